This design comes from an exercise in tuning for small area and a short achievable clock period on the open sky130 flow, not from production work. Where RTL was checked, it was by simulation tests only, not by an equivalence proof against the original. Runs are listed by start time; runs that overlapped did not see each other's results, and the first one shown may already differ from the original design. The series may have gaps, and a smaller design here may also do less where the tests do not look. For runs 4 to 15, 18, 27, 32, 34, 37, 38 and 41 to 44, only the layout was checked, not whether the RTL still works. Power and IR drop assume default switching activity.

--- run.sh ---
#!/bin/bash
# synth_recipe.tcl (not shown) runs the flow's synth.tcl, then flattens the netlist and writes it again
# the make line also repeats each setting of config.mk as NAME=value (left out here)
make -C /OpenROAD-flow-scripts/flow DESIGN_CONFIG=/design/flow/config.mk WORK_HOME=/design/flow/orfs CLKGATE_MAP_FILE= SYNTH_SCRIPT=/design/flow/synth_recipe.tcl finish
--- config.mk ---
export PLATFORM = sky130hd
export DESIGN_NAME = CPU
export DESIGN_NICKNAME = CPU
export VERILOG_FILES = /design/flow/design.v
export SDC_FILE = /design/flow/constraint.sdc
export NUM_CORES = 4
export LEC_CHECK = 0
export CAP_MARGIN = 20
export CORE_MARGIN = 2
export CORE_UTILIZATION = 40
export SLEW_MARGIN = 20
--- design.v ---
`timescale 1ns / 1ps
module CPU(
input [15:0]i_datain,
input [15:0]d_datain,
input clock,
input reset,
input enable,
input start,
output [7:0]i_addr,
output [7:0]d_addr,
output [15:0]d_dataout,
output d_we
);
reg [15:0]gr[7:0];
reg state;
reg next_state;
reg [7:0]pc;
reg [15:0]id_ir;
reg [15:0]ex_ir;
reg [15:0]mem_ir;
reg [15:0]wb_ir;
reg [15:0]reg_A;
reg [15:0]reg_B;
reg [15:0]reg_C;
reg [15:0]reg_C1;
reg [15:0]smdr;
reg [15:0]smdr1;
wire [15:0]ALUo;
reg nf,zf,dw;
reg cf;
wire alu_cf;    
assign i_addr = pc;
assign d_addr = reg_C[7:0];
assign d_we = dw;
assign d_dataout = smdr1;
always @(posedge clock or negedge reset)
    begin
        if (!reset)
            state <= 1'b0;
        else
            state <= next_state;
    end
always @(*)
    begin
        case (state)
            1'b0 : 
                if ((enable == 1'b1) 
                && (start == 1'b1))
                    next_state <= 1'b1;
                else    
                    next_state <= 1'b0;
            1'b1 :
                if ((enable == 1'b0) 
                || (wb_ir[15:11] == 5'b00001))
                    next_state <= 1'b0;
                else
                    next_state <= 1'b1;
        endcase
    end
always @(posedge clock or negedge reset)
    begin
        if (!reset)
            begin
                id_ir <= 0;
                pc <= 0;
            end
        else if (state ==1'b1)
            begin
                id_ir <= i_datain;
                if((mem_ir[15:11] == 5'b11000)
                || (mem_ir[15:11] == 5'b11001)
                ||  ((mem_ir[15:11] == 5'b11010)
                    && (zf == 1'b1)) 
                || ((mem_ir[15:11] == 5'b11011)
                    && (zf == 1'b0)) 
                || ((mem_ir[15:11] == 5'b11100)
                    && (nf == 1'b1))
                || ((mem_ir[15:11] == 5'b11101)
                    && (nf == 1'b0))
                || ((mem_ir[15:11] == 5'b11110)
                    && (cf == 1'b1))
                || ((mem_ir[15:11] == 5'b11111)
                    && (cf == 1'b0)))
                    pc <= reg_C[7:0]; 
                else
                    pc <= pc + 1; 
            end
    end
always @(posedge clock or negedge reset)
    begin
        if (!reset)
            begin
                ex_ir<=0;
                reg_A<=0;
                reg_B<=0;
                smdr<=0;
            end
        else if (state == 1'b1)
            begin
                ex_ir <= id_ir;
                if ((id_ir[15:11] == 5'b10000)
                || (id_ir[15:11] == 5'b01001) || (id_ir[15:11] == 5'b01011)
                || (id_ir[15:11] == 5'b11001)
                || (id_ir[15:11] == 5'b11010) || (id_ir[15:11] == 5'b11011)
                || (id_ir[15:11] == 5'b11100) || (id_ir[15:11] == 5'b11101)
                || (id_ir[15:11] == 5'b11110) || (id_ir[15:11] == 5'b11111))
                    reg_A <= gr[(id_ir[10:8])]; 
                else if(id_ir[15:11] == 5'b11000)
                    reg_A <= {8'b0000_0000, id_ir[7:0]}; 
                else
                    reg_A <= gr[id_ir[6:4]]; 
                if ((id_ir[15:11] == 5'b00010)
                || (id_ir[15:11] == 5'b00100) || (id_ir[15:11] == 5'b00110) 
                || (id_ir[15:11] == 5'b00101) || (id_ir[15:11] == 5'b00111))
                    reg_B <= {12'b0000_0000_0000, id_ir[3:0]}; 
                else if (id_ir[15:11] == 5'b00011)
                    begin
                        reg_B <= {12'b0000_0000_0000, id_ir[3:0]}; 
                        smdr <= gr[id_ir[10:8]];
                    end
                else if ((id_ir[15:11] == 5'b01001) || (id_ir[15:11] == 5'b01011) 
                || (id_ir[15:11] == 5'b11010) || (id_ir[15:11] == 5'b11011) 
                || (id_ir[15:11] == 5'b11100) || (id_ir[15:11] == 5'b11101) 
                || (id_ir[15:11] == 5'b11110) || (id_ir[15:11] == 5'b11111) 
                || (id_ir[15:11] == 5'b11001))
                    reg_B <= {8'b0000_0000,id_ir[7:0]}; 
                else if (id_ir[15:11] == 5'b11000) 
                    reg_B <= 0; 
                else if ((id_ir[15:11] == 5'b10001) || (id_ir[15:11] == 5'b10010))
                    reg_B <= gr[id_ir[2:0]]+cf; 
                else if (id_ir[15:11] == 5'b10000)
                   reg_B <= {id_ir[7:0],8'b0000_0000}; 
                else
                   reg_B <= gr[id_ir[2:0]];
            end
    end
ALU alu(
    .a(reg_A),
    .b(reg_B),
    .ir(ex_ir[15:11]),
    .ALUo(ALUo),
    .cf(alu_cf)
);
always @(posedge clock or negedge reset)
    begin
        if (!reset)
            begin
                reg_C<=0;
                mem_ir<=0;
                zf<=0;
                nf<=0;
                cf<=0;
                dw<=0;
                smdr1<=0;
            end
        else if (state == 1'b1)
            begin
                mem_ir <= ex_ir;
                reg_C <= ALUo;
                if ((ex_ir[15:11] == 5'b01000) || (ex_ir[15:11] == 5'b01001) || (ex_ir[15:11] == 5'b10001)
                || (ex_ir[15:11] == 5'b01010) || (ex_ir[15:11] == 5'b01011) || (ex_ir[15:11] == 5'b10010)
                || (ex_ir[15:11] == 5'b01100))
                    begin
                        if (ALUo == 16'b0000_0000_0000_0000)
                            zf <= 1'b1;
                        else
                            zf <= 1'b0;
                        begin
                        if (ALUo[15] == 1'b1)
                            nf <= 1'b1;
                        else
                            nf <= 1'b0;
                        end
                    end
                if ((ex_ir[15:11] == 5'b01000) || (ex_ir[15:11] == 5'b01001) || (ex_ir[15:11] == 5'b10001))
                    cf <= alu_cf;
                if (ex_ir[15:11] == 5'b00011)
                    begin
                        dw <= 1'b1;
                        smdr1 <= smdr;
                    end
                else
                    dw <= 1'b0;
            end
    end
always @(posedge clock or negedge reset)
    begin
        if (!reset)
            begin
                reg_C1<=0;
                wb_ir<=0;
            end
        else if (state == 1'b1)
            begin
                wb_ir <= mem_ir;
                if (mem_ir[15:11] == 5'b00010)
                    reg_C1 <= d_datain;
                else
                    reg_C1 <= reg_C;
            end
    end     
always @(posedge clock or negedge reset)
    begin
        if (!reset)
            begin
                gr[0] <= 16'b0000_0000_0000_0000;
                gr[1] <= 16'b0000_0000_0000_0000;
                gr[2] <= 16'b0000_0000_0000_0000;
                gr[3] <= 16'b0000_0000_0000_0000;
                gr[4] <= 16'b0000_0000_0000_0000;
                gr[5] <= 16'b0000_0000_0000_0000;
                gr[6] <= 16'b0000_0000_0000_0000;
                gr[7] <= 16'b0000_0000_0000_0000;
            end
        else if (state == 1'b1)
            begin
                if ((wb_ir[15:11] == 5'b00010) || (wb_ir[15:11] == 5'b10000)
                || (wb_ir[15:11] == 5'b01000)|| (wb_ir[15:11] == 5'b01001) || (wb_ir[15:11] == 5'b10001)
                || (wb_ir[15:11] == 5'b01010)|| (wb_ir[15:11] == 5'b01011) || (wb_ir[15:11] == 5'b10010)
                || (wb_ir[15:11] == 5'b01101)|| (wb_ir[15:11] == 5'b01110) || (wb_ir[15:11] == 5'b01111)
                || (wb_ir[15:11] == 5'b00100)|| (wb_ir[15:11] == 5'b00110) 
                || (wb_ir[15:11] == 5'b00101)|| (wb_ir[15:11] == 5'b00111))
                    gr[wb_ir[10:8]] <= reg_C1;
            end
    end
endmodule
module ALU(
input [15:0]a,
input [15:0]b,
input [4:0]ir,
output reg [15:0]ALUo,
output reg cf
);
always@(a or b or ir)begin
    cf <= 1'b0;
    if(ir==5'b00010 || ir==5'b00011 || ir==5'b10000
    || ir==5'b01000 || ir==5'b01001 || ir==5'b10001
    || ir==5'b11000 || ir==5'b11001 
    || ir==5'b11010 || ir==5'b11011 || ir==5'b11100 || ir==5'b11101 || ir==5'b11110 || ir==5'b11111)
        {cf,ALUo} <= a+b;
    else if(ir==5'b01010 || ir==5'b01011 || ir==5'b10010
    || ir==5'b01100)
        ALUo <= $signed(a)-b;
    else if(ir==5'b01101)
        ALUo <= a&b;
    else if(ir==5'b01110)
        ALUo <= a|b;
    else if(ir==5'b01111)
        ALUo <= a^b;
    else if(ir==5'b00100)
        ALUo <= a<<b;
    else if(ir==5'b00110)
        ALUo <= a>>b;
    else if(ir==5'b00101)
        ALUo <= $signed(a)<<<b;
    else if(ir==5'b00111)
        ALUo <= $signed(a)>>>b;
    else
        ALUo <= 16'b0000_0000_0000_0000;
end
endmodule
--- constraint.sdc ---
create_clock -name core_clock -period 3.8 [get_ports {clock}]
set_input_delay 0.7600 -clock core_clock [delete_from_list [all_inputs] [get_ports {clock}]]
set_output_delay 0.7600 -clock core_clock [all_outputs]
set_load 0.01 [all_outputs]
==> summary.txt, run 1 <==
Pwr
  – Static Leak: 9.64 nW
  – IR Drop Worst-Case VDD: 0.499 mV
  – PwrDens: 949 nW/µm²

Synthesis
  – Area leader, netlist: dfrtp_1
  – Largest cells by area after synthesis: dfrtp_1, mux2_2, mux4_2, mux2i_1, a21oi_1
  – Synthesis-stage register bit count: 277
  – Share of Yosys cell area claimed by the top area cell type: 0.348
  – Summed instance area of the synthesized netlist: 19900 µm²
  – Post-synth cell types: 93
  – Most common flop cell mapped by yosys: dfrtp_1
  – Most frequent cells after synthesis: dfrtp_1, mux2_2, nor2_1
  – Post-synth EDFFs: 0
  – Count of warnings emitted by yosys: 3
  – Post-synthesis async set-or-reset flop share: 1.00
  – Post-synthesis sequential area ratio: 0.348
  – Most numerous cell in the Yosys netlist: dfrtp_1
  – Cell count after synthesis: 2126
  – Synth Area per Inst: 9.37 µm²
  – Post-synthesis net count: 2214

Setup path
  – Critical Path Start: reg_A[0]
  – CP max stage delay: 0.48 ns
  – Kind of start point of the critical path: flop
  – Setup Crit Path Kind: flop to flop
  – Reg-to-reg setup timing slack: 0.28 ns
  – Data required time of the critical path: 4.33 ns
  – Termination of the worst setup path: zf
  – Worst Path Max Fanout: 7
  – Sequence of cells on the critical path: buf_4 -> inv_1 -> ha_1 -> fa_1 -> o21ba_2 -> or4_1 -> a21o_1 -> nand3_1 -> and4_1 -> a2111oi_0 -> buf_4 -> nor4_1 -> nand4_1 -> o21ai_1
  – Slowest stage cell, crit path: or4_1
  – Reg2reg end: zf
  – Worst flop-to-flop path startpoint: reg_A[0]
  – Most frequent cell on the critical path: buf_4
  – Crit path DAT: 4.05 ns
  – Critical path endpoint category: flop
  – Path depth of the worst reg2reg path: 14

Place
  – Total instance count after detailed placement: 2854
  – Routability-driven placement congestion ratio: 0.984
  – Buffers on Ports: 68
  – Cell Area, Placed: 22100 µm²
  – HPWL after DPL: 60300 µm

Floorplanning
  – Placeable core area: 49100 µm²
  – IO Count: 69
  – Die area: 51600 µm²
  – Die span in y: 227 µm
  – Starting density of the core: 0.406
  – Die width: 227 µm
  – Total number of placement rows: 81

Final layout
  – Non-Filler Cell Area, Final: 23200 µm²
  – Proportion of layout cells with a drive suffix above 1: 0.233
  – Signed area change from the synthesized netlist to the final layout: 16.4%
  – Total number of nets in the final design: 2312
  – Final non-filler cell total: 2914

Timing
  – Ratio of final minimum period to clock period: 0.927
  – Endpoints failing hold: 0
  – Unrepaired setup endpoints after global routing: false
  – F_max: 284 MHz
  – Slew at the pin closest to its max-slew limit: 0.955 ns
  – Setup violation total in the final timing report: 0
  – Number of max-slew violations in the final report: 0
  – Post-route clock skew: 0.0345 ns
  – Hold slack: 0.204 ns
  – Clock period minus final worst setup slack: 3.52 ns
  – Final setup TNS: 0 ns
  – Worst max-slew margin expressed relative to the limit: 0.362

Clock network
  – Register clock-pin slew on the reported worst setup and hold paths: 0.07 ns
  – Total of hold buffers inserted after clock tree synthesis: 0
  – Clk latency of the worst-skew pair: 0.60 ns
  – Clock tree root buffer cell: clkbuf_16
  – Post-CTS Repair Setup Buffers: 0
  – TritonCTS buffer count: 31
  – Clock tree sinks: 277
  – Number of levels the H-tree was split into: 1
  – Clock Path Buffers: 3
  – Number of gates resized after CTS: 0
  – CTS tree: yes

Detailed routing
  – Number of vias in the routed layout: 18771
  – Number of vias per cell: 6.44
  – Drt pass-1 iters: 6
  – Antenna Nets Post-Route: 0
  – Final routed wirelength across all metal layers: 81200 µm
  – Violation count after the first detailed-routing iteration: 2462
  – Residual DRC: 0
  – Wire per inst: 27.9 µm

Run status
  – Outcome: no timing/DRC/antenna violations

Flow run
  – Count of maximum capacitance violations: 0

Global routing
  – Wire length of the first global-routing pass: 121000 µm
  – Largest net degree at the start of global routing: 90
  – Grt ovf: 0
  – Via count of the first global-routing pass: 18278
  – Initial antenna violation count: 3
  – Global routing usage summed across all routing layers: 0.314

Min path
  – Tightest Hold Check Type: input port to asynchronous set/reset pin
[layer usage]
metal / up-vias / track usage / part of all wire
met4: 0 / 0.156 / 0.059
met3: 251 / 0.0350 / 0.073
met5: - / 0 / 0
met2: 1067 / 0.515 / 0.46
met1: 9283 / 0.411 / 0.40
li1: 8170 / - / -
[power by group]
| part | total [mW] | internal (mW) | switching (mW) | leakage, nW |
|---|---|---|---|---|
| Combinational | 12.7 | 5.40 | 7.30 | 5.68 |
| Sequential | 6.03 | 4.22 | 1.81 | 3.41 |
| Clock | 3.29 | 1.97 | 1.32 | 0.542 |
| Total | 22.0 | 11.6 | 10.4 | 9.64 |
[sequential cells by signal, summed over array words and instances, names as in the netlist]
name    flops
reg_C1     16
dw          1
reg_C      16
cf          1
gr        128
nf          1
reg_B      16
smdr       16
smdr1      16
ex_ir       8
reg_A      16
mem_ir      8
zf          1
state       1
id_ir      16
wb_ir       8
pc          8
[cell families after synthesis]
group	share of synthesized area
multiplexers	0.211
XOR/XNOR	0.00439
flip-flops	0.348
AO/OA/AOI/OAI	0.209
AND/OR/NAND/NOR	0.140
adder cells (fa/ha/maj)	0.0334
buffers and inverters	0.0537
[stage by stage]
stage                     total power, mW   util  setup WS, ns
final                                22.0  0.473         0.276
after floorplan                      13.3      -         0.106
after detailed placement             18.4  0.450         0.366
after global placement               18.4  0.450         0.375
after global routing                 23.2  0.473         0.107
after CTS                            21.8  0.473         0.348
[worst min path at each step]
| stage | to | cells after the start | slack, ns | start |
|---|---|---|---|---|
| floorplan | smdr[11] | 2 | 0.44 | smdr[11] |
| global placement | smdr[12] | 2 | 0.47 | smdr[12] |
| detailed placement | smdr[12] | 2 | 0.48 | smdr[12] |
| CTS | id_ir[1] | 1 | 0.21 | reset |
| global route | id_ir[2] | 1 | 0.26 | reset |
| finish | gr[7][9] | 1 | 0.20 | reset |
[final cells by class]
| type | instances | area (µm²) |
|---|---|---|
| diodes | 1 | 2.50 |
| clock buffers | 38 | 832 |
| clock inverters | 20 | 270 |
| fillers | 4742 | 25900 |
| inverters | 84 | 315 |
| multi-input cells | 1595 | 12000 |
| flip-flops and latches | 277 | 6940 |
| well taps | 664 | 831 |
| repair buffers | 235 | 2060 |
[worst max-delay path, delay by kind of cell (launching register included)]
family	cells	cell delay (ns)
flip-flops	1	0.36
adder cells (fa/ha/maj)	2	0.67
AO/OA/AOI/OAI	4	0.68
buffers and inverters	3	0.41
AND/OR/NAND/NOR	5	1.33
[layout by cell type, fill, tap and decap left out, types with 9 or more instances in the layout]
cell type        instances
dfrtp_1                272
mux2_2                 210
nor2_1                 185
buf_4                  157
a21oi_1                152
nand2_1                134
o21ai_0                121
mux2i_1                 85
inv_1                   79
clkdlybuf4s50_1         67
nor3_1                  52
ha_1                    50
o22ai_1                 49
mux4_2                  43
a221oi_1                38
nand3_1                 37
clkbuf_16               31
a211oi_1                28
nand2b_1                27
a31oi_1                 22
o211ai_1                20
nor2b_1                 18
o31ai_1                 18
and3_1                  17
o221ai_1                16
or3_1                   13
nor4_1                  13
a21o_1                  13
a22oi_1                 13
a22o_1                  10
or2_2                   10
o2bb2ai_1                9
nor3b_1                  9
nand3b_1                 9
and2_1                   9
a211o_1                  9
buf_12                   9
==> inputs of run 2 (changes only) <==
==> design.v (replaced) <==
`timescale 1ns / 1ps
module CPU(
input [15:0]i_datain,
input [15:0]d_datain,
input clock,
input reset,
input enable,
input start,
output [7:0]i_addr,
output [7:0]d_addr,
output [15:0]d_dataout,
output d_we
);
reg        state;           
wire       run = state;
reg  [7:0] pc;
reg  [4:0] id_op;           
reg  [10:0] id_f;           
reg  [2:0] id_ixl, id_ixh, id_iy;    
reg  [4:0] ex_op;           
reg  [2:0] ex_rd;
reg  [15:0] ex_a, ex_b;
reg        ex_cin;
reg  [7:0] ex_sd;           
reg  [15:0] m_c;
reg  [7:0] m_sd;
reg        m_we, m_take, m_wen, m_halt;    
reg        m_load;
reg  [2:0] m_rd;
reg  [15:0] w_c;
reg        w_wen, w_halt;                  
reg  [2:0] w_rd;
reg        zf, nf, cf;
reg  [15:0] gr [7:0];
assign i_addr    = pc;
assign d_addr    = m_c[7:0];
assign d_we      = m_we;
assign d_dataout = {m_c[15:8], m_sd};
always @(posedge clock or negedge reset)
    if (!reset)
        state <= 1'b0;
    else if (state)
        state <= enable & ~w_halt;
    else
        state <= enable & start;
wire [4:0] f_op = i_datain[15:11];
wire f_user1 = (f_op == 5'b10000) || (f_op == 5'b01001) || (f_op == 5'b01011)
             || (f_op[4:3] == 2'b11);
wire f_store = (f_op == 5'b00011);
always @(posedge clock or negedge reset)
    if (!reset) begin
        pc <= 8'd0;
        id_op <= 5'd0;
    end else if (run) begin
        pc <= m_take ? m_c[7:0] : pc + 8'd1;
        id_op <= f_op;
    end
always @(posedge clock)
    if (run) begin
        id_f <= i_datain[10:0];
        id_ixl <= f_user1 ? i_datain[10:8] : i_datain[6:4];
        id_ixh <= f_user1 ? i_datain[10:8] : i_datain[6:4];
        id_iy  <= f_store ? i_datain[10:8] : i_datain[2:0];
    end
wire [15:0] rx = {gr[id_ixh][15:8], gr[id_ixl][7:0]};
wire [15:0] ry = gr[id_iy];
wire [7:0]  imm8 = id_f[7:0];
wire d_jump  = (id_op == 5'b11000);
wire d_store = (id_op == 5'b00011);
wire d_shl   = (id_op[4:1] == 4'b0010);
wire d_val3  = (id_op[4:2] == 3'b001) || (id_op[4:1] == 4'b0001);   
wire d_imm   = (id_op == 5'b01001) || (id_op == 5'b01011) || (id_op[4:3] == 2'b11);
wire d_ldih  = (id_op == 5'b10000);
wire d_sub   = (id_op == 5'b01010) || (id_op == 5'b01011) || (id_op == 5'b10010)
             || (id_op == 5'b01100);
wire d_addc  = (id_op == 5'b10001);
wire d_subc  = (id_op == 5'b10010);
integer k;
reg [15:0] d_a, d_b;
always @(*) begin
    for (k = 0; k < 16; k = k + 1)
        d_a[k] = d_shl ? rx[15-k] : rx[k];
    if (d_store) d_a[15:8] = 8'd0;
    if (d_val3)
        d_b = {(d_store ? ry[15:8] : 8'd0), 4'd0, id_f[3:0]};
    else if (d_imm)
        d_b = {8'd0, imm8};
    else if (d_ldih)
        d_b = {imm8, 8'd0};
    else
        d_b = ry;
    if (d_sub) d_b = ~d_b;
end
always @(posedge clock or negedge reset)
    if (!reset)
        ex_op <= 5'd0;
    else if (run)
        ex_op <= id_op;
always @(posedge clock)
    if (run) begin
        ex_rd <= id_f[10:8];
        ex_a <= d_a;
        ex_b <= d_b;
        ex_cin <= d_addc ? cf : d_subc ? ~cf : d_sub;
        ex_sd <= ry[7:0];
    end
wire [15:0] a = ex_a;
wire [15:0] b = ex_b;
wire [16:0] s = {1'b0, a} + {1'b0, b} + {16'd0, ex_cin};
wire [15:0] sum = s[15:0];
wire        cout = s[16];
wire [15:0] p = a ^ b;
wire [15:0] o = a | b;
wire        z = &(~(p ^ {o[14:0], ex_cin}));
reg t3, t2, t1;
always @(*) begin
    case (ex_op)
        5'b01101: {t3, t2, t1} = 3'b100;    
        5'b01110: {t3, t2, t1} = 3'b111;    
        5'b01111: {t3, t2, t1} = 3'b011;    
        default:  {t3, t2, t1} = 3'b101;    
    endcase
end
wire [15:0] lg = (a & b & {16{t3}}) | (a & ~b & {16{t2}}) | (~a & b & {16{t1}});
wire        e_shl = (ex_op[4:1] == 4'b0010);
wire        fill = (ex_op == 5'b00111) & a[15];
wire [31:0] sh0 = {{16{fill}}, a};
wire [31:0] sh1 = b[0] ? {1'b0, sh0[31:1]} : sh0;
wire [31:0] sh2 = b[1] ? {2'b0, sh1[31:2]} : sh1;
wire [31:0] sh3 = b[2] ? {4'b0, sh2[31:4]} : sh2;
wire [15:0] y   = b[3] ? sh3[23:8] : sh3[15:0];
reg  [15:0] yr;
always @(*)
    for (k = 0; k < 16; k = k + 1)
        yr[k] = y[15-k];
wire e_logic = (ex_op[4:2] == 3'b011);
wire e_shift = (ex_op[4:2] == 3'b001);
wire e_jump  = (ex_op == 5'b11000);
wire e_store = (ex_op == 5'b00011);
wire [15:0] sh = e_shl ? yr : y;
wire [7:0] res_lo = (e_logic | e_jump) ? lg[7:0] : e_shift ? sh[7:0] : sum[7:0];
wire [7:0] res_hi = (e_logic | e_store) ? lg[15:8] : e_shift ? sh[15:8] : sum[15:8];
wire e_zn = (ex_op == 5'b01000) || (ex_op == 5'b01001) || (ex_op == 5'b10001)
          || (ex_op == 5'b01010) || (ex_op == 5'b01011) || (ex_op == 5'b10010)
          || (ex_op == 5'b01100);
wire e_c  = (ex_op == 5'b01000) || (ex_op == 5'b01001) || (ex_op == 5'b10001);
wire kill = (ex_op == 5'b10001) & ex_cin & (&b);
reg cond;
always @(*)
    case (ex_op[2:1])
        2'b00: cond = 1'b1;
        2'b01: cond = zf;
        2'b10: cond = nf;
        2'b11: cond = cf;
    endcase
wire e_take = (ex_op[4:3] == 2'b11) && ((ex_op[2:1] == 2'b00) || (cond ^ ex_op[0]));
wire e_wen = (ex_op == 5'b00010) || (ex_op == 5'b10000) || (ex_op == 5'b01000)
          || (ex_op == 5'b01001) || (ex_op == 5'b10001) || (ex_op == 5'b01010)
          || (ex_op == 5'b01011) || (ex_op == 5'b10010) || (ex_op == 5'b01101)
          || (ex_op == 5'b01110) || (ex_op == 5'b01111) || (ex_op[4:2] == 3'b001);
always @(posedge clock or negedge reset)
    if (!reset) begin
        zf <= 1'b0; nf <= 1'b0; cf <= 1'b0;
        m_we <= 1'b0; m_take <= 1'b0; m_wen <= 1'b0; m_halt <= 1'b0;
    end else if (run) begin
        if (e_zn) begin
            zf <= z;
            nf <= sum[15];
        end
        if (e_c)
            cf <= cout & ~kill;
        m_we <= e_store;
        m_take <= e_take;
        m_wen <= e_wen;
        m_halt <= (ex_op == 5'b00001);
    end
always @(posedge clock)
    if (run) begin
        m_c <= {res_hi, res_lo};
        m_sd <= ex_sd;
        m_load <= (ex_op == 5'b00010);
        m_rd <= ex_rd;
    end
always @(posedge clock or negedge reset)
    if (!reset) begin
        w_wen <= 1'b0; w_halt <= 1'b0;
    end else if (run) begin
        w_wen <= m_wen;
        w_halt <= m_halt;
    end
always @(posedge clock)
    if (run) begin
        w_c <= m_load ? d_datain : m_c;
        w_rd <= m_rd;
    end
always @(posedge clock or negedge reset)
    if (!reset) begin
        for (k = 0; k < 8; k = k + 1)
            gr[k] <= 16'd0;
    end else if (run & w_wen)
        gr[w_rd] <= w_c;
endmodule
==> summary.txt, run 2 <==
Run status
  – Outcome: no timing/DRC/antenna violations

Clock network
  – Total of hold buffers inserted after clock tree synthesis: 0 (unchanged)
  – Clock tree root buffer cell: clkbuf_16
  – Clk latency of the worst-skew pair: 0.57 ns (-0.03 ns)
  – Register clock-pin slew on the reported worst setup and hold paths: 0.06 ns (about the same)
  – Number of gates resized after CTS: 0 (unchanged)
  – Clock Path Buffers: 3 (unchanged)
  – Post-CTS Repair Setup Buffers: 0 (unchanged)
  – CTS tree: yes
  – TritonCTS buffer count: 30 (-3.2%)
  – Number of levels the H-tree was split into: 1 (unchanged)
  – Clock tree sinks: 264 (-4.7%)

Synthesis
  – Synth Area per Inst: 11.2 µm² (+20%)
  – Area leader, netlist: dfrtp_1
  – Share of Yosys cell area claimed by the top area cell type: 0.248 (-0.100)
  – Most numerous cell in the Yosys netlist: mux2_2
  – Post-synthesis async set-or-reset flop share: 0.591 (-0.409)
  – Post-synth EDFFs: 108 (+108)
  – Most frequent cells after synthesis: mux2_2, dfrtp_1, edfxtp_1
  – Post-synthesis sequential area ratio: 0.454 (+0.106)
  – Summed instance area of the synthesized netlist: 15800 µm² (-21%)
  – Synthesis-stage register bit count: 264 (-4.7%)
  – Largest cells by area after synthesis: dfrtp_1, edfxtp_1, mux2_2, ha_1, mux4_2
  – Most common flop cell mapped by yosys: dfrtp_1
  – Count of warnings emitted by yosys: 2 (-1)
  – Post-synthesis net count: 1505 (-32%)
  – Post-synth cell types: 82 (-12%)
  – Cell count after synthesis: 1403 (-34%)

Setup path
  – Critical Path Start: ex_a[0]
  – Critical path endpoint category: flop
  – Worst flop-to-flop path startpoint: ex_a[0]
  – Worst Path Max Fanout: 4 (-3)
  – Crit path DAT: 3.42 ns (-0.63 ns)
  – Kind of start point of the critical path: flop
  – Sequence of cells on the critical path: inv_1 -> fa_1 -> fa_1 -> nor2b_1 -> o31ai_1 -> a211o_1 -> a31o_1 -> or3_1 -> a32oi_1
  – Most frequent cell on the critical path: fa_1
  – Slowest stage cell, crit path: fa_1
  – Data required time of the critical path: 4.19 ns (-0.14 ns)
  – CP max stage delay: 0.46 ns (-0.02 ns)
  – Setup Crit Path Kind: flop to flop

Final layout
  – Final non-filler cell total: 1994 (-32%)
  – Biggest register: gr
  – Max reg flops: 128 (unchanged)
  – Antenna cell count: 0 (-1)
  – Proportion of layout cells with a drive suffix above 1: 0.210 (-0.0230)
  – Number of fill cells: 3583 (-24%)
  – Highest-count cells in the layout ignoring fill and taps: mux2_2, dfrtp_1, edfxtp_1
  – Signed area change from the synthesized netlist to the final layout: 14.6%
  – Total number of nets in the final design: 1554 (-33%)
  – Post-layout utilization of the core: 0.466 (-0.00690)
  – Most common cell after layout, fill and taps aside: mux2_2

Timing
  – Number of max-slew violations in the final report: 0 (unchanged)
  – Final setup TNS: 0 ns (unchanged)
  – Unrepaired setup endpoints after global routing: false
  – Ratio of final minimum period to clock period: 0.795 (-0.132)
  – Setup violation total in the final timing report: 0 (unchanged)
  – Endpoints failing hold: 0 (unchanged)
  – Worst max-slew margin expressed relative to the limit: 0.319 (-0.0428)
  – Clock period minus final worst setup slack: 3.02 ns (-0.503 ns)
  – Slew at the pin closest to its max-slew limit: 1.02 ns (+0.0665 ns)
  – Post-route clock skew: 0.0126 ns (-0.0218 ns)
  – F_max: 331 MHz (+17%)

Place
  – HPWL after DPL: 35500 µm (-41%)
  – Routability-driven placement congestion ratio: 0.966 (-1.8%)
  – Buffers on Ports: 68 (unchanged)
  – Total instance count after detailed placement: 1938 (-32%)

Detailed routing
  – Number of vias in the routed layout: 11895 (-37%)
  – Final routed wirelength across all metal layers: 48600 µm (-40%)
  – Antenna Nets Post-Route: 0 (unchanged)
  – Drt pass-1 iters: 6 (unchanged)
  – Number of vias per cell: 5.97 (-7.4%)
  – Violation count after the first detailed-routing iteration: 1040 (-58%)
  – Residual DRC: 0 (unchanged)
  – Wire per inst: 24.4 µm (-13%)

Pwr
  – Power dissipated by switching net loads: 4.44 mW (-57%)
  – Power share of the combinational group: 0.352 (-0.225)
  – Switching share of power: 0.358 (-0.116)
  – IR Drop Worst-Case VDD: 0.442 mV (-11%)
  – Static Leak: 7.32 nW (-24%)
  – P_int: 7.96 mW (-31%)
  – Clock Power Share: 0.246 (+0.097)
  – PwrDens: 687 nW/µm² (-28%)
  – Proportion of power drawn by flip-flops and latches: 0.401 (+0.127)

Global routing
  – Wire length of the first global-routing pass: 74000 µm (-39%)
  – Via count of the first global-routing pass: 11779 (-36%)
  – Global routing usage summed across all routing layers: 0.236 (-0.0773)
  – Largest net degree at the start of global routing: 80 (-11%)
  – Initial antenna violation count: 0 (-3)
  – Grt ovf: 0 (unchanged)

Flow run
  – Count of maximum capacitance violations: 0 (unchanged)

Floorplanning
  – Die width: 202 µm (-11%)
  – Die span in y: 202 µm (-11%)
  – Total number of placement rows: 72 (-11%)
  – Starting density of the core: 0.407 (about the same)
  – IO Count: 69 (unchanged)
  – Die area: 41000 µm² (-21%)
  – Placeable core area: 38700 µm² (-21%)

Min path
  – Tightest Hold Check Type: input port to asynchronous set/reset pin
## run 2: changes by cell type after synthesis, moves of 36 or more
| cell | change |
|---|---|
| dfrtp_1 | -121 |
| edfxtp_1 | +108 |
| nor2_1 | -95 |
| a21oi_1 | -94 |
| clkbuf_1 | -67 |
| o21ai_0 | -64 |
| nand2_1 | -48 |
| nor3_1 | -40 |
| mux2i_1 | -38 |
| mux2_2 | -36 |
## run 2: kinds of logic (layout without fill, tap and decap cells)
| family | after synthesis | count (layout) | share of synthesized area |
|---|---|---|---|
| simple gates | 328 | 328 | 0.104 |
| compound gates | 318 | 318 | 0.141 |
| flops | 264 | 264 | 0.454 |
| mux | 245 | 245 | 0.189 |
| buf+inv | 146 | 219 | 0.0400 |
| fa+ha+maj | 66 | 66 | 0.0534 |
| xor+xnor | 36 | 36 | 0.0200 |
## run 2: per-layer routing
metal,global-route usage,share of wire,up-vias
met4,0.0633,0.028,0
met5,0,0,-
met3,0.0282,0.051,84
met1,0.324,0.44,6062
met2,0.396,0.48,398
li1,-,-,5351
## run 2: cell type report
cell class              count  area (µm²)  area share
clock buffers              41         863      0.0478
clock inverters            15         189      0.0105
inverters                  54         203      0.0112
multi-input cells         993        7990       0.442
flip-flops and latches    264        7150       0.396
well taps                 518         648      0.0359
repair buffers            109        1010      0.0562
## run 2: critical path: cells and delay by family (launching register included)
| kind | cells | cell delay (ns) |
|---|---|---|
| AND/OR/NAND/NOR | 2 | 0.55 |
| AO/OA/AOI/OAI | 4 | 0.93 |
| adder cells (fa/ha/maj) | 2 | 0.87 |
| flip-flops | 1 | 0.39 |
| buffers and inverters | 1 | 0.11 |
## run 2: through the flow
step | worst slack (ns) | total power, mW | instance area [µm²] | hold WS, ns
floorplan | 0.648 | 7.71 | 15800 | 0.400
global route | 0.609 | 13.1 | 18100 | 0.180
finish | 0.779 | 12.4 | 18100 | 0.154
detailed placement | 0.858 | 9.32 | 17000 | 0.405
CTS | 0.819 | 12.4 | 18100 | 0.159
global placement | 0.830 | 9.27 | 17000 | 0.403
## run 2: worst paths after layout
check | endpoint | depth (start not counted) | slack, ns
max | m_c[14] | 9 | 0.78
min | gr[3][7] | 1 | 0.15
max reg2reg | m_c[14] | 9 | 0.78
min reg2reg | m_rd[0] | 0 | 0.42
max in group asynchronous | state | 2 | 2.75
min in group core_clock | m_rd[0] | 0 | 0.42
## run 2: power by group through the flow
stage / combinational [mW] / sequential (mW) / clock (mW)
after floorplan: 3.06 / 4.65 / 0
final: 4.37 / 4.97 / 3.06
after CTS: 4.34 / 4.96 / 3.11
after detailed placement: 4.32 / 5.01 / 0
after global routing: 4.74 / 5.10 / 3.22
after global placement: 4.29 / 4.98 / 0
==> inputs of run 3 (changes only) <==
--- a/design.v
+++ b/design.v
@@ -64,4 +64,5 @@
     end
-wire [15:0] rx = {gr[id_ixh][15:8], gr[id_ixl][7:0]};
-wire [15:0] ry = gr[id_iy];
+reg  [7:0] gv;
+wire [15:0] rx = {gr[id_ixh][15:8] & {8{gv[id_ixh]}}, gr[id_ixl][7:0] & {8{gv[id_ixl]}}};
+wire [15:0] ry = gr[id_iy] & {16{gv[id_iy]}};
 wire [7:0]  imm8 = id_f[7:0];
@@ -108,5 +109,18 @@
 wire [15:0] b = ex_b;
-wire [16:0] s = {1'b0, a} + {1'b0, b} + {16'd0, ex_cin};
-wire [15:0] sum = s[15:0];
-wire        cout = s[16];
+reg  [16:0] pg, pp;
+reg  [16:0] c;
+integer lv, j;
+always @(*) begin
+    pg = {a & b, ex_cin};
+    pp = {a ^ b, 1'b0};
+    for (lv = 0; lv < 5; lv = lv + 1)
+        for (j = 16; j >= 0; j = j - 1)
+            if (j[lv]) begin
+                pg[j] = pg[j] | (pp[j] & pg[((j >> lv) << lv) - 1]);
+                pp[j] = pp[j] & pp[((j >> lv) << lv) - 1];
+            end
+    c = pg;
+end
+wire [15:0] sum = (a ^ b) ^ c[15:0];
+wire        cout = c[16];
 wire [15:0] p = a ^ b;
@@ -196,6 +210,8 @@
 always @(posedge clock or negedge reset)
-    if (!reset) begin
-        for (k = 0; k < 8; k = k + 1)
-            gr[k] <= 16'd0;
-    end else if (run & w_wen)
+    if (!reset)
+        gv <= 8'd0;
+    else if (run & w_wen)
+        gv[w_rd] <= 1'b1;
+always @(posedge clock)
+    if (run & w_wen)
         gr[w_rd] <= w_c;
==> summary.txt, run 3 <==
Min path
  – Tightest Hold Check Type: input port to asynchronous set/reset pin

Timing
  – Post-route clock skew: 0.0394 ns (+0.0268 ns)
  – Setup violation total in the final timing report: 0 (unchanged)
  – Hold slack: 0.303 ns (+0.149 ns)
  – Final setup TNS: 0 ns (unchanged)
  – Clock period minus final worst setup slack: 3.20 ns (+0.175 ns)
  – Slew at the pin closest to its max-slew limit: 1.13 ns (+0.113 ns)
  – Endpoints failing hold: 0 (unchanged)
  – Number of max-slew violations in the final report: 0 (unchanged)
  – Ratio of final minimum period to clock period: 0.841 (+0.0459)
  – F_max: 313 MHz (-5.5%)
  – Unrepaired setup endpoints after global routing: false
  – Worst max-slew margin expressed relative to the limit: 0.244 (-0.0753)

Clock network
  – Register clock-pin slew on the reported worst setup and hold paths: 0.06 ns (about the same)
  – Clock tree sinks: 278 (+5.3%)
  – Clock Path Buffers: 3 (unchanged)
  – Clock tree root buffer cell: clkbuf_16
  – Number of levels the H-tree was split into: 1 (unchanged)
  – TritonCTS buffer count: 30 (unchanged)
  – CTS tree: yes
  – Total of hold buffers inserted after clock tree synthesis: 0 (unchanged)
  – Number of gates resized after CTS: 0 (unchanged)
  – Clk latency of the worst-skew pair: 0.58 ns (about the same)
  – Post-CTS Repair Setup Buffers: 0 (unchanged)

Synthesis
  – Dominant combinational cell family by area after synthesis: multiplexers
  – Post-synthesis async set-or-reset flop share: 0.129 (-0.461)
  – Most common flop cell mapped by yosys: edfxtp_1
  – Synth Area per Inst: 13.3 µm² (+19%)
  – Xor-xnor portion of the synthesized cell area: 0.0212 (+0.00120)
  – Largest cells by area after synthesis: edfxtp_1, mux4_2, dfrtp_1, ha_1, mux2i_1
  – Count of warnings emitted by yosys: 1 (-1)
  – Synthesized-area fraction occupied by adder cells: 0.0623 (+0.00888)
  – Cell count after synthesis: 1147 (-18%)
  – Synthesis-stage register bit count: 278 (+5.3%)
  – Post-synth EDFFs: 236 (+120%)
  – Most frequent cells after synthesis: edfxtp_1, mux4_2, nor2_1
  – Post-synthesis sequential area ratio: 0.531 (+0.0771)
  – Post-synthesis net count: 1256 (-17%)
  – Area fraction in compound gates after synthesis: 0.0911 (-0.0494)
  – Share of Yosys cell area claimed by the top area cell type: 0.464 (+0.216)
  – Summed instance area of the synthesized netlist: 15300 µm² (-3.0%)
  – Post-synth cell types: 67 (-18%)
  – Most numerous cell in the Yosys netlist: edfxtp_1
  – Mux contribution to synthesized area: 0.184 (-0.00491)
  – Area leader, netlist: edfxtp_1
  – Fraction of the mapped netlist area in simple logic gates: 0.0797 (-0.0241)

Floorplanning
  – Starting density of the core: 0.405 (-0.00113)
  – Placeable core area: 37700 µm² (-2.8%)
  – IO Count: 69 (unchanged)
  – Die area: 39800 µm² (-3.0%)
  – Die span in y: 199 µm (-1.5%)
  – Die width: 199 µm (-1.5%)
  – Total number of placement rows: 71 (-1.4%)

Detailed routing
  – Final routed wirelength across all metal layers: 42200 µm (-13%)
  – Violation count after the first detailed-routing iteration: 915 (-12%)
  – Residual DRC: 0 (unchanged)
  – Antenna Nets Post-Route: 0 (unchanged)
  – Number of vias in the routed layout: 10086 (-15%)
  – Wire per inst: 24.2 µm (-0.78%)
  – Drt pass-1 iters: 8 (+2)
  – Number of vias per cell: 5.77 (-3.2%)

Final layout
  – Highest-count cells in the layout ignoring fill and taps: edfxtp_1, mux4_2, nor2_1
  – Biggest register: gr
  – Post-layout utilization of the core: 0.465 (-0.000632)
  – Final non-filler cell total: 1747 (-12%)
  – Most common cell after layout, fill and taps aside: edfxtp_1
  – Signed area change from the synthesized netlist to the final layout: 14.8%
  – Antenna cell count: 0 (unchanged)
  – Proportion of layout cells with a drive suffix above 1: 0.182 (-0.0280)
  – Max reg flops: 128 (unchanged)
  – Number of fill cells: 3371 (-5.9%)
  – Total number of nets in the final design: 1321 (-15%)

Setup path
  – Worst Path Max Fanout: 4 (unchanged)
  – Kind of start point of the critical path: flop
  – Data required time of the critical path: 4.08 ns (-0.11 ns)
  – Setup Crit Path Kind: flop to flop
  – Path depth of the worst reg2reg path: 11 (+2)
  – Critical path endpoint category: flop
  – Crit path DAT: 3.48 ns (+0.06 ns)

Global routing
  – Largest net degree at the start of global routing: 71 (-11%)
  – Wire length of the first global-routing pass: 63900 µm (-14%)
  – Initial antenna violation count: 1 (+1)
  – Grt ovf: 0 (unchanged)
  – Via count of the first global-routing pass: 10168 (-14%)
  – Global routing usage summed across all routing layers: 0.217 (-0.0191)

Pwr
  – PwrDens: 592 nW/µm² (-14%)
  – Static Leak: 6.43 nW (-12%)
  – IR Drop Worst-Case VDD: 0.379 mV (-14%)

Place
  – Total instance count after detailed placement: 1691 (-13%)
  – HPWL after DPL: 30000 µm (-15%)
  – Buffers on Ports: 68 (unchanged)
  – Routability-driven placement congestion ratio: 0.959 (-0.67%)

Flow run
  – Count of maximum capacitance violations: 0 (unchanged)

Run status
  – Outcome: no timing/DRC/antenna violations
-- run 3: cell count changes after synthesis, moves of 18 or more --
cell,before,now
buf_2,27,9
edfxtp_1,108,236
a221oi_1,33,7
nor2b_1,22,4
nand2_1,86,68
mux2_2,174,34
dfrtp_1,156,36
mux4_2,24,78
o21ai_0,57,33
-- run 3: logic make-up (layout without fill, tap and decap cells) --
group / count (synthesis) / in the layout
simple gates: 252 / 252
compound gates: 210 / 210
mux: 176 / 176
fa+ha+maj: 73 / 73
buf+inv: 121 / 210
xor+xnor: 37 / 37
flops: 278 / 278
-- run 3: area by class of cell --
class / instances / area [µm²] / share of cell area
inverter: 47 / 176 / 0.0101
clock inverter: 13 / 91.3 / 0.00521
sequential: 278 / 8110 / 0.463
tap: 511 / 639 / 0.0365
clock buffer: 43 / 830 / 0.0473
multi-input combinational: 748 / 6710 / 0.383
timing repair buffer: 107 / 968 / 0.0552
-- run 3: worst paths after layout --
path                         start  endpoint  slack, ns
min reg2reg                m_rd[2]   w_rd[2]       0.42
max reg2reg                ex_a[0]    m_c[8]       0.60
max                        ex_a[0]    m_c[8]       0.60
min in group core_clock    m_rd[2]   w_rd[2]       0.42
max in group asynchronous    reset     state       2.79
min                          reset     gv[3]       0.30
-- run 3: metal layers --
layer  vias up  part of all wire  global-route usage
met5         -                 0                   0
met4         0             0.032              0.0702
met3        74             0.052              0.0209
met2       344              0.48               0.364
met1      5133              0.44               0.299
li1       4535                 -                   -
-- run 3: worst max-delay path, stage by stage, from the launching register on --
cell,delay (ns)
edfxtp_1,0.48
fa_1,0.53
a211oi_1,0.35
o21ai_0,0.22
a21o_1,0.24
nand2_1,0.07
nand2_1,0.06
fa_1,0.38
xnor2_1,0.18
nor3_1,0.06
a221oi_1,0.25
o21ai_1,0.11
-- run 3: through the flow --
stage          power, mW  cell area [µm²]  setup slack [ns]
6_report            10.4            17500             0.604
4_1_cts             10.4            17500             0.630
3_5_place_dp        7.70            16600             0.676
5_1_grt             10.9            17500             0.388
3_3_place_gp        7.70            16600             0.737
2_1_floorplan       6.38            15300             0.177
-- run 3: power breakdown --
group / switching, mW / internal, mW
Clock: 1.19 / 1.52
Sequential: 0.495 / 3.84
Combinational: 1.87 / 1.46
==> inputs of run 4 (changes only) <==
--- a/design.v
+++ b/design.v
@@ -18,3 +18,3 @@
 reg  [10:0] id_f;           
-reg  [2:0] id_ixl, id_ixh, id_iy;    
+reg  [2:0] id_ixl, id_iy;    
 reg  [4:0] ex_op;           
@@ -34,2 +34,3 @@
 reg  [15:0] gr [7:0];
+integer k;
 assign i_addr    = pc;
@@ -61,3 +62,2 @@
         id_ixl <= f_user1 ? i_datain[10:8] : i_datain[6:4];
-        id_ixh <= f_user1 ? i_datain[10:8] : i_datain[6:4];
         id_iy  <= f_store ? i_datain[10:8] : i_datain[2:0];
@@ -65,4 +65,13 @@
 reg  [7:0] gv;
-wire [15:0] rx = {gr[id_ixh][15:8] & {8{gv[id_ixh]}}, gr[id_ixl][7:0] & {8{gv[id_ixl]}}};
-wire [15:0] ry = gr[id_iy] & {16{gv[id_iy]}};
+wire [7:0] selx = (8'd1 << id_ixl) & gv;
+wire [7:0] sely = (8'd1 << id_iy) & gv;
+reg  [15:0] rx, ry;
+always @(*) begin
+    rx = 16'd0;
+    ry = 16'd0;
+    for (k = 0; k < 8; k = k + 1) begin
+        rx = rx | (gr[k] & {16{selx[k]}});
+        ry = ry | (gr[k] & {16{sely[k]}});
+    end
+end
 wire [7:0]  imm8 = id_f[7:0];
@@ -78,3 +87,2 @@
 wire d_subc  = (id_op == 5'b10010);
-integer k;
 reg [15:0] d_a, d_b;
@@ -109,18 +117,20 @@
 wire [15:0] b = ex_b;
-reg  [16:0] pg, pp;
-reg  [16:0] c;
+reg  [15:0] gg, gp, tg, tp;
 integer lv, j;
 always @(*) begin
-    pg = {a & b, ex_cin};
-    pp = {a ^ b, 1'b0};
-    for (lv = 0; lv < 5; lv = lv + 1)
-        for (j = 16; j >= 0; j = j - 1)
-            if (j[lv]) begin
-                pg[j] = pg[j] | (pp[j] & pg[((j >> lv) << lv) - 1]);
-                pp[j] = pp[j] & pp[((j >> lv) << lv) - 1];
+    gg = a & b;
+    gp = a ^ b;
+    for (lv = 0; lv < 4; lv = lv + 1) begin
+        tg = gg;
+        tp = gp;
+        for (j = 0; j < 16; j = j + 1)
+            if (j >= (1 << lv)) begin
+                gg[j] = tg[j] | (tp[j] & tg[j - (1 << lv)]);
+                gp[j] = tp[j] & tp[j - (1 << lv)];
             end
-    c = pg;
-end
-wire [15:0] sum = (a ^ b) ^ c[15:0];
-wire        cout = c[16];
+    end
+end
+wire [15:0] p0 = a ^ b;
+wire [15:0] sum = (p0 ^ {gg[14:0], 1'b0}) ^ ({gp[14:0], 1'b1} & {16{ex_cin}});
+wire        cout = gg[15] | (gp[15] & ex_cin);
 wire [15:0] p = a ^ b;
==> summary.txt, run 4 <==
Run status
  – Outcome: no timing/DRC/antenna violations

Setup path
  – Setup Crit Path Kind: flop to flop
  – Slowest stage cell, crit path: a2111oi_0
  – Worst Path Max Fanout: 14 (+10)
  – Critical path endpoint category: flop
  – Sequence of cells on the critical path: buf_4 -> nand4bb_1 -> nor2_1 -> o211ai_1 -> o21ai_0 -> a2111oi_0 -> mux2i_1
  – WP buf/inv: 1 (+1)
  – Crit path DAT: 3.57 ns (+0.09 ns)
  – Data required time of the critical path: 4.03 ns (-0.05 ns)
  – CP max stage delay: 0.63 ns (+0.10 ns)
  – Family with the most delay on the worst path: compound AO/OA/AOI/OAI gates
  – Kind of start point of the critical path: flop

Final layout
  – Signed area change from the synthesized netlist to the final layout: 14.9% (about the same)
  – Max reg flops: 128 (unchanged)
  – Highest-count cells in the layout ignoring fill and taps: edfxtp_1, nand2_1, ha_1
  – Non-Filler Cell Area, Final: 17500 µm² (-0.22%)
  – Biggest register: gr
  – Most common cell after layout, fill and taps aside: edfxtp_1
  – Multi-input logic area: 6700 µm² (-0.26%)
  – Proportion of layout cells with a drive suffix above 1: 0.140 (-0.0423)
  – Area of all sequential standard cells: 7990 µm² (-1.5%)
  – Final non-filler cell total: 1864 (+6.7%)
  – Number of fill cells: 3331 (-1.2%)
  – Antenna cell count: 0 (unchanged)
  – Total number of nets in the final design: 1434 (+8.6%)

Floorplanning
  – Total number of placement rows: 71 (unchanged)
  – Die span in y: 199 µm (-0.14%)
  – Die width: 199 µm (-0.14%)
  – Starting density of the core: 0.405 (about the same)
  – IO Count: 69 (unchanged)
  – Placeable core area: 37600 µm² (-0.24%)
  – Die area: 39700 µm² (-0.27%)

Synthesis
  – Synthesis-stage register bit count: 272 (-2.2%)
  – Post-synth EDFFs: 236 (unchanged)
  – Cell count after synthesis: 1271 (+11%)
  – Most numerous cell in the Yosys netlist: edfxtp_1
  – Most common flop cell mapped by yosys: edfxtp_1
  – Count of warnings emitted by yosys: 1 (unchanged)
  – Most frequent cells after synthesis: edfxtp_1, nand2_1, ha_1
  – Post-synthesis net count: 1376 (+9.6%)
  – Largest cells by area after synthesis: edfxtp_1, dfrtp_1, ha_1, a22oi_1, mux2_2
  – Share of Yosys cell area claimed by the top area cell type: 0.465 (+0.00130)
  – Post-synthesis async set-or-reset flop share: 0.132 (+0.00286)
  – Post-synth cell types: 98 (+46%)
  – Area leader, netlist: edfxtp_1
  – Summed instance area of the synthesized netlist: 15200 µm² (-0.28%)
  – Synth Area per Inst: 12.0 µm² (-10%)
  – Post-synthesis sequential area ratio: 0.524 (-0.00640)

Detailed routing
  – Final routed wirelength across all metal layers: 49000 µm (+16%)
  – Number of vias per cell: 6.17 (+6.8%)
  – Residual DRC: 0 (unchanged)
  – Violation count after the first detailed-routing iteration: 1294 (+41%)
  – Antenna Nets Post-Route: 0 (unchanged)
  – Drt pass-1 iters: 9 (+1)
  – Wire per inst: 26.3 µm (+8.7%)
  – Number of vias in the routed layout: 11492 (+14%)

Timing
  – Clock period minus final worst setup slack: 3.34 ns (+0.147 ns)
  – Hold slack: 0.261 ns (-0.0411 ns)
  – F_max: 299 MHz (-4.4%)
  – Unrepaired setup endpoints after global routing: false
  – Worst max-slew margin expressed relative to the limit: 0.325 (+0.0816)
  – Final setup TNS: 0 ns (unchanged)
  – Setup violation total in the final timing report: 0 (unchanged)
  – Number of max-slew violations in the final report: 0 (unchanged)
  – Endpoints failing hold: 0 (unchanged)
  – Slew at the pin closest to its max-slew limit: 1.01 ns (-0.123 ns)
  – Ratio of final minimum period to clock period: 0.880 (+0.0386)
  – Post-route clock skew: 0.0390 ns (-0.000384 ns)

Place
  – HPWL after DPL: 34500 µm (+15%)
  – Buffers on Ports: 68 (unchanged)
  – Cell Area, Placed: 16500 µm² (-0.71%)
  – Total instance count after detailed placement: 1808 (+6.9%)
  – Routability-driven placement congestion ratio: 0.980 (+2.2%)

Pwr
  – Clock Power Share: 0.270 (+0.009)
  – Proportion of power drawn by flip-flops and latches: 0.404 (-0.014)
  – Switching share of power: 0.356 (+0.0131)
  – Static Leak: 6.23 nW (-3.1%)
  – Power share of the combinational group: 0.326 (+0.005)
  – P_int: 6.96 mW (+2.0%)
  – Power dissipated by switching net loads: 3.85 mW (+8.1%)
  – PwrDens: 618 nW/µm² (+4.3%)
  – IR Drop Worst-Case VDD: 0.407 mV (+7.3%)

Clock network
  – TritonCTS buffer count: 30 (unchanged)
  – Post-CTS Repair Setup Buffers: 0 (unchanged)
  – Clock tree root buffer cell: clkbuf_16
  – CTS tree: yes
  – Register clock-pin slew on the reported worst setup and hold paths: 0.06 ns (about the same)
  – Number of gates resized after CTS: 0 (unchanged)
  – Number of levels the H-tree was split into: 1 (unchanged)
  – Clock Path Buffers: 3 (unchanged)
  – Total of hold buffers inserted after clock tree synthesis: 0 (unchanged)
  – Clk latency of the worst-skew pair: 0.59 ns (about the same)
  – Clock tree sinks: 272 (-2.2%)

Global routing
  – Initial antenna violation count: 1 (unchanged)
  – Wire length of the first global-routing pass: 72500 µm (+13%)
  – Via count of the first global-routing pass: 11261 (+11%)
  – Largest net degree at the start of global routing: 58 (-18%)
  – Global routing usage summed across all routing layers: 0.248 (+0.0308)
  – Grt ovf: 0 (unchanged)

Min path
  – Tightest Hold Check Type: input port to asynchronous set/reset pin

Flow run
  – Count of maximum capacitance violations: 0 (unchanged)
[run 4: cell count changes after synthesis, moves of 20 or more]
| cell | delta |
|---|---|
| mux4_2 | -62 |
| a22oi_1 | +41 |
| mux2i_1 | -40 |
| a222oi_1 | +29 |
| nand3_1 | +23 |
| o21ai_0 | +20 |
[run 4: cell type report]
type                            instances  share of cell area
Clock inverter                         20              0.0129
Tap cell                              511              0.0365
Clock buffer                           36              0.0442
Sequential cell                       272               0.457
Timing Repair Buffer                  110              0.0566
Multi-Input combinational cell        868               0.383
Inverter                               47              0.0101
[run 4: final timing paths]
kind,from,endpoint,slack [ns],cells past startpoint
hold / removal,reset,gv[7],0.26,1
setup reg to reg,ex_op[3],m_c[6],0.46,7
hold reg to reg,ex_sd[2],m_sd[2],0.42,0
setup / recovery,ex_op[3],m_c[6],0.46,7
min in group core_clock,ex_sd[2],m_sd[2],0.42,0
max in group asynchronous,reset,state,2.89,1
[run 4: kinds of logic (layout without fill, tap and decap cells)]
kind of cell / Yosys count / after routing / synth area share
adders and majority gates: 69 / 69 / 0.0572
buffers and inverters: 131 / 213 / 0.0398
and+or+nand+nor: 308 / 308 / 0.109
xor gates and xnor gates: 48 / 48 / 0.0276
DFF: 272 / 272 / 0.524
muxes: 71 / 71 / 0.0628
AOI/OAI and AO/OA: 372 / 372 / 0.179
[run 4: power groups by stage]
| stage | combinational [mW] | sequential (mW) | clock (mW) |
|---|---|---|---|
| floorplan | 2.35 | 4.15 | 0 |
| global placement | 3.46 | 4.40 | 0 |
| detailed placement | 3.45 | 4.41 | 0 |
| CTS | 3.48 | 4.36 | 2.97 |
| global route | 3.79 | 4.42 | 3.09 |
| finish | 3.53 | 4.37 | 2.92 |
[run 4: routing by layer]
metal / vias up / wire [µm] / track usage
li1: 5141 / - / -
met1: 5691 / 20300 / 0.327
met2: 534 / 22700 / 0.402
met3: 126 / 3280 / 0.0343
met4: 0 / 2710 / 0.124
met5: - / 0 / 0
[run 4: through the flow]
stage          power (mW)   util  setup WS [ns]
3_3_place_gp         7.87  0.439          0.506
2_1_floorplan        6.50      -          0.335
3_5_place_dp         7.86  0.439          0.560
6_report             10.8  0.466          0.457
4_1_cts              10.8  0.466          0.520
5_1_grt              11.3  0.466          0.325
==> inputs of run 5 (changes only) <==
--- a/design.v
+++ b/design.v
@@ -117,20 +117,18 @@
 wire [15:0] b = ex_b;
-reg  [15:0] gg, gp, tg, tp;
+reg  [16:0] pg, pp;
+reg  [16:0] c;
 integer lv, j;
 always @(*) begin
-    gg = a & b;
-    gp = a ^ b;
-    for (lv = 0; lv < 4; lv = lv + 1) begin
-        tg = gg;
-        tp = gp;
-        for (j = 0; j < 16; j = j + 1)
-            if (j >= (1 << lv)) begin
-                gg[j] = tg[j] | (tp[j] & tg[j - (1 << lv)]);
-                gp[j] = tp[j] & tp[j - (1 << lv)];
+    pg = {a & b, ex_cin};
+    pp = {a ^ b, 1'b0};
+    for (lv = 0; lv < 5; lv = lv + 1)
+        for (j = 16; j >= 0; j = j - 1)
+            if (j[lv]) begin
+                pg[j] = pg[j] | (pp[j] & pg[((j >> lv) << lv) - 1]);
+                pp[j] = pp[j] & pp[((j >> lv) << lv) - 1];
             end
-    end
-end
-wire [15:0] p0 = a ^ b;
-wire [15:0] sum = (p0 ^ {gg[14:0], 1'b0}) ^ ({gp[14:0], 1'b1} & {16{ex_cin}});
-wire        cout = gg[15] | (gp[15] & ex_cin);
+    c = pg;
+end
+wire [15:0] sum = (a ^ b) ^ c[15:0];
+wire        cout = c[16];
 wire [15:0] p = a ^ b;
==> summary.txt, run 5 <==
Run status
  – Outcome: no timing/DRC/antenna violations

Floorplanning
  – Die width: 194 µm (-2.8%)
  – IO Count: 69 (unchanged)
  – Die span in y: 194 µm (-2.8%)
  – Total number of placement rows: 69 (-2.8%)
  – Starting density of the core: 0.405 (about the same)
  – Die area: 37500 µm² (-5.5%)
  – Placeable core area: 35500 µm² (-5.6%)

Detailed routing
  – Antenna Nets Post-Route: 0 (unchanged)
  – Residual DRC: 0 (unchanged)
  – Number of vias in the routed layout: 10626 (-7.5%)
  – Drt pass-1 iters: 8 (-1)
  – Final routed wirelength across all metal layers: 45100 µm (-7.9%)
  – Number of vias per cell: 6.14 (-0.49%)
  – Wire per inst: 26.1 µm (-0.84%)
  – Violation count after the first detailed-routing iteration: 1031 (-20%)

Setup path
  – Worst flop-to-flop path startpoint: ex_b[2]
  – Worst Path Max Fanout: 9 (-5)
  – Reg2reg end: m_c[8]
  – Family with the most delay on the worst path: compound AO/OA/AOI/OAI gates
  – WP buf/inv: 2 (+1)
  – Critical path endpoint category: flop
  – Slowest stage cell, crit path: ha_1
  – CP max stage delay: 0.38 ns (-0.25 ns)
  – Crit path DAT: 3.45 ns (-0.12 ns)
  – Reg-to-reg setup timing slack: 0.65 ns (+0.19 ns)
  – Data required time of the critical path: 4.10 ns (+0.07 ns)
  – Sequence of cells on the critical path: buf_4 -> clkinv_1 -> ha_1 -> o211ai_1 -> o21ai_0 -> a21oi_1 -> nor2b_1 -> nor2_1 -> fa_1 -> xor2_1 -> o21ai_0 -> a221oi_1 -> a21oi_1
  – Setup Crit Path Kind: flop to flop
  – Path depth of the worst reg2reg path: 13 (+6)
  – Kind of start point of the critical path: flop

Final layout
  – Highest-count cells in the layout ignoring fill and taps: edfxtp_1, a22oi_1, nand2_1
  – Proportion of layout cells with a drive suffix above 1: 0.138 (-0.00200)
  – Signed area change from the synthesized netlist to the final layout: 17.2%
  – Final non-filler cell total: 1732 (-7.1%)
  – Antenna cell count: 0 (unchanged)
  – Non-Filler Cell Area, Final: 16800 µm² (-3.7%)
  – Max reg flops: 128 (unchanged)
  – Post-layout utilization of the core: 0.475 (+0.00936)
  – Most common cell after layout, fill and taps aside: edfxtp_1
  – Number of fill cells: 3156 (-5.3%)
  – Total number of nets in the final design: 1355 (-5.5%)
  – Biggest register: gr
  – Area of all sequential standard cells: 7990 µm² (unchanged)
  – Multi-input logic area: 6000 µm² (-10%)

Timing
  – Setup violation total in the final timing report: 0 (unchanged)
  – Number of max-slew violations in the final report: 0 (unchanged)
  – Endpoints failing hold: 0 (unchanged)
  – Unrepaired setup endpoints after global routing: false
  – PnR worst setup slack: 0.648 ns (+0.191 ns)
  – Ratio of final minimum period to clock period: 0.829 (-0.0502)
  – Final setup TNS: 0 ns (unchanged)
  – Post-route clock skew: 0.0379 ns (-0.00108 ns)
  – Hold slack: 0.273 ns (+0.0117 ns)
  – Worst max-slew margin expressed relative to the limit: 0.300 (-0.0254)
  – Clock period minus final worst setup slack: 3.15 ns (-0.191 ns)
  – Slew at the pin closest to its max-slew limit: 1.05 ns (+0.0355 ns)
  – F_max: 317 MHz (+6.1%)

Synthesis
  – Most common flop cell mapped by yosys: edfxtp_1
  – Most numerous cell in the Yosys netlist: edfxtp_1
  – Largest cells by area after synthesis: edfxtp_1, dfrtp_1, ha_1, a22oi_1, mux2_2
  – Post-synthesis net count: 1284 (-6.7%)
  – Post-synthesis async set-or-reset flop share: 0.132 (unchanged)
  – Post-synth EDFFs: 236 (unchanged)
  – Count of warnings emitted by yosys: 1 (unchanged)
  – Summed instance area of the synthesized netlist: 14400 µm² (-5.6%)
  – Post-synthesis sequential area ratio: 0.556 (+0.0312)
  – Most frequent cells after synthesis: edfxtp_1, a22oi_1, nand2_1
  – Cell count after synthesis: 1176 (-7.5%)
  – Synthesis-stage register bit count: 272 (unchanged)
  – Synth Area per Inst: 12.2 µm² (+2.0%)
  – Share of Yosys cell area claimed by the top area cell type: 0.493 (+0.0277)
  – Post-synth cell types: 67 (-32%)
  – Area leader, netlist: edfxtp_1

Clock network
  – Total of hold buffers inserted after clock tree synthesis: 0 (unchanged)
  – Clock tree sinks: 272 (unchanged)
  – Clock tree root buffer cell: clkbuf_16
  – Clock Path Buffers: 3 (unchanged)
  – Clk latency of the worst-skew pair: 0.59 ns (about the same)
  – Number of levels the H-tree was split into: 1 (unchanged)
  – TritonCTS buffer count: 30 (unchanged)
  – Number of gates resized after CTS: 0 (unchanged)
  – CTS tree: yes
  – Post-CTS Repair Setup Buffers: 0 (unchanged)
  – Register clock-pin slew on the reported worst setup and hold paths: 0.06 ns (about the same)

Pwr
  – PwrDens: 623 nW/µm² (+0.76%)
  – Static Leak: 6.15 nW (-1.4%)
  – Total power consumption of the routed design: 10.5 mW (-2.9%)
  – IR Drop Worst-Case VDD: 0.482 mV (+18%)

Place
  – Total instance count after detailed placement: 1675 (-7.4%)
  – Minimum setup slack after placement: 0.657 ns (+0.0970 ns)
  – Cell Area, Placed: 15800 µm² (-4.5%)
  – Buffers on Ports: 68 (unchanged)
  – HPWL after DPL: 31400 µm (-9.0%)
  – Routability-driven placement congestion ratio: 0.903 (-7.9%)

Min path
  – Tightest Hold Check Type: input port to asynchronous set/reset pin

Global routing
  – Global routing usage summed across all routing layers: 0.235 (-0.0133)
  – Grt ovf: 0 (unchanged)
  – Initial antenna violation count: 1 (unchanged)
  – Via count of the first global-routing pass: 10353 (-8.1%)
  – Largest net degree at the start of global routing: 71 (+22%)
  – Wire length of the first global-routing pass: 66700 µm (-8.0%)

Flow run
  – Count of maximum capacitance violations: 0 (unchanged)
==> run 5: changes by cell type after synthesis, sizes merged, moves of 14 or more <==
cell,delta
nand2,-14
a22oi,+30
xor2,+17
a222oi,-18
xnor2,-22
==> run 5: power breakdown <==
group	total [mW]	switching [mW]	leakage [nW]	internal [mW]
Sequential	4.25	0.480	2.63	3.77
Combinational	3.14	1.84	2.99	1.30
Clock	3.10	1.26	0.525	1.84
Total	10.5	3.58	6.15	6.92
==> run 5: metal layers <==
layer  GRT usage  share of wire  vias to the layer above  wire length (µm)
met5           0        0.00035                        -                16
met4      0.0950          0.040                        2              1790
met3      0.0309          0.066                      116              3000
met2       0.381           0.47                      476             21400
met1       0.319           0.42                     5307             18900
li1            -              -                     4725                 -
==> run 5: cell type report <==
type	count	share of cell area
flip-flops and latches	272	0.474
clock buffers	37	0.0492
clock inverters	19	0.0148
well taps	461	0.0342
multi-input cells	785	0.356
repair buffers	114	0.0618
inverters	44	0.00980
==> run 5: worst max path at each step <==
| stage | start | endpoint | slack (ns) | cells past startpoint |
|---|---|---|---|---|
| global placement | ex_op[3] | m_c[10] | 0.73 | 8 |
| CTS | ex_b[2] | m_c[8] | 0.64 | 13 |
| global route | ex_b[2] | m_c[8] | 0.41 | 13 |
| floorplan | state | gr[4][0] | 0.40 | 4 |
| finish | ex_b[2] | m_c[8] | 0.65 | 13 |
| detailed placement | ex_b[2] | m_c[8] | 0.66 | 13 |
==> run 5: kinds of logic after synthesis <==
kind of cell    Yosys count  share of synthesized area
simple gates            255                     0.0914
flops                   272                      0.556
buf+inv                 119                     0.0323
mux                      73                     0.0618
xor+xnor                 43                     0.0262
compound gates          342                      0.167
fa+ha+maj                72                     0.0653
==> inputs of run 6 (changes only) <==
--- a/config.mk
+++ b/config.mk
@@ -10,2 +10,3 @@
 export CORE_UTILIZATION = 40
+export SETUP_SLACK_MARGIN = 1.0
 export SLEW_MARGIN = 20
==> summary.txt, run 6 <==
Run status
  – Outcome: no timing/DRC/antenna violations

Timing
  – Number of max-slew violations in the final report: 0 (unchanged)
  – Clock period minus final worst setup slack: 2.79 ns (-0.362 ns)
  – Ratio of final minimum period to clock period: 0.734 (-0.0952)
  – Final setup TNS: 0 ns (unchanged)
  – Endpoints failing hold: 0 (unchanged)
  – Worst max-slew margin expressed relative to the limit: 0.266 (-0.0338)
  – Slew at the pin closest to its max-slew limit: 1.10 ns (+0.0505 ns)
  – PnR worst setup slack: 1.01 ns (+0.362 ns)
  – Post-route clock skew: 0.0314 ns (-0.00655 ns)
  – F_max: 358 MHz (+13%)
  – Setup violation total in the final timing report: 0 (unchanged)
  – Unrepaired setup endpoints after global routing: true

Clock network
  – CTS tree: yes
  – TritonCTS buffer count: 30 (unchanged)
  – Clk latency of the worst-skew pair: 0.58 ns (about the same)
  – Register clock-pin slew on the reported worst setup and hold paths: 0.07 ns (about the same)
  – Number of levels the H-tree was split into: 1 (unchanged)
  – Clock Path Buffers: 3 (unchanged)
  – Clock tree root buffer cell: clkbuf_16
  – Clock tree sinks: 272 (unchanged)

Floorplanning
  – Starting density of the core: 0.405 (unchanged)
  – Placeable core area: 35500 µm² (unchanged)
  – Total number of placement rows: 69 (unchanged)
  – Die width: 194 µm (unchanged)
  – IO Count: 69 (unchanged)
  – Die span in y: 194 µm (unchanged)
  – Die area: 37500 µm² (unchanged)

Synthesis
  – Post-synthesis sequential area ratio: 0.556 (unchanged)
  – Synthesis-stage register bit count: 272 (unchanged)
  – Post-synth EDFFs: 236 (unchanged)
  – Post-synthesis net count: 1284 (unchanged)
  – Synth Area per Inst: 12.2 µm² (unchanged)
  – Post-synthesis async set-or-reset flop share: 0.132 (unchanged)
  – Cell count after synthesis: 1176 (unchanged)
  – Most frequent cells after synthesis: edfxtp_1, a22oi_1, nand2_1
  – Most numerous cell in the Yosys netlist: edfxtp_1
  – Summed instance area of the synthesized netlist: 14400 µm² (unchanged)
  – Post-synth cell types: 67 (unchanged)
  – Count of warnings emitted by yosys: 1 (unchanged)
  – Largest cells by area after synthesis: edfxtp_1, dfrtp_1, ha_1, a22oi_1, mux2_2
  – Share of Yosys cell area claimed by the top area cell type: 0.493 (unchanged)
  – Most common flop cell mapped by yosys: edfxtp_1
  – Area leader, netlist: edfxtp_1

Pwr
  – IR Drop Worst-Case VDD: 0.439 mV (-8.8%)
  – Proportion of power drawn by flip-flops and latches: 0.407 (+0.002)
  – Power share of the combinational group: 0.316 (+0.016)
  – Switching share of power: 0.343 (+0.00267)
  – Static Leak: 6.23 nW (+1.3%)
  – Clock Power Share: 0.277 (-0.018)
  – P_int: 6.89 mW (-0.35%)
  – PwrDens: 613 nW/µm² (-1.5%)
  – Power dissipated by switching net loads: 3.61 mW (+0.84%)

Setup path
  – Worst Path Max Fanout: 3 (-6)
  – Reg2reg end: m_c[15]
  – Crit path DAT: 3.23 ns (-0.22 ns)
  – Kind of start point of the critical path: flop
  – Path depth of the worst reg2reg path: 9 (-4)
  – Worst flop-to-flop path startpoint: ex_a[0]
  – Data required time of the critical path: 4.24 ns (+0.14 ns)
  – Setup Crit Path Kind: flop to flop
  – Critical Path Start: ex_a[0]
  – Critical path endpoint category: flop
  – Reg-to-reg setup timing slack: 1.01 ns (+0.36 ns)

Final layout
  – Max reg flops: 128 (unchanged)
  – Antenna cell count: 0 (unchanged)
  – Proportion of layout cells with a drive suffix above 1: 0.170 (+0.0318)
  – Biggest register: gr
  – Signed area change from the synthesized netlist to the final layout: 19.1%
  – Highest-count cells in the layout ignoring fill and taps: edfxtp_1, a22oi_1, nand2_1
  – Total number of nets in the final design: 1376 (+1.5%)
  – Most common cell after layout, fill and taps aside: edfxtp_1

Global routing
  – Wire length of the first global-routing pass: 67400 µm (+1.1%)
  – Grt ovf: 0 (unchanged)
  – Initial antenna violation count: 1 (unchanged)
  – Largest net degree at the start of global routing: 66 (-7.0%)
  – Via count of the first global-routing pass: 10359 (+0.058%)
  – Global routing usage summed across all routing layers: 0.239 (+0.00408)

Detailed routing
  – Residual DRC: 0 (unchanged)
  – Number of vias per cell: 6.16 (+0.33%)
  – Final routed wirelength across all metal layers: 45700 µm (+1.2%)
  – Drt pass-1 iters: 8 (unchanged)
  – Antenna Nets Post-Route: 0 (unchanged)
  – Violation count after the first detailed-routing iteration: 1212 (+18%)
  – Wire per inst: 26.0 µm (about the same)
  – Number of vias in the routed layout: 10790 (+1.5%)

Flow run
  – Count of maximum capacitance violations: 0 (unchanged)

Place
  – Minimum setup slack after placement: 0.637 ns (-0.0199 ns)
  – Buffers on Ports: 68 (unchanged)
  – HPWL after DPL: 31300 µm (-0.21%)
  – Routability-driven placement congestion ratio: 0.977 (+8.3%)

Min path
  – Tightest Hold Check Type: input port to asynchronous set/reset pin
## run 6: cell counts after synthesis
No cell type changed its count.
## run 6: worst max path at each step
stage | endpoint | slack (ns) | cells after the start
global placement | m_c[15] | 0.67 | 9
CTS | m_c[8] | 0.97 | 12
detailed placement | m_c[8] | 0.64 | 11
finish | m_c[15] | 1.01 | 9
floorplan | gr[5][0] | 0.82 | 4
global route | m_c[8] | 0.93 | 11
## run 6: cell type report
type | count | area, µm²
Timing Repair Buffer | 135 | 1230
Multi-Input combinational cell | 785 | 6140
Sequential cell | 272 | 8000
Tap cell | 461 | 577
Clock buffer | 35 | 779
Clock inverter | 21 | 226
Fill cell | 3126 | 18400
Inverter | 44 | 173
## run 6: metal layers
layer  vias up  global-route usage  part of all wire
li1       4775                   -                 -
met1      5390               0.322              0.41
met2       513               0.396              0.48
met3       112              0.0258             0.070
met4         0              0.0947             0.040
met5         -                   0                 0
## run 6: through the flow
| stage | total power [mW] | instances | utilization | hold slack, ns | area [µm²] |
|---|---|---|---|---|---|
| CTS | 10.4 | 1743 | 0.478 | 0.320 | 17000 |
| global route | 11.0 | 1753 | 0.482 | 0.360 | 17100 |
| floorplan | 6.08 | 1176 | - | 0.400 | 14400 |
| finish | 10.5 | 1753 | 0.482 | 0.305 | 17100 |
| detailed placement | 7.38 | 1671 | 0.444 | 0.406 | 15800 |
| global placement | 7.37 | 1671 | 0.444 | 0.402 | 15800 |
## run 6: timing repair
item | CTS | global route
hold buffers | 0 | 0
pin swaps | 5 | 5
buffers inserted | 15 | 10
endpoints found under the setup margin | 8 | 14
resized for setup | 15 | 19
cloned | 1 | 0
## run 6: cell families (layout without fill, tap and decap cells)
logic type / Yosys count / count (layout) / synth area share
AO/OA/AOI/OAI: 342 / 342 / 0.167
XOR/XNOR: 43 / 43 / 0.0262
adder cells (fa/ha/maj): 72 / 72 / 0.0653
buffers and inverters: 119 / 235 / 0.0323
flip-flops: 272 / 272 / 0.556
multiplexers: 73 / 73 / 0.0618
AND/OR/NAND/NOR: 255 / 255 / 0.0914
## run 6: power by group through the flow
stage	Clock (mW)	Combinational (mW)	Sequential, mW
global route	3.10	3.57	4.32
detailed placement	0	3.04	4.34
global placement	0	3.04	4.33
CTS	2.97	3.19	4.27
finish	2.91	3.32	4.27
floorplan	0	1.94	4.15
## run 6: critical path, stage by stage (launching register included)
cell,delay (ns)
edfxtp_1,0.43
fa_2,0.45
a211oi_4,0.27
o211a_1,0.27
o211ai_1,0.13
a21o_1,0.22
a21oi_4,0.18
fa_1,0.45
nand3_1,0.08
and3_1,0.17
==> inputs of run 7 (changes only) <==
--- a/config.mk
+++ b/config.mk
@@ -10,3 +10,3 @@
 export CORE_UTILIZATION = 40
-export SETUP_SLACK_MARGIN = 1.0
+export SETUP_SLACK_MARGIN = 1.5
 export SLEW_MARGIN = 20
==> summary.txt, run 7 <==
Run status
  – Outcome: no timing/DRC/antenna violations

Detailed routing
  – Antenna Nets Post-Route: 0 (unchanged)
  – Number of vias in the routed layout: 11035 (+2.3%)
  – Residual DRC: 0 (unchanged)
  – Violation count after the first detailed-routing iteration: 1261 (+4.0%)
  – Number of vias per cell: 6.07 (-1.4%)
  – Wire per inst: 25.8 µm (-1.1%)
  – Drt pass-1 iters: 6 (-2)
  – Final routed wirelength across all metal layers: 46800 µm (+2.6%)

Synthesis
  – Mux contribution to synthesized area: 0.0618 (unchanged)
  – Synthesized-area fraction occupied by adder cells: 0.0653 (unchanged)
  – Synthesis-stage register bit count: 272 (unchanged)
  – Fraction of the mapped netlist area in simple logic gates: 0.0914 (unchanged)
  – Xor-xnor portion of the synthesized cell area: 0.0262 (unchanged)
  – Share of Yosys cell area claimed by the top area cell type: 0.493 (unchanged)
  – Area leader, netlist: edfxtp_1
  – Post-synthesis net count: 1284 (unchanged)
  – Most numerous cell in the Yosys netlist: edfxtp_1
  – Synth Area per Inst: 12.2 µm² (unchanged)
  – Post-synth EDFFs: 236 (unchanged)
  – Post-synthesis async set-or-reset flop share: 0.132 (unchanged)
  – Most common flop cell mapped by yosys: edfxtp_1
  – Post-synth cell types: 67 (unchanged)
  – Cell count after synthesis: 1176 (unchanged)
  – Dominant combinational cell family by area after synthesis: compound AO/OA/AOI/OAI gates
  – Summed instance area of the synthesized netlist: 14400 µm² (unchanged)
  – Post-synthesis sequential area ratio: 0.556 (unchanged)
  – Area fraction in compound gates after synthesis: 0.167 (unchanged)
  – Most frequent cells after synthesis: edfxtp_1, a22oi_1, nand2_1
  – Count of warnings emitted by yosys: 1 (unchanged)
  – Largest cells by area after synthesis: edfxtp_1, dfrtp_1, ha_1, a22oi_1, mux2_2

Clock network
  – Register clock-pin slew on the reported worst setup and hold paths: 0.07 ns (about the same)
  – Clock tree root buffer cell: clkbuf_16
  – CTS tree: yes
  – Clk latency of the worst-skew pair: 0.56 ns (-0.02 ns)
  – Clock tree sinks: 272 (unchanged)
  – TritonCTS buffer count: 30 (unchanged)
  – Number of levels the H-tree was split into: 1 (unchanged)
  – Clock Path Buffers: 3 (unchanged)

Pwr
  – Proportion of power drawn by flip-flops and latches: 0.379 (-0.028)
  – PwrDens: 612 nW/µm² (-0.26%)
  – Power dissipated by switching net loads: 3.76 mW (+4.3%)
  – Power share of the combinational group: 0.346 (+0.030)
  – Switching share of power: 0.338 (-0.00500)
  – Static Leak: 6.76 nW (+8.5%)
  – P_int: 7.35 mW (+6.7%)
  – IR Drop Worst-Case VDD: 0.393 mV (-11%)
  – Clock Power Share: 0.276 (about the same)

Final layout
  – Multi-input logic area: 6560 µm² (+6.8%)
  – Highest-count cells in the layout ignoring fill and taps: edfxtp_1, buf_4, a22oi_1
  – Antenna cell count: 0 (unchanged)
  – Biggest register: gr
  – Number of fill cells: 3051 (-2.4%)
  – Max reg flops: 128 (unchanged)
  – Proportion of layout cells with a drive suffix above 1: 0.258 (+0.0890)
  – Final non-filler cell total: 1819 (+3.8%)
  – Most common cell after layout, fill and taps aside: edfxtp_1
  – Signed area change from the synthesized netlist to the final layout: 26.4%
  – Total number of nets in the final design: 1442 (+4.8%)
  – Area of all sequential standard cells: 8000 µm² (about the same)

Setup path
  – Critical Path Start: ex_b[1]
  – Sequence of cells on the critical path: clkinvlp_4 -> ha_4 -> a211oi_4 -> o211a_1 -> o211ai_1 -> a21o_1 -> a21oi_2 -> fa_1 -> nand3_1 -> and3_1
  – Crit path DAT: 3.01 ns (-0.22 ns)
  – Critical path endpoint category: flop
  – Setup Crit Path Kind: flop to flop
  – CP max stage delay: 0.50 ns (+0.05 ns)
  – Worst flop-to-flop path startpoint: ex_b[1]
  – Family with the most delay on the worst path: compound AO/OA/AOI/OAI gates
  – Worst Path Max Fanout: 3 (unchanged)
  – Reg2reg end: m_c[15]
  – Data required time of the critical path: 4.12 ns (-0.12 ns)
  – Path depth of the worst reg2reg path: 10 (+1)
  – WP buf/inv: 1 (+1)
  – Slowest stage cell, crit path: fa_1
  – Kind of start point of the critical path: flop
  – Reg-to-reg setup timing slack: 1.11 ns (+0.10 ns)

Global routing
  – Via count of the first global-routing pass: 10940 (+5.6%)
  – Largest net degree at the start of global routing: 150 (+130%)
  – Grt ovf: 0 (unchanged)
  – Wire length of the first global-routing pass: 68900 µm (+2.2%)
  – Global routing usage summed across all routing layers: 0.241 (+0.00186)
  – Initial antenna violation count: 2 (+1)

Timing
  – Unrepaired setup endpoints after global routing: true
  – Slew at the pin closest to its max-slew limit: 0.961 ns (-0.136 ns)
  – Clock period minus final worst setup slack: 2.69 ns (-0.0969 ns)
  – F_max: 371 MHz (+3.6%)
  – Endpoints failing hold: 0 (unchanged)
  – Number of max-slew violations in the final report: 0 (unchanged)
  – Setup violation total in the final timing report: 0 (unchanged)
  – Final setup TNS: 0 ns (unchanged)
  – Worst max-slew margin expressed relative to the limit: 0.357 (+0.0912)
  – Post-route clock skew: 0.0158 ns (-0.0156 ns)
  – Ratio of final minimum period to clock period: 0.709 (-0.0255)

Min path
  – Tightest Hold Check Type: input port to asynchronous set/reset pin

Floorplanning
  – Total number of placement rows: 69 (unchanged)
  – Die area: 37500 µm² (unchanged)
  – Die span in y: 194 µm (unchanged)
  – Die width: 194 µm (unchanged)
  – IO Count: 69 (unchanged)
  – Starting density of the core: 0.405 (unchanged)
  – Placeable core area: 35500 µm² (unchanged)

Place
  – Buffers on Ports: 68 (unchanged)
  – Routability-driven placement congestion ratio: 0.972 (-0.52%)
  – HPWL after DPL: 31100 µm (-0.66%)
  – Total instance count after detailed placement: 1661 (-0.60%)

Flow run
  – Count of maximum capacitance violations: 0 (unchanged)
## run 7: final cells by class
class | count | area share
timing repair buffer | 200 | 0.100
multi-input combinational | 786 | 0.361
clock buffer | 37 | 0.0450
sequential | 272 | 0.440
tap | 461 | 0.0317
clock inverter | 19 | 0.0125
inverter | 44 | 0.00978
## run 7: per-stage QoR
stage          setup slack (ns)  cell area [µm²]  utilization  hold slack [ns]  power [mW]
2_1_floorplan             0.953            14600            -            0.400        6.12
3_3_place_gp              0.788            15800        0.445            0.404        7.37
3_5_place_dp              0.708            15800        0.445            0.406        7.37
4_1_cts                    1.13            17700        0.498            0.350        10.9
5_1_grt                   0.992            18200        0.512            0.387        11.6
6_report                   1.11            18200        0.512            0.325        11.1
## run 7: cell families after synthesis
kind of cell	count (synthesis)
AOI/OAI and AO/OA	342
DFF	272
and+or+nand+nor	255
buffers and inverters	119
muxes	73
adders and majority gates	72
xor gates and xnor gates	43
## run 7: worst max-delay path by stage
stage                         end  slack (ns)  cells after the start
after global placement    m_c[15]        0.79                      9
after detailed placement   m_c[8]        0.71                     12
after global routing      m_c[15]        0.99                     10
after CTS                 m_c[15]        1.13                     10
after floorplan           m_c[15]        0.95                     12
final                     m_c[15]        1.11                     10
## run 7: power groups by stage
stage | Clock, mW | Sequential (mW) | Combinational [mW]
2_1_floorplan | 0 | 4.16 | 1.96
3_3_place_gp | 0 | 4.34 | 3.03
3_5_place_dp | 0 | 4.34 | 3.02
4_1_cts | 3.11 | 4.21 | 3.54
5_1_grt | 3.24 | 4.25 | 4.11
6_report | 3.06 | 4.21 | 3.84
## run 7: timing repair
item / 4_1_cts / 5_1_grt
resized for setup: 91 / 55
hold buffers: 0 / 0
setup buffers: 63 / 36
pin swaps: 22 / 32
endpoints found under the setup margin: 63 / 55
gates cloned: 1 / 2
## run 7: metal layers
layer  track usage  wire length (µm)  up-vias
li1              -                 -     4904
met1         0.313             18900     5506
met2         0.400             22600      509
met3        0.0387              3270      116
met4         0.101              1990        0
met5             0                 0        -
==> inputs of run 8 (changes only) <==
--- a/design.v
+++ b/design.v
@@ -117,18 +117,20 @@
 wire [15:0] b = ex_b;
-reg  [16:0] pg, pp;
-reg  [16:0] c;
+reg  [15:0] gg, gp, tg, tp;
 integer lv, j;
 always @(*) begin
-    pg = {a & b, ex_cin};
-    pp = {a ^ b, 1'b0};
-    for (lv = 0; lv < 5; lv = lv + 1)
-        for (j = 16; j >= 0; j = j - 1)
-            if (j[lv]) begin
-                pg[j] = pg[j] | (pp[j] & pg[((j >> lv) << lv) - 1]);
-                pp[j] = pp[j] & pp[((j >> lv) << lv) - 1];
+    gg = a & b;
+    gp = a ^ b;
+    for (lv = 0; lv < 4; lv = lv + 1) begin
+        tg = gg;
+        tp = gp;
+        for (j = 0; j < 16; j = j + 1)
+            if (j & (1 << lv)) begin
+                gg[j] = tg[j] | (tp[j] & tg[((j >> lv) << lv) - 1]);
+                gp[j] = tp[j] & tp[((j >> lv) << lv) - 1];
             end
-    c = pg;
-end
-wire [15:0] sum = (a ^ b) ^ c[15:0];
-wire        cout = c[16];
+    end
+end
+wire [15:0] p0 = a ^ b;
+wire [15:0] sum = p0 ^ ({gg[14:0], 1'b0} ^ ({gp[14:0], 1'b1} & {16{ex_cin}}));
+wire        cout = gg[15] | (gp[15] & ex_cin);
 wire [15:0] p = a ^ b;
--- a/config.mk
+++ b/config.mk
@@ -10,3 +10,3 @@
 export CORE_UTILIZATION = 40
-export SETUP_SLACK_MARGIN = 1.5
+export SETUP_SLACK_MARGIN = 1.0
 export SLEW_MARGIN = 20
==> summary.txt, run 8 <==
Setup path
  – CP max stage delay: 0.41 ns (-0.09 ns)
  – Worst Path Max Fanout: 6 (+3)
  – Sequence of cells on the critical path: buf_4 -> ha_1 -> a21o_4 -> a211oi_4 -> nand3_4 -> and2_4 -> or3_1 -> a32o_1 -> a41o_1
  – Critical path endpoint category: flop
  – WP buf/inv: 1 (unchanged)
  – Worst flop-to-flop path startpoint: ex_a[4]
  – Reg2reg end: m_c[14]
  – Slowest stage cell, crit path: edfxtp_1
  – Crit path DAT: 3.05 ns (+0.04 ns)
  – Path depth of the worst reg2reg path: 9 (-1)
  – Data required time of the critical path: 4.10 ns (-0.02 ns)
  – Reg-to-reg setup timing slack: 1.05 ns (-0.06 ns)
  – Setup Crit Path Kind: flop to flop
  – Family with the most delay on the worst path: compound AO/OA/AOI/OAI gates
  – Kind of start point of the critical path: flop

Final layout
  – Multi-input logic area: 6560 µm² (about the same)
  – Antenna cell count: 0 (unchanged)
  – Signed area change from the synthesized netlist to the final layout: 18.7%
  – Max reg flops: 128 (unchanged)
  – Most common cell after layout, fill and taps aside: edfxtp_1
  – Total number of nets in the final design: 1433 (-0.62%)
  – Area of all sequential standard cells: 7990 µm² (about the same)
  – Highest-count cells in the layout ignoring fill and taps: edfxtp_1, nand2_1, a22oi_1
  – Number of fill cells: 3280 (+7.5%)
  – Biggest register: gr
  – Proportion of layout cells with a drive suffix above 1: 0.175 (-0.0835)

Timing
  – Unrepaired setup endpoints after global routing: true
  – Final setup TNS: 0 ns (unchanged)
  – Post-route clock skew: 0.0147 ns (-0.00107 ns)
  – Ratio of final minimum period to clock period: 0.725 (+0.0162)
  – Hold slack: 0.329 ns (+0.00353 ns)
  – F_max: 363 MHz (-2.2%)
  – Clock period minus final worst setup slack: 2.75 ns (+0.0617 ns)
  – Worst max-slew margin expressed relative to the limit: 0.257 (-0.101)
  – Setup violation total in the final timing report: 0 (unchanged)
  – Endpoints failing hold: 0 (unchanged)
  – Number of max-slew violations in the final report: 0 (unchanged)
  – Slew at the pin closest to its max-slew limit: 1.11 ns (+0.154 ns)
  – PnR worst setup slack: 1.05 ns (-0.0617 ns)

Synthesis
  – Post-synth EDFFs: 236 (unchanged)
  – Most numerous cell in the Yosys netlist: edfxtp_1
  – Xor-xnor portion of the synthesized cell area: 0.0303 (+0.00411)
  – Synthesized-area fraction occupied by adder cells: 0.0582 (-0.00704)
  – Post-synthesis async set-or-reset flop share: 0.132 (unchanged)
  – Summed instance area of the synthesized netlist: 14700 µm² (+2.5%)
  – Post-synthesis sequential area ratio: 0.542 (-0.0137)
  – Largest cells by area after synthesis: edfxtp_1, dfrtp_1, ha_1, a22oi_1, mux2_2
  – Mux contribution to synthesized area: 0.0632 (+0.00144)
  – Count of warnings emitted by yosys: 1 (unchanged)
  – Post-synthesis net count: 1340 (+4.4%)
  – Cell count after synthesis: 1236 (+5.1%)
  – Area leader, netlist: edfxtp_1
  – Share of Yosys cell area claimed by the top area cell type: 0.481 (-0.0122)
  – Dominant combinational cell family by area after synthesis: compound AO/OA/AOI/OAI gates
  – Area fraction in compound gates after synthesis: 0.163 (-0.00448)
  – Most common flop cell mapped by yosys: edfxtp_1
  – Post-synth cell types: 83 (+24%)
  – Synth Area per Inst: 11.9 µm² (-2.4%)
  – Synthesis-stage register bit count: 272 (unchanged)
  – Most frequent cells after synthesis: edfxtp_1, nand2_1, a22oi_1
  – Fraction of the mapped netlist area in simple logic gates: 0.110 (+0.0185)

Run status
  – Outcome: no timing/DRC/antenna violations

Min path
  – Tightest Hold Check Type: input port to asynchronous set/reset pin

Global routing
  – Grt ovf: 0 (unchanged)
  – Initial antenna violation count: 0 (-2)
  – Via count of the first global-routing pass: 10768 (-1.6%)
  – Largest net degree at the start of global routing: 63 (-58%)
  – Wire length of the first global-routing pass: 69400 µm (+0.70%)
  – Global routing usage summed across all routing layers: 0.243 (+0.00219)

Clock network
  – Total of hold buffers inserted after clock tree synthesis: 0 (unchanged)
  – Clock Path Buffers: 3 (unchanged)
  – Clock tree sinks: 272 (unchanged)
  – Register clock-pin slew on the reported worst setup and hold paths: 0.06 ns (about the same)
  – TritonCTS buffer count: 28 (-6.7%)
  – Number of levels the H-tree was split into: 1 (unchanged)
  – Clock tree root buffer cell: clkbuf_16
  – CTS tree: yes
  – Clk latency of the worst-skew pair: 0.55 ns (about the same)

Detailed routing
  – Number of vias per cell: 6.20 (+2.2%)
  – Violation count after the first detailed-routing iteration: 1410 (+12%)
  – Wire per inst: 26.4 µm (+2.4%)
  – Final routed wirelength across all metal layers: 47900 µm (+2.3%)
  – Number of vias in the routed layout: 11261 (+2.0%)
  – Residual DRC: 0 (unchanged)
  – Drt pass-1 iters: 6 (unchanged)
  – Antenna Nets Post-Route: 0 (unchanged)

Flow run
  – Count of maximum capacitance violations: 0 (unchanged)

Place
  – Buffers on Ports: 68 (unchanged)
  – Routability-driven placement congestion ratio: 0.963 (-0.93%)
  – Minimum setup slack after placement: 0.777 ns (+0.0684 ns)
  – HPWL after DPL: 33300 µm (+7.0%)

Floorplanning
  – Die area: 38400 µm² (+2.5%)
  – Die span in y: 196 µm (+1.2%)
  – Die width: 196 µm (+1.2%)
  – Starting density of the core: 0.405 (-0.000595)
  – IO Count: 69 (unchanged)
  – Placeable core area: 36400 µm² (+2.7%)
  – Total number of placement rows: 70 (+1.4%)

Pwr
  – IR Drop Worst-Case VDD: 0.318 mV (-19%)
  – PwrDens: 612 nW/µm² (about the same)
  – Static Leak: 6.28 nW (-7.1%)
-- run 8: cell count changes after synthesis, moves of 6 or more --
| cell | delta |
|---|---|
| nand2_1 | +21 |
| o21ai_1 | +6 |
| a22oi_1 | -17 |
| xor2_1 | -15 |
| xnor2_1 | +23 |
| a221oi_1 | +16 |
| a211oi_1 | -7 |
| o21ai_0 | -7 |
| o22ai_1 | +6 |
| nor4_1 | +6 |
| or2_2 | -7 |
| nand3_1 | +15 |
-- run 8: worst max path at each step --
stage / from / end / slack, ns / depth (start not counted)
after floorplan: state / gr[5][0] / 0.82 / 4
after global placement: ex_a[9] / m_c[14] / 0.85 / 9
after detailed placement: ex_a[9] / m_c[14] / 0.78 / 9
after CTS: ex_b[3] / m_c[14] / 1.00 / 10
after global routing: ex_a[15] / m_c[13] / 0.92 / 7
final: ex_a[4] / m_c[14] / 1.05 / 9
-- run 8: cell families after synthesis --
logic type / Yosys count
compound gates: 337
xor+xnor: 51
fa+ha+maj: 68
buf+inv: 124
flops: 272
mux: 72
simple gates: 312
-- run 8: layout make-up --
cell class,instances,area share
multi-input cells,840,0.375
clock buffers,33,0.0423
repair buffers,145,0.0742
well taps,468,0.0335
inverters,42,0.00915
flip-flops and latches,272,0.457
clock inverters,17,0.00901
-- run 8: per-stage QoR --
step                utilization  area [µm²]  cells  total power [mW]
floorplan                     -       14800   1236              6.35
global placement          0.441       16100   1734              7.74
detailed placement        0.441       16100   1734              7.74
CTS                       0.470       17100   1791              10.5
global route              0.480       17500   1817              11.2
finish                    0.480       17500   1817              10.7
-- run 8: layer usage --
| layer | vias to the layer above | routed length (µm) | track usage |
|---|---|---|---|
| li1 | 5002 | - | - |
| met4 | 0 | 2350 | 0.114 |
| met1 | 5566 | 19600 | 0.322 |
| met5 | - | 0 | 0 |
| met3 | 134 | 3430 | 0.0325 |
| met2 | 559 | 22600 | 0.398 |
-- run 8: repair_timing --
action                     CTS  global route
setup endpoints to repair    8            19
gates resized for setup     17            37
setup buffers                7            25
cloned                       0             1
pin swaps                    2             7
-- run 8: where the power goes --
| part | internal, mW | switching (mW) |
|---|---|---|
| Combinational | 1.58 | 2.20 |
| Clock | 1.54 | 1.15 |
| Sequential | 3.78 | 0.461 |
==> inputs of run 9 (changes only) <==
--- a/design.v
+++ b/design.v
@@ -126,5 +126,5 @@
         for (j = 0; j < 16; j = j + 1)
-            if (j & (1 << lv)) begin
-                gg[j] = tg[j] | (tp[j] & tg[((j >> lv) << lv) - 1]);
-                gp[j] = tp[j] & tp[((j >> lv) << lv) - 1];
+            if (j >= (1 << lv)) begin
+                gg[j] = tg[j] | (tp[j] & tg[j - (1 << lv)]);
+                gp[j] = tp[j] & tp[j - (1 << lv)];
             end
==> summary.txt, run 9 <==
Run status
  – Outcome: no timing/DRC/antenna violations

Timing
  – Clock period minus final worst setup slack: 2.75 ns (-0.00127 ns)
  – Worst max-slew margin expressed relative to the limit: 0.355 (+0.0988)
  – Endpoints failing hold: 0 (unchanged)
  – PnR worst setup slack: 1.05 ns (+0.00127 ns)
  – Setup violation total in the final timing report: 0 (unchanged)
  – Hold slack: 0.305 ns (-0.0239 ns)
  – Ratio of final minimum period to clock period: 0.725 (about the same)
  – Slew at the pin closest to its max-slew limit: 0.966 ns (-0.149 ns)
  – Post-route clock skew: 0.0238 ns (+0.00912 ns)
  – F_max: 363 MHz (about the same)
  – Number of max-slew violations in the final report: 0 (unchanged)
  – Unrepaired setup endpoints after global routing: true
  – Final setup TNS: 0 ns (unchanged)

Final layout
  – Proportion of layout cells with a drive suffix above 1: 0.163 (-0.0124)
  – Most common cell after layout, fill and taps aside: edfxtp_1
  – Highest-count cells in the layout ignoring fill and taps: edfxtp_1, a22oi_1, nand2_1
  – Post-layout utilization of the core: 0.472 (-0.00862)
  – Final non-filler cell total: 1791 (-1.4%)
  – Max reg flops: 128 (unchanged)
  – Non-Filler Cell Area, Final: 17300 µm² (-0.85%)
  – Signed area change from the synthesized netlist to the final layout: 15.7%
  – Biggest register: gr
  – Total number of nets in the final design: 1403 (-2.1%)
  – Antenna cell count: 0 (unchanged)

Setup path
  – Setup Crit Path Kind: flop to flop
  – CP max stage delay: 0.45 ns (+0.04 ns)
  – Data required time of the critical path: 4.09 ns (about the same)
  – Sequence of cells on the critical path: clkinv_2 -> ha_4 -> nand4_4 -> or3_4 -> a21oi_1 -> xnor2_1 -> a221oi_2 -> a21oi_1
  – Worst Path Max Fanout: 9 (+3)
  – Worst flop-to-flop path startpoint: ex_b[3]
  – Crit path DAT: 3.04 ns (about the same)
  – Kind of start point of the critical path: flop
  – Slowest stage cell, crit path: or3_4
  – Critical Path Start: ex_b[3]
  – Most frequent cell on the critical path: a21oi_1
  – Critical path endpoint category: flop

Floorplanning
  – IO Count: 69 (unchanged)
  – Placeable core area: 36800 µm² (+0.96%)
  – Starting density of the core: 0.408 (+0.00319)
  – Die span in y: 198 µm (+0.86%)
  – Die width: 198 µm (+0.86%)
  – Total number of placement rows: 70 (unchanged)
  – Die area: 39100 µm² (+1.7%)

Detailed routing
  – Violation count after the first detailed-routing iteration: 1417 (+0.50%)
  – Residual DRC: 0 (unchanged)
  – Wire per inst: 26.8 µm (+1.7%)
  – Drt pass-1 iters: 6 (unchanged)
  – Final routed wirelength across all metal layers: 48000 µm (+0.25%)
  – Number of vias per cell: 6.32 (+2.0%)
  – Number of vias in the routed layout: 11317 (+0.50%)
  – Antenna Nets Post-Route: 0 (unchanged)

Synthesis
  – Cell count after synthesis: 1235 (-0.081%)
  – Post-synthesis sequential area ratio: 0.533 (-0.00936)
  – Synth Area per Inst: 12.1 µm² (+1.8%)
  – Post-synthesis async set-or-reset flop share: 0.132 (unchanged)
  – Most numerous cell in the Yosys netlist: edfxtp_1
  – Area leader, netlist: edfxtp_1
  – Most frequent cells after synthesis: edfxtp_1, a22oi_1, nand2_1
  – Post-synth cell types: 87 (+4.8%)
  – Summed instance area of the synthesized netlist: 15000 µm² (+1.8%)
  – Post-synthesis net count: 1339 (-0.075%)
  – Synthesis-stage register bit count: 272 (unchanged)
  – Largest cells by area after synthesis: edfxtp_1, dfrtp_1, ha_1, a22oi_1, mux2_2
  – Post-synth EDFFs: 236 (unchanged)
  – Share of Yosys cell area claimed by the top area cell type: 0.472 (-0.00830)
  – Count of warnings emitted by yosys: 1 (unchanged)
  – Most common flop cell mapped by yosys: edfxtp_1

Pwr
  – Static Leak: 6.12 nW (-2.5%)
  – Total power consumption of the routed design: 10.6 mW (-1.5%)
  – IR Drop Worst-Case VDD: 0.378 mV (+19%)
  – PwrDens: 608 nW/µm² (-0.61%)

Place
  – Minimum setup slack after placement: 0.658 ns (-0.118 ns)
  – Cell Area, Placed: 16200 µm² (+0.63%)
  – HPWL after DPL: 33100 µm (-0.42%)
  – Buffers on Ports: 68 (unchanged)
  – Total instance count after detailed placement: 1723 (-0.63%)
  – Routability-driven placement congestion ratio: 0.958 (-0.53%)

Global routing
  – Grt ovf: 0 (unchanged)
  – Initial antenna violation count: 2 (+2)
  – Global routing usage summed across all routing layers: 0.244 (+0.00151)
  – Wire length of the first global-routing pass: 70900 µm (+2.2%)
  – Largest net degree at the start of global routing: 129 (+100%)
  – Via count of the first global-routing pass: 11125 (+3.3%)

Flow run
  – Count of maximum capacitance violations: 0 (unchanged)

Clock network
  – Clock tree root buffer cell: clkbuf_16
  – Clk latency of the worst-skew pair: 0.58 ns (+0.03 ns)
  – Number of levels the H-tree was split into: 1 (unchanged)
  – Clock tree sinks: 272 (unchanged)
  – CTS tree: yes
  – Register clock-pin slew on the reported worst setup and hold paths: 0.07 ns (about the same)
  – Clock Path Buffers: 3 (unchanged)
  – TritonCTS buffer count: 30 (+7.1%)

Min path
  – Tightest Hold Check Type: input port to asynchronous set/reset pin
run 9: cell types whose count changed in the layout (fill, tap and decap cells not counted), sizes merged, moves of 6 or more:
| cell | previous run | this run |
|---|---|---|
| a221oi | 36 | 24 |
| nand2 | 92 | 70 |
| xnor2 | 35 | 28 |
| a222oi | 18 | 37 |
| mux2i | 23 | 17 |
| nor2 | 62 | 68 |
| clkinv | 11 | 20 |
| a22o | 16 | 23 |
| a41oi | 0 | 8 |
| buf | 77 | 51 |
run 9: kinds of logic (layout without fill, tap and decap cells):
family          count (synthesis)  in the layout  synth area share
fa+ha+maj                      68             68            0.0572
mux                            70             70            0.0616
simple gates                  280            280            0.0994
compound gates                364            364             0.178
xor+xnor                       49             49            0.0286
buf+inv                       132            220            0.0423
flops                         272            272             0.533
run 9: final cells by class:
| cell class | count | area [µm²] |
|---|---|---|
| repair buffers | 118 | 1070 |
| fillers | 3263 | 19400 |
| clock inverters | 23 | 139 |
| inverters | 46 | 175 |
| flip-flops and latches | 272 | 7990 |
| multi-input cells | 831 | 6630 |
| well taps | 468 | 586 |
| clock buffers | 33 | 762 |
run 9: per-layer routing:
layer / part of all wire / GRT usage / wire length (µm) / vias up
met5: 0.00044 / 0 / 21 / -
met4: 0.039 / 0.0936 / 1870 / 4
met3: 0.075 / 0.0422 / 3580 / 121
met2: 0.47 / 0.406 / 22600 / 522
met1: 0.41 / 0.320 / 19900 / 5675
li1: - / - / - / 4995
run 9: worst max-delay path: cells and delay by family, from the launching register on:
| family | cells | cell delay (ns) |
|---|---|---|
| AO/OA/AOI/OAI | 3 | 0.73 |
| XOR/XNOR | 1 | 0.12 |
| adder cells (fa/ha/maj) | 1 | 0.40 |
| buffers and inverters | 1 | 0.18 |
| flip-flops | 1 | 0.39 |
| AND/OR/NAND/NOR | 2 | 0.62 |
run 9: timing repair:
| action | CTS | global route |
|---|---|---|
| setup buffers | 8 | 4 |
| pin swaps | 3 | 5 |
| hold buffers | 0 | 0 |
| setup endpoints to repair | 10 | 15 |
| gates resized for setup | 11 | 27 |
run 9: report_power, final:
| part | internal, mW | switching [mW] | total (mW) |
|---|---|---|---|
| clock | 1.45 | 1.21 | 2.66 |
| sequential | 3.77 | 0.531 | 4.31 |
| combinational | 1.52 | 2.07 | 3.58 |
run 9: final timing paths:
path                           end  slack, ns  depth (start not counted)
setup reg to reg           m_c[10]       1.05                          8
max in group asynchronous    state       2.81                          1
setup / recovery           m_c[10]       1.05                          8
hold reg to reg            w_rd[2]       0.42                          0
min in group core_clock    w_rd[2]       0.42                          0
hold / removal               gv[7]       0.30                          1
==> inputs of run 10 (changes only) <==
==> design.v (replaced) <==
`timescale 1ns / 1ps
module CPU(
input [15:0]i_datain,
input [15:0]d_datain,
input clock,
input reset,
input enable,
input start,
output [7:0]i_addr,
output [7:0]d_addr,
output [15:0]d_dataout,
output d_we
);
reg        state;           
wire       run = state;
reg  [7:0] pc;
reg  [15:0] gr [7:0];
reg  [7:0] gv;              
reg        zf, nf, cf;
reg  [4:0] d_op;            
reg  [2:0] d_rd;
reg  [15:0] d_a, d_b;
reg  [4:0] e_op;            
reg  [2:0] e_rd;
reg  [15:0] e_r;            
reg  [7:0] e_sd;            
reg        e_cf;            
reg  [15:0] m_c;
reg  [7:0] m_sd;
reg        m_we, m_take, m_wen, m_halt;    
reg        m_load;
reg  [2:0] m_rd;
reg        w_halt;          
integer k;
assign i_addr    = pc;
assign d_addr    = m_c[7:0];
assign d_we      = m_we;
assign d_dataout = {m_c[15:8], m_sd};
always @(posedge clock or negedge reset)
    if (!reset)
        state <= 1'b0;
    else if (state)
        state <= enable & ~w_halt;
    else
        state <= enable & start;
wire [4:0] f_op  = i_datain[15:11];
wire [2:0] f_r1  = i_datain[10:8];
wire [7:0] f_imm = i_datain[7:0];
wire f_user1 = (f_op == 5'b10000) || (f_op == 5'b01001) || (f_op == 5'b01011)
             || (f_op[4:3] == 2'b11);
wire f_store = (f_op == 5'b00011);
wire f_shl   = (f_op[4:1] == 4'b0010);
wire f_val3  = (f_op[4:2] == 3'b001) || (f_op[4:1] == 4'b0001);   
wire f_imm8  = (f_op == 5'b01001) || (f_op == 5'b01011) || (f_op[4:3] == 2'b11);
wire f_ldih  = (f_op == 5'b10000);
wire f_sub   = (f_op == 5'b01010) || (f_op == 5'b01011) || (f_op == 5'b10010)
             || (f_op == 5'b01100);
wire [2:0] f_ia = f_user1 ? f_r1 : i_datain[6:4];
wire [2:0] f_ib = f_store ? f_r1 : i_datain[2:0];
wire [7:0] sela = (8'd1 << f_ia) & gv;
wire [7:0] selb = (8'd1 << f_ib) & gv;
reg  [15:0] rx, ry;
always @(*) begin
    rx = 16'd0;
    ry = 16'd0;
    for (k = 0; k < 8; k = k + 1) begin
        rx = rx | (gr[k] & {16{sela[k]}});
        ry = ry | (gr[k] & {16{selb[k]}});
    end
end
reg [15:0] f_a, f_b;
always @(*) begin
    for (k = 0; k < 16; k = k + 1)
        f_a[k] = f_shl ? rx[15-k] : rx[k];
    if (f_store) f_a[15:8] = ry[7:0];         
    if (f_val3)
        f_b = {(f_store ? ry[15:8] : 8'd0), 4'd0, i_datain[3:0]};
    else if (f_imm8)
        f_b = {8'd0, f_imm};
    else if (f_ldih)
        f_b = {f_imm, 8'd0};
    else
        f_b = ry;
    if (f_sub) f_b = ~f_b;
end
always @(posedge clock or negedge reset)
    if (!reset) begin
        pc <= 8'd0;
        d_op <= 5'd0;
    end else if (run) begin
        pc <= m_take ? m_c[7:0] : pc + 8'd1;
        d_op <= f_op;
    end
always @(posedge clock)
    if (run) begin
        d_rd <= f_r1;
        d_a <= f_a;
        d_b <= f_b;
    end
wire [15:0] a = d_a;
wire [15:0] b = d_b;
wire d_addc = (d_op == 5'b10001);
wire d_subc = (d_op == 5'b10010);
wire d_sub  = (d_op == 5'b01010) || (d_op == 5'b01011) || (d_op == 5'b01100);
wire cin = d_addc ? cf : d_subc ? ~cf : d_sub;
reg  [15:0] gg, gp, tg, tp;
integer lv, j;
always @(*) begin
    gg = a & b;
    gp = a ^ b;
    for (lv = 0; lv < 4; lv = lv + 1) begin
        tg = gg;
        tp = gp;
        for (j = 0; j < 16; j = j + 1)
            if (j >= (1 << lv)) begin
                gg[j] = tg[j] | (tp[j] & tg[j - (1 << lv)]);
                gp[j] = tp[j] & tp[j - (1 << lv)];
            end
    end
end
wire [15:0] p0   = a ^ b;
wire [15:0] sum  = p0 ^ ({gg[14:0], 1'b0} ^ ({gp[14:0], 1'b1} & {16{cin}}));
wire        cout = gg[15] | (gp[15] & cin);
wire        kill = d_addc & cf & (&b);
reg t3, t2, t1;
always @(*) begin
    case (d_op)
        5'b01101: {t3, t2, t1} = 3'b100;    
        5'b01110: {t3, t2, t1} = 3'b111;    
        5'b01111: {t3, t2, t1} = 3'b011;    
        default:  {t3, t2, t1} = 3'b101;    
    endcase
end
wire [15:0] lg = (a & b & {16{t3}}) | (a & ~b & {16{t2}}) | (~a & b & {16{t1}});
wire        d_shl = (d_op[4:1] == 4'b0010);
wire        fill = (d_op == 5'b00111) & a[15];
wire [31:0] sh0 = {{16{fill}}, a};
wire [31:0] sh1 = b[0] ? {1'b0, sh0[31:1]} : sh0;
wire [31:0] sh2 = b[1] ? {2'b0, sh1[31:2]} : sh1;
wire [31:0] sh3 = b[2] ? {4'b0, sh2[31:4]} : sh2;
wire [15:0] y   = b[3] ? sh3[23:8] : sh3[15:0];
reg  [15:0] yr;
always @(*)
    for (k = 0; k < 16; k = k + 1)
        yr[k] = y[15-k];
wire d_logic = (d_op[4:2] == 3'b011) && (d_op[1:0] != 2'b00);    
wire d_shift = (d_op[4:2] == 3'b001);
wire d_jump  = (d_op == 5'b11000);
wire d_store = (d_op == 5'b00011);
wire [15:0] sh = d_shl ? yr : y;
wire [7:0] res_lo = (d_logic | d_jump) ? lg[7:0] : d_shift ? sh[7:0] : sum[7:0];
wire [7:0] res_hi = (d_logic | d_store) ? lg[15:8] : d_shift ? sh[15:8] : sum[15:8];
always @(posedge clock or negedge reset)
    if (!reset)
        e_op <= 5'd0;
    else if (run)
        e_op <= d_op;
always @(posedge clock)
    if (run) begin
        e_rd <= d_rd;
        e_r  <= {res_hi, res_lo};
        e_sd <= a[15:8];
        e_cf <= cout & ~kill;
    end
wire e_zn = (e_op == 5'b01000) || (e_op == 5'b01001) || (e_op == 5'b10001)
          || (e_op == 5'b01010) || (e_op == 5'b01011) || (e_op == 5'b10010)
          || (e_op == 5'b01100);
wire e_c  = (e_op == 5'b01000) || (e_op == 5'b01001) || (e_op == 5'b10001);
reg cond;
always @(*)
    case (e_op[2:1])
        2'b00: cond = 1'b1;
        2'b01: cond = zf;
        2'b10: cond = nf;
        2'b11: cond = cf;
    endcase
wire e_take = (e_op[4:3] == 2'b11) && ((e_op[2:1] == 2'b00) || (cond ^ e_op[0]));
wire e_wen = (e_op == 5'b00010) || (e_op == 5'b10000) || (e_op == 5'b01000)
          || (e_op == 5'b01001) || (e_op == 5'b10001) || (e_op == 5'b01010)
          || (e_op == 5'b01011) || (e_op == 5'b10010) || (e_op == 5'b01101)
          || (e_op == 5'b01110) || (e_op == 5'b01111) || (e_op[4:2] == 3'b001);
always @(posedge clock or negedge reset)
    if (!reset) begin
        zf <= 1'b0; nf <= 1'b0; cf <= 1'b0;
        m_we <= 1'b0; m_take <= 1'b0; m_wen <= 1'b0; m_halt <= 1'b0;
    end else if (run) begin
        if (e_zn) begin
            zf <= (e_r == 16'd0);
            nf <= e_r[15];
        end
        if (e_c)
            cf <= e_cf;
        m_we <= (e_op == 5'b00011);
        m_take <= e_take;
        m_wen <= e_wen;
        m_halt <= (e_op == 5'b00001);
    end
always @(posedge clock)
    if (run) begin
        m_c <= e_r;
        m_sd <= e_sd;
        m_load <= (e_op == 5'b00010);
        m_rd <= e_rd;
    end
always @(posedge clock or negedge reset)
    if (!reset) begin
        w_halt <= 1'b0;
        gv <= 8'd0;
    end else if (run) begin
        w_halt <= m_halt;
        if (m_wen)
            gv[m_rd] <= 1'b1;
    end
always @(posedge clock)
    if (run & m_wen)
        gr[m_rd] <= m_load ? d_datain : m_c;
endmodule
==> summary.txt, run 10 <==
Run status
  – Outcome: no timing/DRC/antenna violations

Detailed routing
  – Number of vias per cell: 6.27 (-0.79%)
  – Violation count after the first detailed-routing iteration: 1265 (-11%)
  – Residual DRC: 0 (unchanged)
  – Final routed wirelength across all metal layers: 49600 µm (+3.4%)
  – Number of vias in the routed layout: 12136 (+7.2%)
  – Wire per inst: 25.6 µm (-4.4%)
  – Drt pass-1 iters: 9 (+3)
  – Antenna Nets Post-Route: 0 (unchanged)

Floorplanning
  – Die span in y: 195 µm (-1.5%)
  – Starting density of the core: 0.408 (about the same)
  – IO Count: 69 (unchanged)
  – Die width: 195 µm (-1.5%)
  – Placeable core area: 35700 µm² (-3.1%)
  – Total number of placement rows: 69 (-1.4%)
  – Die area: 37900 µm² (-2.9%)

Clock network
  – Clock tree sinks: 254 (-6.6%)
  – Total of hold buffers inserted after clock tree synthesis: 0 (unchanged)
  – Number of levels the H-tree was split into: 1 (unchanged)
  – CTS tree: yes
  – Register clock-pin slew on the reported worst setup and hold paths: 0.06 ns (about the same)
  – Clock tree root buffer cell: clkbuf_16
  – Clk latency of the worst-skew pair: 0.56 ns (-0.02 ns)
  – Clock Path Buffers: 3 (unchanged)
  – TritonCTS buffer count: 28 (-6.7%)

Setup path
  – Crit path DAT: 3.21 ns (+0.17 ns)
  – Kind of start point of the critical path: flop
  – Critical path endpoint category: flop
  – Sequence of cells on the critical path: buf_6 -> ha_4 -> or4_4 -> o22ai_4 -> o221a_4 -> mux2i_1 -> o21ai_1 -> xnor2_1 -> o311a_1
  – Worst Path Max Fanout: 4 (-5)
  – Slowest stage cell, crit path: edfxtp_1
  – CP max stage delay: 0.54 ns (+0.09 ns)
  – Setup Crit Path Kind: flop to flop
  – Data required time of the critical path: 4.09 ns (about the same)

Timing
  – F_max: 342 MHz (-5.9%)
  – Post-route clock skew: 0.0129 ns (-0.0109 ns)
  – Slew at the pin closest to its max-slew limit: 1.14 ns (+0.176 ns)
  – Number of max-slew violations in the final report: 0 (unchanged)
  – Unrepaired setup endpoints after global routing: true
  – Hold slack: 0.318 ns (+0.0130 ns)
  – Endpoints failing hold: 0 (unchanged)
  – Clock period minus final worst setup slack: 2.93 ns (+0.172 ns)
  – Ratio of final minimum period to clock period: 0.770 (+0.0452)
  – Setup violation total in the final timing report: 0 (unchanged)
  – Worst max-slew margin expressed relative to the limit: 0.232 (-0.124)

Synthesis
  – Post-synthesis sequential area ratio: 0.512 (-0.0204)
  – Most numerous cell in the Yosys netlist: edfxtp_1
  – Post-synthesis net count: 1373 (+2.5%)
  – Area leader, netlist: edfxtp_1
  – Cell count after synthesis: 1284 (+4.0%)
  – Post-synth EDFFs: 219 (-7.2%)
  – Most common flop cell mapped by yosys: edfxtp_1
  – Count of warnings emitted by yosys: 1 (unchanged)
  – Share of Yosys cell area claimed by the top area cell type: 0.452 (-0.0205)
  – Most frequent cells after synthesis: edfxtp_1, nand2_1, a22oi_1
  – Synth Area per Inst: 11.3 µm² (-6.7%)
  – Largest cells by area after synthesis: edfxtp_1, dfrtp_1, ha_1, mux2i_1, a22oi_1
  – Summed instance area of the synthesized netlist: 14600 µm² (-3.0%)
  – Post-synthesis async set-or-reset flop share: 0.138 (+0.00544)
  – Post-synth cell types: 86 (-1.1%)
  – Synthesis-stage register bit count: 254 (-6.6%)

Pwr
  – Static Leak: 6.89 nW (+13%)
  – PwrDens: 514 nW/µm² (-16%)
  – Total power consumption of the routed design: 9.60 mW (-9.0%)
  – IR Drop Worst-Case VDD: 0.288 mV (-24%)

Global routing
  – Wire length of the first global-routing pass: 73300 µm (+3.3%)
  – Largest net degree at the start of global routing: 58 (-55%)
  – Via count of the first global-routing pass: 11784 (+5.9%)
  – Initial antenna violation count: 0 (-2)
  – Global routing usage summed across all routing layers: 0.253 (+0.00916)
  – Grt ovf: 0 (unchanged)

Final layout
  – Biggest register: gr
  – Signed area change from the synthesized netlist to the final layout: 28.4%
  – Number of fill cells: 3059 (-6.3%)
  – Multi-input logic area: 7450 µm² (+13%)
  – Area of all sequential standard cells: 7460 µm² (-6.7%)
  – Proportion of layout cells with a drive suffix above 1: 0.277 (+0.114)
  – Most common cell after layout, fill and taps aside: edfxtp_1
  – Max reg flops: 128 (unchanged)
  – Antenna cell count: 0 (unchanged)
  – Total number of nets in the final design: 1542 (+9.9%)
  – Highest-count cells in the layout ignoring fill and taps: edfxtp_1, buf_4, nand2_1

Flow run
  – Count of maximum capacitance violations: 0 (unchanged)

Place
  – HPWL after DPL: 34200 µm (+3.3%)
  – Routability-driven placement congestion ratio: 0.936 (-2.3%)
  – Buffers on Ports: 68 (unchanged)

Min path
  – Tightest Hold Check Type: input port to asynchronous set/reset pin
run 10: cell count changes in the layout (fill, tap and decap cells not counted), moves of 10 or more:
cell / previous run / this run
mux2i_1: 16 / 43
edfxtp_1: 236 / 219
a22oi_1: 78 / 49
buf_6: 1 / 14
buf_4: 48 / 136
a221oi_2: 2 / 15
xnor2_1: 28 / 12
clkdlybuf4s50_1: 67 / 56
a22oi_2: 0 / 10
nand2_1: 70 / 105
nor2_1: 67 / 51
ha_1: 56 / 40
a221oi_1: 22 / 12
run 10: path summary, 6_finish.rpt:
kind | startpoint | endpoint | slack, ns | cells after the start
min in group core_clock | e_rd[0] | m_rd[0] | 0.42 | 0
min reg2reg | e_rd[0] | m_rd[0] | 0.42 | 0
max reg2reg | d_a[6] | e_r[11] | 0.87 | 9
max | d_a[6] | e_r[11] | 0.87 | 9
min | reset | gv[0] | 0.32 | 1
max in group asynchronous | reset | state | 2.83 | 1
run 10: kinds of logic (layout without fill, tap and decap cells):
family / Yosys count / in the layout / share of synthesized area
AND/OR/NAND/NOR: 345 / 345 / 0.119
XOR/XNOR: 34 / 34 / 0.0205
multiplexers: 94 / 94 / 0.0772
adder cells (fa/ha/maj): 53 / 53 / 0.0461
buffers and inverters: 147 / 337 / 0.0414
flip-flops: 254 / 254 / 0.512
AO/OA/AOI/OAI: 357 / 358 / 0.183
run 10: cell type report:
type	count	share of cell area
Multi-Input combinational cell	884	0.399
Clock inverter	21	0.0119
Clock buffer	31	0.0381
Sequential cell	254	0.399
Inverter	58	0.0122
Tap cell	461	0.0309
Timing Repair Buffer	227	0.109
run 10: report_power, final:
group          switching, mW  internal (mW)  total [mW]
clock network           1.17           1.58        2.74
logic                   1.68           1.34        3.02
registers              0.379           3.46        3.83
run 10: layer usage:
layer	global-route usage	up-vias	wire length (µm)
met1	0.331	5981	20200
li1	-	5378	-
met4	0.117	0	2370
met3	0.0314	149	3450
met2	0.423	628	23600
met5	0	-	0
run 10: timing repair:
item	in CTS	in global routing
gates resized for setup	93	83
setup buffers	41	29
pin swaps	36	36
gates cloned	0	1
endpoints found under the setup margin	42	42
run 10: critical path, delay by kind of cell (launching register included):
family | cells | cell delay [ns]
AOI/OAI and AO/OA | 4 | 0.91
and+or+nand+nor | 1 | 0.52
DFF | 1 | 0.54
muxes | 1 | 0.19
adders and majority gates | 1 | 0.14
xor gates and xnor gates | 1 | 0.14
buffers and inverters | 1 | 0.19
run 10: stage by stage:
step	instances	utilization	area, µm²	setup TNS, ns	setup slack (ns)
after floorplan	1284	-	15000	0	0.894
after global placement	1813	0.461	16400	-0.162	-0.162
after detailed placement	1813	0.461	16400	-0.181	-0.144
after CTS	1906	0.506	18100	0	0.966
after global routing	1936	0.524	18700	0	0.852
final	1936	0.524	18700	0	0.875
==> inputs of run 11 (changes only) <==
--- a/config.mk
+++ b/config.mk
@@ -10,3 +10,3 @@
 export CORE_UTILIZATION = 40
-export SETUP_SLACK_MARGIN = 1.0
+export SETUP_SLACK_MARGIN = 1.5
 export SLEW_MARGIN = 20
==> summary.txt, run 11 <==
Run status
  – Outcome: no timing/DRC/antenna violations

Synthesis
  – Summed instance area of the synthesized netlist: 14600 µm² (unchanged)
  – Most numerous cell in the Yosys netlist: edfxtp_1
  – Cell count after synthesis: 1284 (unchanged)
  – Count of warnings emitted by yosys: 1 (unchanged)
  – Most common flop cell mapped by yosys: edfxtp_1
  – Post-synth EDFFs: 219 (unchanged)
  – Post-synthesis net count: 1373 (unchanged)
  – Area leader, netlist: edfxtp_1
  – Post-synth cell types: 86 (unchanged)
  – Post-synthesis sequential area ratio: 0.512 (unchanged)
  – Synthesis-stage register bit count: 254 (unchanged)
  – Post-synthesis async set-or-reset flop share: 0.138 (unchanged)
  – Largest cells by area after synthesis: edfxtp_1, dfrtp_1, ha_1, mux2i_1, a22oi_1
  – Synth Area per Inst: 11.3 µm² (unchanged)
  – Share of Yosys cell area claimed by the top area cell type: 0.452 (unchanged)
  – Most frequent cells after synthesis: edfxtp_1, nand2_1, a22oi_1

Timing
  – Worst max-slew margin expressed relative to the limit: 0.201 (-0.0308)
  – Setup violation total in the final timing report: 0 (unchanged)
  – Post-route clock skew: 0.0247 ns (+0.0118 ns)
  – Number of max-slew violations in the final report: 0 (unchanged)
  – Final setup TNS: 0 ns (unchanged)
  – Clock period minus final worst setup slack: 2.84 ns (-0.0814 ns)
  – Unrepaired setup endpoints after global routing: true
  – Slew at the pin closest to its max-slew limit: 1.19 ns (+0.0457 ns)
  – Ratio of final minimum period to clock period: 0.748 (-0.0214)
  – Hold slack: 0.291 ns (-0.0264 ns)
  – Endpoints failing hold: 0 (unchanged)
  – F_max: 352 MHz (+2.9%)

Detailed routing
  – Antenna Nets Post-Route: 0 (unchanged)
  – Violation count after the first detailed-routing iteration: 1821 (+44%)
  – Residual DRC: 0 (unchanged)
  – Final routed wirelength across all metal layers: 53500 µm (+7.8%)
  – Wire per inst: 26.5 µm (+3.5%)
  – Number of vias per cell: 6.37 (+1.7%)
  – Drt pass-1 iters: 9 (unchanged)
  – Number of vias in the routed layout: 12857 (+5.9%)

Final layout
  – Proportion of layout cells with a drive suffix above 1: 0.389 (+0.113)
  – Post-layout utilization of the core: 0.573 (+0.0491)
  – Final non-filler cell total: 2017 (+4.2%)
  – Most common cell after layout, fill and taps aside: edfxtp_1
  – Signed area change from the synthesized netlist to the final layout: 40.4%
  – Antenna cell count: 0 (unchanged)
  – Total number of nets in the final design: 1625 (+5.4%)
  – Biggest register: gr
  – Highest-count cells in the layout ignoring fill and taps: edfxtp_1, buf_4, nand2_1
  – Max reg flops: 128 (unchanged)

Floorplanning
  – IO Count: 69 (unchanged)
  – Starting density of the core: 0.408 (unchanged)
  – Die width: 195 µm (unchanged)
  – Die area: 37900 µm² (unchanged)
  – Placeable core area: 35700 µm² (unchanged)
  – Die span in y: 195 µm (unchanged)
  – Total number of placement rows: 69 (unchanged)

Place
  – Buffers on Ports: 68 (unchanged)
  – HPWL after DPL: 34300 µm (+0.27%)
  – Routability-driven placement congestion ratio: 0.980 (+4.6%)
  – Total instance count after detailed placement: 1792 (-1.2%)

Clock network
  – Clock Path Buffers: 3 (unchanged)
  – Register clock-pin slew on the reported worst setup and hold paths: 0.07 ns (about the same)
  – Clock tree root buffer cell: clkbuf_16
  – Clk latency of the worst-skew pair: 0.56 ns (about the same)
  – TritonCTS buffer count: 26 (-7.1%)
  – CTS tree: yes
  – Clock tree sinks: 254 (unchanged)
  – Number of levels the H-tree was split into: 1 (unchanged)
  – Total of hold buffers inserted after clock tree synthesis: 0 (unchanged)

Setup path
  – Family with the most delay on the worst path: compound AO/OA/AOI/OAI gates
  – Sequence of cells on the critical path: buf_6 -> ha_4 -> or4_4 -> o22ai_4 -> o221a_4 -> mux2i_1 -> o21ai_1 -> xnor2_1 -> o311a_1
  – CP max stage delay: 0.50 ns (-0.04 ns)
  – Crit path DAT: 3.13 ns (-0.08 ns)
  – Reg-to-reg setup timing slack: 0.96 ns (+0.08 ns)
  – WP buf/inv: 1 (unchanged)
  – Slowest stage cell, crit path: edfxtp_1
  – Data required time of the critical path: 4.09 ns (about the same)
  – Kind of start point of the critical path: flop
  – Worst flop-to-flop path startpoint: d_b[4]
  – Critical Path Start: d_b[4]
  – Worst Path Max Fanout: 5 (+1)
  – Setup Crit Path Kind: flop to flop
  – Critical path endpoint category: flop

Global routing
  – Initial antenna violation count: 0 (unchanged)
  – Wire length of the first global-routing pass: 78300 µm (+6.9%)
  – Via count of the first global-routing pass: 12235 (+3.8%)
  – Grt ovf: 0 (unchanged)
  – Global routing usage summed across all routing layers: 0.271 (+0.0175)
  – Largest net degree at the start of global routing: 68 (+17%)

Pwr
  – Static Leak: 7.72 nW (+12%)
  – Power dissipated by switching net loads: 3.47 mW (+7.5%)
  – Switching share of power: 0.341 (+0.00446)
  – Proportion of power drawn by flip-flops and latches: 0.377 (-0.022)
  – Power share of the combinational group: 0.351 (+0.036)
  – Clock Power Share: 0.273 (-0.013)
  – IR Drop Worst-Case VDD: 0.326 mV (+13%)
  – P_int: 6.71 mW (+5.3%)
  – Total power consumption of the routed design: 10.2 mW (+6.1%)
  – PwrDens: 498 nW/µm² (-3.0%)

Min path
  – Tightest Hold Check Type: input port to asynchronous set/reset pin

Flow run
  – Count of maximum capacitance violations: 0 (unchanged)
[run 11: layout make-up]
type | count | area [µm²]
Inverter | 58 | 220
Clock inverter | 21 | 268
Fill cell | 2854 | 15200
Clock buffer | 27 | 676
Multi-Input combinational cell | 889 | 8240
Timing Repair Buffer | 307 | 3000
Sequential cell | 254 | 7460
Tap cell | 461 | 577
[run 11: kinds of logic after synthesis]
logic type,synth area share
xor+xnor,0.0205
simple gates,0.119
flops,0.512
mux,0.0772
compound gates,0.183
fa+ha+maj,0.0461
buf+inv,0.0414
[run 11: what timing repair did]
action | 4_1_cts | 5_1_grt
pin swaps | 99 | 84
setup buffers | 116 | 50
endpoints found under the setup margin | 66 | 63
gates resized for setup | 260 | 117
cloned | 9 | 2
[run 11: power by group through the flow]
| stage | registers [mW] | clock network (mW) | logic, mW |
|---|---|---|---|
| after floorplan | 3.76 | 0 | 1.84 |
| after global placement | 3.89 | 0 | 2.62 |
| after detailed placement | 3.88 | 0 | 2.64 |
| after CTS | 3.83 | 2.82 | 3.19 |
| after global routing | 3.87 | 2.93 | 3.77 |
| final | 3.84 | 2.78 | 3.57 |
[run 11: metal layers]
layer | vias up | GRT usage | part of all wire | wire, µm
met5 | - | 0 | 0 | 0
met4 | 0 | 0.125 | 0.059 | 3180
met3 | 191 | 0.0338 | 0.085 | 4560
met2 | 771 | 0.441 | 0.46 | 24700
met1 | 6334 | 0.362 | 0.39 | 21000
li1 | 5561 | - | - | -
[run 11: worst reg2reg max path, cell delays in order (launching register included)]
cell      delay, ns
edfxtp_1       0.50
buf_6          0.17
ha_4           0.17
or4_4          0.50
o22ai_4        0.21
o221a_4        0.27
mux2i_1        0.20
o21ai_1        0.10
xnor2_1        0.14
o311a_1        0.33
[run 11: path summary, 6_finish.rpt]
path,to,cells past startpoint
setup / recovery,e_r[11],9
setup reg to reg,e_r[11],9
hold / removal,gv[6],1
max in group asynchronous,state,1
hold reg to reg,m_rd[2],0
min in group core_clock,m_rd[2],0
[run 11: per-stage QoR]
stage                     worst slack, ns  cell area (µm²)
final                               0.956            20400
after global routing                0.866            20400
after CTS                            1.01            19500
after detailed placement          -0.0950            16500
after global placement            -0.0790            16500
after floorplan                     0.904            15300
==> inputs of run 12 (changes only) <==
==> design.v (replaced) <==
`timescale 1ns / 1ps
module CPU(
input [15:0]i_datain,
input [15:0]d_datain,
input clock,
input reset,
input enable,
input start,
output [7:0]i_addr,
output [7:0]d_addr,
output [15:0]d_dataout,
output d_we
);
reg        state;           
wire       run = state;
reg  [7:0] pc;
reg  [4:0] id_op;           
reg  [10:0] id_f;           
reg  [2:0] id_ixl, id_iy;    
reg  [4:0] ex_op;           
reg  [2:0] ex_rd;
reg  [15:0] ex_a, ex_b;
reg        ex_cin;
reg  [7:0] ex_sd;           
reg  [15:0] m_c;
reg  [7:0] m_sd;
reg        m_we, m_take, m_wen, m_halt;    
reg        m_load;
reg  [2:0] m_rd;
reg  [15:0] w_c;
reg        w_wen, w_halt;                  
reg  [2:0] w_rd;
reg        zf, nf, cf;
reg  [15:0] gr [7:0];
integer k;
assign i_addr    = pc;
assign d_addr    = m_c[7:0];
assign d_we      = m_we;
assign d_dataout = {m_c[15:8], m_sd};
always @(posedge clock or negedge reset)
    if (!reset)
        state <= 1'b0;
    else if (state)
        state <= enable & ~w_halt;
    else
        state <= enable & start;
wire [4:0] f_op = i_datain[15:11];
wire f_user1 = (f_op == 5'b10000) || (f_op == 5'b01001) || (f_op == 5'b01011)
             || (f_op[4:3] == 2'b11);
wire f_store = (f_op == 5'b00011);
always @(posedge clock or negedge reset)
    if (!reset) begin
        pc <= 8'd0;
        id_op <= 5'd0;
    end else if (run) begin
        pc <= m_take ? m_c[7:0] : pc + 8'd1;
        id_op <= f_op;
    end
always @(posedge clock)
    if (run) begin
        id_f <= i_datain[10:0];
        id_ixl <= f_user1 ? i_datain[10:8] : i_datain[6:4];
        id_iy  <= f_store ? i_datain[10:8] : i_datain[2:0];
    end
reg  [7:0] gv;
wire [7:0] selx = (8'd1 << id_ixl) & gv;
wire [7:0] sely = (8'd1 << id_iy) & gv;
reg  [15:0] rx, ry;
always @(*) begin
    rx = 16'd0;
    ry = 16'd0;
    for (k = 0; k < 8; k = k + 1) begin
        rx = rx | (gr[k] & {16{selx[k]}});
        ry = ry | (gr[k] & {16{sely[k]}});
    end
end
wire [7:0]  imm8 = id_f[7:0];
wire d_jump  = (id_op == 5'b11000);
wire d_store = (id_op == 5'b00011);
wire d_shl   = (id_op[4:1] == 4'b0010);
wire d_val3  = (id_op[4:2] == 3'b001) || (id_op[4:1] == 4'b0001);   
wire d_imm   = (id_op == 5'b01001) || (id_op == 5'b01011) || (id_op[4:3] == 2'b11);
wire d_ldih  = (id_op == 5'b10000);
wire d_sub   = (id_op == 5'b01010) || (id_op == 5'b01011) || (id_op == 5'b10010)
             || (id_op == 5'b01100);
wire d_addc  = (id_op == 5'b10001);
wire d_subc  = (id_op == 5'b10010);
reg [15:0] d_a, d_b;
always @(*) begin
    for (k = 0; k < 16; k = k + 1)
        d_a[k] = d_shl ? rx[15-k] : rx[k];
    if (d_store) d_a[15:8] = 8'd0;
    if (d_val3)
        d_b = {(d_store ? ry[15:8] : 8'd0), 4'd0, id_f[3:0]};
    else if (d_imm)
        d_b = {8'd0, imm8};
    else if (d_ldih)
        d_b = {imm8, 8'd0};
    else
        d_b = ry;
    if (d_sub) d_b = ~d_b;
end
always @(posedge clock or negedge reset)
    if (!reset)
        ex_op <= 5'd0;
    else if (run)
        ex_op <= id_op;
always @(posedge clock)
    if (run) begin
        ex_rd <= id_f[10:8];
        ex_a <= d_a;
        ex_b <= d_b;
        ex_cin <= d_addc ? cf : d_subc ? ~cf : d_sub;
        ex_sd <= ry[7:0];
    end
wire [15:0] a = ex_a;
wire [15:0] b = ex_b;
wire [15:0] g = a & b;
wire [15:0] t = a | b;
reg  [15:0] gg, gt, tg, tt;
integer lv, j;
always @(*) begin
    gg = g;
    gt = t;
    for (lv = 0; lv < 4; lv = lv + 1) begin
        tg = gg;
        tt = gt;
        for (j = 0; j < 16; j = j + 1)
            if (j >= (1 << lv)) begin
                gg[j] = tg[j] | (tt[j] & tg[j - (1 << lv)]);
                gt[j] = tt[j] & tt[j - (1 << lv)];
            end
    end
end
wire [15:0] c    = {gg[14:0], 1'b0} | ({gt[14:0], 1'b1} & {16{ex_cin}});
wire [15:0] sum  = (t ^ c) ^ g;
wire        cout = gg[15] | (gt[15] & ex_cin);
wire        z = &(~((t ^ {t[14:0], ex_cin}) ^ g));
reg t3, t2, t1;
always @(*) begin
    case (ex_op)
        5'b01101: {t3, t2, t1} = 3'b100;    
        5'b01110: {t3, t2, t1} = 3'b111;    
        5'b01111: {t3, t2, t1} = 3'b011;    
        default:  {t3, t2, t1} = 3'b101;    
    endcase
end
wire [15:0] lg = (a & b & {16{t3}}) | (a & ~b & {16{t2}}) | (~a & b & {16{t1}});
wire        e_shl = (ex_op[4:1] == 4'b0010);
wire        fill = (ex_op == 5'b00111) & a[15];
wire [31:0] sh0 = {{16{fill}}, a};
wire [31:0] sh1 = b[0] ? {1'b0, sh0[31:1]} : sh0;
wire [31:0] sh2 = b[1] ? {2'b0, sh1[31:2]} : sh1;
wire [31:0] sh3 = b[2] ? {4'b0, sh2[31:4]} : sh2;
wire [15:0] y   = b[3] ? sh3[23:8] : sh3[15:0];
reg  [15:0] yr;
always @(*)
    for (k = 0; k < 16; k = k + 1)
        yr[k] = y[15-k];
wire e_logic = (ex_op[4:2] == 3'b011);
wire e_shift = (ex_op[4:2] == 3'b001);
wire e_jump  = (ex_op == 5'b11000);
wire e_store = (ex_op == 5'b00011);
wire [15:0] sh = e_shl ? yr : y;
wire [7:0] res_lo = (e_logic | e_jump) ? lg[7:0] : e_shift ? sh[7:0] : sum[7:0];
wire [7:0] res_hi = (e_logic | e_store) ? lg[15:8] : e_shift ? sh[15:8] : sum[15:8];
wire e_zn = (ex_op == 5'b01000) || (ex_op == 5'b01001) || (ex_op == 5'b10001)
          || (ex_op == 5'b01010) || (ex_op == 5'b01011) || (ex_op == 5'b10010)
          || (ex_op == 5'b01100);
wire e_c  = (ex_op == 5'b01000) || (ex_op == 5'b01001) || (ex_op == 5'b10001);
wire kill = (ex_op == 5'b10001) & ex_cin & (&b);
reg cond;
always @(*)
    case (ex_op[2:1])
        2'b00: cond = 1'b1;
        2'b01: cond = zf;
        2'b10: cond = nf;
        2'b11: cond = cf;
    endcase
wire e_take = (ex_op[4:3] == 2'b11) && ((ex_op[2:1] == 2'b00) || (cond ^ ex_op[0]));
wire e_wen = (ex_op == 5'b00010) || (ex_op == 5'b10000) || (ex_op == 5'b01000)
          || (ex_op == 5'b01001) || (ex_op == 5'b10001) || (ex_op == 5'b01010)
          || (ex_op == 5'b01011) || (ex_op == 5'b10010) || (ex_op == 5'b01101)
          || (ex_op == 5'b01110) || (ex_op == 5'b01111) || (ex_op[4:2] == 3'b001);
always @(posedge clock or negedge reset)
    if (!reset) begin
        zf <= 1'b0; nf <= 1'b0; cf <= 1'b0;
        m_we <= 1'b0; m_take <= 1'b0; m_wen <= 1'b0; m_halt <= 1'b0;
    end else if (run) begin
        if (e_zn) begin
            zf <= z;
            nf <= sum[15];
        end
        if (e_c)
            cf <= cout & ~kill;
        m_we <= e_store;
        m_take <= e_take;
        m_wen <= e_wen;
        m_halt <= (ex_op == 5'b00001);
    end
always @(posedge clock)
    if (run) begin
        m_c <= {res_hi, res_lo};
        m_sd <= ex_sd;
        m_load <= (ex_op == 5'b00010);
        m_rd <= ex_rd;
    end
always @(posedge clock or negedge reset)
    if (!reset) begin
        w_wen <= 1'b0; w_halt <= 1'b0;
    end else if (run) begin
        w_wen <= m_wen;
        w_halt <= m_halt;
    end
always @(posedge clock)
    if (run) begin
        w_c <= m_load ? d_datain : m_c;
        w_rd <= m_rd;
    end
always @(posedge clock or negedge reset)
    if (!reset)
        gv <= 8'd0;
    else if (run & w_wen)
        gv[w_rd] <= 1'b1;
always @(posedge clock)
    if (run & w_wen)
        gr[w_rd] <= w_c;
endmodule
--- a/config.mk
+++ b/config.mk
@@ -10,3 +10,3 @@
 export CORE_UTILIZATION = 40
-export SETUP_SLACK_MARGIN = 1.5
+export SETUP_SLACK_MARGIN = 1.0
 export SLEW_MARGIN = 20
==> summary.txt, run 12 <==
Run status
  – Outcome: no timing/DRC/antenna violations

Timing
  – Number of max-slew violations in the final report: 0 (unchanged)
  – Final setup TNS: 0 ns (unchanged)
  – Ratio of final minimum period to clock period: 0.747 (-0.00187)
  – F_max: 353 MHz (+0.25%)
  – Worst max-slew margin expressed relative to the limit: 0.270 (+0.0694)
  – Slew at the pin closest to its max-slew limit: 1.09 ns (-0.0931 ns)
  – Setup violation total in the final timing report: 0 (unchanged)
  – Clock period minus final worst setup slack: 2.84 ns (-0.00709 ns)
  – Unrepaired setup endpoints after global routing: true
  – PnR worst setup slack: 0.963 ns (+0.00709 ns)
  – Post-route clock skew: 0.0156 ns (-0.00906 ns)
  – Endpoints failing hold: 0 (unchanged)

Synthesis
  – Post-synth cell types: 89 (+3.5%)
  – Mux contribution to synthesized area: 0.0734 (-0.00384)
  – Post-synth EDFFs: 236 (+7.8%)
  – Count of warnings emitted by yosys: 1 (unchanged)
  – Fraction of the mapped netlist area in simple logic gates: 0.113 (-0.00592)
  – Largest cells by area after synthesis: edfxtp_1, dfrtp_1, mux2_2, a22oi_1, nand2_1
  – Most frequent cells after synthesis: edfxtp_1, nand2_1, a21oi_1
  – Synth Area per Inst: 11.8 µm² (+4.1%)
  – Synthesized-area fraction occupied by adder cells: 0.0192 (-0.0269)
  – Synthesis-stage register bit count: 272 (+7.1%)
  – Summed instance area of the synthesized netlist: 14500 µm² (-0.16%)
  – Area fraction in compound gates after synthesis: 0.178 (-0.00530)
  – Cell count after synthesis: 1232 (-4.0%)
  – Post-synthesis sequential area ratio: 0.550 (+0.0377)
  – Most common flop cell mapped by yosys: edfxtp_1
  – Share of Yosys cell area claimed by the top area cell type: 0.488 (+0.0359)
  – Post-synthesis net count: 1288 (-6.2%)
  – Xor-xnor portion of the synthesized cell area: 0.0289 (+0.00847)
  – Dominant combinational cell family by area after synthesis: compound AO/OA/AOI/OAI gates
  – Post-synthesis async set-or-reset flop share: 0.132 (-0.00544)
  – Most numerous cell in the Yosys netlist: edfxtp_1
  – Area leader, netlist: edfxtp_1

Floorplanning
  – IO Count: 69 (unchanged)
  – Die area: 37900 µm² (-0.16%)
  – Total number of placement rows: 69 (unchanged)
  – Die span in y: 195 µm (about the same)
  – Placeable core area: 35700 µm² (unchanged)
  – Starting density of the core: 0.407 (-0.000667)
  – Die width: 195 µm (about the same)

Final layout
  – Highest-count cells in the layout ignoring fill and taps: edfxtp_1, nand2_1, a21oi_1
  – Signed area change from the synthesized netlist to the final layout: 16.7%
  – Total number of nets in the final design: 1343 (-17%)
  – Proportion of layout cells with a drive suffix above 1: 0.164 (-0.225)
  – Antenna cell count: 0 (unchanged)
  – Max reg flops: 128 (unchanged)
  – Most common cell after layout, fill and taps aside: edfxtp_1
  – Number of fill cells: 3202 (+12%)
  – Biggest register: gr
  – Final non-filler cell total: 1772 (-12%)

Place
  – Total instance count after detailed placement: 1701 (-5.1%)
  – HPWL after DPL: 32700 µm (-4.9%)
  – Minimum setup slack after placement: 0.697 ns (+0.792 ns)
  – Buffers on Ports: 68 (unchanged)
  – Routability-driven placement congestion ratio: 0.975 (-0.50%)

Clock network
  – Number of levels the H-tree was split into: 1 (unchanged)
  – Clock tree root buffer cell: clkbuf_16
  – Total of hold buffers inserted after clock tree synthesis: 0 (unchanged)
  – Clk latency of the worst-skew pair: 0.59 ns (+0.03 ns)
  – TritonCTS buffer count: 31 (+19%)
  – CTS tree: yes
  – Register clock-pin slew on the reported worst setup and hold paths: 0.06 ns (about the same)
  – Clock tree sinks: 272 (+7.1%)
  – Clock Path Buffers: 3 (unchanged)

Setup path
  – Setup Crit Path Kind: flop to flop
  – Most frequent cell on the critical path: a21oi_1
  – Worst Path Max Fanout: 15 (+10)
  – Family with the most delay on the worst path: simple AND/OR/NAND/NOR gates
  – Reg-to-reg setup timing slack: 0.96 ns (about the same)
  – Critical path endpoint category: flop
  – Slowest stage cell, crit path: or3b_1
  – WP buf/inv: 0 (-1)
  – Sequence of cells on the critical path: or3b_1 -> or2_2 -> a21oi_1 -> o21a_1 -> a21oi_1 -> a31oi_1
  – Kind of start point of the critical path: flop
  – Crit path DAT: 3.14 ns (about the same)
  – CP max stage delay: 0.62 ns (+0.12 ns)
  – Data required time of the critical path: 4.11 ns (+0.02 ns)

Pwr
  – Static Leak: 5.93 nW (-23%)
  – IR Drop Worst-Case VDD: 0.462 mV (+42%)
  – Total power consumption of the routed design: 10.7 mW (+5.4%)
  – PwrDens: 633 nW/µm² (+27%)

Global routing
  – Largest net degree at the start of global routing: 71 (+4.4%)
  – Via count of the first global-routing pass: 10454 (-15%)
  – Global routing usage summed across all routing layers: 0.245 (-0.0257)
  – Initial antenna violation count: 1 (+1)
  – Grt ovf: 0 (unchanged)
  – Wire length of the first global-routing pass: 69700 µm (-11%)

Detailed routing
  – Number of vias per cell: 6.31 (-0.96%)
  – Wire per inst: 26.7 µm (+0.61%)
  – Drt pass-1 iters: 9 (unchanged)
  – Violation count after the first detailed-routing iteration: 1445 (-21%)
  – Number of vias in the routed layout: 11187 (-13%)
  – Residual DRC: 0 (unchanged)
  – Antenna Nets Post-Route: 0 (unchanged)
  – Final routed wirelength across all metal layers: 47300 µm (-12%)

Min path
  – Tightest Hold Check Type: input port to asynchronous set/reset pin

Flow run
  – Count of maximum capacitance violations: 0 (unchanged)
[run 12: cell count changes in the layout (fill, tap and decap cells not counted), moves of 26 or more]
cell / before / now
a21oi_1: 44 / 72
buf_4: 158 / 47
a22oi_1: 35 / 65
buf_6: 58 / 0
o21ai_0: 30 / 56
clkdlybuf4s50_1: 35 / 67
[run 12: through the flow]
stage | hold slack [ns] | util | instance area [µm²]
final | 0.0822 | 0.475 | 17000
after global routing | 0.0698 | 0.475 | 17000
after CTS | 0.358 | 0.470 | 16800
after detailed placement | 0.405 | 0.440 | 15700
after global placement | 0.400 | 0.440 | 15700
after floorplan | 0.400 | - | 14600
[run 12: metal layers]
metal  up-vias  track usage  wire [µm]
met1      5514        0.349      20600
met3        87       0.0446       4210
li1       4959            -          -
met4         0       0.0695       1360
met2       627        0.385      21200
met5         -            0          0
[run 12: repair_timing]
| action | CTS | global route |
|---|---|---|
| buffers inserted | 1 | 12 |
| gates resized for setup | 4 | 9 |
| hold endpoints to repair | 0 | 0 |
| endpoints found under the setup margin | 4 | 23 |
| cloned | 0 | 0 |
[run 12: worst paths after layout]
check,start,endpoint,cells after the start
worst max-delay path,ex_op[3],m_c[8],6
worst min-delay path,reset,gv[0],1
worst max register to register,ex_op[3],m_c[8],6
worst min register to register,ex_sd[5],m_sd[5],0
max in group asynchronous,reset,state,2
min in group core_clock,ex_sd[5],m_sd[5],0
[run 12: final cells by class]
type	count	area, µm²	area share
multi-input cells	837	6150	0.363
inverters	27	101	0.00598
repair buffers	118	1080	0.0639
well taps	461	577	0.0340
clock inverters	22	253	0.0149
flip-flops and latches	272	7990	0.472
clock buffers	35	791	0.0467
[run 12: kinds of logic (layout without fill, tap and decap cells)]
kind of cell	count (synthesis)	in the layout
compound gates	366	366
simple gates	318	318
flops	272	272
buf+inv	123	202
mux	83	83
xor+xnor	48	48
fa+ha+maj	22	22
[run 12: worst reg2reg max path, cell delays in order (launching register included)]
cell     delay (ns)
dfrtp_1        0.54
or3b_1         0.62
or2_2          0.40
a21oi_1        0.32
o21a_1         0.18
a21oi_1        0.04
a31oi_1        0.46
[run 12: where the power goes]
group          leakage, nW  switching (mW)  internal [mW]
sequential            2.63           0.607           3.77
clock                0.510            1.26           1.78
combinational         2.79            1.90           1.41
total                 5.93            3.77           6.97
==> inputs of run 13 (changes only) <==
--- a/config.mk
+++ b/config.mk
@@ -10,3 +10,3 @@
 export CORE_UTILIZATION = 40
-export SETUP_SLACK_MARGIN = 1.0
+export SETUP_SLACK_MARGIN = 0.7
 export SLEW_MARGIN = 20
==> summary.txt, run 13 <==
Setup path
  – Setup Crit Path Kind: flop to flop
  – Most frequent cell on the critical path: a21oi_1
  – CP max stage delay: 0.81 ns (+0.19 ns)
  – Termination of the worst setup path: m_c[5]
  – Sequence of cells on the critical path: buf_4 -> mux2_2 -> mux4_2 -> nor2_1 -> a21oi_1 -> a221oi_1 -> a21oi_1
  – Reg2reg end: m_c[5]
  – Reg-to-reg setup timing slack: 0.85 ns (-0.12 ns)
  – Critical Path Start: ex_b[1]
  – Worst flop-to-flop path startpoint: ex_b[1]
  – Worst Path Max Fanout: 19 (+4)
  – Slowest stage cell, crit path: edfxtp_1
  – Path depth of the worst reg2reg path: 7 (+1)
  – Data required time of the critical path: 4.08 ns (-0.03 ns)
  – Crit path DAT: 3.24 ns (+0.10 ns)
  – Kind of start point of the critical path: flop
  – Critical path endpoint category: flop

Floorplanning
  – Total number of placement rows: 69 (unchanged)
  – Die span in y: 195 µm (unchanged)
  – Placeable core area: 35700 µm² (unchanged)
  – IO Count: 69 (unchanged)
  – Die area: 37900 µm² (unchanged)
  – Die width: 195 µm (unchanged)
  – Starting density of the core: 0.407 (unchanged)

Min path
  – Tightest Hold Check Type: input port to asynchronous set/reset pin

Clock network
  – TritonCTS buffer count: 29 (-6.5%)
  – CTS tree: yes
  – Post-CTS Repair Setup Buffers: 0 (-1)
  – Clk latency of the worst-skew pair: 0.59 ns (about the same)
  – Clock tree sinks: 272 (unchanged)
  – Number of levels the H-tree was split into: 1 (unchanged)
  – Register clock-pin slew on the reported worst setup and hold paths: 0.07 ns (about the same)
  – Clock Path Buffers: 3 (unchanged)
  – Clock tree root buffer cell: clkbuf_16

Synthesis
  – Count of warnings emitted by yosys: 1 (unchanged)
  – Synthesis-stage register bit count: 272 (unchanged)
  – Post-synth EDFFs: 236 (unchanged)
  – Summed instance area of the synthesized netlist: 14500 µm² (unchanged)
  – Largest cells by area after synthesis: edfxtp_1, dfrtp_1, mux2_2, a22oi_1, nand2_1
  – Share of Yosys cell area claimed by the top area cell type: 0.488 (unchanged)
  – Post-synthesis sequential area ratio: 0.550 (unchanged)
  – Most numerous cell in the Yosys netlist: edfxtp_1
  – Cell count after synthesis: 1232 (unchanged)
  – Most frequent cells after synthesis: edfxtp_1, nand2_1, a21oi_1
  – Synth Area per Inst: 11.8 µm² (unchanged)
  – Area leader, netlist: edfxtp_1
  – Post-synthesis async set-or-reset flop share: 0.132 (unchanged)
  – Most common flop cell mapped by yosys: edfxtp_1
  – Post-synth cell types: 89 (unchanged)
  – Post-synthesis net count: 1288 (unchanged)

Pwr
  – Static Leak: 5.81 nW (-2.0%)
  – PwrDens: 630 nW/µm² (-0.49%)
  – IR Drop Worst-Case VDD: 0.373 mV (-19%)

Final layout
  – Max reg flops: 128 (unchanged)
  – Antenna cell count: 0 (unchanged)
  – Total number of nets in the final design: 1326 (-1.3%)
  – Signed area change from the synthesized netlist to the final layout: 15.1%
  – Highest-count cells in the layout ignoring fill and taps: edfxtp_1, nand2_1, a21oi_1
  – Proportion of layout cells with a drive suffix above 1: 0.147 (-0.0171)
  – Most common cell after layout, fill and taps aside: edfxtp_1
  – Final non-filler cell total: 1754 (-1.0%)
  – Number of fill cells: 3160 (-1.3%)
  – Biggest register: gr

Global routing
  – Met1 Usage GRT: 0.365 (+0.0156)
  – Met2 Use GR: 0.384 (-0.000796)
  – Via count of the first global-routing pass: 10517 (+0.60%)
  – Global routing usage summed across all routing layers: 0.249 (+0.00379)
  – Grt ovf: 0 (unchanged)
  – Largest net degree at the start of global routing: 122 (+72%)
  – Most heavily used metal layer in global routing: met2
  – Wire length of the first global-routing pass: 70500 µm (+1.2%)
  – Met3 track utilization from global routing: 0.0338 (-0.0108)
  – Initial antenna violation count: 2 (+1)

Timing
  – Setup violation total in the final timing report: 0 (unchanged)
  – Slew at the pin closest to its max-slew limit: 1.13 ns (+0.0310 ns)
  – Clock period minus final worst setup slack: 2.95 ns (+0.116 ns)
  – F_max: 339 MHz (-3.9%)
  – Ratio of final minimum period to clock period: 0.777 (+0.0305)
  – Worst max-slew margin expressed relative to the limit: 0.249 (-0.0207)
  – Unrepaired setup endpoints after global routing: false
  – Final setup TNS: 0 ns (unchanged)
  – Number of max-slew violations in the final report: 0 (unchanged)
  – Endpoints failing hold: 0 (unchanged)
  – Post-route clock skew: 0.0357 ns (+0.0201 ns)
  – Hold slack: 0.170 ns (+0.0875 ns)

Run status
  – Outcome: no timing/DRC/antenna violations

Place
  – Routability-driven placement congestion ratio: 0.988 (+1.4%)
  – HPWL after DPL: 33300 µm (+2.1%)
  – Total instance count after detailed placement: 1699 (-0.12%)
  – Buffers on Ports: 68 (unchanged)

Detailed routing
  – Antenna Nets Post-Route: 0 (unchanged)
  – Drt pass-1 iters: 9 (unchanged)
  – Number of vias in the routed layout: 11121 (-0.59%)
  – Violation count after the first detailed-routing iteration: 1695 (+17%)
  – Number of vias per cell: 6.34 (+0.43%)
  – Final routed wirelength across all metal layers: 47800 µm (+1.0%)
  – Wire per inst: 27.2 µm (+2.0%)
  – Residual DRC: 0 (unchanged)

Flow run
  – Count of maximum capacitance violations: 0 (unchanged)
## run 13: changes by cell type in the layout (fill, tap and decap cells not counted), sizes merged
cell	before	now
clkinv	14	10
clkinvlp	2	5
buf	51	36
bufinv	4	3
clkbuf	35	34
## run 13: final cells by class
type	count	area [µm²]	share of cell area
tap	461	577	0.0345
multi-input combinational	837	6090	0.364
clock buffer	34	774	0.0463
sequential	272	7990	0.478
clock inverter	20	223	0.0133
timing repair buffer	103	973	0.0582
inverter	27	101	0.00606
## run 13: how the worst min path moves through the flow
stage | slack (ns) | to | from
final | 0.17 | gv[0] | reset
after global routing | 0.19 | gv[0] | reset
after CTS | 0.36 | gv[0] | reset
after detailed placement | 0.41 | ex_rd[2] | id_f[10]
after global placement | 0.40 | ex_rd[0] | id_f[8]
after floorplan | 0.40 | ex_rd[0] | id_f[8]
## run 13: where the power goes
part | total [mW] | switching [mW] | internal (mW)
Sequential | 4.41 | 0.643 | 3.77
Clock | 2.94 | 1.26 | 1.69
Combinational | 3.19 | 1.82 | 1.36
## run 13: stage by stage
stage / total power, mW / worst slack, ns / area [µm²] / utilization
final: 10.5 / 0.847 / 16700 / 0.469
after global routing: 11.0 / 0.719 / 16700 / 0.469
after CTS: 10.5 / 0.725 / 16700 / 0.468
after detailed placement: 7.56 / 0.764 / 15700 / 0.440
after global placement: 7.56 / 0.766 / 15700 / 0.440
after floorplan: 6.28 / 0.425 / 14500 / -
## run 13: layer usage
layer / share of wire / wire length [µm] / vias up
met5: 0 / 0 / -
met4: 0.033 / 1550 / 0
met3: 0.090 / 4300 / 89
met2: 0.44 / 21200 / 666
met1: 0.43 / 20800 / 5450
li1: - / - / 4916
## run 13: cells by family after synthesis
| logic type | synth area share |
|---|---|
| AO/OA/AOI/OAI | 0.178 |
| adder cells (fa/ha/maj) | 0.0192 |
| XOR/XNOR | 0.0289 |
| AND/OR/NAND/NOR | 0.113 |
| buffers and inverters | 0.0371 |
| multiplexers | 0.0734 |
| flip-flops | 0.550 |
## run 13: worst max-delay path: cells and delay by family, from the launching register on
family	cells	cell delay (ns)
DFF	1	0.81
buffers and inverters	1	0.36
AOI/OAI and AO/OA	3	0.52
muxes	2	0.85
and+or+nand+nor	1	0.10
## run 13: timing repair
| item | 4_1_cts | 5_1_grt |
|---|---|---|
| hold buffers | 0 | 0 |
| setup endpoints to repair | 0 | 3 |
| resized for setup | 0 | 2 |
==> inputs of run 14 (changes only) <==
--- a/config.mk
+++ b/config.mk
@@ -10,3 +10,4 @@
 export CORE_UTILIZATION = 40
-export SETUP_SLACK_MARGIN = 0.7
+export CTS_BUF_LIST = sky130_fd_sc_hd__clkbuf_8
+export SETUP_SLACK_MARGIN = 1.0
 export SLEW_MARGIN = 20
==> summary.txt, run 14 <==
Run status
  – Outcome: no timing/DRC/antenna violations

Setup path
  – Data required time of the critical path: 4.13 ns (+0.05 ns)
  – Worst flop-to-flop path startpoint: ex_op[4]
  – Worst Path Max Fanout: 17 (-2)
  – Critical path endpoint category: flop
  – Setup Crit Path Kind: flop to flop
  – Crit path DAT: 3.10 ns (-0.14 ns)
  – Kind of start point of the critical path: flop
  – Reg2reg end: m_c[4]
  – Reg-to-reg setup timing slack: 1.03 ns (+0.18 ns)
  – Path depth of the worst reg2reg path: 6 (-1)

Synthesis
  – Post-synthesis net count: 1288 (unchanged)
  – Synth Area per Inst: 11.8 µm² (unchanged)
  – Post-synth cell types: 89 (unchanged)
  – Post-synth EDFFs: 236 (unchanged)
  – Post-synthesis sequential area ratio: 0.550 (unchanged)
  – Largest cells by area after synthesis: edfxtp_1, dfrtp_1, mux2_2, a22oi_1, nand2_1
  – Count of warnings emitted by yosys: 1 (unchanged)
  – Summed instance area of the synthesized netlist: 14500 µm² (unchanged)
  – Cell count after synthesis: 1232 (unchanged)
  – Synthesis-stage register bit count: 272 (unchanged)
  – Most common flop cell mapped by yosys: edfxtp_1
  – Most numerous cell in the Yosys netlist: edfxtp_1
  – Area leader, netlist: edfxtp_1
  – Share of Yosys cell area claimed by the top area cell type: 0.488 (unchanged)
  – Most frequent cells after synthesis: edfxtp_1, nand2_1, a21oi_1
  – Post-synthesis async set-or-reset flop share: 0.132 (unchanged)

Clock network
  – Number of levels the H-tree was split into: 2 (+1)
  – TritonCTS buffer count: 48 (+66%)
  – Clock Path Buffers: 3 (unchanged)
  – Clock tree root buffer cell: clkbuf_8
  – Clk latency of the worst-skew pair: 0.63 ns (+0.04 ns)
  – Register clock-pin slew on the reported worst setup and hold paths: 0.07 ns (about the same)
  – CTS tree: yes
  – Clock tree sinks: 272 (unchanged)
  – Total of hold buffers inserted after clock tree synthesis: 0 (unchanged)

Global routing
  – Met1 Usage GRT: 0.345 (-0.0200)
  – Met3 track utilization from global routing: 0.0557 (+0.0219)
  – Initial antenna violation count: 4 (+2)
  – Largest net degree at the start of global routing: 71 (-42%)
  – Most heavily used metal layer in global routing: met2
  – Met2 Use GR: 0.379 (-0.00518)
  – Grt ovf: 0 (unchanged)
  – Via count of the first global-routing pass: 10699 (+1.7%)
  – Global routing usage summed across all routing layers: 0.248 (-0.000785)
  – Wire length of the first global-routing pass: 69900 µm (-0.87%)

Place
  – HPWL after DPL: 32700 µm (-2.0%)
  – Minimum setup slack after placement: 0.697 ns (-0.0677 ns)
  – Buffers on Ports: 68 (unchanged)
  – Routability-driven placement congestion ratio: 0.975 (-1.4%)

Min path
  – Tightest Hold Check Type: input port to asynchronous set/reset pin

Final layout
  – Max reg flops: 128 (unchanged)
  – Biggest register: gr
  – Antenna cell count: 0 (unchanged)
  – Signed area change from the synthesized netlist to the final layout: 17.3%
  – Total number of nets in the final design: 1364 (+2.9%)
  – Most common cell after layout, fill and taps aside: edfxtp_1
  – Proportion of layout cells with a drive suffix above 1: 0.176 (+0.0291)
  – Highest-count cells in the layout ignoring fill and taps: edfxtp_1, nand2_1, a21oi_1

Detailed routing
  – Wire per inst: 26.3 µm (-3.3%)
  – Drt pass-1 iters: 8 (-1)
  – Residual DRC: 0 (unchanged)
  – Violation count after the first detailed-routing iteration: 1323 (-22%)
  – Final routed wirelength across all metal layers: 47600 µm (-0.41%)
  – Number of vias in the routed layout: 11428 (+2.8%)
  – Antenna Nets Post-Route: 0 (unchanged)
  – Number of vias per cell: 6.32 (-0.25%)

Floorplanning
  – Die width: 195 µm (unchanged)
  – IO Count: 69 (unchanged)
  – Placeable core area: 35700 µm² (unchanged)
  – Die area: 37900 µm² (unchanged)
  – Total number of placement rows: 69 (unchanged)
  – Starting density of the core: 0.407 (unchanged)
  – Die span in y: 195 µm (unchanged)

Timing
  – Post-route clock skew: 0.0380 ns (+0.00232 ns)
  – Final setup TNS: 0 ns (unchanged)
  – F_max: 361 MHz (+6.6%)
  – Worst max-slew margin expressed relative to the limit: 0.307 (+0.0574)
  – Slew at the pin closest to its max-slew limit: 1.04 ns (-0.0860 ns)
  – Clock period minus final worst setup slack: 2.77 ns (-0.182 ns)
  – Unrepaired setup endpoints after global routing: true
  – Endpoints failing hold: 0 (unchanged)
  – Number of max-slew violations in the final report: 0 (unchanged)
  – PnR worst setup slack: 1.03 ns (+0.182 ns)
  – Ratio of final minimum period to clock period: 0.729 (-0.0479)
  – Setup violation total in the final timing report: 0 (unchanged)
  – Hold slack: 0.0281 ns (-0.142 ns)

Pwr
  – IR Drop Worst-Case VDD: 0.269 mV (-28%)
  – PwrDens: 635 nW/µm² (+0.82%)
  – Static Leak: 6.03 nW (+3.9%)

Flow run
  – Count of maximum capacitance violations: 0 (unchanged)
-- run 14: cell counts after synthesis --
Identical to the previous run, type by type.
-- run 14: where the power goes --
part	internal (mW)	switching (mW)	leakage [nW]
Clock	1.84	1.28	0.588
Sequential	3.77	0.609	2.63
Combinational	1.42	1.89	2.81
-- run 14: timing repair --
| item | CTS | global route |
|---|---|---|
| setup buffers | 0 | 16 |
| setup endpoints to repair | 4 | 19 |
| cloned | 0 | 0 |
| resized for setup | 5 | 12 |
-- run 14: how the worst max path moves through the flow --
stage	startpoint	end	slack, ns	cells past startpoint
6_report	ex_op[4]	m_c[4]	1.03	6
2_1_floorplan	state	gr[5][0]	0.83	5
5_1_grt	ex_op[4]	m_c[2]	1.0	6
3_3_place_gp	ex_a[6]	m_c[15]	0.74	8
3_5_place_dp	ex_a[6]	m_c[15]	0.70	8
4_1_cts	ex_b[2]	m_c[15]	0.98	7
-- run 14: area by class of cell --
class / instances / area, µm²
repair buffers: 122 / 1100
fillers: 3229 / 18600
multi-input cells: 837 / 6170
flip-flops and latches: 272 / 7990
inverters: 27 / 101
clock buffers: 50 / 688
clock inverters: 38 / 405
well taps: 461 / 577
-- run 14: routing by layer --
| layer | vias up | share of wire |
|---|---|---|
| met1 | 5670 | 0.42 |
| met2 | 630 | 0.45 |
| li1 | 5014 | - |
| met5 | - | 0.00063 |
| met3 | 110 | 0.090 |
| met4 | 4 | 0.036 |
-- run 14: worst max-delay path, stage by stage, from the launching register on --
cell	delay (ns)
dfrtp_1	0.55
or3b_1	0.61
nor2_4	0.33
o22ai_1	0.21
o21ai_0	0.20
a21oi_1	0.06
a311oi_1	0.53
-- run 14: kinds of logic (layout without fill, tap and decap cells) --
kind of cell | Yosys count | after routing | share of synthesized area
xor+xnor | 48 | 48 | 0.0289
mux | 83 | 83 | 0.0734
simple gates | 318 | 318 | 0.113
buf+inv | 123 | 237 | 0.0371
flops | 272 | 272 | 0.550
compound gates | 366 | 366 | 0.178
fa+ha+maj | 22 | 22 | 0.0192
-- run 14: through the flow --
step                       util  total power [mW]  area (µm²)  std cells
after global routing      0.478              11.3       17000       1807
after floorplan               -              6.28       14600       1232
final                     0.478              10.8       17000       1807
after detailed placement  0.440              7.56       15700       1701
after global placement    0.440              7.55       15700       1700
after CTS                 0.472              10.7       16800       1789
==> inputs of run 15 (changes only) <==
--- a/config.mk
+++ b/config.mk
@@ -10,3 +10,3 @@
 export CORE_UTILIZATION = 40
-export CTS_BUF_LIST = sky130_fd_sc_hd__clkbuf_8
+export CTS_BUF_LIST = sky130_fd_sc_hd__clkbuf_4 sky130_fd_sc_hd__clkbuf_8
 export SETUP_SLACK_MARGIN = 1.0
==> summary.txt, run 15 <==
Setup path
  – Worst flop-to-flop path startpoint: ex_op[4]
  – Critical Path Start: ex_op[4]
  – Worst Path Max Fanout: 17 (unchanged)
  – Reg-to-reg setup timing slack: 1.06 ns (+0.03 ns)
  – Data required time of the critical path: 4.13 ns (about the same)
  – Reg2reg end: m_c[4]
  – Setup Crit Path Kind: flop to flop
  – Critical path endpoint category: flop
  – Termination of the worst setup path: m_c[4]
  – Crit path DAT: 3.07 ns (-0.03 ns)
  – Kind of start point of the critical path: flop
  – Path depth of the worst reg2reg path: 6 (unchanged)

Synthesis
  – Post-synthesis net count: 1288 (unchanged)
  – Post-synthesis sequential area ratio: 0.550 (unchanged)
  – Synth Area per Inst: 11.8 µm² (unchanged)
  – Synthesis-stage register bit count: 272 (unchanged)
  – Area leader, netlist: edfxtp_1
  – Share of Yosys cell area claimed by the top area cell type: 0.488 (unchanged)
  – Post-synthesis async set-or-reset flop share: 0.132 (unchanged)
  – Most frequent cells after synthesis: edfxtp_1, nand2_1, a21oi_1
  – Cell count after synthesis: 1232 (unchanged)
  – Count of warnings emitted by yosys: 1 (unchanged)
  – Synthesized-area fraction occupied by adder cells: 0.0192 (unchanged)
  – Largest cells by area after synthesis: edfxtp_1, dfrtp_1, mux2_2, a22oi_1, nand2_1
  – Xor-xnor portion of the synthesized cell area: 0.0289 (unchanged)
  – Dominant combinational cell family by area after synthesis: compound AO/OA/AOI/OAI gates
  – Post-synth EDFFs: 236 (unchanged)
  – Fraction of the mapped netlist area in simple logic gates: 0.113 (unchanged)
  – Most numerous cell in the Yosys netlist: edfxtp_1
  – Most common flop cell mapped by yosys: edfxtp_1
  – Area fraction in compound gates after synthesis: 0.178 (unchanged)
  – Summed instance area of the synthesized netlist: 14500 µm² (unchanged)
  – Post-synth cell types: 89 (unchanged)
  – Mux contribution to synthesized area: 0.0734 (unchanged)

Pwr
  – Clock Power Share: 0.296 (+0.007)
  – PwrDens: 641 nW/µm² (+0.87%)
  – P_int: 7.15 mW (+1.5%)
  – Switching share of power: 0.347 (-0.00261)
  – Static Leak: 6.01 nW (-0.29%)
  – Proportion of power drawn by flip-flops and latches: 0.401 (-0.004)
  – IR Drop Worst-Case VDD: 0.286 mV (+6.2%)
  – Power dissipated by switching net loads: 3.79 mW (+0.31%)
  – Power share of the combinational group: 0.303 (-0.003)

Clock network
  – Clock Path Buffers: 3 (unchanged)
  – Clock tree sinks: 272 (unchanged)
  – Clk latency of the worst-skew pair: 0.63 ns (about the same)
  – TritonCTS buffer count: 48 (unchanged)
  – Number of levels the H-tree was split into: 2 (unchanged)
  – Total of hold buffers inserted after clock tree synthesis: 0 (unchanged)
  – Register clock-pin slew on the reported worst setup and hold paths: 0.07 ns (about the same)
  – CTS tree: yes
  – Clock tree root buffer cell: clkbuf_8

Final layout
  – Post-layout utilization of the core: 0.479 (+0.000947)
  – Highest-count cells in the layout ignoring fill and taps: edfxtp_1, nand2_1, a21oi_1
  – Proportion of layout cells with a drive suffix above 1: 0.185 (+0.00845)
  – Total number of nets in the final design: 1362 (-0.15%)
  – Number of fill cells: 3221 (-0.25%)
  – Signed area change from the synthesized netlist to the final layout: 17.5%
  – Most common cell after layout, fill and taps aside: edfxtp_1
  – Non-Filler Cell Area, Final: 17100 µm² (+0.20%)
  – Biggest register: gr
  – Max reg flops: 128 (unchanged)
  – Antenna cell count: 0 (unchanged)

Detailed routing
  – Antenna Nets Post-Route: 0 (unchanged)
  – Drt pass-1 iters: 6 (-2)
  – Final routed wirelength across all metal layers: 47800 µm (+0.45%)
  – Residual DRC: 0 (unchanged)
  – Violation count after the first detailed-routing iteration: 1384 (+4.6%)
  – Number of vias in the routed layout: 11439 (+0.096%)
  – Number of vias per cell: 6.34 (+0.21%)
  – Wire per inst: 26.5 µm (+0.56%)

Floorplanning
  – Die area: 37900 µm² (unchanged)
  – Die span in y: 195 µm (unchanged)
  – Placeable core area: 35700 µm² (unchanged)
  – IO Count: 69 (unchanged)
  – Die width: 195 µm (unchanged)
  – Total number of placement rows: 69 (unchanged)
  – Starting density of the core: 0.407 (unchanged)

Place
  – Routability-driven placement congestion ratio: 0.975 (unchanged)
  – Cell Area, Placed: 15700 µm² (unchanged)
  – Buffers on Ports: 68 (unchanged)
  – HPWL after DPL: 32700 µm (unchanged)

Timing
  – Clock period minus final worst setup slack: 2.74 ns (-0.0287 ns)
  – Worst max-slew margin expressed relative to the limit: 0.291 (-0.0157)
  – Setup violation total in the final timing report: 0 (unchanged)
  – Endpoints failing hold: 0 (unchanged)
  – Post-route clock skew: 0.0383 ns (+0.000291 ns)
  – F_max: 365 MHz (+1.0%)
  – Ratio of final minimum period to clock period: 0.722 (-0.00756)
  – Number of max-slew violations in the final report: 0 (unchanged)
  – Slew at the pin closest to its max-slew limit: 1.06 ns (+0.0235 ns)
  – Final setup TNS: 0 ns (unchanged)
  – Unrepaired setup endpoints after global routing: true

Min path
  – Tightest Hold Check Type: input port to asynchronous set/reset pin

Global routing
  – Via count of the first global-routing pass: 10726 (+0.25%)
  – Grt ovf: 0 (unchanged)
  – Global routing usage summed across all routing layers: 0.249 (+0.000379)
  – Initial antenna violation count: 4 (unchanged)
  – Largest net degree at the start of global routing: 71 (unchanged)
  – Wire length of the first global-routing pass: 70100 µm (+0.23%)

Run status
  – Outcome: no timing/DRC/antenna violations

Flow run
  – Count of maximum capacitance violations: 0 (unchanged)
run 15: cell counts after synthesis:
No cell type changed its count.
run 15: metal layers:
layer	GRT usage	vias to the layer above	routed length, µm
met5	0	-	44
met4	0.0991	6	1750
met3	0.0569	105	4330
met2	0.379	629	21300
met1	0.344	5693	20300
li1	-	5006	-
run 15: worst min path at each step:
stage              from  slack (ns)        to  depth (start not counted)
6_report          reset        0.03     gv[0]                          1
5_1_grt           reset        0.02     gv[2]                          1
4_1_cts           reset        0.31     gv[0]                          1
3_5_place_dp   ex_sd[5]        0.40   m_sd[5]                          0
3_3_place_gp    id_f[9]        0.40  ex_rd[1]                          0
2_1_floorplan   id_f[8]        0.40  ex_rd[0]                          0
run 15: final cells by class:
type                            instances  area (µm²)  share of cell area
Inverter                               27         101             0.00594
Sequential cell                       272        7990               0.468
Timing Repair Buffer                  120        1090              0.0638
Clock buffer                           61         771              0.0452
Tap cell                              461         577              0.0338
Multi-Input combinational cell        837        6170               0.362
Clock inverter                         27         364              0.0213
run 15: what timing repair did:
action / 4_1_cts / 5_1_grt
buffers inserted: 0 / 15
resized for setup: 5 / 14
setup endpoints to repair: 4 / 25
endpoints found under the hold margin: 0 / 0
cloned: 0 / 0
run 15: power by group through the flow:
| stage | registers [mW] | clock network (mW) | logic [mW] |
|---|---|---|---|
| after floorplan | 4.11 | 0 | 2.17 |
| after global placement | 4.45 | 0 | 3.10 |
| after detailed placement | 4.45 | 0 | 3.11 |
| after CTS | 4.40 | 3.30 | 3.15 |
| after global routing | 4.44 | 3.42 | 3.57 |
| final | 4.38 | 3.24 | 3.32 |
run 15: worst max-delay path, stage by stage (launching register included):
cell and delay (ns):
dfrtp_1 0.55, or3b_1 0.61, nor2_4 0.32, o22ai_1 0.22
o21ai_0 0.20, a21oi_1 0.06, a311oi_1 0.50
run 15: kinds of logic after synthesis:
group                      after synthesis
AOI/OAI and AO/OA                      366
and+or+nand+nor                        318
DFF                                    272
buffers and inverters                  123
muxes                                   83
xor gates and xnor gates                48
adders and majority gates               22
run 15: through the flow:
| stage | cells | setup WS (ns) | power (mW) | hold slack, ns |
|---|---|---|---|---|
| floorplan | 1232 | 0.827 | 6.28 | 0.400 |
| global placement | 1700 | 0.744 | 7.55 | 0.400 |
| detailed placement | 1701 | 0.697 | 7.56 | 0.405 |
| CTS | 1789 | 0.978 | 10.9 | 0.306 |
| global route | 1805 | 0.998 | 11.4 | 0.0194 |
| finish | 1805 | 1.06 | 10.9 | 0.0286 |
==> inputs of run 16 (changes only) <==
--- a/design.v
+++ b/design.v
@@ -23,2 +23,4 @@
 reg        ex_cin;
+reg        ex_sra;
+reg        ex_lo_lg, ex_hi_lg, ex_lo_sum, ex_hi_sum, ex_shl, ex_shr;    
 reg  [7:0] ex_sd;           
@@ -86,2 +88,4 @@
 wire d_addc  = (id_op == 5'b10001);
+wire d_logic = (id_op[4:2] == 3'b011);
+wire d_shift = (id_op[4:2] == 3'b001);
 wire d_subc  = (id_op == 5'b10010);
@@ -113,2 +117,9 @@
         ex_cin <= d_addc ? cf : d_subc ? ~cf : d_sub;
+        ex_lo_lg  <= d_logic | d_jump;
+        ex_hi_lg  <= d_logic | d_store;
+        ex_lo_sum <= ~(d_logic | d_jump | d_shift);
+        ex_hi_sum <= ~(d_logic | d_store | d_shift);
+        ex_shl <= d_shl;
+        ex_sra <= (id_op == 5'b00111);
+        ex_shr <= d_shift & ~d_shl;
         ex_sd <= ry[7:0];
@@ -148,4 +159,3 @@
 wire [15:0] lg = (a & b & {16{t3}}) | (a & ~b & {16{t2}}) | (~a & b & {16{t1}});
-wire        e_shl = (ex_op[4:1] == 4'b0010);
-wire        fill = (ex_op == 5'b00111) & a[15];
+wire        fill = ex_sra & a[15];
 wire [31:0] sh0 = {{16{fill}}, a};
@@ -159,9 +169,7 @@
         yr[k] = y[15-k];
-wire e_logic = (ex_op[4:2] == 3'b011);
-wire e_shift = (ex_op[4:2] == 3'b001);
-wire e_jump  = (ex_op == 5'b11000);
 wire e_store = (ex_op == 5'b00011);
-wire [15:0] sh = e_shl ? yr : y;
-wire [7:0] res_lo = (e_logic | e_jump) ? lg[7:0] : e_shift ? sh[7:0] : sum[7:0];
-wire [7:0] res_hi = (e_logic | e_store) ? lg[15:8] : e_shift ? sh[15:8] : sum[15:8];
+wire [7:0] res_lo = (lg[7:0] & {8{ex_lo_lg}}) | (yr[7:0] & {8{ex_shl}})
+                  | (y[7:0] & {8{ex_shr}}) | (sum[7:0] & {8{ex_lo_sum}});
+wire [7:0] res_hi = (lg[15:8] & {8{ex_hi_lg}}) | (yr[15:8] & {8{ex_shl}})
+                  | (y[15:8] & {8{ex_shr}}) | (sum[15:8] & {8{ex_hi_sum}});
 wire e_zn = (ex_op == 5'b01000) || (ex_op == 5'b01001) || (ex_op == 5'b10001)
--- a/config.mk
+++ b/config.mk
@@ -10,3 +10,4 @@
 export CORE_UTILIZATION = 40
-export CTS_BUF_LIST = sky130_fd_sc_hd__clkbuf_4 sky130_fd_sc_hd__clkbuf_8
+export CTS_CLUSTER_DIAMETER = 100
+export CTS_CLUSTER_SIZE = 30
 export SETUP_SLACK_MARGIN = 1.0
==> summary.txt, run 16 <==
Synthesis
  – Count of warnings emitted by yosys: 1 (unchanged)
  – Cell count after synthesis: 1169 (-5.1%)
  – Post-synthesis async set-or-reset flop share: 0.129 (-0.00332)
  – Post-synth cell types: 69 (-22%)
  – Post-synthesis sequential area ratio: 0.569 (+0.0190)
  – Most frequent cells after synthesis: edfxtp_1, a22oi_1, nand2_1
  – Share of Yosys cell area claimed by the top area cell type: 0.506 (+0.0185)
  – Synthesis-stage register bit count: 279 (+2.6%)
  – Post-synthesis net count: 1225 (-4.9%)
  – Synth Area per Inst: 12.3 µm² (+4.6%)
  – Largest cells by area after synthesis: edfxtp_1, dfrtp_1, a22oi_1, mux2_2, mux2i_1
  – Summed instance area of the synthesized netlist: 14400 µm² (-0.79%)
  – Area leader, netlist: edfxtp_1
  – Most common flop cell mapped by yosys: edfxtp_1
  – Most numerous cell in the Yosys netlist: edfxtp_1
  – Post-synth EDFFs: 243 (+3.0%)

Setup path
  – Reg2reg end: m_c[15]
  – Kind of start point of the critical path: flop
  – Number of cells on the critical path: 7 (+1)
  – Critical path endpoint category: flop
  – Path depth of the worst reg2reg path: 7 (+1)
  – Crit path DAT: 2.96 ns (-0.11 ns)
  – Data required time of the critical path: 4.05 ns (-0.08 ns)
  – Reg-to-reg setup timing slack: 1.09 ns (+0.03 ns)
  – WP buf/inv: 0 (unchanged)
  – Family with the most delay on the worst path: compound AO/OA/AOI/OAI gates
  – Worst Path Max Fanout: 8 (-9)
  – Worst flop-to-flop path startpoint: ex_a[2]
  – Setup Crit Path Kind: flop to flop
  – CP max stage delay: 0.59 ns (-0.02 ns)
  – Sequence of cells on the critical path: or2_2 -> ha_1 -> a2bb2oi_2 -> o31ai_2 -> a31oi_2 -> mux2i_1 -> a211o_1
  – Slowest stage cell, crit path: edfxtp_1

Final layout
  – Proportion of layout cells with a drive suffix above 1: 0.131 (-0.0531)
  – Antenna cell count: 0 (unchanged)
  – Most common cell after layout, fill and taps aside: edfxtp_1
  – Biggest register: gr
  – Signed area change from the synthesized netlist to the final layout: 12.0%
  – Final non-filler cell total: 1678 (-7.0%)
  – Highest-count cells in the layout ignoring fill and taps: edfxtp_1, a22oi_1, nand2_1
  – Total number of nets in the final design: 1265 (-7.1%)
  – Non-Filler Cell Area, Final: 16100 µm² (-5.4%)
  – Max reg flops: 128 (unchanged)

Floorplanning
  – Starting density of the core: 0.405 (-0.00225)
  – Die width: 194 µm (-0.39%)
  – Die span in y: 194 µm (-0.39%)
  – Placeable core area: 35600 µm² (-0.24%)
  – Die area: 37600 µm² (-0.77%)
  – IO Count: 69 (unchanged)
  – Total number of placement rows: 69 (unchanged)

Clock network
  – Clock Path Buffers: 3 (unchanged)
  – Clock tree sinks: 279 (+2.6%)
  – TritonCTS buffer count: 14 (-71%)
  – Clk latency of the worst-skew pair: 0.54 ns (-0.09 ns)
  – Clock tree root buffer cell: clkbuf_16
  – CTS tree: yes
  – Number of levels the H-tree was split into: 1 (-1)
  – Total of hold buffers inserted after clock tree synthesis: 0 (unchanged)
  – Register clock-pin slew on the reported worst setup and hold paths: 0.11 ns (+0.04 ns)

Timing
  – Worst max-slew margin expressed relative to the limit: 0.254 (-0.0376)
  – Number of max-slew violations in the final report: 0 (unchanged)
  – F_max: 369 MHz (+1.1%)
  – Endpoints failing hold: 0 (unchanged)
  – Clock period minus final worst setup slack: 2.71 ns (-0.0296 ns)
  – Unrepaired setup endpoints after global routing: true
  – Post-route clock skew: 0.0583 ns (+0.0200 ns)
  – PnR worst setup slack: 1.09 ns (+0.0296 ns)
  – Ratio of final minimum period to clock period: 0.714 (-0.00778)
  – Slew at the pin closest to its max-slew limit: 1.12 ns (+0.0564 ns)
  – Setup violation total in the final timing report: 0 (unchanged)
  – Final setup TNS: 0 ns (unchanged)

Global routing
  – Grt ovf: 0 (unchanged)
  – Initial antenna violation count: 3 (-1)
  – Global routing usage summed across all routing layers: 0.236 (-0.0123)
  – Largest net degree at the start of global routing: 66 (-7.0%)
  – Via count of the first global-routing pass: 10064 (-6.2%)
  – Wire length of the first global-routing pass: 66700 µm (-4.9%)

Pwr
  – PwrDens: 559 nW/µm² (-13%)
  – Static Leak: 5.44 nW (-9.5%)
  – Total power consumption of the routed design: 9.03 mW (-17%)
  – IR Drop Worst-Case VDD: 0.350 mV (+22%)

Detailed routing
  – Residual DRC: 0 (unchanged)
  – Drt pass-1 iters: 9 (+3)
  – Final routed wirelength across all metal layers: 45500 µm (-4.9%)
  – Antenna Nets Post-Route: 0 (unchanged)
  – Wire per inst: 27.1 µm (+2.3%)
  – Violation count after the first detailed-routing iteration: 1338 (-3.3%)
  – Number of vias per cell: 6.32 (-0.23%)
  – Number of vias in the routed layout: 10610 (-7.2%)

Place
  – Routability-driven placement congestion ratio: 0.962 (-1.3%)
  – Minimum setup slack after placement: 0.880 ns (+0.184 ns)
  – HPWL after DPL: 31400 µm (-3.7%)
  – Cell Area, Placed: 15600 µm² (-0.55%)
  – Total instance count after detailed placement: 1643 (-3.4%)
  – Buffers on Ports: 68 (unchanged)

Min path
  – Tightest Hold Check Type: input port to asynchronous set/reset pin

Flow run
  – Count of maximum capacitance violations: 0 (unchanged)

Run status
  – Outcome: no timing/DRC/antenna violations
run 16: cell types whose count changed after synthesis, moves of 12 or more:
cell and change:
a222oi_1 -20, a22o_1 +16, nor2_1 -17, buf_2 -13, nand2_1 -22, a21oi_1 -21
and3_1 +12, a22oi_1 +23
run 16: where the power goes:
part           switching, mW  internal, mW
clock                  0.981         0.731
sequential             0.567          3.82
combinational           1.62          1.31
run 16: how the worst max path moves through the flow:
stage | from | end | slack (ns)
CTS | ex_b[0] | m_c[8] | 1.04
global placement | ex_b[1] | m_c[12] | 0.90
global route | ex_op[0] | m_c[9] | 0.98
detailed placement | ex_b[1] | m_c[12] | 0.88
finish | ex_a[2] | m_c[15] | 1.09
floorplan | state | gr[1][0] | 0.54
run 16: per-layer routing:
metal	track usage	vias to the layer above	routed length, µm
li1	-	4659	-
met1	0.352	5308	19700
met2	0.360	572	20400
met3	0.0275	69	4010
met4	0.0786	2	1410
met5	0	-	13
run 16: cells by family after synthesis:
group | count (synthesis) | synth area share
DFF | 279 | 0.569
muxes | 90 | 0.0793
and+or+nand+nor | 279 | 0.102
xor gates and xnor gates | 52 | 0.0316
buffers and inverters | 109 | 0.0311
AOI/OAI and AO/OA | 338 | 0.168
adders and majority gates | 22 | 0.0193
run 16: what timing repair did:
action | 4_1_cts | 5_1_grt
gates resized for setup | 0 | 5
endpoints found under the hold margin | 0 | 0
setup endpoints to repair | 7 | 8
cloned | 0 | 0
buffers inserted | 5 | 6
run 16: per-stage QoR:
stage / util / hold slack, ns
after detailed placement: 0.439 / 0.405
final: 0.454 / 0.223
after floorplan: - / 0.400
after global placement: 0.439 / 0.401
after global routing: 0.454 / 0.249
after CTS: 0.452 / 0.231
run 16: layout make-up:
cell class,count,area [µm²]
fillers,3217,19400
flip-flops and latches,279,8200
multi-input cells,781,5860
repair buffers,107,993
well taps,461,577
clock buffers,21,387
inverters,26,97.6
clock inverters,3,32.5
run 16: worst register-to-register path, stage by stage, from the launching register on:
cell,delay [ns]
edfxtp_1,0.59
or2_2,0.42
ha_1,0.21
a2bb2oi_2,0.22
o31ai_2,0.13
a31oi_2,0.41
mux2i_1,0.15
a211o_1,0.30
==> inputs of run 17 (changes only) <==
--- a/config.mk
+++ b/config.mk
@@ -10,4 +10,2 @@
 export CORE_UTILIZATION = 40
-export CTS_CLUSTER_DIAMETER = 100
-export CTS_CLUSTER_SIZE = 30
 export SETUP_SLACK_MARGIN = 1.0
==> summary.txt, run 17 <==
Place
  – Minimum setup slack after placement: 0.880 ns (unchanged)
  – Routability-driven placement congestion ratio: 0.962 (unchanged)
  – Buffers on Ports: 68 (unchanged)
  – HPWL after DPL: 31400 µm (unchanged)
  – Total instance count after detailed placement: 1643 (unchanged)

Timing
  – Final setup TNS: 0 ns (unchanged)
  – Unrepaired setup endpoints after global routing: true
  – F_max: 369 MHz (+0.20%)
  – Number of max-slew violations in the final report: 0 (unchanged)
  – Post-route clock skew: 0.0259 ns (-0.0324 ns)
  – Slew at the pin closest to its max-slew limit: 1.11 ns (-0.00774 ns)
  – Clock period minus final worst setup slack: 2.71 ns (-0.00537 ns)
  – Endpoints failing hold: 0 (unchanged)
  – Setup violation total in the final timing report: 0 (unchanged)
  – Ratio of final minimum period to clock period: 0.712 (-0.00141)
  – PnR worst setup slack: 1.09 ns (+0.00537 ns)
  – Worst max-slew margin expressed relative to the limit: 0.259 (+0.00516)

Run status
  – Outcome: no timing/DRC/antenna violations

Global routing
  – Grt ovf: 0 (unchanged)
  – Wire length of the first global-routing pass: 67500 µm (+1.2%)
  – Via count of the first global-routing pass: 10307 (+2.4%)
  – Global routing usage summed across all routing layers: 0.238 (+0.00200)
  – Largest net degree at the start of global routing: 66 (unchanged)
  – Initial antenna violation count: 2 (-1)

Detailed routing
  – Antenna Nets Post-Route: 0 (unchanged)
  – Number of vias in the routed layout: 10732 (+1.1%)
  – Violation count after the first detailed-routing iteration: 1357 (+1.4%)
  – Residual DRC: 0 (unchanged)
  – Wire per inst: 26.8 µm (-0.96%)
  – Drt pass-1 iters: 7 (-2)
  – Final routed wirelength across all metal layers: 45800 µm (+0.81%)
  – Number of vias per cell: 6.28 (-0.63%)

Clock network
  – CTS tree: yes
  – TritonCTS buffer count: 30 (+16)
  – Register clock-pin slew on the reported worst setup and hold paths: 0.06 ns (-0.05 ns)
  – Clock Path Buffers: 3 (unchanged)
  – Clock tree sinks: 279 (unchanged)
  – Number of levels the H-tree was split into: 1 (unchanged)
  – Clk latency of the worst-skew pair: 0.60 ns (+0.06 ns)
  – Clock tree root buffer cell: clkbuf_16
  – Total of hold buffers inserted after clock tree synthesis: 0 (unchanged)

Synthesis
  – Summed instance area of the synthesized netlist: 14400 µm² (unchanged)
  – Post-synthesis net count: 1225 (unchanged)
  – Post-synthesis async set-or-reset flop share: 0.129 (unchanged)
  – Area leader, netlist: edfxtp_1
  – Largest cells by area after synthesis: edfxtp_1, dfrtp_1, a22oi_1, mux2_2, mux2i_1
  – Most frequent cells after synthesis: edfxtp_1, a22oi_1, nand2_1
  – Post-synth cell types: 69 (unchanged)
  – Cell count after synthesis: 1169 (unchanged)
  – Count of warnings emitted by yosys: 1 (unchanged)
  – Synthesis-stage register bit count: 279 (unchanged)
  – Share of Yosys cell area claimed by the top area cell type: 0.506 (unchanged)
  – Post-synth EDFFs: 243 (unchanged)
  – Most numerous cell in the Yosys netlist: edfxtp_1
  – Post-synthesis sequential area ratio: 0.569 (unchanged)
  – Synth Area per Inst: 12.3 µm² (unchanged)
  – Most common flop cell mapped by yosys: edfxtp_1

Pwr
  – Switching share of power: 0.339 (-0.0123)
  – P_int: 6.72 mW (+15%)
  – IR Drop Worst-Case VDD: 0.459 mV (+31%)
  – PwrDens: 610 nW/µm² (+9.0%)
  – Clock Power Share: 0.280 (+0.090)
  – Proportion of power drawn by flip-flops and latches: 0.433 (-0.053)
  – Power dissipated by switching net loads: 3.44 mW (+8.6%)
  – Power share of the combinational group: 0.287 (-0.038)
  – Static Leak: 5.70 nW (+4.7%)

Floorplanning
  – Die span in y: 194 µm (unchanged)
  – Placeable core area: 35600 µm² (unchanged)
  – Total number of placement rows: 69 (unchanged)
  – Starting density of the core: 0.405 (unchanged)
  – IO Count: 69 (unchanged)
  – Die width: 194 µm (unchanged)
  – Die area: 37600 µm² (unchanged)

Final layout
  – Multi-input logic area: 5860 µm² (about the same)
  – Signed area change from the synthesized netlist to the final layout: 15.7%
  – Area of all sequential standard cells: 8200 µm² (unchanged)
  – Number of fill cells: 3181 (-1.1%)
  – Proportion of layout cells with a drive suffix above 1: 0.150 (+0.0186)
  – Total number of nets in the final design: 1278 (+1.0%)
  – Most common cell after layout, fill and taps aside: edfxtp_1
  – Biggest register: gr
  – Final non-filler cell total: 1708 (+1.8%)
  – Max reg flops: 128 (unchanged)
  – Highest-count cells in the layout ignoring fill and taps: edfxtp_1, a22oi_1, nand2_1

Setup path
  – CP max stage delay: 0.94 ns (+0.35 ns)
  – Worst Path Max Fanout: 16 (+8)
  – Most frequent cell on the critical path: a22oi_1
  – Slowest stage cell, crit path: and4b_1
  – Worst flop-to-flop path startpoint: id_iy[2]
  – Critical path endpoint category: flop
  – Reg2reg end: ex_b[0]
  – Sequence of cells on the critical path: and4b_1 -> a22oi_1 -> nand3_1 -> a22oi_1 -> xor2_1
  – Setup Crit Path Kind: flop to flop
  – Kind of start point of the critical path: flop
  – Crit path DAT: 2.99 ns (+0.03 ns)
  – Reg-to-reg setup timing slack: 1.09 ns (about the same)
  – Data required time of the critical path: 4.09 ns (+0.04 ns)
  – Path depth of the worst reg2reg path: 5 (-2)

Min path
  – Tightest Hold Check Type: input port to asynchronous set/reset pin

Flow run
  – Count of maximum capacitance violations: 0 (unchanged)
[run 17: cell families after synthesis]
logic type	Yosys count	synth area share
adder cells (fa/ha/maj)	22	0.0193
AO/OA/AOI/OAI	338	0.168
XOR/XNOR	52	0.0316
multiplexers	90	0.0793
flip-flops	279	0.569
buffers and inverters	109	0.0311
AND/OR/NAND/NOR	279	0.102
[run 17: worst max-delay path by stage]
stage | start | to | cells after the start
floorplan | state | gr[1][0] | 4
global placement | ex_b[1] | m_c[12] | 5
detailed placement | ex_b[1] | m_c[12] | 5
CTS | ex_b[0] | m_c[8] | 7
global route | ex_op[0] | m_c[9] | 6
finish | id_iy[2] | ex_b[0] | 5
[run 17: final cells by class]
class / instances / share of cell area
clock buffers: 33 / 0.0457
diodes: 1 / 0.000150
clock inverters: 23 / 0.0120
well taps: 461 / 0.0346
inverters: 26 / 0.00585
multi-input cells: 781 / 0.351
flip-flops and latches: 279 / 0.492
repair buffers: 104 / 0.0582
[run 17: power groups by stage]
| stage | combinational (mW) | clock (mW) | sequential [mW] |
|---|---|---|---|
| final | 2.92 | 2.84 | 4.40 |
| after global routing | 3.14 | 3.01 | 4.44 |
| after CTS | 2.84 | 2.89 | 4.40 |
| after detailed placement | 2.79 | 0 | 4.47 |
| after global placement | 2.77 | 0 | 4.47 |
| after floorplan | 1.98 | 0 | 4.16 |
[run 17: critical path: cells and delay by family (launching register included)]
kind,cells,cell delay (ns)
xor+xnor,1,0.18
compound gates,2,0.38
flops,1,0.51
simple gates,2,1.30
[run 17: metrics by stage]
step / area [µm²] / hold WS [ns] / utilization / power, mW
finish: 16700 / 0.179 / 0.469 / 10.2
global route: 16700 / 0.196 / 0.469 / 10.6
CTS: 16600 / 0.179 / 0.467 / 10.1
detailed placement: 15600 / 0.405 / 0.439 / 7.26
global placement: 15600 / 0.401 / 0.439 / 7.24
floorplan: 14400 / 0.400 / - / 6.14
[run 17: routing by layer]
layer	up-vias	part of all wire	GRT usage
li1	4717	-	-
met2	568	0.44	0.359
met4	0	0.039	0.0932
met3	94	0.091	0.0329
met1	5353	0.43	0.349
met5	-	0	0
[run 17: timing repair]
action	4_1_cts	5_1_grt
setup endpoints to repair	6	6
resized for setup	0	4
gates cloned	0	0
setup buffers	4	4
pin swaps	0	0
==> inputs of run 18 (changes only) <==
--- a/design.v
+++ b/design.v
@@ -25,3 +25,2 @@
 reg        ex_lo_lg, ex_hi_lg, ex_lo_sum, ex_hi_sum, ex_shl, ex_shr;    
-reg  [7:0] ex_sd;           
 reg  [15:0] m_c;
@@ -95,3 +94,3 @@
         d_a[k] = d_shl ? rx[15-k] : rx[k];
-    if (d_store) d_a[15:8] = 8'd0;
+    if (d_store) d_a[15:8] = ry[7:0];    
     if (d_val3)
@@ -124,3 +123,2 @@
         ex_shr <= d_shift & ~d_shl;
-        ex_sd <= ry[7:0];
     end
@@ -211,3 +209,3 @@
         m_c <= {res_hi, res_lo};
-        m_sd <= ex_sd;
+        m_sd <= a[15:8];
         m_load <= (ex_op == 5'b00010);
--- a/config.mk
+++ b/config.mk
@@ -10,2 +10,4 @@
 export CORE_UTILIZATION = 40
+export CTS_CLUSTER_DIAMETER = 80
+export CTS_CLUSTER_SIZE = 20
 export SETUP_SLACK_MARGIN = 1.0
==> summary.txt, run 18 <==
Final layout
  – Most common cell after layout, fill and taps aside: edfxtp_1
  – Proportion of layout cells with a drive suffix above 1: 0.132 (-0.0184)
  – Signed area change from the synthesized netlist to the final layout: 13.6%
  – Total number of nets in the final design: 1279 (+0.078%)
  – Highest-count cells in the layout ignoring fill and taps: edfxtp_1, nand2_1, a22oi_1
  – Biggest register: gr
  – Max reg flops: 128 (unchanged)
  – Antenna cell count: 0 (-1)
  – Number of fill cells: 3208 (+0.85%)

Place
  – Buffers on Ports: 68 (unchanged)
  – Routability-driven placement congestion ratio: 0.922 (-4.2%)
  – HPWL after DPL: 30400 µm (-3.5%)

Setup path
  – Data required time of the critical path: 4.05 ns (-0.04 ns)
  – Reg-to-reg setup timing slack: 1.06 ns (-0.04 ns)
  – Reg2reg end: m_c[11]
  – Worst flop-to-flop path startpoint: ex_a[1]
  – CP max stage delay: 0.57 ns (-0.37 ns)
  – Path depth of the worst reg2reg path: 8 (+3)
  – Crit path DAT: 3.00 ns (about the same)
  – Critical path endpoint category: flop
  – Worst Path Max Fanout: 10 (-6)
  – Kind of start point of the critical path: flop
  – Slowest stage cell, crit path: edfxtp_1
  – Sequence of cells on the critical path: or2_2 -> ha_1 -> o2bb2ai_1 -> a221oi_2 -> buf_4 -> and2_1 -> o22ai_1 -> a221o_1
  – Setup Crit Path Kind: flop to flop

Timing
  – F_max: 364 MHz (-1.4%)
  – Setup violation total in the final timing report: 0 (unchanged)
  – Hold slack: 0.333 ns (+0.154 ns)
  – Number of max-slew violations in the final report: 0 (unchanged)
  – Post-route clock skew: 0.0211 ns (-0.00486 ns)
  – Slew at the pin closest to its max-slew limit: 1.01 ns (-0.0974 ns)
  – Endpoints failing hold: 0 (unchanged)
  – Unrepaired setup endpoints after global routing: true
  – Final setup TNS: 0 ns (unchanged)
  – Clock period minus final worst setup slack: 2.74 ns (+0.0380 ns)
  – Ratio of final minimum period to clock period: 0.722 (+0.00999)
  – Worst max-slew margin expressed relative to the limit: 0.323 (+0.0644)

Pwr
  – Static Leak: 5.49 nW (-3.6%)
  – PwrDens: 556 nW/µm² (-8.8%)
  – IR Drop Worst-Case VDD: 0.298 mV (-35%)

Clock network
  – Register clock-pin slew on the reported worst setup and hold paths: 0.09 ns (+0.03 ns)
  – Clock Path Buffers: 3 (unchanged)
  – Clk latency of the worst-skew pair: 0.52 ns (-0.08 ns)
  – Number of levels the H-tree was split into: 1 (unchanged)
  – Clock tree root buffer cell: clkbuf_16
  – TritonCTS buffer count: 19 (-37%)
  – CTS tree: yes
  – Total of hold buffers inserted after clock tree synthesis: 0 (unchanged)
  – Clock tree sinks: 271 (-2.9%)

Global routing
  – Wire length of the first global-routing pass: 65000 µm (-3.6%)
  – Via count of the first global-routing pass: 10295 (-0.12%)
  – Grt ovf: 0 (unchanged)
  – Global routing usage summed across all routing layers: 0.238 (-0.000778)
  – Largest net degree at the start of global routing: 85 (+29%)
  – Initial antenna violation count: 0 (-2)

Synthesis
  – Most numerous cell in the Yosys netlist: edfxtp_1
  – Post-synth cell types: 69 (unchanged)
  – Summed instance area of the synthesized netlist: 14200 µm² (-1.2%)
  – Share of Yosys cell area claimed by the top area cell type: 0.496 (-0.0107)
  – Post-synthesis sequential area ratio: 0.559 (-0.00997)
  – Post-synthesis net count: 1226 (+0.082%)
  – Synthesis-stage register bit count: 271 (-2.9%)
  – Most frequent cells after synthesis: edfxtp_1, nand2_1, a22oi_1
  – Synth Area per Inst: 12.2 µm² (-1.3%)
  – Post-synthesis async set-or-reset flop share: 0.133 (+0.00381)
  – Largest cells by area after synthesis: edfxtp_1, dfrtp_1, a22oi_1, mux2_2, o21ai_0
  – Area leader, netlist: edfxtp_1
  – Most common flop cell mapped by yosys: edfxtp_1
  – Count of warnings emitted by yosys: 1 (unchanged)
  – Cell count after synthesis: 1170 (+0.086%)
  – Post-synth EDFFs: 235 (-3.3%)

Detailed routing
  – Drt pass-1 iters: 5 (-2)
  – Final routed wirelength across all metal layers: 44400 µm (-3.1%)
  – Antenna Nets Post-Route: 0 (unchanged)
  – Violation count after the first detailed-routing iteration: 1050 (-23%)
  – Wire per inst: 26.3 µm (-2.2%)
  – Number of vias per cell: 6.30 (+0.25%)
  – Residual DRC: 0 (unchanged)
  – Number of vias in the routed layout: 10652 (-0.75%)

Floorplanning
  – Die span in y: 193 µm (-0.59%)
  – Die width: 193 µm (-0.59%)
  – Die area: 37100 µm² (-1.2%)
  – IO Count: 69 (unchanged)
  – Starting density of the core: 0.403 (-0.00192)
  – Placeable core area: 35300 µm² (-0.73%)
  – Total number of placement rows: 69 (unchanged)

Run status
  – Outcome: no timing/DRC/antenna violations

Min path
  – Tightest Hold Check Type: input port to asynchronous set/reset pin

Flow run
  – Count of maximum capacitance violations: 0 (unchanged)
[run 18: cell count changes in the layout (fill, tap and decap cells not counted), sizes merged, moves of 7 or more]
cell and delta:
nor3b +9, a22oi -7, o21ai +31, clkinv -17
a21oi -9, a21o +9, a211oi -10, mux2i -8
nand2b +7, buf +12, nor2b -15, clkbuf -9
edfxtp -8
[run 18: worst max-delay path: cells and delay by family (launching register included)]
kind                       cells  cell delay (ns)
adders and majority gates      1             0.21
DFF                            1             0.57
and+or+nand+nor                2             0.60
buffers and inverters          1             0.17
AOI/OAI and AO/OA              4             0.92
[run 18: how the worst max path moves through the flow]
stage	start	endpoint	depth (start not counted)
floorplan	state	gr[1][0]	5
global placement	ex_b[1]	m_c[12]	5
detailed placement	ex_b[1]	m_c[11]	8
CTS	ex_b[0]	m_c[11]	5
global route	ex_a[5]	m_c[11]	9
finish	ex_a[1]	m_c[11]	8
[run 18: cell type report]
cell class | count | area (µm²) | area share
clock buffers | 24 | 494 | 0.0306
flip-flops and latches | 271 | 7960 | 0.492
clock inverters | 4 | 60.1 | 0.00371
inverters | 29 | 109 | 0.00673
well taps | 461 | 577 | 0.0357
multi-input cells | 786 | 5910 | 0.365
repair buffers | 116 | 1060 | 0.0656
[run 18: kinds of logic (layout without fill, tap and decap cells)]
group,count (synthesis),count (layout),synth area share
xor+xnor,52,52,0.0320
compound gates,356,356,0.175
simple gates,268,268,0.101
flops,271,271,0.559
mux,86,86,0.0799
fa+ha+maj,24,24,0.0210
buf+inv,113,173,0.0319
[run 18: power by group]
part           total, mW  internal, mW  leakage, nW  switching, mW
logic               2.75          1.27         2.61           1.48
clock network       2.01         0.952        0.268           1.05
registers           4.23          3.68         2.61          0.546
total               8.99          5.91         5.49           3.08
[run 18: repair_timing]
action | CTS | global route
buffers inserted | 4 | 7
gates cloned | 0 | 0
endpoints found under the setup margin | 10 | 7
gates resized for setup | 0 | 1
[run 18: through the flow]
| stage | utilization | total power, mW | area, µm² | worst slack [ns] | std cells |
|---|---|---|---|---|---|
| global route | 0.458 | 9.39 | 16200 | 0.931 | 1691 |
| global placement | 0.440 | 6.92 | 15500 | 0.835 | 1652 |
| detailed placement | 0.440 | 6.95 | 15500 | 0.795 | 1652 |
| finish | 0.458 | 8.99 | 16200 | 1.06 | 1691 |
| floorplan | - | 5.90 | 14300 | 0.430 | 1170 |
| CTS | 0.456 | 8.96 | 16100 | 1.01 | 1684 |
[run 18: layer usage]
layer,wire length (µm),vias to the layer above,GRT usage
met3,3340,140,0.0307
met4,2150,0,0.117
li1,-,4702,-
met5,0,-,0
met1,18200,5298,0.315
met2,20700,512,0.384
==> inputs of run 19 (changes only) <==
--- a/design.v
+++ b/design.v
@@ -25,2 +25,3 @@
 reg        ex_lo_lg, ex_hi_lg, ex_lo_sum, ex_hi_sum, ex_shl, ex_shr;    
+reg  [7:0] ex_sd;           
 reg  [15:0] m_c;
@@ -94,3 +95,3 @@
         d_a[k] = d_shl ? rx[15-k] : rx[k];
-    if (d_store) d_a[15:8] = ry[7:0];    
+    if (d_store) d_a[15:8] = 8'd0;
     if (d_val3)
@@ -123,2 +124,3 @@
         ex_shr <= d_shift & ~d_shl;
+        ex_sd <= ry[7:0];
     end
@@ -209,3 +211,3 @@
         m_c <= {res_hi, res_lo};
-        m_sd <= a[15:8];
+        m_sd <= ex_sd;
         m_load <= (ex_op == 5'b00010);
--- a/config.mk
+++ b/config.mk
@@ -12,3 +12,3 @@
 export CTS_CLUSTER_SIZE = 20
-export SETUP_SLACK_MARGIN = 1.0
+export SETUP_SLACK_MARGIN = 1.3
 export SLEW_MARGIN = 20
==> summary.txt, run 19 <==
Run status
  – Outcome: no timing/DRC/antenna violations

Clock network
  – CTS tree: yes
  – Clk latency of the worst-skew pair: 0.53 ns (about the same)
  – Total of hold buffers inserted after clock tree synthesis: 0 (unchanged)
  – Clock tree root buffer cell: clkbuf_16
  – Number of levels the H-tree was split into: 1 (unchanged)
  – Clock tree sinks: 279 (+3.0%)
  – Clock Path Buffers: 3 (unchanged)
  – TritonCTS buffer count: 19 (unchanged)
  – Register clock-pin slew on the reported worst setup and hold paths: 0.09 ns (about the same)

Timing
  – Slew at the pin closest to its max-slew limit: 0.865 ns (-0.150 ns)
  – Worst max-slew margin expressed relative to the limit: 0.423 (+0.100)
  – Clock period minus final worst setup slack: 2.57 ns (-0.175 ns)
  – Number of max-slew violations in the final report: 0 (unchanged)
  – Unrepaired setup endpoints after global routing: true
  – Final setup TNS: 0 ns (unchanged)
  – F_max: 389 MHz (+6.8%)
  – Setup violation total in the final timing report: 0 (unchanged)
  – Post-route clock skew: 0.0181 ns (-0.00298 ns)
  – Ratio of final minimum period to clock period: 0.676 (-0.0461)
  – PnR worst setup slack: 1.23 ns (+0.175 ns)
  – Endpoints failing hold: 0 (unchanged)
  – Hold slack: 0.279 ns (-0.0533 ns)

Setup path
  – Critical path endpoint category: flop
  – Sequence of cells on the critical path: buf_6 -> mux4_1 -> mux4_2 -> a221oi_1 -> o21ai_1
  – Crit path DAT: 2.81 ns (-0.19 ns)
  – Setup Crit Path Kind: flop to flop
  – Worst Path Max Fanout: 8 (-2)
  – Reg-to-reg setup timing slack: 1.23 ns (+0.17 ns)
  – Data required time of the critical path: 4.04 ns (about the same)
  – Kind of start point of the critical path: flop
  – Slowest stage cell, crit path: mux4_1
  – CP max stage delay: 0.60 ns (+0.03 ns)

Global routing
  – Global routing usage summed across all routing layers: 0.240 (+0.00218)
  – Via count of the first global-routing pass: 10004 (-2.8%)
  – Largest net degree at the start of global routing: 112 (+32%)
  – Wire length of the first global-routing pass: 67700 µm (+4.1%)
  – Initial antenna violation count: 0 (unchanged)
  – Grt ovf: 0 (unchanged)

Synthesis
  – Post-synth EDFFs: 243 (+3.4%)
  – Most frequent cells after synthesis: edfxtp_1, a22oi_1, nand2_1
  – Largest cells by area after synthesis: edfxtp_1, dfrtp_1, a22oi_1, mux2_2, mux2i_1
  – Share of Yosys cell area claimed by the top area cell type: 0.506 (+0.0107)
  – Synthesis-stage register bit count: 279 (+3.0%)
  – Summed instance area of the synthesized netlist: 14400 µm² (+1.2%)
  – Post-synthesis async set-or-reset flop share: 0.129 (-0.00381)
  – Post-synthesis net count: 1225 (-0.082%)
  – Count of warnings emitted by yosys: 1 (unchanged)
  – Post-synthesis sequential area ratio: 0.569 (+0.00997)
  – Post-synth cell types: 69 (unchanged)
  – Most common flop cell mapped by yosys: edfxtp_1
  – Synth Area per Inst: 12.3 µm² (+1.3%)
  – Cell count after synthesis: 1169 (-0.085%)
  – Most numerous cell in the Yosys netlist: edfxtp_1
  – Area leader, netlist: edfxtp_1

Pwr
  – IR Drop Worst-Case VDD: 0.323 mV (+8.7%)
  – PwrDens: 572 nW/µm² (+3.0%)
  – Static Leak: 5.82 nW (+6.0%)
  – Total power consumption of the routed design: 9.67 mW (+7.5%)

Floorplanning
  – Starting density of the core: 0.405 (+0.00192)
  – Die width: 194 µm (+0.59%)
  – Total number of placement rows: 69 (unchanged)
  – Die span in y: 194 µm (+0.59%)
  – Die area: 37600 µm² (+1.2%)
  – IO Count: 69 (unchanged)
  – Placeable core area: 35600 µm² (+0.73%)

Detailed routing
  – Residual DRC: 0 (unchanged)
  – Number of vias in the routed layout: 10938 (+2.7%)
  – Violation count after the first detailed-routing iteration: 1494 (+42%)
  – Number of vias per cell: 6.29 (about the same)
  – Drt pass-1 iters: 6 (+1)
  – Final routed wirelength across all metal layers: 46500 µm (+4.8%)
  – Antenna Nets Post-Route: 0 (unchanged)
  – Wire per inst: 26.8 µm (+2.0%)

Place
  – Routability-driven placement congestion ratio: 0.952 (+3.3%)
  – Buffers on Ports: 68 (unchanged)
  – Minimum setup slack after placement: 0.997 ns (+0.202 ns)
  – HPWL after DPL: 31400 µm (+3.5%)

Final layout
  – Signed area change from the synthesized netlist to the final layout: 17.2%
  – Biggest register: gr
  – Max reg flops: 128 (unchanged)
  – Proportion of layout cells with a drive suffix above 1: 0.189 (+0.0572)
  – Highest-count cells in the layout ignoring fill and taps: edfxtp_1, a22oi_1, buf_4
  – Most common cell after layout, fill and taps aside: edfxtp_1
  – Total number of nets in the final design: 1320 (+3.2%)

Flow run
  – Count of maximum capacitance violations: 0 (unchanged)

Min path
  – Tightest Hold Check Type: input port to asynchronous set/reset pin
==> run 19: changes by cell type after synthesis, sizes merged, moves of 7 or more <==
cell / previous run / this run
o21ai: 79 / 48
nor2b: 4 / 19
a211oi: 0 / 10
a21o: 14 / 5
a21oi: 44 / 53
nor3b: 15 / 6
edfxtp: 235 / 243
mux2i: 24 / 32
a22oi: 81 / 88
nand2b: 10 / 3
==> run 19: per-layer routing <==
metal  share of wire  global-route usage  vias to the layer above  wire [µm]
li1                -                   -                     4783          -
met1            0.44               0.363                     5455      20300
met2            0.44               0.353                      596      20400
met3           0.088              0.0287                      104       4100
met4           0.039              0.0909                        0       1800
met5               0                   0                        -          0
==> run 19: metrics by stage <==
stage	instance area [µm²]	util	cells
4_1_cts	16500	0.463	1697
6_report	16900	0.475	1738
2_1_floorplan	14500	-	1169
3_3_place_gp	15700	0.441	1646
5_1_grt	16900	0.475	1737
3_5_place_dp	15700	0.441	1646
==> run 19: power breakdown <==
| group | total, mW | internal, mW | switching (mW) |
|---|---|---|---|
| registers | 4.35 | 3.82 | 0.527 |
| logic | 3.24 | 1.47 | 1.77 |
| clock network | 2.08 | 0.964 | 1.11 |
| total | 9.67 | 6.25 | 3.42 |
==> run 19: layout make-up <==
| class | instances | area, µm² |
|---|---|---|
| fillers | 3222 | 18700 |
| well taps | 461 | 577 |
| multi-input cells | 781 | 6070 |
| diodes | 1 | 2.50 |
| clock buffers | 28 | 509 |
| repair buffers | 157 | 1380 |
| inverters | 26 | 97.6 |
| flip-flops and latches | 279 | 8200 |
| clock inverters | 5 | 53.8 |
==> run 19: repair_timing <==
action	CTS	global route
setup buffers	18	40
endpoints found under the setup margin	27	28
resized for setup	19	28
endpoints found under the hold margin	0	0
gates cloned	0	0
pin swaps	6	11
==> run 19: logic make-up after synthesis <==
family / Yosys count / synth area share
XOR/XNOR: 52 / 0.0316
adder cells (fa/ha/maj): 22 / 0.0193
AO/OA/AOI/OAI: 338 / 0.168
buffers and inverters: 109 / 0.0311
flip-flops: 279 / 0.569
multiplexers: 90 / 0.0793
AND/OR/NAND/NOR: 279 / 0.102
==> run 19: worst max-delay path: cells and delay by family, from the launching register on <==
| family | cells | cell delay [ns] |
|---|---|---|
| buffers and inverters | 1 | 0.18 |
| DFF | 1 | 0.45 |
| muxes | 2 | 1.13 |
| AOI/OAI and AO/OA | 2 | 0.53 |
==> run 19: worst paths after layout <==
check                      startpoint       to  cells past startpoint
setup / recovery              ex_b[1]  m_c[13]                      5
hold / removal                  reset    gv[5]                      1
setup reg to reg              ex_b[1]  m_c[13]                      5
hold reg to reg               m_rd[0]  w_rd[0]                      0
max in group asynchronous       reset    pc[7]                      2
min in group core_clock       m_rd[0]  w_rd[0]                      0
==> inputs of run 20 (changes only) <==
==> flow/run.sh (new file) <==
#!/bin/bash
# The standard flow (standard.sh), with one change: the buffers that the
# placement step puts on every input and output port are buf_2 cells
# instead of the cell buffer_ports picks by default.
set -euo pipefail
bash standard.sh synth > synth.log 2>&1
bash standard.sh "BUFFER_PORTS_ARGS=-buffer_cell sky130_fd_sc_hd__buf_2" finish > layout.log 2>&1
==> standard.sh (new file) <==
#!/bin/bash
# synth_recipe.tcl (not shown) runs the flow's synth.tcl, then flattens the netlist and writes it again
# the make line also repeats each setting of config.mk as NAME=value (left out here)
make -C /OpenROAD-flow-scripts/flow DESIGN_CONFIG=/design/flow/config.mk WORK_HOME=/design/flow/orfs CLKGATE_MAP_FILE= SYNTH_SCRIPT=/design/flow/synth_recipe.tcl "${@:-finish}"
removed: run.sh
==> summary.txt, run 20 <==
Run status
  – Outcome: no timing/DRC/antenna violations

Synthesis
  – Synthesis-stage register bit count: 279 (unchanged)
  – Post-synth EDFFs: 243 (unchanged)
  – Xor-xnor portion of the synthesized cell area: 0.0316 (unchanged)
  – Share of Yosys cell area claimed by the top area cell type: 0.506 (unchanged)
  – Dominant combinational cell family by area after synthesis: compound AO/OA/AOI/OAI gates
  – Most numerous cell in the Yosys netlist: edfxtp_1
  – Largest cells by area after synthesis: edfxtp_1, dfrtp_1, a22oi_1, mux2_2, mux2i_1
  – Post-synthesis async set-or-reset flop share: 0.129 (unchanged)
  – Synth Area per Inst: 12.3 µm² (unchanged)
  – Count of warnings emitted by yosys: 1 (unchanged)
  – Cell count after synthesis: 1169 (unchanged)
  – Most frequent cells after synthesis: edfxtp_1, a22oi_1, nand2_1
  – Most common flop cell mapped by yosys: edfxtp_1
  – Mux contribution to synthesized area: 0.0793 (unchanged)
  – Summed instance area of the synthesized netlist: 14400 µm² (unchanged)
  – Post-synth cell types: 69 (unchanged)
  – Post-synthesis net count: 1225 (unchanged)
  – Fraction of the mapped netlist area in simple logic gates: 0.102 (unchanged)
  – Synthesized-area fraction occupied by adder cells: 0.0193 (unchanged)
  – Area fraction in compound gates after synthesis: 0.168 (unchanged)
  – Area leader, netlist: edfxtp_1
  – Post-synthesis sequential area ratio: 0.569 (unchanged)

Floorplanning
  – Die area: 37600 µm² (unchanged)
  – Die width: 194 µm (unchanged)
  – Placeable core area: 35600 µm² (unchanged)
  – Starting density of the core: 0.405 (unchanged)
  – Die span in y: 194 µm (unchanged)
  – Total number of placement rows: 69 (unchanged)
  – IO Count: 69 (unchanged)

Global routing
  – Via count of the first global-routing pass: 10299 (+2.9%)
  – Largest net degree at the start of global routing: 84 (-25%)
  – Wire length of the first global-routing pass: 67700 µm (about the same)
  – Global routing usage summed across all routing layers: 0.241 (+0.00141)
  – Grt ovf: 0 (unchanged)
  – Initial antenna violation count: 0 (unchanged)

Clock network
  – Clock tree sinks: 279 (unchanged)
  – Register clock-pin slew on the reported worst setup and hold paths: 0.09 ns (about the same)
  – Total of hold buffers inserted after clock tree synthesis: 0 (unchanged)
  – CTS tree: yes
  – Number of levels the H-tree was split into: 1 (unchanged)
  – Clk latency of the worst-skew pair: 0.53 ns (about the same)
  – TritonCTS buffer count: 19 (unchanged)
  – Clock Path Buffers: 3 (unchanged)
  – Clock tree root buffer cell: clkbuf_16

Detailed routing
  – Residual DRC: 0 (unchanged)
  – Number of vias per cell: 6.30 (about the same)
  – Final routed wirelength across all metal layers: 46600 µm (+0.12%)
  – Wire per inst: 26.9 µm (+0.64%)
  – Number of vias in the routed layout: 10892 (-0.42%)
  – Drt pass-1 iters: 8 (+2)
  – Antenna Nets Post-Route: 0 (unchanged)
  – Violation count after the first detailed-routing iteration: 1416 (-5.2%)

Setup path
  – Setup Crit Path Kind: flop to flop
  – Family with the most delay on the worst path: multiplexers
  – Reg-to-reg setup timing slack: 1.24 ns (about the same)
  – Path depth of the worst reg2reg path: 5 (unchanged)
  – Data required time of the critical path: 4.08 ns (+0.04 ns)
  – Critical path endpoint category: flop
  – Sequence of cells on the critical path: mux4_1 -> mux4_2 -> nand2_1 -> o211ai_1 -> or3_1
  – Worst flop-to-flop path startpoint: ex_a[12]
  – Slowest stage cell, crit path: edfxtp_1
  – CP max stage delay: 0.62 ns (+0.02 ns)
  – Crit path DAT: 2.84 ns (+0.03 ns)
  – Kind of start point of the critical path: flop
  – Worst Path Max Fanout: 10 (+2)
  – WP buf/inv: 0 (-1)
  – Reg2reg end: m_c[12]

Final layout
  – Most common cell after layout, fill and taps aside: edfxtp_1
  – Max reg flops: 128 (unchanged)
  – Number of fill cells: 3230 (+0.25%)
  – Biggest register: gr
  – Highest-count cells in the layout ignoring fill and taps: edfxtp_1, a22oi_1, nand2_1
  – Signed area change from the synthesized netlist to the final layout: 14.5%
  – Proportion of layout cells with a drive suffix above 1: 0.232 (+0.0430)
  – Total number of nets in the final design: 1311 (-0.68%)
  – Post-layout utilization of the core: 0.464 (-0.0108)
  – Antenna cell count: 0 (-1)
  – Final non-filler cell total: 1729 (-0.52%)

Timing
  – Number of max-slew violations in the final report: 0 (unchanged)
  – Clock period minus final worst setup slack: 2.56 ns (-0.00562 ns)
  – Final setup TNS: 0 ns (unchanged)
  – Setup violation total in the final timing report: 0 (unchanged)
  – Ratio of final minimum period to clock period: 0.675 (-0.00148)
  – Endpoints failing hold: 0 (unchanged)
  – Post-route clock skew: 0.0170 ns (-0.00107 ns)
  – Unrepaired setup endpoints after global routing: true
  – F_max: 390 MHz (+0.22%)
  – Slew at the pin closest to its max-slew limit: 1.09 ns (+0.228 ns)
  – Worst max-slew margin expressed relative to the limit: 0.272 (-0.152)

Place
  – Routability-driven placement congestion ratio: 0.937 (-1.6%)
  – Buffers on Ports: 68 (unchanged)
  – HPWL after DPL: 31800 µm (+1.3%)
  – Total instance count after detailed placement: 1648 (+0.12%)

Pwr
  – Switching share of power: 0.354 (+0.000514)
  – Power dissipated by switching net loads: 3.36 mW (-1.7%)
  – IR Drop Worst-Case VDD: 0.277 mV (-14%)
  – P_int: 6.14 mW (-1.9%)
  – PwrDens: 575 nW/µm² (+0.49%)
  – Proportion of power drawn by flip-flops and latches: 0.460 (+0.010)
  – Static Leak: 5.81 nW (about the same)
  – Total power consumption of the routed design: 9.49 mW (-1.8%)
  – Power share of the combinational group: 0.324 (-0.011)
  – Clock Power Share: 0.216 (about the same)

Min path
  – Tightest Hold Check Type: input port to asynchronous set/reset pin

Flow run
  – Count of maximum capacitance violations: 0 (unchanged)
==> run 20: cell count changes in the layout (fill, tap and decap cells not counted), moves of 3 or more <==
cell,before,now
buf_2,1,68
clkdlybuf4s50_1,67,0
buf_4,82,71
buf_12,1,5
o21ai_0,45,42
==> run 20: how the worst max path moves through the flow <==
stage,cells after the start,from,end,slack [ns]
final,5,ex_a[12],m_c[12],1.24
after global placement,7,ex_b[1],m_c[14],0.87
after global routing,5,ex_a[12],m_c[12],1.21
after floorplan,3,state,gr[2][0],1.14
after CTS,5,ex_a[13],m_c[12],1.23
after detailed placement,7,ex_b[1],m_c[14],0.84
==> run 20: power by group through the flow <==
| stage | registers [mW] | clock network, mW | logic [mW] |
|---|---|---|---|
| after floorplan | 4.17 | 0 | 2.01 |
| after global placement | 4.49 | 0 | 2.67 |
| after detailed placement | 4.48 | 0 | 2.69 |
| after CTS | 4.38 | 2.09 | 2.84 |
| after global routing | 4.41 | 2.19 | 3.31 |
| final | 4.36 | 2.05 | 3.08 |
==> run 20: worst register-to-register path, cell delays in order (launching register included) <==
cell      delay, ns
edfxtp_1       0.62
mux4_1         0.63
mux4_2         0.51
nand2_1        0.09
o211ai_1       0.09
or3_1          0.37
==> run 20: repair_timing <==
| action | 4_1_cts | 5_1_grt |
|---|---|---|
| setup endpoints to repair | 36 | 32 |
| setup buffers | 18 | 29 |
| resized for setup | 17 | 31 |
| pin swaps | 3 | 17 |
==> run 20: metrics by stage <==
stage	worst slack (ns)	cell area, µm²	hold WS, ns
6_report	1.24	16500	0.301
5_1_grt	1.21	16500	0.330
4_1_cts	1.23	16200	0.312
3_5_place_dp	0.844	15400	0.405
3_3_place_gp	0.866	15400	0.401
2_1_floorplan	1.14	14500	0.400
==> run 20: cell type report <==
cell class,instances,area [µm²],area share
Inverter,26,97.6,0.00591
Multi-Input combinational cell,781,6050,0.366
Clock inverter,6,57.6,0.00349
Clock buffer,28,509,0.0308
Sequential cell,279,8200,0.497
Tap cell,461,577,0.0349
Timing Repair Buffer,148,1020,0.0617
==> run 20: cells by family (layout without fill, tap and decap cells) <==
kind of cell | after synthesis | count (layout)
xor+xnor | 52 | 52
fa+ha+maj | 22 | 22
compound gates | 338 | 338
buf+inv | 109 | 208
flops | 279 | 279
simple gates | 279 | 279
mux | 90 | 90
==> run 20: metal layers <==
layer / part of all wire / vias to the layer above / GRT usage
met2: 0.44 / 599 / 0.364
met3: 0.10 / 95 / 0.0405
met4: 0.039 / 0 / 0.0898
met5: 0 / - / 0
met1: 0.42 / 5442 / 0.350
li1: - / 4756 / -
==> inputs of run 21 (changes only) <==
==> run.sh (new file) <==
#!/bin/bash
# synth_recipe.tcl (not shown) runs the flow's synth.tcl, then flattens the netlist and writes it again
# the make line also repeats each setting of config.mk as NAME=value (left out here)
make -C /OpenROAD-flow-scripts/flow DESIGN_CONFIG=/design/flow/config.mk WORK_HOME=/design/flow/orfs CLKGATE_MAP_FILE= SYNTH_SCRIPT=/design/flow/synth_recipe.tcl finish
--- a/config.mk
+++ b/config.mk
@@ -12,3 +12,3 @@
 export CTS_CLUSTER_SIZE = 20
-export SETUP_SLACK_MARGIN = 1.3
+export SETUP_SLACK_MARGIN = 1.6
 export SLEW_MARGIN = 20
removed: flow/run.sh
removed: standard.sh
==> summary.txt, run 21 <==
Final layout
  – Highest-count cells in the layout ignoring fill and taps: edfxtp_1, buf_4, nand2_1
  – Multi-input logic area: 6680 µm² (+11%)
  – Total number of nets in the final design: 1418 (+8.2%)
  – Proportion of layout cells with a drive suffix above 1: 0.322 (+0.0906)
  – Max reg flops: 128 (unchanged)
  – Signed area change from the synthesized netlist to the final layout: 27.5%
  – Antenna cell count: 0 (unchanged)
  – Biggest register: gr
  – Area of all sequential standard cells: 8210 µm² (+0.12%)
  – Post-layout utilization of the core: 0.516 (+0.0524)
  – Number of fill cells: 3115 (-3.6%)
  – Most common cell after layout, fill and taps aside: edfxtp_1

Synthesis
  – Cell count after synthesis: 1169 (unchanged)
  – Post-synthesis net count: 1225 (unchanged)
  – Share of Yosys cell area claimed by the top area cell type: 0.506 (unchanged)
  – Post-synthesis sequential area ratio: 0.569 (unchanged)
  – Most numerous cell in the Yosys netlist: edfxtp_1
  – Largest cells by area after synthesis: edfxtp_1, dfrtp_1, a22oi_1, mux2_2, mux2i_1
  – Synth Area per Inst: 12.3 µm² (unchanged)
  – Most frequent cells after synthesis: edfxtp_1, a22oi_1, nand2_1
  – Post-synthesis async set-or-reset flop share: 0.129 (unchanged)
  – Count of warnings emitted by yosys: 1 (unchanged)
  – Synthesis-stage register bit count: 279 (unchanged)
  – Post-synth EDFFs: 243 (unchanged)
  – Most common flop cell mapped by yosys: edfxtp_1
  – Summed instance area of the synthesized netlist: 14400 µm² (unchanged)
  – Post-synth cell types: 69 (unchanged)
  – Area leader, netlist: edfxtp_1

Clock network
  – Clock tree sinks: 279 (unchanged)
  – Register clock-pin slew on the reported worst setup and hold paths: 0.09 ns (about the same)
  – Clk latency of the worst-skew pair: 0.54 ns (about the same)
  – Clock tree root buffer cell: clkbuf_16
  – Total of hold buffers inserted after clock tree synthesis: 0 (unchanged)
  – TritonCTS buffer count: 19 (unchanged)
  – CTS tree: yes
  – Number of levels the H-tree was split into: 1 (unchanged)
  – Clock Path Buffers: 3 (unchanged)

Timing
  – PnR worst setup slack: 1.36 ns (+0.121 ns)
  – Post-route clock skew: 0.0171 ns (+0.0000923 ns)
  – Endpoints failing hold: 0 (unchanged)
  – Worst max-slew margin expressed relative to the limit: 0.352 (+0.0806)
  – Final setup TNS: 0 ns (unchanged)
  – Clock period minus final worst setup slack: 2.44 ns (-0.121 ns)
  – Unrepaired setup endpoints after global routing: true
  – Ratio of final minimum period to clock period: 0.643 (-0.0317)
  – Slew at the pin closest to its max-slew limit: 0.972 ns (-0.121 ns)
  – Setup violation total in the final timing report: 0 (unchanged)
  – F_max: 409 MHz (+4.9%)
  – Number of max-slew violations in the final report: 0 (unchanged)

Setup path
  – Critical path endpoint category: flop
  – Setup Crit Path Kind: flop to flop
  – Worst flop-to-flop path startpoint: ex_b[8]
  – Sequence of cells on the critical path: or2_4 -> ha_4 -> and3_4 -> a32oi_4 -> nand3_4 -> and4_1 -> or3_1
  – Reg-to-reg setup timing slack: 1.36 ns (+0.12 ns)
  – Reg2reg end: m_c[12]
  – Slowest stage cell, crit path: edfxtp_1
  – CP max stage delay: 0.55 ns (-0.07 ns)
  – Worst Path Max Fanout: 3 (-7)
  – Data required time of the critical path: 4.08 ns (about the same)
  – Kind of start point of the critical path: flop
  – Crit path DAT: 2.72 ns (-0.12 ns)
  – Path depth of the worst reg2reg path: 7 (+2)

Global routing
  – Initial antenna violation count: 2 (+2)
  – Grt ovf: 0 (unchanged)
  – Wire length of the first global-routing pass: 69600 µm (+2.8%)
  – Largest net degree at the start of global routing: 71 (-15%)
  – Via count of the first global-routing pass: 10453 (+1.5%)
  – Global routing usage summed across all routing layers: 0.248 (+0.00648)

Floorplanning
  – Starting density of the core: 0.405 (unchanged)
  – IO Count: 69 (unchanged)
  – Placeable core area: 35600 µm² (unchanged)
  – Die area: 37600 µm² (unchanged)
  – Die width: 194 µm (unchanged)
  – Die span in y: 194 µm (unchanged)
  – Total number of placement rows: 69 (unchanged)

Detailed routing
  – Number of vias in the routed layout: 11698 (+7.4%)
  – Violation count after the first detailed-routing iteration: 1506 (+6.4%)
  – Number of vias per cell: 6.37 (+1.2%)
  – Final routed wirelength across all metal layers: 50800 µm (+9.0%)
  – Antenna Nets Post-Route: 0 (unchanged)
  – Wire per inst: 27.7 µm (+2.7%)
  – Drt pass-1 iters: 8 (unchanged)
  – Residual DRC: 0 (unchanged)

Min path
  – Tightest Hold Check Type: input port to asynchronous set/reset pin

Pwr
  – PwrDens: 558 nW/µm² (-2.9%)
  – Total power consumption of the routed design: 10.3 mW (+8.1%)
  – Power dissipated by switching net loads: 3.71 mW (+10%)
  – Static Leak: 6.56 nW (+13%)
  – IR Drop Worst-Case VDD: 0.349 mV (+26%)
  – Power share of the combinational group: 0.374 (+0.050)
  – Proportion of power drawn by flip-flops and latches: 0.425 (-0.035)
  – Switching share of power: 0.362 (+0.00784)
  – Clock Power Share: 0.201 (-0.015)
  – P_int: 6.55 mW (+6.7%)

Place
  – Minimum setup slack after placement: 0.951 ns (+0.107 ns)
  – HPWL after DPL: 31800 µm (-0.21%)
  – Routability-driven placement congestion ratio: 0.952 (+1.6%)
  – Buffers on Ports: 68 (unchanged)

Flow run
  – Count of maximum capacitance violations: 0 (unchanged)

Run status
  – Outcome: no timing/DRC/antenna violations
run 21: worst max-delay path, delay by kind of cell (launching register included):
kind	cells	cell delay, ns
and+or+nand+nor	5	1.20
DFF	1	0.55
AOI/OAI and AO/OA	1	0.25
adders and majority gates	1	0.19
run 21: worst max-delay path by stage:
stage                     startpoint  slack (ns)  endpoint
after global routing         ex_a[9]        1.31   m_c[12]
final                        ex_b[8]        1.36   m_c[12]
after detailed placement     ex_b[1]        0.95   m_c[10]
after floorplan                state        1.14  gr[2][0]
after CTS                    ex_b[1]        1.37   m_c[12]
after global placement       ex_b[1]        0.98   m_c[10]
run 21: power by group through the flow:
stage	clock (mW)	sequential (mW)	combinational, mW
floorplan	0	4.17	2.07
global placement	0	4.50	2.82
detailed placement	0	4.49	2.85
CTS	2.08	4.32	3.29
global route	2.18	4.39	4.05
finish	2.06	4.36	3.84
run 21: layer usage:
metal  global-route usage  share of wire
met1                0.362           0.42
met2                0.373           0.43
met3               0.0456           0.11
met4               0.0811          0.038
met5                    0        0.00039
run 21: kinds of logic (layout without fill, tap and decap cells):
kind of cell | after synthesis | in the layout | share of synthesized area
multiplexers | 90 | 90 | 0.0793
AO/OA/AOI/OAI | 338 | 338 | 0.168
AND/OR/NAND/NOR | 279 | 284 | 0.102
buffers and inverters | 109 | 309 | 0.0311
flip-flops | 279 | 279 | 0.569
XOR/XNOR | 52 | 52 | 0.0316
adder cells (fa/ha/maj) | 22 | 22 | 0.0193
run 21: what timing repair did:
action	CTS	global route
endpoints found under the setup margin	77	51
buffers inserted	72	81
cloned	0	9
pin swaps	15	63
gates resized for setup	101	138
run 21: area by class of cell:
class                   count  share of cell area
flip-flops and latches    279               0.447
multi-input cells         786               0.364
repair buffers            250               0.122
well taps                 461              0.0314
clock buffers              27              0.0275
inverters                  26             0.00531
clock inverters             6             0.00286
run 21: stage by stage:
stage | cell area, µm² | hold WS, ns | cells
after floorplan | 14600 | 0.400 | 1169
after global placement | 15700 | 0.401 | 1640
after detailed placement | 15700 | 0.405 | 1640
after CTS | 17100 | 0.300 | 1745
after global routing | 18400 | 0.335 | 1835
final | 18400 | 0.281 | 1835
==> inputs of run 22 (changes only) <==
==> flow/run.sh (new file) <==
#!/bin/bash
# The standard flow (standard.sh), with one change: the buffers that the
# placement step puts on every input and output port are buf_1 cells
# instead of the cell buffer_ports picks by default.
set -euo pipefail
bash standard.sh synth > synth.log 2>&1
bash standard.sh "BUFFER_PORTS_ARGS=-buffer_cell sky130_fd_sc_hd__buf_1" finish > layout.log 2>&1
==> standard.sh (new file) <==
#!/bin/bash
# synth_recipe.tcl (not shown) runs the flow's synth.tcl, then flattens the netlist and writes it again
# the make line also repeats each setting of config.mk as NAME=value (left out here)
make -C /OpenROAD-flow-scripts/flow DESIGN_CONFIG=/design/flow/config.mk WORK_HOME=/design/flow/orfs CLKGATE_MAP_FILE= SYNTH_SCRIPT=/design/flow/synth_recipe.tcl "${@:-finish}"
--- a/config.mk
+++ b/config.mk
@@ -12,3 +12,3 @@
 export CTS_CLUSTER_SIZE = 20
-export SETUP_SLACK_MARGIN = 1.6
+export SETUP_SLACK_MARGIN = 1.3
 export SLEW_MARGIN = 20
removed: run.sh
==> summary.txt, run 22 <==
Synthesis
  – Count of warnings emitted by yosys: 1 (unchanged)
  – Post-synth EDFFs: 243 (unchanged)
  – Cell count after synthesis: 1169 (unchanged)
  – Synthesis-stage register bit count: 279 (unchanged)
  – Synth Area per Inst: 12.3 µm² (unchanged)
  – Most frequent cells after synthesis: edfxtp_1, a22oi_1, nand2_1
  – Summed instance area of the synthesized netlist: 14400 µm² (unchanged)
  – Post-synthesis net count: 1225 (unchanged)
  – Post-synthesis async set-or-reset flop share: 0.129 (unchanged)
  – Share of Yosys cell area claimed by the top area cell type: 0.506 (unchanged)
  – Area leader, netlist: edfxtp_1
  – Most common flop cell mapped by yosys: edfxtp_1
  – Post-synth cell types: 69 (unchanged)
  – Largest cells by area after synthesis: edfxtp_1, dfrtp_1, a22oi_1, mux2_2, mux2i_1
  – Post-synthesis sequential area ratio: 0.569 (unchanged)
  – Most numerous cell in the Yosys netlist: edfxtp_1

Floorplanning
  – IO Count: 69 (unchanged)
  – Die span in y: 194 µm (unchanged)
  – Starting density of the core: 0.405 (unchanged)
  – Die width: 194 µm (unchanged)
  – Total number of placement rows: 69 (unchanged)
  – Die area: 37600 µm² (unchanged)
  – Placeable core area: 35600 µm² (unchanged)

Timing
  – F_max: 403 MHz (-1.6%)
  – Final setup TNS: 0 ns (unchanged)
  – Slew at the pin closest to its max-slew limit: 1.07 ns (+0.0977 ns)
  – Number of max-slew violations in the final report: 0 (unchanged)
  – Setup violation total in the final timing report: 0 (unchanged)
  – Clock period minus final worst setup slack: 2.48 ns (+0.0389 ns)
  – Worst max-slew margin expressed relative to the limit: 0.287 (-0.0651)
  – Post-route clock skew: 0.0161 ns (-0.000965 ns)
  – Unrepaired setup endpoints after global routing: true
  – Endpoints failing hold: 0 (unchanged)
  – PnR worst setup slack: 1.32 ns (-0.0389 ns)
  – Ratio of final minimum period to clock period: 0.653 (+0.0102)

Clock network
  – Register clock-pin slew on the reported worst setup and hold paths: 0.08 ns (about the same)
  – CTS tree: yes
  – TritonCTS buffer count: 19 (unchanged)
  – Number of levels the H-tree was split into: 1 (unchanged)
  – Clock Path Buffers: 3 (unchanged)
  – Clock tree sinks: 279 (unchanged)
  – Clock tree root buffer cell: clkbuf_16
  – Clk latency of the worst-skew pair: 0.52 ns (-0.02 ns)

Final layout
  – Multi-input logic area: 6040 µm² (-9.6%)
  – Number of fill cells: 3242 (+4.1%)
  – Most common cell after layout, fill and taps aside: edfxtp_1
  – Max reg flops: 128 (unchanged)
  – Proportion of layout cells with a drive suffix above 1: 0.184 (-0.138)
  – Area of all sequential standard cells: 8200 µm² (-0.11%)
  – Highest-count cells in the layout ignoring fill and taps: edfxtp_1, a22oi_1, buf_4
  – Antenna cell count: 0 (unchanged)
  – Biggest register: gr
  – Total number of nets in the final design: 1319 (-7.0%)
  – Signed area change from the synthesized netlist to the final layout: 14.2%

Detailed routing
  – Final routed wirelength across all metal layers: 46600 µm (-8.3%)
  – Number of vias in the routed layout: 10852 (-7.2%)
  – Wire per inst: 26.9 µm (-2.9%)
  – Residual DRC: 0 (unchanged)
  – Drt pass-1 iters: 6 (-2)
  – Number of vias per cell: 6.27 (-1.7%)
  – Violation count after the first detailed-routing iteration: 1494 (-0.80%)
  – Antenna Nets Post-Route: 0 (unchanged)

Pwr
  – P_int: 6.17 mW (-5.8%)
  – Power share of the combinational group: 0.323 (-0.051)
  – Static Leak: 5.66 nW (-14%)
  – Proportion of power drawn by flip-flops and latches: 0.459 (+0.034)
  – Clock Power Share: 0.218 (+0.017)
  – Switching share of power: 0.349 (-0.0124)
  – IR Drop Worst-Case VDD: 0.454 mV (+30%)
  – PwrDens: 576 nW/µm² (+3.1%)
  – Power dissipated by switching net loads: 3.31 mW (-11%)

Flow run
  – Count of maximum capacitance violations: 0 (unchanged)

Setup path
  – Critical path endpoint category: flop
  – Crit path DAT: 2.75 ns (+0.03 ns)
  – Setup Crit Path Kind: flop to flop
  – Data required time of the critical path: 4.06 ns (-0.02 ns)
  – Worst Path Max Fanout: 8 (+5)
  – Kind of start point of the critical path: flop

Global routing
  – Largest net degree at the start of global routing: 61 (-14%)
  – Grt ovf: 0 (unchanged)
  – Initial antenna violation count: 0 (-2)
  – Via count of the first global-routing pass: 10185 (-2.6%)
  – Global routing usage summed across all routing layers: 0.242 (-0.00567)
  – Wire length of the first global-routing pass: 68100 µm (-2.2%)

Place
  – Routability-driven placement congestion ratio: 0.938 (-1.5%)
  – Buffers on Ports: 68 (unchanged)
  – Minimum setup slack after placement: 0.753 ns (-0.198 ns)
  – HPWL after DPL: 32100 µm (+1.0%)

Min path
  – Tightest Hold Check Type: input port to asynchronous set/reset pin

Run status
  – Outcome: no timing/DRC/antenna violations
==> run 22: critical path: stages, from the launching register on <==
cell,delay (ns)
edfxtp_1,0.56
buf_4,0.21
mux4_2,0.43
mux4_2,0.48
nand2_1,0.09
o211ai_1,0.10
or3_1,0.38
==> run 22: power groups by stage <==
| stage | clock (mW) | combinational (mW) | sequential [mW] |
|---|---|---|---|
| floorplan | 0 | 2.01 | 4.17 |
| global placement | 0 | 2.67 | 4.48 |
| detailed placement | 0 | 2.68 | 4.48 |
| CTS | 2.12 | 2.88 | 4.35 |
| global route | 2.22 | 3.30 | 4.40 |
| finish | 2.06 | 3.06 | 4.35 |
==> run 22: final timing paths <==
kind,slack [ns],startpoint,cells after the start,endpoint
min in group core_clock,0.42,i_datain[7],1,id_f[7]
max in group asynchronous,2.75,reset,2,pc[6]
setup / recovery,1.32,ex_a[5],6,m_c[12]
hold / removal,0.36,reset,1,gv[2]
hold reg to reg,0.42,ex_sd[5],0,m_sd[5]
setup reg to reg,1.32,ex_a[5],6,m_c[12]
==> run 22: what timing repair did <==
| item | 4_1_cts | 5_1_grt |
|---|---|---|
| setup endpoints to repair | 34 | 30 |
| hold buffers | 0 | 0 |
| resized for setup | 15 | 27 |
| pin swaps | 4 | 9 |
| buffers inserted | 29 | 23 |
==> run 22: layer usage <==
layer	global-route usage	share of wire
met5	0	0
met4	0.0553	0.028
met3	0.0287	0.092
met2	0.374	0.45
met1	0.366	0.43
==> run 22: cell families (layout without fill, tap and decap cells) <==
group,count (synthesis),in the layout,synth area share
flops,279,279,0.569
xor+xnor,52,52,0.0316
buf+inv,109,211,0.0311
fa+ha+maj,22,22,0.0193
compound gates,338,338,0.168
simple gates,279,279,0.102
mux,90,90,0.0793
==> run 22: final cells by class <==
type | count | area share
Sequential cell | 279 | 0.499
Timing Repair Buffer | 156 | 0.0584
Clock buffer | 24 | 0.0306
Multi-Input combinational cell | 781 | 0.367
Clock inverter | 5 | 0.00426
Tap cell | 461 | 0.0351
Inverter | 26 | 0.00593
==> run 22: metrics by stage <==
| step | power (mW) | std cells | hold slack, ns | utilization | instance area (µm²) |
|---|---|---|---|---|---|
| 5_1_grt | 9.91 | 1732 | 0.396 | 0.463 | 16500 |
| 3_5_place_dp | 7.16 | 1651 | 0.405 | 0.430 | 15300 |
| 6_report | 9.47 | 1732 | 0.357 | 0.463 | 16500 |
| 3_3_place_gp | 7.15 | 1651 | 0.401 | 0.430 | 15300 |
| 2_1_floorplan | 6.17 | 1169 | 0.400 | - | 14500 |
| 4_1_cts | 9.35 | 1709 | 0.361 | 0.455 | 16200 |
==> inputs of run 23 (changes only) <==
--- a/design.v
+++ b/design.v
@@ -18,6 +18,6 @@
 reg  [10:0] id_f;           
-reg  [2:0] id_ixl, id_iy;    
+reg  [7:0] id_sa, id_sb;    
 reg  [4:0] ex_op;           
 reg  [2:0] ex_rd;
-reg  [15:0] ex_a, ex_b;
+reg  [15:0] ex_g, ex_t;    
 reg        ex_cin;
@@ -52,2 +52,7 @@
 wire f_store = (f_op == 5'b00011);
+wire f_jump  = (f_op == 5'b11000);
+reg  [7:0] gv;
+wire [7:0] gvn = gv | ({8{w_wen}} & (8'd1 << w_rd));
+wire [2:0] f_ia = f_user1 ? i_datain[10:8] : i_datain[6:4];
+wire [2:0] f_ib = f_store ? i_datain[10:8] : i_datain[2:0];
 always @(posedge clock or negedge reset)
@@ -63,8 +68,7 @@
         id_f <= i_datain[10:0];
-        id_ixl <= f_user1 ? i_datain[10:8] : i_datain[6:4];
-        id_iy  <= f_store ? i_datain[10:8] : i_datain[2:0];
-    end
-reg  [7:0] gv;
-wire [7:0] selx = (8'd1 << id_ixl) & gv;
-wire [7:0] sely = (8'd1 << id_iy) & gv;
+        id_sa <= f_jump ? 8'd0 : (8'd1 << f_ia) & gvn;    
+        id_sb <= (8'd1 << f_ib) & gvn;
+    end
+wire [7:0] selx = id_sa;
+wire [7:0] sely = id_sb;
 reg  [15:0] rx, ry;
@@ -96,3 +100,5 @@
     if (d_store) d_a[15:8] = 8'd0;
-    if (d_val3)
+    if (d_shift)
+        d_b = 16'd0;                         
+    else if (d_val3)
         d_b = {(d_store ? ry[15:8] : 8'd0), 4'd0, id_f[3:0]};
@@ -114,4 +120,4 @@
         ex_rd <= id_f[10:8];
-        ex_a <= d_a;
-        ex_b <= d_b;
+        ex_g <= d_a & d_b;
+        ex_t <= d_a | d_b;
         ex_cin <= d_addc ? cf : d_subc ? ~cf : d_sub;
@@ -124,8 +130,6 @@
         ex_shr <= d_shift & ~d_shl;
-        ex_sd <= ry[7:0];
-    end
-wire [15:0] a = ex_a;
-wire [15:0] b = ex_b;
-wire [15:0] g = a & b;
-wire [15:0] t = a | b;
+        ex_sd <= d_store ? ry[7:0] : d_shift ? {4'd0, id_f[3:0]} : {7'd0, d_addc & cf & (&ry)};
+    end
+wire [15:0] g = ex_g;
+wire [15:0] t = ex_t;
 reg  [15:0] gg, gt, tg, tt;
@@ -149,18 +153,12 @@
 wire        z = &(~((t ^ {t[14:0], ex_cin}) ^ g));
-reg t3, t2, t1;
-always @(*) begin
-    case (ex_op)
-        5'b01101: {t3, t2, t1} = 3'b100;    
-        5'b01110: {t3, t2, t1} = 3'b111;    
-        5'b01111: {t3, t2, t1} = 3'b011;    
-        default:  {t3, t2, t1} = 3'b101;    
-    endcase
-end
-wire [15:0] lg = (a & b & {16{t3}}) | (a & ~b & {16{t2}}) | (~a & b & {16{t1}});
-wire        fill = ex_sra & a[15];
-wire [31:0] sh0 = {{16{fill}}, a};
-wire [31:0] sh1 = b[0] ? {1'b0, sh0[31:1]} : sh0;
-wire [31:0] sh2 = b[1] ? {2'b0, sh1[31:2]} : sh1;
-wire [31:0] sh3 = b[2] ? {4'b0, sh2[31:4]} : sh2;
-wire [15:0] y   = b[3] ? sh3[23:8] : sh3[15:0];
+wire l_and = (ex_op[1:0] != 2'b11);        
+wire l_xor = (ex_op[1:0] != 2'b01);        
+wire [15:0] lg = (g & {16{l_and}}) | (t & ~g & {16{l_xor}});
+wire [3:0]  amt = ex_sd[3:0];
+wire        fill = ex_sra & t[15];
+wire [31:0] sh0 = {{16{fill}}, t};
+wire [31:0] sh1 = amt[0] ? {1'b0, sh0[31:1]} : sh0;
+wire [31:0] sh2 = amt[1] ? {2'b0, sh1[31:2]} : sh1;
+wire [31:0] sh3 = amt[2] ? {4'b0, sh2[31:4]} : sh2;
+wire [15:0] y   = amt[3] ? sh3[23:8] : sh3[15:0];
 reg  [15:0] yr;
@@ -178,3 +176,3 @@
 wire e_c  = (ex_op == 5'b01000) || (ex_op == 5'b01001) || (ex_op == 5'b10001);
-wire kill = (ex_op == 5'b10001) & ex_cin & (&b);
+wire kill = ex_sd[0];    
 reg cond;
--- a/config.mk
+++ b/config.mk
@@ -12,3 +12,3 @@
 export CTS_CLUSTER_SIZE = 20
-export SETUP_SLACK_MARGIN = 1.3
+export SETUP_SLACK_MARGIN = 1.7
 export SLEW_MARGIN = 20
==> summary.txt, run 23 <==
Run status
  – Outcome: no timing/DRC/antenna violations

Setup path
  – Data required time of the critical path: 4.06 ns (about the same)
  – Slowest stage cell, crit path: edfxtp_1
  – Kind of start point of the critical path: flop
  – Sequence of cells on the critical path: buf_6 -> mux4_2 -> nand2_1 -> o21ai_1 -> mux2_4 -> a221oi_2 -> o21ai_1
  – Setup Crit Path Kind: flop to flop
  – Family with the most delay on the worst path: multiplexers
  – Worst Path Max Fanout: 6 (-2)
  – CP max stage delay: 0.52 ns (-0.04 ns)
  – Crit path DAT: 2.54 ns (-0.21 ns)
  – Most frequent cell on the critical path: o21ai_1
  – WP buf/inv: 1 (unchanged)
  – Critical path endpoint category: flop

Final layout
  – Max reg flops: 128 (unchanged)
  – Total number of nets in the final design: 1441 (+9.2%)
  – Highest-count cells in the layout ignoring fill and taps: edfxtp_1, buf_4, a22oi_1
  – Signed area change from the synthesized netlist to the final layout: 20.9%
  – Antenna cell count: 0 (unchanged)
  – Biggest register: gr
  – Final non-filler cell total: 1862 (+7.5%)
  – Proportion of layout cells with a drive suffix above 1: 0.242 (+0.0584)
  – Most common cell after layout, fill and taps aside: edfxtp_1

Clock network
  – Clk latency of the worst-skew pair: 0.55 ns (+0.03 ns)
  – CTS tree: yes
  – Clock tree sinks: 289 (+3.6%)
  – TritonCTS buffer count: 20 (+1)
  – Clock Path Buffers: 3 (unchanged)
  – Register clock-pin slew on the reported worst setup and hold paths: 0.08 ns (about the same)
  – Total of hold buffers inserted after clock tree synthesis: 0 (unchanged)
  – Number of levels the H-tree was split into: 1 (unchanged)
  – Clock tree root buffer cell: clkbuf_16

Synthesis
  – Post-synthesis net count: 1286 (+5.0%)
  – Post-synthesis sequential area ratio: 0.579 (+0.00998)
  – Post-synthesis async set-or-reset flop share: 0.125 (-0.00446)
  – Most frequent cells after synthesis: edfxtp_1, a22oi_1, nand2_1
  – Most common flop cell mapped by yosys: edfxtp_1
  – Count of warnings emitted by yosys: 1 (unchanged)
  – Synth Area per Inst: 12.0 µm² (-2.9%)
  – Summed instance area of the synthesized netlist: 14700 µm² (+1.9%)
  – Largest cells by area after synthesis: edfxtp_1, a22oi_1, dfrtp_1, xnor2_1, nand2_1
  – Most numerous cell in the Yosys netlist: edfxtp_1
  – Cell count after synthesis: 1226 (+4.9%)
  – Area leader, netlist: edfxtp_1
  – Share of Yosys cell area claimed by the top area cell type: 0.517 (+0.0111)
  – Post-synth EDFFs: 253 (+4.1%)
  – Post-synth cell types: 78 (+13%)
  – Synthesis-stage register bit count: 289 (+3.6%)

Place
  – HPWL after DPL: 30200 µm (-5.9%)
  – Buffers on Ports: 68 (unchanged)
  – Routability-driven placement congestion ratio: 0.913 (-2.6%)
  – Total instance count after detailed placement: 1684 (+2.0%)

Floorplanning
  – Starting density of the core: 0.404 (-0.00124)
  – Die span in y: 196 µm (+0.91%)
  – Die width: 196 µm (+0.91%)
  – IO Count: 69 (unchanged)
  – Die area: 38300 µm² (+1.8%)
  – Total number of placement rows: 70 (+1.4%)
  – Placeable core area: 36300 µm² (+2.2%)

Detailed routing
  – Violation count after the first detailed-routing iteration: 1353 (-9.4%)
  – Number of vias in the routed layout: 11343 (+4.5%)
  – Number of vias per cell: 6.09 (-2.8%)
  – Wire per inst: 25.1 µm (-6.8%)
  – Drt pass-1 iters: 6 (unchanged)
  – Residual DRC: 0 (unchanged)
  – Antenna Nets Post-Route: 0 (unchanged)
  – Final routed wirelength across all metal layers: 46700 µm (+0.23%)

Timing
  – Setup violation total in the final timing report: 0 (unchanged)
  – Clock period minus final worst setup slack: 2.28 ns (-0.205 ns)
  – Endpoints failing hold: 0 (unchanged)
  – Number of max-slew violations in the final report: 0 (unchanged)
  – Post-route clock skew: 0.0332 ns (+0.0170 ns)
  – Worst max-slew margin expressed relative to the limit: 0.325 (+0.0378)
  – Final setup TNS: 0 ns (unchanged)
  – Ratio of final minimum period to clock period: 0.599 (-0.0540)
  – F_max: 439 MHz (+9.0%)
  – Slew at the pin closest to its max-slew limit: 1.01 ns (-0.0568 ns)
  – Unrepaired setup endpoints after global routing: true

Global routing
  – Wire length of the first global-routing pass: 69400 µm (+2.0%)
  – Grt ovf: 0 (unchanged)
  – Largest net degree at the start of global routing: 50 (-18%)
  – Initial antenna violation count: 0 (unchanged)
  – Global routing usage summed across all routing layers: 0.241 (-0.000845)
  – Via count of the first global-routing pass: 11058 (+8.6%)

Pwr
  – IR Drop Worst-Case VDD: 0.322 mV (-29%)
  – Static Leak: 6.16 nW (+8.7%)
  – PwrDens: 515 nW/µm² (-11%)

Flow run
  – Count of maximum capacitance violations: 0 (unchanged)

Min path
  – Tightest Hold Check Type: input port to asynchronous set/reset pin
[run 23: changes by cell type after synthesis, moves of 15 or more]
cell,delta
a22o_1,-27
a22oi_1,+54
and3_1,-16
xnor2_1,+33
or2_2,-15
mux2i_1,-17
nand2_1,+27
a221oi_1,-27
nand4_1,+18
[run 23: through the flow]
step                utilization  hold slack, ns  total power [mW]  setup WS [ns]  instance area, µm²
finish                    0.488           0.337              9.14           1.52               17700
CTS                       0.469           0.367              8.88           1.52               17100
detailed placement        0.422           0.405              6.44           1.06               15300
floorplan                     -           0.400              5.77           1.05               14800
global route              0.488           0.413              9.54           1.49               17700
global placement          0.422           0.402              6.41           1.01               15300
[run 23: routing by layer]
layer | up-vias | global-route usage | wire length, µm
met3 | 106 | 0.0636 | 4790
met5 | - | 0 | 0
li1 | 5053 | - | -
met2 | 642 | 0.383 | 21100
met1 | 5542 | 0.330 | 19400
met4 | 0 | 0.0597 | 1370
[run 23: cell type report]
type	count	area (µm²)
Timing Repair Buffer	222	1600
Fill cell	3176	18600
Multi-Input combinational cell	822	6310
Clock inverter	7	100
Inverter	26	104
Sequential cell	289	8510
Clock buffer	28	531
Tap cell	468	586
[run 23: logic make-up (layout without fill, tap and decap cells)]
logic type      count (synthesis)  in the layout  share of synthesized area
compound gates                363            363                      0.170
simple gates                  299            299                     0.0997
xor+xnor                       74             74                     0.0441
fa+ha+maj                      24             24                     0.0205
buf+inv                       115            283                     0.0326
mux                            62             62                     0.0539
flops                         289            289                      0.579
[run 23: where the power goes]
group	internal [mW]	switching, mW	total (mW)
Sequential	3.88	0.460	4.34
Combinational	1.13	1.44	2.57
Clock	1.08	1.16	2.24
[run 23: final timing paths]
path                         start        to  slack, ns  cells past startpoint
setup / recovery           ex_t[6]   m_c[12]       1.52                      7
hold / removal               reset     pc[7]       0.34                      1
setup reg to reg           ex_t[6]   m_c[12]       1.52                      7
hold reg to reg            m_rd[0]   w_rd[0]       0.41                      0
max in group asynchronous    reset  ex_op[1]       2.77                      1
min in group core_clock    m_rd[0]   w_rd[0]       0.41                      0
[run 23: timing repair]
action | in CTS | in global routing
endpoints found under the hold margin | 0 | 0
buffers inserted | 103 | 38
pin swaps | 28 | 54
gates cloned | 1 | 1
endpoints found under the setup margin | 139 | 114
resized for setup | 56 | 94
==> inputs of run 24 (changes only) <==
--- a/config.mk
+++ b/config.mk
@@ -12,3 +12,3 @@
 export CTS_CLUSTER_SIZE = 20
-export SETUP_SLACK_MARGIN = 1.7
+export SETUP_SLACK_MARGIN = 1.5
 export SLEW_MARGIN = 20
==> summary.txt, run 24 <==
Setup path
  – Slowest stage cell, crit path: edfxtp_1
  – Number of cells on the critical path: 8 (+1)
  – Crit path DAT: 2.56 ns (+0.02 ns)
  – Path depth of the worst reg2reg path: 8 (+1)
  – Family with the most delay on the worst path: multiplexers
  – Reg2reg end: m_c[12]
  – Most frequent cell on the critical path: buf_4
  – Sequence of cells on the critical path: buf_4 -> buf_4 -> mux2_4 -> a22oi_1 -> nand2_1 -> mux2_2 -> a221oi_4 -> o21ai_2
  – Critical path endpoint category: flop
  – Data required time of the critical path: 4.06 ns (about the same)
  – WP buf/inv: 2 (+1)
  – Reg-to-reg setup timing slack: 1.49 ns (-0.03 ns)
  – Setup Crit Path Kind: flop to flop
  – CP max stage delay: 0.42 ns (-0.10 ns)
  – Worst flop-to-flop path startpoint: ex_sd[1]
  – Kind of start point of the critical path: flop
  – Worst Path Max Fanout: 6 (unchanged)

Synthesis
  – Area leader, netlist: edfxtp_1
  – Synthesis-stage register bit count: 289 (unchanged)
  – Post-synth EDFFs: 253 (unchanged)
  – Most numerous cell in the Yosys netlist: edfxtp_1
  – Most common flop cell mapped by yosys: edfxtp_1
  – Post-synth cell types: 78 (unchanged)
  – Count of warnings emitted by yosys: 1 (unchanged)
  – Post-synthesis sequential area ratio: 0.579 (unchanged)
  – Post-synthesis async set-or-reset flop share: 0.125 (unchanged)
  – Summed instance area of the synthesized netlist: 14700 µm² (unchanged)
  – Cell count after synthesis: 1226 (unchanged)
  – Share of Yosys cell area claimed by the top area cell type: 0.517 (unchanged)
  – Most frequent cells after synthesis: edfxtp_1, a22oi_1, nand2_1
  – Largest cells by area after synthesis: edfxtp_1, a22oi_1, dfrtp_1, xnor2_1, nand2_1
  – Post-synthesis net count: 1286 (unchanged)
  – Synth Area per Inst: 12.0 µm² (unchanged)

Timing
  – Worst max-slew margin expressed relative to the limit: 0.312 (-0.0130)
  – Endpoints failing hold: 0 (unchanged)
  – Clock period minus final worst setup slack: 2.31 ns (+0.0313 ns)
  – Slew at the pin closest to its max-slew limit: 1.03 ns (+0.0195 ns)
  – F_max: 433 MHz (-1.4%)
  – Ratio of final minimum period to clock period: 0.607 (+0.00824)
  – Setup violation total in the final timing report: 0 (unchanged)
  – Unrepaired setup endpoints after global routing: true
  – Final setup TNS: 0 ns (unchanged)
  – Number of max-slew violations in the final report: 0 (unchanged)
  – Post-route clock skew: 0.0294 ns (-0.00374 ns)

Global routing
  – Global routing usage summed across all routing layers: 0.233 (-0.00763)
  – Via count of the first global-routing pass: 10522 (-4.8%)
  – Grt ovf: 0 (unchanged)
  – Wire length of the first global-routing pass: 66700 µm (-3.9%)
  – Largest net degree at the start of global routing: 123 (+150%)
  – Initial antenna violation count: 0 (unchanged)

Detailed routing
  – Number of vias in the routed layout: 11056 (-2.5%)
  – Wire per inst: 25.1 µm (+0.16%)
  – Number of vias per cell: 6.16 (+1.2%)
  – Violation count after the first detailed-routing iteration: 1303 (-3.7%)
  – Final routed wirelength across all metal layers: 45000 µm (-3.5%)
  – Drt pass-1 iters: 7 (+1)
  – Antenna Nets Post-Route: 0 (unchanged)
  – Residual DRC: 0 (unchanged)

Final layout
  – Biggest register: gr
  – Max reg flops: 128 (unchanged)
  – Highest-count cells in the layout ignoring fill and taps: edfxtp_1, a22oi_1, nand2_1
  – Number of fill cells: 3215 (+1.2%)
  – Non-Filler Cell Area, Final: 16900 µm² (-5.0%)
  – Most common cell after layout, fill and taps aside: edfxtp_1
  – Total number of nets in the final design: 1374 (-4.6%)
  – Signed area change from the synthesized netlist to the final layout: 14.8%
  – Antenna cell count: 0 (unchanged)
  – Final non-filler cell total: 1794 (-3.7%)
  – Proportion of layout cells with a drive suffix above 1: 0.163 (-0.0796)

Clock network
  – CTS tree: yes
  – Clock tree root buffer cell: clkbuf_16
  – Clock tree sinks: 289 (unchanged)
  – TritonCTS buffer count: 19 (-5.0%)
  – Register clock-pin slew on the reported worst setup and hold paths: 0.08 ns (about the same)
  – Clk latency of the worst-skew pair: 0.53 ns (-0.02 ns)
  – Clock Path Buffers: 3 (unchanged)
  – Number of levels the H-tree was split into: 1 (unchanged)
  – Total of hold buffers inserted after clock tree synthesis: 0 (unchanged)

Floorplanning
  – Die area: 38300 µm² (unchanged)
  – Starting density of the core: 0.404 (unchanged)
  – Die width: 196 µm (unchanged)
  – IO Count: 69 (unchanged)
  – Total number of placement rows: 70 (unchanged)
  – Placeable core area: 36300 µm² (unchanged)
  – Die span in y: 196 µm (unchanged)

Pwr
  – Static Leak: 5.70 nW (-7.5%)
  – IR Drop Worst-Case VDD: 0.331 mV (+3.0%)
  – PwrDens: 515 nW/µm² (about the same)

Min path
  – Tightest Hold Check Type: input port to asynchronous set/reset pin

Place
  – Routability-driven placement congestion ratio: 0.921 (+0.89%)
  – Buffers on Ports: 68 (unchanged)
  – Total instance count after detailed placement: 1687 (+0.18%)
  – HPWL after DPL: 30300 µm (+0.40%)
  – Cell Area, Placed: 15400 µm² (+0.16%)

Flow run
  – Count of maximum capacitance violations: 0 (unchanged)

Run status
  – Outcome: no timing/DRC/antenna violations
[run 24: cell types whose count changed in the layout (fill, tap and decap cells not counted), moves of 5 or more]
cell	delta
buf_4	-55
a22oi_1	+13
a22oi_2	-13
o21ai_0	+12
buf_6	-10
xnor2_1	+9
xnor2_2	-9
o21ai_1	-8
and4_1	+5
and4_4	-5
[run 24: what timing repair did]
item | in CTS | in global routing
pin swaps | 5 | 22
buffers inserted | 46 | 28
gates resized for setup | 17 | 39
setup endpoints to repair | 108 | 98
hold endpoints to repair | 0 | 0
gates cloned | 0 | 0
[run 24: per-stage QoR]
step	hold WS, ns	utilization	setup WS, ns	total power, mW
after global routing	0.394	0.464	1.44	9.09
after CTS	0.378	0.452	1.49	8.60
final	0.329	0.464	1.49	8.69
after detailed placement	0.407	0.423	1.05	6.45
after floorplan	0.400	-	1.04	5.76
after global placement	0.406	0.423	1.10	6.42
[run 24: final cells by class]
type / instances / area [µm²] / area share
Clock buffer: 29 / 523 / 0.0310
Clock inverter: 4 / 43.8 / 0.00260
Inverter: 26 / 98.8 / 0.00586
Multi-Input combinational cell: 822 / 6050 / 0.359
Timing Repair Buffer: 156 / 1050 / 0.0624
Tap cell: 468 / 586 / 0.0347
Sequential cell: 289 / 8510 / 0.504
[run 24: kinds of logic after synthesis]
kind of cell | share of synthesized area
xor+xnor | 0.0441
flops | 0.579
compound gates | 0.170
mux | 0.0539
simple gates | 0.0997
buf+inv | 0.0326
fa+ha+maj | 0.0205
[run 24: worst reg2reg max path: cells and delay by family (launching register included)]
| family | cells | cell delay [ns] |
|---|---|---|
| mux | 2 | 0.62 |
| buf+inv | 2 | 0.33 |
| flops | 1 | 0.42 |
| compound gates | 3 | 0.59 |
| simple gates | 1 | 0.10 |
[run 24: worst max path at each step]
stage          startpoint       end  slack, ns
2_1_floorplan       state  gr[2][0]       1.04
3_3_place_gp     ex_sd[1]   m_c[14]       1.10
3_5_place_dp     id_op[2]  ex_g[15]       1.05
4_1_cts           ex_t[4]   m_c[15]       1.49
5_1_grt          ex_sd[1]   m_c[12]       1.44
6_report         ex_sd[1]   m_c[12]       1.49
[run 24: report_power, final]
group / switching (mW) / internal (mW) / leakage [nW]
clock: 1.07 / 0.974 / 0.270
sequential: 0.548 / 3.87 / 2.74
combinational: 1.26 / 0.967 / 2.69
[run 24: per-layer routing]
metal,global-route usage,vias up,share of wire
li1,-,4903,-
met1,0.338,5439,0.43
met2,0.355,593,0.44
met3,0.0411,121,0.090
met4,0.0780,0,0.039
met5,0,-,0
==> inputs of run 25 (changes only) <==
==> flow/run.sh (replaced) <==
#!/bin/bash
# The standard flow (standard.sh), with one change: the buffers that the
# placement step puts on every input and output port are buf_2 cells
# instead of the cell buffer_ports picks by default.
set -euo pipefail
bash standard.sh synth > synth.log 2>&1
bash standard.sh "BUFFER_PORTS_ARGS=-buffer_cell sky130_fd_sc_hd__buf_2" finish > layout.log 2>&1
--- a/config.mk
+++ b/config.mk
@@ -12,3 +12,3 @@
 export CTS_CLUSTER_SIZE = 20
-export SETUP_SLACK_MARGIN = 1.5
+export SETUP_SLACK_MARGIN = 1.3
 export SLEW_MARGIN = 20
==> summary.txt, run 25 <==
Final layout
  – Highest-count cells in the layout ignoring fill and taps: edfxtp_1, a22oi_1, nand2_1
  – Number of fill cells: 3245 (+0.93%)
  – Biggest register: gr
  – Signed area change from the synthesized netlist to the final layout: 11.9%
  – Most common cell after layout, fill and taps aside: edfxtp_1
  – Antenna cell count: 0 (unchanged)
  – Proportion of layout cells with a drive suffix above 1: 0.164 (+0.00104)
  – Total number of nets in the final design: 1329 (-3.3%)
  – Non-Filler Cell Area, Final: 16400 µm² (-2.6%)
  – Max reg flops: 128 (unchanged)

Synthesis
  – Synthesis-stage register bit count: 289 (unchanged)
  – Post-synth cell types: 78 (unchanged)
  – Most numerous cell in the Yosys netlist: edfxtp_1
  – Post-synthesis net count: 1286 (unchanged)
  – Post-synthesis async set-or-reset flop share: 0.125 (unchanged)
  – Share of Yosys cell area claimed by the top area cell type: 0.517 (unchanged)
  – Largest cells by area after synthesis: edfxtp_1, a22oi_1, dfrtp_1, xnor2_1, nand2_1
  – Most common flop cell mapped by yosys: edfxtp_1
  – Summed instance area of the synthesized netlist: 14700 µm² (unchanged)
  – Cell count after synthesis: 1226 (unchanged)
  – Count of warnings emitted by yosys: 1 (unchanged)
  – Post-synth EDFFs: 253 (unchanged)
  – Area leader, netlist: edfxtp_1
  – Synth Area per Inst: 12.0 µm² (unchanged)
  – Post-synthesis sequential area ratio: 0.579 (unchanged)
  – Most frequent cells after synthesis: edfxtp_1, a22oi_1, nand2_1

Clock network
  – Clk latency of the worst-skew pair: 0.53 ns (about the same)
  – TritonCTS buffer count: 19 (unchanged)
  – Total of hold buffers inserted after clock tree synthesis: 0 (unchanged)
  – Clock tree root buffer cell: clkbuf_16
  – Clock Path Buffers: 3 (unchanged)
  – Clock tree sinks: 289 (unchanged)
  – Number of levels the H-tree was split into: 1 (unchanged)
  – CTS tree: yes
  – Register clock-pin slew on the reported worst setup and hold paths: 0.08 ns (about the same)

Place
  – HPWL after DPL: 30300 µm (-0.22%)
  – Cell Area, Placed: 15400 µm² (+0.42%)
  – Buffers on Ports: 68 (unchanged)
  – Routability-driven placement congestion ratio: 0.975 (+5.8%)

Timing
  – Final setup TNS: 0 ns (unchanged)
  – Ratio of final minimum period to clock period: 0.636 (+0.0286)
  – Unrepaired setup endpoints after global routing: false
  – Hold slack: 0.322 ns (-0.00696 ns)
  – Endpoints failing hold: 0 (unchanged)
  – Number of max-slew violations in the final report: 0 (unchanged)
  – Clock period minus final worst setup slack: 2.42 ns (+0.109 ns)
  – Worst max-slew margin expressed relative to the limit: 0.263 (-0.0489)
  – Post-route clock skew: 0.0235 ns (-0.00593 ns)
  – Slew at the pin closest to its max-slew limit: 1.10 ns (+0.0698 ns)
  – F_max: 414 MHz (-4.5%)
  – Setup violation total in the final timing report: 0 (unchanged)

Floorplanning
  – Die area: 38300 µm² (unchanged)
  – Total number of placement rows: 70 (unchanged)
  – Placeable core area: 36300 µm² (unchanged)
  – Die width: 196 µm (unchanged)
  – Die span in y: 196 µm (unchanged)
  – IO Count: 69 (unchanged)
  – Starting density of the core: 0.404 (unchanged)

Setup path
  – Worst flop-to-flop path startpoint: ex_t[3]
  – Worst Path Max Fanout: 10 (+4)
  – Critical path endpoint category: flop
  – Crit path DAT: 2.69 ns (+0.13 ns)
  – Critical Path Start: ex_t[3]
  – Kind of start point of the critical path: flop
  – Setup Crit Path Kind: flop to flop
  – Data required time of the critical path: 4.07 ns (about the same)

Global routing
  – Wire length of the first global-routing pass: 65700 µm (-1.5%)
  – Met3 track utilization from global routing: 0.0375 (-0.00363)
  – Most heavily used metal layer in global routing: met2
  – Met1 Usage GRT: 0.331 (-0.00744)
  – Grt ovf: 0 (unchanged)
  – Via count of the first global-routing pass: 10308 (-2.0%)
  – Met2 Use GR: 0.356 (+0.000794)
  – Global routing usage summed across all routing layers: 0.230 (-0.00386)
  – Initial antenna violation count: 1 (+1)
  – Largest net degree at the start of global routing: 86 (-30%)

Pwr
  – IR Drop Worst-Case VDD: 0.275 mV (-17%)
  – Total power consumption of the routed design: 8.60 mW (-1.0%)
  – Static Leak: 5.65 nW (-0.83%)
  – PwrDens: 524 nW/µm² (+1.6%)

Detailed routing
  – Wire per inst: 25.3 µm (+0.89%)
  – Antenna Nets Post-Route: 0 (unchanged)
  – Final routed wirelength across all metal layers: 44300 µm (-1.6%)
  – Drt pass-1 iters: 5 (-2)
  – Violation count after the first detailed-routing iteration: 1297 (-0.46%)
  – Number of vias in the routed layout: 10736 (-2.9%)
  – Residual DRC: 0 (unchanged)
  – Number of vias per cell: 6.14 (-0.40%)

Run status
  – Outcome: no timing/DRC/antenna violations

Min path
  – Tightest Hold Check Type: input port to asynchronous set/reset pin

Flow run
  – Count of maximum capacitance violations: 0 (unchanged)
## run 25: what timing repair did
action | in CTS | in global routing
buffers inserted | 6 | 23
hold endpoints to repair | 0 | 0
gates resized for setup | 3 | 6
setup endpoints to repair | 44 | 35
## run 25: area by class of cell
class                   count  area, µm²  share of cell area
well taps                 468        586              0.0356
flip-flops and latches    289       8500               0.518
inverters                  26       98.8             0.00602
clock buffers              27        515              0.0314
multi-input cells         822       5840               0.355
clock inverters             6       75.1             0.00457
repair buffers            111        812              0.0494
## run 25: worst paths after layout
path                            to  depth (start not counted)  slack (ns)
hold / removal               pc[5]                          1        0.32
hold reg to reg            m_rd[1]                          0        0.43
max in group asynchronous    state                          1        2.85
setup / recovery           m_c[15]                          7        1.38
min in group core_clock    id_f[7]                          1        0.40
setup reg to reg           m_c[15]                          7        1.38
## run 25: per-layer routing
metal | vias to the layer above | wire length (µm)
met5 | - | 0
met4 | 0 | 1440
met3 | 95 | 4180
met2 | 545 | 19800
met1 | 5280 | 18900
li1 | 4816 | -
## run 25: through the flow
stage | util | setup WS, ns | cells
finish | 0.452 | 1.38 | 1749
floorplan | - | 1.04 | 1226
detailed placement | 0.425 | 0.931 | 1686
global route | 0.452 | 1.30 | 1749
global placement | 0.425 | 0.965 | 1686
CTS | 0.443 | 1.31 | 1725
## run 25: worst max-delay path: stages (launching register included)
cell,delay (ns)
edfxtp_1,0.60
ha_1,0.31
nand2_1,0.08
o221ai_2,0.16
a311oi_2,0.40
nor2_1,0.14
mux2i_1,0.16
a221o_1,0.31
## run 25: kinds of logic (layout without fill, tap and decap cells)
group | after synthesis | in the layout | share of synthesized area
xor+xnor | 74 | 74 | 0.0441
simple gates | 299 | 299 | 0.0997
buf+inv | 115 | 170 | 0.0326
mux | 62 | 62 | 0.0539
fa+ha+maj | 24 | 24 | 0.0205
compound gates | 363 | 363 | 0.170
flops | 289 | 289 | 0.579
## run 25: power breakdown
part           internal [mW]  switching, mW
clock                   1.04           1.07
combinational          0.896           1.16
sequential              3.87          0.562
total                   5.81           2.80
==> inputs of run 26 (changes only) <==
==> flow/run.sh (replaced) <==
#!/bin/bash
# The standard flow (standard.sh), with one change: the buffers that the
# placement step puts on every input and output port are buf_1 cells
# instead of the cell buffer_ports picks by default.
set -euo pipefail
bash standard.sh synth > synth.log 2>&1
bash standard.sh "BUFFER_PORTS_ARGS=-buffer_cell sky130_fd_sc_hd__buf_1" finish > layout.log 2>&1
--- a/config.mk
+++ b/config.mk
@@ -10,5 +10,5 @@
 export CORE_UTILIZATION = 40
-export CTS_CLUSTER_DIAMETER = 80
-export CTS_CLUSTER_SIZE = 20
-export SETUP_SLACK_MARGIN = 1.3
+export CTS_CLUSTER_DIAMETER = 90
+export CTS_CLUSTER_SIZE = 25
+export SETUP_SLACK_MARGIN = 1.5
 export SLEW_MARGIN = 20
==> summary.txt, run 26 <==
Global routing
  – Via count of the first global-routing pass: 10381 (+0.71%)
  – Global routing usage summed across all routing layers: 0.232 (+0.00198)
  – Grt ovf: 0 (unchanged)
  – Largest net degree at the start of global routing: 123 (+43%)
  – Initial antenna violation count: 0 (-1)
  – Wire length of the first global-routing pass: 66200 µm (+0.87%)

Place
  – Buffers on Ports: 68 (unchanged)
  – Minimum setup slack after placement: 1.05 ns (+0.115 ns)
  – HPWL after DPL: 30300 µm (+0.22%)
  – Routability-driven placement congestion ratio: 0.921 (-5.5%)

Detailed routing
  – Number of vias per cell: 6.15 (+0.21%)
  – Violation count after the first detailed-routing iteration: 1262 (-2.7%)
  – Drt pass-1 iters: 6 (+1)
  – Antenna Nets Post-Route: 0 (unchanged)
  – Wire per inst: 25.2 µm (-0.44%)
  – Final routed wirelength across all metal layers: 44700 µm (+0.98%)
  – Number of vias in the routed layout: 10912 (+1.6%)
  – Residual DRC: 0 (unchanged)

Final layout
  – Signed area change from the synthesized netlist to the final layout: 13.4%
  – Most common cell after layout, fill and taps aside: edfxtp_1
  – Proportion of layout cells with a drive suffix above 1: 0.145 (-0.0185)
  – Antenna cell count: 0 (unchanged)
  – Area of all sequential standard cells: 8510 µm² (about the same)
  – Max reg flops: 128 (unchanged)
  – Total number of nets in the final design: 1356 (+2.0%)
  – Multi-input logic area: 6000 µm² (+2.9%)
  – Highest-count cells in the layout ignoring fill and taps: edfxtp_1, a22oi_1, nand2_1
  – Biggest register: gr
  – Number of fill cells: 3257 (+0.37%)

Timing
  – Final setup TNS: 0 ns (unchanged)
  – F_max: 433 MHz (+4.6%)
  – PnR worst setup slack: 1.49 ns (+0.106 ns)
  – Clock period minus final worst setup slack: 2.31 ns (-0.106 ns)
  – Number of max-slew violations in the final report: 0 (unchanged)
  – Setup violation total in the final timing report: 0 (unchanged)
  – Ratio of final minimum period to clock period: 0.608 (-0.0278)
  – Slew at the pin closest to its max-slew limit: 1.07 ns (-0.0354 ns)
  – Unrepaired setup endpoints after global routing: true
  – Post-route clock skew: 0.0399 ns (+0.0164 ns)
  – Endpoints failing hold: 0 (unchanged)
  – Worst max-slew margin expressed relative to the limit: 0.289 (+0.0260)

Synthesis
  – Post-synthesis sequential area ratio: 0.579 (unchanged)
  – Summed instance area of the synthesized netlist: 14700 µm² (unchanged)
  – Share of Yosys cell area claimed by the top area cell type: 0.517 (unchanged)
  – Cell count after synthesis: 1226 (unchanged)
  – Post-synth EDFFs: 253 (unchanged)
  – Most numerous cell in the Yosys netlist: edfxtp_1
  – Largest cells by area after synthesis: edfxtp_1, a22oi_1, dfrtp_1, xnor2_1, nand2_1
  – Area leader, netlist: edfxtp_1
  – Synth Area per Inst: 12.0 µm² (unchanged)
  – Post-synthesis async set-or-reset flop share: 0.125 (unchanged)
  – Count of warnings emitted by yosys: 1 (unchanged)
  – Post-synthesis net count: 1286 (unchanged)
  – Synthesis-stage register bit count: 289 (unchanged)
  – Most common flop cell mapped by yosys: edfxtp_1
  – Most frequent cells after synthesis: edfxtp_1, a22oi_1, nand2_1
  – Post-synth cell types: 78 (unchanged)

Clock network
  – Total of hold buffers inserted after clock tree synthesis: 0 (unchanged)
  – Clk latency of the worst-skew pair: 0.53 ns (about the same)
  – Clock tree sinks: 289 (unchanged)
  – Clock Path Buffers: 3 (unchanged)
  – Clock tree root buffer cell: clkbuf_16
  – TritonCTS buffer count: 16 (-3)
  – CTS tree: yes
  – Register clock-pin slew on the reported worst setup and hold paths: 0.11 ns (+0.03 ns)
  – Number of levels the H-tree was split into: 1 (unchanged)

Pwr
  – IR Drop Worst-Case VDD: 0.318 mV (+15%)
  – PwrDens: 514 nW/µm² (-1.8%)
  – Static Leak: 5.61 nW (-0.78%)
  – Total power consumption of the routed design: 8.56 mW (-0.47%)

Setup path
  – Critical Path Start: ex_sd[1]
  – Reg-to-reg setup timing slack: 1.49 ns (+0.11 ns)
  – Family with the most delay on the worst path: compound AO/OA/AOI/OAI gates
  – Number of cells on the critical path: 7 (unchanged)
  – Worst Path Max Fanout: 6 (-4)
  – Slowest stage cell, crit path: edfxtp_1
  – Path depth of the worst reg2reg path: 7 (unchanged)
  – Sequence of cells on the critical path: buf_4 -> mux2_1 -> a22oi_1 -> o21ai_1 -> a21o_1 -> a221oi_1 -> o21ai_1
  – Critical path endpoint category: flop
  – Reg2reg end: m_c[13]
  – Worst flop-to-flop path startpoint: ex_sd[1]
  – Data required time of the critical path: 4.03 ns (-0.04 ns)
  – Most frequent cell on the critical path: o21ai_1
  – Kind of start point of the critical path: flop
  – Setup Crit Path Kind: flop to flop
  – Crit path DAT: 2.54 ns (-0.15 ns)
  – Termination of the worst setup path: m_c[13]
  – CP max stage delay: 0.50 ns (-0.10 ns)
  – WP buf/inv: 1 (+1)

Floorplanning
  – Die width: 196 µm (unchanged)
  – Starting density of the core: 0.404 (unchanged)
  – IO Count: 69 (unchanged)
  – Die span in y: 196 µm (unchanged)
  – Die area: 38300 µm² (unchanged)
  – Placeable core area: 36300 µm² (unchanged)
  – Total number of placement rows: 70 (unchanged)

Min path
  – Tightest Hold Check Type: input port to asynchronous set/reset pin

Flow run
  – Count of maximum capacitance violations: 0 (unchanged)

Run status
  – Outcome: no timing/DRC/antenna violations
-- run 26: cell counts after synthesis --
Identical to the previous run, type by type.
-- run 26: what timing repair did --
action,in CTS,in global routing
endpoints found under the setup margin,108,87
pin swaps,4,13
buffers inserted,36,23
gates resized for setup,16,26
cloned,0,0
-- run 26: area by class of cell --
| class | instances | area share |
|---|---|---|
| Multi-Input combinational cell | 822 | 0.360 |
| Timing Repair Buffer | 141 | 0.0565 |
| Tap cell | 468 | 0.0352 |
| Clock buffer | 25 | 0.0279 |
| Inverter | 26 | 0.00593 |
| Clock inverter | 3 | 0.00346 |
| Sequential cell | 289 | 0.511 |
-- run 26: cell families after synthesis --
| family | synth area share |
|---|---|
| AO/OA/AOI/OAI | 0.170 |
| XOR/XNOR | 0.0441 |
| adder cells (fa/ha/maj) | 0.0205 |
| buffers and inverters | 0.0326 |
| flip-flops | 0.579 |
| multiplexers | 0.0539 |
| AND/OR/NAND/NOR | 0.0997 |
-- run 26: how the worst min path moves through the flow --
| stage | from | to | slack, ns | cells past startpoint |
|---|---|---|---|---|
| global placement | m_rd[0] | w_rd[0] | 0.41 | 0 |
| global route | i_datain[7] | id_f[7] | 0.40 | 1 |
| floorplan | id_f[8] | ex_rd[0] | 0.40 | 0 |
| detailed placement | ex_rd[2] | m_rd[2] | 0.41 | 0 |
| finish | reset | pc[6] | 0.34 | 1 |
| CTS | reset | id_op[4] | 0.39 | 1 |
-- run 26: metal layers --
layer	GRT usage	wire length [µm]	vias to the layer above
met3	0.0321	4230	84
met4	0.0597	1180	0
met1	0.342	19300	5375
li1	-	-	4871
met5	0	0	-
met2	0.360	20000	582
-- run 26: through the flow --
stage | utilization | hold slack, ns | cells | cell area, µm²
floorplan | - | 0.400 | 1226 | 14800
global placement | 0.423 | 0.406 | 1687 | 15400
detailed placement | 0.423 | 0.407 | 1687 | 15400
CTS | 0.449 | 0.392 | 1751 | 16300
global route | 0.458 | 0.404 | 1774 | 16700
finish | 0.458 | 0.340 | 1774 | 16700
-- run 26: where the power goes --
part           total [mW]  switching [mW]  internal (mW)
logic                2.18            1.24          0.947
clock network        1.95            1.06          0.884
registers            4.43           0.556           3.87
==> inputs of run 27 (changes only) <==
--- a/design.v
+++ b/design.v
@@ -152,3 +152,3 @@
 wire        cout = gg[15] | (gt[15] & ex_cin);
-wire        z = &(~((t ^ {t[14:0], ex_cin}) ^ g));
+wire        z = &(~((t ^ g) ^ {t[14:0], ex_cin}));
 wire l_and = (ex_op[1:0] != 2'b11);        
--- a/config.mk
+++ b/config.mk
@@ -10,4 +10,4 @@
 export CORE_UTILIZATION = 40
-export CTS_CLUSTER_DIAMETER = 90
-export CTS_CLUSTER_SIZE = 25
+export CTS_CLUSTER_DIAMETER = 80
+export CTS_CLUSTER_SIZE = 20
 export SETUP_SLACK_MARGIN = 1.5
==> summary.txt, run 27 <==
Clock network
  – Clk latency of the worst-skew pair: 0.54 ns (about the same)
  – Clock tree root buffer cell: clkbuf_16
  – Number of levels the H-tree was split into: 1 (unchanged)
  – Clock tree sinks: 289 (unchanged)
  – Clock Path Buffers: 3 (unchanged)
  – CTS tree: yes
  – TritonCTS buffer count: 20 (+4)
  – Register clock-pin slew on the reported worst setup and hold paths: 0.08 ns (-0.03 ns)

Pwr
  – Switching share of power: 0.330 (-0.00330)
  – IR Drop Worst-Case VDD: 0.313 mV (-1.6%)
  – Power share of the combinational group: 0.254 (about the same)
  – PwrDens: 520 nW/µm² (+1.2%)
  – P_int: 5.90 mW (+3.4%)
  – Total power consumption of the routed design: 8.81 mW (+2.9%)
  – Clock Power Share: 0.247 (+0.019)
  – Proportion of power drawn by flip-flops and latches: 0.499 (-0.018)
  – Power dissipated by switching net loads: 2.91 mW (+1.9%)
  – Static Leak: 5.81 nW (+3.6%)

Setup path
  – Worst flop-to-flop path startpoint: ex_sd[1]
  – Setup Crit Path Kind: flop to flop
  – Path depth of the worst reg2reg path: 6 (-1)
  – Crit path DAT: 2.65 ns (+0.11 ns)
  – Termination of the worst setup path: m_c[14]
  – Reg-to-reg setup timing slack: 1.42 ns (-0.07 ns)
  – Kind of start point of the critical path: flop
  – Worst Path Max Fanout: 3 (-3)
  – Critical path endpoint category: flop
  – Reg2reg end: m_c[14]
  – Critical Path Start: ex_sd[1]
  – Data required time of the critical path: 4.07 ns (+0.04 ns)

Timing
  – F_max: 421 MHz (-2.8%)
  – Post-route clock skew: 0.0345 ns (-0.00543 ns)
  – Endpoints failing hold: 0 (unchanged)
  – Ratio of final minimum period to clock period: 0.626 (+0.0174)
  – Slew at the pin closest to its max-slew limit: 1.00 ns (-0.0631 ns)
  – Number of max-slew violations in the final report: 0 (unchanged)
  – Unrepaired setup endpoints after global routing: true
  – Clock period minus final worst setup slack: 2.38 ns (+0.0660 ns)
  – Worst max-slew margin expressed relative to the limit: 0.331 (+0.0421)
  – Final setup TNS: 0 ns (unchanged)
  – Hold slack: 0.349 ns (+0.00946 ns)
  – Setup violation total in the final timing report: 0 (unchanged)

Final layout
  – Total number of nets in the final design: 1378 (+1.6%)
  – Biggest register: gr
  – Post-layout utilization of the core: 0.465 (+0.00659)
  – Proportion of layout cells with a drive suffix above 1: 0.153 (+0.00767)
  – Max reg flops: 128 (unchanged)
  – Non-Filler Cell Area, Final: 16900 µm² (+1.7%)
  – Signed area change from the synthesized netlist to the final layout: 14.8%
  – Most common cell after layout, fill and taps aside: edfxtp_1
  – Highest-count cells in the layout ignoring fill and taps: edfxtp_1, a22oi_1, nand2_1

Place
  – Buffers on Ports: 68 (unchanged)
  – Cell Area, Placed: 15400 µm² (+0.25%)
  – Routability-driven placement congestion ratio: 0.925 (+0.38%)
  – HPWL after DPL: 30300 µm (about the same)

Detailed routing
  – Number of vias in the routed layout: 11173 (+2.4%)
  – Number of vias per cell: 6.20 (+0.86%)
  – Residual DRC: 0 (unchanged)
  – Drt pass-1 iters: 5 (-1)
  – Violation count after the first detailed-routing iteration: 1322 (+4.8%)
  – Final routed wirelength across all metal layers: 45300 µm (+1.3%)
  – Wire per inst: 25.2 µm (-0.20%)
  – Antenna Nets Post-Route: 0 (unchanged)

Synthesis
  – Post-synthesis async set-or-reset flop share: 0.125 (unchanged)
  – Largest cells by area after synthesis: edfxtp_1, a22oi_1, dfrtp_1, mux2_2, nand2_1
  – Synth Area per Inst: 11.9 µm² (-0.59%)
  – Summed instance area of the synthesized netlist: 14800 µm² (+0.46%)
  – Cell count after synthesis: 1239 (+1.1%)
  – Post-synthesis net count: 1299 (+1.0%)
  – Post-synthesis sequential area ratio: 0.576 (-0.00265)
  – Post-synth EDFFs: 253 (unchanged)
  – Most common flop cell mapped by yosys: edfxtp_1
  – Most numerous cell in the Yosys netlist: edfxtp_1
  – Area leader, netlist: edfxtp_1
  – Most frequent cells after synthesis: edfxtp_1, a22oi_1, nand2_1
  – Share of Yosys cell area claimed by the top area cell type: 0.515 (-0.00237)
  – Synthesis-stage register bit count: 289 (unchanged)
  – Count of warnings emitted by yosys: 1 (unchanged)
  – Post-synth cell types: 70 (-10%)

Floorplanning
  – Die area: 38400 µm² (+0.45%)
  – IO Count: 69 (unchanged)
  – Placeable core area: 36400 µm² (+0.24%)
  – Die span in y: 196 µm (+0.22%)
  – Starting density of the core: 0.405 (+0.000883)
  – Die width: 196 µm (+0.22%)
  – Total number of placement rows: 70 (unchanged)

Flow run
  – Count of maximum capacitance violations: 0 (unchanged)

Run status
  – Outcome: no timing/DRC/antenna violations

Global routing
  – Initial antenna violation count: 0 (unchanged)
  – Global routing usage summed across all routing layers: 0.235 (+0.00337)
  – Largest net degree at the start of global routing: 126 (+2.4%)
  – Wire length of the first global-routing pass: 67600 µm (+2.0%)
  – Grt ovf: 0 (unchanged)
  – Via count of the first global-routing pass: 10561 (+1.7%)

Min path
  – Tightest Hold Check Type: input port to asynchronous set/reset pin
## run 27: cell types whose count changed after synthesis, sizes merged, moves of 5 or more
cell	before	now
nor3	27	19
nand2b	12	6
mux2i	16	37
nor4	5	11
xor2	15	21
inv	26	32
xnor2	59	38
nand4	27	35
nor2	52	57
## run 27: how the worst min path moves through the flow
| stage | startpoint | endpoint | slack (ns) |
|---|---|---|---|
| final | reset | pc[4] | 0.35 |
| after global routing | reset | pc[5] | 0.41 |
| after CTS | reset | pc[3] | 0.37 |
| after detailed placement | ex_rd[0] | m_rd[0] | 0.41 |
| after global placement | m_rd[2] | w_rd[2] | 0.40 |
| after floorplan | id_f[8] | ex_rd[0] | 0.40 |
## run 27: kinds of logic after synthesis
| logic type | share of synthesized area |
|---|---|
| AND/OR/NAND/NOR | 0.101 |
| flip-flops | 0.576 |
| AO/OA/AOI/OAI | 0.165 |
| buffers and inverters | 0.0324 |
| XOR/XNOR | 0.0350 |
| adder cells (fa/ha/maj) | 0.0204 |
| multiplexers | 0.0696 |
## run 27: layout make-up
type | count | area, µm²
sequential | 289 | 8510
clock buffer | 26 | 523
multi-input combinational | 828 | 6010
antenna | 1 | 2.50
tap | 468 | 586
timing repair buffer | 146 | 1070
inverter | 33 | 126
fill | 3288 | 19500
clock inverter | 10 | 106
## run 27: timing repair
action	in CTS	in global routing
hold buffers	0	0
setup buffers	45	24
pin swaps	3	11
gates resized for setup	21	22
cloned	0	0
endpoints found under the setup margin	51	69
## run 27: layer usage
layer	vias up	part of all wire	track usage
met4	0	0.037	0.0802
met5	-	0	0
met1	5514	0.42	0.335
met2	597	0.45	0.362
li1	4967	-	-
met3	95	0.094	0.0428
## run 27: power groups by stage
stage                     clock (mW)  combinational (mW)  sequential (mW)
final                           2.18                2.23             4.40
after global placement             0                1.93             4.53
after CTS                       2.24                2.14             4.39
after floorplan                    0                1.56             4.20
after detailed placement           0                1.94             4.53
after global routing            2.34                2.45             4.45
## run 27: critical path, cell delays in order, from the launching register on
cell and delay (ns):
edfxtp_1 0.46, buf_6 0.15, mux4_2 0.49, mux2_4 0.29, a221o_1 0.37, a221oi_2 0.26
o211ai_1 0.11
## run 27: stage by stage
| stage | worst slack, ns | instances |
|---|---|---|
| final | 1.42 | 1801 |
| after global routing | 1.35 | 1800 |
| after CTS | 1.36 | 1775 |
| after detailed placement | 0.971 | 1694 |
| after global placement | 1.05 | 1694 |
| after floorplan | 1.07 | 1239 |
==> inputs of run 28 (changes only) <==
--- a/design.v
+++ b/design.v
@@ -23,4 +23,3 @@
 reg        ex_cin;
-reg        ex_sra;
-reg        ex_lo_lg, ex_hi_lg, ex_lo_sum, ex_hi_sum, ex_shl, ex_shr;    
+reg        ex_lo_lg, ex_hi_lg, ex_shl, ex_shr;    
 reg  [7:0] ex_sd;           
@@ -125,8 +124,6 @@
         ex_hi_lg  <= d_logic | d_store;
-        ex_lo_sum <= ~(d_logic | d_jump | d_shift);
-        ex_hi_sum <= ~(d_logic | d_store | d_shift);
         ex_shl <= d_shl;
-        ex_sra <= (id_op == 5'b00111);
         ex_shr <= d_shift & ~d_shl;
-        ex_sd <= d_store ? ry[7:0] : d_shift ? {4'd0, id_f[3:0]} : {7'd0, d_addc & cf & (&ry)};
+        ex_sd <= d_store ? ry[7:0] : d_shift ? {4'd1 << id_f[3:2], 4'd1 << id_f[1:0]}
+               : {7'd0, d_addc & cf & (&ry)};
     end
@@ -156,9 +153,10 @@
 wire [15:0] lg = (g & {16{l_and}}) | (t & ~g & {16{l_xor}});
-wire [3:0]  amt = ex_sd[3:0];
-wire        fill = ex_sra & t[15];
+wire [3:0]  am_lo = ex_sd[3:0];
+wire [3:0]  am_hi = ex_sd[7:4];
+wire        fill = (ex_op == 5'b00111) & t[15];    
 wire [31:0] sh0 = {{16{fill}}, t};
-wire [31:0] sh1 = amt[0] ? {1'b0, sh0[31:1]} : sh0;
-wire [31:0] sh2 = amt[1] ? {2'b0, sh1[31:2]} : sh1;
-wire [31:0] sh3 = amt[2] ? {4'b0, sh2[31:4]} : sh2;
-wire [15:0] y   = amt[3] ? sh3[23:8] : sh3[15:0];
+wire [27:0] sh1 = (sh0[27:0] & {28{am_lo[0]}}) | (sh0[28:1] & {28{am_lo[1]}})
+                | (sh0[29:2] & {28{am_lo[2]}}) | (sh0[30:3] & {28{am_lo[3]}});
+wire [15:0] y   = (sh1[15:0] & {16{am_hi[0]}}) | (sh1[19:4] & {16{am_hi[1]}})
+                | (sh1[23:8] & {16{am_hi[2]}}) | (sh1[27:12] & {16{am_hi[3]}});
 reg  [15:0] yr;
@@ -168,2 +166,4 @@
 wire e_store = (ex_op == 5'b00011);
+wire ex_lo_sum = ~(ex_lo_lg | ex_shl | ex_shr);
+wire ex_hi_sum = ~(ex_hi_lg | ex_shl | ex_shr);
 wire [7:0] res_lo = (lg[7:0] & {8{ex_lo_lg}}) | (yr[7:0] & {8{ex_shl}})
--- a/config.mk
+++ b/config.mk
@@ -12,3 +12,3 @@
 export CTS_CLUSTER_SIZE = 20
-export SETUP_SLACK_MARGIN = 1.5
+export SETUP_SLACK_MARGIN = 1.4
 export SLEW_MARGIN = 20
==> summary.txt, run 28 <==
Run status
  – Outcome: no timing/DRC/antenna violations

Final layout
  – Total number of nets in the final design: 1346 (-2.3%)
  – Biggest register: gr
  – Signed area change from the synthesized netlist to the final layout: 12.8%
  – Proportion of layout cells with a drive suffix above 1: 0.123 (-0.0300)
  – Number of fill cells: 3190 (-3.0%)
  – Area of all sequential standard cells: 8420 µm² (-1.1%)
  – Most common cell after layout, fill and taps aside: edfxtp_1
  – Multi-input logic area: 5640 µm² (-6.2%)
  – Final non-filler cell total: 1760 (-2.3%)
  – Max reg flops: 128 (unchanged)
  – Antenna cell count: 0 (-1)
  – Highest-count cells in the layout ignoring fill and taps: edfxtp_1, a22oi_1, nand2_1

Pwr
  – P_int: 5.65 mW (-4.2%)
  – Proportion of power drawn by flip-flops and latches: 0.518 (+0.019)
  – Power share of the combinational group: 0.241 (-0.013)
  – IR Drop Worst-Case VDD: 0.345 mV (+10%)
  – Power dissipated by switching net loads: 2.79 mW (-4.1%)
  – Clock Power Share: 0.242 (-0.005)
  – PwrDens: 520 nW/µm² (about the same)
  – Static Leak: 5.53 nW (-4.8%)
  – Switching share of power: 0.330 (about the same)

Setup path
  – Worst flop-to-flop path startpoint: ex_t[7]
  – Path depth of the worst reg2reg path: 6 (unchanged)
  – Setup Crit Path Kind: flop to flop
  – Reg2reg end: m_c[12]
  – Crit path DAT: 2.65 ns (about the same)
  – Sequence of cells on the critical path: a211o_1 -> a221oi_1 -> o21ai_1 -> a2111oi_0 -> a41oi_1 -> o21ai_0
  – Worst Path Max Fanout: 9 (+6)
  – Reg-to-reg setup timing slack: 1.48 ns (+0.06 ns)
  – Kind of start point of the critical path: flop
  – Data required time of the critical path: 4.13 ns (+0.06 ns)
  – Critical path endpoint category: flop
  – CP max stage delay: 0.55 ns (+0.06 ns)
  – Slowest stage cell, crit path: edfxtp_1

Clock network
  – TritonCTS buffer count: 19 (-5.0%)
  – Register clock-pin slew on the reported worst setup and hold paths: 0.08 ns (about the same)
  – Clock tree sinks: 286 (-1.0%)
  – Clock Path Buffers: 3 (unchanged)
  – CTS tree: yes
  – Clock tree root buffer cell: clkbuf_16
  – Number of levels the H-tree was split into: 1 (unchanged)
  – Clk latency of the worst-skew pair: 0.53 ns (about the same)

Synthesis
  – Summed instance area of the synthesized netlist: 14400 µm² (-2.5%)
  – Area leader, netlist: edfxtp_1
  – Count of warnings emitted by yosys: 1 (unchanged)
  – Most common flop cell mapped by yosys: edfxtp_1
  – Post-synth EDFFs: 250 (-1.2%)
  – Post-synthesis net count: 1283 (-1.2%)
  – Post-synth cell types: 68 (-2.9%)
  – Cell count after synthesis: 1223 (-1.3%)
  – Post-synthesis sequential area ratio: 0.585 (+0.00837)
  – Post-synthesis async set-or-reset flop share: 0.126 (+0.00131)
  – Synthesis-stage register bit count: 286 (-1.0%)
  – Synth Area per Inst: 11.8 µm² (-1.2%)
  – Share of Yosys cell area claimed by the top area cell type: 0.522 (+0.00682)
  – Most numerous cell in the Yosys netlist: edfxtp_1
  – Largest cells by area after synthesis: edfxtp_1, a22oi_1, dfrtp_1, nand2_1, mux2_2
  – Most frequent cells after synthesis: edfxtp_1, a22oi_1, nand2_1

Timing
  – Clock period minus final worst setup slack: 2.32 ns (-0.0592 ns)
  – F_max: 431 MHz (+2.6%)
  – Slew at the pin closest to its max-slew limit: 1.02 ns (+0.0121 ns)
  – Endpoints failing hold: 0 (unchanged)
  – Post-route clock skew: 0.0168 ns (-0.0176 ns)
  – Final setup TNS: 0 ns (unchanged)
  – Setup violation total in the final timing report: 0 (unchanged)
  – Worst max-slew margin expressed relative to the limit: 0.323 (-0.00807)
  – Ratio of final minimum period to clock period: 0.610 (-0.0156)
  – Number of max-slew violations in the final report: 0 (unchanged)
  – Unrepaired setup endpoints after global routing: true

Detailed routing
  – Residual DRC: 0 (unchanged)
  – Wire per inst: 24.4 µm (-2.9%)
  – Final routed wirelength across all metal layers: 43000 µm (-5.1%)
  – Violation count after the first detailed-routing iteration: 1217 (-7.9%)
  – Drt pass-1 iters: 6 (+1)
  – Number of vias in the routed layout: 10892 (-2.5%)
  – Antenna Nets Post-Route: 0 (unchanged)
  – Number of vias per cell: 6.19 (-0.24%)

Flow run
  – Count of maximum capacitance violations: 0 (unchanged)

Floorplanning
  – Total number of placement rows: 69 (-1.4%)
  – Die area: 37500 µm² (-2.4%)
  – Die width: 194 µm (-1.2%)
  – Starting density of the core: 0.405 (+0.000567)
  – IO Count: 69 (unchanged)
  – Placeable core area: 35500 µm² (-2.6%)
  – Die span in y: 194 µm (-1.2%)

Place
  – Buffers on Ports: 68 (unchanged)
  – Routability-driven placement congestion ratio: 0.906 (-2.0%)
  – Total instance count after detailed placement: 1661 (-1.9%)
  – HPWL after DPL: 28600 µm (-5.7%)

Global routing
  – Grt ovf: 0 (unchanged)
  – Initial antenna violation count: 0 (unchanged)
  – Via count of the first global-routing pass: 10200 (-3.4%)
  – Wire length of the first global-routing pass: 63900 µm (-5.5%)
  – Global routing usage summed across all routing layers: 0.222 (-0.0125)
  – Largest net degree at the start of global routing: 60 (-52%)

Min path
  – Tightest Hold Check Type: input port to asynchronous set/reset pin
[run 28: cell types whose count changed in the layout (fill, tap and decap cells not counted), sizes merged, moves of 11 or more]
cell   before  now
mux4       11    0
a21oi      68   53
mux2i      37   10
a22oi     142  173
[run 28: final cells by class]
type,count,area share
multi-input combinational,811,0.348
sequential,286,0.519
tap,461,0.0355
inverter,29,0.00678
timing repair buffer,139,0.0566
clock buffer,28,0.0314
clock inverter,6,0.00347
[run 28: stage by stage]
stage | util | hold WS (ns) | setup slack [ns] | power (mW) | cell area (µm²)
after floorplan | - | 0.400 | 1.09 | 5.66 | 14500
after global placement | 0.422 | 0.404 | 1.17 | 6.29 | 15000
after detailed placement | 0.422 | 0.405 | 1.14 | 6.30 | 15000
after CTS | 0.441 | 0.385 | 1.40 | 8.36 | 15600
after global routing | 0.457 | 0.408 | 1.39 | 8.87 | 16200
final | 0.457 | 0.362 | 1.48 | 8.44 | 16200
[run 28: worst max path at each step]
stage | slack, ns | end | from
finish | 1.48 | m_c[12] | ex_t[7]
global route | 1.39 | m_c[6] | ex_t[15]
CTS | 1.40 | m_c[12] | ex_sd[1]
detailed placement | 1.14 | id_sb[1] | i_datain[11]
global placement | 1.17 | m_c[5] | ex_op[0]
floorplan | 1.09 | gr[0][0] | state
[run 28: what timing repair did]
action,4_1_cts,5_1_grt
hold buffers,0,0
pin swaps,2,1
setup buffers,9,56
setup endpoints to repair,63,53
resized for setup,5,14
[run 28: kinds of logic (layout without fill, tap and decap cells)]
| logic type | Yosys count | count (layout) | synth area share |
|---|---|---|---|
| AOI/OAI and AO/OA | 402 | 402 | 0.195 |
| adders and majority gates | 24 | 24 | 0.0209 |
| and+or+nand+nor | 284 | 284 | 0.0980 |
| buffers and inverters | 126 | 202 | 0.0339 |
| DFF | 286 | 286 | 0.585 |
| xor gates and xnor gates | 61 | 61 | 0.0371 |
| muxes | 40 | 40 | 0.0304 |
[run 28: power groups by stage]
stage | clock network [mW] | registers [mW] | logic (mW)
6_report | 2.04 | 4.37 | 2.03
5_1_grt | 2.19 | 4.42 | 2.26
4_1_cts | 2.09 | 4.43 | 1.84
3_5_place_dp | 0 | 4.50 | 1.80
3_3_place_gp | 0 | 4.49 | 1.80
2_1_floorplan | 0 | 4.15 | 1.51
[run 28: metal layers]
| metal | part of all wire | up-vias | track usage |
|---|---|---|---|
| li1 | - | 4897 | - |
| met1 | 0.42 | 5282 | 0.324 |
| met2 | 0.44 | 624 | 0.341 |
| met3 | 0.10 | 89 | 0.0435 |
| met4 | 0.030 | 0 | 0.0585 |
| met5 | 0 | - | 0 |
[run 28: critical path: cells and delay by family (launching register included)]
| family | cells | cell delay [ns] |
|---|---|---|
| AOI/OAI and AO/OA | 6 | 1.57 |
| DFF | 1 | 0.55 |
==> inputs of run 29 (changes only) <==
--- a/config.mk
+++ b/config.mk
@@ -12,3 +12,3 @@
 export CTS_CLUSTER_SIZE = 20
-export SETUP_SLACK_MARGIN = 1.4
+export SETUP_SLACK_MARGIN = 1.6
 export SLEW_MARGIN = 20
==> summary.txt, run 29 <==
Run status
  – Outcome: no timing/DRC/antenna violations

Clock network
  – CTS tree: yes
  – Number of levels the H-tree was split into: 1 (unchanged)
  – Clock tree root buffer cell: clkbuf_16
  – Clock tree sinks: 286 (unchanged)
  – TritonCTS buffer count: 19 (unchanged)
  – Total of hold buffers inserted after clock tree synthesis: 0 (unchanged)
  – Clock Path Buffers: 3 (unchanged)
  – Clk latency of the worst-skew pair: 0.53 ns (about the same)
  – Register clock-pin slew on the reported worst setup and hold paths: 0.09 ns (about the same)

Final layout
  – Final non-filler cell total: 1818 (+3.3%)
  – Number of fill cells: 3099 (-2.9%)
  – Biggest register: gr
  – Antenna cell count: 0 (unchanged)
  – Signed area change from the synthesized netlist to the final layout: 18.6%
  – Non-Filler Cell Area, Final: 17100 µm² (+5.1%)
  – Highest-count cells in the layout ignoring fill and taps: edfxtp_1, a22oi_1, buf_4
  – Max reg flops: 128 (unchanged)
  – Most common cell after layout, fill and taps aside: edfxtp_1
  – Post-layout utilization of the core: 0.481 (+0.0235)
  – Proportion of layout cells with a drive suffix above 1: 0.193 (+0.0699)
  – Total number of nets in the final design: 1404 (+4.3%)

Setup path
  – CP max stage delay: 0.56 ns (about the same)
  – Data required time of the critical path: 4.09 ns (-0.04 ns)
  – Setup Crit Path Kind: flop to flop
  – Crit path DAT: 2.56 ns (-0.09 ns)
  – WP buf/inv: 1 (+1)
  – Slowest stage cell, crit path: edfxtp_1
  – Critical path endpoint category: flop
  – Worst Path Max Fanout: 5 (-4)
  – Kind of start point of the critical path: flop
  – Sequence of cells on the critical path: buf_6 -> a22o_1 -> a221o_1 -> a221o_1 -> a221o_1 -> a21o_1
  – Reg-to-reg setup timing slack: 1.53 ns (+0.05 ns)
  – Family with the most delay on the worst path: compound AO/OA/AOI/OAI gates
  – Most frequent cell on the critical path: a221o_1

Synthesis
  – Synth Area per Inst: 11.8 µm² (unchanged)
  – Post-synthesis sequential area ratio: 0.585 (unchanged)
  – Share of Yosys cell area claimed by the top area cell type: 0.522 (unchanged)
  – Summed instance area of the synthesized netlist: 14400 µm² (unchanged)
  – Post-synthesis net count: 1283 (unchanged)
  – Area leader, netlist: edfxtp_1
  – Post-synth cell types: 68 (unchanged)
  – Most frequent cells after synthesis: edfxtp_1, a22oi_1, nand2_1
  – Post-synthesis async set-or-reset flop share: 0.126 (unchanged)
  – Most common flop cell mapped by yosys: edfxtp_1
  – Most numerous cell in the Yosys netlist: edfxtp_1
  – Cell count after synthesis: 1223 (unchanged)
  – Synthesis-stage register bit count: 286 (unchanged)
  – Count of warnings emitted by yosys: 1 (unchanged)
  – Post-synth EDFFs: 250 (unchanged)
  – Largest cells by area after synthesis: edfxtp_1, a22oi_1, dfrtp_1, nand2_1, mux2_2

Timing
  – Worst max-slew margin expressed relative to the limit: 0.348 (+0.0251)
  – Clock period minus final worst setup slack: 2.27 ns (-0.0462 ns)
  – Post-route clock skew: 0.0175 ns (+0.000717 ns)
  – Number of max-slew violations in the final report: 0 (unchanged)
  – Ratio of final minimum period to clock period: 0.598 (-0.0122)
  – Unrepaired setup endpoints after global routing: true
  – Setup violation total in the final timing report: 0 (unchanged)
  – Final setup TNS: 0 ns (unchanged)
  – F_max: 440 MHz (+2.0%)
  – Endpoints failing hold: 0 (unchanged)
  – Slew at the pin closest to its max-slew limit: 0.978 ns (-0.0377 ns)

Detailed routing
  – Number of vias in the routed layout: 11282 (+3.6%)
  – Antenna Nets Post-Route: 0 (unchanged)
  – Violation count after the first detailed-routing iteration: 1308 (+7.5%)
  – Wire per inst: 24.7 µm (+1.1%)
  – Final routed wirelength across all metal layers: 44900 µm (+4.4%)
  – Number of vias per cell: 6.21 (+0.28%)
  – Drt pass-1 iters: 5 (-1)
  – Residual DRC: 0 (unchanged)

Place
  – Total instance count after detailed placement: 1661 (unchanged)
  – Cell Area, Placed: 15000 µm² (unchanged)
  – HPWL after DPL: 28600 µm (unchanged)
  – Buffers on Ports: 68 (unchanged)
  – Routability-driven placement congestion ratio: 0.906 (unchanged)

Floorplanning
  – IO Count: 69 (unchanged)
  – Die span in y: 194 µm (unchanged)
  – Placeable core area: 35500 µm² (unchanged)
  – Starting density of the core: 0.405 (unchanged)
  – Die area: 37500 µm² (unchanged)
  – Die width: 194 µm (unchanged)
  – Total number of placement rows: 69 (unchanged)

Global routing
  – Via count of the first global-routing pass: 10624 (+4.2%)
  – Global routing usage summed across all routing layers: 0.229 (+0.00672)
  – Largest net degree at the start of global routing: 60 (unchanged)
  – Initial antenna violation count: 1 (+1)
  – Wire length of the first global-routing pass: 65700 µm (+2.7%)
  – Grt ovf: 0 (unchanged)

Pwr
  – PwrDens: 511 nW/µm² (-1.8%)
  – Static Leak: 5.90 nW (+6.8%)
  – IR Drop Worst-Case VDD: 0.333 mV (-3.5%)

Flow run
  – Count of maximum capacitance violations: 0 (unchanged)

Min path
  – Tightest Hold Check Type: input port to asynchronous set/reset pin
run 29: path summary, 6_finish.rpt:
path	end	start	cells past startpoint
worst max-delay path	m_c[9]	ex_t[15]	6
worst min-delay path	id_op[0]	reset	1
worst max register to register	m_c[9]	ex_t[15]	6
worst min register to register	w_rd[0]	m_rd[0]	0
max in group asynchronous	state	reset	1
min in group core_clock	id_f[7]	i_datain[7]	1
run 29: cell type report:
cell class,count,area [µm²],share of cell area
inverters,29,111,0.00652
flip-flops and latches,286,8420,0.493
well taps,461,577,0.0338
multi-input cells,812,5890,0.345
clock inverters,6,56.3,0.00330
clock buffers,28,509,0.0298
repair buffers,196,1500,0.0881
run 29: what timing repair did:
| item | CTS | global route |
|---|---|---|
| pin swaps | 5 | 32 |
| resized for setup | 28 | 58 |
| gates cloned | 1 | 2 |
| hold endpoints to repair | 0 | 0 |
| endpoints found under the setup margin | 86 | 167 |
| setup buffers | 66 | 54 |
run 29: metal layers:
metal,vias to the layer above,GRT usage,share of wire
met5,-,0,0.00036
met4,2,0.0698,0.031
met3,92,0.0457,0.10
met2,657,0.355,0.45
met1,5511,0.326,0.42
li1,5020,-,-
run 29: per-stage QoR:
step	total power [mW]	hold slack [ns]	worst slack, ns
6_report	8.72	0.365	1.53
5_1_grt	9.12	0.408	1.44
4_1_cts	8.51	0.385	1.55
3_5_place_dp	6.30	0.405	1.14
3_3_place_gp	6.29	0.404	1.17
2_1_floorplan	5.66	0.400	1.09
run 29: logic make-up after synthesis:
family	Yosys count	share of synthesized area
xor+xnor	61	0.0371
buf+inv	126	0.0339
flops	286	0.585
simple gates	284	0.0980
mux	40	0.0304
compound gates	402	0.195
fa+ha+maj	24	0.0209
run 29: where the power goes:
part,switching [mW],internal [mW],total (mW)
combinational,1.34,1.01,2.34
sequential,0.484,3.84,4.32
clock,1.09,0.960,2.05
total,2.91,5.81,8.72
==> inputs of run 30 (changes only) <==
--- a/config.mk
+++ b/config.mk
@@ -9,6 +9,6 @@
 export CORE_MARGIN = 2
-export CORE_UTILIZATION = 40
+export CORE_UTILIZATION = 55
 export CTS_CLUSTER_DIAMETER = 80
 export CTS_CLUSTER_SIZE = 20
-export SETUP_SLACK_MARGIN = 1.6
+export SETUP_SLACK_MARGIN = 1.5
 export SLEW_MARGIN = 20
==> summary.txt, run 30 <==
Place
  – HPWL after DPL: 27800 µm (-2.8%)
  – Cell Area, Placed: 14800 µm² (-1.1%)
  – Buffers on Ports: 68 (unchanged)
  – Routability-driven placement congestion ratio: 0.937 (+3.4%)

Timing
  – Setup violation total in the final timing report: 0 (unchanged)
  – Number of max-slew violations in the final report: 0 (unchanged)
  – Clock period minus final worst setup slack: 2.28 ns (+0.00601 ns)
  – Endpoints failing hold: 0 (unchanged)
  – F_max: 439 MHz (-0.26%)
  – Unrepaired setup endpoints after global routing: true
  – Slew at the pin closest to its max-slew limit: 1.03 ns (+0.0483 ns)
  – Hold slack: 0.353 ns (-0.0129 ns)
  – Ratio of final minimum period to clock period: 0.599 (+0.00158)
  – Final setup TNS: 0 ns (unchanged)
  – Post-route clock skew: 0.0274 ns (+0.00982 ns)
  – Worst max-slew margin expressed relative to the limit: 0.316 (-0.0322)

Synthesis
  – Most frequent cells after synthesis: edfxtp_1, a22oi_1, nand2_1
  – Summed instance area of the synthesized netlist: 14400 µm² (unchanged)
  – Largest cells by area after synthesis: edfxtp_1, a22oi_1, dfrtp_1, nand2_1, mux2_2
  – Post-synthesis async set-or-reset flop share: 0.126 (unchanged)
  – Most common flop cell mapped by yosys: edfxtp_1
  – Count of warnings emitted by yosys: 1 (unchanged)
  – Post-synth EDFFs: 250 (unchanged)
  – Post-synthesis net count: 1283 (unchanged)
  – Cell count after synthesis: 1223 (unchanged)
  – Synthesis-stage register bit count: 286 (unchanged)
  – Synth Area per Inst: 11.8 µm² (unchanged)
  – Share of Yosys cell area claimed by the top area cell type: 0.522 (unchanged)
  – Most numerous cell in the Yosys netlist: edfxtp_1
  – Area leader, netlist: edfxtp_1
  – Post-synth cell types: 68 (unchanged)
  – Post-synthesis sequential area ratio: 0.585 (unchanged)

Floorplanning
  – IO Count: 69 (unchanged)
  – Total number of placement rows: 59 (-14%)
  – Placeable core area: 25800 µm² (-27%)
  – Die span in y: 166 µm (-14%)
  – Die area: 27500 µm² (-27%)
  – Die width: 166 µm (-14%)
  – Starting density of the core: 0.557 (+0.151)

Clock network
  – TritonCTS buffer count: 19 (unchanged)
  – Clock Path Buffers: 3 (unchanged)
  – Number of levels the H-tree was split into: 1 (unchanged)
  – Clock tree root buffer cell: clkbuf_16
  – CTS tree: yes
  – Clk latency of the worst-skew pair: 0.54 ns (about the same)
  – Clock tree sinks: 286 (unchanged)
  – Register clock-pin slew on the reported worst setup and hold paths: 0.09 ns (about the same)

Global routing
  – Initial antenna violation count: 0 (-1)
  – Wire length of the first global-routing pass: 64100 µm (-2.4%)
  – Global routing usage summed across all routing layers: 0.306 (+0.0768)
  – Via count of the first global-routing pass: 10300 (-3.0%)
  – Grt ovf: 0 (unchanged)
  – Largest net degree at the start of global routing: 73 (+22%)

Final layout
  – Most common cell after layout, fill and taps aside: edfxtp_1
  – Biggest register: gr
  – Antenna cell count: 0 (unchanged)
  – Number of fill cells: 2006 (-35%)
  – Total number of nets in the final design: 1386 (-1.3%)
  – Max reg flops: 128 (unchanged)
  – Highest-count cells in the layout ignoring fill and taps: edfxtp_1, a22oi_1, nand2_1
  – Non-Filler Cell Area, Final: 16600 µm² (-2.9%)
  – Post-layout utilization of the core: 0.642 (+0.161)
  – Proportion of layout cells with a drive suffix above 1: 0.159 (-0.0340)
  – Signed area change from the synthesized netlist to the final layout: 15.3%

Flow run
  – Count of maximum capacitance violations: 0 (unchanged)

Setup path
  – Sequence of cells on the critical path: buf_12 -> nor4_2 -> nor4_2 -> a221o_1 -> a221oi_1 -> o21ai_0
  – Worst Path Max Fanout: 15 (+10)
  – Setup Crit Path Kind: flop to flop
  – Reg-to-reg setup timing slack: 1.52 ns (about the same)
  – Data required time of the critical path: 4.04 ns (-0.05 ns)
  – CP max stage delay: 0.44 ns (-0.12 ns)
  – Kind of start point of the critical path: flop
  – Worst flop-to-flop path startpoint: ex_sd[0]
  – Path depth of the worst reg2reg path: 6 (unchanged)
  – Reg2reg end: m_c[8]
  – Critical path endpoint category: flop
  – Slowest stage cell, crit path: edfxtp_1
  – Most frequent cell on the critical path: nor4_2
  – Crit path DAT: 2.52 ns (-0.04 ns)
  – WP buf/inv: 1 (unchanged)
  – Family with the most delay on the worst path: compound AO/OA/AOI/OAI gates

Detailed routing
  – Antenna Nets Post-Route: 0 (unchanged)
  – Drt pass-1 iters: 6 (+1)
  – Wire per inst: 25.8 µm (+4.5%)
  – Number of vias per cell: 6.70 (+7.9%)
  – Number of vias in the routed layout: 11208 (-0.66%)
  – Residual DRC: 0 (unchanged)
  – Final routed wirelength across all metal layers: 43200 µm (-3.7%)
  – Violation count after the first detailed-routing iteration: 1604 (+23%)

Pwr
  – PwrDens: 525 nW/µm² (+2.8%)
  – Static Leak: 5.77 nW (-2.2%)
  – Switching share of power: 0.329 (-0.00471)
  – Power dissipated by switching net loads: 2.87 mW (-1.5%)
  – Clock Power Share: 0.245 (+0.010)
  – IR Drop Worst-Case VDD: 0.390 mV (+17%)
  – Power share of the combinational group: 0.257 (-0.012)
  – P_int: 5.84 mW (+0.60%)
  – Proportion of power drawn by flip-flops and latches: 0.498 (+0.002)
  – Total power consumption of the routed design: 8.71 mW (-0.11%)

Min path
  – Tightest Hold Check Type: input port to asynchronous set/reset pin

Run status
  – Outcome: no timing/DRC/antenna violations
-- run 30: cell counts after synthesis --
Identical to the previous run, type by type.
-- run 30: timing repair --
action                                  in CTS  in global routing
pin swaps                                    3                 10
cloned                                       0                  0
endpoints found under the hold margin        0                  0
hold buffers                                 0                  0
endpoints found under the setup margin      84                 47
gates resized for setup                     10                 28
setup buffers                               52                 56
-- run 30: final cells by class --
| cell class | count | area, µm² | share of cell area |
|---|---|---|---|
| sequential | 286 | 8420 | 0.508 |
| multi-input combinational | 811 | 5720 | 0.345 |
| timing repair buffer | 179 | 1320 | 0.0795 |
| clock buffer | 29 | 513 | 0.0309 |
| tap | 335 | 419 | 0.0253 |
| inverter | 29 | 110 | 0.00664 |
| clock inverter | 5 | 75.1 | 0.00453 |
-- run 30: power by group through the flow --
stage / logic [mW] / clock network (mW) / registers [mW]
floorplan: 1.51 / 0 / 4.15
global placement: 1.78 / 0 / 4.51
detailed placement: 1.79 / 0 / 4.51
CTS: 1.97 / 2.17 / 4.37
global route: 2.45 / 2.29 / 4.39
finish: 2.24 / 2.13 / 4.34
-- run 30: layer usage --
metal	share of wire	track usage	vias up	routed length, µm
li1	-	-	4990	-
met1	0.41	0.459	5393	17800
met2	0.44	0.458	746	19200
met3	0.12	0.0724	79	5270
met4	0.022	0.0669	0	955
met5	0	0	-	0
-- run 30: cells by family (layout without fill, tap and decap cells) --
| family | count (synthesis) | in the layout | share of synthesized area |
|---|---|---|---|
| fa+ha+maj | 24 | 24 | 0.0209 |
| compound gates | 402 | 402 | 0.195 |
| xor+xnor | 61 | 61 | 0.0371 |
| buf+inv | 126 | 242 | 0.0339 |
| mux | 40 | 40 | 0.0304 |
| flops | 286 | 286 | 0.585 |
| simple gates | 284 | 284 | 0.0980 |
-- run 30: how the worst max path moves through the flow --
stage             start       end  slack [ns]  cells past startpoint
3_3_place_gp   ex_op[0]    m_c[5]        1.20                      6
5_1_grt        ex_op[3]    m_c[5]        1.42                      6
4_1_cts        ex_op[0]    m_c[5]        1.50                      6
2_1_floorplan     state  gr[0][0]        1.09                      4
3_5_place_dp   ex_op[0]    m_c[5]        1.14                      6
6_report       ex_sd[0]    m_c[8]        1.52                      6
-- run 30: metrics by stage --
step	cells	setup WS [ns]
6_report	1674	1.52
5_1_grt	1674	1.42
4_1_cts	1618	1.50
3_5_place_dp	1532	1.14
3_3_place_gp	1532	1.20
2_1_floorplan	1223	1.09
-- run 30: worst reg2reg max path, cell delays in order, from the launching register on --
cell and delay, ns:
edfxtp_1 0.44, buf_12 0.18, nor4_2 0.38, nor4_2 0.12, a221o_1 0.32, a221oi_1 0.39
o21ai_0 0.17
==> inputs of run 31 (changes only) <==
--- a/config.mk
+++ b/config.mk
@@ -9,3 +9,3 @@
 export CORE_MARGIN = 2
-export CORE_UTILIZATION = 55
+export CORE_UTILIZATION = 40
 export CTS_CLUSTER_DIAMETER = 80
==> summary.txt, run 31 <==
Setup path
  – Worst flop-to-flop path startpoint: ex_t[15]
  – Critical path endpoint category: flop
  – Setup Crit Path Kind: flop to flop
  – Worst Path Max Fanout: 5 (-10)
  – Path depth of the worst reg2reg path: 6 (unchanged)
  – Data required time of the critical path: 4.08 ns (+0.04 ns)
  – Reg2reg end: m_c[9]
  – Crit path DAT: 2.59 ns (+0.07 ns)
  – Reg-to-reg setup timing slack: 1.50 ns (-0.02 ns)
  – Kind of start point of the critical path: flop

Pwr
  – IR Drop Worst-Case VDD: 0.346 mV (-11%)
  – Proportion of power drawn by flip-flops and latches: 0.512 (+0.014)
  – Static Leak: 5.64 nW (-2.3%)
  – PwrDens: 518 nW/µm² (-1.4%)
  – Power share of the combinational group: 0.248 (-0.009)
  – Power dissipated by switching net loads: 2.82 mW (-1.4%)
  – Clock Power Share: 0.240 (-0.005)
  – P_int: 5.70 mW (-2.4%)
  – Switching share of power: 0.331 (+0.00226)

Synthesis
  – Most numerous cell in the Yosys netlist: edfxtp_1
  – Largest cells by area after synthesis: edfxtp_1, a22oi_1, dfrtp_1, nand2_1, mux2_2
  – Post-synth cell types: 68 (unchanged)
  – Mux contribution to synthesized area: 0.0304 (unchanged)
  – Most frequent cells after synthesis: edfxtp_1, a22oi_1, nand2_1
  – Summed instance area of the synthesized netlist: 14400 µm² (unchanged)
  – Xor-xnor portion of the synthesized cell area: 0.0371 (unchanged)
  – Synth Area per Inst: 11.8 µm² (unchanged)
  – Cell count after synthesis: 1223 (unchanged)
  – Count of warnings emitted by yosys: 1 (unchanged)
  – Synthesized-area fraction occupied by adder cells: 0.0209 (unchanged)
  – Area leader, netlist: edfxtp_1
  – Most common flop cell mapped by yosys: edfxtp_1
  – Area fraction in compound gates after synthesis: 0.195 (unchanged)
  – Post-synthesis async set-or-reset flop share: 0.126 (unchanged)
  – Synthesis-stage register bit count: 286 (unchanged)
  – Post-synth EDFFs: 250 (unchanged)
  – Fraction of the mapped netlist area in simple logic gates: 0.0980 (unchanged)
  – Post-synthesis net count: 1283 (unchanged)
  – Post-synthesis sequential area ratio: 0.585 (unchanged)
  – Dominant combinational cell family by area after synthesis: compound AO/OA/AOI/OAI gates
  – Share of Yosys cell area claimed by the top area cell type: 0.522 (unchanged)

Detailed routing
  – Number of vias in the routed layout: 11051 (-1.4%)
  – Final routed wirelength across all metal layers: 43400 µm (+0.31%)
  – Wire per inst: 24.4 µm (-5.6%)
  – Drt pass-1 iters: 7 (+1)
  – Residual DRC: 0 (unchanged)
  – Antenna Nets Post-Route: 0 (unchanged)
  – Number of vias per cell: 6.22 (-7.2%)
  – Violation count after the first detailed-routing iteration: 1279 (-20%)

Global routing
  – Wire length of the first global-routing pass: 64500 µm (+0.71%)
  – Global routing usage summed across all routing layers: 0.225 (-0.0811)
  – Grt ovf: 0 (unchanged)
  – Via count of the first global-routing pass: 10416 (+1.1%)
  – Initial antenna violation count: 0 (unchanged)
  – Largest net degree at the start of global routing: 60 (-18%)

Timing
  – Unrepaired setup endpoints after global routing: true
  – Slew at the pin closest to its max-slew limit: 0.978 ns (-0.0479 ns)
  – Final setup TNS: 0 ns (unchanged)
  – Clock period minus final worst setup slack: 2.30 ns (+0.0248 ns)
  – F_max: 434 MHz (-1.1%)
  – Number of max-slew violations in the final report: 0 (unchanged)
  – Worst max-slew margin expressed relative to the limit: 0.348 (+0.0319)
  – Endpoints failing hold: 0 (unchanged)
  – Setup violation total in the final timing report: 0 (unchanged)
  – Ratio of final minimum period to clock period: 0.606 (+0.00652)
  – Post-route clock skew: 0.0166 ns (-0.0108 ns)

Place
  – Cell Area, Placed: 15000 µm² (+1.1%)
  – Buffers on Ports: 68 (unchanged)
  – Routability-driven placement congestion ratio: 0.906 (-3.3%)
  – HPWL after DPL: 28600 µm (+2.8%)

Floorplanning
  – Starting density of the core: 0.405 (-0.151)
  – Die area: 37500 µm² (+37%)
  – Die span in y: 194 µm (+17%)
  – Total number of placement rows: 69 (+17%)
  – Die width: 194 µm (+17%)
  – Placeable core area: 35500 µm² (+37%)
  – IO Count: 69 (unchanged)

Min path
  – Tightest Hold Check Type: input port to asynchronous set/reset pin

Clock network
  – Clock Path Buffers: 3 (unchanged)
  – Total of hold buffers inserted after clock tree synthesis: 0 (unchanged)
  – Clk latency of the worst-skew pair: 0.53 ns (about the same)
  – Number of levels the H-tree was split into: 1 (unchanged)
  – Clock tree sinks: 286 (unchanged)
  – Register clock-pin slew on the reported worst setup and hold paths: 0.09 ns (about the same)
  – Clock tree root buffer cell: clkbuf_16
  – CTS tree: yes
  – TritonCTS buffer count: 19 (unchanged)

Final layout
  – Biggest register: gr
  – Multi-input logic area: 5700 µm² (-0.44%)
  – Post-layout utilization of the core: 0.464 (-0.178)
  – Total number of nets in the final design: 1364 (-1.6%)
  – Max reg flops: 128 (unchanged)
  – Antenna cell count: 0 (unchanged)
  – Non-Filler Cell Area, Final: 16500 µm² (-0.69%)
  – Area of all sequential standard cells: 8420 µm² (about the same)
  – Signed area change from the synthesized netlist to the final layout: 14.5%
  – Proportion of layout cells with a drive suffix above 1: 0.144 (-0.0148)
  – Number of fill cells: 3151 (+57%)
  – Most common cell after layout, fill and taps aside: edfxtp_1
  – Highest-count cells in the layout ignoring fill and taps: edfxtp_1, a22oi_1, nand2_1

Flow run
  – Count of maximum capacitance violations: 0 (unchanged)

Run status
  – Outcome: no timing/DRC/antenna violations
## run 31: metal layers
metal | vias up | track usage | part of all wire
li1 | 4940 | - | -
met1 | 5359 | 0.324 | 0.42
met2 | 661 | 0.345 | 0.44
met3 | 91 | 0.0433 | 0.11
met4 | 0 | 0.0687 | 0.031
met5 | - | 0 | 0
## run 31: through the flow
stage	power, mW	setup slack [ns]	hold slack (ns)	std cells
4_1_cts	8.44	1.50	0.385	1741
6_report	8.52	1.50	0.362	1778
3_3_place_gp	6.29	1.17	0.404	1661
5_1_grt	8.94	1.42	0.408	1778
2_1_floorplan	5.66	1.09	0.400	1223
3_5_place_dp	6.30	1.14	0.405	1661
## run 31: power groups by stage
| stage | logic (mW) | clock network (mW) | registers (mW) |
|---|---|---|---|
| 4_1_cts | 1.98 | 2.09 | 4.37 |
| 6_report | 2.11 | 2.05 | 4.36 |
| 2_1_floorplan | 1.51 | 0 | 4.15 |
| 5_1_grt | 2.34 | 2.19 | 4.41 |
| 3_3_place_gp | 1.80 | 0 | 4.49 |
| 3_5_place_dp | 1.80 | 0 | 4.50 |
## run 31: worst max-delay path by stage
| stage | endpoint | from | slack (ns) | cells past startpoint |
|---|---|---|---|---|
| global placement | m_c[5] | ex_op[0] | 1.17 | 6 |
| finish | m_c[9] | ex_t[15] | 1.50 | 6 |
| detailed placement | id_sb[1] | i_datain[11] | 1.14 | 6 |
| global route | m_c[12] | ex_sd[0] | 1.42 | 7 |
| CTS | m_c[12] | ex_t[5] | 1.50 | 6 |
| floorplan | gr[0][0] | state | 1.09 | 4 |
## run 31: cell type report
class	count	share of cell area
sequential	286	0.511
tap	461	0.0350
inverter	29	0.00669
multi-input combinational	811	0.346
clock buffer	28	0.0309
clock inverter	6	0.00342
timing repair buffer	157	0.0665
## run 31: kinds of logic after synthesis
family | count (synthesis)
compound gates | 402
xor+xnor | 61
fa+ha+maj | 24
buf+inv | 126
flops | 286
mux | 40
simple gates | 284
## run 31: worst max-delay path, cell delays in order (launching register included)
cell and delay (ns):
edfxtp_1 0.57, buf_6 0.20, a22o_1 0.17, a221o_1 0.31, a221o_1 0.35, a221o_1 0.30, a21o_1 0.15
## run 31: what timing repair did
item,CTS,global route
pin swaps,2,6
endpoints found under the setup margin,71,59
resized for setup,10,27
gates cloned,0,0
buffers inserted,46,37
==> inputs of run 32 (changes only) <==
--- a/design.v
+++ b/design.v
@@ -23,3 +23,3 @@
 reg        ex_cin;
-reg        ex_lo_lg, ex_hi_lg, ex_shl, ex_shr;    
+reg        ex_lo_lg, ex_hi_lg, ex_sh;    
 reg  [7:0] ex_sd;           
@@ -28,3 +28,3 @@
 reg        m_we, m_take, m_wen, m_halt;    
-reg        m_load;
+reg        m_load, m_shift;
 reg  [2:0] m_rd;
@@ -124,4 +124,3 @@
         ex_hi_lg  <= d_logic | d_store;
-        ex_shl <= d_shl;
-        ex_shr <= d_shift & ~d_shl;
+        ex_sh <= d_shift;
         ex_sd <= d_store ? ry[7:0] : d_shift ? {4'd1 << id_f[3:2], 4'd1 << id_f[1:0]}
@@ -157,17 +156,11 @@
 wire [31:0] sh0 = {{16{fill}}, t};
-wire [27:0] sh1 = (sh0[27:0] & {28{am_lo[0]}}) | (sh0[28:1] & {28{am_lo[1]}})
-                | (sh0[29:2] & {28{am_lo[2]}}) | (sh0[30:3] & {28{am_lo[3]}});
-wire [15:0] y   = (sh1[15:0] & {16{am_hi[0]}}) | (sh1[19:4] & {16{am_hi[1]}})
-                | (sh1[23:8] & {16{am_hi[2]}}) | (sh1[27:12] & {16{am_hi[3]}});
-reg  [15:0] yr;
-always @(*)
-    for (k = 0; k < 16; k = k + 1)
-        yr[k] = y[15-k];
+wire [15:0] sh1 = (sh0[15:0] & {16{am_lo[0]}}) | (sh0[16:1] & {16{am_lo[1]}})
+                | (sh0[17:2] & {16{am_lo[2]}}) | (sh0[18:3] & {16{am_lo[3]}});
 wire e_store = (ex_op == 5'b00011);
-wire ex_lo_sum = ~(ex_lo_lg | ex_shl | ex_shr);
-wire ex_hi_sum = ~(ex_hi_lg | ex_shl | ex_shr);
-wire [7:0] res_lo = (lg[7:0] & {8{ex_lo_lg}}) | (yr[7:0] & {8{ex_shl}})
-                  | (y[7:0] & {8{ex_shr}}) | (sum[7:0] & {8{ex_lo_sum}});
-wire [7:0] res_hi = (lg[15:8] & {8{ex_hi_lg}}) | (yr[15:8] & {8{ex_shl}})
-                  | (y[15:8] & {8{ex_shr}}) | (sum[15:8] & {8{ex_hi_sum}});
+wire ex_lo_sum = ~(ex_lo_lg | ex_sh);
+wire ex_hi_sum = ~(ex_hi_lg | ex_sh);
+wire [7:0] res_lo = (lg[7:0] & {8{ex_lo_lg}}) | (sh1[7:0] & {8{ex_sh}})
+                  | (sum[7:0] & {8{ex_lo_sum}});
+wire [7:0] res_hi = (lg[15:8] & {8{ex_hi_lg}}) | (sh1[15:8] & {8{ex_sh}})
+                  | (sum[15:8] & {8{ex_hi_sum}});
 wire e_zn = (ex_op == 5'b01000) || (ex_op == 5'b01001) || (ex_op == 5'b10001)
@@ -209,6 +202,14 @@
         m_c <= {res_hi, res_lo};
-        m_sd <= ex_sd;
+        m_sd <= ex_sh ? {2'd0, ~ex_op[1], fill, am_hi} : ex_sd;
         m_load <= (ex_op == 5'b00010);
+        m_shift <= ex_sh;
         m_rd <= ex_rd;
     end
+wire [27:0] m_s0 = {{12{m_sd[4]}}, m_c};
+wire [15:0] m_y0 = (m_s0[15:0] & {16{m_sd[0]}}) | (m_s0[19:4] & {16{m_sd[1]}})
+                 | (m_s0[23:8] & {16{m_sd[2]}}) | (m_s0[27:12] & {16{m_sd[3]}});
+reg  [15:0] m_y;
+always @(*)
+    for (k = 0; k < 16; k = k + 1)
+        m_y[k] = m_sd[5] ? m_y0[15-k] : m_y0[k];
 always @(posedge clock or negedge reset)
@@ -222,3 +223,3 @@
     if (run) begin
-        w_c <= m_load ? d_datain : m_c;
+        w_c <= m_load ? d_datain : m_shift ? m_y : m_c;
         w_rd <= m_rd;
==> summary.txt, run 32 <==
Run status
  – Outcome: no timing/DRC/antenna violations

Floorplanning
  – Die width: 196 µm (+1.0%)
  – IO Count: 69 (unchanged)
  – Starting density of the core: 0.404 (-0.00128)
  – Die area: 38300 µm² (+2.1%)
  – Total number of placement rows: 70 (+1.4%)
  – Placeable core area: 36300 µm² (+2.4%)
  – Die span in y: 196 µm (+1.0%)

Clock network
  – Total of hold buffers inserted after clock tree synthesis: 0 (unchanged)
  – Number of levels the H-tree was split into: 1 (unchanged)
  – Register clock-pin slew on the reported worst setup and hold paths: 0.09 ns (about the same)
  – CTS tree: yes
  – TritonCTS buffer count: 19 (unchanged)
  – Clock Path Buffers: 3 (unchanged)
  – Clock tree sinks: 286 (unchanged)
  – Clk latency of the worst-skew pair: 0.53 ns (about the same)
  – Clock tree root buffer cell: clkbuf_16

Final layout
  – Max reg flops: 128 (unchanged)
  – Signed area change from the synthesized netlist to the final layout: 12.3%
  – Post-layout utilization of the core: 0.454 (-0.0103)
  – Multi-input logic area: 5880 µm² (+3.1%)
  – Area of all sequential standard cells: 8420 µm² (about the same)
  – Biggest register: gr
  – Most common cell after layout, fill and taps aside: edfxtp_1
  – Highest-count cells in the layout ignoring fill and taps: edfxtp_1, a22oi_1, nand2_1
  – Number of fill cells: 3291 (+4.4%)
  – Antenna cell count: 0 (unchanged)
  – Proportion of layout cells with a drive suffix above 1: 0.103 (-0.0411)
  – Total number of nets in the final design: 1405 (+3.0%)

Synthesis
  – Share of Yosys cell area claimed by the top area cell type: 0.511 (-0.0108)
  – Post-synthesis async set-or-reset flop share: 0.126 (unchanged)
  – Post-synthesis sequential area ratio: 0.572 (-0.0121)
  – Post-synthesis net count: 1358 (+5.8%)
  – Cell count after synthesis: 1297 (+6.1%)
  – Summed instance area of the synthesized netlist: 14700 µm² (+2.1%)
  – Synth Area per Inst: 11.3 µm² (-3.7%)
  – Most frequent cells after synthesis: edfxtp_1, a22oi_1, nand2_1
  – Synthesis-stage register bit count: 286 (unchanged)
  – Largest cells by area after synthesis: edfxtp_1, a22oi_1, dfrtp_1, xnor2_1, nand2_1
  – Post-synth EDFFs: 250 (unchanged)
  – Most common flop cell mapped by yosys: edfxtp_1
  – Most numerous cell in the Yosys netlist: edfxtp_1
  – Area leader, netlist: edfxtp_1
  – Count of warnings emitted by yosys: 1 (unchanged)
  – Post-synth cell types: 58 (-15%)

Place
  – Buffers on Ports: 68 (unchanged)
  – Routability-driven placement congestion ratio: 0.861 (-4.9%)
  – HPWL after DPL: 29700 µm (+3.7%)

Detailed routing
  – Residual DRC: 0 (unchanged)
  – Drt pass-1 iters: 6 (-1)
  – Violation count after the first detailed-routing iteration: 1154 (-9.8%)
  – Final routed wirelength across all metal layers: 44200 µm (+1.9%)
  – Number of vias in the routed layout: 11164 (+1.0%)
  – Number of vias per cell: 6.12 (-1.6%)
  – Antenna Nets Post-Route: 0 (unchanged)
  – Wire per inst: 24.2 µm (-0.69%)

Flow run
  – Count of maximum capacitance violations: 0 (unchanged)

Timing
  – Final setup TNS: 0 ns (unchanged)
  – Number of max-slew violations in the final report: 0 (unchanged)
  – Post-route clock skew: 0.0315 ns (+0.0150 ns)
  – Slew at the pin closest to its max-slew limit: 0.972 ns (-0.00645 ns)
  – F_max: 436 MHz (+0.37%)
  – Clock period minus final worst setup slack: 2.29 ns (-0.00843 ns)
  – Ratio of final minimum period to clock period: 0.604 (-0.00222)
  – Worst max-slew margin expressed relative to the limit: 0.352 (+0.00430)
  – Unrepaired setup endpoints after global routing: true
  – Endpoints failing hold: 0 (unchanged)
  – Setup violation total in the final timing report: 0 (unchanged)

Pwr
  – Total power consumption of the routed design: 8.40 mW (-1.4%)
  – PwrDens: 509 nW/µm² (-1.6%)
  – IR Drop Worst-Case VDD: 0.397 mV (+15%)
  – Static Leak: 5.74 nW (+1.9%)

Global routing
  – Global routing usage summed across all routing layers: 0.229 (+0.00375)
  – Initial antenna violation count: 0 (unchanged)
  – Via count of the first global-routing pass: 10700 (+2.7%)
  – Wire length of the first global-routing pass: 65800 µm (+2.0%)
  – Grt ovf: 0 (unchanged)
  – Largest net degree at the start of global routing: 52 (-13%)

Min path
  – Tightest Hold Check Type: input port to asynchronous set/reset pin

Setup path
  – Critical path endpoint category: flop
  – Crit path DAT: 2.54 ns (-0.05 ns)
  – Data required time of the critical path: 4.05 ns (-0.03 ns)
  – Worst Path Max Fanout: 14 (+9)
  – Kind of start point of the critical path: flop
  – Setup Crit Path Kind: flop to flop
[run 32: changes by cell type after synthesis, sizes merged, moves of 10 or more]
cell	previous run	this run
a21oi	53	70
buf	10	27
clkbuf	87	71
inv	28	49
mux2	30	16
mux2i	10	23
nand2	97	119
o21ai	64	76
xnor2	38	52
xor2	23	13
[run 32: repair_timing]
item / CTS / global route
setup endpoints to repair: 76 / 66
gates cloned: 0 / 0
buffers inserted: 28 / 17
gates resized for setup: 10 / 17
pin swaps: 2 / 4
[run 32: cell type report]
type,count,share of cell area
multi-input combinational,864,0.356
clock inverter,5,0.00296
tap,468,0.0355
timing repair buffer,124,0.0526
sequential,286,0.510
inverter,49,0.0112
clock buffer,29,0.0311
[run 32: metrics by stage]
stage	setup WS [ns]	instance area, µm²	hold slack [ns]	cells
2_1_floorplan	1.08	14800	0.400	1297
3_3_place_gp	1.24	15300	0.413	1744
3_5_place_dp	1.19	15300	0.405	1745
4_1_cts	1.50	16300	0.381	1807
5_1_grt	1.47	16500	0.108	1825
6_report	1.51	16500	0.0949	1825
[run 32: critical path, cell delays in order, from the launching register on]
cell	delay [ns]
edfxtp_1	0.60
a22o_1	0.28
a221oi_1	0.38
o22ai_1	0.17
nor3_1	0.52
a21oi_1	0.09
[run 32: final timing paths]
check | from | end | slack [ns] | cells past startpoint
hold reg to reg | m_rd[1] | w_rd[1] | 0.43 | 0
hold / removal | reset | state | 0.09 | 1
max in group asynchronous | reset | id_op[1] | 3.22 | 2
setup / recovery | m_sd[1] | w_c[12] | 1.51 | 5
setup reg to reg | m_sd[1] | w_c[12] | 1.51 | 5
min in group core_clock | i_datain[7] | id_f[7] | 0.39 | 1
[run 32: cell families after synthesis]
family                     synth area share
AOI/OAI and AO/OA                     0.196
xor gates and xnor gates             0.0388
adders and majority gates            0.0213
buffers and inverters                0.0405
DFF                                   0.572
muxes                                0.0279
and+or+nand+nor                       0.103
[run 32: where the power goes]
group / switching [mW] / internal [mW] / leakage (nW)
Sequential: 0.560 / 3.82 / 2.73
Clock: 1.08 / 0.965 / 0.272
Combinational: 1.12 / 0.849 / 2.74
[run 32: per-layer routing]
layer  GRT usage  wire length [µm]  vias to the layer above
met3      0.0325              3340                      107
met5           0                 0                        -
met4      0.0845              1550                        0
met1       0.307             18200                     5472
li1            -                 -                     5055
met2       0.378             21100                      530
==> inputs of run 33 (changes only) <==
==> design.v: back to that of run 28 <==
--- a/config.mk
+++ b/config.mk
@@ -12,2 +12,3 @@
 export CTS_CLUSTER_SIZE = 20
+export PLACE_DENSITY = 0.8
 export SETUP_SLACK_MARGIN = 1.5
==> summary.txt, run 33 <==
Run status
  – Outcome: no timing/DRC/antenna violations

Timing
  – F_max: 434 MHz (-0.34%)
  – Final setup TNS: 0 ns (unchanged)
  – Setup violation total in the final timing report: 0 (unchanged)
  – Number of max-slew violations in the final report: 0 (unchanged)
  – PnR worst setup slack: 1.50 ns (-0.00792 ns)
  – Post-route clock skew: 0.0195 ns (-0.0121 ns)
  – Worst max-slew margin expressed relative to the limit: 0.338 (-0.0139)
  – Ratio of final minimum period to clock period: 0.606 (+0.00208)
  – Endpoints failing hold: 0 (unchanged)
  – Clock period minus final worst setup slack: 2.30 ns (+0.00792 ns)
  – Unrepaired setup endpoints after global routing: true
  – Slew at the pin closest to its max-slew limit: 0.993 ns (+0.0208 ns)
  – Hold slack: 0.357 ns (+0.262 ns)

Pwr
  – Switching share of power: 0.334 (+0.00508)
  – P_int: 5.79 mW (+2.7%)
  – Static Leak: 5.71 nW (-0.60%)
  – PwrDens: 523 nW/µm² (+2.6%)
  – Proportion of power drawn by flip-flops and latches: 0.503 (-0.019)
  – Total power consumption of the routed design: 8.69 mW (+3.5%)
  – Power dissipated by switching net loads: 2.90 mW (+5.1%)
  – Clock Power Share: 0.245 (about the same)
  – Power share of the combinational group: 0.252 (+0.018)
  – IR Drop Worst-Case VDD: 0.446 mV (+12%)

Detailed routing
  – Drt pass-1 iters: 7 (+1)
  – Final routed wirelength across all metal layers: 44200 µm (about the same)
  – Top routing layer in use: met4
  – Routed wire length on met3: 5440 µm (+63%)
  – Antenna Nets Post-Route: 0 (unchanged)
  – Violation count after the first detailed-routing iteration: 2007 (+74%)
  – Post-route met1 wirelength: 16500 µm (-9.4%)
  – Routed wire length on met2: 20400 µm (-3.3%)
  – Number of vias in the routed layout: 11695 (+4.8%)
  – Residual DRC: 0 (unchanged)
  – Number of vias per cell: 6.54 (+6.9%)
  – Wire per inst: 24.7 µm (+2.1%)

Synthesis
  – Largest cells by area after synthesis: edfxtp_1, a22oi_1, dfrtp_1, nand2_1, mux2_2
  – Most frequent cells after synthesis: edfxtp_1, a22oi_1, nand2_1
  – Post-synthesis async set-or-reset flop share: 0.126 (unchanged)
  – Area leader, netlist: edfxtp_1
  – Share of Yosys cell area claimed by the top area cell type: 0.522 (+0.0108)
  – Most numerous cell in the Yosys netlist: edfxtp_1
  – Most common flop cell mapped by yosys: edfxtp_1
  – Summed instance area of the synthesized netlist: 14400 µm² (-2.1%)
  – Synthesized-area fraction occupied by adder cells: 0.0209 (-0.000420)
  – Post-synthesis sequential area ratio: 0.585 (+0.0121)
  – Count of warnings emitted by yosys: 1 (unchanged)
  – Dominant combinational cell family by area after synthesis: compound AO/OA/AOI/OAI gates
  – Xor-xnor portion of the synthesized cell area: 0.0371 (-0.00162)
  – Synthesis-stage register bit count: 286 (unchanged)
  – Post-synth cell types: 68 (+17%)
  – Area fraction in compound gates after synthesis: 0.195 (-0.00116)
  – Post-synthesis net count: 1283 (-5.5%)
  – Mux contribution to synthesized area: 0.0304 (+0.00250)
  – Fraction of the mapped netlist area in simple logic gates: 0.0980 (-0.00487)
  – Cell count after synthesis: 1223 (-5.7%)
  – Synth Area per Inst: 11.8 µm² (+3.9%)
  – Post-synth EDFFs: 250 (unchanged)

Place
  – HPWL after DPL: 28200 µm (-5.1%)
  – Buffers on Ports: 68 (unchanged)
  – Routability-driven placement congestion ratio: 0.944 (+9.6%)
  – Minimum setup slack after placement: 1.18 ns (-0.00566 ns)

Clock network
  – CTS tree: yes
  – Clock Path Buffers: 3 (unchanged)
  – Total of hold buffers inserted after clock tree synthesis: 0 (unchanged)
  – TritonCTS buffer count: 19 (unchanged)
  – Number of levels the H-tree was split into: 1 (unchanged)
  – Clk latency of the worst-skew pair: 0.53 ns (about the same)
  – Clock tree root buffer cell: clkbuf_16
  – Register clock-pin slew on the reported worst setup and hold paths: 0.09 ns (about the same)
  – Clock tree sinks: 286 (unchanged)

Floorplanning
  – Die area: 37500 µm² (-2.0%)
  – Die span in y: 194 µm (-1.0%)
  – Die width: 194 µm (-1.0%)
  – IO Count: 69 (unchanged)
  – Placeable core area: 35500 µm² (-2.4%)
  – Starting density of the core: 0.405 (+0.00128)
  – Total number of placement rows: 69 (-1.4%)

Setup path
  – Data required time of the critical path: 4.21 ns (+0.16 ns)
  – Crit path DAT: 2.71 ns (+0.17 ns)
  – Kind of start point of the critical path: flop
  – Critical path endpoint category: flop
  – Worst Path Max Fanout: 6 (-8)
  – Setup Crit Path Kind: flop to flop

Final layout
  – Post-layout utilization of the core: 0.469 (+0.0149)
  – Max reg flops: 128 (unchanged)
  – Proportion of layout cells with a drive suffix above 1: 0.150 (+0.0468)
  – Number of fill cells: 3035 (-7.8%)
  – Signed area change from the synthesized netlist to the final layout: 15.6%
  – Biggest register: gr
  – Highest-count cells in the layout ignoring fill and taps: edfxtp_1, a22oi_1, nand2_1
  – Most common cell after layout, fill and taps aside: edfxtp_1
  – Total number of nets in the final design: 1374 (-2.2%)
  – Antenna cell count: 0 (unchanged)

Global routing
  – Via count of the first global-routing pass: 11041 (+3.2%)
  – Wire length of the first global-routing pass: 65500 µm (-0.55%)
  – Largest net degree at the start of global routing: 66 (+27%)
  – Global routing usage summed across all routing layers: 0.222 (-0.00607)
  – Grt ovf: 0 (unchanged)
  – Initial antenna violation count: 0 (unchanged)

Flow run
  – Count of maximum capacitance violations: 0 (unchanged)

Min path
  – Tightest Hold Check Type: input port to asynchronous set/reset pin
==> run 33: cell types whose count changed in the layout (fill, tap and decap cells not counted), moves of 7 or more <==
cell and change:
a22oi_1 -7, inv_1 -21, xor2_1 +10, nor2_1 -11, xnor2_1 -15, mux2_2 +14
mux2i_1 -13, a21oi_1 -14, o21ai_0 -7, nand2_1 -22, a22o_1 -8, o22ai_1 +8
buf_4 +40
==> run 33: area by class of cell <==
class	count	area, µm²	area share
clock inverters	5	77.6	0.00467
well taps	461	577	0.0347
repair buffers	167	1210	0.0731
clock buffers	29	513	0.0309
multi-input cells	811	5720	0.344
inverters	29	110	0.00662
flip-flops and latches	286	8420	0.506
==> run 33: stage by stage <==
stage               instance area, µm²  instances
floorplan                        14500       1223
global placement                 15000       1657
detailed placement               15000       1657
CTS                              16100       1742
global route                     16600       1788
finish                           16600       1788
==> run 33: power groups by stage <==
stage                     Clock [mW]  Combinational, mW  Sequential, mW
after floorplan                    0               1.51            4.15
after global placement             0               1.73            4.49
after detailed placement           0               1.78            4.50
after CTS                       2.13               1.96            4.36
after global routing            2.24               2.37            4.41
final                           2.13               2.19            4.37
==> run 33: logic make-up after synthesis <==
group | Yosys count
multiplexers | 40
AND/OR/NAND/NOR | 284
XOR/XNOR | 61
AO/OA/AOI/OAI | 402
buffers and inverters | 126
flip-flops | 286
adder cells (fa/ha/maj) | 24
==> run 33: critical path, cell delays in order, from the launching register on <==
cell and delay, ns:
edfxtp_1 0.51, a211oi_2 0.37, o2111a_2 0.32, o211a_1 0.22, o2111ai_1 0.25, and3_1 0.25, o31a_1 0.27
==> run 33: path summary, 6_finish.rpt <==
kind,startpoint,end,slack (ns),depth (start not counted)
min in group core_clock,m_rd[2],w_rd[2],0.42,0
setup / recovery,ex_g[1],nf,1.50,6
hold reg to reg,m_rd[2],w_rd[2],0.42,0
hold / removal,reset,pc[0],0.36,1
setup reg to reg,ex_g[1],nf,1.50,6
max in group asynchronous,reset,state,2.77,1
==> run 33: what timing repair did <==
action                                  4_1_cts  5_1_grt
setup buffers                                51       46
pin swaps                                     3        3
endpoints found under the setup margin       83       58
resized for setup                             8       31
==> run 33: metal layers <==
layer / GRT usage / vias to the layer above
li1: - / 4961
met1: 0.299 / 5618
met5: 0 / -
met4: 0.0797 / 0
met3: 0.0449 / 171
met2: 0.359 / 945
==> inputs of run 34 (changes only) <==
--- a/design.v
+++ b/design.v
@@ -157,4 +157,5 @@
 wire [31:0] sh0 = {{16{fill}}, t};
-wire [27:0] sh1 = (sh0[27:0] & {28{am_lo[0]}}) | (sh0[28:1] & {28{am_lo[1]}})
-                | (sh0[29:2] & {28{am_lo[2]}}) | (sh0[30:3] & {28{am_lo[3]}});
+wire [27:0] sh1 = {{12{fill}},
+                   (sh0[15:0] & {16{am_lo[0]}}) | (sh0[16:1] & {16{am_lo[1]}})
+                 | (sh0[17:2] & {16{am_lo[2]}}) | (sh0[18:3] & {16{am_lo[3]}})};
 wire [15:0] y   = (sh1[15:0] & {16{am_hi[0]}}) | (sh1[19:4] & {16{am_hi[1]}})
--- a/config.mk
+++ b/config.mk
@@ -12,3 +12,2 @@
 export CTS_CLUSTER_SIZE = 20
-export PLACE_DENSITY = 0.8
 export SETUP_SLACK_MARGIN = 1.5
==> summary.txt, run 34 <==
Synthesis
  – Count of warnings emitted by yosys: 1 (unchanged)
  – Summed instance area of the synthesized netlist: 15000 µm² (+4.2%)
  – Area leader, netlist: edfxtp_1
  – Dominant combinational cell family by area after synthesis: compound AO/OA/AOI/OAI gates
  – Most common flop cell mapped by yosys: edfxtp_1
  – Most frequent cells after synthesis: edfxtp_1, a22oi_1, o21ai_0
  – Post-synth EDFFs: 250 (unchanged)
  – Synthesis-stage register bit count: 286 (unchanged)
  – Post-synth cell types: 79 (+16%)
  – Synthesized-area fraction occupied by adder cells: 0.0200 (-0.000847)
  – Area fraction in compound gates after synthesis: 0.208 (+0.0132)
  – Post-synthesis async set-or-reset flop share: 0.126 (unchanged)
  – Post-synthesis net count: 1331 (+3.7%)
  – Most numerous cell in the Yosys netlist: edfxtp_1
  – Mux contribution to synthesized area: 0.0374 (+0.00694)
  – Largest cells by area after synthesis: edfxtp_1, a22oi_1, dfrtp_1, o21ai_0, a21oi_1
  – Cell count after synthesis: 1271 (+3.9%)
  – Xor-xnor portion of the synthesized cell area: 0.0263 (-0.0109)
  – Fraction of the mapped netlist area in simple logic gates: 0.106 (+0.00812)
  – Share of Yosys cell area claimed by the top area cell type: 0.501 (-0.0212)
  – Post-synthesis sequential area ratio: 0.561 (-0.0237)
  – Synth Area per Inst: 11.8 µm² (+0.29%)

Detailed routing
  – Wire per inst: 25.9 µm (+4.8%)
  – Number of vias per cell: 6.43 (-1.8%)
  – Number of vias in the routed layout: 11791 (+0.82%)
  – Drt pass-1 iters: 6 (-1)
  – Antenna Nets Post-Route: 0 (unchanged)
  – Final routed wirelength across all metal layers: 47600 µm (+7.6%)
  – Violation count after the first detailed-routing iteration: 1499 (-25%)
  – Residual DRC: 0 (unchanged)

Setup path
  – Setup Crit Path Kind: flop to flop
  – Kind of start point of the critical path: flop
  – Reg-to-reg setup timing slack: 1.43 ns (-0.07 ns)
  – Critical path endpoint category: flop
  – Reg2reg end: m_c[4]
  – Worst Path Max Fanout: 11 (+5)
  – Data required time of the critical path: 4.04 ns (-0.17 ns)
  – Crit path DAT: 2.61 ns (-0.10 ns)
  – Path depth of the worst reg2reg path: 5 (-1)
  – Worst flop-to-flop path startpoint: ex_t[6]

Timing
  – Slew at the pin closest to its max-slew limit: 0.984 ns (-0.00835 ns)
  – Endpoints failing hold: 0 (unchanged)
  – Unrepaired setup endpoints after global routing: true
  – Worst max-slew margin expressed relative to the limit: 0.344 (+0.00557)
  – Post-route clock skew: 0.0412 ns (+0.0218 ns)
  – Ratio of final minimum period to clock period: 0.624 (+0.0186)
  – Clock period minus final worst setup slack: 2.37 ns (+0.0707 ns)
  – Final setup TNS: 0 ns (unchanged)
  – Number of max-slew violations in the final report: 0 (unchanged)
  – Setup violation total in the final timing report: 0 (unchanged)
  – F_max: 421 MHz (-3.0%)

Place
  – Routability-driven placement congestion ratio: 0.945 (about the same)
  – HPWL after DPL: 32100 µm (+14%)
  – Cell Area, Placed: 15500 µm² (+3.6%)
  – Buffers on Ports: 68 (unchanged)

Global routing
  – Largest net degree at the start of global routing: 62 (-6.1%)
  – Wire length of the first global-routing pass: 71300 µm (+8.9%)
  – Grt ovf: 0 (unchanged)
  – Initial antenna violation count: 1 (+1)
  – Via count of the first global-routing pass: 11095 (+0.49%)
  – Global routing usage summed across all routing layers: 0.242 (+0.0190)

Final layout
  – Total number of nets in the final design: 1416 (+3.1%)
  – Antenna cell count: 0 (unchanged)
  – Biggest register: gr
  – Proportion of layout cells with a drive suffix above 1: 0.154 (+0.00366)
  – Most common cell after layout, fill and taps aside: edfxtp_1
  – Max reg flops: 128 (unchanged)
  – Highest-count cells in the layout ignoring fill and taps: edfxtp_1, a22oi_1, buf_4
  – Non-Filler Cell Area, Final: 17100 µm² (+2.6%)
  – Signed area change from the synthesized netlist to the final layout: 13.8%

Clock network
  – Clock Path Buffers: 3 (unchanged)
  – Clk latency of the worst-skew pair: 0.55 ns (+0.02 ns)
  – Clock tree sinks: 286 (unchanged)
  – Clock tree root buffer cell: clkbuf_16
  – TritonCTS buffer count: 20 (+1)
  – Total of hold buffers inserted after clock tree synthesis: 0 (unchanged)
  – CTS tree: yes
  – Register clock-pin slew on the reported worst setup and hold paths: 0.08 ns (about the same)
  – Number of levels the H-tree was split into: 1 (unchanged)

Pwr
  – Static Leak: 5.83 nW (+2.1%)
  – IR Drop Worst-Case VDD: 0.292 mV (-35%)
  – PwrDens: 504 nW/µm² (-3.6%)

Floorplanning
  – Die span in y: 198 µm (+2.0%)
  – Total number of placement rows: 70 (+1.4%)
  – IO Count: 69 (unchanged)
  – Starting density of the core: 0.408 (+0.00218)
  – Placeable core area: 36800 µm² (+3.7%)
  – Die width: 198 µm (+2.0%)
  – Die area: 39000 µm² (+4.1%)

Min path
  – Tightest Hold Check Type: input port to asynchronous set/reset pin

Flow run
  – Count of maximum capacitance violations: 0 (unchanged)

Run status
  – Outcome: no timing/DRC/antenna violations
[run 34: cell types whose count changed after synthesis, moves of 10 or more]
| cell | before | now |
|---|---|---|
| a22oi_1 | 173 | 135 |
| o21ai_0 | 60 | 75 |
| xor2_1 | 23 | 6 |
| a21oi_1 | 53 | 74 |
| buf_2 | 4 | 24 |
| nand3_1 | 17 | 31 |
| or3_1 | 5 | 24 |
| mux2i_1 | 10 | 20 |
| a22o_1 | 4 | 30 |
| nand2_1 | 97 | 52 |
| nor3b_1 | 3 | 15 |
| clkbuf_1 | 85 | 55 |
[run 34: layout make-up]
class,count,area (µm²)
Fill cell,3355,19700
Sequential cell,286,8420
Multi-Input combinational cell,853,6160
Timing Repair Buffer,163,1140
Tap cell,468,586
Clock buffer,28,552
Inverter,32,120
Clock inverter,5,81.3
[run 34: repair_timing]
| action | in CTS | in global routing |
|---|---|---|
| buffers inserted | 43 | 44 |
| gates cloned | 0 | 1 |
| pin swaps | 1 | 9 |
| resized for setup | 9 | 22 |
| setup endpoints to repair | 99 | 63 |
[run 34: critical path, stage by stage (launching register included)]
cell and delay (ns):
edfxtp_1 0.64, a22o_1 0.33, o21ai_0 0.20, nand4_1 0.18, a221oi_1 0.53, o21ai_0 0.17
[run 34: power by group]
group | internal, mW | switching [mW] | leakage (nW)
registers | 3.81 | 0.475 | 2.73
logic | 0.883 | 1.24 | 2.80
clock network | 1.05 | 1.13 | 0.302
[run 34: metal layers]
layer | share of wire | vias to the layer above | global-route usage
li1 | - | 5196 | -
met1 | 0.42 | 5765 | 0.354
met2 | 0.44 | 729 | 0.368
met3 | 0.098 | 101 | 0.0384
met4 | 0.036 | 0 | 0.0727
met5 | 0 | - | 0
[run 34: cell families (layout without fill, tap and decap cells)]
group | Yosys count | in the layout
simple gates | 288 | 288
fa+ha+maj | 24 | 24
xor+xnor | 45 | 45
compound gates | 443 | 444
buf+inv | 133 | 228
flops | 286 | 286
mux | 52 | 52
[run 34: worst max path at each step]
stage,from,end,cells after the start
floorplan,state,gr[0][0],4
global placement,i_datain[12],id_sb[0],6
detailed placement,id_op[1],ex_t[12],6
CTS,ex_t[0],m_c[13],5
global route,ex_t[6],m_c[4],5
finish,ex_t[6],m_c[4],5
[run 34: through the flow]
step | utilization | instances | worst slack, ns | total power [mW] | hold WS (ns)
finish | 0.464 | 1835 | 1.43 | 8.59 | 0.346
global route | 0.464 | 1835 | 1.39 | 9.00 | 0.416
CTS | 0.450 | 1790 | 1.43 | 8.47 | 0.373
detailed placement | 0.421 | 1714 | 1.16 | 6.23 | 0.405
global placement | 0.421 | 1714 | 1.24 | 6.23 | 0.402
floorplan | - | 1271 | 1.09 | 5.61 | 0.400
==> inputs of run 35 (changes only) <==
--- a/design.v
+++ b/design.v
@@ -157,5 +157,4 @@
 wire [31:0] sh0 = {{16{fill}}, t};
-wire [27:0] sh1 = {{12{fill}},
-                   (sh0[15:0] & {16{am_lo[0]}}) | (sh0[16:1] & {16{am_lo[1]}})
-                 | (sh0[17:2] & {16{am_lo[2]}}) | (sh0[18:3] & {16{am_lo[3]}})};
+wire [27:0] sh1 = (sh0[27:0] & {28{am_lo[0]}}) | (sh0[28:1] & {28{am_lo[1]}})
+                | (sh0[29:2] & {28{am_lo[2]}}) | (sh0[30:3] & {28{am_lo[3]}});
 wire [15:0] y   = (sh1[15:0] & {16{am_hi[0]}}) | (sh1[19:4] & {16{am_hi[1]}})
--- a/config.mk
+++ b/config.mk
@@ -14 +14,2 @@
 export SLEW_MARGIN = 20
+export TNS_END_PERCENT = 5
==> summary.txt, run 35 <==
Clock network
  – Register clock-pin slew on the reported worst setup and hold paths: 0.08 ns (about the same)
  – Clock tree sinks: 286 (unchanged)
  – Number of levels the H-tree was split into: 1 (unchanged)
  – Clock tree root buffer cell: clkbuf_16
  – CTS tree: yes
  – TritonCTS buffer count: 19 (-5.0%)
  – Clock Path Buffers: 3 (unchanged)
  – Clk latency of the worst-skew pair: 0.52 ns (-0.03 ns)

Global routing
  – Wire length of the first global-routing pass: 64200 µm (-10%)
  – Via count of the first global-routing pass: 10316 (-7.0%)
  – Largest net degree at the start of global routing: 62 (unchanged)
  – Global routing usage summed across all routing layers: 0.224 (-0.0174)
  – Grt ovf: 0 (unchanged)
  – Initial antenna violation count: 1 (unchanged)

Setup path
  – Setup Crit Path Kind: flop to flop
  – Critical path endpoint category: flop
  – WP buf/inv: 0 (unchanged)
  – Crit path DAT: 2.59 ns (-0.02 ns)
  – Data required time of the critical path: 4.06 ns (+0.02 ns)
  – Slowest stage cell, crit path: edfxtp_1
  – Family with the most delay on the worst path: compound AO/OA/AOI/OAI gates
  – Worst Path Max Fanout: 9 (-2)
  – Sequence of cells on the critical path: xnor2_1 -> nor3_1 -> o21ai_0 -> o21ai_0 -> a221oi_1 -> o21ai_0
  – Kind of start point of the critical path: flop
  – CP max stage delay: 0.61 ns (-0.03 ns)
  – Most frequent cell on the critical path: o21ai_0

Pwr
  – PwrDens: 530 nW/µm² (+5.2%)
  – Total power consumption of the routed design: 8.51 mW (-0.98%)
  – IR Drop Worst-Case VDD: 0.307 mV (+5.4%)
  – Static Leak: 5.41 nW (-7.1%)

Final layout
  – Max reg flops: 128 (unchanged)
  – Most common cell after layout, fill and taps aside: edfxtp_1
  – Biggest register: gr
  – Signed area change from the synthesized netlist to the final layout: 11.7%
  – Final non-filler cell total: 1731 (-5.7%)
  – Number of fill cells: 3220 (-4.0%)
  – Antenna cell count: 0 (unchanged)
  – Total number of nets in the final design: 1317 (-7.0%)
  – Area of all sequential standard cells: 8420 µm² (unchanged)
  – Multi-input logic area: 5640 µm² (-8.5%)
  – Highest-count cells in the layout ignoring fill and taps: edfxtp_1, a22oi_1, nand2_1
  – Proportion of layout cells with a drive suffix above 1: 0.106 (-0.0481)

Timing
  – Ratio of final minimum period to clock period: 0.616 (-0.00893)
  – Number of max-slew violations in the final report: 0 (unchanged)
  – Unrepaired setup endpoints after global routing: true
  – Clock period minus final worst setup slack: 2.34 ns (-0.0339 ns)
  – Post-route clock skew: 0.0165 ns (-0.0247 ns)
  – Final setup TNS: 0 ns (unchanged)
  – Slew at the pin closest to its max-slew limit: 1.10 ns (+0.113 ns)
  – Worst max-slew margin expressed relative to the limit: 0.268 (-0.0753)
  – Setup violation total in the final timing report: 0 (unchanged)
  – Endpoints failing hold: 0 (unchanged)
  – F_max: 428 MHz (+1.5%)

Place
  – Buffers on Ports: 68 (unchanged)
  – Routability-driven placement congestion ratio: 0.913 (-3.3%)
  – HPWL after DPL: 28700 µm (-11%)
  – Total instance count after detailed placement: 1660 (-3.2%)

Synthesis
  – Post-synthesis sequential area ratio: 0.585 (+0.0237)
  – Fraction of the mapped netlist area in simple logic gates: 0.0980 (-0.00812)
  – Most frequent cells after synthesis: edfxtp_1, a22oi_1, nand2_1
  – Xor-xnor portion of the synthesized cell area: 0.0371 (+0.0109)
  – Synth Area per Inst: 11.8 µm² (-0.29%)
  – Count of warnings emitted by yosys: 1 (unchanged)
  – Mux contribution to synthesized area: 0.0304 (-0.00694)
  – Post-synth cell types: 68 (-14%)
  – Synthesis-stage register bit count: 286 (unchanged)
  – Synthesized-area fraction occupied by adder cells: 0.0209 (+0.000847)
  – Summed instance area of the synthesized netlist: 14400 µm² (-4.1%)
  – Post-synthesis net count: 1283 (-3.6%)
  – Cell count after synthesis: 1223 (-3.8%)
  – Largest cells by area after synthesis: edfxtp_1, a22oi_1, dfrtp_1, nand2_1, mux2_2
  – Dominant combinational cell family by area after synthesis: compound AO/OA/AOI/OAI gates
  – Post-synthesis async set-or-reset flop share: 0.126 (unchanged)
  – Most numerous cell in the Yosys netlist: edfxtp_1
  – Area fraction in compound gates after synthesis: 0.195 (-0.0132)
  – Area leader, netlist: edfxtp_1
  – Most common flop cell mapped by yosys: edfxtp_1
  – Share of Yosys cell area claimed by the top area cell type: 0.522 (+0.0212)
  – Post-synth EDFFs: 250 (unchanged)

Detailed routing
  – Final routed wirelength across all metal layers: 43100 µm (-9.5%)
  – Number of vias per cell: 6.27 (-2.5%)
  – Residual DRC: 0 (unchanged)
  – Drt pass-1 iters: 8 (+2)
  – Antenna Nets Post-Route: 0 (unchanged)
  – Violation count after the first detailed-routing iteration: 1443 (-3.7%)
  – Number of vias in the routed layout: 10846 (-8.0%)
  – Wire per inst: 24.9 µm (-4.0%)

Floorplanning
  – Placeable core area: 35500 µm² (-3.5%)
  – Die area: 37500 µm² (-4.0%)
  – Die span in y: 194 µm (-2.0%)
  – Starting density of the core: 0.405 (-0.00218)
  – IO Count: 69 (unchanged)
  – Die width: 194 µm (-2.0%)
  – Total number of placement rows: 69 (-1.4%)

Flow run
  – Count of maximum capacitance violations: 0 (unchanged)

Run status
  – Outcome: no timing/DRC/antenna violations

Min path
  – Tightest Hold Check Type: input port to asynchronous set/reset pin
## run 35: changes by cell type after synthesis, moves of 20 or more
cell	delta
nand2_1	+45
a22oi_1	+38
clkbuf_1	+30
a22o_1	-26
a21oi_1	-21
buf_2	-20
## run 35: cell families (layout without fill, tap and decap cells)
group	after synthesis	after routing
xor gates and xnor gates	61	61
buffers and inverters	126	172
DFF	286	286
adders and majority gates	24	24
and+or+nand+nor	284	285
AOI/OAI and AO/OA	402	402
muxes	40	40
## run 35: final timing paths
kind	from	to	slack [ns]	cells after the start
worst max register to register	ex_t[12]	m_c[12]	1.46	6
worst min-delay path	reset	pc[6]	0.36	1
min in group core_clock	i_datain[7]	id_f[7]	0.40	1
max in group asynchronous	reset	state	2.77	1
worst min register to register	id_f[10]	ex_rd[2]	0.43	0
worst max-delay path	ex_t[12]	m_c[12]	1.46	6
## run 35: metal layers
metal  track usage  wire length, µm  part of all wire  up-vias
met4        0.0922             1730             0.040        2
met1         0.316            18000              0.42     5285
met5             0               13           0.00030        -
li1              -                -                 -     4835
met3        0.0461             4440              0.10      105
met2         0.338            18900              0.44      619
## run 35: where the power goes
part           switching [mW]  leakage (nW)  internal, mW
logic                    1.18          2.41         0.847
registers               0.571          2.72          3.84
clock network            1.07         0.286          1.00
## run 35: worst reg2reg max path, delay by kind of cell (launching register included)
kind             cells  cell delay, ns
AO/OA/AOI/OAI        4            1.00
XOR/XNOR             1            0.40
flip-flops           1            0.61
AND/OR/NAND/NOR      1            0.07
## run 35: layout make-up
class	instances	share of cell area
well taps	461	0.0359
repair buffers	109	0.0455
inverters	29	0.00701
flip-flops and latches	286	0.524
clock buffers	29	0.0333
clock inverters	5	0.00319
multi-input cells	812	0.351
## run 35: repair_timing
item | CTS | global route
endpoints found under the hold margin | 0 | 0
setup buffers | 21 | 15
gates cloned | 0 | 1
pin swaps | 2 | 4
hold buffers | 0 | 0
endpoints found under the setup margin | 82 | 77
resized for setup | 4 | 16
## run 35: stage by stage
| step | utilization | area, µm² | setup slack, ns | hold WS [ns] |
|---|---|---|---|---|
| 6_report | 0.453 | 16100 | 1.46 | 0.363 |
| 5_1_grt | 0.453 | 16100 | 1.37 | 0.418 |
| 4_1_cts | 0.446 | 15800 | 1.39 | 0.391 |
| 3_5_place_dp | 0.422 | 15000 | 1.12 | 0.409 |
| 3_3_place_gp | 0.422 | 15000 | 1.18 | 0.403 |
| 2_1_floorplan | - | 14500 | 1.09 | 0.400 |
==> inputs of run 36 (changes only) <==
--- a/config.mk
+++ b/config.mk
@@ -7,3 +7,3 @@
 export LEC_CHECK = 0
-export CAP_MARGIN = 20
+export CAP_MARGIN = 10
 export CORE_MARGIN = 2
@@ -13,3 +13,2 @@
 export SETUP_SLACK_MARGIN = 1.5
-export SLEW_MARGIN = 20
-export TNS_END_PERCENT = 5
+export SLEW_MARGIN = 10
==> summary.txt, run 36 <==
Run status
  – Outcome: no timing/DRC/antenna violations

Setup path
  – Reg2reg end: m_c[9]
  – Reg-to-reg setup timing slack: 1.50 ns (+0.04 ns)
  – Slowest stage cell, crit path: edfxtp_1
  – Family with the most delay on the worst path: compound AO/OA/AOI/OAI gates
  – Most frequent cell on the critical path: a221o_1
  – Worst Path Max Fanout: 5 (-4)
  – Critical Path Start: ex_t[15]
  – Kind of start point of the critical path: flop
  – CP max stage delay: 0.57 ns (-0.04 ns)
  – Termination of the worst setup path: m_c[9]
  – Worst flop-to-flop path startpoint: ex_t[15]
  – Setup Crit Path Kind: flop to flop
  – WP buf/inv: 1 (+1)
  – Sequence of cells on the critical path: buf_6 -> a22o_1 -> a221o_1 -> a221o_1 -> a221o_1 -> a21o_1
  – Path depth of the worst reg2reg path: 6 (unchanged)
  – Crit path DAT: 2.59 ns (about the same)
  – Data required time of the critical path: 4.08 ns (+0.02 ns)
  – Critical path endpoint category: flop
  – Number of cells on the critical path: 6 (unchanged)

Synthesis
  – Synthesis-stage register bit count: 286 (unchanged)
  – Post-synthesis sequential area ratio: 0.585 (unchanged)
  – Post-synth EDFFs: 250 (unchanged)
  – Most frequent cells after synthesis: edfxtp_1, a22oi_1, nand2_1
  – Synth Area per Inst: 11.8 µm² (unchanged)
  – Area leader, netlist: edfxtp_1
  – Largest cells by area after synthesis: edfxtp_1, a22oi_1, dfrtp_1, nand2_1, mux2_2
  – Most common flop cell mapped by yosys: edfxtp_1
  – Count of warnings emitted by yosys: 1 (unchanged)
  – Post-synthesis async set-or-reset flop share: 0.126 (unchanged)
  – Cell count after synthesis: 1223 (unchanged)
  – Most numerous cell in the Yosys netlist: edfxtp_1
  – Share of Yosys cell area claimed by the top area cell type: 0.522 (unchanged)
  – Post-synthesis net count: 1283 (unchanged)
  – Summed instance area of the synthesized netlist: 14400 µm² (unchanged)
  – Post-synth cell types: 68 (unchanged)

Detailed routing
  – Number of vias per cell: 6.22 (-0.80%)
  – Residual DRC: 0 (unchanged)
  – Violation count after the first detailed-routing iteration: 1279 (-11%)
  – Final routed wirelength across all metal layers: 43400 µm (+0.67%)
  – Number of vias in the routed layout: 11051 (+1.9%)
  – Wire per inst: 24.4 µm (-2.0%)
  – Drt pass-1 iters: 7 (-1)
  – Antenna Nets Post-Route: 0 (unchanged)

Pwr
  – Switching share of power: 0.331 (about the same)
  – Clock Power Share: 0.240 (-0.004)
  – PwrDens: 518 nW/µm² (-2.3%)
  – Power share of the combinational group: 0.248 (+0.010)
  – P_int: 5.70 mW (+0.22%)
  – Power dissipated by switching net loads: 2.82 mW (+0.12%)
  – Proportion of power drawn by flip-flops and latches: 0.512 (-0.006)
  – IR Drop Worst-Case VDD: 0.346 mV (+13%)
  – Static Leak: 5.64 nW (+4.2%)

Timing
  – Clock period minus final worst setup slack: 2.30 ns (-0.0362 ns)
  – Post-route clock skew: 0.0166 ns (+0.0000885 ns)
  – Unrepaired setup endpoints after global routing: true
  – Setup violation total in the final timing report: 0 (unchanged)
  – Hold slack: 0.362 ns (-0.000504 ns)
  – Number of max-slew violations in the final report: 0 (unchanged)
  – F_max: 434 MHz (+1.6%)
  – PnR worst setup slack: 1.50 ns (+0.0362 ns)
  – Worst max-slew margin expressed relative to the limit: 0.348 (+0.0793)
  – Final setup TNS: 0 ns (unchanged)
  – Endpoints failing hold: 0 (unchanged)
  – Ratio of final minimum period to clock period: 0.606 (-0.00954)
  – Slew at the pin closest to its max-slew limit: 0.978 ns (-0.119 ns)

Place
  – Cell Area, Placed: 15000 µm² (about the same)
  – Total instance count after detailed placement: 1661 (+0.060%)
  – HPWL after DPL: 28600 µm (-0.36%)
  – Routability-driven placement congestion ratio: 0.906 (-0.81%)
  – Minimum setup slack after placement: 1.14 ns (+0.0199 ns)
  – Buffers on Ports: 68 (unchanged)

Clock network
  – TritonCTS buffer count: 19 (unchanged)
  – Clock Path Buffers: 3 (unchanged)
  – Clock tree sinks: 286 (unchanged)
  – Clock tree root buffer cell: clkbuf_16
  – Register clock-pin slew on the reported worst setup and hold paths: 0.09 ns (about the same)
  – Clk latency of the worst-skew pair: 0.53 ns (about the same)
  – CTS tree: yes
  – Number of levels the H-tree was split into: 1 (unchanged)

Min path
  – Tightest Hold Check Type: input port to asynchronous set/reset pin

Global routing
  – Via count of the first global-routing pass: 10416 (+0.97%)
  – Wire length of the first global-routing pass: 64500 µm (+0.59%)
  – Initial antenna violation count: 0 (-1)
  – Largest net degree at the start of global routing: 60 (-3.2%)
  – Grt ovf: 0 (unchanged)
  – Global routing usage summed across all routing layers: 0.225 (+0.000654)

Final layout
  – Max reg flops: 128 (unchanged)
  – Signed area change from the synthesized netlist to the final layout: 14.5%
  – Antenna cell count: 0 (unchanged)
  – Biggest register: gr
  – Most common cell after layout, fill and taps aside: edfxtp_1
  – Total number of nets in the final design: 1364 (+3.6%)
  – Non-Filler Cell Area, Final: 16500 µm² (+2.5%)
  – Number of fill cells: 3151 (-2.1%)
  – Proportion of layout cells with a drive suffix above 1: 0.144 (+0.0388)
  – Highest-count cells in the layout ignoring fill and taps: edfxtp_1, a22oi_1, nand2_1
  – Final non-filler cell total: 1778 (+2.7%)

Floorplanning
  – Placeable core area: 35500 µm² (unchanged)
  – Die area: 37500 µm² (unchanged)
  – Die span in y: 194 µm (unchanged)
  – Starting density of the core: 0.405 (unchanged)
  – IO Count: 69 (unchanged)
  – Die width: 194 µm (unchanged)
  – Total number of placement rows: 69 (unchanged)

Flow run
  – Count of maximum capacitance violations: 0 (unchanged)
==> run 36: cell count changes in the layout (fill, tap and decap cells not counted), moves of 3 or more <==
cell | previous run | this run
o21ai_0 | 60 | 56
buf_4 | 27 | 74
a221oi_2 | 0 | 3
a221oi_1 | 9 | 6
o21ai_1 | 3 | 7
==> run 36: worst reg2reg max path: cells and delay by family, from the launching register on <==
kind | cells | cell delay [ns]
AOI/OAI and AO/OA | 5 | 1.28
buffers and inverters | 1 | 0.20
DFF | 1 | 0.57
==> run 36: worst min path at each step <==
| stage | startpoint | endpoint | slack [ns] | cells past startpoint |
|---|---|---|---|---|
| final | reset | id_op[0] | 0.36 | 1 |
| after detailed placement | m_rd[0] | w_rd[0] | 0.41 | 0 |
| after global routing | i_datain[7] | id_f[7] | 0.41 | 1 |
| after floorplan | id_f[8] | ex_rd[0] | 0.40 | 0 |
| after CTS | reset | pc[6] | 0.39 | 1 |
| after global placement | ex_rd[0] | m_rd[0] | 0.40 | 0 |
==> run 36: area by class of cell <==
cell class	instances	area, µm²	share of cell area
Inverter	29	110	0.00669
Multi-Input combinational cell	811	5700	0.346
Tap cell	461	577	0.0350
Clock inverter	6	56.3	0.00342
Timing Repair Buffer	157	1090	0.0665
Sequential cell	286	8420	0.511
Clock buffer	28	509	0.0309
==> run 36: power groups by stage <==
| stage | sequential [mW] | clock, mW | combinational [mW] |
|---|---|---|---|
| 2_1_floorplan | 4.15 | 0 | 1.51 |
| 4_1_cts | 4.37 | 2.09 | 1.98 |
| 3_5_place_dp | 4.50 | 0 | 1.80 |
| 3_3_place_gp | 4.49 | 0 | 1.80 |
| 6_report | 4.36 | 2.05 | 2.11 |
| 5_1_grt | 4.41 | 2.19 | 2.34 |
==> run 36: logic make-up (layout without fill, tap and decap cells) <==
kind of cell / count (synthesis) / after routing / synth area share
AO/OA/AOI/OAI: 402 / 402 / 0.195
flip-flops: 286 / 286 / 0.585
AND/OR/NAND/NOR: 284 / 284 / 0.0980
buffers and inverters: 126 / 220 / 0.0339
XOR/XNOR: 61 / 61 / 0.0371
multiplexers: 40 / 40 / 0.0304
adder cells (fa/ha/maj): 24 / 24 / 0.0209
==> run 36: stage by stage <==
| stage | util | total power [mW] |
|---|---|---|
| after floorplan | - | 5.66 |
| after global placement | 0.422 | 6.29 |
| after detailed placement | 0.422 | 6.30 |
| after CTS | 0.453 | 8.44 |
| after global routing | 0.464 | 8.94 |
| final | 0.464 | 8.52 |
==> run 36: metal layers <==
layer | part of all wire | global-route usage | wire length (µm) | vias up
met5 | 0 | 0 | 0 | -
met4 | 0.031 | 0.0687 | 1340 | 0
met3 | 0.11 | 0.0433 | 4590 | 91
met2 | 0.44 | 0.345 | 19200 | 661
met1 | 0.42 | 0.324 | 18200 | 5359
li1 | - | - | - | 4940
==> run 36: timing repair <==
action                                  CTS  global route
pin swaps                                 2             6
hold buffers                              0             0
buffers inserted                         46            37
endpoints found under the setup margin   71            59
resized for setup                        10            27
==> inputs of run 37 (changes only) <==
==> design.v (replaced) <==
`timescale 1ns / 1ps
module CPU(
input [15:0]i_datain,
input [15:0]d_datain,
input clock,
input reset,
input enable,
input start,
output [7:0]i_addr,
output [7:0]d_addr,
output [15:0]d_dataout,
output d_we
);
reg        state;           
wire       run = state;
reg  [7:0] pc;
reg  [15:0] gr [7:0];
reg  [7:0] gv;              
reg        zf, nf, cf;
reg  [4:0] d_op;            
reg  [2:0] d_rd;
reg  [15:0] d_g, d_t;       
reg  [7:0] d_sd;            
reg        d_lo_lg, d_hi_lg, d_shl, d_shr;    
reg  [4:0] e_op;            
reg  [2:0] e_rd;
reg  [15:0] e_r;            
reg  [7:0] e_sd;            
reg        e_cf;            
reg  [15:0] m_c;
reg  [7:0] m_sd;
reg        m_we, m_take, m_wen, m_halt;    
reg        m_load;
reg  [2:0] m_rd;
reg        w_halt;          
integer k;
assign i_addr    = pc;
assign d_addr    = m_c[7:0];
assign d_we      = m_we;
assign d_dataout = {m_c[15:8], m_sd};
always @(posedge clock or negedge reset)
    if (!reset)
        state <= 1'b0;
    else if (state)
        state <= enable & ~w_halt;
    else
        state <= enable & start;
wire [4:0] f_op  = i_datain[15:11];
wire [2:0] f_r1  = i_datain[10:8];
wire [7:0] f_imm = i_datain[7:0];
wire f_user1 = (f_op == 5'b10000) || (f_op == 5'b01001) || (f_op == 5'b01011)
             || (f_op[4:3] == 2'b11);
wire f_store = (f_op == 5'b00011);
wire f_jump  = (f_op == 5'b11000);
wire f_shl   = (f_op[4:1] == 4'b0010);
wire f_shift = (f_op[4:2] == 3'b001);
wire f_logic = (f_op[4:2] == 3'b011) && (f_op[1:0] != 2'b00);    
wire f_val3  = (f_op[4:1] == 4'b0001);                             
wire f_imm8  = (f_op == 5'b01001) || (f_op == 5'b01011) || (f_op[4:3] == 2'b11);
wire f_ldih  = (f_op == 5'b10000);
wire f_sub   = (f_op == 5'b01010) || (f_op == 5'b01011) || (f_op == 5'b10010)
             || (f_op == 5'b01100);
wire [2:0] f_ia = f_user1 ? f_r1 : i_datain[6:4];
wire [2:0] f_ib = f_store ? f_r1 : i_datain[2:0];
wire [7:0] sela = f_jump ? 8'd0 : (8'd1 << f_ia) & gv;    
wire [7:0] selb = (8'd1 << f_ib) & gv;
reg  [15:0] rx, ry;
always @(*) begin
    rx = 16'd0;
    ry = 16'd0;
    for (k = 0; k < 8; k = k + 1) begin
        rx = rx | (gr[k] & {16{sela[k]}});
        ry = ry | (gr[k] & {16{selb[k]}});
    end
end
reg [15:0] f_a, f_b;
always @(*) begin
    for (k = 0; k < 16; k = k + 1)
        f_a[k] = f_shl ? rx[15-k] : rx[k];
    if (f_store) f_a[15:8] = 8'd0;
    if (f_shift)
        f_b = 16'd0;                         
    else if (f_val3)
        f_b = {(f_store ? ry[15:8] : 8'd0), 4'd0, i_datain[3:0]};
    else if (f_imm8)
        f_b = {8'd0, f_imm};
    else if (f_ldih)
        f_b = {f_imm, 8'd0};
    else
        f_b = ry;
    if (f_sub) f_b = ~f_b;
end
always @(posedge clock or negedge reset)
    if (!reset) begin
        pc <= 8'd0;
        d_op <= 5'd0;
    end else if (run) begin
        pc <= m_take ? m_c[7:0] : pc + 8'd1;
        d_op <= f_op;
    end
always @(posedge clock)
    if (run) begin
        d_rd <= f_r1;
        d_g <= f_a & f_b;
        d_t <= f_a | f_b;
        d_sd <= f_store ? ry[7:0] : f_shift ? {4'd1 << i_datain[3:2], 4'd1 << i_datain[1:0]}
              : {7'd0, &ry};
        d_lo_lg <= f_logic | f_jump;
        d_hi_lg <= f_logic | f_store;
        d_shl <= f_shl;
        d_shr <= f_shift & ~f_shl;
    end
wire d_addc = (d_op == 5'b10001);
wire d_subc = (d_op == 5'b10010);
wire d_sub  = (d_op == 5'b01010) || (d_op == 5'b01011) || (d_op == 5'b01100);
wire cin = d_addc ? cf : d_subc ? ~cf : d_sub;
wire kill = d_addc & cf & d_sd[0];
wire [15:0] g = d_g;
wire [15:0] t = d_t;
reg  [15:0] gg, gt, tg, tt;
integer lv, j;
always @(*) begin
    gg = g;
    gt = t;
    for (lv = 0; lv < 4; lv = lv + 1) begin
        tg = gg;
        tt = gt;
        for (j = 0; j < 16; j = j + 1)
            if (j >= (1 << lv)) begin
                gg[j] = tg[j] | (tt[j] & tg[j - (1 << lv)]);
                gt[j] = tt[j] & tt[j - (1 << lv)];
            end
    end
end
wire [15:0] c    = {gg[14:0], 1'b0} | ({gt[14:0], 1'b1} & {16{cin}});
wire [15:0] sum  = (t ^ c) ^ g;
wire        cout = gg[15] | (gt[15] & cin);
wire l_and = (d_op[1:0] != 2'b11);        
wire l_xor = (d_op[1:0] != 2'b01);        
wire [15:0] lg = (g & {16{l_and}}) | (t & ~g & {16{l_xor}});
wire [3:0]  am_lo = d_sd[3:0];
wire [3:0]  am_hi = d_sd[7:4];
wire        fill = (d_op == 5'b00111) & t[15];    
wire [31:0] sh0 = {{16{fill}}, t};
wire [27:0] sh1 = (sh0[27:0] & {28{am_lo[0]}}) | (sh0[28:1] & {28{am_lo[1]}})
                | (sh0[29:2] & {28{am_lo[2]}}) | (sh0[30:3] & {28{am_lo[3]}});
wire [15:0] y   = (sh1[15:0] & {16{am_hi[0]}}) | (sh1[19:4] & {16{am_hi[1]}})
                | (sh1[23:8] & {16{am_hi[2]}}) | (sh1[27:12] & {16{am_hi[3]}});
reg  [15:0] yr;
always @(*)
    for (k = 0; k < 16; k = k + 1)
        yr[k] = y[15-k];
wire lo_sum = ~(d_lo_lg | d_shl | d_shr);
wire hi_sum = ~(d_hi_lg | d_shl | d_shr);
wire [7:0] res_lo = (lg[7:0] & {8{d_lo_lg}}) | (yr[7:0] & {8{d_shl}})
                  | (y[7:0] & {8{d_shr}}) | (sum[7:0] & {8{lo_sum}});
wire [7:0] res_hi = (lg[15:8] & {8{d_hi_lg}}) | (yr[15:8] & {8{d_shl}})
                  | (y[15:8] & {8{d_shr}}) | (sum[15:8] & {8{hi_sum}});
always @(posedge clock or negedge reset)
    if (!reset)
        e_op <= 5'd0;
    else if (run)
        e_op <= d_op;
always @(posedge clock)
    if (run) begin
        e_rd <= d_rd;
        e_r  <= {res_hi, res_lo};
        e_sd <= d_sd;
        e_cf <= cout & ~kill;
    end
wire e_zn = (e_op == 5'b01000) || (e_op == 5'b01001) || (e_op == 5'b10001)
          || (e_op == 5'b01010) || (e_op == 5'b01011) || (e_op == 5'b10010)
          || (e_op == 5'b01100);
wire e_c  = (e_op == 5'b01000) || (e_op == 5'b01001) || (e_op == 5'b10001);
reg cond;
always @(*)
    case (e_op[2:1])
        2'b00: cond = 1'b1;
        2'b01: cond = zf;
        2'b10: cond = nf;
        2'b11: cond = cf;
    endcase
wire e_take = (e_op[4:3] == 2'b11) && ((e_op[2:1] == 2'b00) || (cond ^ e_op[0]));
wire e_wen = (e_op == 5'b00010) || (e_op == 5'b10000) || (e_op == 5'b01000)
          || (e_op == 5'b01001) || (e_op == 5'b10001) || (e_op == 5'b01010)
          || (e_op == 5'b01011) || (e_op == 5'b10010) || (e_op == 5'b01101)
          || (e_op == 5'b01110) || (e_op == 5'b01111) || (e_op[4:2] == 3'b001);
always @(posedge clock or negedge reset)
    if (!reset) begin
        zf <= 1'b0; nf <= 1'b0; cf <= 1'b0;
        m_we <= 1'b0; m_take <= 1'b0; m_wen <= 1'b0; m_halt <= 1'b0;
    end else if (run) begin
        if (e_zn) begin
            zf <= (e_r == 16'd0);
            nf <= e_r[15];
        end
        if (e_c)
            cf <= e_cf;
        m_we <= (e_op == 5'b00011);
        m_take <= e_take;
        m_wen <= e_wen;
        m_halt <= (e_op == 5'b00001);
    end
always @(posedge clock)
    if (run) begin
        m_c <= e_r;
        m_sd <= e_sd;
        m_load <= (e_op == 5'b00010);
        m_rd <= e_rd;
    end
always @(posedge clock or negedge reset)
    if (!reset) begin
        w_halt <= 1'b0;
        gv <= 8'd0;
    end else if (run) begin
        w_halt <= m_halt;
        if (m_wen)
            gv[m_rd] <= 1'b1;
    end
always @(posedge clock)
    if (run & m_wen)
        gr[m_rd] <= m_load ? d_datain : m_c;
endmodule
--- a/config.mk
+++ b/config.mk
@@ -7,3 +7,3 @@
 export LEC_CHECK = 0
-export CAP_MARGIN = 10
+export CAP_MARGIN = 20
 export CORE_MARGIN = 2
@@ -13,2 +13,2 @@
 export SETUP_SLACK_MARGIN = 1.5
-export SLEW_MARGIN = 10
+export SLEW_MARGIN = 20
==> summary.txt, run 37 <==
Floorplanning
  – Placeable core area: 35700 µm² (+0.73%)
  – Total number of placement rows: 69 (unchanged)
  – Die width: 195 µm (+0.74%)
  – Die area: 38100 µm² (+1.5%)
  – IO Count: 69 (unchanged)
  – Die span in y: 195 µm (+0.74%)
  – Starting density of the core: 0.409 (+0.00315)

Timing
  – Setup violation total in the final timing report: 0 (unchanged)
  – Endpoints failing hold: 0 (unchanged)
  – Hold slack: 0.369 ns (+0.00690 ns)
  – Post-route clock skew: 0.0231 ns (+0.00655 ns)
  – F_max: 336 MHz (-23%)
  – Worst max-slew margin expressed relative to the limit: 0.240 (-0.108)
  – Number of max-slew violations in the final report: 0 (unchanged)
  – Slew at the pin closest to its max-slew limit: 1.13 ns (+0.152 ns)
  – Unrepaired setup endpoints after global routing: true
  – Clock period minus final worst setup slack: 2.98 ns (+0.675 ns)
  – Ratio of final minimum period to clock period: 0.784 (+0.178)

Clock network
  – Number of levels the H-tree was split into: 1 (unchanged)
  – CTS tree: yes
  – Total of hold buffers inserted after clock tree synthesis: 0 (unchanged)
  – TritonCTS buffer count: 17 (-2)
  – Clock tree root buffer cell: clkbuf_16
  – Register clock-pin slew on the reported worst setup and hold paths: 0.09 ns (about the same)
  – Clk latency of the worst-skew pair: 0.51 ns (-0.02 ns)
  – Clock Path Buffers: 3 (unchanged)
  – Clock tree sinks: 266 (-7.0%)

Synthesis
  – Most numerous cell in the Yosys netlist: edfxtp_1
  – Most common flop cell mapped by yosys: edfxtp_1
  – Post-synth EDFFs: 231 (-7.6%)
  – Post-synthesis net count: 1341 (+4.5%)
  – Dominant combinational cell family by area after synthesis: compound AO/OA/AOI/OAI gates
  – Synth Area per Inst: 11.2 µm² (-4.4%)
  – Share of Yosys cell area claimed by the top area cell type: 0.475 (-0.0469)
  – Post-synthesis sequential area ratio: 0.535 (-0.0495)
  – Area fraction in compound gates after synthesis: 0.213 (+0.0177)
  – Summed instance area of the synthesized netlist: 14600 µm² (+1.5%)
  – Xor-xnor portion of the synthesized cell area: 0.0198 (-0.0173)
  – Most frequent cells after synthesis: edfxtp_1, nand2_1, clkbuf_1
  – Area leader, netlist: edfxtp_1
  – Cell count after synthesis: 1299 (+6.2%)
  – Post-synthesis async set-or-reset flop share: 0.132 (+0.00570)
  – Fraction of the mapped netlist area in simple logic gates: 0.151 (+0.0525)
  – Synthesized-area fraction occupied by adder cells: 0.00514 (-0.0157)
  – Synthesis-stage register bit count: 266 (-7.0%)
  – Mux contribution to synthesized area: 0.0404 (+0.0100)
  – Count of warnings emitted by yosys: 1 (unchanged)
  – Largest cells by area after synthesis: edfxtp_1, dfrtp_1, nand2_1, a22oi_1, mux2_2
  – Post-synth cell types: 101 (+49%)

Final layout
  – Proportion of layout cells with a drive suffix above 1: 0.339 (+0.195)
  – Max reg flops: 128 (unchanged)
  – Signed area change from the synthesized netlist to the final layout: 29.9%
  – Highest-count cells in the layout ignoring fill and taps: edfxtp_1, buf_4, nand2_1
  – Total number of nets in the final design: 1550 (+14%)
  – Non-Filler Cell Area, Final: 19000 µm² (+15%)
  – Biggest register: gr
  – Most common cell after layout, fill and taps aside: edfxtp_1
  – Number of fill cells: 3151 (unchanged)

Pwr
  – IR Drop Worst-Case VDD: 0.262 mV (-24%)
  – Clock Power Share: 0.204 (-0.036)
  – PwrDens: 456 nW/µm² (-12%)
  – Switching share of power: 0.345 (+0.0138)
  – Static Leak: 6.73 nW (+19%)
  – Proportion of power drawn by flip-flops and latches: 0.458 (-0.054)
  – P_int: 5.66 mW (-0.67%)
  – Total power consumption of the routed design: 8.64 mW (+1.4%)
  – Power share of the combinational group: 0.337 (+0.089)
  – Power dissipated by switching net loads: 2.98 mW (+5.7%)

Global routing
  – Largest net degree at the start of global routing: 82 (+37%)
  – Global routing usage summed across all routing layers: 0.275 (+0.0504)
  – Wire length of the first global-routing pass: 78400 µm (+21%)
  – Via count of the first global-routing pass: 11997 (+15%)
  – Grt ovf: 0 (unchanged)
  – Initial antenna violation count: 1 (+1)

Place
  – Routability-driven placement congestion ratio: 1.03 (+14%)
  – HPWL after DPL: 38700 µm (+35%)
  – Cell Area, Placed: 16100 µm² (+7.7%)
  – Buffers on Ports: 68 (unchanged)

Detailed routing
  – Number of vias per cell: 6.37 (+2.5%)
  – Number of vias in the routed layout: 12601 (+14%)
  – Wire per inst: 27.2 µm (+12%)
  – Drt pass-1 iters: 8 (+1)
  – Final routed wirelength across all metal layers: 53900 µm (+24%)
  – Antenna Nets Post-Route: 0 (unchanged)
  – Violation count after the first detailed-routing iteration: 1632 (+28%)
  – Residual DRC: 0 (unchanged)

Setup path
  – Critical path endpoint category: flop
  – Sequence of cells on the critical path: nor4bb_1 -> o21ai_4 -> buf_12 -> a21boi_0 -> a2111oi_4 -> buf_4 -> a31oi_2 -> nor4b_4 -> nand4_1 -> nand2_1
  – Slowest stage cell, crit path: nor4bb_1
  – Worst Path Max Fanout: 6 (+1)
  – Family with the most delay on the worst path: simple AND/OR/NAND/NOR gates
  – Worst flop-to-flop path startpoint: gv[2]
  – Crit path DAT: 3.36 ns (+0.77 ns)
  – Data required time of the critical path: 4.19 ns (+0.11 ns)
  – Setup Crit Path Kind: flop to flop
  – Kind of start point of the critical path: flop
  – Critical Path Start: gv[2]
  – CP max stage delay: 0.63 ns (+0.06 ns)
  – WP buf/inv: 2 (+1)

Flow run
  – Count of maximum capacitance violations: 0 (unchanged)

Run status
  – Outcome: no timing/DRC/antenna violations

Min path
  – Tightest Hold Check Type: input port to asynchronous set/reset pin
[run 37: logic make-up after synthesis]
family	after synthesis
flip-flops	266
multiplexers	53
adder cells (fa/ha/maj)	6
AO/OA/AOI/OAI	422
AND/OR/NAND/NOR	396
XOR/XNOR	33
buffers and inverters	123
[run 37: path summary, 6_finish.rpt]
path	endpoint	slack [ns]	depth (start not counted)
max in group asynchronous	state	2.72	1
worst min-delay path	gv[0]	0.37	1
min in group core_clock	m_sd[2]	0.41	0
worst max register to register	d_sd[0]	0.82	10
worst min register to register	m_sd[2]	0.41	0
worst max-delay path	d_sd[0]	0.82	10
[run 37: area by class of cell]
cell class	count	area, µm²	area share
antenna	1	2.50	0.000132
clock buffer	23	448	0.0236
clock inverter	3	18.8	0.000989
inverter	26	97.6	0.00514
multi-input combinational	912	7720	0.407
sequential	266	7820	0.412
tap	461	577	0.0304
timing repair buffer	285	2290	0.121
[run 37: power groups by stage]
stage	clock network [mW]	logic, mW	registers, mW
floorplan	0	1.51	3.81
global placement	0	2.14	4.06
detailed placement	0	2.15	4.06
CTS	1.80	2.59	3.95
global route	1.90	3.09	4.00
finish	1.76	2.92	3.96
[run 37: metal layers]
metal,track usage,up-vias,part of all wire
met4,0.116,0,0.049
met2,0.449,681,0.47
li1,-,5533,-
met3,0.0352,156,0.074
met5,0,-,0
met1,0.371,6231,0.41
[run 37: timing repair]
action                     in CTS  in global routing
setup buffers                  71                 42
setup endpoints to repair      56                 57
gates cloned                    2                  0
resized for setup             185                137
hold endpoints to repair        0                  0
pin swaps                      88                102
[run 37: worst reg2reg max path, cell delays in order, from the launching register on]
cell and delay [ns]:
dfrtp_1 0.58, nor4bb_1 0.63, o21ai_4 0.17, buf_12 0.18, a21boi_0 0.31, a2111oi_4 0.11, buf_4 0.15, a31oi_2 0.22
nor4b_4 0.27, nand4_1 0.14, nand2_1 0.10
[run 37: stage by stage]
step | setup slack, ns | utilization | cells | setup TNS, ns
final | 0.822 | 0.531 | 1977 | 0
after detailed placement | -0.0893 | 0.451 | 1835 | -0.271
after global placement | -0.0528 | 0.451 | 1835 | -0.127
after global routing | 0.817 | 0.531 | 1976 | 0
after CTS | 0.812 | 0.503 | 1934 | 0
after floorplan | 0.622 | - | 1299 | 0
==> inputs of run 38 (changes only) <==
--- a/config.mk
+++ b/config.mk
@@ -12,3 +12,3 @@
 export CTS_CLUSTER_SIZE = 20
-export SETUP_SLACK_MARGIN = 1.5
+export SETUP_SLACK_MARGIN = 1.3
 export SLEW_MARGIN = 20
==> summary.txt, run 38 <==
Floorplanning
  – Starting density of the core: 0.409 (unchanged)
  – Total number of placement rows: 69 (unchanged)
  – Die span in y: 195 µm (unchanged)
  – Die width: 195 µm (unchanged)
  – Die area: 38100 µm² (unchanged)
  – Placeable core area: 35700 µm² (unchanged)
  – IO Count: 69 (unchanged)

Global routing
  – Initial antenna violation count: 1 (unchanged)
  – Largest net degree at the start of global routing: 58 (-29%)
  – Wire length of the first global-routing pass: 77700 µm (-0.92%)
  – Grt ovf: 0 (unchanged)
  – Via count of the first global-routing pass: 11814 (-1.5%)
  – Global routing usage summed across all routing layers: 0.273 (-0.00221)

Place
  – Buffers on Ports: 68 (unchanged)
  – Total instance count after detailed placement: 1822 (-0.71%)
  – Routability-driven placement congestion ratio: 0.999 (-3.5%)
  – HPWL after DPL: 38200 µm (-1.3%)

Timing
  – Post-route clock skew: 0.0147 ns (-0.00846 ns)
  – Ratio of final minimum period to clock period: 0.770 (-0.0142)
  – Slew at the pin closest to its max-slew limit: 0.983 ns (-0.147 ns)
  – Unrepaired setup endpoints after global routing: true
  – Endpoints failing hold: 0 (unchanged)
  – F_max: 342 MHz (+1.8%)
  – Clock period minus final worst setup slack: 2.92 ns (-0.0541 ns)
  – Setup violation total in the final timing report: 0 (unchanged)
  – Worst max-slew margin expressed relative to the limit: 0.338 (+0.0988)
  – Number of max-slew violations in the final report: 0 (unchanged)

Setup path
  – CP max stage delay: 0.53 ns (-0.10 ns)
  – Kind of start point of the critical path: input port
  – Path depth of the worst reg2reg path: 9 (-1)
  – Most frequent cell on the critical path: buf_6
  – Sequence of cells on the critical path: buf_8 -> or4b_4 -> and4_4 -> o21ai_4 -> buf_6 -> buf_6 -> nor2b_4 -> a22o_1 -> nor4_4 -> mux2i_1 -> buf_4 -> or2_1
  – Worst Path Max Fanout: 5 (-1)
  – Slowest stage cell, crit path: or4b_4
  – Data required time of the critical path: 4.07 ns (-0.12 ns)
  – WP buf/inv: 4 (+2)
  – Crit path DAT: 3.20 ns (-0.16 ns)
  – Reg2reg end: d_t[5]
  – Worst flop-to-flop path startpoint: gv[2]
  – Critical path endpoint category: flop
  – Reg-to-reg setup timing slack: 0.93 ns (+0.11 ns)
  – Setup Crit Path Kind: input port to flop
  – Family with the most delay on the worst path: simple AND/OR/NAND/NOR gates

Synthesis
  – Synthesis-stage register bit count: 266 (unchanged)
  – Count of warnings emitted by yosys: 1 (unchanged)
  – Synth Area per Inst: 11.2 µm² (unchanged)
  – Largest cells by area after synthesis: edfxtp_1, dfrtp_1, nand2_1, a22oi_1, mux2_2
  – Cell count after synthesis: 1299 (unchanged)
  – Area leader, netlist: edfxtp_1
  – Most numerous cell in the Yosys netlist: edfxtp_1
  – Post-synth cell types: 101 (unchanged)
  – Most common flop cell mapped by yosys: edfxtp_1
  – Summed instance area of the synthesized netlist: 14600 µm² (unchanged)
  – Share of Yosys cell area claimed by the top area cell type: 0.475 (unchanged)
  – Post-synth EDFFs: 231 (unchanged)
  – Post-synthesis sequential area ratio: 0.535 (unchanged)
  – Most frequent cells after synthesis: edfxtp_1, nand2_1, clkbuf_1
  – Post-synthesis net count: 1341 (unchanged)
  – Post-synthesis async set-or-reset flop share: 0.132 (unchanged)

Clock network
  – Clk latency of the worst-skew pair: 0.52 ns (about the same)
  – Clock tree root buffer cell: clkbuf_16
  – CTS tree: yes
  – Clock tree sinks: 266 (unchanged)
  – Clock Path Buffers: 3 (unchanged)
  – Register clock-pin slew on the reported worst setup and hold paths: 0.08 ns (about the same)
  – Number of levels the H-tree was split into: 1 (unchanged)
  – TritonCTS buffer count: 18 (+1)

Detailed routing
  – Drt pass-1 iters: 9 (+1)
  – Final routed wirelength across all metal layers: 53300 µm (-1.1%)
  – Violation count after the first detailed-routing iteration: 1417 (-13%)
  – Antenna Nets Post-Route: 0 (unchanged)
  – Number of vias in the routed layout: 12518 (-0.66%)
  – Number of vias per cell: 6.40 (+0.41%)
  – Wire per inst: 27.2 µm (about the same)
  – Residual DRC: 0 (unchanged)

Final layout
  – Signed area change from the synthesized netlist to the final layout: 26.7%
  – Max reg flops: 128 (unchanged)
  – Number of fill cells: 3130 (-0.67%)
  – Biggest register: gr
  – Final non-filler cell total: 1956 (-1.1%)
  – Most common cell after layout, fill and taps aside: edfxtp_1
  – Total number of nets in the final design: 1524 (-1.7%)
  – Highest-count cells in the layout ignoring fill and taps: edfxtp_1, buf_4, nand2_1
  – Proportion of layout cells with a drive suffix above 1: 0.300 (-0.0394)

Pwr
  – Total power consumption of the routed design: 8.61 mW (-0.41%)
  – Static Leak: 6.54 nW (-2.8%)
  – IR Drop Worst-Case VDD: 0.309 mV (+18%)
  – PwrDens: 465 nW/µm² (+2.1%)

Flow run
  – Count of maximum capacitance violations: 0 (unchanged)

Run status
  – Outcome: no timing/DRC/antenna violations

Min path
  – Tightest Hold Check Type: input port to asynchronous set/reset pin
-- run 38: cell count changes in the layout (fill, tap and decap cells not counted), sizes merged --
cell    before  now
buf        282  255
inv         27   30
clkbuf      26   28
and3        16   17
clkinv       2    1
nand2      126  127
nor3b        8    7
or2         11   12
-- run 38: layout make-up --
type / count / area [µm²] / share of cell area
Antenna cell: 1 / 2.50 / 0.000135
Clock buffer: 27 / 505 / 0.0273
Clock inverter: 5 / 40.0 / 0.00216
Inverter: 26 / 97.6 / 0.00527
Multi-Input combinational cell: 914 / 7390 / 0.399
Sequential cell: 266 / 7820 / 0.423
Tap cell: 461 / 577 / 0.0312
Timing Repair Buffer: 256 / 2080 / 0.112
-- run 38: power by group --
group          leakage [nW]  internal, mW  switching, mW
combinational          3.71          1.18           1.52
clock                 0.269         0.945          0.976
sequential             2.56          3.54          0.455
-- run 38: cells by family after synthesis --
group / after synthesis / share of synthesized area
and+or+nand+nor: 396 / 0.151
muxes: 53 / 0.0404
DFF: 266 / 0.535
xor gates and xnor gates: 33 / 0.0198
adders and majority gates: 6 / 0.00514
buffers and inverters: 123 / 0.0363
AOI/OAI and AO/OA: 422 / 0.213
-- run 38: worst max-delay path by stage --
| stage | to | cells after the start | slack [ns] | start |
|---|---|---|---|---|
| floorplan | d_t[0] | 11 | 0.62 | i_datain[13] |
| global placement | d_g[7] | 10 | -0.06 | i_datain[13] |
| detailed placement | d_g[7] | 10 | -0.11 | i_datain[15] |
| CTS | d_t[0] | 12 | 0.90 | i_datain[12] |
| global route | d_t[0] | 12 | 0.81 | i_datain[12] |
| finish | d_t[0] | 12 | 0.88 | i_datain[12] |
-- run 38: repair_timing --
item / CTS / global route
buffers inserted: 62 / 34
pin swaps: 60 / 39
setup endpoints to repair: 80 / 56
resized for setup: 172 / 71
cloned: 4 / 1
hold buffers: 0 / 0
-- run 38: stage by stage --
step	instance area, µm²	TNS (ns)	hold WS [ns]	util	worst slack [ns]
global placement	16000	-0.0932	0.401	0.447	-0.0596
global route	18500	0	0.428	0.518	0.814
CTS	17800	0	0.380	0.498	0.904
floorplan	14900	0	0.400	-	0.622
finish	18500	0	0.361	0.518	0.876
detailed placement	16000	-0.355	0.405	0.447	-0.113
-- run 38: layer usage --
| metal | track usage | vias up | part of all wire | wire [µm] |
|---|---|---|---|---|
| li1 | - | 5491 | - | - |
| met1 | 0.364 | 6167 | 0.41 | 22000 |
| met2 | 0.444 | 681 | 0.46 | 24600 |
| met3 | 0.0396 | 179 | 0.070 | 3740 |
| met4 | 0.121 | 0 | 0.056 | 2970 |
| met5 | 0 | - | 0 | 0 |
==> inputs of run 39 (changes only) <==
==> design.v: back to that of run 28 <==
--- a/config.mk
+++ b/config.mk
@@ -12,3 +12,3 @@
 export CTS_CLUSTER_SIZE = 20
-export SETUP_SLACK_MARGIN = 1.3
+export SETUP_SLACK_MARGIN = 1.55
 export SLEW_MARGIN = 20
==> summary.txt, run 39 <==
Run status
  – Outcome: no timing/DRC/antenna violations

Global routing
  – Largest net degree at the start of global routing: 60 (+3.4%)
  – Global routing usage summed across all routing layers: 0.228 (-0.0451)
  – Wire length of the first global-routing pass: 65300 µm (-16%)
  – Initial antenna violation count: 1 (unchanged)
  – Grt ovf: 0 (unchanged)
  – Via count of the first global-routing pass: 10555 (-11%)

Timing
  – Setup violation total in the final timing report: 0 (unchanged)
  – Ratio of final minimum period to clock period: 0.603 (-0.166)
  – Post-route clock skew: 0.0169 ns (+0.00224 ns)
  – Number of max-slew violations in the final report: 0 (unchanged)
  – Worst max-slew margin expressed relative to the limit: 0.323 (-0.0156)
  – Final setup TNS: 0 ns (unchanged)
  – Hold slack: 0.360 ns (-0.000426 ns)
  – F_max: 436 MHz (+28%)
  – PnR worst setup slack: 1.51 ns (+0.631 ns)
  – Endpoints failing hold: 0 (unchanged)
  – Slew at the pin closest to its max-slew limit: 1.02 ns (+0.0325 ns)
  – Unrepaired setup endpoints after global routing: true
  – Clock period minus final worst setup slack: 2.29 ns (-0.631 ns)

Clock network
  – CTS tree: yes
  – Clock tree sinks: 286 (+7.5%)
  – Clock tree root buffer cell: clkbuf_16
  – Register clock-pin slew on the reported worst setup and hold paths: 0.09 ns (about the same)
  – Clk latency of the worst-skew pair: 0.53 ns (about the same)
  – Clock Path Buffers: 3 (unchanged)
  – Number of levels the H-tree was split into: 1 (unchanged)
  – TritonCTS buffer count: 19 (+1)

Detailed routing
  – Number of vias per cell: 6.22 (-2.8%)
  – Final routed wirelength across all metal layers: 44100 µm (-17%)
  – Wire per inst: 24.7 µm (-9.2%)
  – Drt pass-1 iters: 6 (-3)
  – Violation count after the first detailed-routing iteration: 1221 (-14%)
  – Antenna Nets Post-Route: 0 (unchanged)
  – Residual DRC: 0 (unchanged)
  – Number of vias in the routed layout: 11084 (-11%)

Synthesis
  – Post-synthesis async set-or-reset flop share: 0.126 (-0.00570)
  – Synth Area per Inst: 11.8 µm² (+4.6%)
  – Post-synth cell types: 68 (-33%)
  – Post-synthesis sequential area ratio: 0.585 (+0.0495)
  – Post-synth EDFFs: 250 (+8.2%)
  – Summed instance area of the synthesized netlist: 14400 µm² (-1.5%)
  – Cell count after synthesis: 1223 (-5.9%)
  – Synthesis-stage register bit count: 286 (+7.5%)
  – Most frequent cells after synthesis: edfxtp_1, a22oi_1, nand2_1
  – Post-synthesis net count: 1283 (-4.3%)
  – Most common flop cell mapped by yosys: edfxtp_1
  – Most numerous cell in the Yosys netlist: edfxtp_1
  – Share of Yosys cell area claimed by the top area cell type: 0.522 (+0.0469)
  – Count of warnings emitted by yosys: 1 (unchanged)
  – Largest cells by area after synthesis: edfxtp_1, a22oi_1, dfrtp_1, nand2_1, mux2_2
  – Area leader, netlist: edfxtp_1

Place
  – Minimum setup slack after placement: 1.14 ns (+1.26 ns)
  – Cell Area, Placed: 15000 µm² (-6.2%)
  – Buffers on Ports: 68 (unchanged)
  – Routability-driven placement congestion ratio: 0.906 (-9.3%)
  – HPWL after DPL: 28600 µm (-25%)

Final layout
  – Most common cell after layout, fill and taps aside: edfxtp_1
  – Number of fill cells: 3137 (+0.22%)
  – Highest-count cells in the layout ignoring fill and taps: edfxtp_1, a22oi_1, nand2_1
  – Proportion of layout cells with a drive suffix above 1: 0.154 (-0.146)
  – Total number of nets in the final design: 1367 (-10%)
  – Non-Filler Cell Area, Final: 16500 µm² (-11%)
  – Antenna cell count: 0 (-1)
  – Area of all sequential standard cells: 8420 µm² (+7.6%)
  – Max reg flops: 128 (unchanged)
  – Signed area change from the synthesized netlist to the final layout: 15.0%
  – Multi-input logic area: 5750 µm² (-22%)
  – Biggest register: gr

Floorplanning
  – Total number of placement rows: 69 (unchanged)
  – Die width: 194 µm (-0.73%)
  – Starting density of the core: 0.405 (-0.00315)
  – Placeable core area: 35500 µm² (-0.72%)
  – Die span in y: 194 µm (-0.73%)
  – IO Count: 69 (unchanged)
  – Die area: 37500 µm² (-1.5%)

Pwr
  – IR Drop Worst-Case VDD: 0.333 mV (+8.1%)
  – Static Leak: 5.66 nW (-13%)
  – PwrDens: 519 nW/µm² (+12%)

Setup path
  – Kind of start point of the critical path: flop
  – Reg-to-reg setup timing slack: 1.51 ns (+0.58 ns)
  – Critical path endpoint category: flop
  – Reg2reg end: m_c[9]
  – Data required time of the critical path: 4.09 ns (+0.02 ns)
  – Worst Path Max Fanout: 5 (unchanged)
  – Worst flop-to-flop path startpoint: ex_t[15]
  – Path depth of the worst reg2reg path: 6 (-3)
  – Crit path DAT: 2.58 ns (-0.62 ns)
  – Setup Crit Path Kind: flop to flop

Min path
  – Tightest Hold Check Type: input port to asynchronous set/reset pin

Flow run
  – Count of maximum capacitance violations: 0 (unchanged)
-- run 39: worst max-delay path, cell delays in order (launching register included) --
cell and delay, ns:
edfxtp_1 0.56, buf_6 0.20, a22o_1 0.17, a221o_1 0.32, a221o_1 0.35, a221o_1 0.30
a21o_1 0.15
-- run 39: logic make-up after synthesis --
| logic type | count (synthesis) | synth area share |
|---|---|---|
| buf+inv | 126 | 0.0339 |
| compound gates | 402 | 0.195 |
| fa+ha+maj | 24 | 0.0209 |
| flops | 286 | 0.585 |
| mux | 40 | 0.0304 |
| simple gates | 284 | 0.0980 |
| xor+xnor | 61 | 0.0371 |
-- run 39: layer usage --
metal | up-vias | wire [µm] | global-route usage
li1 | 4955 | - | -
met1 | 5377 | 18300 | 0.324
met2 | 646 | 19500 | 0.351
met3 | 104 | 4650 | 0.0470
met4 | 2 | 1540 | 0.0721
met5 | - | 16 | 0
-- run 39: layout make-up --
type	instances	share of cell area
clock buffers	28	0.0308
well taps	461	0.0349
multi-input cells	812	0.348
repair buffers	159	0.0673
inverters	29	0.00666
flip-flops and latches	286	0.509
clock inverters	6	0.00340
-- run 39: repair_timing --
action	CTS	global route
setup buffers	60	25
gates resized for setup	18	33
pin swaps	3	16
cloned	1	0
hold buffers	0	0
endpoints found under the setup margin	75	100
-- run 39: power by group --
| group | internal, mW | switching, mW | total (mW) |
|---|---|---|---|
| Clock | 0.960 | 1.09 | 2.05 |
| Sequential | 3.84 | 0.528 | 4.36 |
| Combinational | 0.929 | 1.25 | 2.18 |
-- run 39: stage by stage --
| step | util | instances | power [mW] |
|---|---|---|---|
| 2_1_floorplan | - | 1223 | 5.66 |
| 3_3_place_gp | 0.422 | 1661 | 6.29 |
| 3_5_place_dp | 0.422 | 1661 | 6.30 |
| 4_1_cts | 0.457 | 1756 | 8.48 |
| 5_1_grt | 0.466 | 1781 | 9.00 |
| 6_report | 0.466 | 1781 | 8.59 |
-- run 39: worst max-delay path by stage --
stage,startpoint,endpoint,slack (ns),cells after the start
after CTS,ex_g[6],m_c[12],1.55,6
final,ex_t[15],m_c[9],1.51,6
after global placement,ex_op[0],m_c[5],1.17,6
after floorplan,state,gr[0][0],1.09,4
after detailed placement,i_datain[11],id_sb[1],1.14,6
after global routing,ex_t[15],m_c[9],1.45,6
==> inputs of run 40 (changes only) <==
--- a/config.mk
+++ b/config.mk
@@ -12,3 +12,4 @@
 export CTS_CLUSTER_SIZE = 20
-export SETUP_SLACK_MARGIN = 1.55
+export GPL_TIMING_DRIVEN = 0
+export SETUP_SLACK_MARGIN = 1.5
 export SLEW_MARGIN = 20
==> summary.txt, run 40 <==
Global routing
  – Global routing usage summed across all routing layers: 0.232 (+0.00368)
  – Via count of the first global-routing pass: 10790 (+2.2%)
  – Initial antenna violation count: 1 (unchanged)
  – Largest net degree at the start of global routing: 57 (-5.0%)
  – Grt ovf: 0 (unchanged)
  – Wire length of the first global-routing pass: 67100 µm (+2.8%)

Synthesis
  – Largest cells by area after synthesis: edfxtp_1, a22oi_1, dfrtp_1, nand2_1, mux2_2
  – Share of Yosys cell area claimed by the top area cell type: 0.522 (unchanged)
  – Summed instance area of the synthesized netlist: 14400 µm² (unchanged)
  – Post-synth cell types: 68 (unchanged)
  – Cell count after synthesis: 1223 (unchanged)
  – Count of warnings emitted by yosys: 1 (unchanged)
  – Most common flop cell mapped by yosys: edfxtp_1
  – Most numerous cell in the Yosys netlist: edfxtp_1
  – Post-synthesis net count: 1283 (unchanged)
  – Post-synth EDFFs: 250 (unchanged)
  – Area leader, netlist: edfxtp_1
  – Synthesis-stage register bit count: 286 (unchanged)
  – Post-synthesis async set-or-reset flop share: 0.126 (unchanged)
  – Post-synthesis sequential area ratio: 0.585 (unchanged)
  – Synth Area per Inst: 11.8 µm² (unchanged)
  – Most frequent cells after synthesis: edfxtp_1, a22oi_1, nand2_1

Timing
  – Ratio of final minimum period to clock period: 0.636 (+0.0323)
  – Clock period minus final worst setup slack: 2.42 ns (+0.123 ns)
  – Setup violation total in the final timing report: 0 (unchanged)
  – Final setup TNS: 0 ns (unchanged)
  – Worst max-slew margin expressed relative to the limit: 0.420 (+0.0968)
  – Unrepaired setup endpoints after global routing: true
  – F_max: 414 MHz (-5.1%)
  – Post-route clock skew: 0.0353 ns (+0.0184 ns)
  – Number of max-slew violations in the final report: 0 (unchanged)
  – Endpoints failing hold: 0 (unchanged)
  – Slew at the pin closest to its max-slew limit: 0.871 ns (-0.145 ns)

Setup path
  – Data required time of the critical path: 4.04 ns (-0.05 ns)
  – Reg-to-reg setup timing slack: 1.38 ns (-0.12 ns)
  – Sequence of cells on the critical path: buf_8 -> clkbuf_16 -> a22oi_2 -> nand2_1 -> a222oi_1 -> nand2_1 -> o2bb2ai_2 -> a221o_1
  – Most frequent cell on the critical path: nand2_1
  – CP max stage delay: 0.44 ns (-0.12 ns)
  – Family with the most delay on the worst path: compound AO/OA/AOI/OAI gates
  – Critical path endpoint category: flop
  – Crit path DAT: 2.66 ns (+0.08 ns)
  – Slowest stage cell, crit path: a222oi_1
  – Kind of start point of the critical path: flop
  – Setup Crit Path Kind: flop to flop
  – WP buf/inv: 2 (+1)
  – Worst Path Max Fanout: 10 (+5)

Pwr
  – Total power consumption of the routed design: 8.80 mW (+2.5%)
  – Power dissipated by switching net loads: 2.93 mW (+2.3%)
  – Static Leak: 5.85 nW (+3.4%)
  – Switching share of power: 0.333 (-0.000538)
  – PwrDens: 516 nW/µm² (-0.67%)
  – Power share of the combinational group: 0.291 (+0.038)
  – Clock Power Share: 0.239 (about the same)
  – IR Drop Worst-Case VDD: 0.401 mV (+20%)
  – P_int: 5.87 mW (+2.6%)
  – Proportion of power drawn by flip-flops and latches: 0.470 (-0.038)

Floorplanning
  – Placeable core area: 35500 µm² (unchanged)
  – IO Count: 69 (unchanged)
  – Die area: 37500 µm² (unchanged)
  – Total number of placement rows: 69 (unchanged)
  – Die span in y: 194 µm (unchanged)
  – Starting density of the core: 0.405 (unchanged)
  – Die width: 194 µm (unchanged)

Detailed routing
  – Antenna Nets Post-Route: 0 (unchanged)
  – Residual DRC: 0 (unchanged)
  – Final routed wirelength across all metal layers: 44400 µm (+0.69%)
  – Number of vias in the routed layout: 11330 (+2.2%)
  – Drt pass-1 iters: 6 (unchanged)
  – Number of vias per cell: 6.17 (-0.79%)
  – Violation count after the first detailed-routing iteration: 1428 (+17%)
  – Wire per inst: 24.2 µm (-2.3%)

Clock network
  – Register clock-pin slew on the reported worst setup and hold paths: 0.08 ns (about the same)
  – Clk latency of the worst-skew pair: 0.53 ns (about the same)
  – CTS tree: yes
  – Clock Path Buffers: 3 (unchanged)
  – Total of hold buffers inserted after clock tree synthesis: 0 (unchanged)
  – TritonCTS buffer count: 19 (unchanged)
  – Number of levels the H-tree was split into: 1 (unchanged)
  – Clock tree sinks: 286 (unchanged)
  – Clock tree root buffer cell: clkbuf_16

Min path
  – Tightest Hold Check Type: input port to asynchronous set/reset pin

Run status
  – Outcome: no timing/DRC/antenna violations

Final layout
  – Highest-count cells in the layout ignoring fill and taps: edfxtp_1, a22oi_1, nand2_1
  – Antenna cell count: 0 (unchanged)
  – Final non-filler cell total: 1835 (+3.0%)
  – Biggest register: gr
  – Proportion of layout cells with a drive suffix above 1: 0.178 (+0.0238)
  – Signed area change from the synthesized netlist to the final layout: 18.6%
  – Multi-input logic area: 5930 µm² (+3.1%)
  – Most common cell after layout, fill and taps aside: edfxtp_1
  – Max reg flops: 128 (unchanged)
  – Non-Filler Cell Area, Final: 17100 µm² (+3.2%)
  – Number of fill cells: 3178 (+1.3%)
  – Area of all sequential standard cells: 8410 µm² (about the same)
  – Total number of nets in the final design: 1421 (+4.0%)
  – Post-layout utilization of the core: 0.481 (+0.0148)

Place
  – Total instance count after detailed placement: 1755 (+5.7%)
  – Routability-driven placement congestion ratio: 0.897 (-1.0%)
  – Buffers on Ports: 68 (unchanged)
  – HPWL after DPL: 30900 µm (+8.0%)
  – Cell Area, Placed: 15400 µm² (+3.0%)

Flow run
  – Count of maximum capacitance violations: 0 (unchanged)
-- run 40: routing by layer --
layer / vias to the layer above / GRT usage / wire [µm]
met3: 98 / 0.0313 / 4090
met2: 610 / 0.356 / 19800
met5: - / 0 / 0
met1: 5560 / 0.345 / 19100
li1: 5062 / - / -
met4: 0 / 0.0622 / 1300
-- run 40: worst paths after layout --
| path | depth (start not counted) | startpoint | endpoint |
|---|---|---|---|
| setup / recovery | 8 | ex_sd[2] | m_c[13] |
| min in group core_clock | 0 | id_f[8] | ex_rd[0] |
| hold / removal | 1 | reset | gv[1] |
| setup reg to reg | 8 | ex_sd[2] | m_c[13] |
| max in group asynchronous | 2 | reset | state |
| hold reg to reg | 0 | id_f[8] | ex_rd[0] |
-- run 40: worst reg2reg max path, cell delays in order (launching register included) --
cell	delay, ns
edfxtp_1	0.43
buf_8	0.17
clkbuf_16	0.16
a22oi_2	0.15
nand2_1	0.10
a222oi_1	0.44
nand2_1	0.19
o2bb2ai_2	0.16
a221o_1	0.35
-- run 40: kinds of logic (layout without fill, tap and decap cells) --
group	after synthesis	in the layout	share of synthesized area
and+or+nand+nor	284	284	0.0980
AOI/OAI and AO/OA	402	402	0.195
DFF	286	286	0.585
xor gates and xnor gates	61	61	0.0371
adders and majority gates	24	24	0.0209
muxes	40	40	0.0304
buffers and inverters	126	277	0.0339
-- run 40: cell type report --
| type | instances | area share |
|---|---|---|
| Clock inverter | 5 | 0.00418 |
| Clock buffer | 29 | 0.0306 |
| Inverter | 29 | 0.00645 |
| Timing Repair Buffer | 117 | 0.0466 |
| Multi-Input combinational cell | 811 | 0.348 |
| Sequential cell | 286 | 0.493 |
| Buffer | 97 | 0.0378 |
| Tap cell | 461 | 0.0338 |
-- run 40: power groups by stage --
| stage | registers [mW] | clock network [mW] | logic [mW] |
|---|---|---|---|
| 3_3_place_gp | 4.24 | 0 | 2.16 |
| 5_1_grt | 4.18 | 2.26 | 2.78 |
| 3_5_place_dp | 4.20 | 0 | 2.23 |
| 6_report | 4.14 | 2.11 | 2.56 |
| 2_1_floorplan | 4.15 | 0 | 1.51 |
| 4_1_cts | 4.14 | 2.16 | 2.41 |
-- run 40: repair_timing --
action	CTS	global route
pin swaps	29	34
endpoints found under the setup margin	171	90
cloned	1	0
gates resized for setup	124	80
buffers inserted	29	16
-- run 40: metrics by stage --
step	hold slack (ns)	setup WS [ns]
after floorplan	0.400	1.09
after CTS	0.195	1.49
after global routing	0.216	1.34
after detailed placement	0.405	0.929
final	0.210	1.38
after global placement	0.401	0.244
==> inputs of run 41 (changes only) <==
--- a/design.v
+++ b/design.v
@@ -23,3 +23,2 @@
 reg        ex_cin;
-reg        ex_lo_lg, ex_hi_lg, ex_shl, ex_shr;    
 reg  [7:0] ex_sd;           
@@ -122,6 +121,2 @@
         ex_cin <= d_addc ? cf : d_subc ? ~cf : d_sub;
-        ex_lo_lg  <= d_logic | d_jump;
-        ex_hi_lg  <= d_logic | d_store;
-        ex_shl <= d_shl;
-        ex_shr <= d_shift & ~d_shl;
         ex_sd <= d_store ? ry[7:0] : d_shift ? {4'd1 << id_f[3:2], 4'd1 << id_f[1:0]}
@@ -166,2 +161,7 @@
 wire e_store = (ex_op == 5'b00011);
+wire e_logic  = (ex_op[4:2] == 3'b011);
+wire ex_shl   = (ex_op[4:1] == 4'b0010);
+wire ex_shr   = (ex_op[4:1] == 4'b0011);
+wire ex_lo_lg = e_logic | (ex_op == 5'b11000);
+wire ex_hi_lg = e_logic | e_store;
 wire ex_lo_sum = ~(ex_lo_lg | ex_shl | ex_shr);
--- a/config.mk
+++ b/config.mk
@@ -12,3 +12,2 @@
 export CTS_CLUSTER_SIZE = 20
-export GPL_TIMING_DRIVEN = 0
 export SETUP_SLACK_MARGIN = 1.5
==> summary.txt, run 41 <==
Run status
  – Outcome: no timing/DRC/antenna violations

Detailed routing
  – Post-route met1 wirelength: 18900 µm (-1.2%)
  – Drt pass-1 iters: 8 (+2)
  – Residual DRC: 0 (unchanged)
  – Wire per inst: 24.9 µm (+2.8%)
  – Antenna Nets Post-Route: 0 (unchanged)
  – Number of vias per cell: 6.21 (+0.55%)
  – Top routing layer in use: met4
  – Final routed wirelength across all metal layers: 44400 µm (about the same)
  – Routed wire length on met2: 20700 µm (+4.1%)
  – Violation count after the first detailed-routing iteration: 1350 (-5.5%)
  – Number of vias in the routed layout: 11082 (-2.2%)
  – Routed wire length on met3: 3280 µm (-20%)

Setup path
  – Worst flop-to-flop path startpoint: ex_g[2]
  – Reg-to-reg setup timing slack: 1.48 ns (+0.10 ns)
  – Data required time of the critical path: 4.04 ns (about the same)
  – Setup Crit Path Kind: flop to flop
  – Family with the most delay on the worst path: simple AND/OR/NAND/NOR gates
  – Crit path DAT: 2.56 ns (-0.10 ns)
  – Path depth of the worst reg2reg path: 8 (unchanged)
  – Kind of start point of the critical path: flop
  – WP buf/inv: 1 (-1)
  – Slowest stage cell, crit path: nor3b_1
  – CP max stage delay: 0.48 ns (+0.04 ns)
  – Worst Path Max Fanout: 3 (-7)
  – Sequence of cells on the critical path: buf_4 -> o211ai_1 -> and3_1 -> nor3b_1 -> a21boi_1 -> o21ai_0 -> xnor2_1 -> o221ai_1
  – Critical path endpoint category: flop
  – Reg2reg end: m_c[8]

Final layout
  – Signed area change from the synthesized netlist to the final layout: 16.0%
  – Post-layout utilization of the core: 0.468 (-0.0125)
  – Proportion of layout cells with a drive suffix above 1: 0.168 (-0.00915)
  – Final non-filler cell total: 1785 (-2.7%)
  – Highest-count cells in the layout ignoring fill and taps: edfxtp_1, a22oi_1, nand2_1
  – Antenna cell count: 0 (unchanged)
  – Biggest register: gr
  – Total number of nets in the final design: 1370 (-3.6%)
  – Number of fill cells: 3162 (-0.50%)
  – Max reg flops: 128 (unchanged)
  – Most common cell after layout, fill and taps aside: edfxtp_1

Clock network
  – Number of levels the H-tree was split into: 1 (unchanged)
  – CTS tree: yes
  – Total of hold buffers inserted after clock tree synthesis: 0 (unchanged)
  – Clk latency of the worst-skew pair: 0.55 ns (+0.02 ns)
  – TritonCTS buffer count: 20 (+1)
  – Register clock-pin slew on the reported worst setup and hold paths: 0.09 ns (about the same)
  – Clock tree root buffer cell: clkbuf_16
  – Clock Path Buffers: 3 (unchanged)
  – Clock tree sinks: 282 (-1.4%)

Place
  – HPWL after DPL: 29100 µm (-5.7%)
  – Total instance count after detailed placement: 1658 (-5.5%)
  – Routability-driven placement congestion ratio: 0.943 (+5.2%)
  – Buffers on Ports: 68 (unchanged)

Timing
  – Setup violation total in the final timing report: 0 (unchanged)
  – Ratio of final minimum period to clock period: 0.611 (-0.0252)
  – Number of max-slew violations in the final report: 0 (unchanged)
  – Final setup TNS: 0 ns (unchanged)
  – F_max: 431 MHz (+4.1%)
  – Endpoints failing hold: 0 (unchanged)
  – Hold slack: 0.354 ns (+0.144 ns)
  – Post-route clock skew: 0.0303 ns (-0.00503 ns)
  – Worst max-slew margin expressed relative to the limit: 0.269 (-0.150)
  – Clock period minus final worst setup slack: 2.32 ns (-0.0958 ns)
  – Slew at the pin closest to its max-slew limit: 1.09 ns (+0.222 ns)
  – Unrepaired setup endpoints after global routing: true

Synthesis
  – Summed instance area of the synthesized netlist: 14300 µm² (-0.87%)
  – Most numerous cell in the Yosys netlist: edfxtp_1
  – Post-synth cell types: 70 (+2.9%)
  – Synth Area per Inst: 11.8 µm² (about the same)
  – Post-synthesis async set-or-reset flop share: 0.128 (+0.00179)
  – Post-synthesis sequential area ratio: 0.581 (-0.00329)
  – Most common flop cell mapped by yosys: edfxtp_1
  – Post-synth EDFFs: 246 (-1.6%)
  – Area leader, netlist: edfxtp_1
  – Synthesis-stage register bit count: 282 (-1.4%)
  – Count of warnings emitted by yosys: 1 (unchanged)
  – Share of Yosys cell area claimed by the top area cell type: 0.518 (-0.00384)
  – Largest cells by area after synthesis: edfxtp_1, a22oi_1, dfrtp_1, nand2_1, xnor2_1
  – Post-synthesis net count: 1272 (-0.86%)
  – Cell count after synthesis: 1212 (-0.90%)
  – Most frequent cells after synthesis: edfxtp_1, a22oi_1, nand2_1

Pwr
  – Static Leak: 5.68 nW (-2.9%)
  – IR Drop Worst-Case VDD: 0.322 mV (-20%)
  – PwrDens: 558 nW/µm² (+8.2%)

Global routing
  – Via count of the first global-routing pass: 10509 (-2.6%)
  – Wire length of the first global-routing pass: 64800 µm (-3.5%)
  – Global routing usage summed across all routing layers: 0.235 (+0.00386)
  – Largest net degree at the start of global routing: 148 (+160%)
  – Grt ovf: 0 (unchanged)
  – Initial antenna violation count: 1 (unchanged)

Floorplanning
  – Die width: 193 µm (-0.43%)
  – IO Count: 69 (unchanged)
  – Die span in y: 193 µm (-0.43%)
  – Total number of placement rows: 69 (unchanged)
  – Die area: 37200 µm² (-0.86%)
  – Starting density of the core: 0.404 (-0.00156)
  – Placeable core area: 35300 µm² (-0.49%)

Flow run
  – Count of maximum capacitance violations: 0 (unchanged)

Min path
  – Tightest Hold Check Type: input port to asynchronous set/reset pin
run 41: cell types whose count changed after synthesis, sizes merged, moves of 7 or more:
cell	delta
a221oi	-8
clkbuf	-13
nand2	+18
nor2	+17
nor2b	-8
o211ai	+22
o21ai	-24
o22ai	-7
run 41: what timing repair did:
item / 4_1_cts / 5_1_grt
setup buffers: 66 / 24
setup endpoints to repair: 38 / 55
gates resized for setup: 25 / 41
pin swaps: 8 / 22
run 41: power by group:
| group | switching, mW | internal (mW) | leakage, nW |
|---|---|---|---|
| Sequential | 0.555 | 3.87 | 2.68 |
| Clock | 1.14 | 1.09 | 0.315 |
| Combinational | 1.50 | 1.08 | 2.68 |
run 41: metrics by stage:
step,setup WS [ns],power (mW),area (µm²)
3_3_place_gp,1.10,6.69,14900
2_1_floorplan,1.13,5.91,14400
6_report,1.48,9.23,16500
4_1_cts,1.49,9.10,16200
5_1_grt,1.41,9.67,16500
3_5_place_dp,1.07,6.72,14900
run 41: kinds of logic (layout without fill, tap and decap cells):
kind of cell | after synthesis | count (layout) | synth area share
and+or+nand+nor | 307 | 307 | 0.104
adders and majority gates | 24 | 24 | 0.0211
xor gates and xnor gates | 63 | 63 | 0.0387
DFF | 282 | 282 | 0.581
buffers and inverters | 118 | 230 | 0.0347
muxes | 42 | 42 | 0.0319
AOI/OAI and AO/OA | 376 | 376 | 0.188
run 41: worst reg2reg max path, stage by stage, from the launching register on:
cell      delay (ns)
edfxtp_1        0.38
buf_4           0.13
o211ai_1        0.08
and3_1          0.22
nor3b_1         0.48
a21boi_1        0.20
o21ai_0         0.22
xnor2_1         0.14
o221ai_1        0.16
run 41: metal layers:
layer / up-vias / global-route usage
li1: 4915 / -
met1: 5472 / 0.326
met5: - / 0
met3: 109 / 0.0346
met2: 586 / 0.376
met4: 0 / 0.0860
run 41: worst max-delay path by stage:
stage	from	to	slack, ns	cells after the start
final	ex_g[2]	m_c[8]	1.48	8
after global routing	ex_op[4]	m_c[0]	1.41	8
after CTS	ex_sd[0]	m_c[14]	1.49	7
after detailed placement	ex_op[0]	m_c[14]	1.07	6
after global placement	ex_op[0]	m_c[14]	1.10	6
after floorplan	state	gr[0][0]	1.13	4
run 41: area by class of cell:
class	count	area, µm²	share of cell area
clock buffers	27	527	0.0318
clock inverters	9	131	0.00794
inverters	27	101	0.00613
multi-input cells	812	5770	0.349
flip-flops and latches	282	8300	0.502
well taps	461	577	0.0349
repair buffers	167	1130	0.0681
==> inputs of run 42 (changes only) <==
--- a/config.mk
+++ b/config.mk
@@ -12,3 +12,3 @@
 export CTS_CLUSTER_SIZE = 20
-export SETUP_SLACK_MARGIN = 1.5
+export SETUP_SLACK_MARGIN = 1.4
 export SLEW_MARGIN = 20
==> summary.txt, run 42 <==
Synthesis
  – Largest cells by area after synthesis: edfxtp_1, a22oi_1, dfrtp_1, nand2_1, xnor2_1
  – Summed instance area of the synthesized netlist: 14300 µm² (unchanged)
  – Post-synthesis sequential area ratio: 0.581 (unchanged)
  – Area leader, netlist: edfxtp_1
  – Most frequent cells after synthesis: edfxtp_1, a22oi_1, nand2_1
  – Cell count after synthesis: 1212 (unchanged)
  – Most numerous cell in the Yosys netlist: edfxtp_1
  – Synthesis-stage register bit count: 282 (unchanged)
  – Most common flop cell mapped by yosys: edfxtp_1
  – Post-synth EDFFs: 246 (unchanged)
  – Post-synthesis async set-or-reset flop share: 0.128 (unchanged)
  – Count of warnings emitted by yosys: 1 (unchanged)
  – Synth Area per Inst: 11.8 µm² (unchanged)
  – Post-synth cell types: 70 (unchanged)
  – Share of Yosys cell area claimed by the top area cell type: 0.518 (unchanged)
  – Post-synthesis net count: 1272 (unchanged)

Run status
  – Outcome: no timing/DRC/antenna violations

Setup path
  – Setup Crit Path Kind: flop to flop
  – Slowest stage cell, crit path: dfrtp_4
  – Most frequent cell on the critical path: a21oi_1
  – Critical path endpoint category: flop
  – CP max stage delay: 0.58 ns (+0.10 ns)
  – Worst Path Max Fanout: 20 (+17)
  – Kind of start point of the critical path: flop
  – Sequence of cells on the critical path: nor4b_1 -> a21o_1 -> nor2_1 -> a21oi_1 -> a21oi_1 -> a31oi_1 -> o21ai_0
  – Data required time of the critical path: 4.04 ns (about the same)
  – Crit path DAT: 2.63 ns (+0.07 ns)

Clock network
  – Clock tree sinks: 282 (unchanged)
  – Register clock-pin slew on the reported worst setup and hold paths: 0.08 ns (about the same)
  – Clk latency of the worst-skew pair: 0.53 ns (-0.02 ns)
  – Number of levels the H-tree was split into: 1 (unchanged)
  – Clock tree root buffer cell: clkbuf_16
  – Clock Path Buffers: 3 (unchanged)
  – TritonCTS buffer count: 20 (unchanged)
  – CTS tree: yes

Timing
  – Ratio of final minimum period to clock period: 0.628 (+0.0173)
  – Setup violation total in the final timing report: 0 (unchanged)
  – Final setup TNS: 0 ns (unchanged)
  – Hold slack: 0.334 ns (-0.0204 ns)
  – Slew at the pin closest to its max-slew limit: 1.07 ns (-0.0175 ns)
  – Clock period minus final worst setup slack: 2.39 ns (+0.0658 ns)
  – Number of max-slew violations in the final report: 0 (unchanged)
  – Unrepaired setup endpoints after global routing: true
  – Endpoints failing hold: 0 (unchanged)
  – PnR worst setup slack: 1.41 ns (-0.0658 ns)
  – Post-route clock skew: 0.0142 ns (-0.0161 ns)
  – Worst max-slew margin expressed relative to the limit: 0.283 (+0.0140)
  – F_max: 419 MHz (-2.8%)

Pwr
  – Switching share of power: 0.346 (-0.000385)
  – P_int: 5.93 mW (-1.8%)
  – Total power consumption of the routed design: 9.06 mW (-1.8%)
  – Power dissipated by switching net loads: 3.13 mW (-1.9%)
  – PwrDens: 556 nW/µm² (-0.39%)
  – IR Drop Worst-Case VDD: 0.272 mV (-15%)
  – Proportion of power drawn by flip-flops and latches: 0.491 (+0.012)
  – Power share of the combinational group: 0.270 (-0.009)
  – Static Leak: 5.59 nW (-1.5%)
  – Clock Power Share: 0.239 (-0.003)

Final layout
  – Multi-input logic area: 5720 µm² (-1.0%)
  – Signed area change from the synthesized netlist to the final layout: 14.3%
  – Final non-filler cell total: 1774 (-0.62%)
  – Highest-count cells in the layout ignoring fill and taps: edfxtp_1, a22oi_1, nand2_1
  – Proportion of layout cells with a drive suffix above 1: 0.155 (-0.0129)
  – Non-Filler Cell Area, Final: 16300 µm² (-1.4%)
  – Max reg flops: 128 (unchanged)
  – Most common cell after layout, fill and taps aside: edfxtp_1
  – Area of all sequential standard cells: 8300 µm² (about the same)
  – Biggest register: gr
  – Total number of nets in the final design: 1362 (-0.58%)
  – Number of fill cells: 3193 (+0.98%)
  – Post-layout utilization of the core: 0.462 (-0.00677)

Floorplanning
  – Placeable core area: 35300 µm² (unchanged)
  – IO Count: 69 (unchanged)
  – Total number of placement rows: 69 (unchanged)
  – Die span in y: 193 µm (unchanged)
  – Die width: 193 µm (unchanged)
  – Die area: 37200 µm² (unchanged)
  – Starting density of the core: 0.404 (unchanged)

Place
  – Buffers on Ports: 68 (unchanged)
  – Minimum setup slack after placement: 1.08 ns (+0.00407 ns)
  – Cell Area, Placed: 14900 µm² (about the same)
  – HPWL after DPL: 28900 µm (-0.80%)
  – Routability-driven placement congestion ratio: 0.926 (-1.8%)
  – Total instance count after detailed placement: 1658 (unchanged)

Detailed routing
  – Antenna Nets Post-Route: 0 (unchanged)
  – Number of vias per cell: 6.16 (-0.81%)
  – Violation count after the first detailed-routing iteration: 1492 (+11%)
  – Number of vias in the routed layout: 10924 (-1.4%)
  – Final routed wirelength across all metal layers: 44100 µm (-0.64%)
  – Wire per inst: 24.9 µm (about the same)
  – Drt pass-1 iters: 6 (-2)
  – Residual DRC: 0 (unchanged)

Global routing
  – Wire length of the first global-routing pass: 65100 µm (+0.52%)
  – Via count of the first global-routing pass: 10354 (-1.5%)
  – Initial antenna violation count: 0 (-1)
  – Grt ovf: 0 (unchanged)
  – Global routing usage summed across all routing layers: 0.236 (+0.000812)
  – Largest net degree at the start of global routing: 63 (-57%)

Min path
  – Tightest Hold Check Type: input port to asynchronous set/reset pin

Flow run
  – Count of maximum capacitance violations: 0 (unchanged)
-- run 42: changes by cell type in the layout (fill, tap and decap cells not counted), moves of 4 or more --
| cell | before | now |
|---|---|---|
| o21ai_0 | 30 | 38 |
| o21ai_1 | 9 | 2 |
| buf_12 | 9 | 4 |
| dfrtp_2 | 10 | 6 |
-- run 42: logic make-up (layout without fill, tap and decap cells) --
family | Yosys count | count (layout) | share of synthesized area
compound gates | 376 | 376 | 0.188
xor+xnor | 63 | 63 | 0.0387
fa+ha+maj | 24 | 24 | 0.0211
buf+inv | 118 | 218 | 0.0347
flops | 282 | 282 | 0.581
mux | 42 | 42 | 0.0319
other cells | 0 | 1 | 0
simple gates | 307 | 307 | 0.104
-- run 42: path summary, 6_finish.rpt --
check	slack [ns]	endpoint	depth (start not counted)	from
setup reg to reg	1.41	m_c[0]	7	ex_op[1]
min in group core_clock	0.40	id_f[7]	1	i_datain[7]
hold reg to reg	0.43	ex_rd[1]	0	id_f[9]
max in group asynchronous	2.80	ex_op[1]	1	reset
setup / recovery	1.41	m_c[0]	7	ex_op[1]
hold / removal	0.33	gv[6]	1	reset
-- run 42: worst max-delay path: cells and delay by family (launching register included) --
| kind | cells | cell delay [ns] |
|---|---|---|
| AOI/OAI and AO/OA | 5 | 0.88 |
| and+or+nand+nor | 2 | 0.64 |
| DFF | 1 | 0.58 |
-- run 42: area by class of cell --
class	count	share of cell area
timing repair buffer	159	0.0609
multi-input combinational	812	0.351
clock inverter	7	0.00430
sequential	282	0.509
antenna	1	0.000153
inverter	27	0.00622
tap	461	0.0354
clock buffer	25	0.0332
-- run 42: metal layers --
layer	vias up	global-route usage	wire, µm
li1	4883	-	-
met2	541	0.389	21000
met3	116	0.0415	3370
met1	5384	0.318	18200
met4	0	0.0734	1460
met5	-	0	0
-- run 42: power groups by stage --
stage / Combinational, mW / Sequential, mW / Clock (mW)
2_1_floorplan: 1.69 / 4.22 / 0
6_report: 2.45 / 4.45 / 2.16
4_1_cts: 2.30 / 4.45 / 2.19
3_5_place_dp: 2.13 / 4.58 / 0
5_1_grt: 2.69 / 4.50 / 2.31
3_3_place_gp: 2.12 / 4.58 / 0
-- run 42: what timing repair did --
action                                  CTS  global route
gates resized for setup                   8            32
buffers inserted                         51            32
hold endpoints to repair                  0             0
hold buffers                              0             0
endpoints found under the setup margin   63            69
pin swaps                                 5            11
==> inputs of run 43 (changes only) <==
--- a/design.v
+++ b/design.v
@@ -23,2 +23,4 @@
 reg        ex_cin;
+reg        ex_sra;
+reg        ex_lo_lg, ex_hi_lg, ex_lo_sum, ex_hi_sum, ex_shl, ex_shr;    
 reg  [7:0] ex_sd;           
@@ -121,2 +123,9 @@
         ex_cin <= d_addc ? cf : d_subc ? ~cf : d_sub;
+        ex_lo_lg  <= d_logic | d_jump;
+        ex_hi_lg  <= d_logic | d_store;
+        ex_lo_sum <= ~(d_logic | d_jump | d_shift);
+        ex_hi_sum <= ~(d_logic | d_store | d_shift);
+        ex_shl <= d_shl;
+        ex_sra <= (id_op == 5'b00111);
+        ex_shr <= d_shift & ~d_shl;
         ex_sd <= d_store ? ry[7:0] : d_shift ? {4'd1 << id_f[3:2], 4'd1 << id_f[1:0]}
@@ -150,3 +159,3 @@
 wire [3:0]  am_hi = ex_sd[7:4];
-wire        fill = (ex_op == 5'b00111) & t[15];    
+wire        fill = ex_sra & t[15];
 wire [31:0] sh0 = {{16{fill}}, t};
@@ -161,9 +170,2 @@
 wire e_store = (ex_op == 5'b00011);
-wire e_logic  = (ex_op[4:2] == 3'b011);
-wire ex_shl   = (ex_op[4:1] == 4'b0010);
-wire ex_shr   = (ex_op[4:1] == 4'b0011);
-wire ex_lo_lg = e_logic | (ex_op == 5'b11000);
-wire ex_hi_lg = e_logic | e_store;
-wire ex_lo_sum = ~(ex_lo_lg | ex_shl | ex_shr);
-wire ex_hi_sum = ~(ex_hi_lg | ex_shl | ex_shr);
 wire [7:0] res_lo = (lg[7:0] & {8{ex_lo_lg}}) | (yr[7:0] & {8{ex_shl}})
==> summary.txt, run 43 <==
Run status
  – Outcome: no timing/DRC/antenna violations

Final layout
  – Antenna cell count: 0 (-1)
  – Non-Filler Cell Area, Final: 16500 µm² (+0.93%)
  – Biggest register: gr
  – Proportion of layout cells with a drive suffix above 1: 0.124 (-0.0317)
  – Most common cell after layout, fill and taps aside: edfxtp_1
  – Area of all sequential standard cells: 8510 µm² (+2.4%)
  – Highest-count cells in the layout ignoring fill and taps: edfxtp_1, a22oi_1, nand2_1
  – Total number of nets in the final design: 1347 (-1.1%)
  – Max reg flops: 128 (unchanged)
  – Multi-input logic area: 5700 µm² (-0.20%)
  – Final non-filler cell total: 1762 (-0.68%)
  – Number of fill cells: 3253 (+1.9%)
  – Post-layout utilization of the core: 0.460 (-0.00134)
  – Signed area change from the synthesized netlist to the final layout: 12.9%

Floorplanning
  – Die width: 195 µm (+1.1%)
  – Die area: 38000 µm² (+2.2%)
  – Die span in y: 195 µm (+1.1%)
  – Placeable core area: 35700 µm² (+1.2%)
  – Total number of placement rows: 69 (unchanged)
  – Starting density of the core: 0.408 (+0.00401)
  – IO Count: 69 (unchanged)

Timing
  – F_max: 432 MHz (+3.0%)
  – Clock period minus final worst setup slack: 2.32 ns (-0.0684 ns)
  – Post-route clock skew: 0.0196 ns (+0.00541 ns)
  – Final setup TNS: 0 ns (unchanged)
  – Unrepaired setup endpoints after global routing: true
  – Endpoints failing hold: 0 (unchanged)
  – Ratio of final minimum period to clock period: 0.610 (-0.0180)
  – Setup violation total in the final timing report: 0 (unchanged)
  – Number of max-slew violations in the final report: 0 (unchanged)
  – Slew at the pin closest to its max-slew limit: 1.12 ns (+0.0401 ns)
  – Worst max-slew margin expressed relative to the limit: 0.254 (-0.0291)

Synthesis
  – Cell count after synthesis: 1230 (+1.5%)
  – Post-synthesis net count: 1290 (+1.4%)
  – Most numerous cell in the Yosys netlist: edfxtp_1
  – Share of Yosys cell area claimed by the top area cell type: 0.521 (+0.00313)
  – Area leader, netlist: edfxtp_1
  – Synthesis-stage register bit count: 289 (+2.5%)
  – Synth Area per Inst: 11.9 µm² (+0.73%)
  – Post-synth EDFFs: 253 (+2.8%)
  – Most common flop cell mapped by yosys: edfxtp_1
  – Largest cells by area after synthesis: edfxtp_1, a22oi_1, dfrtp_1, nand2_1, xnor2_1
  – Most frequent cells after synthesis: edfxtp_1, a22oi_1, nand2_1
  – Post-synthesis async set-or-reset flop share: 0.125 (-0.00309)
  – Post-synth cell types: 73 (+4.3%)
  – Summed instance area of the synthesized netlist: 14600 µm² (+2.2%)
  – Post-synthesis sequential area ratio: 0.583 (+0.00175)
  – Count of warnings emitted by yosys: 1 (unchanged)

Setup path
  – Crit path DAT: 2.59 ns (-0.04 ns)
  – Path depth of the worst reg2reg path: 8 (+1)
  – Kind of start point of the critical path: flop
  – Setup Crit Path Kind: flop to flop
  – Reg-to-reg setup timing slack: 1.48 ns (+0.07 ns)
  – Worst flop-to-flop path startpoint: ex_sd[0]
  – Data required time of the critical path: 4.07 ns (+0.03 ns)
  – Critical path endpoint category: flop
  – Worst Path Max Fanout: 16 (-20%)
  – Critical Path Start: ex_sd[0]
  – Reg2reg end: m_c[12]

Detailed routing
  – Number of vias per cell: 6.14 (-0.31%)
  – Antenna Nets Post-Route: 0 (unchanged)
  – Final routed wirelength across all metal layers: 42900 µm (-2.6%)
  – Residual DRC: 0 (unchanged)
  – Wire per inst: 24.4 µm (-2.0%)
  – Violation count after the first detailed-routing iteration: 1444 (-3.2%)
  – Drt pass-1 iters: 6 (unchanged)
  – Number of vias in the routed layout: 10817 (-0.98%)

Place
  – HPWL after DPL: 28400 µm (-1.8%)
  – Buffers on Ports: 68 (unchanged)
  – Total instance count after detailed placement: 1669 (+0.66%)
  – Routability-driven placement congestion ratio: 0.900 (-2.9%)
  – Cell Area, Placed: 15200 µm² (+2.0%)

Pwr
  – Static Leak: 5.66 nW (+1.2%)
  – IR Drop Worst-Case VDD: 0.331 mV (+21%)
  – PwrDens: 533 nW/µm² (-4.1%)

Global routing
  – Via count of the first global-routing pass: 10306 (-0.46%)
  – Wire length of the first global-routing pass: 64100 µm (-1.5%)
  – Global routing usage summed across all routing layers: 0.221 (-0.0149)
  – Initial antenna violation count: 0 (unchanged)
  – Largest net degree at the start of global routing: 169 (+170%)
  – Grt ovf: 0 (unchanged)

Clock network
  – Clock tree root buffer cell: clkbuf_16
  – CTS tree: yes
  – Clk latency of the worst-skew pair: 0.54 ns (about the same)
  – Register clock-pin slew on the reported worst setup and hold paths: 0.08 ns (about the same)
  – Number of levels the H-tree was split into: 1 (unchanged)
  – Clock tree sinks: 289 (+2.5%)
  – TritonCTS buffer count: 20 (unchanged)
  – Clock Path Buffers: 3 (unchanged)

Flow run
  – Count of maximum capacitance violations: 0 (unchanged)

Min path
  – Tightest Hold Check Type: input port to asynchronous set/reset pin
[run 43: how the worst max path moves through the flow]
| stage | depth (start not counted) | slack [ns] | endpoint |
|---|---|---|---|
| after global placement | 6 | 1.24 | m_c[13] |
| after global routing | 7 | 1.35 | m_c[14] |
| after floorplan | 4 | 1.06 | gr[0][0] |
| final | 8 | 1.48 | m_c[12] |
| after CTS | 6 | 1.40 | ex_g[0] |
| after detailed placement | 6 | 1.22 | m_c[13] |
[run 43: per-layer routing]
layer,share of wire,up-vias,GRT usage
met1,0.43,5269,0.322
met2,0.45,565,0.340
met3,0.090,88,0.0366
met5,0,-,0
li1,-,4895,-
met4,0.027,0,0.0650
[run 43: what timing repair did]
action                                  CTS  global route
setup buffers                            10            46
pin swaps                                 0             1
resized for setup                         2            11
endpoints found under the setup margin   29            41
hold buffers                              0             0
hold endpoints to repair                  0             0
[run 43: cells by family (layout without fill, tap and decap cells)]
kind of cell | count (synthesis) | count (layout) | share of synthesized area
multiplexers | 53 | 53 | 0.0389
AND/OR/NAND/NOR | 298 | 298 | 0.0999
adder cells (fa/ha/maj) | 24 | 24 | 0.0206
AO/OA/AOI/OAI | 380 | 380 | 0.186
flip-flops | 289 | 289 | 0.583
buffers and inverters | 126 | 197 | 0.0356
XOR/XNOR | 60 | 60 | 0.0360
[run 43: where the power goes]
group | internal (mW) | switching [mW]
registers | 3.87 | 0.537
logic | 0.873 | 1.20
clock network | 1.17 | 1.13
[run 43: layout make-up]
| type | instances | area share |
|---|---|---|
| well taps | 461 | 0.0351 |
| inverters | 31 | 0.00715 |
| clock inverters | 5 | 0.00350 |
| multi-input cells | 815 | 0.347 |
| flip-flops and latches | 289 | 0.517 |
| clock buffers | 31 | 0.0380 |
| repair buffers | 130 | 0.0527 |
[run 43: stage by stage]
step	hold WS [ns]	power [mW]	setup slack, ns
6_report	0.360	8.77	1.48
5_1_grt	0.395	9.19	1.35
4_1_cts	0.389	8.70	1.40
3_5_place_dp	0.408	6.39	1.22
3_3_place_gp	0.404	6.38	1.24
2_1_floorplan	0.400	5.73	1.06
[run 43: worst max-delay path, cell delays in order (launching register included)]
cell and delay, ns:
edfxtp_1 0.42, buf_12 0.17, buf_4 0.14, a22oi_1 0.16, nand2_1 0.13, a222oi_1 0.28, nand2_1 0.17, a221o_1 0.31
a221o_1 0.27
==> inputs of run 44 (changes only) <==
--- a/config.mk
+++ b/config.mk
@@ -12,3 +12,3 @@
 export CTS_CLUSTER_SIZE = 20
-export SETUP_SLACK_MARGIN = 1.4
+export SETUP_SLACK_MARGIN = 1.5
 export SLEW_MARGIN = 20
==> summary.txt, run 44 <==
Final layout
  – Max reg flops: 128 (unchanged)
  – Area of all sequential standard cells: 8510 µm² (about the same)
  – Most common cell after layout, fill and taps aside: edfxtp_1
  – Number of fill cells: 3240 (-0.40%)
  – Multi-input logic area: 5740 µm² (+0.55%)
  – Highest-count cells in the layout ignoring fill and taps: edfxtp_1, a22oi_1, nand2_1
  – Total number of nets in the final design: 1348 (+0.074%)
  – Post-layout utilization of the core: 0.462 (+0.00196)
  – Signed area change from the synthesized netlist to the final layout: 13.4%
  – Antenna cell count: 0 (unchanged)
  – Biggest register: gr
  – Proportion of layout cells with a drive suffix above 1: 0.131 (+0.00682)

Place
  – HPWL after DPL: 28400 µm (unchanged)
  – Buffers on Ports: 68 (unchanged)
  – Routability-driven placement congestion ratio: 0.900 (unchanged)

Global routing
  – Met3 track utilization from global routing: 0.0357 (-0.000868)
  – Initial antenna violation count: 1 (+1)
  – Via count of the first global-routing pass: 10423 (+1.1%)
  – Met1 Usage GRT: 0.322 (-0.000567)
  – Met2 Use GR: 0.343 (+0.00212)
  – Wire length of the first global-routing pass: 64400 µm (+0.50%)
  – Global routing usage summed across all routing layers: 0.222 (+0.000945)
  – Most heavily used metal layer in global routing: met2
  – Grt ovf: 0 (unchanged)
  – Largest net degree at the start of global routing: 169 (unchanged)

Floorplanning
  – Starting density of the core: 0.408 (unchanged)
  – Die span in y: 195 µm (unchanged)
  – Total number of placement rows: 69 (unchanged)
  – Placeable core area: 35700 µm² (unchanged)
  – IO Count: 69 (unchanged)
  – Die width: 195 µm (unchanged)
  – Die area: 38000 µm² (unchanged)

Clock network
  – Number of levels the H-tree was split into: 1 (unchanged)
  – CTS tree: yes
  – Clock tree sinks: 289 (unchanged)
  – Clock tree root buffer cell: clkbuf_16
  – Clock Path Buffers: 3 (unchanged)
  – TritonCTS buffer count: 20 (unchanged)
  – Register clock-pin slew on the reported worst setup and hold paths: 0.09 ns (about the same)
  – Clk latency of the worst-skew pair: 0.54 ns (about the same)

Setup path
  – Worst flop-to-flop path startpoint: ex_sd[0]
  – Setup Crit Path Kind: flop to flop
  – Worst Path Max Fanout: 14 (-2)
  – Data required time of the critical path: 4.07 ns (about the same)
  – Kind of start point of the critical path: flop
  – Critical Path Start: ex_sd[0]
  – Crit path DAT: 2.58 ns (about the same)
  – Critical path endpoint category: flop

Synthesis
  – Synth Area per Inst: 11.9 µm² (unchanged)
  – Post-synth cell types: 73 (unchanged)
  – Most common flop cell mapped by yosys: edfxtp_1
  – Post-synthesis net count: 1290 (unchanged)
  – Largest cells by area after synthesis: edfxtp_1, a22oi_1, dfrtp_1, nand2_1, xnor2_1
  – Summed instance area of the synthesized netlist: 14600 µm² (unchanged)
  – Cell count after synthesis: 1230 (unchanged)
  – Synthesis-stage register bit count: 289 (unchanged)
  – Share of Yosys cell area claimed by the top area cell type: 0.521 (unchanged)
  – Area leader, netlist: edfxtp_1
  – Post-synthesis async set-or-reset flop share: 0.125 (unchanged)
  – Most numerous cell in the Yosys netlist: edfxtp_1
  – Count of warnings emitted by yosys: 1 (unchanged)
  – Post-synth EDFFs: 253 (unchanged)
  – Post-synthesis sequential area ratio: 0.583 (unchanged)
  – Most frequent cells after synthesis: edfxtp_1, a22oi_1, nand2_1

Timing
  – Endpoints failing hold: 0 (unchanged)
  – Setup violation total in the final timing report: 0 (unchanged)
  – Post-route clock skew: 0.0212 ns (+0.00159 ns)
  – Ratio of final minimum period to clock period: 0.607 (-0.00279)
  – Clock period minus final worst setup slack: 2.31 ns (-0.0106 ns)
  – Slew at the pin closest to its max-slew limit: 1.10 ns (-0.0105 ns)
  – F_max: 434 MHz (+0.46%)
  – Final setup TNS: 0 ns (unchanged)
  – Worst max-slew margin expressed relative to the limit: 0.261 (+0.00705)
  – Unrepaired setup endpoints after global routing: true
  – Number of max-slew violations in the final report: 0 (unchanged)

Detailed routing
  – Number of vias in the routed layout: 10815 (-0.018%)
  – Final routed wirelength across all metal layers: 43100 µm (+0.36%)
  – Antenna Nets Post-Route: 0 (unchanged)
  – Number of vias per cell: 6.13 (about the same)
  – Drt pass-1 iters: 8 (+2)
  – Wire per inst: 24.4 µm (+0.31%)
  – Violation count after the first detailed-routing iteration: 1359 (-5.9%)
  – Residual DRC: 0 (unchanged)

Pwr
  – Static Leak: 5.67 nW (+0.24%)
  – Total power consumption of the routed design: 8.80 mW (+0.33%)
  – PwrDens: 533 nW/µm² (about the same)
  – IR Drop Worst-Case VDD: 0.331 mV (+0.10%)

Min path
  – Tightest Hold Check Type: input port to asynchronous set/reset pin

Flow run
  – Count of maximum capacitance violations: 0 (unchanged)

Run status
  – Outcome: no timing/DRC/antenna violations
-- run 44: repair_timing --
item	CTS	global route
hold buffers	0	0
pin swaps	0	4
setup endpoints to repair	42	62
buffers inserted	29	29
resized for setup	10	13
-- run 44: through the flow --
stage                     worst slack, ns  instances  hold WS [ns]  area [µm²]
after floorplan                      1.06       1230         0.400       14700
final                                1.49       1763         0.360       16500
after global placement               1.24       1669         0.404       15200
after CTS                            1.41       1734         0.389       16200
after detailed placement             1.22       1669         0.408       15200
after global routing                 1.37       1763         0.395       16500
-- run 44: area by class of cell --
type	count	area share
tap	461	0.0349
clock inverter	5	0.00348
inverter	31	0.00719
sequential	289	0.515
clock buffer	31	0.0379
timing repair buffer	131	0.0546
multi-input combinational	815	0.347
-- run 44: worst paths after layout --
check                           to  slack, ns  cells past startpoint
hold reg to reg            m_rd[2]       0.42                      0
setup / recovery           m_c[12]       1.49                      8
min in group core_clock    id_f[3]       0.40                      1
max in group asynchronous    state       2.75                      1
hold / removal               pc[3]       0.36                      1
setup reg to reg           m_c[12]       1.49                      8
-- run 44: kinds of logic (layout without fill, tap and decap cells) --
kind of cell / count (synthesis) / in the layout / synth area share
XOR/XNOR: 60 / 60 / 0.0360
flip-flops: 289 / 289 / 0.583
AND/OR/NAND/NOR: 298 / 298 / 0.0999
AO/OA/AOI/OAI: 380 / 380 / 0.186
adder cells (fa/ha/maj): 24 / 24 / 0.0206
multiplexers: 53 / 53 / 0.0389
buffers and inverters: 126 / 198 / 0.0356
-- run 44: worst max-delay path: stages (launching register included) --
cell	delay (ns)
edfxtp_1	0.41
buf_12	0.17
buf_4	0.14
a22oi_1	0.16
nand2_1	0.13
a222oi_1	0.29
nand2_1	0.17
a221o_1	0.31
a221o_1	0.27
-- run 44: routing by layer --
metal | routed length, µm | share of wire
met5 | 0 | 0
met4 | 1350 | 0.031
met3 | 3820 | 0.089
met2 | 19400 | 0.45
met1 | 18600 | 0.43
-- run 44: power by group --
group | internal, mW | switching (mW) | leakage (nW) | total (mW)
registers | 3.87 | 0.534 | 2.75 | 4.41
clock network | 1.17 | 1.12 | 0.334 | 2.29
logic | 0.884 | 1.22 | 2.59 | 2.10

[separate check: timing with driven ports]
The flow's constraints put no driver on any port. The routed layouts listed below were extracted and timed again, unchanged, in two steps. Step 1: set_driving_cell puts a clkbuf_16 on clock and a buf_2 on each other input, an assumption about the parent block. Step 2 times the ports against the registers' clock, not the clock port: input delays grow and output delays shrink by t, the midpoint of the rising clock arrivals with the driver on. Slacks: ideal ports / drivers / drivers and shift; pairs: ideal ports / drivers.
run | shift t [ns] | setup WS [ns] | latest minus earliest clock arrival (ns) | slew at the worst register clock pin (ns) | cell pins on the clock port's net
run 1 | 0.645 | 0.276 / 0.276 / 0.276 | 0.034 / 0.035 | 0.08 / 0.08 | 1
run 2 | 0.607 | 0.779 / 0.779 / 0.779 | 0.012 / 0.013 | 0.07 / 0.07 | 1
run 3 | 0.619 | 0.604 / 0.604 / 0.604 | 0.040 / 0.041 | 0.06 / 0.06 | 1
run 4 | 0.621 | 0.457 / 0.457 / 0.457 | 0.039 / 0.039 | 0.07 / 0.07 | 1
run 5 | 0.620 | 0.648 / 0.648 / 0.648 | 0.038 / 0.038 | 0.07 / 0.07 | 1
run 6 | 0.616 | 1.010 / 1.010 / 1.010 | 0.032 / 0.032 | 0.07 / 0.07 | 1
run 7 | 0.608 | 1.107 / 1.107 / 1.107 | 0.016 / 0.016 | 0.07 / 0.07 | 1
run 8 | 0.598 | 1.045 / 1.045 / 1.045 | 0.016 / 0.016 | 0.07 / 0.07 | 1
run 9 | 0.620 | 1.046 / 1.046 / 1.046 | 0.024 / 0.024 | 0.07 / 0.07 | 1
run 10 | 0.609 | 0.875 / 0.875 / 0.413 | 0.014 / 0.014 | 0.07 / 0.07 | 1
run 11 | 0.601 | 0.956 / 0.956 / 0.515 | 0.027 / 0.027 | 0.07 / 0.07 | 1
run 12 | 0.627 | 0.963 / 0.963 / 0.963 | 0.015 / 0.016 | 0.07 / 0.07 | 1
run 13 | 0.619 | 0.847 / 0.847 / 0.847 | 0.036 / 0.036 | 0.07 / 0.07 | 1
run 14 | 0.653 | 1.030 / 1.030 / 1.030 | 0.041 / 0.041 | 0.07 / 0.07 | 1
run 15 | 0.657 | 1.058 / 1.058 / 1.058 | 0.042 / 0.042 | 0.08 / 0.08 | 1
run 16 | 0.561 | 1.088 / 1.088 / 1.088 | 0.059 / 0.059 | 0.12 / 0.12 | 1
run 17 | 0.633 | 1.093 / 1.093 / 1.093 | 0.027 / 0.027 | 0.06 / 0.06 | 1
run 18 | 0.561 | 1.055 / 1.055 / 1.055 | 0.024 / 0.024 | 0.09 / 0.09 | 1
run 19 | 0.580 | 1.230 / 1.230 / 1.230 | 0.020 / 0.020 | 0.09 / 0.09 | 1
run 20 | 0.573 | 1.236 / 1.236 / 1.236 | 0.017 / 0.017 | 0.09 / 0.09 | 1
run 21 | 0.580 | 1.356 / 1.356 / 1.283 | 0.019 / 0.020 | 0.09 / 0.09 | 1
run 22 | 0.556 | 1.318 / 1.318 / 1.318 | 0.021 / 0.021 | 0.09 / 0.09 | 1
run 23 | 0.587 | 1.523 / 1.523 / 1.456 | 0.039 / 0.039 | 0.09 / 0.09 | 1
run 24 | 0.576 | 1.492 / 1.492 / 1.489 | 0.031 / 0.030 | 0.09 / 0.09 | 1
run 25 | 0.577 | 1.383 / 1.383 / 1.383 | 0.023 / 0.023 | 0.09 / 0.09 | 1
run 26 | 0.561 | 1.489 / 1.489 / 1.489 | 0.040 / 0.040 | 0.11 / 0.11 | 1
run 27 | 0.578 | 1.423 / 1.423 / 1.188 | 0.034 / 0.034 | 0.09 / 0.09 | 1
run 28 | 0.573 | 1.482 / 1.482 / 1.123 | 0.016 / 0.017 | 0.09 / 0.09 | 1
run 29 | 0.574 | 1.528 / 1.528 / 1.344 | 0.018 / 0.018 | 0.09 / 0.09 | 1
run 30 | 0.573 | 1.522 / 1.522 / 1.188 | 0.028 / 0.027 | 0.09 / 0.09 | 1
run 31 | 0.575 | 1.497 / 1.497 / 1.207 | 0.017 / 0.017 | 0.09 / 0.09 | 1
run 32 | 0.569 | 1.506 / 1.506 / 1.175 | 0.031 / 0.031 | 0.09 / 0.09 | 1
run 33 | 0.570 | 1.498 / 1.498 / 1.272 | 0.020 / 0.021 | 0.09 / 0.09 | 1
run 34 | 0.585 | 1.427 / 1.427 / 1.150 | 0.041 / 0.042 | 0.09 / 0.09 | 1
run 35 | 0.567 | 1.461 / 1.461 / 1.152 | 0.018 / 0.019 | 0.09 / 0.09 | 1
run 36 | 0.575 | 1.497 / 1.497 / 1.207 | 0.017 / 0.017 | 0.09 / 0.09 | 1
run 37 | 0.550 | 0.822 / 0.822 / 0.302 | 0.024 / 0.023 | 0.09 / 0.09 | 1
run 38 | 0.561 | 0.876 / 0.885 / 0.323 | 0.015 / 0.015 | 0.08 / 0.08 | 1
run 39 | 0.576 | 1.507 / 1.507 / 1.207 | 0.018 / 0.018 | 0.09 / 0.09 | 1
run 40 | 0.560 | 1.384 / 1.384 / 1.246 | 0.039 / 0.040 | 0.09 / 0.09 | 1
run 41 | 0.588 | 1.480 / 1.480 / 1.331 | 0.030 / 0.030 | 0.09 / 0.09 | 1
run 42 | 0.576 | 1.414 / 1.414 / 1.337 | 0.016 / 0.016 | 0.08 / 0.08 | 1
run 43 | 0.577 | 1.483 / 1.483 / 1.347 | 0.028 / 0.028 | 0.09 / 0.09 | 1
run 44 | 0.577 | 1.493 / 1.493 / 1.353 | 0.030 / 0.029 | 0.09 / 0.09 | 1
After both steps every run listed still meets setup and hold. For run 38, which loses most, drivers alone change the setup slack by +0.009 ns; drivers and shift together by -0.553 ns.
